This design comes from an exercise in tuning for small area and a short achievable clock period on the open sky130 flow, not from production work. At most, simulation tests tie the RTL to the original design; equivalence was not proved. Order is by start time. A run may have started before the one above it ended, and the first run may already hold edits. Some runs may be left out. An edit can pass the tests and still lose a function that they never use. Function not checked in runs 6, 7, 15 to 17, 25, 26, 33, 37, 39 and 40: the RTL went through the layout flow alone.

==> config.mk <==
export PLATFORM = sky130hd
export DESIGN_NAME = top
export DESIGN_NICKNAME = top
export VERILOG_FILES = /design/flow/design.v
export SDC_FILE = /design/flow/constraint.sdc
export NUM_CORES = 4
export LEC_CHECK = 0
export CAP_MARGIN = 20
export CORE_MARGIN = 2
export CORE_UTILIZATION = 40
export SLEW_MARGIN = 20
==> constraint.sdc <==
create_clock -name core_clock -period 12.0 [get_ports {clk}]
set_input_delay 2.4000 -clock core_clock [delete_from_list [all_inputs] [get_ports {clk}]]
set_output_delay 2.4000 -clock core_clock [all_outputs]
set_load 0.01 [all_outputs]
==> design.v <==
`timescale 1ns / 1ps
module iir_section1 (input logic clk, rst, 
        input logic signed  [10:0] x,
        output logic signed [10:0] y);
localparam logic signed [11:0] b0=12'sb000000011100;
localparam logic signed [11:0] b1=12'sb000000100001;
localparam logic signed [11:0] b2=12'sb000000011100;
localparam logic signed [11:0] ma1=12'sb011000101001;  
localparam logic signed [11:0] ma2=12'sb110101101110;  
localparam logic signed [20:0] round_const=21'sb000000000001000000000;  
logic signed [10:0] x1;
logic signed [10:0] x2;
logic signed [10:0] y0;
logic signed [10:0] y1;
logic signed [10:0] y2;
logic signed [22:0] t0;
logic signed [22:0] t1;
logic signed [22:0] t2;
logic signed [22:0] t3;
logic signed [22:0] t4;
logic signed [22:0] tout;
logic signed [20:0] t_troncato;
logic signed [20:0] temp;
always_ff @(posedge clk)
begin
        if (rst)
                begin
                        x1<='0;
                        x2<='0;
                        y<='0;
                        y1<='0;
                        y2<='0;       
                end
        else
                begin
                        x1<=x;
                        x2<=x1;
                        y2<=y1;
                        y1<=y0;
                        y<=y0;
                end
end
assign t0 = b0*x;
assign t1= x1 * b1;
assign t2 = x2 * b2;
assign t3 = y1 * ma1;
assign t4 = y2 * ma2;
assign tout = t0 + t1 + t2 + t3 + t4;
assign t_troncato = signed '(tout[20:0]);
assign temp = t_troncato + round_const;
assign y0 = signed '(temp[20:10]);
endmodule
`timescale 1ns / 1ps
module iir_section2 (input logic clk, rst, 
        input logic signed  [10:0] x,
        output logic signed [10:0] y);
localparam logic signed [11:0] b0=12'sb000000101111;
localparam logic signed [11:0] b1=12'sb111111110010;
localparam logic signed [11:0] b2=12'sb000000101111;
localparam logic signed [11:0] ma1=12'sb011000001000;
localparam logic signed [11:0] ma2=12'sb110010001111;
localparam logic signed [20:0] round_const=21'sb000000000001000000000; 
logic signed [10:0] x1;
logic signed [10:0] x2;
logic signed [10:0] y0;
logic signed [10:0] y1;
logic signed [10:0] y2;
logic signed [22:0] t0;
logic signed [22:0] t1;
logic signed [22:0] t2;
logic signed [22:0] t3;
logic signed [22:0] t4;
logic signed [22:0] tout;
logic signed [20:0] t_troncato;
logic signed [20:0] temp;
always_ff @(posedge clk)
begin
        if (rst)
                begin
                        x1<='0;
                        x2<='0;
                        y<='0;
                        y1<='0;
                        y2<='0;       
                end
        else
                begin
                        x1<=x;
                        x2<=x1;
                        y2<=y1;
                        y1<=y0;
                        y<=y0;
                end
end
assign t0 = b0*x;
assign t1= x1 * b1;
assign t2 = x2 * b2;
assign t3 = y1 * ma1;
assign t4 = y2 * ma2;
assign tout = t0 + t1 + t2 + t3 + t4;
assign t_troncato = signed '(tout[20:0]);
assign temp = t_troncato + round_const;
assign y0 = signed '(temp[20:10]);
endmodule
`timescale 1ns / 1ps
module iir (input logic clk, rst, 
        input logic signed  [10:0] x,
        output logic signed [10:0] z);
logic signed [10:0] yreg;
logic signed [10:0] y_intermedia;
always_ff @(posedge clk)
begin
        if (rst)
                yreg <= '0;
        else
                yreg <=x;
end
iir_section1 iir1 (.clk(clk),.rst(rst),.x(yreg),.y(y_intermedia));
iir_section2 iir2 (.clk(clk),.rst(rst),.x(y_intermedia),.y(z));
endmodule
`timescale 1ns / 1ps
module aso (input logic clk, rst, 
        input logic signed  [10:0] z,
        output logic signed [11:0] p);
localparam logic signed [21:0] round_const=signed'({12'b0,1'b1, 9'b0});
logic signed [10:0] z0,z1,z2,z3,z4,t1;
logic signed [21:0] t2,temp;
logic signed [11:0] p1;
always_ff @(posedge clk)
begin
        if (rst)
                begin
                        z0<='0;
                        z1<='0;
                        z2<='0;
                        z3<='0;
                        z4<='0;
                        p<='0;
                end
        else
                begin
                        z0<=z;
                        z1<=z0;
                        z2<=z1;
                        z3<=z2;
                        z4<=z3;
                        p<=p1;
                end
end
always_comb 
begin
        t1 = z0-z4;
        t2 = t1 * z0;
        temp = t2 + round_const;
        p1 = signed'(temp[21:10]);
end
endmodule
`timescale 1ns / 1ps
module fir (input logic clk, rst, 
        input logic signed  [11:0] p,
        output logic signed [11:0] q);
localparam logic signed [9:0] b0=10'sb0000010101;
localparam logic signed [9:0] b1=10'sb0001000011;
localparam logic signed [9:0] b2=10'sb0010101010;
localparam logic signed [9:0] b3=10'sb0011111101;
localparam logic signed [9:0] b4=10'sb0011111101;
localparam logic signed [9:0] b5=10'sb0010101010;
localparam logic signed [9:0] b6=10'sb0001000011;
localparam logic signed [9:0] b7=10'sb0000010101;
localparam logic signed [21:0] round_const=signed'({12'b0,1'b1, 9'b0});
logic signed [11:0] p0,p1,p2,p3,p4,p5,p6,p7,q1;
logic signed [21:0] r0,r1,r2,r3,r4,r5,r6,r7,t_sum,temp;
always_ff @(posedge clk)
begin
        if (rst)
                begin
                        p0<='0;
                        p1<='0;
                        p2<='0;
                        p3<='0;
                        p4<='0;
                        p5<='0;
                        p6<='0;
                        p7<='0;
                        q<='0;
                end
        else
                begin
                        p0<=p;
                        p1<=p0;
                        p2<=p1;
                        p3<=p2;
                        p4<=p3;
                        p5<=p4;
                        p6<=p5;
                        p7<=p6;
                        q<=q1;
                end
end
always_comb 
begin
        r0 = b0 * p0;
        r1 = b1 * p1;
        r2 = b2 * p2;
        r3 = b3 * p3;
        r4 = b4 * p4;
        r5 = b5 * p5;
        r6 = b6 * p6;
        r7 = b7 * p7;
        t_sum = r0+r1+r2+r3+r4+r5+r6+r7;
        temp = t_sum + round_const;
        q1 = signed '(temp[21:10]);
end
endmodule
`timescale 1ns / 1ps
module enfasi (input logic clk, rst,
               input logic signed  [10:0] z,
               output logic signed [11:0] q);
logic signed [11:0] p;
aso D1 (.clk(clk),.rst(rst),.p(p),.z(z));
fir D2 (.clk(clk),.rst(rst),.p(p),.q(q));
endmodule
`timescale 1ns/1ps
module ser_par(input logic clk, rst,
               input logic enable, din,
               output logic signed [11:0] soglia);
logic signed [11:0] temp;
always_ff @(posedge clk)
begin
    if (rst)
        begin
            temp <='0;
        end
    else if (enable)
        begin
            temp[11:1]<=temp[10:0];
            temp[0]<=din;
        end
end
assign soglia = temp;
endmodule
`timescale 1ns/1ps
module fsm(input logic clk, rst,
          input logic signed [11:0] q, soglia,
          output logic spike);
typedef enum logic [2:0] {S0, S1, S2, S3, S4, Z2, Z3} stato_t;
stato_t stato_corrente, stato_futuro;
logic r;
always_comb 
    begin
        if (q>=soglia)
            r = 1'b 1;
        else
            r = 1'b 0;
    end
always_comb
    begin
        case (stato_corrente)
            S0: stato_futuro = (r)?S1:S0;
            S1: stato_futuro = (r)?S2:Z2;
            S2: stato_futuro = (r)?S3:Z3;
            S3: stato_futuro = S4;
            S4: stato_futuro = (r)?S4:S0;
            Z2: stato_futuro = (r)?S0:Z3;
            Z3: stato_futuro = (r)?S4:S0;
            default:
                stato_futuro = S0;
        endcase
    end
always_ff @(posedge clk)
    begin
        if (rst)
            stato_corrente <= S0;
        else
            stato_corrente <= stato_futuro;
    end
    assign spike = stato_corrente == S4;
endmodule
`timescale 1ns/1ps
module detector(input logic clk, rst,
               input logic enable, din,
               input logic signed [11:0] q,
               output logic spike);
logic signed [11:0] soglia;
ser_par m1 (.*);
fsm m2 (.*);
endmodule
`timescale 1ns/1ps
module top (input logic clk, rst,
            input logic enable, din,
            input logic signed [10:0] x,
            output logic signed [11:0] q,
            output logic spike);
logic signed [10:0] output_iir;
logic signed [11:0] output_enfasi;
iir blocco1 (.clk(clk),.rst(rst),.x(x),.z(output_iir));
enfasi blocco2(.clk(clk),.rst(rst),.z(output_iir),.q(output_enfasi));
detector blocco3(.clk(clk),.rst(rst),.enable(enable),.din(din),.q(output_enfasi),.spike(spike));
assign q = output_enfasi;
endmodule
==> run.sh <==
#!/bin/bash
# synth_recipe.tcl (not shown) runs the flow's synth.tcl, then flattens the netlist and writes it again
# the make line also repeats each setting of config.mk as NAME=value (left out here)
make -C /OpenROAD-flow-scripts/flow DESIGN_CONFIG=/design/flow/config.mk WORK_HOME=/design/flow/orfs CLKGATE_MAP_FILE= SYNTH_SCRIPT=/design/flow/synth_recipe.tcl finish
==> summary.txt, run 1 <==
* Status: no timing/DRC/antenna violations
* CTS tree: built
* Critical Path Max Stage Delay at 0.56 ns
* Vias per inst at 4.59
* CTS Buffer Depth at 3
* Required time of the critical path at 12.49 ns
* CTS Sinks at between 200 and 300
* Crit-path slowest cell: fa_1
* Fin util at 43.4%
* Layout Skew at approximately 0.038 ns
* Initial DRC count at 1080
* Die X at 344 um
* # H-tree levels at 2
* CTS root buffer: clkbuf_16
* Post-Syn Area at ~0.046 mm2
* Synth area leaders: fa_1 38%, ha_1 23%, inv_1 12%, dfxtp_1 12%, xnor2_1 3.0%
* Max-slew violations at 0
* Max_cap viols at 0
* Fmax at between 0.1 and 0.15 GHz
* Crit Path Max Fanout at 5
* Die ar. at between 0.1 and 0.15 mm2
* Yosys Warn Count at 7
* Max_slew headroom at 32.3%
* Number of global-route vias before repair at 30836
* Largest net degree at the start of global routing at 84
* Sequential area share after synthesis at 11.6%
* Period utilization at about 82%
* Post-synth EDFFs at 0
* Area share of the leading cell type in the synthesized netlist at 38.1%
* Total Nets Final at 6379
* Num CTS Buffers at 39
* Unrepaired setup endpoints after global routing: no
* Synth Register Bits at 267
* Final hold vios at 0
* Clock Pin Slew Worst Setup and Hold Paths at approximately 0.070 ns
* Via count at 28308
* Yosys top cell by area: fa_1
* Final HPWL DP at 86700 um
* Setup crit end kind: flop
* Final Wtd Congestion at 0.855
* Worst Setup Start Kind: flop
* # port buffers at 27
* Ports at 28
* Syn Area/Cell at 10.1 um2
* Measured slew at the worst slew-check pin at just over 1 ns
* Routed length per instance at 16.2 um
* Hold crit path type: reg -> reg
* Row Count at about 120
* GRT overflow at 0
* Most used DFF post-synth: dfxtp_1
* Clock Latency Late Sink at about 0.62 ns
* Die Y at 344 um
* Cts hold-fix bufs at 0
* Post-synth ARST share at 0%
* Detail Route Antenna Nets at 0
* Share of cells above drive strength 1 at around 2.6%
* Unique masters post-synth at 74
* Setup CP Type: reg -> reg
* Final WL at 100000 um
* Initial antenna violation count at 1
* Initial core utilization at 40.3%
* CP dominant cell by count: fa_1
* Critical Path AT at 10.38 ns
* Setup TNS at 0 ns
* Mapped Cells at 4588
* Cts repair resizes at 0
* Tightest hold margin at between 0.4 and 0.5 ns
* DR pass1 iterations at 27
* Global-route total usage across every layer at between 10% and 20%
* Post-CTS Setup Repair Bufs at 0
* Setup Viol. Count Final at 0
* Core Area at approximately 0.11 mm2
* Drt drc at 0
* Minimum clock period at 9.89 ns
* Layout area overhead at 7.47%
* First-pass GRT wire length at 166000 um
==> final cells by class <==
cell class                      count  area (um2)
Antenna cell                        2        5.00
Clock buffer                       49        1080
Clock inverter                     22         214
Fill cell                       11007       64900
Inverter                         1427        5360
Multi-Input combinational cell   2843       35300
Sequential cell                   267        5350
Tap cell                         1512        1890
Timing Repair Buffer               50         448
==> path summary, 6_finish.rpt <==
check | start | to | slack [ns] | cells after the start
hold / removal | blocco2.D1.p[2] | blocco2.D2.p0[2] | 0.43 | 1
setup / recovery | blocco2.D2.p2[5] | blocco2.D2.q[11] | 2.11 | 35
setup reg to reg | blocco2.D2.p2[5] | blocco2.D2.q[11] | 2.11 | 35
hold reg to reg | blocco2.D1.p[2] | blocco2.D2.p0[2] | 0.43 | 1
==> through the flow <==
stage	worst slack [ns]	instance area [um2]	instances
finish	2.11	49600	6172
global route	1.73	49600	6170
CTS	2.08	49600	6170
detailed placement	2.11	48300	6099
global placement	2.14	48300	6099
floorplan	2.69	46200	4588
==> cells by family after synthesis <==
group	share of synthesized area, %
compound gates	3.95
mux	0.485
xor+xnor	4.03
fa+ha+maj	61.3
flops	11.6
buf+inv	12.0
simple gates	6.63
==> metal layers <==
layer  GRT usage [%]  routed length [um]  up-vias
met1            26.0               49000    14107
met2            29.2               45800      343
li1                -                   -    13783
met5               0                   0        -
met3            2.45                3690       75
met4            3.26                1500        0
==> layout by cell type (no fill, tap or decap), drive strengths merged, types with 15 or more instances in the layout <==
cell / synthesis / layout
nand2: 100 / 100
a21o: 35 / 35
clkbuf: 46 / 49
xnor2: 158 / 158
nor2b: 159 / 159
nor3: 29 / 29
o21a: 15 / 15
dfxtp: 267 / 267
ha: 856 / 856
xor2: 52 / 52
o21ai: 51 / 51
nand2b: 20 / 20
nor2: 182 / 182
mux2i: 19 / 19
clkdlybuf4s50: 0 / 26
a21oi: 80 / 80
and2: 38 / 38
fa: 880 / 880
buf: 5 / 24
inv: 1427 / 1432
o21bai: 16 / 16
==> cells in the mapped netlist, drive strengths merged, types with 3 or more instances <==
master and number:
a21o 35, xnor2 158, o22a 3, nand2 100
and3 11, a2111oi 7, a2111o 4, mux2i 19
a31oi 6, nor2 182, clkbuf 46, a21oi 80
or2 14, mux2 3, o21ai 51, inv 1427
o21a 15, nand3 13, ha 856, buf 5
o21bai 16, a211oi 7, a41oi 6, and2 38
a21boi 8, o31a 3, o211ai 6, nand4 5
xor2 52, dfxtp 267, nor2b 159, a211o 3
or3 14, nor3b 5, nor3 29, fa 880
nand2b 20
==> worst max-delay path, delay by kind of cell, from the launching register on <==
kind	cells	cell delay [ns]
adder cells (fa/ha/maj)	15	6.20
buffers and inverters	7	0.33
AO/OA/AOI/OAI	7	1.52
XOR/XNOR	1	0.17
flip-flops	1	0.44
AND/OR/NAND/NOR	5	1.11
Power of run 1 is left out: the tool's default activity adds up to more than one toggle a clock period on the data nets, which glitch-free logic cannot reach.
==> run 2: too many edits to list; what changed since run 1 <==
design.v: 300 -> 2351 lines; modules unchanged: 0
  top: edited, 12 -> 2350 lines, shown in part
  removed: iir_section1, iir_section2, iir, aso, fir, enfasi, ser_par, fsm, detector
  code outside the modules changed too, not shown
==> module top, changes in run 2, first 91 of 2354 lines <==
@@ -4,9 +4,2347 @@
             output logic signed [11:0] q,
             output logic spike);
-logic signed [10:0] output_iir;
-logic signed [11:0] output_enfasi;
-iir blocco1 (.clk(clk),.rst(rst),.x(x),.z(output_iir));
-enfasi blocco2(.clk(clk),.rst(rst),.z(output_iir),.q(output_enfasi));
-detector blocco3(.clk(clk),.rst(rst),.enable(enable),.din(din),.q(output_enfasi),.spike(spike));
-assign q = output_enfasi;
+logic s1_f0_s;
+logic s1_f0_c;
+logic s1_f1_s;
+logic s1_f1_c;
+logic s1_f2_s;
+logic s1_f2_c;
+logic s1_f3_s;
+logic s1_f3_c;
+logic s1_f4_s;
+logic s1_f4_c;
+logic s1_f5_s;
+logic s1_f5_c;
+logic s1_f6_s;
+logic s1_f6_c;
+logic s1_f7_s;
+logic s1_f7_c;
+logic s1_f8_s;
+logic s1_f8_c;
+logic s1_f9_s;
+logic s1_f9_c;
+logic s1_f10_s;
+logic s1_f10_c;
+logic s1_f11_s;
+logic s1_f11_c;
+logic s1_f12_s;
+logic s1_f12_c;
+logic s1_f13_s;
+logic s1_f13_c;
+logic s1_f14_s;
+logic s1_f14_c;
+logic s1_f15_s;
+logic s1_f15_c;
+logic s1_f16_s;
+logic s1_f16_c;
+logic s1_f17_s;
+logic s1_f17_c;
+logic s1_f18_s;
+logic s1_f18_c;
+logic s1_f19_s;
+logic s1_f19_c;
+logic s1_f20_s;
+logic s1_f20_c;
+logic s1_f21_s;
+logic s1_f21_c;
+logic s1_f22_s;
+logic s1_f22_c;
+logic s1_f23_s;
+logic s1_f23_c;
+logic s1_f24_s;
+logic s1_f24_c;
+logic s1_f25_s;
+logic s1_f25_c;
+logic s1_f26_s;
+logic s1_f26_c;
+logic s1_f27_s;
+logic s1_f27_c;
+logic s1_f28_s;
+logic s1_f28_c;
+logic s1_f29_s;
+logic s1_f29_c;
+logic s1_f30_s;
+logic s1_f30_c;
+logic s1_f31_s;
+logic s1_f31_c;
+logic s1_f32_s;
+logic s1_f32_c;
+logic s1_f33_s;
+logic s1_f33_c;
+logic s1_f34_s;
+logic s1_f34_c;
+logic s1_f35_s;
+logic s1_f35_c;
+logic s1_f36_s;
+logic s1_f36_c;
+logic s1_f37_s;
+logic s1_f37_c;
+logic s1_f38_s;
+logic s1_f38_c;
+logic s1_f39_s;
+logic s1_f39_c;
+logic s1_f40_s;
+logic s1_f40_c;
==> summary.txt, run 2 <==
* Area share of the leading cell type in the synthesized netlist at 31.0% (-7.1 points)
* Most common library cell in the layout ignoring fill and taps: inv_1
* Most frequent cells after synthesis: 728 x inv_1, 437 x fa_1, 320 x dfxtp_1, 265 x ha_1, 232 x nor2_1
* Final WL at 59800 um (-40%)
* Unrepaired setup endpoints after global routing: no
* First-pass GRT wire length at 101000 um (-39%)
* Setup crit end kind: flop
* Share of cells above drive strength 1 at 3.45% (+0.83 points)
* Measured slew at the worst slew-check pin at 0.964 ns (-0.0440 ns)
* Initial core utilization at 40.4% (about the same)
* Yosys top cell by area: fa_1
* Unique masters post-synth at 70 (-5.4%)
* Syn Area/Cell at 9.50 um2 (-5.7%)
* Clock Pin Slew Worst Setup and Hold Paths at 0.06 ns (about the same)
* Most frequent cells in the layout: 728 x inv_1, 437 x fa_1, 320 x dfxtp_1
* CTS root buffer: clkbuf_16
* Number of global-route vias before repair at 19794 (-36%)
* Yosys Warn Count at 1 (-6)
* Final Wtd Congestion at 0.824 (-3.5%)
* Initial antenna violation count at 0 (-1)
* Max_cap viols at 0 (unchanged)
* Setup Viol. Count Final at 0 (unchanged)
* Post-synth ARST share at 0% (unchanged)
* Post-CTS Setup Repair Bufs at 0 (unchanged)
* Core Area at 0.0699 mm2 (-39%)
* Row Count at 97 (-22%)
* Initial DRC count at 953 (-12%)
* Fmax at 0.186 GHz (+84%)
* Vias per inst at 4.71 (+2.6%)
* Via count at 18619 (-34%)
* Tightest hold margin at 0.431 ns (+0.00543 ns)
* N_diodes at 0 (-2)
* Post-synth EDFFs at 0 (unchanged)
* GRT overflow at 0 (unchanged)
* Detail Route Antenna Nets at 0 (unchanged)
* CTS tree: built
* Setup TNS at 0 ns (unchanged)
* Die Y at 270 um (-22%)
* Num CTS Buffers at 40 (+2.6%)
* Die X at 270 um (-22%)
* Period utilization at 44.7% (-38 points)
* Final HPWL DP at 47300 um (-45%)
* CTS Buffer Depth at 3 (unchanged)
* Layout area overhead at 9.64%
* Crit Path Max Fanout at 9 (+4)
* Required time of the critical path at 12.40 ns (-0.09 ns)
* Most used DFF post-synth: dfxtp_1
* Minimum clock period at 5.36 ns (-4.53 ns)
* DR pass1 iterations at 5 (-81%)
* Largest net degree at the start of global routing at 135 (+61%)
* Layout Skew at 0.0224 ns (-0.0161 ns)
* Reg area at 0.00641 mm2 (+20%)
* Die ar. at 0.0727 mm2 (-39%)
* # H-tree levels at 2 (unchanged)
* Global-route total usage across every layer at 17.2% (-0.81 points)
* Clock Latency Late Sink at 0.57 ns (-0.05 ns)
* Critical Path AT at 5.76 ns (-4.62 ns)
* Synth Register Bits at 320 (+20%)
* Routed length per instance at 15.1 um (-6.6%)
* Cts repair resizes at 0 (unchanged)
* # port buffers at 27 (unchanged)
* Max-slew violations at 0 (unchanged)
* Ports at 28 (unchanged)
* Status: no timing/DRC/antenna violations
* Biggest regs: h1 (21), h2 (21), fe_r (16)
* Sequential area share after synthesis at 22.7% (+11 points)
* Mapped Cells at 2970 (-35%)
* Top-count cell post-synth: inv_1
* Setup CP Type: reg -> reg
* Hold crit path type: reg -> reg
* Finished Layout Cells at 3956 (-36%)
* Worst Setup Start Kind: flop
* CTS Sinks at 320 (+20%)
* Total Nets Final at 3701 (-42%)
* Synth area leaders: fa_1 31%, dfxtp_1 23%, ha_1 12%, inv_1 9.7%, nor2_1 3.1%
* Area of the multi-input gates at 0.0188 mm2 (-47%)
* Fill count at 6819 (-38%)
* Drt drc at 0 (unchanged)
* Cts hold-fix bufs at 0 (unchanged)
* Placed cell count at 3882 (-36%)
* Post-Syn Area at 0.0282 mm2 (-39%)
* Max_slew headroom at 35.7% (+3.4 points)
* Final hold vios at 0 (unchanged)
run 2: cell families (layout without fill, tap and decap cells):
group	Yosys count	count (layout)	synth area share, %
DFF	320	320	22.7
AOI/OAI and AO/OA	333	333	7.84
muxes	22	22	0.820
xor gates and xnor gates	87	87	2.70
and+or+nand+nor	716	716	12.7
buffers and inverters	790	836	10.5
adders and majority gates	702	702	42.8
run 2: worst paths after layout:
kind | from | end | slack, ns | cells after the start
setup / recovery | y1a[10] | h1[20] | 6.64 | 16
hold / removal | z1[8] | z2[8] | 0.43 | 1
setup reg to reg | y1a[10] | h1[20] | 6.64 | 16
hold reg to reg | z1[8] | z2[8] | 0.43 | 1
run 2: layer usage:
layer / up-vias / share of wire, % / routed length, um / track usage, %
met3: 82 / 3.1 / 1830 / 1.95
met2: 230 / 47 / 27800 / 28.6
met1: 9093 / 48 / 28900 / 23.9
met5: - / 0 / 0 / 0
li1: 9214 / - / - / -
met4: 0 / 2.2 / 1290 / 4.58
run 2: layout make-up:
cell class / count / area share (%)
well taps: 940 / 3.80
multi-input cells: 1860 / 60.9
clock inverters: 25 / 1.14
flip-flops and latches: 320 / 20.7
inverters: 728 / 8.83
repair buffers: 34 / 1.06
clock buffers: 49 / 3.54
run 2: metrics by stage:
stage / instance area (um2) / util (%) / setup WS (ns)
finish: 30900 / 44.3 / 6.64
global route: 30900 / 44.3 / 6.23
CTS: 30900 / 44.3 / 6.62
detailed placement: 29500 / 42.2 / 6.65
global placement: 29500 / 42.2 / 6.67
floorplan: 28200 / - / 7.23
run 2: critical path, stage by stage (launching register included):
cell and delay [ns]:
dfxtp_1 0.79, inv_1 0.45, fa_1 0.63, inv_1 0.05
fa_1 0.44, fa_1 0.54, inv_1 0.05, fa_1 0.53
inv_1 0.04, ha_1 0.30, nand2_1 0.09, nor3_1 0.22
a211oi_1 0.10, a311oi_1 0.49, a31oi_1 0.21, o21ai_1 0.17
a211oi_1 0.08
Power of run 2 is left out for the same reason.
==> inputs of run 3 (changes only) <==
--- a/config.mk
+++ b/config.mk
@@ -6,6 +6,7 @@
 export NUM_CORES = 4
 export LEC_CHECK = 0
-export CAP_MARGIN = 20
+export ABC_CLOCK_PERIOD_IN_PS = 3500
+export CAP_MARGIN = 50
 export CORE_MARGIN = 2
 export CORE_UTILIZATION = 40
-export SLEW_MARGIN = 20
+export SLEW_MARGIN = 80
==> summary.txt, run 3 <==
* Status: no timing/DRC/antenna violations
* Ports at 28 (unchanged)
* Required time of the critical path at 12.50 ns (+0.10 ns)
* Final hold vios at 0 (unchanged)
* Unrepaired setup endpoints after global routing: no
* Max-slew violations at 0 (unchanged)
* Die X at 270 um (unchanged)
* Final instance area at 0.0319 mm2 (+3.2%)
* CTS tree: built
* Drt drc at 0 (unchanged)
* Worst Setup Start Kind: flop
* Fmax at 0.197 GHz (+5.9%)
* Die Y at 270 um (unchanged)
* Max_cap viols at 0 (unchanged)
* Setup TNS at 0 ns (unchanged)
* Total Nets Final at 3725 (+0.65%)
* # port buffers at 27 (unchanged)
* Met3 WL post-DR at 2300 um (+26%)
* Layout Skew at 0.0245 ns (+0.00213 ns)
* Dpl cell area at 0.0302 mm2 (+2.6%)
* Yosys Warn Count at 1 (unchanged)
* Highest routed layer: met4
* Setup Viol. Count Final at 0 (unchanged)
* Global-route total usage across every layer at 17.5% (+0.25 points)
* Synth area leaders: fa_1 31%, dfxtp_1 23%, ha_1 12%, inv_1 9.7%, nor2_1 3.1%
* Final WS setup at 6.94 ns (+0.300 ns)
* Initial core utilization at 40.4% (unchanged)
* Share of cells above drive strength 1 at 8.53% (+5.1 points)
* Most frequent cells in the layout: 706 x inv_1, 437 x fa_1, 272 x dfxtp_1
* GRT overflow at 0 (unchanged)
* First-pass GRT wire length at 103000 um (+1.4%)
* Finished Layout Cells at 3979 (+0.58%)
* Critical Path AT at 5.56 ns (-0.20 ns)
* Crit Path Max Fanout at 12 (+3)
* Max_slew headroom at 80.7% (+45 points)
* Hold crit path type: reg -> reg
* Unique masters post-synth at 70 (unchanged)
* Initial antenna violation count at 0 (unchanged)
* Setup CP Type: reg -> reg
* Row Count at 97 (unchanged)
* Post-synth ARST share at 0% (unchanged)
* Yosys top cell by area: fa_1
* Clock Latency Late Sink at 0.58 ns (about the same)
* Via count at 18909 (+1.6%)
* Cts repair resizes at 0 (unchanged)
* Num CTS Buffers at 40 (unchanged)
* Post-Syn Area at 0.0282 mm2 (unchanged)
* Post-CTS Setup Repair Bufs at 0 (unchanged)
* Core Area at 0.0699 mm2 (unchanged)
* Most frequent cells after synthesis: 728 x inv_1, 437 x fa_1, 320 x dfxtp_1, 265 x ha_1, 232 x nor2_1
* Top-count cell post-synth: inv_1
* Setup crit end kind: flop
* Cts hold-fix bufs at 0 (unchanged)
* Vias per inst at 4.75 (+0.97%)
* Minimum clock period at 5.06 ns (-0.300 ns)
* # H-tree levels at 2 (unchanged)
* Final WL at 61100 um (+2.1%)
* Detail Route met2 WL at 28600 um (+2.8%)
* CTS root buffer: clkbuf_16
* Final HPWL DP at 48300 um (+2.1%)
* Clock Pin Slew Worst Setup and Hold Paths at 0.06 ns (about the same)
* Most used DFF post-synth: dfxtp_1
* Period utilization at 42.2% (-2.5 points)
* Met1 wire length at 29000 um (+0.36%)
* Sequential area share after synthesis at 22.7% (unchanged)
* Die ar. at 0.0727 mm2 (unchanged)
* Placed cell count at 3904 (+0.57%)
* Post-synth EDFFs at 0 (unchanged)
* Mapped Cells at 2970 (unchanged)
* Syn Area/Cell at 9.50 um2 (unchanged)
* Worst reg2reg path depth at 18 (+2)
* Routed length per instance at 15.4 um (+1.5%)
* Synth Register Bits at 320 (unchanged)
* DR pass1 iterations at 6 (+1)
* CTS Buffer Depth at 3 (unchanged)
* Most common library cell in the layout ignoring fill and taps: inv_1
* Measured slew at the worst slew-check pin at 0.287 ns (-0.677 ns)
* Initial DRC count at 943 (-1.0%)
* CTS Sinks at 320 (unchanged)
* Biggest regs: h1 (21), h2 (21), fe_r (16)
* Setup slack at placement at 6.97 ns (+0.320 ns)
* Detail Route Antenna Nets at 0 (unchanged)
* Largest net degree at the start of global routing at 36 (-73%)
* Min-Delay Path Depth at 1 (unchanged)
* Layout area overhead at 13.2%
* Area share of the leading cell type in the synthesized netlist at 31.0% (unchanged)
* Final Wtd Congestion at 0.824 (unchanged)
* Number of global-route vias before repair at 19932 (+0.70%)
==> run 3: cell counts after synthesis <==
Identical to the previous run, type by type.
==> run 3: worst paths after layout <==
kind                             start     to  slack, ns
worst max-delay path            z0[10]   p[9]       6.94
worst min-delay path             z2[2]  z3[2]       0.43
worst max register to register  z0[10]   p[9]       6.94
worst min register to register   z2[2]  z3[2]       0.43
==> run 3: area by class of cell <==
class,instances,area (um2)
sequential,320,6500
timing repair buffer,58,686
tap,940,1180
multi-input combinational,1860,19400
clock buffer,52,1120
clock inverter,20,280
fill,6714,38000
inverter,728,2760
antenna,1,2.50
==> run 3: metal layers <==
| metal | GRT usage, % | vias up |
|---|---|---|
| li1 | - | 9267 |
| met1 | 24.1 | 9290 |
| met2 | 29.0 | 272 |
| met3 | 2.68 | 80 |
| met4 | 3.99 | 0 |
| met5 | 0 | - |
==> run 3: logic make-up after synthesis <==
group                      share of synthesized area (%)
xor gates and xnor gates                            2.70
DFF                                                 22.7
AOI/OAI and AO/OA                                   7.84
buffers and inverters                               10.5
muxes                                              0.820
and+or+nand+nor                                     12.7
adders and majority gates                           42.8
==> run 3: per-stage QoR <==
step | hold WS, ns | util [%]
after floorplan | 0.414 | -
after global placement | 0.416 | 42.2
after detailed placement | 0.420 | 43.3
after CTS | 0.433 | 45.3
after global routing | 0.444 | 45.7
final | 0.427 | 45.7
==> run 3: worst max-delay path, cell delays in order (launching register included) <==
cell and delay, ns:
dfxtp_2 0.47, nand2_1 0.12, fa_1 0.54, inv_1 0.05, fa_1 0.49, inv_1 0.05, fa_1 0.37, fa_1 0.49
inv_1 0.05, fa_1 0.47, inv_1 0.04, ha_1 0.37, nand4_1 0.10, a211o_1 0.27, o211ai_1 0.21, buf_1 0.21
a21oi_1 0.14, or4b_1 0.48, nand3_1 0.08
Power of run 3 is left out for the same reason.
==> inputs of run 4 (changes only) <==
--- a/config.mk
+++ b/config.mk
@@ -7,6 +7,7 @@
 export LEC_CHECK = 0
 export ABC_CLOCK_PERIOD_IN_PS = 3500
-export CAP_MARGIN = 50
+export CAP_MARGIN = 20
 export CORE_MARGIN = 2
 export CORE_UTILIZATION = 40
-export SLEW_MARGIN = 80
+export SETUP_SLACK_MARGIN = 5
+export SLEW_MARGIN = 60
==> summary.txt, run 4 <==
* Final WL at 60000 um (-1.8%)
* Critical R2R Capture: p[9]
* Critical Path AT at 5.64 ns (+0.08 ns)
* Mapped Cells at 2970 (unchanged)
* Most common library cell in the layout ignoring fill and taps: inv_1
* Biggest regs: h1 (21), h2 (21), fe_r (16)
* Post-Syn Area at 0.0282 mm2 (unchanged)
* Ports at 28 (unchanged)
* Core Area at 0.0699 mm2 (unchanged)
* Area share of the leading cell type in the synthesized netlist at 31.0% (unchanged)
* Global-route total usage across every layer at 17.3% (-0.19 points)
* Setup TNS at 0 ns (unchanged)
* Routed length per instance at 15.2 um (-1.3%)
* Clock Pin Slew Worst Setup and Hold Paths at 0.06 ns (about the same)
* CTS root buffer: clkbuf_16
* First-pass GRT wire length at 102000 um (-0.87%)
* Yosys top cell by area: fa_1
* Hold EP: z3[2]
* Synth area leaders: fa_1 31%, dfxtp_1 23%, ha_1 12%, inv_1 9.7%, nor2_1 3.1%
* HP Start: z2[2]
* Final HPWL DP at 47700 um (-1.1%)
* Die ar. at 0.0727 mm2 (unchanged)
* CTS tree: built
* Hold crit path type: reg -> reg
* Yosys Warn Count at 1 (unchanged)
* Crit Path Max Fanout at 12 (unchanged)
* Layout Skew at 0.0283 ns (+0.00376 ns)
* GRT overflow at 0 (unchanged)
* Setup slack at placement at 6.87 ns (-0.101 ns)
* Fmax at 0.194 GHz (-1.6%)
* Top-count cell post-synth: inv_1
* Drt drc at 0 (unchanged)
* CTS Buffer Depth at 3 (unchanged)
* Row Count at 97 (unchanged)
* Largest net degree at the start of global routing at 96 (+170%)
* Post-synth ARST share at 0% (unchanged)
* Vias per inst at 4.71 (-0.98%)
* Syn Area/Cell at 9.50 um2 (unchanged)
* Initial antenna violation count at 0 (unchanged)
* Unique masters post-synth at 70 (unchanged)
* Setup Viol. Count Final at 0 (unchanged)
* # H-tree levels at 2 (unchanged)
* Minimum clock period at 5.15 ns (+0.0820 ns)
* Setup crit end kind: flop
* Max-slew violations at 0 (unchanged)
* Synth Register Bits at 320 (unchanged)
* # port buffers at 27 (unchanged)
* Cts repair resizes at 0 (unchanged)
* Most frequent cells in the layout: 719 x inv_1, 437 x fa_1, 309 x dfxtp_1
* Die X at 270 um (unchanged)
* Max_slew headroom at 60.6% (-20 points)
* Sequential area share after synthesis at 22.7% (unchanged)
* R2R Path Start: z0[10]
* Period utilization at 42.9% (+0.68 points)
* Worst Setup Start Kind: flop
* Status: no timing/DRC/antenna violations
* Final WS setup at 6.85 ns (-0.0820 ns)
* Detail Route Antenna Nets at 0 (unchanged)
* Cts hold-fix bufs at 0 (unchanged)
* Fin util at 44.4% (-1.3 points)
* Final instance area at 0.0310 mm2 (-2.8%)
* Num CTS Buffers at 41 (+2.5%)
* Initial core utilization at 40.4% (unchanged)
* Total Nets Final at 3706 (-0.51%)
* Final hold vios at 0 (unchanged)
* Most frequent cells after synthesis: 728 x inv_1, 437 x fa_1, 320 x dfxtp_1, 265 x ha_1, 232 x nor2_1
* Via count at 18635 (-1.4%)
* DR pass1 iterations at 5 (-1)
* Required time of the critical path at 12.49 ns (about the same)
* Setup CP Type: reg -> reg
* Post-synth EDFFs at 0 (unchanged)
* Unrepaired setup endpoints after global routing: no
* Number of global-route vias before repair at 19890 (-0.21%)
* Worst reg2reg path depth at 17 (-1)
* Post-CTS Setup Repair Bufs at 0 (unchanged)
* Clock Latency Late Sink at 0.57 ns (about the same)
* CTS Sinks at 320 (unchanged)
* Max_cap viols at 0 (unchanged)
* Dpl cell area at 0.0296 mm2 (-2.2%)
* Share of cells above drive strength 1 at 4.30% (-4.2 points)
* Measured slew at the worst slew-check pin at 0.590 ns (+0.303 ns)
* N_diodes at 0 (-1)
* Initial DRC count at 788 (-16%)
* FF-to-FF setup slack at 6.85 ns (-0.08 ns)
* Min-Delay Path Depth at 1 (unchanged)
* Layout area overhead at 9.97%
* Most used DFF post-synth: dfxtp_1
* Die Y at 270 um (unchanged)
* Final Wtd Congestion at 0.824 (unchanged)
run 4: cells by family (layout without fill, tap and decap cells):
group | after synthesis | in the layout | synth area share [%]
flip-flops | 320 | 320 | 22.7
adder cells (fa/ha/maj) | 702 | 702 | 42.8
multiplexers | 22 | 22 | 0.820
AND/OR/NAND/NOR | 716 | 716 | 12.7
XOR/XNOR | 87 | 87 | 2.70
buffers and inverters | 790 | 840 | 10.5
AO/OA/AOI/OAI | 333 | 333 | 7.84
run 4: worst max path at each step:
stage / start / endpoint / slack [ns] / cells after the start
2_1_floorplan: z0[10] / p[9] / 7.23 / 18
3_3_place_gp: y1a[8] / y1a[10] / 6.67 / 13
3_5_place_dp: z0[10] / p[9] / 6.87 / 17
4_1_cts: z0[10] / p[9] / 6.84 / 17
5_1_grt: z0[10] / p[9] / 6.49 / 17
6_report: z0[10] / p[9] / 6.85 / 17
run 4: metrics by stage:
stage,hold WS (ns),instances
global placement,0.416,3882
detailed placement,0.420,3885
floorplan,0.414,2970
finish,0.428,3960
CTS,0.431,3959
global route,0.444,3960
run 4: final cells by class:
type / instances / area (um2)
Fill cell: 6833 / 38900
Multi-Input combinational cell: 1860 / 18900
Sequential cell: 320 / 6420
Inverter: 728 / 2730
Tap cell: 940 / 1180
Clock buffer: 49 / 1090
Timing Repair Buffer: 38 / 424
Clock inverter: 25 / 335
run 4: worst max-delay path, cell delays in order, from the launching register on:
cell      delay (ns)
dfxtp_1         0.61
nand2_1         0.15
fa_1            0.55
inv_1           0.05
fa_1            0.50
inv_1           0.05
fa_1            0.37
fa_1            0.49
inv_1           0.05
fa_1            0.48
inv_1           0.04
ha_1            0.34
nand4_1         0.09
a211o_1         0.26
o211ai_1        0.31
a21oi_1         0.18
or4b_1          0.49
nand3_1         0.09
run 4: routing by layer:
metal	vias to the layer above	GRT usage, %	share of wire, %
met5	-	0	0
met4	0	4.04	1.9
met3	71	2.50	3.5
met2	255	28.8	47
met1	9093	23.8	48
li1	9216	-	-
Power of run 4 is left out for the same reason.
--- run 5: outline of the changes from run 4 ---
design.v: 2351 -> 1842 lines; modules unchanged: 0
  top: edited, 2350 -> 1833 lines, shown in part
  fa: new, 4 lines
  ha: new, 4 lines
==> module top as of run 5, first 113 of 1833 lines <==
module top (input logic clk, rst,
            input logic enable, din,
            input logic signed [10:0] x,
            output logic signed [11:0] q,
            output logic spike);
logic s1_0_s;
logic s1_0_c;
logic s1_1_s;
logic s1_1_c;
logic s1_2_s;
logic s1_2_c;
logic s1_3_s;
logic s1_3_c;
logic s1_4_s;
logic s1_4_c;
logic s1_5_s;
logic s1_5_c;
logic s1_6_s;
logic s1_6_c;
logic s1_7_s;
logic s1_7_c;
logic s1_8_s;
logic s1_8_c;
logic s1_9_s;
logic s1_9_c;
logic s1_10_s;
logic s1_10_c;
logic s1_11_s;
logic s1_11_c;
logic s1_12_s;
logic s1_12_c;
logic s1_13_s;
logic s1_13_c;
logic s1_14_s;
logic s1_14_c;
logic s1_15_s;
logic s1_15_c;
logic s1_16_s;
logic s1_16_c;
logic s1_17_s;
logic s1_17_c;
logic s1_18_s;
logic s1_18_c;
logic s1_19_s;
logic s1_19_c;
logic s1_20_s;
logic s1_20_c;
logic s1_21_s;
logic s1_21_c;
logic s1_22_s;
logic s1_22_c;
logic s1_23_s;
logic s1_23_c;
logic s1_24_s;
logic s1_24_c;
logic s1_25_s;
logic s1_25_c;
logic s1_26_s;
logic s1_26_c;
logic s1_27_s;
logic s1_27_c;
logic s1_28_s;
logic s1_28_c;
logic s1_29_s;
logic s1_29_c;
logic s1_30_s;
logic s1_30_c;
logic s1_31_s;
logic s1_31_c;
logic s1_32_s;
logic s1_32_c;
logic s1_33_s;
logic s1_33_c;
logic s1_34_s;
logic s1_34_c;
logic s1_35_s;
logic s1_35_c;
logic s1_36_s;
logic s1_36_c;
logic s1_37_s;
logic s1_37_c;
logic s1_38_s;
logic s1_38_c;
logic s1_39_s;
logic s1_39_c;
logic s1_40_s;
logic s1_40_c;
logic s1_41_s;
logic s1_41_c;
logic s1_42_s;
logic s1_42_c;
logic s1_43_s;
logic s1_43_c;
logic s1_44_s;
logic s1_44_c;
logic s1_45_s;
logic s1_45_c;
logic s1_46_s;
logic s1_46_c;
logic s1_47_s;
logic s1_47_c;
logic s1_48_s;
logic s1_48_c;
logic s1_49_s;
logic s1_49_c;
logic s1_50_s;
logic s1_50_c;
logic s1_51_s;
logic s1_51_c;
logic s1_52_s;
logic s1_52_c;
logic s1_53_s;
logic s1_53_c;
==> module fa as of run 5 <==
module fa (input logic a, b, c, output logic s, co);
assign s = a ^ b ^ c;
assign co = (a & b) | (a & c) | (b & c);
endmodule
==> module ha as of run 5 <==
module ha (input logic a, b, output logic s, co);
assign s = a ^ b;
assign co = a & b;
endmodule
--- a/config.mk
+++ b/config.mk
@@ -6,8 +6,8 @@
 export NUM_CORES = 4
 export LEC_CHECK = 0
-export ABC_CLOCK_PERIOD_IN_PS = 3500
 export CAP_MARGIN = 20
 export CORE_MARGIN = 2
 export CORE_UTILIZATION = 40
-export SETUP_SLACK_MARGIN = 5
-export SLEW_MARGIN = 60
+export SLEW_MARGIN = 20
+export SYNTH_HIERARCHICAL = 1
+export SYNTH_MINIMUM_KEEP_SIZE = 0
==> summary.txt, run 5 <==
* Status: no timing/DRC/antenna violations
* Detail Route met2 WL at 28900 um (+3.5%)
* Routed length per instance at 17.3 um (+14%)
* Synth area leaders: fa_1 29%, dfxtp_1 25%, ha_1 12%, inv_1 4.2%, nor2b_1 3.6%
* Initial DRC count at 959 (+22%)
* # H-tree levels at 2 (unchanged)
* Minimum clock period at 5.14 ns (-0.00249 ns)
* CTS Sinks at 326 (+1.9%)
* Share of cells above drive strength 1 at 3.57% (-0.73 points)
* Min-Delay Path Depth at 1 (unchanged)
* Critical Path AT at 5.61 ns (-0.03 ns)
* Setup crit end kind: flop
* Period utilization at 42.9% (about the same)
* Hold EP: z2[10]
* Final WL at 59400 um (-1.0%)
* Die X at 262 um (-2.8%)
* DR pass1 iterations at 5 (unchanged)
* Worst reg2reg path depth at 14 (-3)
* Cts hold-fix bufs at 0 (unchanged)
* Yosys top cell by area: fa_1
* Setup TNS at 0 ns (unchanged)
* GRT overflow at 0 (unchanged)
* CTS tree: built
* Drt drc at 0 (unchanged)
* FF-to-FF setup slack at 6.86 ns (about the same)
* Biggest regs: h1 (21), h2 (21), fe_r (16)
* R2R Path Start: y1a[3]
* Post-CTS Setup Repair Bufs at 0 (unchanged)
* Post-synth EDFFs at 0 (unchanged)
* HP Start: z1[10]
* Mapped Cells at 2542 (-14%)
* CTS Buffer Depth at 3 (unchanged)
* Layout Skew at 0.0238 ns (-0.00452 ns)
* Clock Pin Slew Worst Setup and Hold Paths at 0.06 ns (about the same)
* Worst Setup Start Kind: flop
* Post-synth ARST share at 0% (unchanged)
* Cts repair resizes at 0 (unchanged)
* # port buffers at 27 (unchanged)
* Most frequent cells in the layout: 392 x fa_1, 326 x dfxtp_1, 297 x inv_1
* Met1 wire length at 26900 um (-6.8%)
* Syn Area/Cell at 10.5 um2 (+10%)
* N_diodes at 0 (unchanged)
* Ports at 28 (unchanged)
* Max_cap viols at 0 (unchanged)
* Measured slew at the worst slew-check pin at 1.02 ns (+0.427 ns)
* Most common library cell in the layout ignoring fill and taps: fa_1
* Final hold vios at 0 (unchanged)
* Core Area at 0.0659 mm2 (-5.8%)
* Row Count at 94 (-3.1%)
* Global-route total usage across every layer at 18.0% (+0.73 points)
* Most frequent cells after synthesis: 392 x fa_1, 326 x dfxtp_1, 297 x inv_1, 263 x ha_1, 193 x nor2_1
* Number of global-route vias before repair at 18780 (-5.6%)
* Reg area at 0.00653 mm2 (+1.7%)
* Initial antenna violation count at 0 (unchanged)
* Vias per inst at 5.14 (+9.2%)
* Detail Route Antenna Nets at 0 (unchanged)
* Setup Viol. Count Final at 0 (unchanged)
* Sequential area share after synthesis at 24.5% (+1.8 points)
* Clock Latency Late Sink at 0.57 ns (about the same)
* Fill count at 6154 (-9.9%)
* Most used DFF post-synth: dfxtp_1
* Total Nets Final at 3220 (-13%)
* Top-count cell post-synth: fa_1
* First-pass GRT wire length at 98300 um (-3.3%)
* Required time of the critical path at 12.47 ns (-0.02 ns)
* Post-Syn Area at 0.0266 mm2 (-5.6%)
* Fmax at 0.194 GHz (about the same)
* Critical R2R Capture: h1[18]
* Hold crit path type: reg -> reg
* Area of the multi-input gates at 0.0187 mm2 (-0.67%)
* Setup CP Type: reg -> reg
* Yosys Warn Count at 7 (+6)
* Max-slew violations at 0 (unchanged)
* CTS root buffer: clkbuf_16
* Unique masters post-synth at 84 (+20%)
* Area share of the leading cell type in the synthesized netlist at 29.5% (-1.5 points)
* Final HPWL DP at 45800 um (-4.0%)
* Via count at 17681 (-5.1%)
* Synth Register Bits at 326 (+1.9%)
* Die Y at 262 um (-2.8%)
* Final Wtd Congestion at 0.887 (+7.6%)
* Crit Path Max Fanout at 11 (-1)
* Layout area overhead at 9.08%
* Num CTS Buffers at 39 (-4.9%)
* Die ar. at 0.0686 mm2 (-5.5%)
* Highest routed layer: met4
* Unrepaired setup endpoints after global routing: no
* Met3 WL post-DR at 2350 um (+13%)
* Max_slew headroom at 32.1% (-29 points)
* Largest net degree at the start of global routing at 124 (+29%)
* Initial core utilization at 40.4% (+0.069 points)
## run 5: cell count changes in the layout (fill, tap and decap cells not counted), sizes merged, moves of 17 or more
cell	previous run	this run
a21o	44	62
a22oi	1	49
and2	58	10
fa	437	392
inv	732	298
nand2	135	72
nor2	232	193
nor2b	107	155
nor3b	20	3
xnor2	57	100
xor2	30	53
## run 5: worst max-delay path, stage by stage (launching register included)
cell       delay [ns]
dfxtp_1          0.85
inv_1            0.36
ha_1             0.40
fa_1             0.54
inv_1            0.05
fa_1             0.41
fa_1             0.51
inv_1            0.04
ha_1             0.20
a2111oi_0        0.45
a21boi_2         0.29
o31ai_1          0.20
o31ai_4          0.31
nor4b_1          0.10
nor4b_1          0.31
## run 5: per-stage QoR
stage	util, %	std cells	setup slack (ns)	hold slack, ns	area [um2]
2_1_floorplan	-	2542	7.48	0.414	26600
4_1_cts	44.1	3440	6.76	0.434	29000
5_1_grt	44.1	3440	6.42	0.447	29000
6_report	44.1	3440	6.86	0.434	29000
3_3_place_gp	42.2	3373	6.86	0.416	27800
3_5_place_dp	42.2	3373	6.79	0.420	27800
## run 5: worst max path at each step
| stage | endpoint | startpoint | cells after the start |
|---|---|---|---|
| after global routing | h1[18] | y1a[3] | 15 |
| after floorplan | h1[19] | y1a[6] | 14 |
| final | h1[18] | y1a[3] | 14 |
| after detailed placement | y2a[7] | rst | 5 |
| after CTS | h1[18] | y1a[3] | 14 |
| after global placement | h2[19] | rst | 5 |
## run 5: layout make-up
class / instances / area share [%]
repair buffers: 36 / 1.18
clock inverters: 15 / 0.612
flip-flops and latches: 326 / 22.5
multi-input cells: 1850 / 64.5
inverters: 297 / 3.84
well taps: 864 / 3.72
clock buffers: 52 / 3.70
## run 5: per-layer routing
layer,up-vias,track usage (%)
li1,8444,-
met1,8873,24.1
met2,293,30.8
met3,71,2.90
met4,0,3.99
met5,-,0
## run 5: modules after synthesis (local to each module, per instance)
module	copies in the design	cell area, um2	flip-flops and latches
ha	48	12.5	0
fa	386	20.0	0
top	1	18300	326
## run 5: logic make-up after synthesis
logic type / share of synthesized area (%)
xor+xnor: 5.12
mux: 1.15
simple gates: 11.4
buf+inv: 5.16
flops: 24.5
fa+ha+maj: 41.8
compound gates: 10.8
Power of run 5 is left out for the same reason.
## Run 6: large edit since run 5, in outline
design.v: 1842 -> 1766 lines; modules unchanged: 2
  top: edited, 1833 -> 1757 lines, shown in part
==> module top, changes in run 6, first 100 of 731 lines <==
@@ -4,4 +4,6 @@
             output logic signed [11:0] q,
             output logic spike);
+logic [13:0] x7;
+logic [16:0] x33;
 logic s1_0_s;
 logic s1_0_c;
@@ -114,20 +116,4 @@
 logic s1_54_s;
 logic s1_54_c;
-logic s1_55_s;
-logic s1_55_c;
-logic s1_56_s;
-logic s1_56_c;
-logic s1_57_s;
-logic s1_57_c;
-logic s1_58_s;
-logic s1_58_c;
-logic s1_59_s;
-logic s1_59_c;
-logic s1_60_s;
-logic s1_60_c;
-logic s1_61_s;
-logic s1_61_c;
-logic s1_62_s;
-logic s1_62_c;
 logic [20:0] s1_a;
 logic [20:0] s1_b;
@@ -249,35 +235,10 @@
 logic h1n_57_s;
 logic h1n_57_c;
-logic h1n_58_s;
-logic h1n_58_c;
-logic h1n_59_s;
-logic h1n_59_c;
-logic h1n_60_s;
-logic h1n_60_c;
-logic h1n_61_s;
-logic h1n_61_c;
-logic h1n_62_s;
-logic h1n_62_c;
-logic h1n_63_s;
-logic h1n_63_c;
-logic h1n_64_s;
-logic h1n_64_c;
-logic h1n_65_s;
-logic h1n_65_c;
-logic h1n_66_s;
-logic h1n_66_c;
-logic h1n_67_s;
-logic h1n_67_c;
-logic h1n_68_s;
-logic h1n_68_c;
-logic h1n_69_s;
-logic h1n_69_c;
-logic h1n_70_s;
-logic h1n_70_c;
 logic [20:0] h1n_a;
 logic [20:0] h1n_b;
 logic [20:0] h1n;
-logic [10:0] xr;
-logic [10:0] u1;
+logic [13:0] w7;
+logic [16:0] w33;
+logic [13:0] w7d;
 logic [20:0] h1;
 logic [10:0] y1a;
@@ -387,4 +348,35 @@
 logic [20:0] s2_b;
 logic [20:0] s2;
+logic v47n_0_s;
+logic v47n_0_c;
+logic v47n_1_s;
+logic v47n_1_c;
+logic v47n_2_s;
+logic v47n_2_c;
+logic v47n_3_s;
+logic v47n_3_c;
+logic v47n_4_s;
+logic v47n_4_c;
+logic v47n_5_s;
+logic v47n_5_c;
+logic v47n_6_s;
+logic v47n_6_c;
+logic v47n_7_s;
+logic v47n_7_c;
+logic v47n_8_s;
+logic v47n_8_c;
+logic v47n_9_s;
+logic v47n_9_c;
+logic v47n_10_s;
+logic v47n_10_c;
+logic v47n_11_s;
+logic v47n_11_c;
+logic v47n_12_s;
+logic v47n_12_c;
+logic v47n_13_s;
+logic v47n_13_c;
+logic [16:0] v47n_a;
+logic [16:0] v47n_b;
--- a/config.mk
+++ b/config.mk
@@ -6,8 +6,10 @@
 export NUM_CORES = 4
 export LEC_CHECK = 0
+export ABC_CLOCK_PERIOD_IN_PS = 3500
 export CAP_MARGIN = 20
 export CORE_MARGIN = 2
 export CORE_UTILIZATION = 40
-export SLEW_MARGIN = 20
+export SETUP_SLACK_MARGIN = 5
+export SLEW_MARGIN = 60
 export SYNTH_HIERARCHICAL = 1
 export SYNTH_MINIMUM_KEEP_SIZE = 0
==> summary.txt, run 6 <==
* R2R Path Start: y1a[3]
* Layout area overhead at 10.4%
* HP Start: z2[10]
* Most common library cell in the layout ignoring fill and taps: fa_1
* Hold EP: z3[10]
* N_diodes at 0 (unchanged)
* Yosys Warn Count at 7 (unchanged)
* Synth Register Bits at 354 (+8.6%)
* Min-Delay Path Depth at 1 (unchanged)
* Top-count cell post-synth: fa_1
* Final WL at 58200 um (-2.0%)
* Die X at 265 um (+1.2%)
* Biggest regs: h1 (21), h2 (21)
* Post-CTS Setup Repair Bufs at 0 (unchanged)
* Cts hold-fix bufs at 0 (unchanged)
* Unrepaired setup endpoints after global routing: no
* Ports at 28 (unchanged)
* Syn Area/Cell at 10.4 um2 (-0.85%)
* Routed length per instance at 16.4 um (-5.0%)
* Unique masters post-synth at 72 (-14%)
* Global-route total usage across every layer at 17.2% (-0.82 points)
* Cts repair resizes at 0 (unchanged)
* Setup TNS at 0 ns (unchanged)
* Most frequent cells in the layout: 363 x fa_1, 334 x dfxtp_1, 297 x ha_1
* First-pass GRT wire length at 98200 um (about the same)
* Period utilization at 39.3% (-3.6 points)
* Setup CP Type: reg -> reg
* Total Nets Final at 3315 (+3.0%)
* Largest net degree at the start of global routing at 88 (-29%)
* Number of global-route vias before repair at 19577 (+4.2%)
* Required time of the critical path at 12.46 ns (about the same)
* Most frequent cells after synthesis: 363 x fa_1, 354 x dfxtp_1, 297 x ha_1, 277 x inv_1, 241 x nor2_1
* Drt drc at 0 (unchanged)
* Most used DFF post-synth: dfxtp_1
* Final hold vios at 0 (unchanged)
* Synth area leaders: fa_1 27%, dfxtp_1 26%, ha_1 14%, xnor2_1 3.9%, inv_1 3.8%
* Detail Route Antenna Nets at 0 (unchanged)
* Minimum clock period at 4.72 ns (-0.428 ns)
* Layout Skew at 0.0358 ns (+0.0121 ns)
* Post-Syn Area at 0.0273 mm2 (+2.3%)
* Mapped Cells at 2624 (+3.2%)
* DR pass1 iterations at 5 (unchanged)
* Max_slew headroom at 60.2% (+28 points)
* CTS tree: built
* Worst reg2reg path depth at 13 (-1)
* Vias per inst at 5.03 (-2.2%)
* Fmax at 0.212 GHz (+9.1%)
* Sequential area share after synthesis at 26.0% (+1.5 points)
* Die Y at 265 um (+1.2%)
* Post-synth EDFFs at 0 (unchanged)
* # H-tree levels at 2 (unchanged)
* # port buffers at 27 (unchanged)
* CTS root buffer: clkbuf_16
* Initial DRC count at 775 (-19%)
* Status: no timing/DRC/antenna violations
* Row Count at 95 (+1.1%)
* Via count at 17822 (+0.80%)
* Hold crit path type: reg -> reg
* Initial core utilization at 40.5% (+0.080 points)
* Critical Path AT at 5.18 ns (-0.43 ns)
* CTS Buffer Depth at 3 (unchanged)
* Initial antenna violation count at 0 (unchanged)
* Area share of the leading cell type in the synthesized netlist at 26.7% (-2.8 points)
* Final Wtd Congestion at 0.851 (-4.0%)
* Setup Viol. Count Final at 0 (unchanged)
* Num CTS Buffers at 42 (+7.7%)
* CTS Sinks at 354 (+8.6%)
* Die ar. at 0.0702 mm2 (+2.3%)
* Max_cap viols at 0 (unchanged)
* Crit Path Max Fanout at 13 (+2)
* Share of cells above drive strength 1 at 5.35% (+1.8 points)
* Setup crit end kind: flop
* FF-to-FF setup slack at 7.28 ns (+0.43 ns)
* Post-synth ARST share at 0% (unchanged)
* Core Area at 0.0673 mm2 (+2.1%)
* Worst Setup Start Kind: flop
* Max-slew violations at 0 (unchanged)
* Yosys top cell by area: fa_1
* Critical R2R Capture: h2[19]
* Measured slew at the worst slew-check pin at 0.596 ns (-0.420 ns)
* Clock Latency Late Sink at 0.59 ns (+0.02 ns)
* Final HPWL DP at 45500 um (-0.75%)
* Clock Pin Slew Worst Setup and Hold Paths at 0.06 ns (about the same)
* GRT overflow at 0 (unchanged)
## run 6: how the worst max path moves through the flow
stage | start | endpoint | slack [ns] | depth (start not counted)
3_5_place_dp | x[6] | w33[14] | 6.96 | 10
6_report | y1a[3] | h2[19] | 7.28 | 13
4_1_cts | y2a[7] | h2[19] | 7.31 | 13
2_1_floorplan | y1a[8] | h2[19] | 7.72 | 11
5_1_grt | y1a[3] | h2[19] | 7.06 | 13
3_3_place_gp | x[6] | w33[14] | 7.00 | 10
## run 6: modules after synthesis, one instance, submodules excluded
module | cells | cell area, um2
fa | 1 | 20.0
ha | 1 | 12.5
top | 2213 | 19400
## run 6: logic make-up after synthesis
logic type                 count (synthesis)  synth area share [%]
xor gates and xnor gates                 198                  6.36
adders and majority gates                660                  40.3
AOI/OAI and AO/OA                        408                  10.2
buffers and inverters                    347                  4.78
DFF                                      354                  26.0
muxes                                     22                 0.822
and+or+nand+nor                          635                  11.6
## run 6: area by class of cell
type	instances	area, um2
sequential	354	7110
inverter	277	1040
fill	6290	37200
clock inverter	19	278
timing repair buffer	42	444
multi-input combinational	1923	18900
tap	873	1090
clock buffer	57	1200
## run 6: worst max-delay path, cell delays in order (launching register included)
cell and delay (ns):
dfxtp_2 0.66, inv_1 0.34, ha_1 0.39, fa_1 0.50, fa_1 0.42, ha_1 0.38, a21oi_1 0.22, nor2b_1 0.10
o21ai_0 0.23, a211o_1 0.16, o31ai_1 0.10, a221o_1 0.38, a311oi_1 0.35, mux2_2 0.37
## run 6: stage by stage
step	cell area, um2	std cells	hold slack, ns	util [%]	worst slack, ns
6_report	30100	3545	0.436	44.7	7.28
5_1_grt	30100	3545	0.447	44.7	7.06
4_1_cts	30000	3545	0.439	44.6	7.31
3_5_place_dp	28600	3469	0.423	42.5	6.96
3_3_place_gp	28500	3467	0.416	42.3	7.00
2_1_floorplan	27300	2624	0.414	-	7.72
## run 6: metal layers
| metal | wire (um) | track usage [%] | share of wire (%) | up-vias |
|---|---|---|---|---|
| met1 | 26200 | 21.8 | 45 | 8755 |
| li1 | - | - | - | 8719 |
| met2 | 28700 | 30.5 | 49 | 231 |
| met3 | 1460 | 1.95 | 2.5 | 117 |
| met5 | 0 | 0 | 0 | - |
| met4 | 1840 | 6.00 | 3.2 | 0 |
Power of run 6 is left out for the same reason.
==> inputs of run 7 (changes only) <==
--- a/config.mk
+++ b/config.mk
@@ -6,10 +6,10 @@
 export NUM_CORES = 4
 export LEC_CHECK = 0
-export ABC_CLOCK_PERIOD_IN_PS = 3500
-export CAP_MARGIN = 20
+export ABC_CLOCK_PERIOD_IN_PS = 2500
+export CAP_MARGIN = 60
 export CORE_MARGIN = 2
 export CORE_UTILIZATION = 40
 export SETUP_SLACK_MARGIN = 5
-export SLEW_MARGIN = 60
+export SLEW_MARGIN = 85
 export SYNTH_HIERARCHICAL = 1
 export SYNTH_MINIMUM_KEEP_SIZE = 0
==> summary.txt, run 7 <==
* Most used DFF post-synth: dfxtp_1
* Ports at 28 (unchanged)
* Number of global-route vias before repair at 20625 (+5.4%)
* Mapped Cells at 2624 (unchanged)
* Crit Path Max Fanout at 4 (-9)
* Die ar. at 0.0702 mm2 (unchanged)
* Final WL at 63400 um (+9.0%)
* Unique masters post-synth at 72 (unchanged)
* CTS tree: built
* Via count at 19070 (+7.0%)
* CTS root buffer: clkbuf_16
* Setup CP Type: reg -> reg
* Area share of the leading cell type in the synthesized netlist at 26.7% (unchanged)
* Die X at 265 um (unchanged)
* Period utilization at 56.7% (+17 points)
* Finished Layout Cells at 3740 (+5.5%)
* Syn Area/Cell at 10.4 um2 (unchanged)
* Vias per inst at 5.10 (+1.4%)
* Row Count at 95 (unchanged)
* Initial core utilization at 40.5% (unchanged)
* Final Wtd Congestion at 0.851 (unchanged)
* Global-route total usage across every layer at 18.1% (+0.85 points)
* Clock Latency Late Sink at 0.58 ns (about the same)
* Met2 usage in global routing at 33.4% (+2.9 points)
* Yosys top cell by area: fa_1
* Biggest regs: h1 (21), h2 (21)
* Max-slew violations at 0 (unchanged)
* Worst Setup Start Kind: flop
* Drt drc at 0 (unchanged)
* GR peak layer: met2
* Core Area at 0.0673 mm2 (unchanged)
* Yosys Warn Count at 7 (unchanged)
* Placed cell count at 3614 (+4.2%)
* Crit-path slowest cell: clkdlybuf4s50_1
* Layout area overhead at 25.2%
* Measured slew at the worst slew-check pin at 0.287 ns (-0.310 ns)
* Synth area leaders: fa_1 27%, dfxtp_1 26%, ha_1 14%, xnor2_1 3.9%, inv_1 3.8%
* Final hold vios at 0 (unchanged)
* Initial DRC count at 744 (-4.0%)
* Post-synth EDFFs at 0 (unchanged)
* Sequential area share after synthesis at 26.0% (unchanged)
* Fmax at 0.147 GHz (-31%)
* Largest net degree at the start of global routing at 27 (-69%)
* Clock Pin Slew Worst Setup and Hold Paths at 0.06 ns (about the same)
* Fill count at 5831 (-7.3%)
* DR pass1 iterations at 5 (unchanged)
* Top-count cell post-synth: fa_1
* Total Nets Final at 3510 (+5.9%)
* # H-tree levels at 2 (unchanged)
* Minimum clock period at 6.80 ns (+2.08 ns)
* Post-synth ARST share at 0% (unchanged)
* Most common library cell in the layout ignoring fill and taps: fa_1
* Critical Path AT at 7.24 ns (+2.06 ns)
* N_diodes at 0 (unchanged)
* GR Layer Usage met3 at 2.01% (+0.056 points)
* Die Y at 265 um (unchanged)
* Setup Viol. Count Final at 0 (unchanged)
* Initial antenna violation count at 0 (unchanged)
* Most frequent cells after synthesis: 363 x fa_1, 354 x dfxtp_1, 297 x ha_1, 277 x inv_1, 241 x nor2_1
* First-pass GRT wire length at 104000 um (+5.5%)
* Post-Syn Area at 0.0273 mm2 (unchanged)
* GRT overflow at 0 (unchanged)
* Share of cells above drive strength 1 at 19.5% (+14 points)
* Unrepaired setup endpoints after global routing: no
* CTS Buffer Depth at 3 (unchanged)
* CTS Sinks at 354 (unchanged)
* Status: no timing/DRC/antenna violations
* Critical Path Max Stage Delay at 0.53 ns (-0.13 ns)
* Synth Register Bits at 354 (unchanged)
* Met1 global-route usage at 22.2% (+0.41 points)
* Required time of the critical path at 12.44 ns (-0.02 ns)
* Hold crit path type: reg -> reg
* Setup crit end kind: flop
* Detail Route Antenna Nets at 0 (unchanged)
* Num CTS Buffers at 43 (+2.4%)
* Final HPWL DP at 48900 um (+7.6%)
* Routed length per instance at 17.0 um (+3.3%)
* Most frequent cells in the layout: 356 x fa_1, 285 x dfxtp_1, 257 x inv_1
* Cts hold-fix bufs at 0 (unchanged)
* Layout Skew at 0.0404 ns (+0.00454 ns)
* Worst-path cell chain: fa_1 -> fa_1 -> ha_2 -> o21ai_2 -> o21ai_2 -> a31oi_2 -> o21ai_2 -> o41ai_4 -> clkdlybuf4s50_1 -> clkdlybuf4s50_1 -> clkdlybuf4s50_1 -> clkdlybuf4s50_1 -> clkdlybuf4s50_1 -> clkdlybuf4s50_1 -> clkdlybuf4s50_1 -> clkdlybuf4s50_1 -> xor2_1 -> nor2_1
* CP dominant cell by count: clkdlybuf4s50_1
* Setup TNS at 0 ns (unchanged)
* # port buffers at 27 (unchanged)
* Max_slew headroom at 80.9% (+21 points)
* Max_cap viols at 0 (unchanged)
==> run 7: changes by cell type in the layout (fill, tap and decap cells not counted), sizes merged <==
cell           previous run  this run
buf                      16        84
bufinv                    5         2
clkbuf                   58        72
clkdlybuf4s15             0         3
clkdlybuf4s25             0         7
clkdlybuf4s50            25       104
clkinv                   10        13
clkinvlp                  1         3
dlygate4sd2               0         4
dlymetal6s2s              0        18
==> run 7: path summary, 6_finish.rpt <==
check,start,cells past startpoint,slack [ns],to
worst max-delay path,p[2],18,5.20,ft_r[11]
worst min-delay path,z2[0],1,0.42,z3[0]
worst max register to register,p[2],18,5.20,ft_r[11]
worst min register to register,z2[0],1,0.42,z3[0]
==> run 7: repair_timing <==
item	CTS	global route
buffers inserted	1	4
gates cloned	0	0
resized for setup	38	84
endpoints found under the setup margin	5	12
pin swaps	5	24
==> run 7: metrics by stage <==
step                      setup WS (ns)  instance area [um2]  hold WS [ns]  utilization [%]
after floorplan                    7.72                27300         0.414                -
after detailed placement           3.53                31200         0.423             46.4
after CTS                          4.81                32700         0.414             48.6
after global routing               5.04                34100         0.435             50.7
final                              5.20                34100         0.416             50.7
after global placement             7.00                28500         0.416             42.3
==> run 7: modules after synthesis (local to each module, per instance) <==
module,flip-flops and latches,cell area [um2]
fa,0,20.0
ha,0,12.5
top,354,19400
==> run 7: layout make-up <==
class                           count  area, um2  area share (%)
Clock buffer                       56       1220            3.57
Clock inverter                     21        218           0.638
Inverter                          277       1060            3.11
Multi-Input combinational cell   1923      20900            61.2
Sequential cell                   354       7290            21.4
Tap cell                          873       1090            3.20
Timing Repair Buffer              236       2370            6.94
==> run 7: cell families (layout without fill, tap and decap cells) <==
logic type	Yosys count	count (layout)	share of synthesized area (%)
compound gates	408	408	10.2
xor+xnor	198	198	6.36
fa+ha+maj	660	660	40.3
buf+inv	347	590	4.78
flops	354	354	26.0
mux	22	22	0.822
simple gates	635	635	11.6
==> run 7: critical path: cells and delay by family, from the launching register on <==
kind / cells / cell delay [ns]
fa+ha+maj: 3 / 1.32
simple gates: 1 / 0.06
flops: 1 / 0.35
buf+inv: 8 / 3.96
compound gates: 5 / 0.81
xor+xnor: 1 / 0.15
==> run 7: layer usage <==
metal / up-vias / part of all wire [%] / wire [um]
met3: 116 / 3.0 / 1880
met4: 0 / 2.5 / 1560
li1: 9106 / - / -
met2: 325 / 52 / 33200
met1: 9523 / 42 / 26800
met5: - / 0 / 0
Power of run 7 is left out for the same reason.
## Run 8: large edit since run 7, in outline
design.v: 1766 -> 1775 lines; modules unchanged: 2
  top: edited, 1757 -> 1766 lines, shown in part
==> module top, changes in run 8, first 100 of 943 lines <==
@@ -243,4 +243,36 @@
 logic [20:0] h1;
 logic [10:0] y1a;
+logic [10:0] y1n;
+logic v47n_0_s;
+logic v47n_0_c;
+logic v47n_1_s;
+logic v47n_1_c;
+logic v47n_2_s;
+logic v47n_2_c;
+logic v47n_3_s;
+logic v47n_3_c;
+logic v47n_4_s;
+logic v47n_4_c;
+logic v47n_5_s;
+logic v47n_5_c;
+logic v47n_6_s;
+logic v47n_6_c;
+logic v47n_7_s;
+logic v47n_7_c;
+logic v47n_8_s;
+logic v47n_8_c;
+logic v47n_9_s;
+logic v47n_9_c;
+logic v47n_10_s;
+logic v47n_10_c;
+logic v47n_11_s;
+logic v47n_11_c;
+logic v47n_12_s;
+logic v47n_12_c;
+logic v47n_13_s;
+logic v47n_13_c;
+logic [16:0] v47n_a;
+logic [16:0] v47n_b;
+logic [16:0] v47n;
 logic s2_0_s;
 logic s2_0_c;
@@ -348,35 +380,4 @@
 logic [20:0] s2_b;
 logic [20:0] s2;
-logic v47n_0_s;
-logic v47n_0_c;
-logic v47n_1_s;
-logic v47n_1_c;
-logic v47n_2_s;
-logic v47n_2_c;
-logic v47n_3_s;
-logic v47n_3_c;
-logic v47n_4_s;
-logic v47n_4_c;
-logic v47n_5_s;
-logic v47n_5_c;
-logic v47n_6_s;
-logic v47n_6_c;
-logic v47n_7_s;
-logic v47n_7_c;
-logic v47n_8_s;
-logic v47n_8_c;
-logic v47n_9_s;
-logic v47n_9_c;
-logic v47n_10_s;
-logic v47n_10_c;
-logic v47n_11_s;
-logic v47n_11_c;
-logic v47n_12_s;
-logic v47n_12_c;
-logic v47n_13_s;
-logic v47n_13_c;
-logic [16:0] v47n_a;
-logic [16:0] v47n_b;
-logic [16:0] v47n;
 logic h2n_0_s;
 logic h2n_0_c;
@@ -503,23 +504,35 @@
 logic [20:0] h2;
 logic [10:0] y2a;
+logic [10:0] y2n;
 logic [10:0] t1n;
 logic [12:0] tb;
-logic [5:0] bneg_n;
-logic [5:0] bone_n;
-logic [5:0] btwo_n;
+logic [4:0] bop_n;
+logic [4:0] bon_n;
+logic [4:0] btp_n;
+logic [4:0] btn_n;
+logic [11:0] zs;
+logic [11:0] r5_n;
 logic [12:0] za;
+logic [12:0] zb;
 logic [11:0] pp0;
+logic bng0;
 logic [11:0] pp1;
+logic bng1;
 logic [11:0] pp2;
+logic bng2;
 logic [11:0] pp3;
+logic bng3;
 logic [11:0] pp4;
-logic [11:0] pp5;
--- a/config.mk
+++ b/config.mk
@@ -6,10 +6,9 @@
 export NUM_CORES = 4
 export LEC_CHECK = 0
-export ABC_CLOCK_PERIOD_IN_PS = 2500
-export CAP_MARGIN = 60
+export CAP_MARGIN = 20
 export CORE_MARGIN = 2
 export CORE_UTILIZATION = 40
 export SETUP_SLACK_MARGIN = 5
-export SLEW_MARGIN = 85
+export SLEW_MARGIN = 60
 export SYNTH_HIERARCHICAL = 1
 export SYNTH_MINIMUM_KEEP_SIZE = 0
==> summary.txt, run 8 <==
* Status: no timing/DRC/antenna violations
* Clock Latency Late Sink at 0.60 ns (+0.02 ns)
* GR Layer Usage met3 at 2.08% (+0.074 points)
* Max_slew headroom at 62.4% (-19 points)
* Setup TNS at 0 ns (unchanged)
* Total Nets Final at 3467 (-1.2%)
* HP Start: z2[4]
* Fin util at 44.5% (-6.2 points)
* Final hold vios at 0 (unchanged)
* # H-tree levels at 2 (unchanged)
* DR pass1 iterations at 5 (unchanged)
* GRT overflow at 0 (unchanged)
* Post-synth EDFFs at 0 (unchanged)
* Syn Area/Cell at 10.4 um2 (-0.23%)
* Drt drc at 0 (unchanged)
* Layout Skew at 0.0176 ns (-0.0228 ns)
* CTS Sinks at 401 (+13%)
* Setup CP Type: in -> reg
* Final WL at 63900 um (+0.70%)
* Routed length per instance at 16.9 um (-0.42%)
* Most used DFF post-synth: dfxtp_1
* Core Area at 0.0716 mm2 (+6.4%)
* Setup crit end kind: flop
* Die X at 273 um (+3.0%)
* Crit Path Max Fanout at 4 (unchanged)
* Clock Pin Slew Worst Setup and Hold Paths at 0.06 ns (about the same)
* Post-CTS Setup Repair Bufs at 0 (-1)
* Most common library cell in the layout ignoring fill and taps: dfxtp_1
* Cts repair resizes at 0 (-100%)
* Global-route total usage across every layer at 17.8% (-0.29 points)
* Initial antenna violation count at 0 (unchanged)
* Unrepaired setup endpoints after global routing: no
* Die ar. at 0.0746 mm2 (+6.1%)
* CP Launch Point: x[5]
* Required time of the critical path at 12.49 ns (+0.05 ns)
* Setup slack at placement at 6.87 ns (+3.34 ns)
* Dpl cell area at 0.0302 mm2 (-3.1%)
* Share of cells above drive strength 1 at 6.22% (-13 points)
* Cts hold-fix bufs at 0 (unchanged)
* Initial DRC count at 876 (+18%)
* Initial core utilization at 40.4% (-0.078 points)
* Worst Setup Start Kind: input port
* Most frequent cells after synthesis: 401 x dfxtp_1, 364 x fa_1, 294 x ha_1, 236 x inv_1, 233 x nor2_1
* Max-slew violations at 0 (unchanged)
* Layout area overhead at 9.99%
* Synth area leaders: dfxtp_1 28%, fa_1 25%, ha_1 13%, nor2b_1 3.7%, mux2i_1 3.4%
* Ports at 28 (unchanged)
* Die Y at 273 um (+3.0%)
* Final WS setup at 7.47 ns (+2.27 ns)
* Number of global-route vias before repair at 20540 (-0.41%)
* Unique masters post-synth at 85 (+18%)
* Met2 usage in global routing at 30.5% (-2.9 points)
* Setup Viol. Count Final at 0 (unchanged)
* Yosys top cell by area: dfxtp_1
* Max_cap viols at 0 (unchanged)
* # port buffers at 27 (unchanged)
* R2R Path Start: z0[7]
* Via count at 19374 (+1.6%)
* GR peak layer: met2
* CTS tree: built
* Largest net degree at the start of global routing at 100 (+270%)
* Final instance area at 0.0318 mm2 (-6.6%)
* Synth Register Bits at 401 (+13%)
* Final HPWL DP at 48600 um (-0.52%)
* Minimum clock period at 4.53 ns (-2.27 ns)
* Post-synth ARST share at 0% (unchanged)
* Hold crit path type: reg -> reg
* Biggest regs: h1 (21), h2 (21)
* First-pass GRT wire length at 107000 um (+3.0%)
* Row Count at 98 (+3.2%)
* Final Wtd Congestion at 0.836 (-1.8%)
* CTS Buffer Depth at 3 (unchanged)
* CTS root buffer: clkbuf_16
* Top-count cell post-synth: dfxtp_1
* Detail Route Antenna Nets at 0 (unchanged)
* Area share of the leading cell type in the synthesized netlist at 27.7% (+1.1 points)
* Sequential area share after synthesis at 27.7% (+1.7 points)
* Measured slew at the worst slew-check pin at 0.563 ns (+0.277 ns)
* Fmax at 0.221 GHz (+50%)
* Post-Syn Area at 0.0290 mm2 (+6.2%)
* Mapped Cells at 2794 (+6.5%)
* Num CTS Buffers at 47 (+9.3%)
* Vias per inst at 5.12 (+0.47%)
* Most frequent cells in the layout: 376 x dfxtp_1, 364 x fa_1, 294 x ha_1
* Met1 global-route usage at 23.6% (+1.4 points)
* Critical Path AT at 5.02 ns (-2.22 ns)
* Yosys Warn Count at 7 (unchanged)
* Period utilization at 37.8% (-19 points)
[run 8: cell count changes after synthesis, sizes merged, moves of 18 or more]
cell | previous run | this run
mux2i | 19 | 98
nand2 | 67 | 140
xnor2 | 122 | 59
a22oi | 52 | 5
dfxtp | 354 | 401
inv | 277 | 236
o21ai | 63 | 92
xor2 | 76 | 52
a21oi | 94 | 112
nor3 | 50 | 68
[run 8: cell families (layout without fill, tap and decap cells)]
logic type | Yosys count | in the layout | share of synthesized area [%]
other | 0 | 1 | 0
AOI/OAI and AO/OA | 403 | 403 | 9.19
muxes | 111 | 111 | 3.89
buffers and inverters | 326 | 363 | 4.36
and+or+nand+nor | 783 | 783 | 13.6
DFF | 401 | 401 | 27.7
adders and majority gates | 659 | 659 | 37.9
xor gates and xnor gates | 111 | 111 | 3.36
[run 8: area by class of cell]
class,count,area [um2]
diodes,1,2.50
multi-input cells,2067,19700
repair buffers,41,457
well taps,950,1190
flip-flops and latches,401,8060
clock inverters,24,274
inverters,236,886
fillers,6771,39800
clock buffers,62,1280
[run 8: routing by layer]
metal / up-vias / wire length (um)
met5: - / 0
met4: 0 / 1650
met3: 104 / 1950
met2: 291 / 30800
met1: 9636 / 29500
li1: 9343 / -
[run 8: path summary, 6_finish.rpt]
kind	endpoint	slack [ns]	depth (start not counted)
worst max-delay path	w33[15]	7.47	12
worst min-delay path	z3[4]	0.43	1
worst min register to register	z3[4]	0.43	1
worst max register to register	p[10]	7.58	14
[run 8: modules after synthesis (local to each module, per instance)]
module	flops+latches	area, um2
ha	0	12.5
top	401	21000
fa	0	20.0
[run 8: critical path: stages]
cell,delay (ns)
clkdlybuf4s50_1,0.58
ha_1,0.21
inv_1,0.06
fa_1,0.37
nor2b_1,0.15
o21ai_0,0.15
a21boi_0,0.28
o21a_1,0.17
o21ai_0,0.08
a21oi_1,0.23
o21bai_1,0.09
a221oi_1,0.26
[run 8: metrics by stage]
stage               instances  hold WS, ns
floorplan                2794        0.414
global placement         3691        0.421
detailed placement       3694        0.425
CTS                      3780        0.440
global route             3781        0.456
finish                   3782        0.427
Power of run 8 is left out for the same reason.
==> inputs of run 9 (changes only) <==
--- a/config.mk
+++ b/config.mk
@@ -8,7 +8,8 @@
 export CAP_MARGIN = 20
 export CORE_MARGIN = 2
-export CORE_UTILIZATION = 40
+export CORE_UTILIZATION = 50
+export PLACE_DENSITY = 0.6
 export SETUP_SLACK_MARGIN = 5
-export SLEW_MARGIN = 60
+export SLEW_MARGIN = 40
 export SYNTH_HIERARCHICAL = 1
 export SYNTH_MINIMUM_KEEP_SIZE = 0
==> summary.txt, run 9 <==
* Status: no timing/DRC/antenna violations
* Min-Delay Path Depth at 1 (unchanged)
* Max_slew headroom at 44.1% (-18 points)
* Worst reg2reg path depth at 12 (-2)
* Most common library cell in the layout ignoring fill and taps: dfxtp_1
* CP dominant cell by count: fa_1
* Number of global-route vias before repair at 20184 (-1.7%)
* Die Y at 245 um (-10%)
* Drt drc at 0 (unchanged)
* Synth Register Bits at 401 (unchanged)
* Ports at 28 (unchanged)
* Final WL at 62800 um (-1.6%)
* Sequential area share after synthesis at 27.7% (unchanged)
* Syn Area/Cell at 10.4 um2 (unchanged)
* Minimum clock period at 4.53 ns (+0.000960 ns)
* Final hold vios at 0 (unchanged)
* Detail Route Antenna Nets at 0 (unchanged)
* Setup slack at placement at 6.92 ns (+0.0479 ns)
* Final HPWL DP at 48100 um (-1.1%)
* Most used DFF post-synth: dfxtp_1
* Required time of the critical path at 12.45 ns (-0.04 ns)
* Fill count at 5079 (-25%)
* Max-slew violations at 0 (unchanged)
* R2R Path Start: y2a[6]
* Die X at 245 um (-10%)
* Setup CP Type: reg -> reg
* Layout Skew at 0.0195 ns (+0.00191 ns)
* Global-route total usage across every layer at 22.0% (+4.2 points)
* Crit Path Max Fanout at 11 (+7)
* Top-count cell post-synth: dfxtp_1
* Period utilization at 37.8% (about the same)
* Unrepaired setup endpoints after global routing: no
* Crit-path slowest cell: dfxtp_1
* Largest net degree at the start of global routing at 89 (-11%)
* CTS Buffer Depth at 3 (unchanged)
* Area share of the leading cell type in the synthesized netlist at 27.7% (unchanged)
* Initial antenna violation count at 0 (unchanged)
* Post-Syn Area at 0.0290 mm2 (unchanged)
* Max_cap viols at 0 (unchanged)
* Via count at 19114 (-1.3%)
* CTS root buffer: clkbuf_16
* Cts repair resizes at 0 (unchanged)
* Critical Path Max Stage Delay at 0.78 ns (+0.20 ns)
* CTS tree: built
* Post-CTS Setup Repair Bufs at 0 (unchanged)
* Met2 usage in global routing at 37.8% (+7.3 points)
* Measured slew at the worst slew-check pin at 0.838 ns (+0.274 ns)
* DR pass1 iterations at 7 (+2)
* Die ar. at 0.0598 mm2 (-20%)
* Fmax at 0.221 GHz (about the same)
* Cts hold-fix bufs at 0 (unchanged)
* First-pass GRT wire length at 105000 um (-2.0%)
* Clock Pin Slew Worst Setup and Hold Paths at 0.06 ns (about the same)
* Unique masters post-synth at 85 (unchanged)
* Met1 global-route usage at 29.2% (+5.6 points)
* Critical Path AT at 4.98 ns (-0.04 ns)
* FF-to-FF setup slack at 7.47 ns (-0.11 ns)
* Worst Setup Start Kind: flop
* Mapped Cells at 2794 (unchanged)
* CP Launch Point: y2a[6]
* # port buffers at 27 (unchanged)
* Layout area overhead at 8.65%
* Share of cells above drive strength 1 at 5.28% (-0.94 points)
* CTS Sinks at 401 (unchanged)
* Initial core utilization at 50.4% (+9.9 points)
* Yosys top cell by area: dfxtp_1
* GRT overflow at 0 (unchanged)
* Yosys Warn Count at 7 (unchanged)
* Core Area at 0.0575 mm2 (-20%)
* Post-synth EDFFs at 0 (unchanged)
* Row Count at 88 (-10%)
* Clock Latency Late Sink at 0.59 ns (about the same)
* Final Wtd Congestion at 0.841 (+0.59%)
* GR Layer Usage met3 at 2.65% (+0.56 points)
* # H-tree levels at 2 (unchanged)
* Synth area leaders: dfxtp_1 28%, fa_1 25%, ha_1 13%, nor2b_1 3.7%, mux2i_1 3.4%
* HP Start: z2[10]
* GR peak layer: met2
* Post-synth ARST share at 0% (unchanged)
* Vias per inst at 5.33 (+4.0%)
* Final WS setup at 7.47 ns (-0.000960 ns)
* Biggest regs: h1 (21), h2 (21)
* Setup crit end kind: flop
* Total Nets Final at 3462 (-0.14%)
* Setup TNS at 0 ns (unchanged)
* Worst-path cell chain: fa_1 -> fa_1 -> fa_1 -> ha_1 -> a21oi_1 -> o21a_1 -> o32ai_1 -> o41ai_1 -> o21ai_1 -> o31ai_1 -> xor2_1 -> nor2_1
* Num CTS Buffers at 47 (unchanged)
* Hold crit path type: reg -> reg
* Routed length per instance at 17.5 um (+3.7%)
* Initial DRC count at 811 (-7.4%)
* Most frequent cells after synthesis: 401 x dfxtp_1, 364 x fa_1, 294 x ha_1, 236 x inv_1, 233 x nor2_1
* Setup Viol. Count Final at 0 (unchanged)
* Most frequent cells in the layout: 395 x dfxtp_1, 364 x fa_1, 294 x ha_1
[run 9: modules after synthesis, one instance, submodules excluded]
module	times used	cell area [um2]
fa	357	20.0
ha	62	12.5
top	1	21000
[run 9: critical path: cells and delay by family, from the launching register on]
kind | cells | cell delay, ns
adder cells (fa/ha/maj) | 4 | 1.85
XOR/XNOR | 1 | 0.17
AND/OR/NAND/NOR | 1 | 0.05
flip-flops | 1 | 0.78
AO/OA/AOI/OAI | 6 | 1.54
[run 9: cell type report]
type | count | area [um2] | area share, %
inverter | 236 | 886 | 2.82
sequential | 401 | 8040 | 25.5
tap | 765 | 957 | 3.04
antenna | 1 | 2.50 | 0.00795
clock inverter | 23 | 235 | 0.748
clock buffer | 60 | 1330 | 4.22
timing repair buffer | 36 | 350 | 1.11
multi-input combinational | 2067 | 19700 | 62.5
[run 9: layer usage]
| layer | vias up | wire [um] |
|---|---|---|
| met5 | - | 0 |
| met4 | 0 | 1540 |
| met3 | 97 | 2110 |
| met2 | 281 | 30800 |
| met1 | 9396 | 28400 |
| li1 | 9340 | - |
[run 9: worst paths after layout]
| kind | endpoint |
|---|---|
| max reg2reg | h2[19] |
| max | h2[19] |
| min reg2reg | z3[10] |
| min | z3[10] |
[run 9: cell families (layout without fill, tap and decap cells)]
logic type	after synthesis	in the layout	share of synthesized area, %
compound gates	403	403	9.19
xor+xnor	111	111	3.36
fa+ha+maj	659	659	37.9
buf+inv	326	355	4.36
flops	401	401	27.7
mux	111	111	3.89
other cells	0	1	0
simple gates	783	783	13.6
[run 9: per-stage QoR]
stage | hold slack [ns] | cell area [um2] | util [%] | std cells
5_1_grt | 0.453 | 31500 | 54.7 | 3588
2_1_floorplan | 0.414 | 29000 | - | 2794
4_1_cts | 0.441 | 31400 | 54.7 | 3588
3_5_place_dp | 0.427 | 29900 | 52.0 | 3505
6_report | 0.436 | 31500 | 54.7 | 3589
3_3_place_gp | 0.417 | 29900 | 52.0 | 3505
Power of run 9 is left out for the same reason.
==> inputs of run 10 (changes only) <==
==> flow/run.sh (new file) <==
#!/bin/bash
# Standard ORFS layout (standard.sh), with timing repair aimed at a
# setup slack of 8.6 ns at the design's 12 ns clock, so that the resizer keeps
# improving paths that already meet 12 ns.  Logs: standard.log and orfs/logs.
set -euo pipefail
bash standard.sh SETUP_SLACK_MARGIN=8.6 finish > standard.log 2>&1
==> standard.sh (new file) <==
#!/bin/bash
# synth_recipe.tcl (not shown) runs the flow's synth.tcl, then flattens the netlist and writes it again
# the make line also repeats each setting of config.mk as NAME=value (left out here)
make -C /OpenROAD-flow-scripts/flow DESIGN_CONFIG=/design/flow/config.mk WORK_HOME=/design/flow/orfs CLKGATE_MAP_FILE= SYNTH_SCRIPT=/design/flow/synth_recipe.tcl "${@:-finish}"
--- a/config.mk
+++ b/config.mk
@@ -8,8 +8,7 @@
 export CAP_MARGIN = 20
 export CORE_MARGIN = 2
-export CORE_UTILIZATION = 50
-export PLACE_DENSITY = 0.6
+export CORE_UTILIZATION = 40
 export SETUP_SLACK_MARGIN = 5
-export SLEW_MARGIN = 40
+export SLEW_MARGIN = 60
 export SYNTH_HIERARCHICAL = 1
 export SYNTH_MINIMUM_KEEP_SIZE = 0
removed: run.sh
==> summary.txt, run 10 <==
* Final hold vios at 0 (unchanged)
* Clock Pin Slew Worst Setup and Hold Paths at 0.06 ns (about the same)
* Clock Latency Late Sink at 0.60 ns (about the same)
* Initial antenna violation count at 1 (+1)
* N_diodes at 0 (-1)
* Status: no timing/DRC/antenna violations
* Mapped Cells at 2794 (unchanged)
* Period utilization at 34.2% (-3.6 points)
* Syn Area/Cell at 10.4 um2 (unchanged)
* Worst Setup Start Kind: flop
* Setup Viol. Count Final at 0 (unchanged)
* Placed cell count at 3691 (+5.3%)
* Cts hold-fix bufs at 0 (unchanged)
* DR pass1 iterations at 5 (-2)
* Number of global-route vias before repair at 22056 (+9.3%)
* Die X at 273 um (+12%)
* Die ar. at 0.0746 mm2 (+25%)
* Unrepaired setup endpoints after global routing: yes
* Sequential area share after synthesis at 27.7% (unchanged)
* Critical Path AT at 4.59 ns (-0.39 ns)
* # H-tree levels at 2 (unchanged)
* Post-Syn Area at 0.0290 mm2 (unchanged)
* Layout area overhead at 25.4%
* Via count at 20679 (+8.2%)
* Initial DRC count at 945 (+17%)
* Yosys top cell by area: dfxtp_1
* Finished Layout Cells at 4008 (+12%)
* CTS Sinks at 401 (unchanged)
* Detail Route Antenna Nets at 0 (unchanged)
* CTS root buffer: clkbuf_16
* Area share of the leading cell type in the synthesized netlist at 27.7% (unchanged)
* Most frequent cells in the layout: 320 x fa_1, 286 x dfxtp_1, 228 x nor2_1
* Largest net degree at the start of global routing at 97 (+9.0%)
* Crit Path Max Fanout at 5 (-6)
* Unique masters post-synth at 85 (unchanged)
* Row Count at 98 (+11%)
* Share of cells above drive strength 1 at 26.9% (+22 points)
* CTS tree: built
* CTS Buffer Depth at 3 (unchanged)
* Most frequent cells after synthesis: 401 x dfxtp_1, 364 x fa_1, 294 x ha_1, 236 x inv_1, 233 x nor2_1
* Most used DFF post-synth: dfxtp_1
* # port buffers at 27 (unchanged)
* Total Nets Final at 3692 (+6.6%)
* Max-slew violations at 0 (unchanged)
* Final WL at 70100 um (+12%)
* Minimum clock period at 4.11 ns (-0.428 ns)
* Post-synth ARST share at 0% (unchanged)
* Final HPWL DP at 49300 um (+2.5%)
* Fmax at 0.244 GHz (+10%)
* Ports at 28 (unchanged)
* Die Y at 273 um (+12%)
* Final Wtd Congestion at 0.848 (+0.83%)
* Required time of the critical path at 12.48 ns (+0.03 ns)
* Hold crit path type: reg -> reg
* Vias per inst at 5.16 (-3.1%)
* Setup TNS at 0 ns (unchanged)
* Yosys Warn Count at 7 (unchanged)
* Biggest regs: h1 (21), h2 (21)
* GRT overflow at 0 (unchanged)
* Global-route total usage across every layer at 18.9% (-3.0 points)
* FF-to-FF setup slack at 7.89 ns (+0.43 ns)
* Max_cap viols at 0 (unchanged)
* Max_slew headroom at 62.7% (+19 points)
* Measured slew at the worst slew-check pin at 0.560 ns (-0.278 ns)
* Setup crit end kind: flop
* Setup CP Type: reg -> reg
* Core Area at 0.0716 mm2 (+25%)
* Top-count cell post-synth: dfxtp_1
* First-pass GRT wire length at 113000 um (+8.1%)
* Synth area leaders: dfxtp_1 28%, fa_1 25%, ha_1 13%, nor2b_1 3.7%, mux2i_1 3.4%
* Drt drc at 0 (unchanged)
* Initial core utilization at 40.4% (-9.9 points)
* Routed length per instance at 17.5 um (about the same)
* Post-synth EDFFs at 0 (unchanged)
* Layout Skew at 0.0276 ns (+0.00810 ns)
* Most common library cell in the layout ignoring fill and taps: fa_1
* Num CTS Buffers at 48 (+2.1%)
* Synth Register Bits at 401 (unchanged)
run 10: changes by cell type in the layout (fill, tap and decap cells not counted), moves of 44 or more:
cell,delta
dfxtp_4,+64
fa_2,+44
fa_1,-44
dfxtp_2,+45
buf_4,+183
ha_1,-69
ha_4,+60
dfxtp_1,-109
run 10: cells by family (layout without fill, tap and decap cells):
kind of cell | after synthesis | after routing | share of synthesized area (%)
fa+ha+maj | 659 | 659 | 37.9
buf+inv | 326 | 590 | 4.36
compound gates | 403 | 403 | 9.19
xor+xnor | 111 | 111 | 3.36
mux | 111 | 111 | 3.89
flops | 401 | 401 | 27.7
simple gates | 783 | 783 | 13.6
run 10: path summary, 6_finish.rpt:
path,startpoint,endpoint,depth (start not counted)
worst min-delay path,z2[7],z3[7],1
worst min register to register,z2[7],z3[7],1
worst max register to register,z0[10],p[10],12
worst max-delay path,z0[10],p[10],12
run 10: Yosys stat by module (local to each module, per instance):
module / cell area [um2] / cells inside / flip-flops and latches / times used
top: 21000 / 2375 / 401 / 1
ha: 12.5 / 1 / 0 / 62
fa: 20.0 / 1 / 0 / 357
run 10: area by class of cell:
| type | instances | area (um2) |
|---|---|---|
| Tap cell | 950 | 1190 |
| Fill cell | 6314 | 35300 |
| Sequential cell | 401 | 8330 |
| Clock inverter | 30 | 414 |
| Inverter | 236 | 896 |
| Timing Repair Buffer | 265 | 2400 |
| Clock buffer | 59 | 1310 |
| Multi-Input combinational cell | 2067 | 21800 |
run 10: stage by stage:
| step | utilization (%) | hold WS, ns | instance area [um2] | worst slack, ns |
|---|---|---|---|---|
| after global routing | 50.7 | 0.446 | 36300 | 7.80 |
| after floorplan | - | 0.414 | 29500 | 7.93 |
| after detailed placement | 42.8 | 0.427 | 30700 | 6.99 |
| after global placement | 42.7 | 0.424 | 30600 | 6.93 |
| after CTS | 49.0 | 0.441 | 35100 | 7.91 |
| final | 50.7 | 0.438 | 36300 | 7.89 |
run 10: timing repair:
| item | CTS | global route |
|---|---|---|
| buffers inserted | 172 | 55 |
| pin swaps | 163 | 141 |
| setup endpoints to repair | 130 | 130 |
| resized for setup | 451 | 182 |
run 10: worst max-delay path: stages (launching register included):
cell      delay (ns)
dfxtp_4         0.40
mux2i_1         0.22
o21ai_1         0.12
fa_2            0.58
fa_1            0.43
fa_1            0.50
ha_4            0.31
nand3_4         0.06
nor3_4          0.24
and4bb_2        0.29
o31a_2          0.35
o21bai_1        0.14
mux2_2          0.34
run 10: layer usage:
metal	share of wire, %	track usage [%]
met5	0	0
met4	3.6	7.00
met3	3.3	2.40
met2	50	32.9
met1	43	24.0
Power of run 10 is left out for the same reason.
==> inputs of run 11 (changes only) <==
==> flow/run.sh (replaced) <==
#!/bin/bash
# Standard ORFS layout (standard.sh), with timing repair aimed at a
# setup slack of 8.0 ns at the design's 12 ns clock, so that the resizer keeps
# improving paths that already meet 12 ns.  Logs: standard.log and orfs/logs.
set -euo pipefail
bash standard.sh SETUP_SLACK_MARGIN=8.0 finish > standard.log 2>&1
==> summary.txt, run 11 <==
* Required time of the critical path at 12.46 ns (-0.02 ns)
* Max-slew violations at 0 (unchanged)
* Setup CP Type: reg -> reg
* Measured slew at the worst slew-check pin at 0.526 ns (-0.0335 ns)
* Adder-Cell Fraction of Synth Area at 37.9% (unchanged)
* Crit-path slowest cell: fa_1
* First-pass GRT wire length at 106000 um (-6.4%)
* Post-Synth Simple-Gate Area at 13.6% (unchanged)
* Min-Delay Path Depth at 1 (unchanged)
* Setup crit end kind: flop
* Critical Path Max Stage Delay at 0.50 ns (-0.08 ns)
* Via count at 19421 (-6.1%)
* Num CTS Buffers at 45 (-6.3%)
* Synth Register Bits at 401 (unchanged)
* Combinational family with the most area after synthesis: adder cells
* Syn Area/Cell at 10.4 um2 (unchanged)
* CTS Sinks at 401 (unchanged)
* Post-synth ARST share at 0% (unchanged)
* Unique masters post-synth at 85 (unchanged)
* Core Area at 0.0716 mm2 (unchanged)
* Most frequent cells after synthesis: 401 x dfxtp_1, 364 x fa_1, 294 x ha_1, 236 x inv_1, 233 x nor2_1
* # port buffers at 27 (unchanged)
* Vias per inst at 5.06 (-1.8%)
* Most used DFF post-synth: dfxtp_1
* Clock Latency Late Sink at 0.60 ns (about the same)
* Drt drc at 0 (unchanged)
* Area share of the leading cell type in the synthesized netlist at 27.7% (unchanged)
* Minimum clock period at 4.09 ns (-0.0206 ns)
* DR pass1 iterations at 5 (unchanged)
* CTS tree: built
* Fmax at 0.245 GHz (+0.50%)
* Compound-Gate Fraction of Synth Area at 9.19% (unchanged)
* Initial DRC count at 846 (-10%)
* Critical R2R Capture: p[10]
* Die ar. at 0.0746 mm2 (unchanged)
* GRT overflow at 0 (unchanged)
* Fill count at 6662 (+5.5%)
* Detail Route Antenna Nets at 0 (unchanged)
* CTS Buffer Depth at 3 (unchanged)
* Worst Setup Start Kind: flop
* Share of cells above drive strength 1 at 12.4% (-15 points)
* Worst-path cell chain: mux2_2 -> a211oi_2 -> ha_1 -> inv_1 -> fa_1 -> fa_1 -> ha_2 -> nor2_1 -> o211ai_1 -> a211oi_2 -> nor3_2 -> and4bb_1 -> o31a_2 -> o21bai_1 -> mux2_2
* R2R Path Start: z0n[7]
* Xor-xnor portion of the synthesized cell area at 3.36% (unchanged)
* Final hold vios at 0 (unchanged)
* Final Wtd Congestion at 0.802 (-5.4%)
* CP bufs+invs at 1 (+1)
* N_diodes at 0 (unchanged)
* Setup TNS at 0 ns (unchanged)
* Total Nets Final at 3524 (-4.6%)
* Die Y at 273 um (unchanged)
* Layout area overhead at 13.5%
* Status: no timing/DRC/antenna violations
* Initial core utilization at 40.4% (unchanged)
* Mapped Cells at 2794 (unchanged)
* Global-route total usage across every layer at 17.6% (-1.3 points)
* Top-count cell post-synth: dfxtp_1
* HP Start: z2[5]
* Final HPWL DP at 48500 um (-1.7%)
* Final WL at 64400 um (-8.1%)
* Setup Viol. Count Final at 0 (unchanged)
* Yosys top cell by area: dfxtp_1
* Most frequent cells in the layout: 359 x fa_1, 329 x dfxtp_1, 278 x ha_1
* Stages on worst setup path at 15 (+3)
* Unrepaired setup endpoints after global routing: yes
* Crit Path Max Fanout at 4 (-1)
* Routed length per instance at 16.8 um (-3.9%)
* Period utilization at 34.0% (-0.17 points)
* Initial antenna violation count at 0 (-1)
* Biggest regs: h1 (21), h2 (21)
* Sequential area share after synthesis at 27.7% (unchanged)
* Post-synthesis mux area share at 3.89% (unchanged)
* Die X at 273 um (unchanged)
* Ports at 28 (unchanged)
* Cts hold-fix bufs at 0 (unchanged)
* Crit-path leading delay family: adder cells
* Synth area leaders: dfxtp_1 28%, fa_1 25%, ha_1 13%, nor2b_1 3.7%, mux2i_1 3.4%
* Worst reg2reg path depth at 15 (+3)
* Row Count at 98 (unchanged)
* Max_cap viols at 0 (unchanged)
* Layout Skew at 0.0288 ns (+0.00115 ns)
* Post-Syn Area at 0.0290 mm2 (unchanged)
* Max_slew headroom at 64.0% (+1.3 points)
* CTS root buffer: clkbuf_16
* Post-synth EDFFs at 0 (unchanged)
* Number of global-route vias before repair at 20654 (-6.4%)
* Largest net degree at the start of global routing at 88 (-9.3%)
* # H-tree levels at 2 (unchanged)
* FF-to-FF setup slack at 7.91 ns (+0.02 ns)
* Hold EP: z3[5]
* Hold crit path type: reg -> reg
* Critical Path AT at 4.55 ns (-0.04 ns)
* Clock Pin Slew Worst Setup and Hold Paths at 0.06 ns (about the same)
* Most common library cell in the layout ignoring fill and taps: fa_1
* Yosys Warn Count at 7 (unchanged)
-- run 11: worst reg2reg max path, stage by stage, from the launching register on --
cell and delay [ns]:
dfxtp_4 0.38, mux2_2 0.34, a211oi_2 0.21, ha_1 0.26, inv_1 0.07, fa_1 0.42, fa_1 0.50, ha_2 0.19
nor2_1 0.04, o211ai_1 0.13, a211oi_2 0.09, nor3_2 0.29, and4bb_1 0.25, o31a_2 0.30, o21bai_1 0.16, mux2_2 0.34
-- run 11: cell type report --
cell class / instances / area [um2] / share of cell area [%]
multi-input cells: 2067 / 20100 / 61.2
clock inverters: 30 / 369 / 1.12
clock buffers: 51 / 1200 / 3.65
flip-flops and latches: 401 / 8210 / 25.0
repair buffers: 100 / 897 / 2.73
well taps: 950 / 1190 / 3.62
inverters: 236 / 888 / 2.70
-- run 11: per-module statistics from Yosys (local to each module, per instance) --
module,area (um2),times used,flip-flops and latches,cells
ha,12.5,62,0,1
fa,20.0,357,0,1
top,21000,1,401,2375
-- run 11: how the worst max path moves through the flow --
| stage | startpoint | to | slack, ns |
|---|---|---|---|
| 2_1_floorplan | x[1] | w33[14] | 7.93 |
| 4_1_cts | bon[4] | p[10] | 7.80 |
| 6_report | z0n[7] | p[10] | 7.91 |
| 3_5_place_dp | x[0] | w33[15] | 6.98 |
| 3_3_place_gp | x[0] | w33[15] | 7.07 |
| 5_1_grt | btn[3] | p[10] | 7.76 |
-- run 11: cell families after synthesis --
family                   count (synthesis)
AND/OR/NAND/NOR                        783
adder cells (fa/ha/maj)                659
AO/OA/AOI/OAI                          403
flip-flops                             401
buffers and inverters                  326
XOR/XNOR                               111
multiplexers                           111
-- run 11: stage by stage --
step,hold slack (ns),util (%),setup slack (ns),cell area [um2],cells
after detailed placement,0.424,42.3,6.98,30300,3693
after global placement,0.416,42.1,7.07,30200,3689
after floorplan,0.414,-,7.93,29000,2794
after global routing,0.452,45.9,7.76,32900,3835
after CTS,0.436,45.1,7.80,32300,3796
final,0.432,45.9,7.91,32900,3835
-- run 11: repair_timing --
item / in CTS / in global routing
gates cloned: 0 / 0
pin swaps: 20 / 33
endpoints found under the setup margin: 32 / 46
gates resized for setup: 94 / 80
buffers inserted: 22 / 39
-- run 11: routing by layer --
layer | wire length [um] | vias up | part of all wire [%] | track usage, %
met5 | 0 | - | 0 | 0
met4 | 1730 | 0 | 2.7 | 5.94
met3 | 1810 | 100 | 2.8 | 2.13
met2 | 31700 | 234 | 49 | 30.8
met1 | 29100 | 9638 | 45 | 22.6
li1 | - | 9449 | - | -
Power of run 11 is left out for the same reason.
==> inputs of run 12 (changes only) <==
--- a/flow/run.sh
+++ b/flow/run.sh
@@ -4,3 +4,3 @@
 # improving paths that already meet 12 ns.  Logs: standard.log and orfs/logs.
 set -euo pipefail
-bash standard.sh SETUP_SLACK_MARGIN=8.0 finish > standard.log 2>&1
+bash standard.sh SETUP_SLACK_MARGIN=8.0 TNS_END_PERCENT=0 BUFFER_PORTS_ARGS="-buffer_cell sky130_fd_sc_hd__buf_2" finish > standard.log 2>&1
==> summary.txt, run 12 <==
* Status: no timing/DRC/antenna violations
* Yosys Warn Count at 7 (unchanged)
* Initial core utilization at 40.4% (unchanged)
* # port buffers at 27 (unchanged)
* Max_cap viols at 0 (unchanged)
* Clock Latency Late Sink at 0.60 ns (about the same)
* Largest net degree at the start of global routing at 86 (-2.3%)
* GRT overflow at 0 (unchanged)
* DR pass1 iterations at 5 (unchanged)
* Syn Area/Cell at 10.4 um2 (unchanged)
* Initial antenna violation count at 0 (unchanged)
* Required time of the critical path at 12.46 ns (about the same)
* CP Launch Point: bon[4]
* FF-to-FF setup slack at 7.79 ns (-0.13 ns)
* Critical R2R Capture: p[10]
* Die Y at 273 um (unchanged)
* Biggest regs: h1 (21), h2 (21)
* Setup TNS at 0 ns (unchanged)
* Detail Route Antenna Nets at 0 (unchanged)
* Core Area at 0.0716 mm2 (unchanged)
* Most common library cell in the layout ignoring fill and taps: fa_1
* # H-tree levels at 2 (unchanged)
* Worst-path cell chain: nor2b_4 -> a211o_1 -> ha_4 -> fa_1 -> fa_1 -> ha_4 -> nand2_2 -> o211ai_1 -> a211oi_2 -> nor3_2 -> and4bb_2 -> o31a_2 -> o21bai_1 -> mux2_4
* Worst Setup Start Kind: flop
* Setup crit end kind: flop
* Post-Syn Area at 0.0290 mm2 (unchanged)
* Drt drc at 0 (unchanged)
* Die ar. at 0.0746 mm2 (unchanged)
* R2R Path Start: bon[4]
* Most frequent cells after synthesis: 401 x dfxtp_1, 364 x fa_1, 294 x ha_1, 236 x inv_1, 233 x nor2_1
* CTS root buffer: clkbuf_16
* Setup Viol. Count Final at 0 (unchanged)
* Top-count cell post-synth: dfxtp_1
* Post-synth EDFFs at 0 (unchanged)
* Mapped Cells at 2794 (unchanged)
* Synth Register Bits at 401 (unchanged)
* Post-synth ARST share at 0% (unchanged)
* Clock Pin Slew Worst Setup and Hold Paths at 0.06 ns (about the same)
* Final Wtd Congestion at 0.837 (+4.4%)
* Initial DRC count at 1044 (+23%)
* First-pass GRT wire length at 106000 um (-0.42%)
* Unique masters post-synth at 85 (unchanged)
* Fin util at 44.6% (-1.3 points)
* Final HPWL DP at 49400 um (+1.8%)
* Measured slew at the worst slew-check pin at 0.531 ns (+0.00469 ns)
* Area share of the leading cell type in the synthesized netlist at 27.7% (unchanged)
* Fmax at 0.237 GHz (-3.0%)
* Unrepaired setup endpoints after global routing: yes
* Num CTS Buffers at 46 (+2.2%)
* Routed length per instance at 16.9 um (+0.46%)
* Vias per inst at 5.09 (+0.52%)
* Dpl cell area at 0.0302 mm2 (-0.46%)
* Crit-path slowest cell: fa_1
* Period utilization at 35.1% (+1.1 points)
* Setup CP Type: reg -> reg
* Sequential area share after synthesis at 27.7% (unchanged)
* Critical Path Max Stage Delay at 0.54 ns (+0.04 ns)
* CTS tree: built
* Critical Path Sink: p[10]
* Final WL at 63900 um (-0.85%)
* Critical Path AT at 4.67 ns (+0.12 ns)
* Most used DFF post-synth: dfxtp_1
* CTS Buffer Depth at 3 (unchanged)
* Layout Skew at 0.0349 ns (+0.00617 ns)
* Via count at 19268 (-0.79%)
* HP Start: z2[2]
* Crit Path Max Fanout at 6 (+2)
* Yosys top cell by area: dfxtp_1
* Share of cells above drive strength 1 at 9.42% (-3.0 points)
* CTS Sinks at 401 (unchanged)
* Ports at 28 (unchanged)
* Total Nets Final at 3473 (-1.4%)
* Max_slew headroom at 64.5% (+0.48 points)
* Cts hold-fix bufs at 0 (unchanged)
* Final hold vios at 0 (unchanged)
* Most frequent cells in the layout: 364 x fa_1, 341 x dfxtp_1, 288 x ha_1
* Max-slew violations at 0 (unchanged)
* Minimum clock period at 4.21 ns (+0.129 ns)
* Number of global-route vias before repair at 20454 (-0.97%)
* Row Count at 98 (unchanged)
* Global-route total usage across every layer at 17.6% (-0.045 points)
* Synth area leaders: dfxtp_1 28%, fa_1 25%, ha_1 13%, nor2b_1 3.7%, mux2i_1 3.4%
* Die X at 273 um (unchanged)
* Final instance area at 0.0319 mm2 (-2.9%)
* Hold crit path type: reg -> reg
* Layout area overhead at 10.2%
* Worst reg2reg path depth at 14 (-1)
## run 12: cell families after synthesis
| logic type | count (synthesis) | share of synthesized area [%] |
|---|---|---|
| adder cells (fa/ha/maj) | 659 | 37.9 |
| AO/OA/AOI/OAI | 403 | 9.19 |
| AND/OR/NAND/NOR | 783 | 13.6 |
| buffers and inverters | 326 | 4.36 |
| multiplexers | 111 | 3.89 |
| XOR/XNOR | 111 | 3.36 |
| flip-flops | 401 | 27.7 |
## run 12: routing by layer
layer  routed length, um  part of all wire (%)  global-route usage (%)  vias to the layer above
met5                   0                     0                       0                        -
met4                1690                   2.6                    5.39                        0
met3                2160                   3.4                    2.50                      104
met2               30900                    48                    29.9                      298
met1               29100                    46                    23.2                     9515
li1                    -                     -                       -                     9351
## run 12: per-stage QoR
step / hold slack, ns / std cells / setup slack (ns)
finish: 0.437 / 3785 / 7.79
global route: 0.454 / 3784 / 7.62
CTS: 0.436 / 3778 / 7.84
detailed placement: 0.426 / 3695 / 7.53
global placement: 0.420 / 3692 / 7.53
floorplan: 0.414 / 2794 / 7.93
## run 12: Yosys stat by module, one instance, submodules excluded
module / cell area (um2) / times used / cells inside
fa: 20.0 / 357 / 1
top: 21000 / 1 / 2375
ha: 12.5 / 62 / 1
## run 12: critical path: cells and delay by family, from the launching register on
family                   cells  cell delay [ns]
flip-flops                   1             0.37
AND/OR/NAND/NOR              4             0.75
multiplexers                 1             0.31
AO/OA/AOI/OAI                5             1.10
adder cells (fa/ha/maj)      4             1.58
## run 12: cell type report
| cell class | count | area [um2] |
|---|---|---|
| diodes | 1 | 2.50 |
| clock buffers | 60 | 1270 |
| clock inverters | 22 | 218 |
| fillers | 6782 | 39700 |
| inverters | 236 | 886 |
| multi-input cells | 2067 | 19900 |
| flip-flops and latches | 401 | 8120 |
| well taps | 950 | 1190 |
| repair buffers | 48 | 363 |
## run 12: what timing repair did
action	CTS	global route
resized for setup	46	19
buffers inserted	1	6
pin swaps	2	13
setup endpoints to repair	16	47
## run 12: worst min path at each step
stage | end | slack, ns | cells after the start
detailed placement | z3[0] | 0.43 | 1
global route | z3[2] | 0.45 | 1
global placement | z2[3] | 0.42 | 1
finish | z3[2] | 0.44 | 1
CTS | z3[0] | 0.44 | 1
floorplan | z2[0] | 0.41 | 1
Power of run 12 is left out for the same reason.
==> inputs of run 13 (changes only) <==
==> flow/run.sh (replaced) <==
#!/bin/bash
# Standard ORFS layout (standard.sh), with timing repair aimed at a
# setup slack of 8.0 ns at the design's 12 ns clock, so that the resizer keeps
# improving paths that already meet 12 ns.  Logs: standard.log and orfs/logs.
set -euo pipefail
bash standard.sh SETUP_SLACK_MARGIN=8.0 BUFFER_PORTS_ARGS="-buffer_cell sky130_fd_sc_hd__buf_2" finish > standard.log 2>&1
==> summary.txt, run 13 <==
* Fmax at 0.246 GHz (+3.5%)
* Minimum clock period at 4.07 ns (-0.142 ns)
* CTS tree: built
* Required time of the critical path at 12.47 ns (about the same)
* Tightest hold margin at 0.438 ns (+0.00171 ns)
* Mapped Cells at 2794 (unchanged)
* # port buffers at 27 (unchanged)
* Final HPWL DP at 48500 um (-1.7%)
* Hold crit path type: reg -> reg
* CTS Buffer Depth at 3 (unchanged)
* Ports at 28 (unchanged)
* Unique masters post-synth at 85 (unchanged)
* Period utilization at 33.9% (-1.2 points)
* Total Nets Final at 3509 (+1.0%)
* Post-synth EDFFs at 0 (unchanged)
* Status: no timing/DRC/antenna violations
* Adder-Cell Fraction of Synth Area at 37.9% (unchanged)
* Sequential area share after synthesis at 27.7% (unchanged)
* Number of global-route vias before repair at 20757 (+1.5%)
* Critical Path AT at 4.54 ns (-0.13 ns)
* Initial antenna violation count at 1 (+1)
* GRT overflow at 0 (unchanged)
* Post-synth ARST share at 0% (unchanged)
* Placed cell count at 3691 (-0.11%)
* Initial DRC count at 906 (-13%)
* Setup TNS at 0 ns (unchanged)
* Crit Path Max Fanout at 4 (-2)
* DR pass1 iterations at 5 (unchanged)
* Via count at 19460 (+1.0%)
* CTS Sinks at 401 (unchanged)
* Most common library cell in the layout ignoring fill and taps: fa_1
* Core Area at 0.0716 mm2 (unchanged)
* Most frequent cells after synthesis: 401 x dfxtp_1, 364 x fa_1, 294 x ha_1, 236 x inv_1, 233 x nor2_1
* Largest net degree at the start of global routing at 99 (+15%)
* Initial core utilization at 40.4% (unchanged)
* Setup crit end kind: flop
* Setup CP Type: reg -> reg
* Post-synthesis mux area share at 3.89% (unchanged)
* Clock Latency Late Sink at 0.59 ns (about the same)
* Yosys top cell by area: dfxtp_1
* Layout area overhead at 12.6%
* Post-Syn Area at 0.0290 mm2 (unchanged)
* Area share of the leading cell type in the synthesized netlist at 27.7% (unchanged)
* Max_cap viols at 0 (unchanged)
* Share of cells above drive strength 1 at 12.3% (+2.9 points)
* Biggest regs: h1 (21), h2 (21)
* Compound-Gate Fraction of Synth Area at 9.19% (unchanged)
* Post-Synth Simple-Gate Area at 13.6% (unchanged)
* Unrepaired setup endpoints after global routing: yes
* Die ar. at 0.0746 mm2 (unchanged)
* Cts hold-fix bufs at 0 (unchanged)
* Final WL at 63900 um (about the same)
* Finished Layout Cells at 3820 (+0.92%)
* Top-count cell post-synth: dfxtp_1
* Num CTS Buffers at 45 (-2.2%)
* CTS root buffer: clkbuf_16
* Synth Register Bits at 401 (unchanged)
* Yosys Warn Count at 7 (unchanged)
* N_diodes at 0 (-1)
* Clock Pin Slew Worst Setup and Hold Paths at 0.06 ns (about the same)
* Xor-xnor portion of the synthesized cell area at 3.36% (unchanged)
* Worst Setup Start Kind: flop
* Max-slew violations at 0 (unchanged)
* Max_slew headroom at 61.8% (-2.7 points)
* Final Wtd Congestion at 0.857 (+2.4%)
* Global-route total usage across every layer at 17.7% (+0.064 points)
* Combinational family with the most area after synthesis: adder cells
* Most frequent cells in the layout: 358 x fa_1, 323 x dfxtp_1, 279 x ha_1
* Measured slew at the worst slew-check pin at 0.568 ns (+0.0375 ns)
* Vias per inst at 5.09 (about the same)
* Routed length per instance at 16.7 um (-0.85%)
* Fill count at 6716 (-0.97%)
* Syn Area/Cell at 10.4 um2 (unchanged)
* Layout Skew at 0.0198 ns (-0.0151 ns)
* Synth area leaders: dfxtp_1 28%, fa_1 25%, ha_1 13%, nor2b_1 3.7%, mux2i_1 3.4%
* Most used DFF post-synth: dfxtp_1
* Drt drc at 0 (unchanged)
* # H-tree levels at 2 (unchanged)
* Final hold vios at 0 (unchanged)
* Row Count at 98 (unchanged)
* Setup Viol. Count Final at 0 (unchanged)
* First-pass GRT wire length at 106000 um (+0.69%)
* Die X at 273 um (unchanged)
* Die Y at 273 um (unchanged)
* Detail Route Antenna Nets at 0 (unchanged)
[run 13: area by class of cell]
type	count	area, um2	share of cell area, %
Multi-Input combinational cell	2067	20100	61.7
Timing Repair Buffer	85	639	1.96
Clock buffer	57	1220	3.75
Clock inverter	24	317	0.971
Inverter	236	888	2.72
Sequential cell	401	8230	25.2
Tap cell	950	1190	3.65
[run 13: metrics by stage]
step / setup slack (ns) / instance area [um2] / utilization (%)
5_1_grt: 7.73 / 32600 / 45.5
6_report: 7.93 / 32600 / 45.5
3_5_place_dp: 7.52 / 30100 / 42.1
4_1_cts: 7.86 / 32000 / 44.7
3_3_place_gp: 6.79 / 30000 / 41.9
2_1_floorplan: 7.93 / 29000 / -
[run 13: timing repair]
action	4_1_cts	5_1_grt
setup endpoints to repair	18	39
resized for setup	86	75
pin swaps	14	28
setup buffers	10	37
[run 13: critical path, cell delays in order (launching register included)]
cell and delay (ns):
dfxtp_4 0.39, mux2i_1 0.21, nand2_1 0.13, inv_1 0.10
fa_1 0.43, fa_1 0.51, fa_1 0.45, ha_4 0.30
nand3_1 0.09, nor3_2 0.25, and4bb_2 0.29, o31a_2 0.30
o21bai_1 0.15, mux2_2 0.34
[run 13: cells by family after synthesis]
group | after synthesis
flops | 401
simple gates | 783
compound gates | 403
fa+ha+maj | 659
buf+inv | 326
xor+xnor | 111
mux | 111
[run 13: per-module statistics from Yosys, one instance, submodules excluded]
module | flip-flops and latches | area [um2]
fa | 0 | 20.0
ha | 0 | 12.5
top | 401 | 21000
[run 13: final timing paths]
path / start / endpoint / slack (ns) / cells after the start
worst max register to register: z0n[9] / p[10] / 7.93 / 13
worst min-delay path: z1[7] / z2[7] / 0.44 / 1
worst max-delay path: z0n[9] / p[10] / 7.93 / 13
worst min register to register: z1[7] / z2[7] / 0.44 / 1
[run 13: metal layers]
| layer | track usage [%] | up-vias | wire length [um] |
|---|---|---|---|
| li1 | - | 9414 | - |
| met1 | 23.1 | 9659 | 29100 |
| met2 | 30.6 | 289 | 31300 |
| met3 | 2.20 | 98 | 1950 |
| met4 | 5.16 | 0 | 1620 |
| met5 | 0 | - | 0 |
Power of run 13 is left out for the same reason.
==> inputs of run 14 (changes only) <==
==> design.v: back to that of run 5 <==
==> run.sh (new file) <==
#!/bin/bash
# synth_recipe.tcl (not shown) runs the flow's synth.tcl, then flattens the netlist and writes it again
# the make line also repeats each setting of config.mk as NAME=value (left out here)
make -C /OpenROAD-flow-scripts/flow DESIGN_CONFIG=/design/flow/config.mk WORK_HOME=/design/flow/orfs CLKGATE_MAP_FILE= SYNTH_SCRIPT=/design/flow/synth_recipe.tcl finish
--- a/config.mk
+++ b/config.mk
@@ -6,4 +6,5 @@
 export NUM_CORES = 4
 export LEC_CHECK = 0
+export ABC_CLOCK_PERIOD_IN_PS = 3500
 export CAP_MARGIN = 20
 export CORE_MARGIN = 2
removed: flow/run.sh
removed: standard.sh
==> summary.txt, run 14 <==
* Ports at 28 (unchanged)
* Post-synth EDFFs at 0 (unchanged)
* Share of cells above drive strength 1 at 5.23% (-7.1 points)
* Final hold vios at 0 (unchanged)
* Max_slew headroom at 59.7% (-2.1 points)
* Final Wtd Congestion at 0.887 (+3.5%)
* Via count at 17658 (-9.3%)
* Layout area overhead at 10.0%
* Initial antenna violation count at 0 (-1)
* CTS Buffer Depth at 3 (unchanged)
* Die X at 262 um (-4.0%)
* Setup crit end kind: flop
* Post-CTS Setup Repair Bufs at 0 (-10)
* Total Nets Final at 3223 (-8.2%)
* Number of global-route vias before repair at 18987 (-8.5%)
* Area share of the leading cell type in the synthesized netlist at 29.5% (+1.7 points)
* Worst reg2reg path depth at 15 (+2)
* Core Area at 0.0659 mm2 (-8.0%)
* Vias per inst at 5.12 (+0.56%)
* Largest net degree at the start of global routing at 85 (-14%)
* Fin util at 44.5% (-1.1 points)
* Mapped Cells at 2542 (-9.0%)
* Setup CP Type: reg -> reg
* CP Launch Point: y1a[3]
* Clock Pin Slew Worst Setup and Hold Paths at 0.06 ns (about the same)
* Synth Register Bits at 326 (-19%)
* Most used DFF post-synth: dfxtp_1
* Most common library cell in the layout ignoring fill and taps: fa_1
* Initial DRC count at 950 (+4.9%)
* Final HPWL DP at 46000 um (-5.1%)
* Required time of the critical path at 12.51 ns (+0.04 ns)
* GRT overflow at 0 (unchanged)
* Unrepaired setup endpoints after global routing: no
* DR pass1 iterations at 5 (unchanged)
* FF-to-FF setup slack at 7.25 ns (-0.68 ns)
* Minimum clock period at 4.75 ns (+0.675 ns)
* Hold crit path type: reg -> reg
* Row Count at 94 (-4.1%)
* Post-Syn Area at 0.0266 mm2 (-8.0%)
* CTS Sinks at 326 (-19%)
* Max-slew violations at 0 (unchanged)
* Period utilization at 39.6% (+5.6 points)
* Routed length per instance at 17.3 um (+3.5%)
* Setup Viol. Count Final at 0 (unchanged)
* Crit Path Max Fanout at 11 (+7)
* Die ar. at 0.0686 mm2 (-7.9%)
* Max_cap viols at 0 (unchanged)
* Measured slew at the worst slew-check pin at 0.603 ns (+0.0348 ns)
* Critical Path Max Stage Delay at 0.60 ns (+0.09 ns)
* R2R Path Start: y1a[3]
* Global-route total usage across every layer at 18.1% (+0.41 points)
* Layout Skew at 0.0318 ns (+0.0119 ns)
* Cts repair resizes at 0 (-100%)
* Drt drc at 0 (unchanged)
* Clock Latency Late Sink at 0.58 ns (about the same)
* Syn Area/Cell at 10.5 um2 (+1.1%)
* Synth area leaders: fa_1 29%, dfxtp_1 25%, ha_1 12%, inv_1 4.2%, nor2b_1 3.6%
* Fmax at 0.211 GHz (-14%)
* Die Y at 262 um (-4.0%)
* Biggest regs: h1 (21), h2 (21), fe_r (16)
* First-pass GRT wire length at 99100 um (-6.8%)
* Yosys top cell by area: fa_1
* Setup TNS at 0 ns (unchanged)
* Initial core utilization at 40.4% (about the same)
* Worst Setup Start Kind: flop
* HP Start: z1[0]
* Min-Delay Path Depth at 1 (unchanged)
* Num CTS Buffers at 39 (-13%)
* Most frequent cells after synthesis: 392 x fa_1, 326 x dfxtp_1, 297 x inv_1, 263 x ha_1, 193 x nor2_1
* Final WL at 59700 um (-6.6%)
* # H-tree levels at 2 (unchanged)
* Unique masters post-synth at 84 (-1.2%)
* Yosys Warn Count at 7 (unchanged)
* CTS root buffer: clkbuf_16
* Crit-path slowest cell: dfxtp_2
* Fill count at 6165 (-8.2%)
* Critical Path AT at 5.26 ns (+0.72 ns)
* Worst-path cell chain: inv_1 -> ha_1 -> fa_1 -> fa_1 -> inv_1 -> fa_1 -> inv_1 -> ha_1 -> nand2_1 -> o21ai_0 -> nor3_1 -> a21oi_1 -> a32oi_1 -> nor4b_1 -> a211o_1
* # port buffers at 27 (unchanged)
* Top-count cell post-synth: fa_1
* Sequential area share after synthesis at 24.5% (-3.2 points)
* Tightest hold margin at 0.433 ns (-0.00573 ns)
* CTS tree: built
* Status: no timing/DRC/antenna violations
* Post-synth ARST share at 0% (unchanged)
* Detail Route Antenna Nets at 0 (unchanged)
* N_diodes at 0 (unchanged)
* Most frequent cells in the layout: 392 x fa_1, 300 x dfxtp_1, 297 x inv_1
* Cts hold-fix bufs at 0 (unchanged)
[run 14: logic make-up (layout without fill, tap and decap cells)]
logic type / count (synthesis) / after routing / share of synthesized area [%]
adder cells (fa/ha/maj): 655 / 655 / 41.8
XOR/XNOR: 154 / 154 / 5.12
AND/OR/NAND/NOR: 593 / 593 / 11.4
multiplexers: 29 / 29 / 1.15
AO/OA/AOI/OAI: 419 / 419 / 10.8
buffers and inverters: 366 / 407 / 5.16
flip-flops: 326 / 326 / 24.5
[run 14: stage by stage]
stage | setup slack (ns) | area, um2 | cells
final | 7.25 | 29300 | 3447
after CTS | 7.23 | 29300 | 3446
after detailed placement | 7.25 | 27900 | 3375
after global routing | 6.93 | 29300 | 3447
after global placement | 6.86 | 27800 | 3373
after floorplan | 7.48 | 26600 | 2542
[run 14: worst max-delay path, delay by kind of cell (launching register included)]
| family | cells | cell delay [ns] |
|---|---|---|
| simple gates | 3 | 0.48 |
| fa+ha+maj | 5 | 2.20 |
| compound gates | 4 | 1.03 |
| buf+inv | 3 | 0.38 |
| flops | 1 | 0.60 |
[run 14: layout make-up]
type | instances | area (um2) | share of cell area (%)
Sequential cell | 326 | 6560 | 22.4
Clock inverter | 20 | 236 | 0.807
Timing Repair Buffer | 39 | 423 | 1.44
Tap cell | 864 | 1080 | 3.69
Clock buffer | 51 | 1100 | 3.76
Inverter | 297 | 1110 | 3.81
Multi-Input combinational cell | 1850 | 18800 | 64.1
[run 14: worst paths after layout]
kind / endpoint
worst max register to register: h2[19]
worst min-delay path: z2[0]
worst max-delay path: h2[19]
worst min register to register: z2[0]
[run 14: metal layers]
layer	up-vias	GRT usage [%]	part of all wire, %
met4	0	3.99	1.7
met3	67	2.89	3.4
met5	-	0	0
met1	8857	23.7	46
li1	8454	-	-
met2	280	31.4	49
[run 14: modules after synthesis, one instance, submodules excluded]
module	times used	area [um2]	flops+latches
ha	48	12.5	0
fa	386	20.0	0
top	1	18300	326
Power of run 14 is left out for the same reason.
==> run 15: too many edits to list; what changed since run 14 <==
design.v: 1842 -> 1752 lines; modules unchanged: 2
  top: edited, 1833 -> 1743 lines, shown in part
==> module top, changes in run 15, first 101 of 1485 lines <==
@@ -4,4 +4,6 @@
             output logic signed [11:0] q,
             output logic spike);
+logic [13:0] x7;
+logic [16:0] x33;
 logic s1_0_s;
 logic s1_0_c;
@@ -114,20 +116,4 @@
 logic s1_54_s;
 logic s1_54_c;
-logic s1_55_s;
-logic s1_55_c;
-logic s1_56_s;
-logic s1_56_c;
-logic s1_57_s;
-logic s1_57_c;
-logic s1_58_s;
-logic s1_58_c;
-logic s1_59_s;
-logic s1_59_c;
-logic s1_60_s;
-logic s1_60_c;
-logic s1_61_s;
-logic s1_61_c;
-logic s1_62_s;
-logic s1_62_c;
 logic [20:0] s1_a;
 logic [20:0] s1_b;
@@ -249,37 +235,42 @@
 logic h1n_57_s;
 logic h1n_57_c;
-logic h1n_58_s;
-logic h1n_58_c;
-logic h1n_59_s;
-logic h1n_59_c;
-logic h1n_60_s;
-logic h1n_60_c;
-logic h1n_61_s;
-logic h1n_61_c;
-logic h1n_62_s;
-logic h1n_62_c;
-logic h1n_63_s;
-logic h1n_63_c;
-logic h1n_64_s;
-logic h1n_64_c;
-logic h1n_65_s;
-logic h1n_65_c;
-logic h1n_66_s;
-logic h1n_66_c;
-logic h1n_67_s;
-logic h1n_67_c;
-logic h1n_68_s;
-logic h1n_68_c;
-logic h1n_69_s;
-logic h1n_69_c;
-logic h1n_70_s;
-logic h1n_70_c;
 logic [20:0] h1n_a;
 logic [20:0] h1n_b;
 logic [20:0] h1n;
-logic [10:0] xr;
-logic [10:0] u1;
+logic [13:0] w7;
+logic [16:0] w33;
+logic [13:0] w7d;
 logic [20:0] h1;
 logic [10:0] y1a;
+logic [10:0] y1n;
+logic v47n_0_s;
+logic v47n_0_c;
+logic v47n_1_s;
+logic v47n_1_c;
+logic v47n_2_s;
+logic v47n_2_c;
+logic v47n_3_s;
+logic v47n_3_c;
+logic v47n_4_s;
+logic v47n_4_c;
+logic v47n_5_s;
+logic v47n_5_c;
+logic v47n_6_s;
+logic v47n_6_c;
+logic v47n_7_s;
+logic v47n_7_c;
+logic v47n_8_s;
+logic v47n_8_c;
+logic v47n_9_s;
+logic v47n_9_c;
+logic v47n_10_s;
+logic v47n_10_c;
+logic v47n_11_s;
+logic v47n_11_c;
+logic v47n_12_s;
+logic v47n_12_c;
+logic [20:0] v47n_a;
+logic [20:0] v47n_b;
+logic [20:0] v47n;
 logic s2_0_s;
 logic s2_0_c;
@@ -499,77 +490,43 @@
 logic h2n_55_s;
removed: run.sh
==> flow/run.sh (new file) <==
#!/bin/bash
# Standard ORFS layout (standard.sh), with timing repair aimed at a
# setup slack of 8.0 ns at the design's 12 ns clock, so that the resizer keeps
# improving paths that already meet 12 ns.  Logs: standard.log and orfs/logs.
set -euo pipefail
bash standard.sh SETUP_SLACK_MARGIN=8.0 BUFFER_PORTS_ARGS="-buffer_cell sky130_fd_sc_hd__buf_2" finish > standard.log 2>&1
==> standard.sh (new file) <==
#!/bin/bash
# synth_recipe.tcl (not shown) runs the flow's synth.tcl, then flattens the netlist and writes it again
# the make line also repeats each setting of config.mk as NAME=value (left out here)
make -C /OpenROAD-flow-scripts/flow DESIGN_CONFIG=/design/flow/config.mk WORK_HOME=/design/flow/orfs CLKGATE_MAP_FILE= SYNTH_SCRIPT=/design/flow/synth_recipe.tcl "${@:-finish}"
--- a/config.mk
+++ b/config.mk
@@ -6,5 +6,4 @@
 export NUM_CORES = 4
 export LEC_CHECK = 0
-export ABC_CLOCK_PERIOD_IN_PS = 3500
 export CAP_MARGIN = 20
 export CORE_MARGIN = 2
==> summary.txt, run 15 <==
* Status: no timing/DRC/antenna violations
* Yosys top cell by area: dfxtp_1
* Compound-Gate Fraction of Synth Area at 9.73% (-1.1 points)
* Most frequent cells in the layout: 349 x fa_1, 327 x dfxtp_1, 296 x ha_1
* Top-count cell post-synth: dfxtp_1
* Required time of the critical path at 12.51 ns (about the same)
* Biggest regs: h1 (21), h2 (21), v47 (19)
* Most used DFF post-synth: dfxtp_1
* Detail Route met2 WL at 31300 um (+6.0%)
* GRT overflow at 0 (unchanged)
* Largest net degree at the start of global routing at 88 (+3.5%)
* Met3 WL post-DR at 1910 um (-5.9%)
* Period utilization at 32.8% (-6.8 points)
* Combinational family with the most area after synthesis: adder cells
* Crit Path Max Fanout at 4 (-7)
* Routed length per instance at 16.6 um (-4.2%)
* Max-slew violations at 0 (unchanged)
* Finished Layout Cells at 3828 (+11%)
* Crit-path leading delay family: adder cells
* # port buffers at 27 (unchanged)
* Sequential area share after synthesis at 27.8% (+3.3 points)
* DR pass1 iterations at 5 (unchanged)
* Cts hold-fix bufs at 0 (unchanged)
* Global-route total usage across every layer at 17.3% (-0.79 points)
* Most common library cell in the layout ignoring fill and taps: fa_1
* Synth area leaders: dfxtp_1 28%, fa_1 25%, ha_1 13%, nor2b_1 3.8%, mux2i_1 3.5%
* Post-Syn Area at 0.0290 mm2 (+8.8%)
* Measured slew at the worst slew-check pin at 0.563 ns (-0.0406 ns)
* Tightest hold margin at 0.439 ns (+0.00592 ns)
* First-pass GRT wire length at 104000 um (+5.0%)
* CP dominant cell by count: a21o_1
* Yosys Warn Count at 7 (unchanged)
* Row Count at 98 (+4.3%)
* CTS tree: built
* CTS Buffer Depth at 3 (unchanged)
* Unrepaired setup endpoints after global routing: yes
* Clock Latency Late Sink at 0.60 ns (+0.02 ns)
* Final WL at 63500 um (+6.4%)
* Area share of the leading cell type in the synthesized netlist at 27.8% (-1.6 points)
* Worst Setup Start Kind: flop
* N_diodes at 0 (unchanged)
* Initial DRC count at 928 (-2.3%)
* Setup crit end kind: flop
* Fmax at 0.254 GHz (+21%)
* Highest routed layer: met4
* CP bufs+invs at 1 (-2)
* Detail Route Antenna Nets at 0 (unchanged)
* Ports at 28 (unchanged)
* Crit-path slowest cell: fa_1
* Syn Area/Cell at 10.4 um2 (-0.55%)
* Total Nets Final at 3522 (+9.3%)
* Met1 wire length at 28900 um (+6.2%)
* Setup CP Type: reg -> reg
* Core Area at 0.0716 mm2 (+8.7%)
* Vias per inst at 5.10 (-0.35%)
* Unique masters post-synth at 72 (-14%)
* Max_cap viols at 0 (unchanged)
* Critical Path Max Stage Delay at 0.58 ns (-0.02 ns)
* Initial core utilization at 40.5% (about the same)
* CTS Sinks at 403 (+24%)
* Mapped Cells at 2781 (+9.4%)
* Post-synthesis mux area share at 3.53% (+2.4 points)
* Critical Path AT at 4.44 ns (-0.82 ns)
* Most frequent cells after synthesis: 403 x dfxtp_1, 356 x fa_1, 311 x ha_1, 228 x inv_1, 222 x nor2_1
* Clock Pin Slew Worst Setup and Hold Paths at 0.07 ns (about the same)
* Final Wtd Congestion at 0.826 (-6.9%)
* Max_slew headroom at 62.1% (+2.4 points)
* Num CTS Buffers at 47 (+21%)
* Worst-path cell chain: mux2i_1 -> nand2_1 -> fa_2 -> fa_1 -> fa_1 -> ha_4 -> a21o_1 -> a21o_1 -> a21o_1 -> a2111oi_2 -> o211ai_1 -> and3_1 -> buf_4 -> nor3_1
* Drt drc at 0 (unchanged)
* # H-tree levels at 2 (unchanged)
* Minimum clock period at 3.93 ns (-0.813 ns)
* Die ar. at 0.0746 mm2 (+8.7%)
* Setup TNS at 0 ns (unchanged)
* Post-Synth Simple-Gate Area at 12.6% (+1.2 points)
* Final HPWL DP at 48100 um (+4.4%)
* Final hold vios at 0 (unchanged)
* Synth Register Bits at 403 (+24%)
* Post-synth ARST share at 0% (unchanged)
* Initial antenna violation count at 0 (unchanged)
* Xor-xnor portion of the synthesized cell area at 4.05% (-1.1 points)
* Layout Skew at 0.0264 ns (-0.00541 ns)
* Hold crit path type: reg -> reg
* Post-synth EDFFs at 0 (unchanged)
* Layout area overhead at 13.8%
* Adder-Cell Fraction of Synth Area at 38.1% (-3.8 points)
* Via count at 19541 (+11%)
* CTS root buffer: clkbuf_16
* Setup Viol. Count Final at 0 (unchanged)
* Placed cell count at 3684 (+9.2%)
* Fin util at 46.0% (+1.6 points)
* Die X at 273 um (+4.2%)
* Share of cells above drive strength 1 at 12.3% (+7.0 points)
* Die Y at 273 um (+4.2%)
* Number of global-route vias before repair at 20186 (+6.3%)
## run 15: metal layers
| layer | vias to the layer above | GRT usage (%) |
|---|---|---|
| li1 | 9459 | - |
| met1 | 9724 | 22.8 |
| met2 | 258 | 29.9 |
| met3 | 100 | 2.14 |
| met4 | 0 | 4.66 |
| met5 | - | 0 |
## run 15: logic make-up (layout without fill, tap and decap cells)
| group | Yosys count | count (layout) |
|---|---|---|
| xor+xnor | 134 | 134 |
| compound gates | 424 | 424 |
| flops | 403 | 403 |
| mux | 102 | 102 |
| fa+ha+maj | 668 | 668 |
| simple gates | 735 | 735 |
| other cells | 1 | 2 |
| buf+inv | 314 | 410 |
## run 15: stage by stage
step	cell area [um2]	setup slack, ns
CTS	32200	7.97
global placement	30100	6.85
finish	33000	8.07
detailed placement	30200	7.52
global route	33000	7.90
floorplan	29000	7.94
## run 15: path summary, 6_finish.rpt
kind	startpoint	end	slack [ns]	depth (start not counted)
setup / recovery	z0[5]	p[10]	8.07	14
hold / removal	z2[3]	z3[3]	0.44	1
setup reg to reg	z0[5]	p[10]	8.07	14
hold reg to reg	z2[3]	z3[3]	0.44	1
## run 15: per-module statistics from Yosys, one instance, submodules excluded
module,flip-flops and latches,copies in the design,cells inside
top,403,1,2360
ha,0,73,1
fa,0,348,1
## run 15: what timing repair did
| action | CTS | global route |
|---|---|---|
| pin swaps | 6 | 58 |
| endpoints found under the hold margin | 0 | 0 |
| setup buffers | 8 | 48 |
| gates resized for setup | 82 | 93 |
| setup endpoints to repair | 31 | 35 |
## run 15: layout make-up
| class | count | area [um2] |
|---|---|---|
| fill | 6687 | 38600 |
| multi-input combinational | 2065 | 20200 |
| sequential | 403 | 8250 |
| clock buffer | 62 | 1320 |
| tap | 950 | 1190 |
| inverter | 228 | 856 |
| timing repair buffer | 95 | 748 |
| clock inverter | 25 | 415 |
Power of run 15 is left out for the same reason.
==> run 16: too many edits to list; what changed since run 15 <==
design.v: 1752 -> 1818 lines; modules unchanged: 2
  top: edited, 1743 -> 1809 lines, shown in part
==> module top, changes in run 16, first 81 of 378 lines <==
@@ -4,6 +4,4 @@
             output logic signed [11:0] q,
             output logic spike);
-logic [13:0] x7;
-logic [16:0] x33;
 logic s1_0_s;
 logic s1_0_c;
@@ -116,4 +114,26 @@
 logic s1_54_s;
 logic s1_54_c;
+logic s1_55_s;
+logic s1_55_c;
+logic s1_56_s;
+logic s1_56_c;
+logic s1_57_s;
+logic s1_57_c;
+logic s1_58_s;
+logic s1_58_c;
+logic s1_59_s;
+logic s1_59_c;
+logic s1_60_s;
+logic s1_60_c;
+logic s1_61_s;
+logic s1_61_c;
+logic s1_62_s;
+logic s1_62_c;
+logic s1_63_s;
+logic s1_63_c;
+logic s1_64_s;
+logic s1_64_c;
+logic s1_65_s;
+logic s1_65_c;
 logic [20:0] s1_a;
 logic [20:0] s1_b;
@@ -235,10 +255,33 @@
 logic h1n_57_s;
 logic h1n_57_c;
+logic h1n_58_s;
+logic h1n_58_c;
+logic h1n_59_s;
+logic h1n_59_c;
+logic h1n_60_s;
+logic h1n_60_c;
+logic h1n_61_s;
+logic h1n_61_c;
+logic h1n_62_s;
+logic h1n_62_c;
+logic h1n_63_s;
+logic h1n_63_c;
+logic h1n_64_s;
+logic h1n_64_c;
+logic h1n_65_s;
+logic h1n_65_c;
+logic h1n_66_s;
+logic h1n_66_c;
+logic h1n_67_s;
+logic h1n_67_c;
+logic h1n_68_s;
+logic h1n_68_c;
+logic h1n_69_s;
+logic h1n_69_c;
 logic [20:0] h1n_a;
 logic [20:0] h1n_b;
 logic [20:0] h1n;
-logic [13:0] w7;
-logic [16:0] w33;
-logic [13:0] w7d;
+logic [10:0] xr;
+logic [10:0] u1;
 logic [20:0] h1;
 logic [10:0] y1a;
@@ -1004,147 +1047,170 @@
 logic [2:0] st;
 logic [0:0] spk;
-assign x7 = {x, 3'b000} - {{3{x[10]}}, x};
-assign x33 = {x[10], x, 5'b00000} + {{6{x[10]}}, x};
-ha s1_0 (.a(w7[3]), .b(y1a[5]), .s(s1_0_s), .co(s1_0_c));
-fa s1_1 (.a(w7[4]), .b(y1a[6]), .c(y1a[3]), .s(s1_1_s), .co(s1_1_c));
-fa s1_2 (.a(w7[5]), .b(y1a[7]), .c(y1a[4]), .s(s1_2_s), .co(s1_2_c));
-fa s1_3 (.a(w7[6]), .b(y1a[8]), .c(y1a[5]), .s(s1_3_s), .co(s1_3_c));
-fa s1_4 (.a(w7[7]), .b(y1a[9]), .c(y1a[6]), .s(s1_4_s), .co(s1_4_c));
==> summary.txt, run 16 <==
* CTS Buffer Depth at 3 (unchanged)
* Status: no timing/DRC/antenna violations
* Number of global-route vias before repair at 20503 (+1.6%)
* Vias per inst at 5.15 (+0.81%)
* Most used DFF post-synth: dfxtp_1
* Critical Path AT at 4.82 ns (+0.38 ns)
* First-pass GRT wire length at 109000 um (+5.2%)
* Cts hold-fix bufs at 0 (unchanged)
* Area share of the leading cell type in the synthesized netlist at 27.0% (-0.86 points)
* N_diodes at 0 (unchanged)
* Max-slew violations at 0 (unchanged)
* Compound-Gate Fraction of Synth Area at 9.55% (-0.18 points)
* Period utilization at 35.7% (+2.9 points)
* Fill count at 6372 (-4.7%)
* CTS tree: built
* Most frequent cells in the layout: 366 x fa_1, 297 x dfxtp_1, 267 x ha_1
* Crit Path Max Fanout at 5 (+1)
* Setup TNS at 0 ns (unchanged)
* Post-Syn Area at 0.0283 mm2 (-2.4%)
* Minimum clock period at 4.29 ns (+0.353 ns)
* Clock Latency Late Sink at 0.60 ns (about the same)
* Max_cap viols at 0 (unchanged)
* Detail Route Antenna Nets at 0 (unchanged)
* CTS root buffer: clkbuf_16
* Mapped Cells at 2684 (-3.5%)
* Core Area at 0.0700 mm2 (-2.2%)
* Hold crit path type: reg -> reg
* Synth Register Bits at 381 (-5.5%)
* Share of cells above drive strength 1 at 15.0% (+2.7 points)
* Via count at 19170 (-1.9%)
* Post-synthesis mux area share at 3.71% (+0.18 points)
* Post-synth ARST share at 0% (unchanged)
* Post-synth EDFFs at 0 (unchanged)
* Final HPWL DP at 50700 um (+5.4%)
* Worst reg2reg path depth at 12 (-2)
* # port buffers at 27 (unchanged)
* Final hold vios at 0 (unchanged)
* Global-route total usage across every layer at 18.6% (+1.3 points)
* Required time of the critical path at 12.54 ns (+0.03 ns)
* Setup CP Type: reg -> reg
* Final WS setup at 7.71 ns (-0.353 ns)
* Setup crit end kind: flop
* Adder-Cell Fraction of Synth Area at 39.6% (+1.5 points)
* Combinational family with the most area after synthesis: adder cells
* Row Count at 97 (-1.0%)
* Min-Delay Path Depth at 1 (unchanged)
* Measured slew at the worst slew-check pin at 0.567 ns (+0.00469 ns)
* GRT overflow at 0 (unchanged)
* # H-tree levels at 2 (unchanged)
* Xor-xnor portion of the synthesized cell area at 3.41% (-0.64 points)
* Sequential area share after synthesis at 27.0% (-0.86 points)
* Synth area leaders: dfxtp_1 27%, fa_1 27%, ha_1 13%, mux2i_1 3.5%, nor2b_1 3.3%
* Largest net degree at the start of global routing at 87 (-1.1%)
* Layout area overhead at 15.4%
* Setup slack at placement at 7.48 ns (-0.0348 ns)
* Initial antenna violation count at 1 (+1)
* Die ar. at 0.0728 mm2 (-2.4%)
* Die X at 270 um (-1.2%)
* Most common library cell in the layout ignoring fill and taps: fa_1
* Fmax at 0.233 GHz (-8.2%)
* Unrepaired setup endpoints after global routing: yes
* Area of the multi-input gates at 0.0202 mm2 (+0.14%)
* Worst Setup Start Kind: flop
* Setup Viol. Count Final at 0 (unchanged)
* Most frequent cells after synthesis: 381 x dfxtp_1, 376 x fa_1, 292 x ha_1, 237 x inv_1, 210 x nor2_1
* Routed length per instance at 18.0 um (+8.4%)
* Num CTS Buffers at 46 (-2.1%)
* Final Wtd Congestion at 0.863 (+4.5%)
* Post-Synth Simple-Gate Area at 12.4% (-0.26 points)
* Biggest regs: h1 (21), h2 (21), v47 (19)
* Top-count cell post-synth: dfxtp_1
* Die Y at 270 um (-1.2%)
* Final WL at 67000 um (+5.5%)
* Max_slew headroom at 62.0% (-0.13 points)
* Layout Skew at 0.0325 ns (+0.00611 ns)
* Drt drc at 0 (unchanged)
* DR pass1 iterations at 5 (unchanged)
* Reg area at 0.00785 mm2 (-4.9%)
* Unique masters post-synth at 84 (+17%)
* Ports at 28 (unchanged)
* Total Nets Final at 3432 (-2.6%)
* Initial core utilization at 40.4% (-0.098 points)
* Syn Area/Cell at 10.5 um2 (+1.1%)
* Yosys Warn Count at 7 (unchanged)
* Clock Pin Slew Worst Setup and Hold Paths at 0.06 ns (about the same)
* CTS Sinks at 381 (-5.5%)
* Yosys top cell by area: dfxtp_1
* Initial DRC count at 819 (-12%)
[run 16: Yosys stat by module, one instance, submodules excluded]
module | flip-flops and latches | cells inside
ha | 0 | 1
top | 381 | 2244
fa | 0 | 1
[run 16: final cells by class]
class	instances	share of cell area, %
sequential	381	24.1
clock buffer	59	3.93
timing repair buffer	102	2.46
inverter	238	2.76
tap	940	3.61
multi-input combinational	1980	62.0
clock inverter	25	1.17
[run 16: final timing paths]
check	slack [ns]	to	from
max	7.71	p[11]	z0n[6]
min	0.43	z3[4]	z2[4]
max reg2reg	7.71	p[11]	z0n[6]
min reg2reg	0.43	z3[4]	z2[4]
[run 16: timing repair]
action                     CTS  global route
setup endpoints to repair   53            64
pin swaps                   40            68
setup buffers               47            21
resized for setup          141            99
[run 16: worst max-delay path: stages (launching register included)]
cell and delay (ns):
dfxtp_4 0.40, mux2i_1 0.22, nand2_1 0.13, fa_1 0.47, fa_1 0.53, fa_1 0.46
ha_4 0.32, and4_4 0.25, nand3_2 0.08, o2111a_2 0.31, or4b_4 0.50, a2111o_1 0.38
or4b_1 0.16
[run 16: kinds of logic (layout without fill, tap and decap cells)]
kind of cell,Yosys count,in the layout
AOI/OAI and AO/OA,395,395
xor gates and xnor gates,110,110
adders and majority gates,669,669
buffers and inverters,324,424
DFF,381,381
muxes,104,104
other,1,2
and+or+nand+nor,700,700
[run 16: metal layers]
layer,global-route usage [%],vias to the layer above,share of wire (%)
li1,-,9145,-
met1,24.4,9598,45
met2,32.3,320,50
met3,2.14,105,2.9
met4,5.56,2,2.4
met5,0,-,0.019
[run 16: through the flow]
step / cell area, um2 / std cells / util, % / hold WS [ns]
after floorplan: 28400 / 2685 / - / 0.414
after global placement: 29400 / 3569 / 42.0 / 0.417
after detailed placement: 29500 / 3573 / 42.1 / 0.422
after CTS: 32000 / 3704 / 45.6 / 0.436
after global routing: 32600 / 3725 / 46.6 / 0.455
final: 32600 / 3725 / 46.6 / 0.435
Power of run 16 is left out for the same reason.
--- run 17: outline of the changes from run 16 ---
design.v: 1818 -> 1756 lines; modules unchanged: 2
  top: edited, 1809 -> 1747 lines, shown in part
==> module top, changes in run 17, first 92 of 674 lines <==
@@ -4,4 +4,6 @@
             output logic signed [11:0] q,
             output logic spike);
+logic [13:0] x7;
+logic [16:0] x33;
 logic s1_0_s;
 logic s1_0_c;
@@ -114,26 +116,4 @@
 logic s1_54_s;
 logic s1_54_c;
-logic s1_55_s;
-logic s1_55_c;
-logic s1_56_s;
-logic s1_56_c;
-logic s1_57_s;
-logic s1_57_c;
-logic s1_58_s;
-logic s1_58_c;
-logic s1_59_s;
-logic s1_59_c;
-logic s1_60_s;
-logic s1_60_c;
-logic s1_61_s;
-logic s1_61_c;
-logic s1_62_s;
-logic s1_62_c;
-logic s1_63_s;
-logic s1_63_c;
-logic s1_64_s;
-logic s1_64_c;
-logic s1_65_s;
-logic s1_65_c;
 logic [20:0] s1_a;
 logic [20:0] s1_b;
@@ -255,36 +235,12 @@
 logic h1n_57_s;
 logic h1n_57_c;
-logic h1n_58_s;
-logic h1n_58_c;
-logic h1n_59_s;
-logic h1n_59_c;
-logic h1n_60_s;
-logic h1n_60_c;
-logic h1n_61_s;
-logic h1n_61_c;
-logic h1n_62_s;
-logic h1n_62_c;
-logic h1n_63_s;
-logic h1n_63_c;
-logic h1n_64_s;
-logic h1n_64_c;
-logic h1n_65_s;
-logic h1n_65_c;
-logic h1n_66_s;
-logic h1n_66_c;
-logic h1n_67_s;
-logic h1n_67_c;
-logic h1n_68_s;
-logic h1n_68_c;
-logic h1n_69_s;
-logic h1n_69_c;
 logic [20:0] h1n_a;
 logic [20:0] h1n_b;
 logic [20:0] h1n;
-logic [10:0] xr;
-logic [10:0] u1;
+logic [13:0] w7;
+logic [16:0] w33;
+logic [13:0] w7d;
 logic [20:0] h1;
 logic [10:0] y1a;
-logic [10:0] y1n;
 logic v47n_0_s;
 logic v47n_0_c;
@@ -539,5 +495,4 @@
 logic [20:0] h2;
 logic [10:0] y2a;
-logic [10:0] y2n;
 logic [10:0] t1n;
 logic [12:0] tb;
@@ -570,5 +525,4 @@
 logic [10:0] z2;
 logic [10:0] z3;
-logic [10:0] z0n;
 logic [11:0] r5;
 logic pm_0_s;
@@ -1047,173 +1001,152 @@
 logic [2:0] st;
 logic [0:0] spk;
-assign s1_0_s = 1'b1 ^ xr[4] ^ y1a[9];
-assign s1_0_c = (1'b1 & xr[4]) | (1'b1 & y1a[9]) | (xr[4] & y1a[9]);
-assign s1_1_s = 1'b1 ^ xr[5] ^ y1n[10];
==> summary.txt, run 17 <==
* Final WL at 64400 um (-3.9%)
* Total Nets Final at 3541 (+3.2%)
* Area of the multi-input gates at 0.0199 mm2 (-1.7%)
* FF-to-FF setup slack at 7.86 ns (+0.14 ns)
* Crit-path slowest cell: fa_1
* N_diodes at 0 (unchanged)
* Required time of the critical path at 12.43 ns (-0.11 ns)
* Critical Path Max Stage Delay at 0.54 ns (about the same)
* Cts hold-fix bufs at 0 (unchanged)
* CTS tree: built
* Initial core utilization at 40.3% (about the same)
* Unique masters post-synth at 78 (-7.1%)
* Setup crit end kind: flop
* Synth Register Bits at 370 (-2.9%)
* Mapped Cells at 2751 (+2.5%)
* Vias per inst at 5.07 (-1.4%)
* Die X at 270 um (-0.11%)
* Period utilization at 34.5% (-1.2 points)
* Worst Setup Start Kind: flop
* Status: no timing/DRC/antenna violations
* Most frequent cells in the layout: 349 x fa_1, 312 x dfxtp_1, 295 x ha_1
* Final hold vios at 0 (unchanged)
* Post-Syn Area at 0.0282 mm2 (-0.23%)
* Fill count at 6565 (+3.0%)
* Drt drc at 0 (unchanged)
* Hold crit path type: reg -> reg
* Post-synth EDFFs at 0 (unchanged)
* Most frequent cells after synthesis: 370 x dfxtp_1, 355 x fa_1, 312 x ha_1, 293 x inv_1, 228 x nor2_1
* Via count at 19442 (+1.4%)
* CP dominant cell by count: fa_1
* Detail Route Antenna Nets at 0 (unchanged)
* Post-synth ARST share at 0% (unchanged)
* Clock Latency Late Sink at 0.58 ns (-0.02 ns)
* Die Y at 270 um (-0.11%)
* Area share of the leading cell type in the synthesized netlist at 26.3% (-0.72 points)
* Layout area overhead at 14.5%
* Clock Pin Slew Worst Setup and Hold Paths at 0.06 ns (about the same)
* Worst-path cell chain: buf_6 -> mux2i_1 -> nand2_1 -> fa_1 -> fa_1 -> fa_1 -> ha_4 -> a21o_1 -> a21o_1 -> a21oi_2 -> nor2b_1 -> a31o_2 -> o41a_1 -> a31oi_1 -> xor2_1 -> nor2_1
* Num CTS Buffers at 44 (-4.3%)
* CTS root buffer: clkbuf_16
* Initial DRC count at 893 (+9.0%)
* Final HPWL DP at 48000 um (-5.2%)
* # H-tree levels at 2 (unchanged)
* Max-slew violations at 0 (unchanged)
* Most common library cell in the layout ignoring fill and taps: fa_1
* Max_slew headroom at 63.9% (+1.9 points)
* Final Wtd Congestion at 0.843 (-2.3%)
* Yosys Warn Count at 7 (unchanged)
* Share of cells above drive strength 1 at 13.5% (-1.5 points)
* CTS Sinks at 370 (-2.9%)
* Measured slew at the worst slew-check pin at 0.542 ns (-0.0252 ns)
* GRT overflow at 0 (unchanged)
* Setup Viol. Count Final at 0 (unchanged)
* Sequential area share after synthesis at 26.3% (-0.72 points)
* Initial antenna violation count at 0 (-1)
* Top-count cell post-synth: dfxtp_1
* Ports at 28 (unchanged)
* DR pass1 iterations at 5 (unchanged)
* Fmax at 0.241 GHz (+3.5%)
* Critical Path AT at 4.58 ns (-0.24 ns)
* CTS Buffer Depth at 3 (unchanged)
* Global-route total usage across every layer at 17.9% (-0.71 points)
* Layout Skew at 0.0259 ns (-0.00658 ns)
* Unrepaired setup endpoints after global routing: yes
* Minimum clock period at 4.14 ns (-0.143 ns)
* Most used DFF post-synth: dfxtp_1
* Core Area at 0.0699 mm2 (-0.17%)
* Routed length per instance at 16.8 um (-6.6%)
* First-pass GRT wire length at 106000 um (-2.9%)
* Yosys top cell by area: dfxtp_1
* # port buffers at 27 (unchanged)
* Max_cap viols at 0 (unchanged)
* Largest net degree at the start of global routing at 79 (-9.2%)
* Row Count at 97 (unchanged)
* Crit Path Max Fanout at 4 (-1)
* Biggest regs: h1 (21), h2 (21), v47 (19)
* Number of global-route vias before repair at 20555 (+0.25%)
* Synth area leaders: dfxtp_1 26%, fa_1 25%, ha_1 14%, inv_1 3.9%, mux2i_1 3.5%
* Syn Area/Cell at 10.3 um2 (-2.7%)
* Die ar. at 0.0726 mm2 (-0.23%)
* Reg area at 0.00755 mm2 (-3.8%)
* Setup TNS at 0 ns (unchanged)
* Setup CP Type: reg -> reg
==> run 17: cell types whose count changed after synthesis, sizes merged, moves of 11 or more <==
cell | before | now
and2 | 27 | 9
and3 | 13 | 29
a21oi | 92 | 104
inv | 237 | 293
ha | 292 | 312
nor2 | 210 | 229
nand2b | 18 | 29
dfxtp | 381 | 370
fa | 376 | 355
xnor2 | 55 | 70
==> run 17: timing repair <==
item | in CTS | in global routing
pin swaps | 25 | 36
setup buffers | 62 | 37
gates resized for setup | 92 | 68
gates cloned | 0 | 0
hold endpoints to repair | 0 | 0
endpoints found under the setup margin | 42 | 49
==> run 17: critical path: cells and delay by family, from the launching register on <==
family | cells | cell delay (ns)
multiplexers | 1 | 0.16
buffers and inverters | 1 | 0.10
adder cells (fa/ha/maj) | 4 | 1.71
flip-flops | 1 | 0.38
AO/OA/AOI/OAI | 6 | 1.29
XOR/XNOR | 1 | 0.17
AND/OR/NAND/NOR | 3 | 0.20
==> run 17: kinds of logic (layout without fill, tap and decap cells) <==
group / count (synthesis) / count (layout) / share of synthesized area (%)
fa+ha+maj: 667 / 667 / 39.0
buf+inv: 368 / 509 / 4.99
simple gates: 724 / 724 / 12.9
compound gates: 392 / 392 / 9.21
mux: 102 / 102 / 3.63
xor+xnor: 127 / 127 / 3.97
other cells: 1 / 1 / 0.0133
flops: 370 / 370 / 26.3
==> run 17: worst paths after layout <==
| kind | startpoint | endpoint | depth (start not counted) |
|---|---|---|---|
| min | z2[10] | z3[10] | 1 |
| min reg2reg | z2[10] | z3[10] | 1 |
| max | z0[7] | p[11] | 16 |
| max reg2reg | z0[7] | p[11] | 16 |
==> run 17: metal layers <==
metal  up-vias  routed length (um)  track usage [%]
met5         -                   0                0
met4         0                1820             5.92
met3       106                1770             1.97
met2       293               31300             30.7
met1      9669               29500             23.6
li1       9374                   -                -
==> run 17: metrics by stage <==
stage | util, % | worst slack [ns] | instance area, um2 | hold slack, ns | std cells
after floorplan | - | 7.88 | 28300 | 0.414 | 2751
after global placement | 42.0 | 7.38 | 29400 | 0.417 | 3654
after detailed placement | 42.1 | 7.34 | 29400 | 0.420 | 3654
after CTS | 45.4 | 7.76 | 31700 | 0.434 | 3795
after global routing | 46.2 | 7.69 | 32300 | 0.452 | 3832
final | 46.2 | 7.86 | 32300 | 0.435 | 3832
==> run 17: layout make-up <==
cell class,instances,share of cell area (%)
timing repair buffer,137,3.35
clock inverter,19,0.663
multi-input combinational,2013,61.5
clock buffer,60,3.94
inverter,293,3.51
sequential,370,23.4
tap,940,3.64
==> run 17: modules after synthesis (local to each module, per instance) <==
module | flops+latches | copies in the design
ha | 0 | 61
top | 370 | 1
fa | 0 | 347
Power of run 17 is left out for the same reason.
--- run 18: outline of the changes from run 17 ---
design.v: 1756 -> 1750 lines; modules unchanged: 2
  top: edited, 1747 -> 1741 lines, shown in part
==> module top, changes in run 18, first 44 of 517 lines <==
@@ -243,4 +243,5 @@
 logic [20:0] h1;
 logic [10:0] y1a;
+logic [10:0] y1n;
 logic v47n_0_s;
 logic v47n_0_c;
@@ -495,4 +496,5 @@
 logic [20:0] h2;
 logic [10:0] y2a;
+logic [10:0] y2n;
 logic [10:0] t1n;
 logic [12:0] tb;
@@ -504,5 +506,4 @@
 logic [11:0] r5_n;
 logic [11:0] r5p;
-logic [11:0] r5m;
 logic [12:0] za;
 logic [12:0] zb;
@@ -525,4 +526,5 @@
 logic [10:0] z2;
 logic [10:0] z3;
+logic [10:0] z0n;
 logic [11:0] r5;
 logic pm_0_s;
@@ -1008,19 +1010,19 @@
 fa s1_3 (.a(w7[6]), .b(y1a[8]), .c(y1a[5]), .s(s1_3_s), .co(s1_3_c));
 fa s1_4 (.a(w7[7]), .b(y1a[9]), .c(y1a[6]), .s(s1_4_s), .co(s1_4_c));
-ha s1_5 (.a(y1a[4]), .b(h1[9]), .s(s1_5_s), .co(s1_5_c));
-fa s1_6 (.a(w7[8]), .b(y1a[7]), .c(y1a[5]), .s(s1_6_s), .co(s1_6_c));
-fa s1_7 (.a(y1a[10]), .b(y1a[1]), .c(~h1[10]), .s(s1_7_s), .co(s1_7_c));
+ha s1_5 (.a(y1a[4]), .b(y1n[0]), .s(s1_5_s), .co(s1_5_c));
+fa s1_6 (.a(w7[8]), .b(y1n[10]), .c(y1a[7]), .s(s1_6_s), .co(s1_6_c));
+fa s1_7 (.a(y1a[5]), .b(y1n[1]), .c(h1[10]), .s(s1_7_s), .co(s1_7_c));
 fa s1_8 (.a(w7[9]), .b(y1a[8]), .c(y1a[6]), .s(s1_8_s), .co(s1_8_c));
-fa s1_9 (.a(~y1a[2]), .b(y1a[0]), .c(h1[11]), .s(s1_9_s), .co(s1_9_c));
+fa s1_9 (.a(y1n[2]), .b(y1a[0]), .c(h1[11]), .s(s1_9_s), .co(s1_9_c));
 fa s1_10 (.a(w7[10]), .b(y1a[9]), .c(y1a[7]), .s(s1_10_s), .co(s1_10_c));
-fa s1_11 (.a(~y1a[3]), .b(y1a[1]), .c(h1[12]), .s(s1_11_s), .co(s1_11_c));
-fa s1_12 (.a(w7[11]), .b(y1a[8]), .c(y1a[2]), .s(s1_12_s), .co(s1_12_c));
-fa s1_13 (.a(y1a[10]), .b(y1a[4]), .c(~h1[13]), .s(s1_13_s), .co(s1_13_c));
-fa s1_14 (.a(w7[12]), .b(y1a[9]), .c(y1a[3]), .s(s1_14_s), .co(s1_14_c));
-assign s1_15_s = h1[14] ^ y1a[5];
-assign s1_15_c = h1[14] & ~y1a[5];
-fa s1_16 (.a(w7[13]), .b(y1a[10]), .c(y1a[6]), .s(s1_16_s), .co(s1_16_c));
--- a/config.mk
+++ b/config.mk
@@ -6,4 +6,5 @@
 export NUM_CORES = 4
 export LEC_CHECK = 0
+export ABC_AREA = 1
 export CAP_MARGIN = 20
 export CORE_MARGIN = 2
==> summary.txt, run 18 <==
* Initial DRC count at 1354 (+52%)
* Total Nets Final at 4121 (+16%)
* Vias per inst at 4.97 (-2.1%)
* Top-count cell post-synth: inv_1
* Die ar. at 0.0767 mm2 (+5.6%)
* GRT overflow at 0 (unchanged)
* Yosys Warn Count at 7 (unchanged)
* Yosys top cell by area: dfxtp_1
* Synth Register Bits at 403 (+8.9%)
* Via count at 22064 (+13%)
* Post-synth EDFFs at 0 (unchanged)
* Setup TNS at 0 ns (unchanged)
* Biggest regs: h1 (21), h2 (21), v47 (19)
* CTS root buffer: clkbuf_16
* # port buffers at 27 (unchanged)
* Clock Pin Slew Worst Setup and Hold Paths at 0.06 ns (about the same)
* Critical Path AT at 4.34 ns (-0.24 ns)
* Most common library cell in the layout ignoring fill and taps: inv_1
* Row Count at 100 (+3.1%)
* Unique masters post-synth at 55 (-29%)
* Worst reg2reg path depth at 15 (-1)
* Synth area leaders: dfxtp_1 27%, fa_1 24%, ha_1 13%, inv_1 6.5%, nand2_1 5.8%
* DR pass1 iterations at 7 (+2)
* Routed length per instance at 15.5 um (-7.7%)
* Share of cells above drive strength 1 at 8.47% (-5.1 points)
* Fmax at 0.261 GHz (+8.1%)
* Final HPWL DP at 53400 um (+11%)
* Min-Delay Path Depth at 2 (+1)
* # H-tree levels at 2 (unchanged)
* Die Y at 277 um (+2.8%)
* Sequential area share after synthesis at 27.1% (+0.79 points)
* Drt drc at 0 (unchanged)
* Layout area overhead at 10.3%
* Post-synth ARST share at 0% (unchanged)
* Largest net degree at the start of global routing at 82 (+3.8%)
* Unrepaired setup endpoints after global routing: yes
* Hold EP: z3[3]
* Ports at 28 (unchanged)
* N_diodes at 0 (unchanged)
* Minimum clock period at 3.83 ns (-0.309 ns)
* Final hold vios at 0 (unchanged)
* Area share of the leading cell type in the synthesized netlist at 27.1% (+0.79 points)
* Final instance area at 0.0329 mm2 (+1.8%)
* Required time of the critical path at 12.51 ns (+0.08 ns)
* Most used DFF post-synth: dfxtp_1
* CTS Buffer Depth at 3 (unchanged)
* Detail Route Antenna Nets at 0 (unchanged)
* CTS tree: built
* Max-slew violations at 0 (unchanged)
* FF-to-FF setup slack at 8.17 ns (+0.31 ns)
* Number of global-route vias before repair at 21385 (+4.0%)
* Final WL at 68800 um (+6.9%)
* Max_slew headroom at 63.1% (-0.81 points)
* Clock Latency Late Sink at 0.60 ns (+0.02 ns)
* Core Area at 0.0741 mm2 (+6.0%)
* Crit Path Max Fanout at 8 (+4)
* Die X at 277 um (+2.8%)
* Hold crit path type: reg -> reg
* Num CTS Buffers at 45 (+2.3%)
* Setup CP Type: reg -> reg
* R2R Path Start: bon[3]
* Mapped Cells at 3414 (+24%)
* Worst Setup Start Kind: flop
* Initial antenna violation count at 0 (unchanged)
* CTS Sinks at 403 (+8.9%)
* Status: no timing/DRC/antenna violations
* Layout Skew at 0.0247 ns (-0.00121 ns)
* Initial core utilization at 40.2% (-0.090 points)
* Most frequent cells after synthesis: 517 x inv_1, 463 x nand2_1, 403 x dfxtp_1, 356 x fa_1, 330 x a21oi_1
* Setup Viol. Count Final at 0 (unchanged)
* Most frequent cells in the layout: 511 x inv_1, 461 x nand2_1, 358 x dfxtp_1
* Max_cap viols at 0 (unchanged)
* Final Wtd Congestion at 0.845 (+0.18%)
* Period utilization at 32.0% (-2.6 points)
* Post-Syn Area at 0.0298 mm2 (+5.7%)
* Dpl cell area at 0.0310 mm2 (+5.4%)
* Critical R2R Capture: p[9]
* HP Start: z2[3]
* First-pass GRT wire length at 113000 um (+6.1%)
* Global-route total usage across every layer at 18.2% (+0.29 points)
* Syn Area/Cell at 8.73 um2 (-15%)
* Setup crit end kind: flop
* Measured slew at the worst slew-check pin at 0.548 ns (+0.00639 ns)
==> run 18: through the flow <==
stage / instances / setup slack, ns / hold WS [ns] / util (%)
after floorplan: 3415 / 8.04 / 0.388 / -
after global placement: 4350 / 7.24 / 0.389 / 41.8
after detailed placement: 4350 / 7.66 / 0.393 / 41.9
after CTS: 4428 / 8.01 / 0.401 / 43.9
after global routing: 4441 / 7.90 / 0.405 / 44.4
final: 4441 / 8.17 / 0.399 / 44.4
==> run 18: cells by family after synthesis <==
kind of cell / count (synthesis) / synth area share, %
AO/OA/AOI/OAI: 747 / 14.0
XOR/XNOR: 14 / 0.411
adder cells (fa/ha/maj): 665 / 36.9
buffers and inverters: 593 / 7.50
flip-flops: 403 / 27.1
other: 1 / 0.0126
AND/OR/NAND/NOR: 991 / 14.2
==> run 18: repair_timing <==
| action | CTS | global route |
|---|---|---|
| hold buffers | 0 | 0 |
| resized for setup | 15 | 74 |
| pin swaps | 1 | 4 |
| endpoints found under the setup margin | 8 | 29 |
| setup buffers | 0 | 11 |
==> run 18: final cells by class <==
class | instances | area, um2
repair buffers | 44 | 329
fillers | 7325 | 41200
flip-flops and latches | 403 | 8160
well taps | 969 | 1210
clock inverters | 19 | 203
multi-input cells | 2419 | 19700
inverters | 528 | 2010
clock buffers | 59 | 1280
==> run 18: per-layer routing <==
metal	GRT usage, %	vias up	part of all wire [%]
li1	-	11173	-
met1	26.2	10415	49
met2	29.1	382	45
met3	2.08	94	4.2
met4	4.74	0	2.0
met5	0	-	0
==> run 18: worst max path at each step <==
| stage | start | endpoint | slack [ns] | depth (start not counted) |
|---|---|---|---|---|
| global route | ft_r[8] | qr[11] | 7.90 | 13 |
| floorplan | x[0] | w33[15] | 8.04 | 18 |
| CTS | z0[2] | p[11] | 8.01 | 15 |
| global placement | rst | h1[16] | 7.24 | 5 |
| detailed placement | x[5] | w33[15] | 7.66 | 19 |
| finish | bon[3] | p[9] | 8.17 | 15 |
==> run 18: worst max-delay path: stages, from the launching register on <==
cell and delay, ns:
dfxtp_1 0.35, clkinvlp_4 0.19, buf_4 0.19, nand2_1 0.04, o21ai_0 0.07, o211ai_1 0.17
fa_1 0.49, fa_1 0.51, fa_1 0.41, ha_1 0.40, nand2_1 0.16, o21a_1 0.24
o221a_2 0.24, o21ai_2 0.08, o21ai_0 0.10, a21oi_1 0.13
==> run 18: modules after synthesis, one instance, submodules excluded <==
module  cell area (um2)  copies in the design  cells  flip-flops and latches
top               21900                     1   2993                     403
ha                 12.5                    73      1                       0
fa                 20.0                   348      1                       0
Power of run 18 is left out for the same reason.
==> inputs of run 19 (changes only) <==
--- a/config.mk
+++ b/config.mk
@@ -6,5 +6,4 @@
 export NUM_CORES = 4
 export LEC_CHECK = 0
-export ABC_AREA = 1
 export CAP_MARGIN = 20
 export CORE_MARGIN = 2
==> summary.txt, run 19 <==
* Clock Pin Slew Worst Setup and Hold Paths at 0.06 ns (about the same)
* Adder-Cell Fraction of Synth Area at 38.2% (+1.3 points)
* Initial core utilization at 40.3% (+0.091 points)
* Layout area overhead at 16.3%
* Area share of the leading cell type in the synthesized netlist at 28.0% (+0.96 points)
* Core Area at 0.0714 mm2 (-3.7%)
* Most frequent cells in the layout: 347 x fa_1, 326 x dfxtp_1, 281 x ha_1
* GRT overflow at 0 (unchanged)
* Worst Setup Start Kind: flop
* Die ar. at 0.0741 mm2 (-3.4%)
* Num CTS Buffers at 45 (unchanged)
* Die X at 272 um (-1.7%)
* Measured slew at the worst slew-check pin at 0.566 ns (+0.0176 ns)
* Crit Path Max Fanout at 8 (unchanged)
* Layout Skew at 0.0162 ns (-0.00853 ns)
* Final Wtd Congestion at 0.826 (-2.2%)
* Synth area leaders: dfxtp_1 28%, fa_1 25%, ha_1 13%, nor2b_1 3.5%, mux2i_1 3.4%
* First-pass GRT wire length at 105000 um (-6.6%)
* Setup crit end kind: flop
* Global-route total usage across every layer at 17.5% (-0.66 points)
* Max_slew headroom at 62.3% (-0.79 points)
* DR pass1 iterations at 7 (unchanged)
* Sequential area share after synthesis at 28.0% (+0.96 points)
* Unique masters post-synth at 77 (+40%)
* Via count at 19366 (-12%)
* Yosys top cell by area: dfxtp_1
* Setup slack at placement at 7.04 ns (-0.614 ns)
* CTS root buffer: clkbuf_16
* Setup CP Type: reg -> reg
* Combinational family with the most area after synthesis: adder cells
* Setup TNS at 0 ns (unchanged)
* Detail Route Antenna Nets at 0 (unchanged)
* Share of cells above drive strength 1 at 15.9% (+7.5 points)
* Routed length per instance at 16.7 um (+8.0%)
* Most frequent cells after synthesis: 403 x dfxtp_1, 356 x fa_1, 309 x ha_1, 229 x inv_1, 222 x nor2_1
* Die Y at 272 um (-1.7%)
* Fmax at 0.251 GHz (-3.8%)
* Final HPWL DP at 47100 um (-12%)
* Post-Syn Area at 0.0288 mm2 (-3.4%)
* Mapped Cells at 2766 (-19%)
* Cts hold-fix bufs at 0 (unchanged)
* Post-synth ARST share at 0% (unchanged)
* Vias per inst at 5.02 (+1.1%)
* Total Nets Final at 3556 (-14%)
* Setup Viol. Count Final at 0 (unchanged)
* Ports at 28 (unchanged)
* Hold crit path type: reg -> reg
* Initial DRC count at 852 (-37%)
* Clock Latency Late Sink at 0.58 ns (-0.02 ns)
* Synth Register Bits at 403 (unchanged)
* Initial antenna violation count at 0 (unchanged)
* CTS Sinks at 403 (unchanged)
* Syn Area/Cell at 10.4 um2 (+19%)
* Unrepaired setup endpoints after global routing: yes
* Row Count at 98 (-2.0%)
* Fill count at 6640 (-9.4%)
* CTS Buffer Depth at 3 (unchanged)
* Max-slew violations at 0 (unchanged)
* Yosys Warn Count at 7 (unchanged)
* Final WS setup at 8.01 ns (-0.153 ns)
* Biggest regs: h1 (21), h2 (21), v47 (19)
* Most common library cell in the layout ignoring fill and taps: fa_1
* Top-count cell post-synth: dfxtp_1
* # H-tree levels at 2 (unchanged)
* Post-Synth Simple-Gate Area at 12.8% (-1.4 points)
* N_diodes at 0 (unchanged)
* Minimum clock period at 3.99 ns (+0.153 ns)
* Max_cap viols at 0 (unchanged)
* Final hold vios at 0 (unchanged)
* # port buffers at 27 (unchanged)
* Period utilization at 33.2% (+1.3 points)
* Largest net degree at the start of global routing at 77 (-6.1%)
* Required time of the critical path at 12.47 ns (-0.04 ns)
* Post-synthesis mux area share at 3.46% (+3.5 points)
* CTS tree: built
* Final WL at 64600 um (-6.2%)
* Drt drc at 0 (unchanged)
* Xor-xnor portion of the synthesized cell area at 4.14% (+3.7 points)
* Compound-Gate Fraction of Synth Area at 9.16% (-4.8 points)
* Post-synth EDFFs at 0 (unchanged)
* Most used DFF post-synth: dfxtp_1
* Number of global-route vias before repair at 20418 (-4.5%)
* Status: no timing/DRC/antenna violations
* Critical Path AT at 4.46 ns (+0.12 ns)
## run 19: cell count changes after synthesis, moves of 97 or more
| cell | previous run | this run |
|---|---|---|
| mux2i_1 | 0 | 97 |
| nor2b_1 | 0 | 160 |
| inv_1 | 517 | 229 |
| a21oi_1 | 330 | 112 |
| nand2_1 | 463 | 132 |
| o21ai_0 | 257 | 79 |
## run 19: worst max-delay path, stage by stage (launching register included)
cell       delay, ns
dfxtp_4         0.36
inv_4           0.06
ha_4            0.14
inv_2           0.04
fa_2            0.35
a21o_1          0.22
a221oi_4        0.29
a21oi_2         0.13
nand2_1         0.10
a2bb2oi_2       0.19
o21a_4          0.20
clkinv_8        0.07
nor2_4          0.08
a21oi_2         0.04
ha_2            0.19
inv_2           0.07
ha_4            0.17
a21oi_2         0.07
o21bai_2        0.20
a21oi_2         0.10
buf_4           0.16
a2111oi_4       0.30
a211oi_1        0.08
a211o_1         0.25
## run 19: modules after synthesis (local to each module, per instance)
| module | cells | flops+latches |
|---|---|---|
| ha | 1 | 0 |
| fa | 1 | 0 |
| top | 2345 | 403 |
## run 19: logic make-up (layout without fill, tap and decap cells)
kind of cell | Yosys count | in the layout
xor gates and xnor gates | 136 | 136
AOI/OAI and AO/OA | 400 | 400
other | 1 | 2
and+or+nand+nor | 739 | 739
buffers and inverters | 323 | 463
muxes | 99 | 99
adders and majority gates | 665 | 665
DFF | 403 | 403
## run 19: final cells by class
cell class / count / area [um2] / share of cell area (%)
clock buffer: 56 / 1190 / 3.55
tap: 950 / 1190 / 3.55
clock inverter: 22 / 302 / 0.901
inverter: 230 / 881 / 2.63
sequential: 403 / 8290 / 24.7
multi-input combinational: 2041 / 20400 / 60.9
timing repair buffer: 155 / 1240 / 3.71
## run 19: path summary, 6_finish.rpt
kind	start	endpoint	slack, ns	cells after the start
setup reg to reg	y2a[0]	r5[10]	8.01	23
hold reg to reg	z2[2]	z3[2]	0.43	1
setup / recovery	y2a[0]	r5[10]	8.01	23
hold / removal	z2[2]	z3[2]	0.43	1
## run 19: metal layers
layer | wire length (um) | GRT usage, %
met5 | 0 | 0
met4 | 1370 | 5.02
met3 | 1710 | 2.07
met2 | 31900 | 30.4
met1 | 29600 | 23.0
## run 19: what timing repair did
item	CTS	global route
setup buffers	59	62
pin swaps	16	65
gates resized for setup	112	137
endpoints found under the hold margin	0	0
endpoints found under the setup margin	44	42
## run 19: per-stage QoR
step,utilization (%),instance area [um2],hold slack (ns),cells
floorplan,-,29000,0.414,2767
global placement,42.0,29900,0.421,3655
detailed placement,42.2,30100,0.424,3658
CTS,45.3,32400,0.438,3795
global route,46.9,33500,0.453,3857
finish,46.9,33500,0.433,3857
Power of run 19 is left out for the same reason.
==> inputs of run 20 (changes only) <==
--- a/config.mk
+++ b/config.mk
@@ -6,7 +6,11 @@
 export NUM_CORES = 4
 export LEC_CHECK = 0
+export ABC_AREA = 1
 export CAP_MARGIN = 20
 export CORE_MARGIN = 2
-export CORE_UTILIZATION = 40
+export CORE_UTILIZATION = 55
+export CTS_CLUSTER_DIAMETER = 60
+export CTS_CLUSTER_SIZE = 30
+export PLACE_DENSITY = 0.65
 export SETUP_SLACK_MARGIN = 5
 export SLEW_MARGIN = 60
==> summary.txt, run 20 <==
* Detail Route Antenna Nets at 0 (unchanged)
* Number of global-route vias before repair at 22892 (+12%)
* Row Count at 85 (-13%)
* Clock Pin Slew Worst Setup and Hold Paths at 0.09 ns (+0.03 ns)
* Compound-Gate Fraction of Synth Area at 14.0% (+4.8 points)
* Met1 global-route usage at 34.6% (+12 points)
* Largest net degree at the start of global routing at 93 (+21%)
* Most common library cell in the layout ignoring fill and taps: inv_1
* Max-slew violations at 0 (unchanged)
* Num CTS Buffers at 38 (-16%)
* Final hold vios at 0 (unchanged)
* Crit Path Max Fanout at 9 (+1)
* Met2 usage in global routing at 43.5% (+13 points)
* Final Wtd Congestion at 0.896 (+8.5%)
* First-pass GRT wire length at 115000 um (+9.5%)
* # port buffers at 27 (unchanged)
* Syn Area/Cell at 8.73 um2 (-16%)
* Post-synth EDFFs at 0 (unchanged)
* Minimum clock period at 3.84 ns (-0.146 ns)
* Die X at 237 um (-13%)
* CP Launch Point: z0[10]
* CTS root buffer: clkbuf_16
* Routed length per instance at 16.7 um (about the same)
* Max_cap viols at 0 (unchanged)
* Max_slew headroom at 62.0% (-0.26 points)
* Global-route total usage across every layer at 25.5% (+8.0 points)
* Synth area leaders: dfxtp_1 27%, fa_1 24%, ha_1 13%, inv_1 6.5%, nand2_1 5.8%
* Drt drc at 0 (unchanged)
* Initial DRC count at 1335 (+57%)
* Critical Path AT at 4.31 ns (-0.15 ns)
* Combinational family with the most area after synthesis: adder cells
* N_diodes at 0 (unchanged)
* GR peak layer: met2
* Adder-Cell Fraction of Synth Area at 36.9% (-1.3 points)
* Final WL at 69800 um (+8.1%)
* Final HPWL DP at 54900 um (+16%)
* Die ar. at 0.0561 mm2 (-24%)
* Final instance area at 0.0325 mm2 (-2.9%)
* Cts hold-fix bufs at 0 (unchanged)
* Fmax at 0.260 GHz (+3.8%)
* Vias per inst at 5.43 (+8.2%)
* Unrepaired setup endpoints after global routing: yes
* R2R Path Start: z0[10]
* DR pass1 iterations at 8 (+1)
* Post-synthesis mux area share at 0% (-3.5 points)
* CTS Sinks at 403 (unchanged)
* Status: no timing/DRC/antenna violations
* Dpl cell area at 0.0307 mm2 (+2.2%)
* Via count at 22648 (+17%)
* Setup Viol. Count Final at 0 (unchanged)
* Sequential area share after synthesis at 27.1% (-0.96 points)
* Initial core utilization at 55.5% (+15 points)
* Most frequent cells after synthesis: 517 x inv_1, 463 x nand2_1, 403 x dfxtp_1, 356 x fa_1, 330 x a21oi_1
* Synth Register Bits at 403 (unchanged)
* Area share of the leading cell type in the synthesized netlist at 27.1% (-0.96 points)
* CTS tree: built
* Share of cells above drive strength 1 at 8.58% (-7.3 points)
* Measured slew at the worst slew-check pin at 0.570 ns (+0.00385 ns)
* Mapped Cells at 3414 (+23%)
* Worst Setup Start Kind: flop
* Initial antenna violation count at 0 (unchanged)
* Layout area overhead at 9.07%
* Unique masters post-synth at 55 (-29%)
* Xor-xnor portion of the synthesized cell area at 0.411% (-3.7 points)
* GRT overflow at 0 (unchanged)
* Biggest regs: h1 (21), h2 (21), v47 (19)
* Post-Synth Simple-Gate Area at 14.2% (+1.4 points)
* Total Nets Final at 4122 (+16%)
* Final WS setup at 8.16 ns (+0.146 ns)
* Post-Syn Area at 0.0298 mm2 (+3.6%)
* CTS Buffer Depth at 3 (unchanged)
* Required time of the critical path at 12.47 ns (about the same)
* Layout Skew at 0.0230 ns (+0.00684 ns)
* Period utilization at 32.0% (-1.2 points)
* Core Area at 0.0537 mm2 (-25%)
* Setup CP Type: reg -> reg
* Die Y at 237 um (-13%)
* Most frequent cells in the layout: 510 x inv_1, 460 x nand2_1, 354 x fa_1
* Setup TNS at 0 ns (unchanged)
* # H-tree levels at 2 (unchanged)
* Clock Latency Late Sink at 0.58 ns (about the same)
* Post-synth ARST share at 0% (unchanged)
* Setup slack at placement at 7.65 ns (+0.606 ns)
* Yosys Warn Count at 7 (unchanged)
* Yosys top cell by area: dfxtp_1
* Ports at 28 (unchanged)
* HP Start: z1[10]
* GR Layer Usage met3 at 2.69% (+0.62 points)
* Top-count cell post-synth: inv_1
* Setup crit end kind: flop
* Most used DFF post-synth: dfxtp_1
* Hold crit path type: reg -> reg
## run 20: cell count changes in the layout (fill, tap and decap cells not counted), moves of 73 or more
cell	change
a21oi_1	+229
buf_4	-97
inv_1	+290
mux2i_1	-96
nand2_1	+331
nand3_1	+73
nor2_1	+94
nor2b_1	-156
o21ai_0	+187
xnor2_1	-76
## run 20: stage by stage
step | hold slack, ns | utilization, % | instances
after floorplan | 0.388 | - | 3415
after global placement | 0.389 | 57.0 | 4076
after detailed placement | 0.392 | 57.2 | 4079
after CTS | 0.404 | 59.9 | 4149
after global routing | 0.412 | 60.5 | 4168
final | 0.401 | 60.5 | 4168
## run 20: logic make-up (layout without fill, tap and decap cells)
kind of cell / Yosys count / count (layout)
AOI/OAI and AO/OA: 747 / 747
adders and majority gates: 665 / 665
DFF: 403 / 403
buffers and inverters: 593 / 650
xor gates and xnor gates: 14 / 14
and+or+nand+nor: 991 / 991
other: 1 / 2
## run 20: final cells by class
| cell class | count | area [um2] |
|---|---|---|
| repair buffers | 52 | 392 |
| fillers | 4671 | 21200 |
| flip-flops and latches | 403 | 8180 |
| multi-input cells | 2419 | 19700 |
| inverters | 528 | 2010 |
| clock buffers | 44 | 1040 |
| clock inverters | 26 | 365 |
| well taps | 696 | 871 |
## run 20: path summary, 6_finish.rpt
| path | end | slack [ns] | depth (start not counted) |
|---|---|---|---|
| hold / removal | z2[10] | 0.40 | 2 |
| setup / recovery | p[11] | 8.16 | 15 |
| hold reg to reg | z2[10] | 0.40 | 2 |
| setup reg to reg | p[11] | 8.16 | 15 |
## run 20: worst max-delay path, cell delays in order, from the launching register on
cell,delay (ns)
dfxtp_4,0.43
clkinvlp_4,0.16
o21ai_0,0.16
o21ai_0,0.14
fa_1,0.57
fa_1,0.42
fa_1,0.44
ha_1,0.36
a21oi_1,0.21
o21ai_0,0.12
a21oi_2,0.17
inv_1,0.06
a21oi_1,0.12
nand2_1,0.13
o21ai_1,0.17
a21oi_1,0.05
## run 20: repair_timing
action,4_1_cts,5_1_grt
pin swaps,2,8
setup buffers,0,19
gates resized for setup,16,82
endpoints found under the setup margin,9,25
## run 20: modules after synthesis (local to each module, per instance)
module | copies in the design | cell area [um2] | cells inside
fa | 348 | 20.0 | 1
top | 1 | 21900 | 2993
ha | 73 | 12.5 | 1
## run 20: per-layer routing
layer / vias up / wire [um]
li1: 11165 / -
met1: 10858 / 31600
met2: 503 / 33300
met3: 122 / 2960
met4: 0 / 1880
met5: - / 0
Power of run 20 is left out for the same reason.
==> inputs of run 21 (changes only) <==
==> flow/run.sh (replaced) <==
#!/bin/bash
# Standard ORFS layout (standard.sh), with timing repair aimed at a
# setup slack of 8.3 ns at the design's 12 ns clock, so that the resizer keeps
# improving paths that already meet 12 ns.  Logs: standard.log and orfs/logs.
set -euo pipefail
bash standard.sh SETUP_SLACK_MARGIN=8.3 BUFFER_PORTS_ARGS="-buffer_cell sky130_fd_sc_hd__buf_2" finish > standard.log 2>&1
--- a/config.mk
+++ b/config.mk
@@ -9,8 +9,5 @@
 export CAP_MARGIN = 20
 export CORE_MARGIN = 2
-export CORE_UTILIZATION = 55
-export CTS_CLUSTER_DIAMETER = 60
-export CTS_CLUSTER_SIZE = 30
-export PLACE_DENSITY = 0.65
+export CORE_UTILIZATION = 40
 export SETUP_SLACK_MARGIN = 5
 export SLEW_MARGIN = 60
==> summary.txt, run 21 <==
* Initial antenna violation count at 0 (unchanged)
* Fmax at 0.273 GHz (+4.7%)
* Via count at 22350 (-1.3%)
* Most frequent cells after synthesis: 517 x inv_1, 463 x nand2_1, 403 x dfxtp_1, 356 x fa_1, 330 x a21oi_1
* Num CTS Buffers at 47 (+24%)
* Die ar. at 0.0767 mm2 (+37%)
* N_diodes at 0 (unchanged)
* CTS Buffer Depth at 3 (unchanged)
* Core Area at 0.0741 mm2 (+38%)
* Global-route total usage across every layer at 18.4% (-7.1 points)
* Most used DFF post-synth: dfxtp_1
* Largest net degree at the start of global routing at 83 (-11%)
* Layout Skew at 0.0198 ns (-0.00319 ns)
* Max-slew violations at 0 (unchanged)
* Total Nets Final at 4172 (+1.2%)
* Crit Path Max Fanout at 12 (+3)
* Die X at 277 um (+17%)
* Worst Setup Start Kind: flop
* CTS tree: built
* Die Y at 277 um (+17%)
* Hold crit path type: reg -> reg
* Yosys Warn Count at 7 (unchanged)
* Setup CP Type: reg -> reg
* Crit-path slowest cell: fa_1
* Top-count cell post-synth: inv_1
* CTS root buffer: clkbuf_16
* Area share of the leading cell type in the synthesized netlist at 27.1% (unchanged)
* Final Wtd Congestion at 0.859 (-4.2%)
* Post-synth ARST share at 0% (unchanged)
* Minimum clock period at 3.67 ns (-0.173 ns)
* Routed length per instance at 15.6 um (-7.1%)
* # port buffers at 27 (unchanged)
* # H-tree levels at 2 (unchanged)
* Ports at 28 (unchanged)
* Setup crit end kind: flop
* Crit-path leading delay family: adder cells
* Setup Viol. Count Final at 0 (unchanged)
* CP dominant cell by count: fa_1
* Clock Latency Late Sink at 0.58 ns (about the same)
* Critical Path AT at 4.17 ns (-0.14 ns)
* Critical Path Max Stage Delay at 0.52 ns (-0.05 ns)
* Most common library cell in the layout ignoring fill and taps: inv_1
* Mapped Cells at 3414 (unchanged)
* Final HPWL DP at 53300 um (-2.8%)
* Required time of the critical path at 12.50 ns (+0.03 ns)
* Initial core utilization at 40.2% (-15 points)
* Initial DRC count at 1352 (+1.3%)
* Setup TNS at 0 ns (unchanged)
* Final WL at 69900 um (+0.19%)
* CTS Sinks at 403 (unchanged)
* GRT overflow at 0 (unchanged)
* Period utilization at 30.6% (-1.4 points)
* Most frequent cells in the layout: 505 x inv_1, 451 x nand2_1, 352 x fa_1
* Cts hold-fix bufs at 0 (unchanged)
* Post-Syn Area at 0.0298 mm2 (unchanged)
* Measured slew at the worst slew-check pin at 0.560 ns (-0.00989 ns)
* Sequential area share after synthesis at 27.1% (unchanged)
* Row Count at 100 (+18%)
* Biggest regs: h1 (21), h2 (21), v47 (19)
* Layout area overhead at 14.2%
* Syn Area/Cell at 8.73 um2 (unchanged)
* CP bufs+invs at 1 (-1)
* Fin util at 46.0% (-15 points)
* Synth area leaders: dfxtp_1 27%, fa_1 24%, ha_1 13%, inv_1 6.5%, nand2_1 5.8%
* Yosys top cell by area: dfxtp_1
* Vias per inst at 4.97 (-8.5%)
* Final hold vios at 0 (unchanged)
* Max_cap viols at 0 (unchanged)
* Worst-path cell chain: clkinvlp_4 -> o211ai_1 -> fa_1 -> fa_1 -> fa_1 -> ha_4 -> nand2_1 -> o21a_1 -> o221a_2 -> o21ai_4 -> o21ai_0 -> a21oi_1
* Max_slew headroom at 62.7% (+0.66 points)
* Status: no timing/DRC/antenna violations
* Unrepaired setup endpoints after global routing: yes
* First-pass GRT wire length at 115000 um (-0.80%)
* Drt drc at 0 (unchanged)
* Detail Route Antenna Nets at 0 (unchanged)
* Share of cells above drive strength 1 at 12.7% (+4.1 points)
* Synth Register Bits at 403 (unchanged)
* Post-synth EDFFs at 0 (unchanged)
* DR pass1 iterations at 7 (-1)
* Clock Pin Slew Worst Setup and Hold Paths at 0.07 ns (-0.02 ns)
* Unique masters post-synth at 55 (unchanged)
* Number of global-route vias before repair at 21937 (-4.2%)
==> run 21: cell counts after synthesis <==
No cell type changed its count.
==> run 21: final timing paths <==
kind	start	endpoint	slack [ns]	cells past startpoint
worst min-delay path	z1[0]	z2[0]	0.39	2
worst min register to register	z1[0]	z2[0]	0.39	2
worst max register to register	btn[4]	p[9]	8.33	12
worst max-delay path	btn[4]	p[9]	8.33	12
==> run 21: cells by family after synthesis <==
logic type	synth area share (%)
other	0.0126
and+or+nand+nor	14.2
buffers and inverters	7.50
adders and majority gates	36.9
AOI/OAI and AO/OA	14.0
xor gates and xnor gates	0.411
DFF	27.1
==> run 21: timing repair <==
action / in CTS / in global routing
gates resized for setup: 102 / 152
pin swaps: 8 / 40
buffers inserted: 17 / 43
setup endpoints to repair: 38 / 61
==> run 21: worst reg2reg max path, stage by stage, from the launching register on <==
cell and delay, ns:
dfxtp_1 0.38, clkinvlp_4 0.23, o211ai_1 0.28, fa_1 0.47
fa_1 0.52, fa_1 0.45, ha_4 0.32, nand2_1 0.13
o21a_1 0.24, o221a_2 0.26, o21ai_4 0.08, o21ai_0 0.10
a21oi_1 0.15
==> run 21: per-module statistics from Yosys (local to each module, per instance) <==
module | flip-flops and latches | cells inside | area, um2
ha | 0 | 1 | 12.5
top | 403 | 2993 | 21900
fa | 0 | 1 | 20.0
==> run 21: stage by stage <==
step,hold slack [ns],setup WS [ns],area (um2),instances
floorplan,0.388,8.07,29900,3415
global placement,0.390,7.23,31000,4351
detailed placement,0.394,7.71,31100,4351
CTS,0.394,8.23,33100,4451
global route,0.417,8.17,34000,4495
finish,0.395,8.33,34000,4495
==> run 21: layout make-up <==
cell class / instances / area [um2]
Clock buffer: 57 / 1230
Clock inverter: 26 / 375
Fill cell: 7246 / 40000
Inverter: 528 / 2020
Multi-Input combinational cell: 2419 / 20200
Sequential cell: 403 / 8230
Tap cell: 969 / 1210
Timing Repair Buffer: 93 / 764
==> run 21: routing by layer <==
layer  vias to the layer above  GRT usage, %  part of all wire [%]
li1                      11286             -                     -
met5                         -             0                     0
met3                        92          2.06                   3.6
met1                     10604          26.4                    49
met4                         0          4.40                   2.0
met2                       368          29.8                    45
Power of run 21 is left out for the same reason.
==> inputs of run 22 (changes only) <==
==> flow/run.sh (replaced) <==
#!/bin/bash
# Standard ORFS layout (standard.sh), with timing repair aimed at a
# setup slack of 8.6 ns at the design's 12 ns clock, so that the resizer keeps
# improving paths that already meet 12 ns.  Logs: standard.log and orfs/logs.
set -euo pipefail
bash standard.sh SETUP_SLACK_MARGIN=8.6 BUFFER_PORTS_ARGS="-buffer_cell sky130_fd_sc_hd__buf_2" finish > standard.log 2>&1
==> summary.txt, run 22 <==
* Status: no timing/DRC/antenna violations
* Initial DRC count at 1287 (-4.8%)
* Final WS setup at 8.37 ns (+0.0351 ns)
* Final WL at 73500 um (+5.1%)
* Largest net degree at the start of global routing at 77 (-7.2%)
* CP Launch Point: z0[9]
* Required time of the critical path at 12.51 ns (about the same)
* Minimum clock period at 3.63 ns (-0.0351 ns)
* Period utilization at 30.3% (-0.29 points)
* GRT overflow at 0 (unchanged)
* Unrepaired setup endpoints after global routing: yes
* Synth area leaders: dfxtp_1 27%, fa_1 24%, ha_1 13%, inv_1 6.5%, nand2_1 5.8%
* Combinational family with the most area after synthesis: adder cells
* Final HPWL DP at 53800 um (+0.77%)
* Core Area at 0.0741 mm2 (unchanged)
* Vias per inst at 5.03 (+1.2%)
* Clock Latency Late Sink at 0.60 ns (+0.02 ns)
* Area of the multi-input gates at 0.0220 mm2 (+8.7%)
* Setup CP Type: reg -> reg
* Yosys top cell by area: dfxtp_1
* Post-Synth Simple-Gate Area at 14.2% (unchanged)
* Post-synthesis mux area share at 0% (unchanged)
* Yosys Warn Count at 7 (unchanged)
* Most common library cell in the layout ignoring fill and taps: inv_1
* Max_cap viols at 0 (unchanged)
* Max-slew violations at 0 (unchanged)
* Sequential area share after synthesis at 27.1% (unchanged)
* Placed cell count at 4350 (-0.023%)
* R2R Path Start: z0[9]
* Fmax at 0.275 GHz (+0.96%)
* Drt drc at 0 (unchanged)
* Synth Register Bits at 403 (unchanged)
* Most used DFF post-synth: dfxtp_1
* Row Count at 100 (unchanged)
* Mapped Cells at 3414 (unchanged)
* CTS Sinks at 403 (unchanged)
* Biggest regs: h1 (21), h2 (21), v47 (19)
* Layout Skew at 0.0333 ns (+0.0135 ns)
* Total Nets Final at 4247 (+1.8%)
* HP Start: z1[0]
* Final hold vios at 0 (unchanged)
* Setup slack at placement at 7.68 ns (-0.0292 ns)
* Most frequent cells after synthesis: 517 x inv_1, 463 x nand2_1, 403 x dfxtp_1, 356 x fa_1, 330 x a21oi_1
* Die Y at 277 um (unchanged)
* # H-tree levels at 2 (unchanged)
* Share of cells above drive strength 1 at 23.1% (+10 points)
* Finished Layout Cells at 4574 (+1.8%)
* Via count at 23009 (+2.9%)
* CTS tree: built
* Unique masters post-synth at 55 (unchanged)
* Reg area at 0.00831 mm2 (+1.0%)
* Global-route total usage across every layer at 19.0% (+0.58 points)
* Setup crit end kind: flop
* Ports at 28 (unchanged)
* Syn Area/Cell at 8.73 um2 (unchanged)
* Xor-xnor portion of the synthesized cell area at 0.411% (unchanged)
* Clock Pin Slew Worst Setup and Hold Paths at 0.06 ns (about the same)
* Worst Setup Start Kind: flop
* Adder-Cell Fraction of Synth Area at 36.9% (unchanged)
* Initial antenna violation count at 0 (unchanged)
* Setup TNS at 0 ns (unchanged)
* Post-Syn Area at 0.0298 mm2 (unchanged)
* Number of global-route vias before repair at 22918 (+4.5%)
* Critical Path AT at 4.14 ns (-0.03 ns)
* Top-count cell post-synth: inv_1
* Num CTS Buffers at 47 (unchanged)
* Hold crit path type: reg -> reg
* Post-synth ARST share at 0% (unchanged)
* Area share of the leading cell type in the synthesized netlist at 27.1% (unchanged)
* Detail Route Antenna Nets at 0 (unchanged)
* CTS root buffer: clkbuf_16
* Post-synth EDFFs at 0 (unchanged)
* Die X at 277 um (unchanged)
* Compound-Gate Fraction of Synth Area at 14.0% (unchanged)
* Routed length per instance at 16.1 um (+3.3%)
* Die ar. at 0.0767 mm2 (unchanged)
* Most frequent cells in the layout: 492 x inv_1, 405 x nand2_1, 328 x fa_1
* N_diodes at 0 (unchanged)
* Final Wtd Congestion at 0.862 (+0.44%)
* Layout area overhead at 23.1%
* First-pass GRT wire length at 119000 um (+3.8%)
* Crit Path Max Fanout at 12 (unchanged)
* Setup Viol. Count Final at 0 (unchanged)
* Fill count at 6874 (-5.1%)
* CTS Buffer Depth at 3 (unchanged)
* Initial core utilization at 40.2% (unchanged)
* # port buffers at 27 (unchanged)
* DR pass1 iterations at 5 (-2)
## run 22: cell counts after synthesis
Identical to the previous run, type by type.
## run 22: worst max-delay path, cell delays in order (launching register included)
cell and delay [ns]:
dfxtp_4 0.44, nand2_1 0.08, o21ai_0 0.08, o211ai_1 0.16, fa_1 0.61, fa_1 0.45
fa_1 0.52, ha_4 0.34, nand2_2 0.11, o21a_1 0.25, o221a_4 0.23, o21ai_4 0.07
o21ai_1 0.09, a21oi_1 0.12
## run 22: through the flow
stage / util, % / hold slack [ns] / area, um2
floorplan: - / 0.388 / 30100
global route: 49.6 / 0.408 / 36700
finish: 49.6 / 0.400 / 36700
detailed placement: 42.2 / 0.394 / 31300
global placement: 42.1 / 0.389 / 31200
CTS: 47.1 / 0.403 / 34900
## run 22: cell families after synthesis
logic type                 Yosys count
AOI/OAI and AO/OA                  747
xor gates and xnor gates            14
adders and majority gates          665
buffers and inverters              593
DFF                                403
other                                1
and+or+nand+nor                    991
## run 22: final cells by class
class | instances | area share [%]
Sequential cell | 403 | 22.6
Inverter | 528 | 5.58
Timing Repair Buffer | 168 | 4.22
Multi-Input combinational cell | 2419 | 59.8
Clock inverter | 27 | 0.774
Tap cell | 969 | 3.30
Clock buffer | 60 | 3.64
## run 22: final timing paths
kind            to  slack, ns  cells after the start
max           p[9]       8.37                     13
min          z2[0]       0.40                      2
max reg2reg   p[9]       8.37                     13
min reg2reg  z2[0]       0.40                      2
## run 22: modules after synthesis, one instance, submodules excluded
module / times used / flip-flops and latches / cell area [um2]
fa: 348 / 0 / 20.0
ha: 73 / 0 / 12.5
top: 1 / 403 / 21900
## run 22: routing by layer
layer,global-route usage (%),share of wire [%],vias up,wire [um]
li1,-,-,11450,-
met5,0,0,-,0
met3,2.43,3.7,142,2710
met2,30.7,46,401,33600
met4,6.02,2.9,0,2140
met1,26.5,48,11016,35000
## run 22: timing repair
item,in CTS,in global routing
hold buffers,0,0
setup endpoints to repair,181,114
gates resized for setup,342,346
buffers inserted,78,59
pin swaps,98,182
Power of run 22 is left out for the same reason.
==> inputs of run 23 (changes only) <==
==> flow/run.sh (replaced) <==
#!/bin/bash
# Standard ORFS layout (standard.sh), with timing repair aimed at a
# setup slack of 8.3 ns at the design's 12 ns clock, so that the resizer keeps
# improving paths that already meet 12 ns.  Logs: standard.log and orfs/logs.
set -euo pipefail
bash standard.sh SETUP_SLACK_MARGIN=8.3 TNS_END_PERCENT=30 BUFFER_PORTS_ARGS="-buffer_cell sky130_fd_sc_hd__buf_2" finish > standard.log 2>&1
==> summary.txt, run 23 <==
* Status: no timing/DRC/antenna violations
* Most frequent cells after synthesis: 517 x inv_1, 463 x nand2_1, 403 x dfxtp_1, 356 x fa_1, 330 x a21oi_1
* Post-synth ARST share at 0% (unchanged)
* Final WL at 69900 um (-4.9%)
* CTS root buffer: clkbuf_16
* Top-count cell post-synth: inv_1
* Max_slew headroom at 61.0%
* Row Count at 100 (unchanged)
* # H-tree levels at 2 (unchanged)
* Minimum clock period at 3.65 ns (+0.0124 ns)
* Final HPWL DP at 53900 um (+0.23%)
* Final Wtd Congestion at 0.865 (+0.29%)
* Routed length per instance at 15.6 um (-2.9%)
* Vias per inst at 5.01 (-0.46%)
* Clock Pin Slew Worst Setup and Hold Paths at 0.06 ns (about the same)
* Number of global-route vias before repair at 21944 (-4.2%)
* Largest net degree at the start of global routing at 78 (+1.3%)
* # port buffers at 27 (unchanged)
* Ports at 28 (unchanged)
* Yosys top cell by area: dfxtp_1
* Via count at 22413 (-2.6%)
* Setup CP Type: reg -> reg
* Share of cells above drive strength 1 at 11.7% (-11 points)
* Die ar. at 0.0767 mm2 (unchanged)
* Total Nets Final at 4152 (-2.2%)
* Die X at 277 um (unchanged)
* Die Y at 277 um (unchanged)
* Period utilization at 30.4% (+0.10 points)
* CTS Sinks at 403 (unchanged)
* Tightest hold margin at 0.396 ns (-0.00316 ns)
* Detail Route Antenna Nets at 0 (unchanged)
* Critical Path Max Stage Delay at 0.53 ns (-0.08 ns)
* Initial DRC count at 1416 (+10%)
* Max-slew violations at 0 (unchanged)
* Synth Register Bits at 403 (unchanged)
* Layout Skew at 0.0171 ns (-0.0162 ns)
* Unrepaired setup endpoints after global routing: yes
* Fmax at 0.274 GHz (-0.34%)
* Yosys Warn Count at 7 (unchanged)
* Most common library cell in the layout ignoring fill and taps: inv_1
* Global-route total usage across every layer at 18.4% (-0.62 points)
* Worst Setup Start Kind: flop
* Max_cap viols at 0 (unchanged)
* First-pass GRT wire length at 115000 um (-3.6%)
* Area share of the leading cell type in the synthesized netlist at 27.1% (unchanged)
* Post-Syn Area at 0.0298 mm2 (unchanged)
* Setup TNS at 0 ns (unchanged)
* Critical Path AT at 4.14 ns (about the same)
* Initial antenna violation count at 0 (unchanged)
* Hold crit path type: reg -> reg
* CP bufs+invs at 2 (+2)
* Crit-path slowest cell: fa_1
* DR pass1 iterations at 5 (unchanged)
* Setup slack at placement at 7.70 ns (+0.0185 ns)
* Mapped Cells at 3414 (unchanged)
* Num CTS Buffers at 47 (unchanged)
* Measured slew at the worst slew-check pin at 0.585 ns
* Synth area leaders: dfxtp_1 27%, fa_1 24%, ha_1 13%, inv_1 6.5%, nand2_1 5.8%
* Required time of the critical path at 12.50 ns (about the same)
* Most frequent cells in the layout: 507 x inv_1, 451 x nand2_1, 350 x fa_1
* Unique masters post-synth at 55 (unchanged)
* Clock Latency Late Sink at 0.60 ns (about the same)
* Biggest regs: h1 (21), h2 (21), v47 (19)
* Post-synth EDFFs at 0 (unchanged)
* Crit Path Max Fanout at 5 (-7)
* CTS Buffer Depth at 3 (unchanged)
* Final hold vios at 0 (unchanged)
* Syn Area/Cell at 8.73 um2 (unchanged)
* Sequential area share after synthesis at 27.1% (unchanged)
* N_diodes at 0 (unchanged)
* Most used DFF post-synth: dfxtp_1
* Setup Viol. Count Final at 0 (unchanged)
* CTS tree: built
* Core Area at 0.0741 mm2 (unchanged)
* Layout area overhead at 13.2%
* Final WS setup at 8.35 ns (-0.0124 ns)
* Setup crit end kind: flop
* GRT overflow at 0 (unchanged)
* Crit-path leading delay family: adder cells
* Initial core utilization at 40.2% (unchanged)
* Drt drc at 0 (unchanged)
* Worst-path cell chain: buf_12 -> fa_1 -> fa_1 -> fa_1 -> ha_1 -> nand2_1 -> o21ai_0 -> a21oi_1 -> o21ai_0 -> nand3_1 -> nand2_1 -> nand2_1 -> nand3_1 -> inv_1
[run 23: worst register-to-register path: stages, from the launching register on]
cell and delay [ns]:
dfxtp_4 0.38, buf_12 0.14, fa_1 0.46, fa_1 0.53, fa_1 0.44, ha_1 0.37
nand2_1 0.13, o21ai_0 0.18, a21oi_1 0.08, o21ai_0 0.35, nand3_1 0.16, nand2_1 0.10
nand2_1 0.07, nand3_1 0.09, inv_1 0.05
[run 23: layer usage]
metal	part of all wire (%)	wire (um)	track usage (%)	up-vias
li1	-	-	-	11263
met1	48	33800	26.4	10639
met2	45	31800	29.3	397
met3	3.6	2540	1.87	114
met4	2.6	1780	5.62	0
met5	0	0	0	-
[run 23: path summary, 6_finish.rpt]
kind         startpoint  endpoint  slack [ns]  cells past startpoint
min reg2reg       z2[7]     z3[7]        0.40                      2
max             y1n[10]    y1a[5]        8.35                     14
min               z2[7]     z3[7]        0.40                      2
max reg2reg     y1n[10]    y1a[5]        8.35                     14
[run 23: final cells by class]
| type | count | area, um2 |
|---|---|---|
| sequential | 403 | 8230 |
| tap | 969 | 1210 |
| timing repair buffer | 73 | 581 |
| clock buffer | 59 | 1300 |
| inverter | 528 | 2010 |
| fill | 7244 | 40300 |
| multi-input combinational | 2419 | 20000 |
| clock inverter | 25 | 358 |
[run 23: cells by family (layout without fill, tap and decap cells)]
| family | after synthesis | in the layout | share of synthesized area, % |
|---|---|---|---|
| flops | 403 | 403 | 27.1 |
| buf+inv | 593 | 685 | 7.50 |
| compound gates | 747 | 747 | 14.0 |
| simple gates | 991 | 991 | 14.2 |
| fa+ha+maj | 665 | 665 | 36.9 |
| xor+xnor | 14 | 14 | 0.411 |
| other cells | 1 | 2 | 0.0126 |
[run 23: repair_timing]
item	CTS	global route
pin swaps	8	35
hold buffers	0	0
setup endpoints to repair	37	68
setup buffers	10	31
gates resized for setup	83	135
[run 23: modules after synthesis, one instance, submodules excluded]
module | area, um2 | times used | cells | flip-flops and latches
ha | 12.5 | 73 | 1 | 0
top | 21900 | 1 | 2993 | 403
fa | 20.0 | 348 | 1 | 0
[run 23: stage by stage]
| step | cell area (um2) | std cells | utilization [%] |
|---|---|---|---|
| 6_report | 33700 | 4476 | 45.5 |
| 5_1_grt | 33700 | 4476 | 45.5 |
| 4_1_cts | 33000 | 4445 | 44.6 |
| 3_5_place_dp | 31100 | 4351 | 41.9 |
| 3_3_place_gp | 31000 | 4349 | 41.8 |
| 2_1_floorplan | 29800 | 3415 | - |
Power of run 23 is left out for the same reason.
==> inputs of run 24 (changes only) <==
==> flow/run.sh (replaced) <==
#!/bin/bash
# Standard ORFS layout (standard.sh), with timing repair aimed at a
# setup slack of 8.3 ns at the design's 12 ns clock, so that the resizer keeps
# improving paths that already meet 12 ns.  Logs: standard.log and orfs/logs.
set -euo pipefail
bash standard.sh SETUP_SLACK_MARGIN=8.3  BUFFER_PORTS_ARGS="-buffer_cell sky130_fd_sc_hd__buf_2" finish > standard.log 2>&1
--- a/config.mk
+++ b/config.mk
@@ -11,5 +11,5 @@
 export CORE_UTILIZATION = 40
 export SETUP_SLACK_MARGIN = 5
-export SLEW_MARGIN = 60
+export SLEW_MARGIN = 20
 export SYNTH_HIERARCHICAL = 1
 export SYNTH_MINIMUM_KEEP_SIZE = 0
==> summary.txt, run 24 <==
* CP dominant cell by count: fa_1
* Critical Path Max Stage Delay at 0.47 ns (-0.06 ns)
* Clock Latency Late Sink at 0.60 ns (about the same)
* Syn Area/Cell at 8.73 um2 (unchanged)
* CTS tree: built
* Cts hold-fix bufs at 0 (unchanged)
* Via count at 22253 (-0.71%)
* Drt drc at 0 (unchanged)
* Setup crit end kind: flop
* Final hold vios at 0 (unchanged)
* Row Count at 100 (unchanged)
* Post-synth ARST share at 0% (unchanged)
* Yosys top cell by area: dfxtp_1
* Most used DFF post-synth: dfxtp_1
* Initial core utilization at 40.2% (unchanged)
* Biggest regs: h1 (21), h2 (21), v47 (19)
* Worst-path cell chain: ha_1 -> fa_1 -> fa_1 -> fa_1 -> ha_1 -> a21oi_1 -> inv_1 -> a221oi_1 -> o21ai_2 -> a21oi_2 -> o21ai_1 -> a21oi_1 -> o21ai_0
* Status: no timing/DRC/antenna violations
* Most frequent cells after synthesis: 517 x inv_1, 463 x nand2_1, 403 x dfxtp_1, 356 x fa_1, 330 x a21oi_1
* CTS root buffer: clkbuf_16
* Layout Skew at 0.0226 ns (+0.00548 ns)
* Die Y at 277 um (unchanged)
* Setup Viol. Count Final at 0 (unchanged)
* Area share of the leading cell type in the synthesized netlist at 27.1% (unchanged)
* Max_slew headroom at 61.9% (+0.83 points)
* DR pass1 iterations at 5 (unchanged)
* Die ar. at 0.0767 mm2 (unchanged)
* Fill count at 7267 (+0.32%)
* Unique masters post-synth at 55 (unchanged)
* Final WL at 69700 um (-0.29%)
* Mapped Cells at 3414 (unchanged)
* Routed length per instance at 15.5 um (-0.44%)
* Crit-path leading delay family: adder cells
* Critical Path AT at 4.11 ns (-0.03 ns)
* Post-Syn Area at 0.0298 mm2 (unchanged)
* Sequential area share after synthesis at 27.1% (unchanged)
* Total Nets Final at 4157 (+0.12%)
* Num CTS Buffers at 47 (unchanged)
* Die X at 277 um (unchanged)
* Period utilization at 30.2% (-0.18 points)
* Layout area overhead at 14.1%
* Top-count cell post-synth: inv_1
* Initial antenna violation count at 0 (unchanged)
* # H-tree levels at 2 (unchanged)
* Yosys Warn Count at 7 (unchanged)
* Largest net degree at the start of global routing at 83 (+6.4%)
* Crit-path slowest cell: fa_1
* Post-synth EDFFs at 0 (unchanged)
* Required time of the critical path at 12.48 ns (-0.02 ns)
* Ports at 28 (unchanged)
* Share of cells above drive strength 1 at 12.7% (+0.97 points)
* Minimum clock period at 3.63 ns (-0.0211 ns)
* Hold crit path type: reg -> reg
* Fmax at 0.276 GHz (+0.58%)
* Most common library cell in the layout ignoring fill and taps: inv_1
* Initial DRC count at 1236 (-13%)
* Detail Route Antenna Nets at 0 (unchanged)
* CTS Buffer Depth at 3 (unchanged)
* Worst Setup Start Kind: flop
* Setup CP Type: reg -> reg
* Crit Path Max Fanout at 7 (+2)
* Vias per inst at 4.96 (-0.87%)
* Final Wtd Congestion at 0.859 (-0.73%)
* Max_cap viols at 0 (unchanged)
* Reg area at 0.00824 mm2 (+0.12%)
* N_diodes at 0 (unchanged)
* Measured slew at the worst slew-check pin at 0.572 ns (-0.0125 ns)
* Clock Pin Slew Worst Setup and Hold Paths at 0.06 ns (about the same)
* CP bufs+invs at 1 (-1)
* Number of global-route vias before repair at 21883 (-0.28%)
* Final HPWL DP at 53400 um (-0.92%)
* Unrepaired setup endpoints after global routing: yes
* CTS Sinks at 403 (unchanged)
* Synth Register Bits at 403 (unchanged)
* Synth area leaders: dfxtp_1 27%, fa_1 24%, ha_1 13%, inv_1 6.5%, nand2_1 5.8%
* Area of the multi-input gates at 0.0203 mm2 (+1.2%)
* # port buffers at 27 (unchanged)
* First-pass GRT wire length at 114000 um (-0.42%)
* Most frequent cells in the layout: 504 x inv_1, 452 x nand2_1, 352 x fa_1
* Max-slew violations at 0 (unchanged)
* Setup TNS at 0 ns (unchanged)
* Core Area at 0.0741 mm2 (unchanged)
* GRT overflow at 0 (unchanged)
* Global-route total usage across every layer at 18.4% (about the same)
run 24: timing repair:
action / in CTS / in global routing
resized for setup: 145 / 169
setup endpoints to repair: 204 / 124
cloned: 0 / 0
setup buffers: 12 / 34
pin swaps: 9 / 52
run 24: layout make-up:
cell class                      instances  area share (%)
Tap cell                              969            3.56
Clock inverter                         21           0.853
Timing Repair Buffer                   78            1.77
Sequential cell                       403            24.2
Multi-Input combinational cell       2419            59.6
Inverter                              528            5.96
Clock buffer                           65            4.04
run 24: worst min-delay path: stages, from the launching register on:
cell and delay (ns):
dfxtp_1 0.29, inv_1 0.04, nor2_1 0.03
run 24: per-module statistics from Yosys, one instance, submodules excluded:
module / cells / copies in the design / flops+latches / area [um2]
fa: 1 / 348 / 0 / 20.0
ha: 1 / 73 / 0 / 12.5
top: 2993 / 1 / 403 / 21900
run 24: kinds of logic (layout without fill, tap and decap cells):
family          after synthesis  after routing  share of synthesized area (%)
xor+xnor                     14             14                          0.411
fa+ha+maj                   665            665                           36.9
compound gates              747            747                           14.0
buf+inv                     593            692                           7.50
flops                       403            403                           27.1
other cells                   1              2                         0.0126
simple gates                991            991                           14.2
run 24: final timing paths:
path	to	slack, ns	cells after the start	start
min reg2reg	z3[1]	0.40	2	z2[1]
min	z3[1]	0.40	2	z2[1]
max reg2reg	h2[20]	8.37	13	y1n[10]
max	h2[20]	8.37	13	y1n[10]
run 24: per-layer routing:
layer  global-route usage [%]  part of all wire, %
met1                     26.3                   48
met2                     29.7                   45
met3                     2.29                  4.3
met4                     4.24                  1.9
met5                        0                    0
run 24: through the flow:
step                      utilization [%]  hold WS, ns  instances  setup slack, ns  cell area (um2)
after floorplan                         -        0.388       3415             8.07            29900
after global placement               41.9        0.390       4351             7.23            31000
after detailed placement             41.9        0.394       4351             7.21            31000
after CTS                            44.8        0.401       4449             8.27            33200
after global routing                 45.9        0.414       4483             8.18            34000
final                                45.9        0.400       4483             8.37            34000
Power of run 24 is left out for the same reason.
==> inputs of run 25 (changes only) <==
--- a/design.v
+++ b/design.v
@@ -675,6 +675,4 @@
 logic ft_22_s;
 logic ft_22_c;
-logic ft_23_s;
-logic ft_23_c;
 logic [14:0] ft_a;
 logic [14:0] ft_b;
@@ -726,30 +724,4 @@
 logic fd_22_s;
 logic fd_22_c;
-logic fd_23_s;
-logic fd_23_c;
-logic fd_24_s;
-logic fd_24_c;
-logic fd_25_s;
-logic fd_25_c;
-logic fd_26_s;
-logic fd_26_c;
-logic fd_27_s;
-logic fd_27_c;
-logic fd_28_s;
-logic fd_28_c;
-logic fd_29_s;
-logic fd_29_c;
-logic fd_30_s;
-logic fd_30_c;
-logic fd_31_s;
-logic fd_31_c;
-logic fd_32_s;
-logic fd_32_c;
-logic fd_33_s;
-logic fd_33_c;
-logic fd_34_s;
-logic fd_34_c;
-logic fd_35_s;
-logic fd_35_c;
 logic [13:0] fd_a;
 logic [13:0] fd_b;
@@ -870,6 +842,4 @@
 logic fe_52_s;
 logic fe_52_c;
-logic fe_53_s;
-logic fe_53_c;
 logic [15:0] fe_a;
 logic [15:0] fe_b;
@@ -1152,24 +1122,24 @@
   end
 end
-assign v47n_0_s = 1'b1 ^ y1a[5];
-assign v47n_0_c = 1'b1 & y1a[5];
-assign v47n_1_s = 1'b1 ^ y1a[0];
-assign v47n_1_c = 1'b1 & y1a[0];
-fa v47n_2 (.a(y1a[0]), .b(y1a[1]), .c(y1n[5]), .s(v47n_2_s), .co(v47n_2_c));
-fa v47n_3 (.a(y1a[1]), .b(y1a[2]), .c(y1n[6]), .s(v47n_3_s), .co(v47n_3_c));
-fa v47n_4 (.a(y1a[2]), .b(y1a[3]), .c(y1n[7]), .s(v47n_4_s), .co(v47n_4_c));
-fa v47n_5 (.a(y1a[3]), .b(y1a[4]), .c(y1n[8]), .s(v47n_5_s), .co(v47n_5_c));
-fa v47n_6 (.a(y1a[4]), .b(y1a[5]), .c(y1n[9]), .s(v47n_6_s), .co(v47n_6_c));
-fa v47n_7 (.a(y1a[6]), .b(y1a[10]), .c(v47n_0_s), .s(v47n_7_s), .co(v47n_7_c));
-fa v47n_8 (.a(y1a[6]), .b(y1a[7]), .c(v47n_0_c), .s(v47n_8_s), .co(v47n_8_c));
+assign v47n_0_s = 1'b1 ^ y1a[0] ^ y1n[4];
+assign v47n_0_c = (1'b1 & y1a[0]) | (1'b1 & y1n[4]) | (y1a[0] & y1n[4]);
+fa v47n_1 (.a(y1a[0]), .b(y1a[1]), .c(y1n[5]), .s(v47n_1_s), .co(v47n_1_c));
+fa v47n_2 (.a(y1a[1]), .b(y1a[2]), .c(y1n[6]), .s(v47n_2_s), .co(v47n_2_c));
+fa v47n_3 (.a(y1a[2]), .b(y1a[3]), .c(y1n[7]), .s(v47n_3_s), .co(v47n_3_c));
+fa v47n_4 (.a(y1a[3]), .b(y1a[4]), .c(y1n[8]), .s(v47n_4_s), .co(v47n_4_c));
+fa v47n_5 (.a(y1a[4]), .b(y1a[5]), .c(y1n[9]), .s(v47n_5_s), .co(v47n_5_c));
+assign v47n_6_s = 1'b1 ^ y1a[5] ^ y1a[6];
+assign v47n_6_c = (1'b1 & y1a[5]) | (1'b1 & y1a[6]) | (y1a[5] & y1a[6]);
+fa v47n_7 (.a(y1a[10]), .b(v47n_5_c), .c(v47n_6_s), .s(v47n_7_s), .co(v47n_7_c));
+fa v47n_8 (.a(y1a[6]), .b(y1a[7]), .c(v47n_6_c), .s(v47n_8_s), .co(v47n_8_c));
 assign v47n_9_s = 1'b1 ^ y1a[7] ^ y1a[8];
 assign v47n_9_c = (1'b1 & y1a[7]) | (1'b1 & y1a[8]) | (y1a[7] & y1a[8]);
-ha v47n_10 (.a(y1a[8]), .b(y1a[9]), .s(v47n_10_s), .co(v47n_10_c));
+fa v47n_10 (.a(y1a[8]), .b(y1a[9]), .c(v47n_9_c), .s(v47n_10_s), .co(v47n_10_c));
 assign v47n_11_s = 1'b1 ^ y1a[9] ^ y1n[10];
 assign v47n_11_c = (1'b1 & y1a[9]) | (1'b1 & y1n[10]) | (y1a[9] & y1n[10]);
-assign v47n_12_s = 1'b1 ^ y1n[10];
-assign v47n_12_c = 1'b1 & y1n[10];
-assign v47n_a = {1'b0, 1'b0, 1'b0, 1'b1, v47n_12_c, v47n_11_c, v47n_10_c, v47n_9_c, v47n_8_c, v47n_7_c, v47n_6_c, v47n_5_c, v47n_4_c, v47n_3_c, v47n_2_c, v47n_1_c, v47n_1_s, y1n[3], y1n[2], 1'b1, 1'b1};
-assign v47n_b = {1'b0, 1'b0, 1'b0, 1'b0, 1'b1, v47n_12_s, v47n_11_s, v47n_10_s, v47n_9_s, v47n_8_s, v47n_7_s, v47n_6_s, v47n_5_s, v47n_4_s, v47n_3_s, v47n_2_s, y1n[4], 1'b0, 1'b0, y1n[1], y1n[0]};
+assign v47n_12_s = 1'b1 ^ y1n[10] ^ v47n_11_c;
+assign v47n_12_c = (1'b1 & y1n[10]) | (1'b1 & v47n_11_c) | (y1n[10] & v47n_11_c);
+assign v47n_a = {1'b0, 1'b0, 1'b0, 1'b1, 1'b1, v47n_12_s, v47n_11_s, v47n_10_s, v47n_9_s, v47n_7_c, v47n_7_s, v47n_4_c, v47n_3_c, v47n_2_c, v47n_1_c, v47n_0_c, v47n_0_s, y1n[3], y1n[2], 1'b1, 1'b1};
+assign v47n_b = {1'b0, 1'b0, 1'b0, 1'b0, v47n_12_c, 1'b0, v47n_10_c, 1'b0, v47n_8_c, v47n_8_s, 1'b0, v47n_5_s, v47n_4_s, v47n_3_s, v47n_2_s, v47n_1_s, 1'b0, 1'b0, 1'b0, y1n[1], y1n[0]};
 assign v47n = v47n_a + v47n_b;
 ha s2_0 (.a(y1a[0]), .b(y1a[1]), .s(s2_0_s), .co(s2_0_c));
@@ -1475,75 +1445,57 @@
   end
 end
-ha ft_0 (.a(p[1]), .b(p6[1]), .s(ft_0_s), .co(ft_0_c));
+fa ft_0 (.a(p[1]), .b(p6[1]), .c(p1[0]), .s(ft_0_s), .co(ft_0_c));
 fa ft_1 (.a(p[2]), .b(p6[2]), .c(p1[1]), .s(ft_1_s), .co(ft_1_c));
-fa ft_2 (.a(p[3]), .b(p6[3]), .c(p1[2]), .s(ft_2_s), .co(ft_2_c));
-fa ft_3 (.a(p[4]), .b(p6[4]), .c(p1[3]), .s(ft_3_s), .co(ft_3_c));
-fa ft_4 (.a(p[5]), .b(p6[5]), .c(p1[4]), .s(ft_4_s), .co(ft_4_c));
-fa ft_5 (.a(p[6]), .b(p6[6]), .c(p1[5]), .s(ft_5_s), .co(ft_5_c));
-fa ft_6 (.a(p[7]), .b(p6[7]), .c(p1[6]), .s(ft_6_s), .co(ft_6_c));
-fa ft_7 (.a(p[8]), .b(p6[8]), .c(p1[7]), .s(ft_7_s), .co(ft_7_c));
-fa ft_8 (.a(p[9]), .b(p6[9]), .c(p1[8]), .s(ft_8_s), .co(ft_8_c));
-fa ft_9 (.a(p[10]), .b(p6[10]), .c(p1[9]), .s(ft_9_s), .co(ft_9_c));
-fa ft_10 (.a(p[11]), .b(p6[11]), .c(~p1[10]), .s(ft_10_s), .co(ft_10_c));
-assign ft_11_s = p1[11] ^ p4[11];
-assign ft_11_c = p1[11] | p4[11];
-ha ft_12 (.a(p1[0]), .b(p4[0]), .s(ft_12_s), .co(ft_12_c));
-fa ft_13 (.a(p4[1]), .b(ft_0_c), .c(ft_1_s), .s(ft_13_s), .co(ft_13_c));
-fa ft_14 (.a(p4[2]), .b(ft_1_c), .c(ft_2_s), .s(ft_14_s), .co(ft_14_c));
-fa ft_15 (.a(p4[3]), .b(ft_2_c), .c(ft_3_s), .s(ft_15_s), .co(ft_15_c));
-fa ft_16 (.a(p4[4]), .b(ft_3_c), .c(ft_4_s), .s(ft_16_s), .co(ft_16_c));
-fa ft_17 (.a(p4[5]), .b(ft_4_c), .c(ft_5_s), .s(ft_17_s), .co(ft_17_c));
-fa ft_18 (.a(p4[6]), .b(ft_5_c), .c(ft_6_s), .s(ft_18_s), .co(ft_18_c));
-fa ft_19 (.a(p4[7]), .b(ft_6_c), .c(ft_7_s), .s(ft_19_s), .co(ft_19_c));
-fa ft_20 (.a(p4[8]), .b(ft_7_c), .c(ft_8_s), .s(ft_20_s), .co(ft_20_c));
-fa ft_21 (.a(p4[9]), .b(ft_8_c), .c(ft_9_s), .s(ft_21_s), .co(ft_21_c));
-fa ft_22 (.a(p4[10]), .b(ft_9_c), .c(~ft_10_s), .s(ft_22_s), .co(ft_22_c));
-assign ft_23_s = 1'b1 ^ ft_11_s ^ ~ft_10_c;
-assign ft_23_c = (1'b1 & ft_11_s) | (1'b1 & ~ft_10_c) | (ft_11_s & ~ft_10_c);
-assign ft_a = {1'b1, ft_23_c, ft_22_c, ft_21_c, ft_20_c, ft_19_c, ft_18_c, ft_17_c, ft_16_c, ft_15_c, ft_14_c, ft_13_c, ft_12_c, ft_12_s, p[0]};
-assign ft_b = {1'b0, ~ft_11_c, ft_23_s, ft_22_s, ft_21_s, ft_20_s, ft_19_s, ft_18_s, ft_17_s, ft_16_s, ft_15_s, ft_14_s, ft_13_s, ft_0_s, p6[0]};
+fa ft_2 (.a(p4[1]), .b(ft_0_c), .c(ft_1_s), .s(ft_2_s), .co(ft_2_c));
+fa ft_3 (.a(p[3]), .b(p6[3]), .c(p1[2]), .s(ft_3_s), .co(ft_3_c));
+fa ft_4 (.a(p4[2]), .b(ft_1_c), .c(ft_3_s), .s(ft_4_s), .co(ft_4_c));
+fa ft_5 (.a(p[4]), .b(p6[4]), .c(p1[3]), .s(ft_5_s), .co(ft_5_c));
+fa ft_6 (.a(p4[3]), .b(ft_3_c), .c(ft_5_s), .s(ft_6_s), .co(ft_6_c));
+fa ft_7 (.a(p[5]), .b(p6[5]), .c(p1[4]), .s(ft_7_s), .co(ft_7_c));
+fa ft_8 (.a(p4[4]), .b(ft_5_c), .c(ft_7_s), .s(ft_8_s), .co(ft_8_c));
+fa ft_9 (.a(p[6]), .b(p6[6]), .c(p1[5]), .s(ft_9_s), .co(ft_9_c));
+fa ft_10 (.a(p4[5]), .b(ft_7_c), .c(ft_9_s), .s(ft_10_s), .co(ft_10_c));
+fa ft_11 (.a(p[7]), .b(p6[7]), .c(p1[6]), .s(ft_11_s), .co(ft_11_c));
+fa ft_12 (.a(p4[6]), .b(ft_9_c), .c(ft_11_s), .s(ft_12_s), .co(ft_12_c));
+fa ft_13 (.a(p[8]), .b(p6[8]), .c(p1[7]), .s(ft_13_s), .co(ft_13_c));
+fa ft_14 (.a(p4[7]), .b(ft_11_c), .c(ft_13_s), .s(ft_14_s), .co(ft_14_c));
+fa ft_15 (.a(p[9]), .b(p6[9]), .c(p1[8]), .s(ft_15_s), .co(ft_15_c));
+fa ft_16 (.a(p4[8]), .b(ft_13_c), .c(ft_15_s), .s(ft_16_s), .co(ft_16_c));
+fa ft_17 (.a(p[10]), .b(p6[10]), .c(p1[9]), .s(ft_17_s), .co(ft_17_c));
+fa ft_18 (.a(p4[9]), .b(ft_15_c), .c(ft_17_s), .s(ft_18_s), .co(ft_18_c));
+fa ft_19 (.a(p[11]), .b(p6[11]), .c(~p1[10]), .s(ft_19_s), .co(ft_19_c));
+fa ft_20 (.a(p4[10]), .b(ft_17_c), .c(ft_18_c), .s(ft_20_s), .co(ft_20_c));
+assign ft_21_s = ~1'b1 ^ p1[11] ^ p4[11];
+assign ft_21_c = (~1'b1 & p1[11]) | (~1'b1 & p4[11]) | (p1[11] & p4[11]);
+fa ft_22 (.a(ft_19_c), .b(ft_21_s), .c(~ft_20_c), .s(ft_22_s), .co(ft_22_c));
+assign ft_a = {1'b1, ~ft_21_c, ~ft_22_s, ~ft_19_s, ft_16_c, ft_14_c, ft_12_c, ft_10_c, ft_8_c, ft_6_c, ft_4_c, ft_2_c, ft_2_s, p4[0], p[0]};
+assign ft_b = {1'b0, ~ft_22_c, 1'b0, ft_20_s, ft_18_s, ft_16_s, ft_14_s, ft_12_s, ft_10_s, ft_8_s, ft_6_s, ft_4_s, 1'b0, ft_0_s, p6[0]};
 assign ft = ft_a + ft_b;
-assign fd_0_s = 1'b1 ^ p0[1];
-assign fd_0_c = 1'b1 & p0[1];
-ha fd_1 (.a(p0[2]), .b(p5[2]), .s(fd_1_s), .co(fd_1_c));
-ha fd_2 (.a(p0[3]), .b(p5[3]), .s(fd_2_s), .co(fd_2_c));
-ha fd_3 (.a(p0[4]), .b(p5[4]), .s(fd_3_s), .co(fd_3_c));
-ha fd_4 (.a(p0[5]), .b(p5[5]), .s(fd_4_s), .co(fd_4_c));
-ha fd_5 (.a(p0[6]), .b(p5[6]), .s(fd_5_s), .co(fd_5_c));
-ha fd_6 (.a(p0[7]), .b(p5[7]), .s(fd_6_s), .co(fd_6_c));
-ha fd_7 (.a(p0[8]), .b(p5[8]), .s(fd_7_s), .co(fd_7_c));
-ha fd_8 (.a(p0[9]), .b(p5[9]), .s(fd_8_s), .co(fd_8_c));
-ha fd_9 (.a(p0[10]), .b(p5[10]), .s(fd_9_s), .co(fd_9_c));
-assign fd_10_s = p0[11] ^ p5[11];
-assign fd_10_c = p0[11] | p5[11];
-ha fd_11 (.a(p0[0]), .b(p5[0]), .s(fd_11_s), .co(fd_11_c));
-fa fd_12 (.a(~p5[1]), .b(p2[1]), .c(p3[1]), .s(fd_12_s), .co(fd_12_c));
-fa fd_13 (.a(p2[2]), .b(p3[2]), .c(~fd_0_c), .s(fd_13_s), .co(fd_13_c));
-fa fd_14 (.a(p2[3]), .b(p3[3]), .c(~fd_1_c), .s(fd_14_s), .co(fd_14_c));
-fa fd_15 (.a(p2[4]), .b(p3[4]), .c(~fd_2_c), .s(fd_15_s), .co(fd_15_c));
-fa fd_16 (.a(p2[5]), .b(p3[5]), .c(~fd_3_c), .s(fd_16_s), .co(fd_16_c));
-fa fd_17 (.a(p2[6]), .b(p3[6]), .c(~fd_4_c), .s(fd_17_s), .co(fd_17_c));
-fa fd_18 (.a(p2[7]), .b(p3[7]), .c(~fd_5_c), .s(fd_18_s), .co(fd_18_c));
-fa fd_19 (.a(p2[8]), .b(p3[8]), .c(~fd_6_c), .s(fd_19_s), .co(fd_19_c));
-fa fd_20 (.a(p2[9]), .b(p3[9]), .c(~fd_7_c), .s(fd_20_s), .co(fd_20_c));
-fa fd_21 (.a(p2[10]), .b(p3[10]), .c(~fd_8_c), .s(fd_21_s), .co(fd_21_c));
-fa fd_22 (.a(p2[11]), .b(p3[11]), .c(fd_9_c), .s(fd_22_s), .co(fd_22_c));
-assign fd_23_s = p2[0] ^ p3[0];
-assign fd_23_c = p2[0] | p3[0];
-fa fd_24 (.a(fd_11_c), .b(fd_0_s), .c(~fd_12_s), .s(fd_24_s), .co(fd_24_c));
-fa fd_25 (.a(~fd_1_s), .b(fd_12_c), .c(fd_13_s), .s(fd_25_s), .co(fd_25_c));
-fa fd_26 (.a(~fd_2_s), .b(fd_13_c), .c(fd_14_s), .s(fd_26_s), .co(fd_26_c));
-fa fd_27 (.a(~fd_3_s), .b(fd_14_c), .c(fd_15_s), .s(fd_27_s), .co(fd_27_c));
-fa fd_28 (.a(~fd_4_s), .b(fd_15_c), .c(fd_16_s), .s(fd_28_s), .co(fd_28_c));
-fa fd_29 (.a(~fd_5_s), .b(fd_16_c), .c(fd_17_s), .s(fd_29_s), .co(fd_29_c));
-fa fd_30 (.a(~fd_6_s), .b(fd_17_c), .c(fd_18_s), .s(fd_30_s), .co(fd_30_c));
-fa fd_31 (.a(~fd_7_s), .b(fd_18_c), .c(fd_19_s), .s(fd_31_s), .co(fd_31_c));
-fa fd_32 (.a(~fd_8_s), .b(fd_19_c), .c(fd_20_s), .s(fd_32_s), .co(fd_32_c));
-fa fd_33 (.a(~fd_9_s), .b(fd_20_c), .c(fd_21_s), .s(fd_33_s), .co(fd_33_c));
-fa fd_34 (.a(fd_10_s), .b(fd_22_s), .c(~fd_21_c), .s(fd_34_s), .co(fd_34_c));
-assign fd_35_s = fd_22_c ^ fd_10_c;
-assign fd_35_c = fd_22_c & ~fd_10_c;
-assign fd_a = {fd_35_c, fd_34_c, ~fd_33_c, ~fd_32_c, ~fd_31_c, ~fd_30_c, ~fd_29_c, ~fd_28_c, ~fd_27_c, ~fd_26_c, ~fd_25_c, fd_24_c, ~fd_23_c, fd_23_s};
-assign fd_b = {1'b1, ~fd_35_s, fd_34_s, ~fd_33_s, ~fd_32_s, ~fd_31_s, ~fd_30_s, ~fd_29_s, ~fd_28_s, ~fd_27_s, ~fd_26_s, ~fd_25_s, fd_24_s, fd_11_s};
+fa fd_0 (.a(p0[0]), .b(p5[0]), .c(~p2[0]), .s(fd_0_s), .co(fd_0_c));
+assign fd_1_s = 1'b1 ^ p0[1] ^ p5[1];
+assign fd_1_c = (1'b1 & p0[1]) | (1'b1 & p5[1]) | (p0[1] & p5[1]);
+fa fd_2 (.a(p2[1]), .b(p3[1]), .c(~fd_1_s), .s(fd_2_s), .co(fd_2_c));
+fa fd_3 (.a(p0[2]), .b(p5[2]), .c(~p2[2]), .s(fd_3_s), .co(fd_3_c));
+fa fd_4 (.a(~p3[2]), .b(fd_1_c), .c(fd_3_s), .s(fd_4_s), .co(fd_4_c));
+fa fd_5 (.a(p0[3]), .b(p5[3]), .c(~p2[3]), .s(fd_5_s), .co(fd_5_c));
+fa fd_6 (.a(~p3[3]), .b(fd_3_c), .c(fd_5_s), .s(fd_6_s), .co(fd_6_c));
+fa fd_7 (.a(p0[4]), .b(p5[4]), .c(~p2[4]), .s(fd_7_s), .co(fd_7_c));
+fa fd_8 (.a(~p3[4]), .b(fd_5_c), .c(fd_7_s), .s(fd_8_s), .co(fd_8_c));
+fa fd_9 (.a(p0[5]), .b(p5[5]), .c(~p2[5]), .s(fd_9_s), .co(fd_9_c));
+fa fd_10 (.a(~p3[5]), .b(fd_7_c), .c(fd_9_s), .s(fd_10_s), .co(fd_10_c));
+fa fd_11 (.a(p0[6]), .b(p5[6]), .c(~p2[6]), .s(fd_11_s), .co(fd_11_c));
+fa fd_12 (.a(~p3[6]), .b(fd_9_c), .c(fd_11_s), .s(fd_12_s), .co(fd_12_c));
+fa fd_13 (.a(p0[7]), .b(p5[7]), .c(~p2[7]), .s(fd_13_s), .co(fd_13_c));
+fa fd_14 (.a(~p3[7]), .b(fd_11_c), .c(fd_13_s), .s(fd_14_s), .co(fd_14_c));
+fa fd_15 (.a(p0[8]), .b(p5[8]), .c(~p2[8]), .s(fd_15_s), .co(fd_15_c));
+fa fd_16 (.a(~p3[8]), .b(fd_13_c), .c(fd_15_s), .s(fd_16_s), .co(fd_16_c));
+fa fd_17 (.a(p0[9]), .b(p5[9]), .c(~p2[9]), .s(fd_17_s), .co(fd_17_c));
+fa fd_18 (.a(~p3[9]), .b(fd_15_c), .c(fd_17_s), .s(fd_18_s), .co(fd_18_c));
+fa fd_19 (.a(p0[10]), .b(p5[10]), .c(~p2[10]), .s(fd_19_s), .co(fd_19_c));
+fa fd_20 (.a(~p3[10]), .b(fd_17_c), .c(fd_19_s), .s(fd_20_s), .co(fd_20_c));
+fa fd_21 (.a(p0[11]), .b(p5[11]), .c(~p2[11]), .s(fd_21_s), .co(fd_21_c));
+fa fd_22 (.a(p3[11]), .b(fd_19_c), .c(~fd_21_s), .s(fd_22_s), .co(fd_22_c));
+assign fd_a = {1'b1, ~fd_21_c, fd_20_c, fd_18_c, fd_16_c, fd_14_c, fd_12_c, fd_10_c, fd_8_c, fd_6_c, fd_4_c, ~fd_2_c, fd_0_c, ~p3[0]};
+assign fd_b = {1'b0, fd_22_c, fd_22_s, fd_20_s, fd_18_s, fd_16_s, fd_14_s, fd_12_s, fd_10_s, fd_8_s, fd_6_s, fd_4_s, ~fd_2_s, fd_0_s};
 assign fd = fd_a + fd_b;
 always_ff @(posedge clk) begin
@@ -1570,67 +1522,65 @@
   end
 end
-assign fe_0_s = 1'b1 ^ p0[7];
-assign fe_0_c = 1'b1 & p0[7];
-assign fe_1_s = 1'b1 ^ p0[8] ^ p5[8];
-assign fe_1_c = (1'b1 & p0[8]) | (1'b1 & p5[8]) | (p0[8] & p5[8]);
-ha fe_2 (.a(p0[9]), .b(p5[9]), .s(fe_2_s), .co(fe_2_c));
-ha fe_3 (.a(p0[10]), .b(p5[10]), .s(fe_3_s), .co(fe_3_c));
-assign fe_4_s = 1'b1 ^ p1[10] ^ p4[10];
-assign fe_4_c = (1'b1 & p1[10]) | (1'b1 & p4[10]) | (p1[10] & p4[10]);
-fa fe_5 (.a(p0[2]), .b(p5[2]), .c(p1[1]), .s(fe_5_s), .co(fe_5_c));
-fa fe_6 (.a(p0[3]), .b(p5[3]), .c(p1[2]), .s(fe_6_s), .co(fe_6_c));
-ha fe_7 (.a(p4[2]), .b(p2[1]), .s(fe_7_s), .co(fe_7_c));
+fa fe_0 (.a(p0[1]), .b(p5[1]), .c(p1[0]), .s(fe_0_s), .co(fe_0_c));
+fa fe_1 (.a(p0[2]), .b(p5[2]), .c(p1[1]), .s(fe_1_s), .co(fe_1_c));
+fa fe_2 (.a(p4[1]), .b(p2[0]), .c(p3[0]), .s(fe_2_s), .co(fe_2_c));
+fa fe_3 (.a(fe_0_c), .b(fe_1_s), .c(fe_2_s), .s(fe_3_s), .co(fe_3_c));
+fa fe_4 (.a(p0[3]), .b(p5[3]), .c(p1[2]), .s(fe_4_s), .co(fe_4_c));
+fa fe_5 (.a(p4[2]), .b(p2[1]), .c(p3[1]), .s(fe_5_s), .co(fe_5_c));
+fa fe_6 (.a(fe_1_c), .b(fe_2_c), .c(fe_4_s), .s(fe_6_s), .co(fe_6_c));
+fa fe_7 (.a(fe_5_s), .b(fe_3_c), .c(fe_6_s), .s(fe_7_s), .co(fe_7_c));
 fa fe_8 (.a(p0[4]), .b(p5[4]), .c(p1[3]), .s(fe_8_s), .co(fe_8_c));
 fa fe_9 (.a(p4[3]), .b(p2[2]), .c(p3[2]), .s(fe_9_s), .co(fe_9_c));
-fa fe_10 (.a(p0[5]), .b(p5[5]), .c(p1[4]), .s(fe_10_s), .co(fe_10_c));
-fa fe_11 (.a(p4[4]), .b(p2[3]), .c(p3[3]), .s(fe_11_s), .co(fe_11_c));
-fa fe_12 (.a(p0[6]), .b(p5[6]), .c(p1[5]), .s(fe_12_s), .co(fe_12_c));
-fa fe_13 (.a(p4[5]), .b(p2[4]), .c(p3[4]), .s(fe_13_s), .co(fe_13_c));
-fa fe_14 (.a(p5[7]), .b(p1[6]), .c(p4[6]), .s(fe_14_s), .co(fe_14_c));
-fa fe_15 (.a(p2[5]), .b(p3[5]), .c(fe_0_s), .s(fe_15_s), .co(fe_15_c));
-fa fe_16 (.a(p1[7]), .b(p4[7]), .c(p2[6]), .s(fe_16_s), .co(fe_16_c));
-fa fe_17 (.a(p3[6]), .b(fe_0_c), .c(fe_1_s), .s(fe_17_s), .co(fe_17_c));
-fa fe_18 (.a(p1[8]), .b(p4[8]), .c(p2[7]), .s(fe_18_s), .co(fe_18_c));
-fa fe_19 (.a(p3[7]), .b(fe_2_s), .c(fe_1_c), .s(fe_19_s), .co(fe_19_c));
-fa fe_20 (.a(p1[9]), .b(p4[9]), .c(p2[8]), .s(fe_20_s), .co(fe_20_c));
-fa fe_21 (.a(p3[8]), .b(fe_2_c), .c(fe_3_s), .s(fe_21_s), .co(fe_21_c));
-fa fe_22 (.a(p2[9]), .b(p3[9]), .c(fe_3_c), .s(fe_22_s), .co(fe_22_c));
-fa fe_23 (.a(p0[11]), .b(p5[11]), .c(~fe_4_s), .s(fe_23_s), .co(fe_23_c));
-assign fe_24_s = 1'b1 ^ p2[10] ^ p3[10];
-assign fe_24_c = (1'b1 & p2[10]) | (1'b1 & p3[10]) | (p2[10] & p3[10]);
-fa fe_25 (.a(p1[11]), .b(p4[11]), .c(~fe_4_c), .s(fe_25_s), .co(fe_25_c));
-assign fe_26_s = p2[11] ^ p3[11];
-assign fe_26_c = p2[11] | p3[11];
-ha fe_27 (.a(p0[1]), .b(p5[1]), .s(fe_27_s), .co(fe_27_c));
-fa fe_28 (.a(p4[1]), .b(p2[0]), .c(p3[0]), .s(fe_28_s), .co(fe_28_c));
-fa fe_29 (.a(p3[1]), .b(fe_7_s), .c(fe_5_c), .s(fe_29_s), .co(fe_29_c));
-fa fe_30 (.a(fe_7_c), .b(fe_6_c), .c(fe_8_s), .s(fe_30_s), .co(fe_30_c));
-fa fe_31 (.a(fe_8_c), .b(fe_9_c), .c(fe_10_s), .s(fe_31_s), .co(fe_31_c));
-fa fe_32 (.a(fe_10_c), .b(fe_11_c), .c(fe_12_s), .s(fe_32_s), .co(fe_32_c));
-fa fe_33 (.a(fe_12_c), .b(fe_13_c), .c(fe_14_s), .s(fe_33_s), .co(fe_33_c));
-fa fe_34 (.a(fe_14_c), .b(fe_16_s), .c(fe_15_c), .s(fe_34_s), .co(fe_34_c));
-fa fe_35 (.a(fe_16_c), .b(fe_18_s), .c(fe_17_c), .s(fe_35_s), .co(fe_35_c));
-fa fe_36 (.a(fe_18_c), .b(fe_20_s), .c(fe_21_s), .s(fe_36_s), .co(fe_36_c));
-fa fe_37 (.a(fe_20_c), .b(fe_21_c), .c(fe_22_s), .s(fe_37_s), .co(fe_37_c));
-fa fe_38 (.a(fe_24_s), .b(fe_22_c), .c(~fe_23_c), .s(fe_38_s), .co(fe_38_c));
-assign fe_39_s = 1'b1 ^ fe_26_s ^ fe_24_c;
-assign fe_39_c = (1'b1 & fe_26_s) | (1'b1 & fe_24_c) | (fe_26_s & fe_24_c);
-ha fe_40 (.a(p1[0]), .b(p4[0]), .s(fe_40_s), .co(fe_40_c));
-fa fe_41 (.a(fe_27_c), .b(fe_28_s), .c(fe_5_s), .s(fe_41_s), .co(fe_41_c));
-fa fe_42 (.a(fe_28_c), .b(fe_6_s), .c(fe_29_s), .s(fe_42_s), .co(fe_42_c));
-fa fe_43 (.a(fe_9_s), .b(fe_29_c), .c(fe_30_s), .s(fe_43_s), .co(fe_43_c));
-fa fe_44 (.a(fe_11_s), .b(fe_30_c), .c(fe_31_s), .s(fe_44_s), .co(fe_44_c));
-fa fe_45 (.a(fe_13_s), .b(fe_31_c), .c(fe_32_s), .s(fe_45_s), .co(fe_45_c));
-fa fe_46 (.a(fe_15_s), .b(fe_32_c), .c(fe_33_s), .s(fe_46_s), .co(fe_46_c));
-fa fe_47 (.a(fe_33_c), .b(fe_17_s), .c(fe_34_s), .s(fe_47_s), .co(fe_47_c));
-fa fe_48 (.a(fe_19_s), .b(fe_34_c), .c(fe_35_s), .s(fe_48_s), .co(fe_48_c));
-fa fe_49 (.a(fe_19_c), .b(fe_36_s), .c(fe_35_c), .s(fe_49_s), .co(fe_49_c));
-fa fe_50 (.a(fe_36_c), .b(fe_37_s), .c(~fe_23_s), .s(fe_50_s), .co(fe_50_c));
-fa fe_51 (.a(fe_37_c), .b(~fe_25_s), .c(fe_38_s), .s(fe_51_s), .co(fe_51_c));
-fa fe_52 (.a(fe_39_s), .b(~fe_25_c), .c(fe_38_c), .s(fe_52_s), .co(fe_52_c));
-assign fe_53_s = 1'b1 ^ ~fe_26_c ^ fe_39_c;
-assign fe_53_c = (1'b1 & ~fe_26_c) | (1'b1 & fe_39_c) | (~fe_26_c & fe_39_c);
-assign fe_a = {fe_53_c, fe_52_c, fe_51_c, fe_50_c, fe_49_c, fe_48_c, fe_47_c, fe_46_c, fe_45_c, fe_44_c, fe_43_c, fe_42_c, fe_41_c, fe_40_c, fe_40_s, p0[0]};
-assign fe_b = {1'b0, fe_53_s, fe_52_s, fe_51_s, fe_50_s, fe_49_s, fe_48_s, fe_47_s, fe_46_s, fe_45_s, fe_44_s, fe_43_s, fe_42_s, fe_41_s, fe_27_s, p5[0]};
+fa fe_10 (.a(fe_4_c), .b(fe_5_c), .c(fe_8_s), .s(fe_10_s), .co(fe_10_c));
+fa fe_11 (.a(fe_9_s), .b(fe_6_c), .c(fe_10_s), .s(fe_11_s), .co(fe_11_c));
+fa fe_12 (.a(p0[5]), .b(p5[5]), .c(p1[4]), .s(fe_12_s), .co(fe_12_c));
+fa fe_13 (.a(p4[4]), .b(p2[3]), .c(p3[3]), .s(fe_13_s), .co(fe_13_c));
+fa fe_14 (.a(fe_8_c), .b(fe_9_c), .c(fe_12_s), .s(fe_14_s), .co(fe_14_c));
+fa fe_15 (.a(fe_13_s), .b(fe_10_c), .c(fe_14_s), .s(fe_15_s), .co(fe_15_c));
+fa fe_16 (.a(p0[6]), .b(p5[6]), .c(p1[5]), .s(fe_16_s), .co(fe_16_c));
+fa fe_17 (.a(p4[5]), .b(p2[4]), .c(p3[4]), .s(fe_17_s), .co(fe_17_c));
+fa fe_18 (.a(fe_12_c), .b(fe_13_c), .c(fe_16_s), .s(fe_18_s), .co(fe_18_c));
+fa fe_19 (.a(fe_17_s), .b(fe_14_c), .c(fe_18_s), .s(fe_19_s), .co(fe_19_c));
+assign fe_20_s = 1'b1 ^ p0[7] ^ p5[7];
+assign fe_20_c = (1'b1 & p0[7]) | (1'b1 & p5[7]) | (p0[7] & p5[7]);
+fa fe_21 (.a(p1[6]), .b(p4[6]), .c(p2[5]), .s(fe_21_s), .co(fe_21_c));
+fa fe_22 (.a(p3[5]), .b(fe_16_c), .c(fe_17_c), .s(fe_22_s), .co(fe_22_c));
+fa fe_23 (.a(fe_20_s), .b(fe_21_s), .c(fe_18_c), .s(fe_23_s), .co(fe_23_c));
+fa fe_24 (.a(fe_22_s), .b(fe_19_c), .c(fe_23_s), .s(fe_24_s), .co(fe_24_c));
+assign fe_25_s = 1'b1 ^ p0[8] ^ p5[8];
+assign fe_25_c = (1'b1 & p0[8]) | (1'b1 & p5[8]) | (p0[8] & p5[8]);
+fa fe_26 (.a(p1[7]), .b(p4[7]), .c(p2[6]), .s(fe_26_s), .co(fe_26_c));
+fa fe_27 (.a(p3[6]), .b(fe_20_c), .c(fe_21_c), .s(fe_27_s), .co(fe_27_c));
+fa fe_28 (.a(fe_25_s), .b(fe_26_s), .c(fe_22_c), .s(fe_28_s), .co(fe_28_c));
+fa fe_29 (.a(fe_27_s), .b(fe_23_c), .c(fe_28_s), .s(fe_29_s), .co(fe_29_c));
+fa fe_30 (.a(p0[9]), .b(p5[9]), .c(p1[8]), .s(fe_30_s), .co(fe_30_c));
+fa fe_31 (.a(p4[8]), .b(p2[7]), .c(p3[7]), .s(fe_31_s), .co(fe_31_c));
+fa fe_32 (.a(fe_25_c), .b(fe_26_c), .c(fe_30_s), .s(fe_32_s), .co(fe_32_c));
+fa fe_33 (.a(fe_31_s), .b(fe_27_c), .c(fe_32_s), .s(fe_33_s), .co(fe_33_c));
+fa fe_34 (.a(fe_28_c), .b(fe_33_s), .c(fe_29_c), .s(fe_34_s), .co(fe_34_c));
+fa fe_35 (.a(p0[10]), .b(p5[10]), .c(p1[9]), .s(fe_35_s), .co(fe_35_c));
+fa fe_36 (.a(p4[9]), .b(p2[8]), .c(p3[8]), .s(fe_36_s), .co(fe_36_c));
+fa fe_37 (.a(fe_30_c), .b(fe_31_c), .c(fe_35_s), .s(fe_37_s), .co(fe_37_c));
+fa fe_38 (.a(fe_36_s), .b(fe_32_c), .c(fe_37_s), .s(fe_38_s), .co(fe_38_c));
+fa fe_39 (.a(fe_33_c), .b(fe_38_s), .c(fe_34_c), .s(fe_39_s), .co(fe_39_c));
+assign fe_40_s = 1'b1 ^ p1[10] ^ p4[10];
+assign fe_40_c = (1'b1 & p1[10]) | (1'b1 & p4[10]) | (p1[10] & p4[10]);
+fa fe_41 (.a(p0[11]), .b(p5[11]), .c(~p2[9]), .s(fe_41_s), .co(fe_41_c));
+fa fe_42 (.a(p3[9]), .b(fe_35_c), .c(fe_36_c), .s(fe_42_s), .co(fe_42_c));
+fa fe_43 (.a(fe_40_s), .b(fe_37_c), .c(fe_42_s), .s(fe_43_s), .co(fe_43_c));
+fa fe_44 (.a(~fe_41_s), .b(fe_38_c), .c(fe_43_s), .s(fe_44_s), .co(fe_44_c));
+assign fe_45_s = 1'b1 ^ p2[10] ^ p3[10];
+assign fe_45_c = (1'b1 & p2[10]) | (1'b1 & p3[10]) | (p2[10] & p3[10]);
+fa fe_46 (.a(p1[11]), .b(p4[11]), .c(~fe_40_c), .s(fe_46_s), .co(fe_46_c));
+fa fe_47 (.a(fe_45_s), .b(~fe_41_c), .c(fe_42_c), .s(fe_47_s), .co(fe_47_c));
+fa fe_48 (.a(~fe_46_s), .b(fe_43_c), .c(fe_47_s), .s(fe_48_s), .co(fe_48_c));
+assign fe_49_s = ~1'b1 ^ p2[11] ^ p3[11];
+assign fe_49_c = (~1'b1 & p2[11]) | (~1'b1 & p3[11]) | (p2[11] & p3[11]);
+fa fe_50 (.a(~fe_45_c), .b(fe_49_s), .c(fe_46_c), .s(fe_50_s), .co(fe_50_c));
+fa fe_51 (.a(fe_47_c), .b(~fe_50_s), .c(fe_48_c), .s(fe_51_s), .co(fe_51_c));
+assign fe_52_s = ~1'b1 ^ fe_49_c ^ fe_50_c;
+assign fe_52_c = (~1'b1 & fe_49_c) | (~1'b1 & fe_50_c) | (fe_49_c & fe_50_c);
+assign fe_a = {~fe_52_c, ~fe_52_s, fe_51_s, fe_44_c, fe_44_s, fe_39_s, fe_34_s, fe_24_c, fe_24_s, fe_15_c, fe_11_c, fe_7_c, fe_7_s, fe_3_s, p4[0], p0[0]};
+assign fe_b = {1'b0, fe_51_c, 1'b0, fe_48_s, fe_39_c, 1'b0, 1'b0, fe_29_s, 1'b0, fe_19_s, fe_15_s, fe_11_s, 1'b0, 1'b0, fe_0_s, p5[0]};
 assign fe = fe_a + fe_b;
 assign fq_0_s = 1'b1 ^ ft_r[9];
==> flow/run.sh (replaced) <==
#!/bin/bash
# Standard ORFS layout (standard.sh), with timing repair aimed at a
# setup slack of 8.3 ns at the design's 12 ns clock, so that the resizer keeps
# improving paths that already meet 12 ns.  Logs: standard.log and orfs/logs.
set -euo pipefail
bash standard.sh SETUP_SLACK_MARGIN=8.3 TNS_END_PERCENT=30 BUFFER_PORTS_ARGS="-buffer_cell sky130_fd_sc_hd__buf_2" finish > standard.log 2>&1
--- a/config.mk
+++ b/config.mk
@@ -11,5 +11,5 @@
 export CORE_UTILIZATION = 40
 export SETUP_SLACK_MARGIN = 5
-export SLEW_MARGIN = 20
+export SLEW_MARGIN = 60
 export SYNTH_HIERARCHICAL = 1
 export SYNTH_MINIMUM_KEEP_SIZE = 0
==> summary.txt, run 25 <==
* Final hold vios at 0 (unchanged)
* Initial antenna violation count at 0 (unchanged)
* Max-slew violations at 0 (unchanged)
* Final Wtd Congestion at 0.878 (+2.3%)
* Final WL at 69500 um (-0.24%)
* HP Start: z2[2]
* Dpl cell area at 0.0305 mm2 (-1.5%)
* First-pass GRT wire length at 113000 um (-0.84%)
* CP dominant cell by count: inv_1
* Drt drc at 0 (unchanged)
* Period utilization at 31.1% (+0.92 points)
* Final HPWL DP at 52300 um (-2.0%)
* Clock Latency Late Sink at 0.61 ns (about the same)
* Top-count cell post-synth: inv_1
* Setup slack at placement at 7.66 ns (+0.455 ns)
* Hold crit path type: reg -> reg
* Worst reg2reg path depth at 16 (+3)
* Setup CP Type: reg -> reg
* CTS root buffer: clkbuf_16
* Tightest hold margin at 0.397 ns (-0.00293 ns)
* Biggest regs: h1 (21), h2 (21), v47 (19)
* Post-synth EDFFs at 0 (unchanged)
* Detail Route Antenna Nets at 0 (unchanged)
* Final instance area at 0.0338 mm2 (-0.61%)
* Worst Setup Start Kind: flop
* Setup Viol. Count Final at 0 (unchanged)
* Initial DRC count at 1352 (+9.4%)
* Setup crit end kind: flop
* Yosys top cell by area: dfxtp_1
* DR pass1 iterations at 5 (unchanged)
* Unique masters post-synth at 51 (-7.3%)
* Hold EP: z3[2]
* Vias per inst at 5.04 (+1.6%)
* Most used DFF post-synth: dfxtp_1
* CTS tree: built
* Global-route total usage across every layer at 18.8% (+0.43 points)
* Die Y at 274 um (-0.95%)
* Post-Syn Area at 0.0292 mm2 (-1.9%)
* Fmax at 0.268 GHz (-3.0%)
* Synth Register Bits at 403 (unchanged)
* Status: no timing/DRC/antenna violations
* Synth area leaders: dfxtp_1 28%, fa_1 25%, ha_1 12%, inv_1 6.3%, nand2_1 5.8%
* Measured slew at the worst slew-check pin at 0.532 ns (-0.0405 ns)
* Clock Pin Slew Worst Setup and Hold Paths at 0.06 ns (about the same)
* CTS Sinks at 403 (unchanged)
* Row Count at 99 (-1.0%)
* CTS Buffer Depth at 3 (unchanged)
* Core Area at 0.0727 mm2 (-1.8%)
* Initial core utilization at 40.2% (about the same)
* Yosys Warn Count at 7 (unchanged)
* Crit Path Max Fanout at 7 (unchanged)
* Critical Path Max Stage Delay at 0.50 ns (+0.03 ns)
* Ports at 28 (unchanged)
* Area share of the leading cell type in the synthesized netlist at 27.6% (+0.53 points)
* Unrepaired setup endpoints after global routing: yes
* # H-tree levels at 2 (unchanged)
* Die ar. at 0.0753 mm2 (-1.9%)
* Routed length per instance at 15.8 um (+1.7%)
* Max_slew headroom at 64.1% (+2.2 points)
* Layout Skew at 0.0262 ns (+0.00362 ns)
* Critical R2R Capture: y1a[2]
* Share of cells above drive strength 1 at 13.6% (+0.92 points)
* R2R Path Start: y1a[6]
* Most common library cell in the layout ignoring fill and taps: inv_1
* Worst-path cell chain: buf_12 -> fa_1 -> fa_1 -> fa_1 -> ha_1 -> nand2_1 -> inv_1 -> nand3_1 -> inv_1 -> a21oi_1 -> inv_1 -> a21boi_0 -> inv_1 -> or2_2 -> nand3_1 -> inv_1
* Crit-path slowest cell: fa_1
* Layout area overhead at 15.7%
* Die X at 274 um (-0.95%)
* Post-synth ARST share at 0% (unchanged)
* Final WS setup at 8.26 ns (-0.111 ns)
* Largest net degree at the start of global routing at 83 (unchanged)
* Max_cap viols at 0 (unchanged)
* N_diodes at 0 (unchanged)
* Critical Path AT at 4.24 ns (+0.13 ns)
* Minimum clock period at 3.74 ns (+0.111 ns)
* Cts hold-fix bufs at 0 (unchanged)
* Num CTS Buffers at 47 (unchanged)
* Required time of the critical path at 12.50 ns (+0.02 ns)
* Setup TNS at 0 ns (unchanged)
* Number of global-route vias before repair at 21655 (-1.0%)
* GRT overflow at 0 (unchanged)
* Via count at 22185 (-0.31%)
* Most frequent cells after synthesis: 487 x inv_1, 453 x nand2_1, 403 x dfxtp_1, 363 x fa_1, 316 x nor2_1
* Most frequent cells in the layout: 476 x inv_1, 438 x nand2_1, 347 x fa_1
* Sequential area share after synthesis at 27.6% (+0.53 points)
* Min-Delay Path Depth at 2 (unchanged)
* Mapped Cells at 3313 (-3.0%)
* FF-to-FF setup slack at 8.26 ns (-0.11 ns)
* Total Nets Final at 4058 (-2.4%)
* # port buffers at 27 (unchanged)
* Syn Area/Cell at 8.82 um2 (+1.1%)
[run 25: cell types whose count changed after synthesis, sizes merged, moves of 5 or more]
cell   previous run  this run
a21oi           334       292
inv             523       491
o21ai           265       233
ha              309       280
nand2           490       478
nand4            18        26
o21a             25        33
a31oi            10        17
fa              356       363
nand3           100       106
a21o             12        17
[run 25: cell type report]
type / count / area [um2]
fill: 6877 / 38900
timing repair buffer: 101 / 808
clock inverter: 29 / 566
clock buffer: 59 / 1300
tap: 959 / 1200
sequential: 403 / 8210
inverter: 497 / 1910
multi-input combinational: 2350 / 19800
[run 25: critical path, delay by kind of cell, from the launching register on]
kind	cells	cell delay [ns]
compound gates	2	0.64
fa+ha+maj	4	1.63
buf+inv	6	0.44
flops	1	0.40
simple gates	4	0.52
[run 25: cell families (layout without fill, tap and decap cells)]
family / Yosys count / in the layout / synth area share [%]
other cells: 1 / 2 / 0.0128
fa+ha+maj: 643 / 643 / 36.8
flops: 403 / 403 / 27.6
compound gates: 693 / 693 / 13.5
xor+xnor: 16 / 16 / 0.479
simple gates: 996 / 996 / 14.4
buf+inv: 561 / 686 / 7.21
[run 25: per-layer routing]
metal	GRT usage [%]	vias up	wire [um]
met5	0	-	0
met4	6.28	0	2050
met3	2.46	124	3000
met2	30.3	455	31700
met1	26.1	10601	32800
li1	-	11005	-
[run 25: how the worst max path moves through the flow]
stage                     startpoint  endpoint  slack (ns)  cells after the start
after floorplan                 x[0]   w33[15]        8.06                     18
after global placement           rst     w7[5]        7.19                      5
after detailed placement        x[3]    w7[10]        7.66                     14
after CTS                      p0[5]  fe_r[12]        8.22                     14
after global routing          y2a[5]    h2[17]        8.05                     13
final                         y1a[6]    y1a[2]        8.26                     16
[run 25: modules after synthesis, one instance, submodules excluded]
module  copies in the design  flip-flops and latches
top                        1                     403
fa                       356                       0
ha                        55                       0
[run 25: through the flow]
step | std cells | utilization (%)
after floorplan | 3314 | -
after global placement | 4245 | 41.9
after detailed placement | 4246 | 42.0
after CTS | 4347 | 45.2
after global routing | 4398 | 46.5
final | 4398 | 46.5
[run 25: timing repair]
action / 4_1_cts / 5_1_grt
resized for setup: 112 / 147
pin swaps: 17 / 56
setup endpoints to repair: 41 / 69
buffers inserted: 13 / 51
Power of run 25 is left out for the same reason.
==> inputs of run 26 (changes only) <==
--- a/design.v
+++ b/design.v
@@ -527,5 +527,4 @@
 logic [10:0] z2;
 logic [10:0] z3;
-logic [10:0] z0n;
 logic [11:0] r5;
 logic pm_0_s;
@@ -675,4 +674,6 @@
 logic ft_22_s;
 logic ft_22_c;
+logic ft_23_s;
+logic ft_23_c;
 logic [14:0] ft_a;
 logic [14:0] ft_b;
@@ -724,4 +725,30 @@
 logic fd_22_s;
 logic fd_22_c;
+logic fd_23_s;
+logic fd_23_c;
+logic fd_24_s;
+logic fd_24_c;
+logic fd_25_s;
+logic fd_25_c;
+logic fd_26_s;
+logic fd_26_c;
+logic fd_27_s;
+logic fd_27_c;
+logic fd_28_s;
+logic fd_28_c;
+logic fd_29_s;
+logic fd_29_c;
+logic fd_30_s;
+logic fd_30_c;
+logic fd_31_s;
+logic fd_31_c;
+logic fd_32_s;
+logic fd_32_c;
+logic fd_33_s;
+logic fd_33_c;
+logic fd_34_s;
+logic fd_34_c;
+logic fd_35_s;
+logic fd_35_c;
 logic [13:0] fd_a;
 logic [13:0] fd_b;
@@ -842,4 +869,6 @@
 logic fe_52_s;
 logic fe_52_c;
+logic fe_53_s;
+logic fe_53_c;
 logic [15:0] fe_a;
 logic [15:0] fe_b;
@@ -1122,24 +1151,24 @@
   end
 end
-assign v47n_0_s = 1'b1 ^ y1a[0] ^ y1n[4];
-assign v47n_0_c = (1'b1 & y1a[0]) | (1'b1 & y1n[4]) | (y1a[0] & y1n[4]);
-fa v47n_1 (.a(y1a[0]), .b(y1a[1]), .c(y1n[5]), .s(v47n_1_s), .co(v47n_1_c));
-fa v47n_2 (.a(y1a[1]), .b(y1a[2]), .c(y1n[6]), .s(v47n_2_s), .co(v47n_2_c));
-fa v47n_3 (.a(y1a[2]), .b(y1a[3]), .c(y1n[7]), .s(v47n_3_s), .co(v47n_3_c));
-fa v47n_4 (.a(y1a[3]), .b(y1a[4]), .c(y1n[8]), .s(v47n_4_s), .co(v47n_4_c));
-fa v47n_5 (.a(y1a[4]), .b(y1a[5]), .c(y1n[9]), .s(v47n_5_s), .co(v47n_5_c));
-assign v47n_6_s = 1'b1 ^ y1a[5] ^ y1a[6];
-assign v47n_6_c = (1'b1 & y1a[5]) | (1'b1 & y1a[6]) | (y1a[5] & y1a[6]);
-fa v47n_7 (.a(y1a[10]), .b(v47n_5_c), .c(v47n_6_s), .s(v47n_7_s), .co(v47n_7_c));
-fa v47n_8 (.a(y1a[6]), .b(y1a[7]), .c(v47n_6_c), .s(v47n_8_s), .co(v47n_8_c));
+assign v47n_0_s = 1'b1 ^ y1a[5];
+assign v47n_0_c = 1'b1 & y1a[5];
+assign v47n_1_s = 1'b1 ^ y1a[0];
+assign v47n_1_c = 1'b1 & y1a[0];
+fa v47n_2 (.a(y1a[0]), .b(y1a[1]), .c(y1n[5]), .s(v47n_2_s), .co(v47n_2_c));
+fa v47n_3 (.a(y1a[1]), .b(y1a[2]), .c(y1n[6]), .s(v47n_3_s), .co(v47n_3_c));
+fa v47n_4 (.a(y1a[2]), .b(y1a[3]), .c(y1n[7]), .s(v47n_4_s), .co(v47n_4_c));
+fa v47n_5 (.a(y1a[3]), .b(y1a[4]), .c(y1n[8]), .s(v47n_5_s), .co(v47n_5_c));
+fa v47n_6 (.a(y1a[4]), .b(y1a[5]), .c(y1n[9]), .s(v47n_6_s), .co(v47n_6_c));
+fa v47n_7 (.a(y1a[6]), .b(y1a[10]), .c(v47n_0_s), .s(v47n_7_s), .co(v47n_7_c));
+fa v47n_8 (.a(y1a[6]), .b(y1a[7]), .c(v47n_0_c), .s(v47n_8_s), .co(v47n_8_c));
 assign v47n_9_s = 1'b1 ^ y1a[7] ^ y1a[8];
 assign v47n_9_c = (1'b1 & y1a[7]) | (1'b1 & y1a[8]) | (y1a[7] & y1a[8]);
-fa v47n_10 (.a(y1a[8]), .b(y1a[9]), .c(v47n_9_c), .s(v47n_10_s), .co(v47n_10_c));
+ha v47n_10 (.a(y1a[8]), .b(y1a[9]), .s(v47n_10_s), .co(v47n_10_c));
 assign v47n_11_s = 1'b1 ^ y1a[9] ^ y1n[10];
 assign v47n_11_c = (1'b1 & y1a[9]) | (1'b1 & y1n[10]) | (y1a[9] & y1n[10]);
-assign v47n_12_s = 1'b1 ^ y1n[10] ^ v47n_11_c;
-assign v47n_12_c = (1'b1 & y1n[10]) | (1'b1 & v47n_11_c) | (y1n[10] & v47n_11_c);
-assign v47n_a = {1'b0, 1'b0, 1'b0, 1'b1, 1'b1, v47n_12_s, v47n_11_s, v47n_10_s, v47n_9_s, v47n_7_c, v47n_7_s, v47n_4_c, v47n_3_c, v47n_2_c, v47n_1_c, v47n_0_c, v47n_0_s, y1n[3], y1n[2], 1'b1, 1'b1};
-assign v47n_b = {1'b0, 1'b0, 1'b0, 1'b0, v47n_12_c, 1'b0, v47n_10_c, 1'b0, v47n_8_c, v47n_8_s, 1'b0, v47n_5_s, v47n_4_s, v47n_3_s, v47n_2_s, v47n_1_s, 1'b0, 1'b0, 1'b0, y1n[1], y1n[0]};
+assign v47n_12_s = 1'b1 ^ y1n[10];
+assign v47n_12_c = 1'b1 & y1n[10];
+assign v47n_a = {1'b0, 1'b0, 1'b0, 1'b1, v47n_12_c, v47n_11_c, v47n_10_c, v47n_9_c, v47n_8_c, v47n_7_c, v47n_6_c, v47n_5_c, v47n_4_c, v47n_3_c, v47n_2_c, v47n_1_c, v47n_1_s, y1n[3], y1n[2], 1'b1, 1'b1};
+assign v47n_b = {1'b0, 1'b0, 1'b0, 1'b0, 1'b1, v47n_12_s, v47n_11_s, v47n_10_s, v47n_9_s, v47n_8_s, v47n_7_s, v47n_6_s, v47n_5_s, v47n_4_s, v47n_3_s, v47n_2_s, y1n[4], 1'b0, 1'b0, y1n[1], y1n[0]};
 assign v47n = v47n_a + v47n_b;
 ha s2_0 (.a(y1a[0]), .b(y1a[1]), .s(s2_0_s), .co(s2_0_c));
@@ -1293,5 +1322,5 @@
 assign zs = {y2a[10], y2a};
 assign za = {z0[10], z0, 1'b0};
-assign zb = ~{z0n[10], z0n, 1'b1};
+assign zb = za;
 assign pp0[0] = (bop[0] & za[1]) | (bon[0] & ~za[1]) | (btp[0] & za[0]) | (btn[0] & ~za[0]);
 assign pp0[1] = (bop[0] & za[2]) | (bon[0] & ~za[2]) | (btp[0] & za[1]) | (btn[0] & ~za[1]);
@@ -1373,5 +1402,4 @@
     z2 <= 11'd0;
     z3 <= 11'd0;
-    z0n <= 11'd2047;
     r5 <= 12'd3414;
   end else begin
@@ -1380,5 +1408,4 @@
     z2 <= z1;
     z3 <= z2;
-    z0n <= ~y2a;
     r5 <= r5_n;
   end
@@ -1445,57 +1472,75 @@
   end
 end
-fa ft_0 (.a(p[1]), .b(p6[1]), .c(p1[0]), .s(ft_0_s), .co(ft_0_c));
+ha ft_0 (.a(p[1]), .b(p6[1]), .s(ft_0_s), .co(ft_0_c));
 fa ft_1 (.a(p[2]), .b(p6[2]), .c(p1[1]), .s(ft_1_s), .co(ft_1_c));
-fa ft_2 (.a(p4[1]), .b(ft_0_c), .c(ft_1_s), .s(ft_2_s), .co(ft_2_c));
-fa ft_3 (.a(p[3]), .b(p6[3]), .c(p1[2]), .s(ft_3_s), .co(ft_3_c));
-fa ft_4 (.a(p4[2]), .b(ft_1_c), .c(ft_3_s), .s(ft_4_s), .co(ft_4_c));
-fa ft_5 (.a(p[4]), .b(p6[4]), .c(p1[3]), .s(ft_5_s), .co(ft_5_c));
-fa ft_6 (.a(p4[3]), .b(ft_3_c), .c(ft_5_s), .s(ft_6_s), .co(ft_6_c));
-fa ft_7 (.a(p[5]), .b(p6[5]), .c(p1[4]), .s(ft_7_s), .co(ft_7_c));
-fa ft_8 (.a(p4[4]), .b(ft_5_c), .c(ft_7_s), .s(ft_8_s), .co(ft_8_c));
-fa ft_9 (.a(p[6]), .b(p6[6]), .c(p1[5]), .s(ft_9_s), .co(ft_9_c));
-fa ft_10 (.a(p4[5]), .b(ft_7_c), .c(ft_9_s), .s(ft_10_s), .co(ft_10_c));
-fa ft_11 (.a(p[7]), .b(p6[7]), .c(p1[6]), .s(ft_11_s), .co(ft_11_c));
-fa ft_12 (.a(p4[6]), .b(ft_9_c), .c(ft_11_s), .s(ft_12_s), .co(ft_12_c));
-fa ft_13 (.a(p[8]), .b(p6[8]), .c(p1[7]), .s(ft_13_s), .co(ft_13_c));
-fa ft_14 (.a(p4[7]), .b(ft_11_c), .c(ft_13_s), .s(ft_14_s), .co(ft_14_c));
-fa ft_15 (.a(p[9]), .b(p6[9]), .c(p1[8]), .s(ft_15_s), .co(ft_15_c));
-fa ft_16 (.a(p4[8]), .b(ft_13_c), .c(ft_15_s), .s(ft_16_s), .co(ft_16_c));
-fa ft_17 (.a(p[10]), .b(p6[10]), .c(p1[9]), .s(ft_17_s), .co(ft_17_c));
-fa ft_18 (.a(p4[9]), .b(ft_15_c), .c(ft_17_s), .s(ft_18_s), .co(ft_18_c));
-fa ft_19 (.a(p[11]), .b(p6[11]), .c(~p1[10]), .s(ft_19_s), .co(ft_19_c));
-fa ft_20 (.a(p4[10]), .b(ft_17_c), .c(ft_18_c), .s(ft_20_s), .co(ft_20_c));
-assign ft_21_s = ~1'b1 ^ p1[11] ^ p4[11];
-assign ft_21_c = (~1'b1 & p1[11]) | (~1'b1 & p4[11]) | (p1[11] & p4[11]);
-fa ft_22 (.a(ft_19_c), .b(ft_21_s), .c(~ft_20_c), .s(ft_22_s), .co(ft_22_c));
-assign ft_a = {1'b1, ~ft_21_c, ~ft_22_s, ~ft_19_s, ft_16_c, ft_14_c, ft_12_c, ft_10_c, ft_8_c, ft_6_c, ft_4_c, ft_2_c, ft_2_s, p4[0], p[0]};
-assign ft_b = {1'b0, ~ft_22_c, 1'b0, ft_20_s, ft_18_s, ft_16_s, ft_14_s, ft_12_s, ft_10_s, ft_8_s, ft_6_s, ft_4_s, 1'b0, ft_0_s, p6[0]};
+fa ft_2 (.a(p[3]), .b(p6[3]), .c(p1[2]), .s(ft_2_s), .co(ft_2_c));
+fa ft_3 (.a(p[4]), .b(p6[4]), .c(p1[3]), .s(ft_3_s), .co(ft_3_c));
+fa ft_4 (.a(p[5]), .b(p6[5]), .c(p1[4]), .s(ft_4_s), .co(ft_4_c));
+fa ft_5 (.a(p[6]), .b(p6[6]), .c(p1[5]), .s(ft_5_s), .co(ft_5_c));
+fa ft_6 (.a(p[7]), .b(p6[7]), .c(p1[6]), .s(ft_6_s), .co(ft_6_c));
+fa ft_7 (.a(p[8]), .b(p6[8]), .c(p1[7]), .s(ft_7_s), .co(ft_7_c));
+fa ft_8 (.a(p[9]), .b(p6[9]), .c(p1[8]), .s(ft_8_s), .co(ft_8_c));
+fa ft_9 (.a(p[10]), .b(p6[10]), .c(p1[9]), .s(ft_9_s), .co(ft_9_c));
+fa ft_10 (.a(p[11]), .b(p6[11]), .c(~p1[10]), .s(ft_10_s), .co(ft_10_c));
+assign ft_11_s = p1[11] ^ p4[11];
+assign ft_11_c = p1[11] | p4[11];
+ha ft_12 (.a(p1[0]), .b(p4[0]), .s(ft_12_s), .co(ft_12_c));
+fa ft_13 (.a(p4[1]), .b(ft_0_c), .c(ft_1_s), .s(ft_13_s), .co(ft_13_c));
+fa ft_14 (.a(p4[2]), .b(ft_1_c), .c(ft_2_s), .s(ft_14_s), .co(ft_14_c));
+fa ft_15 (.a(p4[3]), .b(ft_2_c), .c(ft_3_s), .s(ft_15_s), .co(ft_15_c));
+fa ft_16 (.a(p4[4]), .b(ft_3_c), .c(ft_4_s), .s(ft_16_s), .co(ft_16_c));
+fa ft_17 (.a(p4[5]), .b(ft_4_c), .c(ft_5_s), .s(ft_17_s), .co(ft_17_c));
+fa ft_18 (.a(p4[6]), .b(ft_5_c), .c(ft_6_s), .s(ft_18_s), .co(ft_18_c));
+fa ft_19 (.a(p4[7]), .b(ft_6_c), .c(ft_7_s), .s(ft_19_s), .co(ft_19_c));
+fa ft_20 (.a(p4[8]), .b(ft_7_c), .c(ft_8_s), .s(ft_20_s), .co(ft_20_c));
+fa ft_21 (.a(p4[9]), .b(ft_8_c), .c(ft_9_s), .s(ft_21_s), .co(ft_21_c));
+fa ft_22 (.a(p4[10]), .b(ft_9_c), .c(~ft_10_s), .s(ft_22_s), .co(ft_22_c));
+assign ft_23_s = 1'b1 ^ ft_11_s ^ ~ft_10_c;
+assign ft_23_c = (1'b1 & ft_11_s) | (1'b1 & ~ft_10_c) | (ft_11_s & ~ft_10_c);
+assign ft_a = {1'b1, ft_23_c, ft_22_c, ft_21_c, ft_20_c, ft_19_c, ft_18_c, ft_17_c, ft_16_c, ft_15_c, ft_14_c, ft_13_c, ft_12_c, ft_12_s, p[0]};
+assign ft_b = {1'b0, ~ft_11_c, ft_23_s, ft_22_s, ft_21_s, ft_20_s, ft_19_s, ft_18_s, ft_17_s, ft_16_s, ft_15_s, ft_14_s, ft_13_s, ft_0_s, p6[0]};
 assign ft = ft_a + ft_b;
-fa fd_0 (.a(p0[0]), .b(p5[0]), .c(~p2[0]), .s(fd_0_s), .co(fd_0_c));
-assign fd_1_s = 1'b1 ^ p0[1] ^ p5[1];
-assign fd_1_c = (1'b1 & p0[1]) | (1'b1 & p5[1]) | (p0[1] & p5[1]);
-fa fd_2 (.a(p2[1]), .b(p3[1]), .c(~fd_1_s), .s(fd_2_s), .co(fd_2_c));
-fa fd_3 (.a(p0[2]), .b(p5[2]), .c(~p2[2]), .s(fd_3_s), .co(fd_3_c));
-fa fd_4 (.a(~p3[2]), .b(fd_1_c), .c(fd_3_s), .s(fd_4_s), .co(fd_4_c));
-fa fd_5 (.a(p0[3]), .b(p5[3]), .c(~p2[3]), .s(fd_5_s), .co(fd_5_c));
-fa fd_6 (.a(~p3[3]), .b(fd_3_c), .c(fd_5_s), .s(fd_6_s), .co(fd_6_c));
-fa fd_7 (.a(p0[4]), .b(p5[4]), .c(~p2[4]), .s(fd_7_s), .co(fd_7_c));
-fa fd_8 (.a(~p3[4]), .b(fd_5_c), .c(fd_7_s), .s(fd_8_s), .co(fd_8_c));
-fa fd_9 (.a(p0[5]), .b(p5[5]), .c(~p2[5]), .s(fd_9_s), .co(fd_9_c));
-fa fd_10 (.a(~p3[5]), .b(fd_7_c), .c(fd_9_s), .s(fd_10_s), .co(fd_10_c));
-fa fd_11 (.a(p0[6]), .b(p5[6]), .c(~p2[6]), .s(fd_11_s), .co(fd_11_c));
-fa fd_12 (.a(~p3[6]), .b(fd_9_c), .c(fd_11_s), .s(fd_12_s), .co(fd_12_c));
-fa fd_13 (.a(p0[7]), .b(p5[7]), .c(~p2[7]), .s(fd_13_s), .co(fd_13_c));
-fa fd_14 (.a(~p3[7]), .b(fd_11_c), .c(fd_13_s), .s(fd_14_s), .co(fd_14_c));
-fa fd_15 (.a(p0[8]), .b(p5[8]), .c(~p2[8]), .s(fd_15_s), .co(fd_15_c));
-fa fd_16 (.a(~p3[8]), .b(fd_13_c), .c(fd_15_s), .s(fd_16_s), .co(fd_16_c));
-fa fd_17 (.a(p0[9]), .b(p5[9]), .c(~p2[9]), .s(fd_17_s), .co(fd_17_c));
-fa fd_18 (.a(~p3[9]), .b(fd_15_c), .c(fd_17_s), .s(fd_18_s), .co(fd_18_c));
-fa fd_19 (.a(p0[10]), .b(p5[10]), .c(~p2[10]), .s(fd_19_s), .co(fd_19_c));
-fa fd_20 (.a(~p3[10]), .b(fd_17_c), .c(fd_19_s), .s(fd_20_s), .co(fd_20_c));
-fa fd_21 (.a(p0[11]), .b(p5[11]), .c(~p2[11]), .s(fd_21_s), .co(fd_21_c));
-fa fd_22 (.a(p3[11]), .b(fd_19_c), .c(~fd_21_s), .s(fd_22_s), .co(fd_22_c));
-assign fd_a = {1'b1, ~fd_21_c, fd_20_c, fd_18_c, fd_16_c, fd_14_c, fd_12_c, fd_10_c, fd_8_c, fd_6_c, fd_4_c, ~fd_2_c, fd_0_c, ~p3[0]};
-assign fd_b = {1'b0, fd_22_c, fd_22_s, fd_20_s, fd_18_s, fd_16_s, fd_14_s, fd_12_s, fd_10_s, fd_8_s, fd_6_s, fd_4_s, ~fd_2_s, fd_0_s};
+assign fd_0_s = 1'b1 ^ p0[1];
+assign fd_0_c = 1'b1 & p0[1];
+ha fd_1 (.a(p0[2]), .b(p5[2]), .s(fd_1_s), .co(fd_1_c));
+ha fd_2 (.a(p0[3]), .b(p5[3]), .s(fd_2_s), .co(fd_2_c));
+ha fd_3 (.a(p0[4]), .b(p5[4]), .s(fd_3_s), .co(fd_3_c));
+ha fd_4 (.a(p0[5]), .b(p5[5]), .s(fd_4_s), .co(fd_4_c));
+ha fd_5 (.a(p0[6]), .b(p5[6]), .s(fd_5_s), .co(fd_5_c));
+ha fd_6 (.a(p0[7]), .b(p5[7]), .s(fd_6_s), .co(fd_6_c));
+ha fd_7 (.a(p0[8]), .b(p5[8]), .s(fd_7_s), .co(fd_7_c));
+ha fd_8 (.a(p0[9]), .b(p5[9]), .s(fd_8_s), .co(fd_8_c));
+ha fd_9 (.a(p0[10]), .b(p5[10]), .s(fd_9_s), .co(fd_9_c));
+assign fd_10_s = p0[11] ^ p5[11];
+assign fd_10_c = p0[11] | p5[11];
+ha fd_11 (.a(p0[0]), .b(p5[0]), .s(fd_11_s), .co(fd_11_c));
+fa fd_12 (.a(~p5[1]), .b(p2[1]), .c(p3[1]), .s(fd_12_s), .co(fd_12_c));
+fa fd_13 (.a(p2[2]), .b(p3[2]), .c(~fd_0_c), .s(fd_13_s), .co(fd_13_c));
+fa fd_14 (.a(p2[3]), .b(p3[3]), .c(~fd_1_c), .s(fd_14_s), .co(fd_14_c));
+fa fd_15 (.a(p2[4]), .b(p3[4]), .c(~fd_2_c), .s(fd_15_s), .co(fd_15_c));
+fa fd_16 (.a(p2[5]), .b(p3[5]), .c(~fd_3_c), .s(fd_16_s), .co(fd_16_c));
+fa fd_17 (.a(p2[6]), .b(p3[6]), .c(~fd_4_c), .s(fd_17_s), .co(fd_17_c));
+fa fd_18 (.a(p2[7]), .b(p3[7]), .c(~fd_5_c), .s(fd_18_s), .co(fd_18_c));
+fa fd_19 (.a(p2[8]), .b(p3[8]), .c(~fd_6_c), .s(fd_19_s), .co(fd_19_c));
+fa fd_20 (.a(p2[9]), .b(p3[9]), .c(~fd_7_c), .s(fd_20_s), .co(fd_20_c));
+fa fd_21 (.a(p2[10]), .b(p3[10]), .c(~fd_8_c), .s(fd_21_s), .co(fd_21_c));
+fa fd_22 (.a(p2[11]), .b(p3[11]), .c(fd_9_c), .s(fd_22_s), .co(fd_22_c));
+assign fd_23_s = p2[0] ^ p3[0];
+assign fd_23_c = p2[0] | p3[0];
+fa fd_24 (.a(fd_11_c), .b(fd_0_s), .c(~fd_12_s), .s(fd_24_s), .co(fd_24_c));
+fa fd_25 (.a(~fd_1_s), .b(fd_12_c), .c(fd_13_s), .s(fd_25_s), .co(fd_25_c));
+fa fd_26 (.a(~fd_2_s), .b(fd_13_c), .c(fd_14_s), .s(fd_26_s), .co(fd_26_c));
+fa fd_27 (.a(~fd_3_s), .b(fd_14_c), .c(fd_15_s), .s(fd_27_s), .co(fd_27_c));
+fa fd_28 (.a(~fd_4_s), .b(fd_15_c), .c(fd_16_s), .s(fd_28_s), .co(fd_28_c));
+fa fd_29 (.a(~fd_5_s), .b(fd_16_c), .c(fd_17_s), .s(fd_29_s), .co(fd_29_c));
+fa fd_30 (.a(~fd_6_s), .b(fd_17_c), .c(fd_18_s), .s(fd_30_s), .co(fd_30_c));
+fa fd_31 (.a(~fd_7_s), .b(fd_18_c), .c(fd_19_s), .s(fd_31_s), .co(fd_31_c));
+fa fd_32 (.a(~fd_8_s), .b(fd_19_c), .c(fd_20_s), .s(fd_32_s), .co(fd_32_c));
+fa fd_33 (.a(~fd_9_s), .b(fd_20_c), .c(fd_21_s), .s(fd_33_s), .co(fd_33_c));
+fa fd_34 (.a(fd_10_s), .b(fd_22_s), .c(~fd_21_c), .s(fd_34_s), .co(fd_34_c));
+assign fd_35_s = fd_22_c ^ fd_10_c;
+assign fd_35_c = fd_22_c & ~fd_10_c;
+assign fd_a = {fd_35_c, fd_34_c, ~fd_33_c, ~fd_32_c, ~fd_31_c, ~fd_30_c, ~fd_29_c, ~fd_28_c, ~fd_27_c, ~fd_26_c, ~fd_25_c, fd_24_c, ~fd_23_c, fd_23_s};
+assign fd_b = {1'b1, ~fd_35_s, fd_34_s, ~fd_33_s, ~fd_32_s, ~fd_31_s, ~fd_30_s, ~fd_29_s, ~fd_28_s, ~fd_27_s, ~fd_26_s, ~fd_25_s, fd_24_s, fd_11_s};
 assign fd = fd_a + fd_b;
 always_ff @(posedge clk) begin
@@ -1522,65 +1567,67 @@
   end
 end
-fa fe_0 (.a(p0[1]), .b(p5[1]), .c(p1[0]), .s(fe_0_s), .co(fe_0_c));
-fa fe_1 (.a(p0[2]), .b(p5[2]), .c(p1[1]), .s(fe_1_s), .co(fe_1_c));
-fa fe_2 (.a(p4[1]), .b(p2[0]), .c(p3[0]), .s(fe_2_s), .co(fe_2_c));
-fa fe_3 (.a(fe_0_c), .b(fe_1_s), .c(fe_2_s), .s(fe_3_s), .co(fe_3_c));
-fa fe_4 (.a(p0[3]), .b(p5[3]), .c(p1[2]), .s(fe_4_s), .co(fe_4_c));
-fa fe_5 (.a(p4[2]), .b(p2[1]), .c(p3[1]), .s(fe_5_s), .co(fe_5_c));
-fa fe_6 (.a(fe_1_c), .b(fe_2_c), .c(fe_4_s), .s(fe_6_s), .co(fe_6_c));
-fa fe_7 (.a(fe_5_s), .b(fe_3_c), .c(fe_6_s), .s(fe_7_s), .co(fe_7_c));
+assign fe_0_s = 1'b1 ^ p0[7];
+assign fe_0_c = 1'b1 & p0[7];
+assign fe_1_s = 1'b1 ^ p0[8] ^ p5[8];
+assign fe_1_c = (1'b1 & p0[8]) | (1'b1 & p5[8]) | (p0[8] & p5[8]);
+ha fe_2 (.a(p0[9]), .b(p5[9]), .s(fe_2_s), .co(fe_2_c));
+ha fe_3 (.a(p0[10]), .b(p5[10]), .s(fe_3_s), .co(fe_3_c));
+assign fe_4_s = 1'b1 ^ p1[10] ^ p4[10];
+assign fe_4_c = (1'b1 & p1[10]) | (1'b1 & p4[10]) | (p1[10] & p4[10]);
+fa fe_5 (.a(p0[2]), .b(p5[2]), .c(p1[1]), .s(fe_5_s), .co(fe_5_c));
+fa fe_6 (.a(p0[3]), .b(p5[3]), .c(p1[2]), .s(fe_6_s), .co(fe_6_c));
+ha fe_7 (.a(p4[2]), .b(p2[1]), .s(fe_7_s), .co(fe_7_c));
 fa fe_8 (.a(p0[4]), .b(p5[4]), .c(p1[3]), .s(fe_8_s), .co(fe_8_c));
 fa fe_9 (.a(p4[3]), .b(p2[2]), .c(p3[2]), .s(fe_9_s), .co(fe_9_c));
-fa fe_10 (.a(fe_4_c), .b(fe_5_c), .c(fe_8_s), .s(fe_10_s), .co(fe_10_c));
-fa fe_11 (.a(fe_9_s), .b(fe_6_c), .c(fe_10_s), .s(fe_11_s), .co(fe_11_c));
-fa fe_12 (.a(p0[5]), .b(p5[5]), .c(p1[4]), .s(fe_12_s), .co(fe_12_c));
-fa fe_13 (.a(p4[4]), .b(p2[3]), .c(p3[3]), .s(fe_13_s), .co(fe_13_c));
-fa fe_14 (.a(fe_8_c), .b(fe_9_c), .c(fe_12_s), .s(fe_14_s), .co(fe_14_c));
-fa fe_15 (.a(fe_13_s), .b(fe_10_c), .c(fe_14_s), .s(fe_15_s), .co(fe_15_c));
-fa fe_16 (.a(p0[6]), .b(p5[6]), .c(p1[5]), .s(fe_16_s), .co(fe_16_c));
-fa fe_17 (.a(p4[5]), .b(p2[4]), .c(p3[4]), .s(fe_17_s), .co(fe_17_c));
-fa fe_18 (.a(fe_12_c), .b(fe_13_c), .c(fe_16_s), .s(fe_18_s), .co(fe_18_c));
-fa fe_19 (.a(fe_17_s), .b(fe_14_c), .c(fe_18_s), .s(fe_19_s), .co(fe_19_c));
-assign fe_20_s = 1'b1 ^ p0[7] ^ p5[7];
-assign fe_20_c = (1'b1 & p0[7]) | (1'b1 & p5[7]) | (p0[7] & p5[7]);
-fa fe_21 (.a(p1[6]), .b(p4[6]), .c(p2[5]), .s(fe_21_s), .co(fe_21_c));
-fa fe_22 (.a(p3[5]), .b(fe_16_c), .c(fe_17_c), .s(fe_22_s), .co(fe_22_c));
-fa fe_23 (.a(fe_20_s), .b(fe_21_s), .c(fe_18_c), .s(fe_23_s), .co(fe_23_c));
-fa fe_24 (.a(fe_22_s), .b(fe_19_c), .c(fe_23_s), .s(fe_24_s), .co(fe_24_c));
-assign fe_25_s = 1'b1 ^ p0[8] ^ p5[8];
-assign fe_25_c = (1'b1 & p0[8]) | (1'b1 & p5[8]) | (p0[8] & p5[8]);
-fa fe_26 (.a(p1[7]), .b(p4[7]), .c(p2[6]), .s(fe_26_s), .co(fe_26_c));
-fa fe_27 (.a(p3[6]), .b(fe_20_c), .c(fe_21_c), .s(fe_27_s), .co(fe_27_c));
-fa fe_28 (.a(fe_25_s), .b(fe_26_s), .c(fe_22_c), .s(fe_28_s), .co(fe_28_c));
-fa fe_29 (.a(fe_27_s), .b(fe_23_c), .c(fe_28_s), .s(fe_29_s), .co(fe_29_c));
-fa fe_30 (.a(p0[9]), .b(p5[9]), .c(p1[8]), .s(fe_30_s), .co(fe_30_c));
-fa fe_31 (.a(p4[8]), .b(p2[7]), .c(p3[7]), .s(fe_31_s), .co(fe_31_c));
-fa fe_32 (.a(fe_25_c), .b(fe_26_c), .c(fe_30_s), .s(fe_32_s), .co(fe_32_c));
-fa fe_33 (.a(fe_31_s), .b(fe_27_c), .c(fe_32_s), .s(fe_33_s), .co(fe_33_c));
-fa fe_34 (.a(fe_28_c), .b(fe_33_s), .c(fe_29_c), .s(fe_34_s), .co(fe_34_c));
-fa fe_35 (.a(p0[10]), .b(p5[10]), .c(p1[9]), .s(fe_35_s), .co(fe_35_c));
-fa fe_36 (.a(p4[9]), .b(p2[8]), .c(p3[8]), .s(fe_36_s), .co(fe_36_c));
-fa fe_37 (.a(fe_30_c), .b(fe_31_c), .c(fe_35_s), .s(fe_37_s), .co(fe_37_c));
-fa fe_38 (.a(fe_36_s), .b(fe_32_c), .c(fe_37_s), .s(fe_38_s), .co(fe_38_c));
-fa fe_39 (.a(fe_33_c), .b(fe_38_s), .c(fe_34_c), .s(fe_39_s), .co(fe_39_c));
-assign fe_40_s = 1'b1 ^ p1[10] ^ p4[10];
-assign fe_40_c = (1'b1 & p1[10]) | (1'b1 & p4[10]) | (p1[10] & p4[10]);
-fa fe_41 (.a(p0[11]), .b(p5[11]), .c(~p2[9]), .s(fe_41_s), .co(fe_41_c));
-fa fe_42 (.a(p3[9]), .b(fe_35_c), .c(fe_36_c), .s(fe_42_s), .co(fe_42_c));
-fa fe_43 (.a(fe_40_s), .b(fe_37_c), .c(fe_42_s), .s(fe_43_s), .co(fe_43_c));
-fa fe_44 (.a(~fe_41_s), .b(fe_38_c), .c(fe_43_s), .s(fe_44_s), .co(fe_44_c));
-assign fe_45_s = 1'b1 ^ p2[10] ^ p3[10];
-assign fe_45_c = (1'b1 & p2[10]) | (1'b1 & p3[10]) | (p2[10] & p3[10]);
-fa fe_46 (.a(p1[11]), .b(p4[11]), .c(~fe_40_c), .s(fe_46_s), .co(fe_46_c));
-fa fe_47 (.a(fe_45_s), .b(~fe_41_c), .c(fe_42_c), .s(fe_47_s), .co(fe_47_c));
-fa fe_48 (.a(~fe_46_s), .b(fe_43_c), .c(fe_47_s), .s(fe_48_s), .co(fe_48_c));
-assign fe_49_s = ~1'b1 ^ p2[11] ^ p3[11];
-assign fe_49_c = (~1'b1 & p2[11]) | (~1'b1 & p3[11]) | (p2[11] & p3[11]);
-fa fe_50 (.a(~fe_45_c), .b(fe_49_s), .c(fe_46_c), .s(fe_50_s), .co(fe_50_c));
-fa fe_51 (.a(fe_47_c), .b(~fe_50_s), .c(fe_48_c), .s(fe_51_s), .co(fe_51_c));
-assign fe_52_s = ~1'b1 ^ fe_49_c ^ fe_50_c;
-assign fe_52_c = (~1'b1 & fe_49_c) | (~1'b1 & fe_50_c) | (fe_49_c & fe_50_c);
-assign fe_a = {~fe_52_c, ~fe_52_s, fe_51_s, fe_44_c, fe_44_s, fe_39_s, fe_34_s, fe_24_c, fe_24_s, fe_15_c, fe_11_c, fe_7_c, fe_7_s, fe_3_s, p4[0], p0[0]};
-assign fe_b = {1'b0, fe_51_c, 1'b0, fe_48_s, fe_39_c, 1'b0, 1'b0, fe_29_s, 1'b0, fe_19_s, fe_15_s, fe_11_s, 1'b0, 1'b0, fe_0_s, p5[0]};
+fa fe_10 (.a(p0[5]), .b(p5[5]), .c(p1[4]), .s(fe_10_s), .co(fe_10_c));
+fa fe_11 (.a(p4[4]), .b(p2[3]), .c(p3[3]), .s(fe_11_s), .co(fe_11_c));
+fa fe_12 (.a(p0[6]), .b(p5[6]), .c(p1[5]), .s(fe_12_s), .co(fe_12_c));
+fa fe_13 (.a(p4[5]), .b(p2[4]), .c(p3[4]), .s(fe_13_s), .co(fe_13_c));
+fa fe_14 (.a(p5[7]), .b(p1[6]), .c(p4[6]), .s(fe_14_s), .co(fe_14_c));
+fa fe_15 (.a(p2[5]), .b(p3[5]), .c(fe_0_s), .s(fe_15_s), .co(fe_15_c));
+fa fe_16 (.a(p1[7]), .b(p4[7]), .c(p2[6]), .s(fe_16_s), .co(fe_16_c));
+fa fe_17 (.a(p3[6]), .b(fe_0_c), .c(fe_1_s), .s(fe_17_s), .co(fe_17_c));
+fa fe_18 (.a(p1[8]), .b(p4[8]), .c(p2[7]), .s(fe_18_s), .co(fe_18_c));
+fa fe_19 (.a(p3[7]), .b(fe_2_s), .c(fe_1_c), .s(fe_19_s), .co(fe_19_c));
+fa fe_20 (.a(p1[9]), .b(p4[9]), .c(p2[8]), .s(fe_20_s), .co(fe_20_c));
+fa fe_21 (.a(p3[8]), .b(fe_2_c), .c(fe_3_s), .s(fe_21_s), .co(fe_21_c));
+fa fe_22 (.a(p2[9]), .b(p3[9]), .c(fe_3_c), .s(fe_22_s), .co(fe_22_c));
+fa fe_23 (.a(p0[11]), .b(p5[11]), .c(~fe_4_s), .s(fe_23_s), .co(fe_23_c));
+assign fe_24_s = 1'b1 ^ p2[10] ^ p3[10];
+assign fe_24_c = (1'b1 & p2[10]) | (1'b1 & p3[10]) | (p2[10] & p3[10]);
+fa fe_25 (.a(p1[11]), .b(p4[11]), .c(~fe_4_c), .s(fe_25_s), .co(fe_25_c));
+assign fe_26_s = p2[11] ^ p3[11];
+assign fe_26_c = p2[11] | p3[11];
+ha fe_27 (.a(p0[1]), .b(p5[1]), .s(fe_27_s), .co(fe_27_c));
+fa fe_28 (.a(p4[1]), .b(p2[0]), .c(p3[0]), .s(fe_28_s), .co(fe_28_c));
+fa fe_29 (.a(p3[1]), .b(fe_7_s), .c(fe_5_c), .s(fe_29_s), .co(fe_29_c));
+fa fe_30 (.a(fe_7_c), .b(fe_6_c), .c(fe_8_s), .s(fe_30_s), .co(fe_30_c));
+fa fe_31 (.a(fe_8_c), .b(fe_9_c), .c(fe_10_s), .s(fe_31_s), .co(fe_31_c));
+fa fe_32 (.a(fe_10_c), .b(fe_11_c), .c(fe_12_s), .s(fe_32_s), .co(fe_32_c));
+fa fe_33 (.a(fe_12_c), .b(fe_13_c), .c(fe_14_s), .s(fe_33_s), .co(fe_33_c));
+fa fe_34 (.a(fe_14_c), .b(fe_16_s), .c(fe_15_c), .s(fe_34_s), .co(fe_34_c));
+fa fe_35 (.a(fe_16_c), .b(fe_18_s), .c(fe_17_c), .s(fe_35_s), .co(fe_35_c));
+fa fe_36 (.a(fe_18_c), .b(fe_20_s), .c(fe_21_s), .s(fe_36_s), .co(fe_36_c));
+fa fe_37 (.a(fe_20_c), .b(fe_21_c), .c(fe_22_s), .s(fe_37_s), .co(fe_37_c));
+fa fe_38 (.a(fe_24_s), .b(fe_22_c), .c(~fe_23_c), .s(fe_38_s), .co(fe_38_c));
+assign fe_39_s = 1'b1 ^ fe_26_s ^ fe_24_c;
+assign fe_39_c = (1'b1 & fe_26_s) | (1'b1 & fe_24_c) | (fe_26_s & fe_24_c);
+ha fe_40 (.a(p1[0]), .b(p4[0]), .s(fe_40_s), .co(fe_40_c));
+fa fe_41 (.a(fe_27_c), .b(fe_28_s), .c(fe_5_s), .s(fe_41_s), .co(fe_41_c));
+fa fe_42 (.a(fe_28_c), .b(fe_6_s), .c(fe_29_s), .s(fe_42_s), .co(fe_42_c));
+fa fe_43 (.a(fe_9_s), .b(fe_29_c), .c(fe_30_s), .s(fe_43_s), .co(fe_43_c));
+fa fe_44 (.a(fe_11_s), .b(fe_30_c), .c(fe_31_s), .s(fe_44_s), .co(fe_44_c));
+fa fe_45 (.a(fe_13_s), .b(fe_31_c), .c(fe_32_s), .s(fe_45_s), .co(fe_45_c));
+fa fe_46 (.a(fe_15_s), .b(fe_32_c), .c(fe_33_s), .s(fe_46_s), .co(fe_46_c));
+fa fe_47 (.a(fe_33_c), .b(fe_17_s), .c(fe_34_s), .s(fe_47_s), .co(fe_47_c));
+fa fe_48 (.a(fe_19_s), .b(fe_34_c), .c(fe_35_s), .s(fe_48_s), .co(fe_48_c));
+fa fe_49 (.a(fe_19_c), .b(fe_36_s), .c(fe_35_c), .s(fe_49_s), .co(fe_49_c));
+fa fe_50 (.a(fe_36_c), .b(fe_37_s), .c(~fe_23_s), .s(fe_50_s), .co(fe_50_c));
+fa fe_51 (.a(fe_37_c), .b(~fe_25_s), .c(fe_38_s), .s(fe_51_s), .co(fe_51_c));
+fa fe_52 (.a(fe_39_s), .b(~fe_25_c), .c(fe_38_c), .s(fe_52_s), .co(fe_52_c));
+assign fe_53_s = 1'b1 ^ ~fe_26_c ^ fe_39_c;
+assign fe_53_c = (1'b1 & ~fe_26_c) | (1'b1 & fe_39_c) | (~fe_26_c & fe_39_c);
+assign fe_a = {fe_53_c, fe_52_c, fe_51_c, fe_50_c, fe_49_c, fe_48_c, fe_47_c, fe_46_c, fe_45_c, fe_44_c, fe_43_c, fe_42_c, fe_41_c, fe_40_c, fe_40_s, p0[0]};
+assign fe_b = {1'b0, fe_53_s, fe_52_s, fe_51_s, fe_50_s, fe_49_s, fe_48_s, fe_47_s, fe_46_s, fe_45_s, fe_44_s, fe_43_s, fe_42_s, fe_41_s, fe_27_s, p5[0]};
 assign fe = fe_a + fe_b;
 assign fq_0_s = 1'b1 ^ ft_r[9];
==> summary.txt, run 26 <==
* Status: no timing/DRC/antenna violations
* Most used DFF post-synth: dfxtp_1
* Placed cell count at 4303 (+1.3%)
* Area share of the leading cell type in the synthesized netlist at 26.7% (-0.90 points)
* Initial core utilization at 40.4% (+0.15 points)
* Finished Layout Cells at 4458 (+1.4%)
* Initial DRC count at 1610 (+19%)
* CTS Sinks at 392 (-2.7%)
* Layout Skew at 0.0391 ns (+0.0129 ns)
* Share of cells above drive strength 1 at 13.2% (-0.43 points)
* Syn Area/Cell at 8.69 um2 (-1.5%)
* Period utilization at 30.6% (-0.54 points)
* Die ar. at 0.0757 mm2 (+0.54%)
* Vias per inst at 5.03 (-0.20%)
* Setup TNS at 0 ns (unchanged)
* Routed length per instance at 16.3 um (+3.0%)
* Synth area leaders: dfxtp_1 27%, fa_1 24%, ha_1 13%, inv_1 6.3%, nand2_1 5.9%
* Worst Setup Start Kind: flop
* Total Nets Final at 4143 (+2.1%)
* Minimum clock period at 3.67 ns (-0.0653 ns)
* Final hold vios at 0 (unchanged)
* Setup CP Type: reg -> reg
* Fmax at 0.272 GHz (+1.8%)
* Drt drc at 0 (unchanged)
* N_diodes at 0 (unchanged)
* Post-synth EDFFs at 0 (unchanged)
* Fill count at 7057 (+2.6%)
* CTS Buffer Depth at 3 (unchanged)
* Global-route total usage across every layer at 19.1% (+0.31 points)
* Biggest regs: h1 (21), h2 (21), v47 (19)
* Top-count cell post-synth: inv_1
* Ports at 28 (unchanged)
* Most frequent cells after synthesis: 495 x inv_1, 459 x nand2_1, 392 x dfxtp_1, 356 x fa_1, 326 x nor2_1
* Number of global-route vias before repair at 21788 (+0.61%)
* # port buffers at 27 (unchanged)
* GRT overflow at 0 (unchanged)
* Detail Route Antenna Nets at 0 (unchanged)
* Max_cap viols at 0 (unchanged)
* Max_slew headroom at 56.4% (-7.7 points)
* Core Area at 0.0728 mm2 (+0.17%)
* Sequential area share after synthesis at 26.7% (-0.90 points)
* Post-synth ARST share at 0% (unchanged)
* Initial antenna violation count at 0 (unchanged)
* Final HPWL DP at 54500 um (+4.3%)
* Most frequent cells in the layout: 485 x inv_1, 444 x nand2_1, 344 x fa_1
* Hold crit path type: reg -> reg
* Cts hold-fix bufs at 0 (unchanged)
* Unrepaired setup endpoints after global routing: yes
* Yosys Warn Count at 7 (unchanged)
* Measured slew at the worst slew-check pin at 0.650 ns (+0.119 ns)
* Clock Latency Late Sink at 0.61 ns (about the same)
* Unique masters post-synth at 48 (-5.9%)
* CTS tree: built
* Final Wtd Congestion at 0.864 (-1.6%)
* Mapped Cells at 3383 (+2.1%)
* Required time of the critical path at 12.46 ns (-0.04 ns)
* Yosys top cell by area: dfxtp_1
* Die Y at 275 um (+0.27%)
* CTS root buffer: clkbuf_16
* Clock Pin Slew Worst Setup and Hold Paths at 0.06 ns (about the same)
* Post-Syn Area at 0.0294 mm2 (+0.54%)
* Critical Path AT at 4.13 ns (-0.11 ns)
* # H-tree levels at 2 (unchanged)
* Most common library cell in the layout ignoring fill and taps: inv_1
* First-pass GRT wire length at 115000 um (+1.5%)
* Crit Path Max Fanout at 10 (+3)
* Max-slew violations at 0 (unchanged)
* Largest net degree at the start of global routing at 83 (unchanged)
* Via count at 22442 (+1.2%)
* Layout area overhead at 14.7%
* Setup crit end kind: flop
* Synth Register Bits at 392 (-2.7%)
* Row Count at 99 (unchanged)
* Die X at 275 um (+0.27%)
* Setup Viol. Count Final at 0 (unchanged)
* DR pass1 iterations at 5 (unchanged)
* Final WL at 72600 um (+4.4%)
* Num CTS Buffers at 45 (-4.3%)
[run 26: cell types whose count changed after synthesis, sizes merged, moves of 5 or more]
cell / change
o21ai: +39
a21oi: +35
ha: +29
o21a: -14
clkbuf: +13
dfxtp: -11
nor2: +11
nand4: -9
inv: +8
fa: -7
o21bai: -7
a31oi: -6
nand3b: -5
[run 26: final cells by class]
class	instances	area, um2	area share (%)
clock buffer	61	1280	3.78
clock inverter	22	249	0.738
inverter	505	1920	5.70
timing repair buffer	106	902	2.67
tap	959	1200	3.56
sequential	392	8010	23.7
multi-input combinational	2413	20200	59.8
[run 26: path summary, 6_finish.rpt]
path / end / cells after the start / slack (ns) / start
hold reg to reg: z3[10] / 2 / 0.40 / z2[10]
setup / recovery: p[11] / 15 / 8.33 / z0[6]
setup reg to reg: p[11] / 15 / 8.33 / z0[6]
hold / removal: z3[10] / 2 / 0.40 / z2[10]
[run 26: metrics by stage]
stage               utilization, %  worst slack [ns]  hold WS (ns)  instance area [um2]
global placement              42.0              7.24         0.390                30600
floorplan                        -              8.07         0.388                29500
detailed placement            42.1              7.65         0.394                30700
finish                        46.3              8.33         0.399                33700
CTS                           44.5              8.17         0.402                32400
global route                  46.3              8.14         0.416                33700
[run 26: cells by family after synthesis]
kind of cell,share of synthesized area [%]
DFF,26.7
xor gates and xnor gates,0.536
buffers and inverters,7.39
adders and majority gates,37.4
and+or+nand+nor,14.1
AOI/OAI and AO/OA,13.9
other,0.0128
[run 26: modules after synthesis (local to each module, per instance)]
module  copies in the design  flip-flops and latches  cells  cell area [um2]
fa                       348                       0      1             20.0
top                        1                     392   2962            21500
ha                        73                       0      1             12.5
[run 26: worst max-delay path, cell delays in order, from the launching register on]
cell	delay, ns
dfxtp_4	0.42
nand2_1	0.07
o21ai_0	0.07
o211ai_1	0.14
fa_1	0.54
fa_1	0.57
fa_1	0.46
ha_4	0.30
a21oi_4	0.18
o21ai_2	0.07
a21oi_2	0.15
nor2_2	0.06
a2111oi_2	0.24
nand2_2	0.11
nor2_2	0.10
nor3b_2	0.05
[run 26: routing by layer]
layer / GRT usage (%) / vias to the layer above / wire (um)
li1: - / 11195 / -
met1: 27.5 / 10684 / 35200
met2: 30.4 / 471 / 32500
met3: 2.63 / 92 / 3260
met4: 4.57 / 0 / 1580
met5: 0 / - / 0
[run 26: timing repair]
action	4_1_cts	5_1_grt
hold endpoints to repair	0	0
pin swaps	6	65
gates resized for setup	55	222
buffers inserted	10	61
endpoints found under the setup margin	35	73
Power of run 26 is left out for the same reason.
==> inputs of run 27 (changes only) <==
--- a/design.v
+++ b/design.v
@@ -527,4 +527,5 @@
 logic [10:0] z2;
 logic [10:0] z3;
+logic [10:0] z0n;
 logic [11:0] r5;
 logic pm_0_s;
@@ -1322,5 +1323,5 @@
 assign zs = {y2a[10], y2a};
 assign za = {z0[10], z0, 1'b0};
-assign zb = za;
+assign zb = ~{z0n[10], z0n, 1'b1};
 assign pp0[0] = (bop[0] & za[1]) | (bon[0] & ~za[1]) | (btp[0] & za[0]) | (btn[0] & ~za[0]);
 assign pp0[1] = (bop[0] & za[2]) | (bon[0] & ~za[2]) | (btp[0] & za[1]) | (btn[0] & ~za[1]);
@@ -1402,4 +1403,5 @@
     z2 <= 11'd0;
     z3 <= 11'd0;
+    z0n <= 11'd2047;
     r5 <= 12'd3414;
   end else begin
@@ -1408,4 +1410,5 @@
     z2 <= z1;
     z3 <= z2;
+    z0n <= ~y2a;
     r5 <= r5_n;
   end
--- a/config.mk
+++ b/config.mk
@@ -9,7 +9,8 @@
 export CAP_MARGIN = 20
 export CORE_MARGIN = 2
-export CORE_UTILIZATION = 40
+export CORE_UTILIZATION = 55
+export PLACE_DENSITY = 0.65
 export SETUP_SLACK_MARGIN = 5
-export SLEW_MARGIN = 60
+export SLEW_MARGIN = 20
 export SYNTH_HIERARCHICAL = 1
 export SYNTH_MINIMUM_KEEP_SIZE = 0
==> summary.txt, run 27 <==
* Status: no timing/DRC/antenna violations
* Fill count at 4576 (-35%)
* Layout Skew at 0.0206 ns (-0.0186 ns)
* Synth area leaders: dfxtp_1 27%, fa_1 24%, ha_1 13%, inv_1 6.5%, nand2_1 5.8%
* Global-route total usage across every layer at 25.9% (+6.8 points)
* Biggest regs: h1 (21), h2 (21), v47 (19)
* Post-Syn Area at 0.0298 mm2 (+1.4%)
* Drt drc at 0 (unchanged)
* Unrepaired setup endpoints after global routing: yes
* Area share of the leading cell type in the synthesized netlist at 27.1% (+0.37 points)
* Syn Area/Cell at 8.73 um2 (+0.49%)
* CP dominant cell by count: fa_1
* Setup TNS at 0 ns (unchanged)
* Row Count at 85 (-14%)
* Min-Delay Path Depth at 2 (unchanged)
* Clock Pin Slew Worst Setup and Hold Paths at 0.06 ns (about the same)
* Final Wtd Congestion at 0.890 (+3.1%)
* Most frequent cells in the layout: 507 x inv_1, 450 x nand2_1, 351 x fa_1
* # H-tree levels at 2 (unchanged)
* GR peak layer: met2
* Met1 global-route usage at 35.1% (+7.6 points)
* Required time of the critical path at 12.45 ns (about the same)
* Worst-path cell chain: o21ai_0 -> o211ai_1 -> fa_1 -> fa_1 -> fa_1 -> ha_4 -> a21oi_4 -> o21ai_1 -> a21oi_2 -> inv_1 -> a21oi_1 -> nand2_1 -> o21ai_1 -> a21oi_1
* Unique masters post-synth at 55 (+15%)
* Yosys Warn Count at 7 (unchanged)
* Most common library cell in the layout ignoring fill and taps: inv_1
* Number of global-route vias before repair at 22908 (+5.1%)
* Sequential area share after synthesis at 27.1% (+0.37 points)
* Most frequent cells after synthesis: 517 x inv_1, 463 x nand2_1, 403 x dfxtp_1, 356 x fa_1, 330 x a21oi_1
* Initial core utilization at 55.5% (+15 points)
* Critical Path Max Stage Delay at 0.58 ns (about the same)
* Via count at 22858 (+1.9%)
* Fin util at 62.7% (+16 points)
* Initial antenna violation count at 0 (unchanged)
* Routed length per instance at 16.9 um (+3.7%)
* Die ar. at 0.0561 mm2 (-26%)
* Worst reg2reg path depth at 14 (-1)
* Setup CP Type: reg -> reg
* First-pass GRT wire length at 117000 um (+1.4%)
* Core Area at 0.0537 mm2 (-26%)
* Detail Route Antenna Nets at 0 (unchanged)
* CP Launch Point: bop[1]
* DR pass1 iterations at 5 (unchanged)
* Post-synth EDFFs at 0 (unchanged)
* Max-slew violations at 0 (unchanged)
* GR Layer Usage met3 at 3.53% (+0.91 points)
* Final hold vios at 0 (unchanged)
* Setup crit end kind: flop
* Die Y at 237 um (-14%)
* Crit-path slowest cell: fa_1
* Tightest hold margin at 0.401 ns (+0.00178 ns)
* Final WL at 71200 um (-1.9%)
* Post-synth ARST share at 0% (unchanged)
* Vias per inst at 5.42 (+7.6%)
* Largest net degree at the start of global routing at 86 (+3.6%)
* R2R Path Start: bop[1]
* CTS root buffer: clkbuf_16
* Crit Path Max Fanout at 10 (unchanged)
* CTS Buffer Depth at 3 (unchanged)
* Minimum clock period at 3.73 ns (+0.0621 ns)
* Initial DRC count at 1569 (-2.5%)
* Period utilization at 31.1% (+0.52 points)
* Share of cells above drive strength 1 at 12.3% (-0.83 points)
* Hold crit path type: reg -> reg
* # port buffers at 27 (unchanged)
* Total Nets Final at 4168 (+0.60%)
* Clock Latency Late Sink at 0.58 ns (-0.03 ns)
* Top-count cell post-synth: inv_1
* Final HPWL DP at 54600 um (about the same)
* Layout area overhead at 13.0%
* N_diodes at 0 (unchanged)
* Mapped Cells at 3414 (+0.92%)
* Worst Setup Start Kind: flop
* CTS tree: built
* Fmax at 0.268 GHz (-1.7%)
* Yosys top cell by area: dfxtp_1
* Max_slew headroom at 58.7% (+2.4 points)
* Synth Register Bits at 403 (+2.8%)
* Ports at 28 (unchanged)
* Max_cap viols at 0 (unchanged)
* CTS Sinks at 403 (+2.8%)
* Num CTS Buffers at 47 (+4.4%)
* Most used DFF post-synth: dfxtp_1
* GRT overflow at 0 (unchanged)
* Die X at 237 um (-14%)
* Critical Path AT at 4.18 ns (+0.05 ns)
* Measured slew at the worst slew-check pin at 0.614 ns (-0.0362 ns)
* Setup Viol. Count Final at 0 (unchanged)
* HP Start: z2[6]
* Met2 usage in global routing at 42.8% (+12 points)
run 27: cell type report:
type                            instances  area (um2)  area share, %
Multi-Input combinational cell       2419       20300           60.3
Sequential cell                       403        8230           24.4
Inverter                              528        2010           5.98
Clock buffer                           68        1360           4.03
Tap cell                              696         871           2.59
Timing Repair Buffer                   88         676           2.01
Clock inverter                         18         231          0.687
Timing Repair inverter                  1        7.51         0.0223
run 27: kinds of logic after synthesis:
family	synth area share, %
simple gates	14.2
buf+inv	7.50
flops	27.1
compound gates	14.0
xor+xnor	0.411
other cells	0.0126
fa+ha+maj	36.9
run 27: path summary, 6_finish.rpt:
path / slack, ns / to
max: 8.27 / p[11]
min: 0.40 / z3[6]
max reg2reg: 8.27 / p[11]
min reg2reg: 0.40 / z3[6]
run 27: routing by layer:
layer	routed length [um]	part of all wire (%)
met1	32100	45
met2	33500	47
met3	3380	4.7
met4	2330	3.3
met5	0	0
run 27: critical path, delay by kind of cell (launching register included):
kind	cells	cell delay (ns)
AO/OA/AOI/OAI	8	1.21
adder cells (fa/ha/maj)	4	1.83
buffers and inverters	1	0.06
flip-flops	1	0.38
AND/OR/NAND/NOR	1	0.14
run 27: per-module statistics from Yosys, one instance, submodules excluded:
module	area (um2)	cells inside	flip-flops and latches	copies in the design
ha	12.5	1	0	73
top	21900	2993	403	1
fa	20.0	1	0	348
run 27: metrics by stage:
step           std cells  setup WS (ns)  area (um2)
2_1_floorplan       3415           8.06       29800
3_3_place_gp        4077           7.31       30600
3_5_place_dp        4077           7.25       30600
4_1_cts             4173           8.17       32600
5_1_grt             4221           8.19       33700
6_report            4221           8.27       33700
run 27: repair_timing:
action	in CTS	in global routing
setup endpoints to repair	183	156
gates resized for setup	122	174
pin swaps	18	50
buffers inserted	9	48
gates cloned	1	0
endpoints found under the hold margin	0	0
hold buffers	0	0
Power of run 27 is left out for the same reason.
==> inputs of run 28 (changes only) <==
--- a/config.mk
+++ b/config.mk
@@ -9,6 +9,5 @@
 export CAP_MARGIN = 20
 export CORE_MARGIN = 2
-export CORE_UTILIZATION = 55
-export PLACE_DENSITY = 0.65
+export CORE_UTILIZATION = 40
 export SETUP_SLACK_MARGIN = 5
 export SLEW_MARGIN = 20
==> summary.txt, run 28 <==
* Worst-path cell chain: buf_2 -> inv_1 -> ha_1 -> a21oi_1 -> o221ai_1 -> a21oi_1 -> nor2_1 -> o21ai_0 -> nand2_1 -> a21oi_1 -> o21a_1
* Routed length per instance at 15.5 um (-8.5%)
* Most used DFF post-synth: dfxtp_1
* CTS tree: built
* Minimum clock period at 3.65 ns (-0.0801 ns)
* Critical Path Max Stage Delay at 0.35 ns (-0.23 ns)
* # port buffers at 27 (unchanged)
* Max-slew violations at 0 (unchanged)
* Total Nets Final at 4175 (+0.17%)
* Num CTS Buffers at 47 (unchanged)
* Measured slew at the worst slew-check pin at 0.783 ns (+0.169 ns)
* Fill count at 7186 (+57%)
* Area share of the leading cell type in the synthesized netlist at 27.1% (unchanged)
* Clock Pin Slew Worst Setup and Hold Paths at 0.06 ns (about the same)
* CP dominant cell by count: a21oi_1
* Drt drc at 0 (unchanged)
* Unrepaired setup endpoints after global routing: yes
* Setup crit end kind: flop
* Setup TNS at 0 ns (unchanged)
* Max_slew headroom at 47.8% (-11 points)
* # H-tree levels at 2 (unchanged)
* Hold crit path type: reg -> reg
* Global-route total usage across every layer at 18.3% (-7.6 points)
* Final HPWL DP at 53300 um (-2.4%)
* Crit-path slowest cell: ha_1
* Finished Layout Cells at 4503 (+6.7%)
* Most common library cell in the layout ignoring fill and taps: inv_1
* Status: no timing/DRC/antenna violations
* Post-synth EDFFs at 0 (unchanged)
* DR pass1 iterations at 6 (+1)
* Ports at 28 (unchanged)
* Worst Setup Start Kind: input port
* Period utilization at 30.4% (-0.67 points)
* Post-synth ARST share at 0% (unchanged)
* Most frequent cells in the layout: 505 x inv_1, 453 x nand2_1, 352 x fa_1
* Via count at 22404 (-2.0%)
* Critical Path AT at 4.19 ns (about the same)
* Sequential area share after synthesis at 27.1% (unchanged)
* Yosys Warn Count at 7 (unchanged)
* Core Area at 0.0741 mm2 (+38%)
* Final hold vios at 0 (unchanged)
* Initial antenna violation count at 0 (unchanged)
* Syn Area/Cell at 8.73 um2 (unchanged)
* Crit Path Max Fanout at 7 (-3)
* Biggest regs: h1 (21), h2 (21), v47 (19)
* Yosys top cell by area: dfxtp_1
* Setup Viol. Count Final at 0 (unchanged)
* Detail Route Antenna Nets at 0 (unchanged)
* CTS Buffer Depth at 3 (unchanged)
* Most frequent cells after synthesis: 517 x inv_1, 463 x nand2_1, 403 x dfxtp_1, 356 x fa_1, 330 x a21oi_1
* Synth area leaders: dfxtp_1 27%, fa_1 24%, ha_1 13%, inv_1 6.5%, nand2_1 5.8%
* Cts hold-fix bufs at 0 (unchanged)
* CTS Sinks at 403 (unchanged)
* Top-count cell post-synth: inv_1
* Share of cells above drive strength 1 at 12.8% (+0.45 points)
* Unique masters post-synth at 55 (unchanged)
* Die ar. at 0.0767 mm2 (+37%)
* Max_cap viols at 0 (unchanged)
* Final WL at 69600 um (-2.3%)
* Vias per inst at 4.98 (-8.1%)
* Setup CP Type: in -> reg
* Post-Syn Area at 0.0298 mm2 (unchanged)
* Fin util at 46.0% (-17 points)
* Mapped Cells at 3414 (unchanged)
* Required time of the critical path at 12.54 ns (+0.09 ns)
* Synth Register Bits at 403 (unchanged)
* Clock Latency Late Sink at 0.60 ns (+0.02 ns)
* Fmax at 0.274 GHz (+2.2%)
* Final Wtd Congestion at 0.865 (-2.8%)
* Number of global-route vias before repair at 21939 (-4.2%)
* First-pass GRT wire length at 114000 um (-1.9%)
* Largest net degree at the start of global routing at 150 (+74%)
* Initial core utilization at 40.2% (-15 points)
* GRT overflow at 0 (unchanged)
* Placed cell count at 4349 (+6.7%)
* Layout Skew at 0.0253 ns (+0.00472 ns)
* CTS root buffer: clkbuf_16
* Die X at 277 um (+17%)
* Initial DRC count at 1464 (-6.7%)
* Die Y at 277 um (+17%)
* Row Count at 100 (+18%)
* Layout area overhead at 14.2%
==> run 28: cell families after synthesis <==
| family | share of synthesized area [%] |
|---|---|
| simple gates | 14.2 |
| other cells | 0.0126 |
| buf+inv | 7.50 |
| compound gates | 14.0 |
| xor+xnor | 0.411 |
| fa+ha+maj | 36.9 |
| flops | 27.1 |
==> run 28: repair_timing <==
action                                  4_1_cts  5_1_grt
resized for setup                           118      168
pin swaps                                     8       56
gates cloned                                  1        0
endpoints found under the hold margin         0        0
endpoints found under the setup margin      117      121
setup buffers                                10       55
==> run 28: cell type report <==
class                   instances  area, um2  share of cell area, %
repair inverters                1       7.51                 0.0221
clock inverters                29        424                   1.25
diodes                          1       2.50                0.00735
multi-input cells            2419      20200                   59.2
repair buffers                 95        693                   2.04
clock buffers                  58       1290                   3.78
inverters                     528       2020                   5.94
flip-flops and latches        403       8250                   24.2
well taps                     969       1210                   3.56
==> run 28: Yosys stat by module, one instance, submodules excluded <==
module  flip-flops and latches  copies in the design  cells inside
fa                           0                   348             1
top                        403                     1          2993
ha                           0                    73             1
==> run 28: worst paths after layout <==
kind / startpoint / end / slack, ns / cells past startpoint
worst max-delay path: x[4] / w7[9] / 8.35 / 11
worst min-delay path: z1[6] / z2[6] / 0.40 / 2
worst max register to register: y1n[10] / y1a[7] / 8.36 / 12
worst min register to register: z1[6] / z2[6] / 0.40 / 2
==> run 28: worst max-delay path: cells and delay by family <==
family	cells	cell delay (ns)
and+or+nand+nor	2	0.16
buffers and inverters	2	0.19
adders and majority gates	1	0.35
AOI/OAI and AO/OA	6	1.10
==> run 28: through the flow <==
step	cell area, um2	worst slack, ns	hold WS, ns
floorplan	29800	8.06	0.388
global placement	31000	7.37	0.389
detailed placement	31000	7.36	0.393
CTS	33000	8.21	0.394
global route	34000	8.19	0.405
finish	34000	8.35	0.395
==> run 28: per-layer routing <==
metal	wire, um	track usage [%]
met4	1560	4.85
met3	2960	2.24
met2	31400	29.2
met5	0	0
met1	33700	26.3
Power of run 28 is left out for the same reason.
==> inputs of run 29 (changes only) <==
--- a/design.v
+++ b/design.v
@@ -519,8 +519,4 @@
 logic [11:0] pp4;
 logic bng4;
-logic [4:0] bop;
-logic [4:0] bon;
-logic [4:0] btp;
-logic [4:0] btn;
 logic [10:0] z0;
 logic [10:0] z1;
@@ -528,4 +524,8 @@
 logic [10:0] z3;
 logic [10:0] z0n;
+logic [4:0] bop;
+logic [4:0] bon;
+logic [4:0] btp;
+logic [4:0] btn;
 logic [11:0] r5;
 logic pm_0_s;
@@ -1392,10 +1392,4 @@
 assign r5_n = r5p + 12'd3414 + {11'd0, ~t1n[9] & t1n[10]};
 always_ff @(posedge clk) begin
-  bop <= bop_n;
-  bon <= bon_n;
-  btp <= btp_n;
-  btn <= btn_n;
-end
-always_ff @(posedge clk) begin
   if (rst) begin
     z0 <= 11'd0;
@@ -1404,4 +1398,8 @@
     z3 <= 11'd0;
     z0n <= 11'd2047;
+    bop <= 5'd0;
+    bon <= 5'd0;
+    btp <= 5'd0;
+    btn <= 5'd0;
     r5 <= 12'd3414;
   end else begin
@@ -1411,4 +1409,8 @@
     z3 <= z2;
     z0n <= ~y2a;
+    bop <= bop_n;
+    bon <= bon_n;
+    btp <= btp_n;
+    btn <= btn_n;
     r5 <= r5_n;
   end
--- a/config.mk
+++ b/config.mk
@@ -11,5 +11,5 @@
 export CORE_UTILIZATION = 40
 export SETUP_SLACK_MARGIN = 5
-export SLEW_MARGIN = 20
+export SLEW_MARGIN = 60
 export SYNTH_HIERARCHICAL = 1
 export SYNTH_MINIMUM_KEEP_SIZE = 0
==> summary.txt, run 29 <==
* HP Start: z2[9]
* Synth area leaders: dfxtp_1 27%, fa_1 24%, ha_1 13%, inv_1 6.7%, nand2_1 6.0%
* Post-synth EDFFs at 0 (unchanged)
* # H-tree levels at 2 (unchanged)
* Layout Skew at 0.0320 ns (+0.00674 ns)
* # port buffers at 27 (unchanged)
* Num CTS Buffers at 46 (-2.1%)
* Post-Syn Area at 0.0297 mm2 (-0.28%)
* Max_cap viols at 0 (unchanged)
* Worst-path cell chain: fa_1 -> fa_1 -> fa_1 -> ha_1 -> nand2_1 -> nor2_4 -> o21ai_0 -> o211ai_1 -> nor2_1 -> o21bai_1 -> nand3_1 -> nand2_1 -> xor2_1 -> nand2_1
* Measured slew at the worst slew-check pin at 0.526 ns (-0.257 ns)
* Most frequent cells in the layout: 515 x inv_1, 466 x nand2_1, 348 x fa_1
* Mapped Cells at 3406 (-0.23%)
* R2R Path Start: y1n[9]
* Crit-path leading delay family: adder cells
* Worst Setup Start Kind: flop
* Ports at 28 (unchanged)
* Number of global-route vias before repair at 21627 (-1.4%)
* Die ar. at 0.0765 mm2 (-0.27%)
* Crit-path slowest cell: fa_1
* Fmax at 0.270 GHz (-1.3%)
* Final hold vios at 0 (unchanged)
* Setup crit end kind: flop
* Synth Register Bits at 403 (unchanged)
* Yosys Warn Count at 7 (unchanged)
* Detail Route Antenna Nets at 0 (unchanged)
* Unrepaired setup endpoints after global routing: yes
* N_diodes at 0 (-1)
* Vias per inst at 5.02 (+0.82%)
* Sequential area share after synthesis at 27.1% (+0.076 points)
* Minimum clock period at 3.70 ns (+0.0484 ns)
* Layout area overhead at 14.6%
* Global-route total usage across every layer at 18.4% (+0.074 points)
* CP bufs+invs at 0 (-2)
* Setup CP Type: reg -> reg
* Drt drc at 0 (unchanged)
* Via count at 22473 (+0.31%)
* Max_slew headroom at 64.9% (+17 points)
* CP Launch Point: y1n[9]
* Total Nets Final at 4170 (-0.12%)
* Most used DFF post-synth: dfxtp_1
* Syn Area/Cell at 8.73 um2 (about the same)
* Hold crit path type: reg -> reg
* DR pass1 iterations at 6 (unchanged)
* Most frequent cells after synthesis: 527 x inv_1, 479 x nand2_1, 403 x dfxtp_1, 356 x fa_1, 315 x a21oi_1
* CTS Buffer Depth at 3 (unchanged)
* Crit Path Max Fanout at 5 (-2)
* CTS root buffer: clkbuf_16
* Initial DRC count at 1404 (-4.1%)
* Final WL at 70400 um (+1.2%)
* Fill count at 7038 (-2.1%)
* Critical Path Max Stage Delay at 0.53 ns (+0.18 ns)
* Die Y at 277 um (-0.14%)
* Status: no timing/DRC/antenna violations
* Period utilization at 30.8% (+0.40 points)
* Row Count at 99 (-1.0%)
* Final HPWL DP at 53500 um (+0.43%)
* Setup Viol. Count Final at 0 (unchanged)
* Top-count cell post-synth: inv_1
* Setup TNS at 0 ns (unchanged)
* Biggest regs: h1 (21), h2 (21), v47 (19)
* Core Area at 0.0732 mm2 (-1.2%)
* Required time of the critical path at 12.50 ns (-0.04 ns)
* Share of cells above drive strength 1 at 12.4% (-0.38 points)
* Area share of the leading cell type in the synthesized netlist at 27.1% (+0.076 points)
* Clock Pin Slew Worst Setup and Hold Paths at 0.06 ns (about the same)
* Routed length per instance at 15.7 um (+1.7%)
* GRT overflow at 0 (unchanged)
* Max-slew violations at 0 (unchanged)
* Clock Latency Late Sink at 0.61 ns (about the same)
* Cts hold-fix bufs at 0 (unchanged)
* Post-synth ARST share at 0% (unchanged)
* Largest net degree at the start of global routing at 81 (-46%)
* Most common library cell in the layout ignoring fill and taps: inv_1
* Initial antenna violation count at 0 (unchanged)
* Critical Path AT at 4.20 ns (about the same)
* Yosys top cell by area: dfxtp_1
* CTS Sinks at 403 (unchanged)
* Initial core utilization at 40.6% (+0.36 points)
* Die X at 277 um (-0.14%)
* Unique masters post-synth at 54 (-1.8%)
* CTS tree: built
* Final Wtd Congestion at 0.844 (-2.4%)
* First-pass GRT wire length at 114000 um (-0.17%)
## run 29: path summary, 6_finish.rpt
check | endpoint | slack, ns | cells after the start
worst max-delay path | h1[17] | 8.30 | 14
worst min-delay path | z3[9] | 0.40 | 2
worst max register to register | h1[17] | 8.30 | 14
worst min register to register | z3[9] | 0.40 | 2
## run 29: repair_timing
item                       CTS  global route
buffers inserted            20            47
pin swaps                    4            59
hold endpoints to repair     0             0
gates resized for setup     86           186
cloned                       0             0
setup endpoints to repair   39            66
## run 29: stage by stage
step	utilization (%)	worst slack, ns	hold slack [ns]	std cells	instance area (um2)
2_1_floorplan	-	8.06	0.388	3407	29700
3_3_place_gp	42.2	7.20	0.389	4332	30900
3_5_place_dp	42.3	7.67	0.394	4333	31000
4_1_cts	44.9	8.22	0.400	4432	32900
5_1_grt	46.5	8.14	0.416	4480	34100
6_report	46.5	8.30	0.400	4480	34100
## run 29: per-module statistics from Yosys (local to each module, per instance)
module,times used,cells inside
top,1,2985
ha,73,1
fa,348,1
## run 29: area by class of cell
cell class | instances | area, um2 | area share (%)
multi-input cells | 2404 | 20200 | 59.3
flip-flops and latches | 403 | 8250 | 24.2
inverters | 534 | 2050 | 6.02
clock buffers | 62 | 1300 | 3.82
well taps | 959 | 1200 | 3.52
repair buffers | 101 | 805 | 2.36
clock inverters | 17 | 268 | 0.786
## run 29: cell families after synthesis
logic type | share of synthesized area [%]
buffers and inverters | 7.61
other | 0.0126
AOI/OAI and AO/OA | 13.6
xor gates and xnor gates | 0.471
adders and majority gates | 37.0
DFF | 27.1
and+or+nand+nor | 14.2
## run 29: per-layer routing
layer / up-vias / routed length, um / track usage, %
met5: - / 0 / 0
met2: 407 / 32000 / 29.8
li1: 11265 / - / -
met3: 102 / 3030 / 2.36
met4: 0 / 1660 / 4.78
met1: 10699 / 33700 / 26.0
## run 29: worst register-to-register path, cell delays in order, from the launching register on
cell and delay [ns]:
dfxtp_4 0.38, fa_1 0.50, fa_1 0.53, fa_1 0.41
ha_1 0.39, nand2_1 0.14, nor2_4 0.17, o21ai_0 0.12
o211ai_1 0.17, nor2_1 0.14, o21bai_1 0.24, nand3_1 0.09
nand2_1 0.08, xor2_1 0.15, nand2_1 0.07
Power of run 29 is left out for the same reason.
==> inputs of run 30 (changes only) <==
==> flow/run.sh (replaced) <==
#!/bin/bash
# Standard ORFS layout (standard.sh), with timing repair aimed at a
# setup slack of 8.3 ns at the design's 12 ns clock, so that the resizer keeps
# improving paths that already meet 12 ns.  Logs: standard.log and orfs/logs.
set -euo pipefail
bash standard.sh SETUP_SLACK_MARGIN=8.3  BUFFER_PORTS_ARGS="-buffer_cell sky130_fd_sc_hd__buf_2" finish > standard.log 2>&1
--- a/config.mk
+++ b/config.mk
@@ -11,5 +11,5 @@
 export CORE_UTILIZATION = 40
 export SETUP_SLACK_MARGIN = 5
-export SLEW_MARGIN = 60
+export SLEW_MARGIN = 20
 export SYNTH_HIERARCHICAL = 1
 export SYNTH_MINIMUM_KEEP_SIZE = 0
==> summary.txt, run 30 <==
* Hold crit path type: reg -> reg
* Worst reg2reg path depth at 16 (+2)
* Yosys Warn Count at 7 (unchanged)
* Mapped Cells at 3406 (unchanged)
* Setup CP Type: reg -> reg
* Max_cap viols at 0 (unchanged)
* Biggest regs: h1 (21), h2 (21), v47 (19)
* Top-count cell post-synth: inv_1
* # H-tree levels at 2 (unchanged)
* Area of the multi-input gates at 0.0203 mm2 (+0.69%)
* Total Nets Final at 4181 (+0.26%)
* Initial antenna violation count at 0 (unchanged)
* Layout Skew at 0.0356 ns (+0.00353 ns)
* Max-slew violations at 0 (unchanged)
* Vias per inst at 5.01 (-0.18%)
* Number of global-route vias before repair at 21811 (+0.85%)
* Layout area overhead at 15.6%
* Most frequent cells after synthesis: 527 x inv_1, 479 x nand2_1, 403 x dfxtp_1, 356 x fa_1, 315 x a21oi_1
* Status: no timing/DRC/antenna violations
* Syn Area/Cell at 8.73 um2 (unchanged)
* Post-Syn Area at 0.0297 mm2 (unchanged)
* Clock Pin Slew Worst Setup and Hold Paths at 0.06 ns (about the same)
* Ports at 28 (unchanged)
* Detail Route Antenna Nets at 0 (unchanged)
* Die ar. at 0.0765 mm2 (unchanged)
* Most used DFF post-synth: dfxtp_1
* Fmax at 0.277 GHz (+2.5%)
* Synth area leaders: dfxtp_1 27%, fa_1 24%, ha_1 13%, inv_1 6.7%, nand2_1 6.0%
* Routed length per instance at 15.7 um (-0.14%)
* Initial DRC count at 1379 (-1.8%)
* Final HPWL DP at 53300 um (-0.47%)
* Most frequent cells in the layout: 512 x inv_1, 463 x nand2_1, 347 x fa_1
* Final hold vios at 0 (unchanged)
* Measured slew at the worst slew-check pin at 0.562 ns (+0.0357 ns)
* Final Wtd Congestion at 0.844 (about the same)
* Synth Register Bits at 403 (unchanged)
* Post-synth EDFFs at 0 (unchanged)
* Minimum clock period at 3.61 ns (-0.0907 ns)
* Fill count at 6982 (-0.80%)
* Worst Setup Start Kind: flop
* Initial core utilization at 40.6% (unchanged)
* Share of cells above drive strength 1 at 13.9% (+1.5 points)
* Period utilization at 30.1% (-0.76 points)
* CTS tree: built
* Critical Path AT at 4.07 ns (-0.13 ns)
* # port buffers at 27 (unchanged)
* Sequential area share after synthesis at 27.1% (unchanged)
* Via count at 22503 (+0.13%)
* DR pass1 iterations at 7 (+1)
* CTS Buffer Depth at 3 (unchanged)
* Unique masters post-synth at 54 (unchanged)
* Unrepaired setup endpoints after global routing: yes
* Core Area at 0.0732 mm2 (unchanged)
* Largest net degree at the start of global routing at 82 (+1.2%)
* Post-synth ARST share at 0% (unchanged)
* Row Count at 99 (unchanged)
* Num CTS Buffers at 45 (-2.2%)
* Global-route total usage across every layer at 18.5% (+0.083 points)
* Drt drc at 0 (unchanged)
* Reg area at 0.00826 mm2 (+0.17%)
* Clock Latency Late Sink at 0.60 ns (about the same)
* Required time of the critical path at 12.46 ns (-0.04 ns)
* Setup TNS at 0 ns (unchanged)
* Most common library cell in the layout ignoring fill and taps: inv_1
* Cts hold-fix bufs at 0 (unchanged)
* Die X at 277 um (unchanged)
* CTS Sinks at 403 (unchanged)
* First-pass GRT wire length at 115000 um (+0.56%)
* N_diodes at 0 (unchanged)
* Area share of the leading cell type in the synthesized netlist at 27.1% (unchanged)
* Crit Path Max Fanout at 10 (+5)
* CTS root buffer: clkbuf_16
* Setup crit end kind: flop
* Die Y at 277 um (unchanged)
* Min-Delay Path Depth at 2 (unchanged)
* GRT overflow at 0 (unchanged)
* Setup Viol. Count Final at 0 (unchanged)
* Final WL at 70500 um (+0.17%)
* Yosys top cell by area: dfxtp_1
* Max_slew headroom at 62.5% (-2.4 points)
==> run 30: cell counts after synthesis <==
Identical to the previous run, type by type.
==> run 30: per-stage QoR <==
stage / instances / hold WS (ns) / instance area, um2 / util (%) / worst slack, ns
final: 4494 / 0.395 / 34400 / 46.9 / 8.39
after detailed placement: 4332 / 0.394 / 30900 / 42.2 / 7.17
after floorplan: 3407 / 0.388 / 29800 / - / 8.07
after global placement: 4332 / 0.389 / 30900 / 42.2 / 7.20
after CTS: 4435 / 0.391 / 33000 / 45.1 / 8.26
after global routing: 4494 / 0.410 / 34400 / 46.9 / 8.17
==> run 30: path summary, 6_finish.rpt <==
check,slack [ns],from,end
setup reg to reg,8.39,bon[2],p[9]
hold reg to reg,0.39,z2[2],z3[2]
setup / recovery,8.39,bon[2],p[9]
hold / removal,0.39,z2[2],z3[2]
==> run 30: layout make-up <==
cell class                 count  area share (%)
clock buffer                  58            3.74
sequential                   403            24.0
multi-input combinational   2404            59.2
timing repair buffer         113            2.62
tap                          959            3.49
inverter                     534            5.98
clock inverter                23           0.983
==> run 30: Yosys stat by module, one instance, submodules excluded <==
module,cells,cell area [um2],copies in the design
ha,1,12.5,73
top,2985,21800,1
fa,1,20.0,348
==> run 30: timing repair <==
action | in CTS | in global routing
setup buffers | 22 | 59
gates resized for setup | 134 | 226
pin swaps | 10 | 85
setup endpoints to repair | 204 | 146
==> run 30: layer usage <==
metal | GRT usage (%) | up-vias | wire [um] | part of all wire, %
li1 | - | 11286 | - | -
met1 | 26.3 | 10690 | 34000 | 48
met2 | 29.8 | 417 | 32100 | 46
met3 | 2.13 | 110 | 2720 | 3.9
met4 | 4.85 | 0 | 1680 | 2.4
met5 | 0 | - | 0 | 0
==> run 30: critical path, stage by stage (launching register included) <==
cell       delay [ns]
dfxtp_4          0.39
o21ai_0          0.21
o211ai_1         0.16
fa_2             0.56
fa_1             0.45
fa_1             0.57
ha_4             0.24
nand2_4          0.10
nor2_4           0.04
nand3_2          0.07
o2111ai_2        0.14
nand2_1          0.12
nand2_2          0.08
a21oi_2          0.18
nand2_1          0.07
nand2_1          0.07
nor2_2           0.05
==> run 30: logic make-up after synthesis <==
family / count (synthesis) / synth area share, %
AO/OA/AOI/OAI: 723 / 13.6
adder cells (fa/ha/maj): 665 / 37.0
flip-flops: 403 / 27.1
AND/OR/NAND/NOR: 998 / 14.2
buffers and inverters: 600 / 7.61
other: 1 / 0.0126
XOR/XNOR: 16 / 0.471
Power of run 30 is left out for the same reason.
==> inputs of run 31 (changes only) <==
--- a/config.mk
+++ b/config.mk
@@ -10,4 +10,6 @@
 export CORE_MARGIN = 2
 export CORE_UTILIZATION = 40
+export CTS_BUF_LIST = sky130_fd_sc_hd__clkbuf_4 sky130_fd_sc_hd__clkbuf_8
+export CTS_CLUSTER_SIZE = 20
 export SETUP_SLACK_MARGIN = 5
 export SLEW_MARGIN = 20
==> summary.txt, run 31 <==
* Status: no timing/DRC/antenna violations
* Vias per inst at 4.99 (-0.40%)
* Period utilization at 30.4% (+0.32 points)
* Compound-Gate Fraction of Synth Area at 13.6% (unchanged)
* Adder-Cell Fraction of Synth Area at 37.0% (unchanged)
* Number of global-route vias before repair at 22036 (+1.0%)
* Initial antenna violation count at 1 (+1)
* Hold crit path type: reg -> reg
* Required time of the critical path at 12.53 ns (+0.07 ns)
* Setup CP Type: reg -> reg
* Initial core utilization at 40.6% (unchanged)
* Worst Setup Start Kind: flop
* Crit-path slowest cell: fa_2
* GRT overflow at 0 (unchanged)
* Post-synth ARST share at 0% (unchanged)
* Die X at 277 um (unchanged)
* Dpl cell area at 0.0309 mm2 (unchanged)
* Final WL at 70600 um (+0.14%)
* Final Wtd Congestion at 0.844 (unchanged)
* Clock Pin Slew Worst Setup and Hold Paths at 0.06 ns (about the same)
* Unrepaired setup endpoints after global routing: yes
* Clock Latency Late Sink at 0.66 ns (+0.06 ns)
* Biggest regs: h1 (21), h2 (21), v47 (19)
* Measured slew at the worst slew-check pin at 0.602 ns (+0.0405 ns)
* Share of cells above drive strength 1 at 14.2% (+0.28 points)
* Most frequent cells after synthesis: 527 x inv_1, 479 x nand2_1, 403 x dfxtp_1, 356 x fa_1, 315 x a21oi_1
* Post-synthesis mux area share at 0% (unchanged)
* Top-count cell post-synth: inv_1
* Layout area overhead at 14.8%
* Row Count at 99 (unchanged)
* Critical Path AT at 4.18 ns (+0.11 ns)
* Crit Path Max Fanout at 9 (-1)
* Crit-path leading delay family: adder cells
* CTS Sinks at 403 (unchanged)
* DR pass1 iterations at 5 (-2)
* CTS root buffer: clkbuf_8
* Core Area at 0.0732 mm2 (unchanged)
* Die ar. at 0.0765 mm2 (unchanged)
* CP bufs+invs at 2 (+2)
* Drt drc at 0 (unchanged)
* Combinational family with the most area after synthesis: adder cells
* Critical Path Max Stage Delay at 0.59 ns (+0.02 ns)
* Mapped Cells at 3406 (unchanged)
* Largest net degree at the start of global routing at 82 (unchanged)
* Fill count at 7010 (+0.40%)
* Most common library cell in the layout ignoring fill and taps: inv_1
* Most frequent cells in the layout: 513 x inv_1, 467 x nand2_1, 348 x fa_1
* Post-synth EDFFs at 0 (unchanged)
* Die Y at 277 um (unchanged)
* Max-slew violations at 0 (unchanged)
* CP dominant cell by count: o21ai_1
* Ports at 28 (unchanged)
* Minimum clock period at 3.65 ns (+0.0388 ns)
* Final instance area at 0.0341 mm2 (-0.71%)
* # H-tree levels at 3 (+1)
* Sequential area share after synthesis at 27.1% (unchanged)
* Worst-path cell chain: inv_4 -> o21ai_0 -> o21ai_1 -> fa_2 -> fa_1 -> fa_1 -> ha_4 -> a21oi_4 -> o21ai_1 -> a21oi_1 -> inv_1 -> nand2_2 -> o2111ai_4 -> o21ai_1 -> a21oi_1
* Post-Syn Area at 0.0297 mm2 (unchanged)
* Post-Synth Simple-Gate Area at 14.2% (unchanged)
* First-pass GRT wire length at 115000 um (+0.34%)
* Most used DFF post-synth: dfxtp_1
* Layout Skew at 0.0602 ns (+0.0247 ns)
* Tightest hold margin at 0.397 ns (+0.00246 ns)
* Max_slew headroom at 59.8% (-2.7 points)
* Setup Viol. Count Final at 0 (unchanged)
* Fmax at 0.274 GHz (-1.1%)
* Global-route total usage across every layer at 18.6% (+0.12 points)
* Initial DRC count at 1455 (+5.5%)
* Final HPWL DP at 53300 um (unchanged)
* Yosys Warn Count at 7 (unchanged)
* Synth Register Bits at 403 (unchanged)
* Unique masters post-synth at 54 (unchanged)
* Syn Area/Cell at 8.73 um2 (unchanged)
* Setup crit end kind: flop
* Max_cap viols at 0 (unchanged)
* Final hold vios at 0 (unchanged)
* Cts hold-fix bufs at 0 (unchanged)
* CTS Buffer Depth at 3 (unchanged)
* Synth area leaders: dfxtp_1 27%, fa_1 24%, ha_1 13%, inv_1 6.7%, nand2_1 6.0%
* CTS tree: built
* # port buffers at 27 (unchanged)
* Area share of the leading cell type in the synthesized netlist at 27.1% (unchanged)
* Num CTS Buffers at 73 (+62%)
* Via count at 22557 (+0.24%)
* Routed length per instance at 15.6 um (-0.50%)
* Setup TNS at 0 ns (unchanged)
* Yosys top cell by area: dfxtp_1
* Total Nets Final at 4192 (+0.26%)
* Detail Route Antenna Nets at 0 (unchanged)
* Xor-xnor portion of the synthesized cell area at 0.471% (unchanged)
## run 31: cell counts after synthesis
No cell type changed its count.
## run 31: final cells by class
type                       count  area, um2  share of cell area, %
timing repair buffer          94        743                   2.18
multi-input combinational   2404      20300                   59.4
inverter                     534       2060                   6.03
timing repair inverter         2       12.5                 0.0367
antenna                        1       2.50                0.00733
clock buffer                 113       1460                   4.26
tap                          959       1200                   3.52
clock inverter                13        136                  0.400
sequential                   403       8250                   24.2
## run 31: final timing paths
kind | start | to | slack (ns) | cells past startpoint
hold / removal | z1[8] | z2[8] | 0.40 | 2
setup reg to reg | z0[10] | p[11] | 8.35 | 15
setup / recovery | z0[10] | p[11] | 8.35 | 15
hold reg to reg | z1[8] | z2[8] | 0.40 | 2
## run 31: metrics by stage
step,utilization [%],setup slack (ns),instances
final,46.6,8.35,4523
after global routing,46.6,8.19,4523
after CTS,45.0,8.26,4477
after detailed placement,42.2,7.17,4332
after global placement,42.2,7.20,4332
after floorplan,-,8.07,3407
## run 31: kinds of logic after synthesis
family,after synthesis
AND/OR/NAND/NOR,998
other,1
buffers and inverters,600
AO/OA/AOI/OAI,723
adder cells (fa/ha/maj),665
XOR/XNOR,16
flip-flops,403
## run 31: routing by layer
metal,global-route usage (%),part of all wire (%),vias to the layer above
met5,0,0,-
met4,5.98,2.7,0
met3,2.50,4.0,121
met2,29.5,45,433
met1,26.3,48,10684
li1,-,-,11319
## run 31: timing repair
action / CTS / global route
buffers inserted: 19 / 43
gates cloned: 0 / 2
gates resized for setup: 137 / 204
endpoints found under the setup margin: 203 / 195
pin swaps: 10 / 72
## run 31: worst min-delay path: cells and delay by family (launching register included)
family | cells | cell delay [ns]
flops | 1 | 0.29
buf+inv | 1 | 0.04
simple gates | 1 | 0.03
## run 31: modules after synthesis, one instance, submodules excluded
| module | times used | area (um2) | cells | flops+latches |
|---|---|---|---|---|
| fa | 348 | 20.0 | 1 | 0 |
| ha | 73 | 12.5 | 1 | 0 |
| top | 1 | 21800 | 2985 | 403 |
Power of run 31 is left out for the same reason.
==> inputs of run 32 (changes only) <==
--- a/config.mk
+++ b/config.mk
@@ -10,6 +10,5 @@
 export CORE_MARGIN = 2
 export CORE_UTILIZATION = 40
-export CTS_BUF_LIST = sky130_fd_sc_hd__clkbuf_4 sky130_fd_sc_hd__clkbuf_8
-export CTS_CLUSTER_SIZE = 20
+export CTS_BUF_LIST = sky130_fd_sc_hd__clkbuf_8
 export SETUP_SLACK_MARGIN = 5
 export SLEW_MARGIN = 20
==> summary.txt, run 32 <==
* GRT overflow at 0 (unchanged)
* Final Wtd Congestion at 0.844 (unchanged)
* Max-slew violations at 0 (unchanged)
* Fmax at 0.271 GHz (-1.1%)
* Setup crit end kind: flop
* Number of global-route vias before repair at 22033 (-0.014%)
* Fin util at 46.7% (+0.070 points)
* CTS root buffer: clkbuf_8
* Setup slack at placement at 7.17 ns (unchanged)
* Unique masters post-synth at 54 (unchanged)
* Final WL at 70500 um (-0.16%)
* CTS Buffer Depth at 3 (unchanged)
* Final WS setup at 8.31 ns (-0.0421 ns)
* Top-count cell post-synth: inv_1
* Most common library cell in the layout ignoring fill and taps: inv_1
* Setup CP Type: reg -> reg
* HP Start: z1[8]
* Detail Route Antenna Nets at 0 (unchanged)
* Fill count at 7014 (+0.057%)
* Hold EP: z2[8]
* Post-synth EDFFs at 0 (unchanged)
* # H-tree levels at 3 (unchanged)
* First-pass GRT wire length at 115000 um (-0.16%)
* Setup Viol. Count Final at 0 (unchanged)
* Syn Area/Cell at 8.73 um2 (unchanged)
* CTS Sinks at 403 (unchanged)
* Biggest regs: h1 (21), h2 (21), v47 (19)
* R2R Path Start: btn[2]
* Ports at 28 (unchanged)
* Initial core utilization at 40.6% (unchanged)
* Most frequent cells in the layout: 528 x inv_1, 461 x nand2_1, 346 x fa_1
* Post-Syn Area at 0.0297 mm2 (unchanged)
* Layout Skew at 0.0558 ns (-0.00444 ns)
* # port buffers at 27 (unchanged)
* Routed length per instance at 15.6 um (-0.29%)
* Area share of the leading cell type in the synthesized netlist at 27.1% (unchanged)
* Share of cells above drive strength 1 at 14.0% (-0.14 points)
* Global-route total usage across every layer at 18.6% (-0.024 points)
* Required time of the critical path at 12.53 ns (about the same)
* Clock Pin Slew Worst Setup and Hold Paths at 0.06 ns (about the same)
* Period utilization at 30.8% (+0.35 points)
* Core Area at 0.0732 mm2 (unchanged)
* Drt drc at 0 (unchanged)
* Clock Latency Late Sink at 0.66 ns (about the same)
* Most frequent cells after synthesis: 527 x inv_1, 479 x nand2_1, 403 x dfxtp_1, 356 x fa_1, 315 x a21oi_1
* Worst Setup Start Kind: flop
* Die Y at 277 um (unchanged)
* Final hold vios at 0 (unchanged)
* FF-to-FF setup slack at 8.31 ns (-0.04 ns)
* Final instance area at 0.0342 mm2 (+0.15%)
* Synth Register Bits at 403 (unchanged)
* Unrepaired setup endpoints after global routing: yes
* Max_cap viols at 0 (unchanged)
* Worst reg2reg path depth at 16 (+1)
* Post-synth ARST share at 0% (unchanged)
* Most used DFF post-synth: dfxtp_1
* Die ar. at 0.0765 mm2 (unchanged)
* Sequential area share after synthesis at 27.1% (unchanged)
* Setup TNS at 0 ns (unchanged)
* Minimum clock period at 3.69 ns (+0.0421 ns)
* Measured slew at the worst slew-check pin at 0.599 ns (-0.00383 ns)
* Max_slew headroom at 60.1% (+0.26 points)
* Initial DRC count at 1419 (-2.5%)
* Num CTS Buffers at 73 (unchanged)
* Largest net degree at the start of global routing at 82 (unchanged)
* Synth area leaders: dfxtp_1 27%, fa_1 24%, ha_1 13%, inv_1 6.7%, nand2_1 6.0%
* Row Count at 99 (unchanged)
* Critical Path AT at 4.23 ns (+0.05 ns)
* Final HPWL DP at 53300 um (unchanged)
* Status: no timing/DRC/antenna violations
* Mapped Cells at 3406 (unchanged)
* Via count at 22535 (-0.098%)
* Dpl cell area at 0.0309 mm2 (unchanged)
* Critical R2R Capture: p[5]
* Yosys top cell by area: dfxtp_1
* CTS tree: built
* Min-Delay Path Depth at 2 (unchanged)
* Layout area overhead at 15.0%
* Total Nets Final at 4198 (+0.14%)
* Crit Path Max Fanout at 4 (-5)
* DR pass1 iterations at 5 (unchanged)
* Hold crit path type: reg -> reg
* Yosys Warn Count at 7 (unchanged)
* Die X at 277 um (unchanged)
* Vias per inst at 4.98 (-0.23%)
* Initial antenna violation count at 1 (unchanged)
* Cts hold-fix bufs at 0 (unchanged)
[run 32: cell counts after synthesis]
No cell type changed its count.
[run 32: Yosys stat by module (local to each module, per instance)]
module | copies in the design | area [um2]
ha | 73 | 12.5
top | 1 | 21800
fa | 348 | 20.0
[run 32: repair_timing]
item                                    in CTS  in global routing
endpoints found under the hold margin        0                  0
endpoints found under the setup margin     203                186
pin swaps                                   10                 86
buffers inserted                            18                 52
resized for setup                          136                219
[run 32: layout make-up]
class | count | area, um2 | area share (%)
Clock buffer | 97 | 1340 | 3.91
Tap cell | 959 | 1200 | 3.51
Clock inverter | 29 | 196 | 0.575
Inverter | 534 | 2050 | 6.01
Multi-Input combinational cell | 2404 | 20300 | 59.5
Timing Repair Buffer | 102 | 791 | 2.31
Sequential cell | 403 | 8260 | 24.2
Antenna cell | 1 | 2.50 | 0.00732
[run 32: per-stage QoR]
stage,instances,hold slack (ns)
4_1_cts,4476,0.399
2_1_floorplan,3407,0.388
3_5_place_dp,4332,0.394
3_3_place_gp,4332,0.389
5_1_grt,4529,0.409
6_report,4529,0.396
[run 32: cells by family (layout without fill, tap and decap cells)]
group	count (synthesis)	after routing	synth area share, %
compound gates	723	723	13.6
xor+xnor	16	16	0.471
fa+ha+maj	665	665	37.0
buf+inv	600	762	7.61
flops	403	403	27.1
other cells	1	3	0.0126
simple gates	998	998	14.2
[run 32: worst max-delay path, stage by stage, from the launching register on]
cell and delay, ns:
dfxtp_2 0.35, clkinvlp_4 0.13, buf_6 0.14, o211ai_1 0.19
fa_2 0.48, fa_1 0.56, fa_2 0.47, ha_4 0.33
nand2_8 0.08, nor2_4 0.09, nand3_2 0.10, o2111ai_4 0.12
nand2_2 0.08, nand2_2 0.11, buf_6 0.10, o21ai_0 0.07
a21oi_1 0.17
[run 32: how the worst max path moves through the flow]
stage               startpoint  endpoint  slack [ns]  cells past startpoint
floorplan                 x[0]   w33[15]        8.07                     18
global placement           rst   ft_r[3]        7.20                      5
detailed placement         rst   fd_r[7]        7.17                      5
CTS                     y1a[9]    y1a[9]        8.26                     14
global route            btn[2]      p[5]        8.13                     16
finish                  btn[2]      p[5]        8.31                     16
[run 32: per-layer routing]
layer | track usage (%) | routed length (um)
met1 | 26.3 | 33800
met2 | 29.3 | 31500
met3 | 2.85 | 3190
met4 | 5.60 | 2000
met5 | 0 | 0
Power of run 32 is left out for the same reason.
--- run 33: outline of the changes from run 32 ---
design.v: 1752 -> 1764 lines; modules unchanged: 2
  top: edited, 1743 -> 1755 lines, shown in part
==> module top, changes in run 33, first 54 of 498 lines <==
@@ -240,5 +240,5 @@
 logic [13:0] w7;
 logic [16:0] w33;
-logic [13:0] w7d;
+logic [13:0] w7di;
 logic [20:0] h1;
 logic [10:0] y1a;
@@ -519,7 +519,7 @@
 logic bng4;
 logic [10:0] z0;
-logic [10:0] z1;
+logic [10:0] z1i;
 logic [10:0] z2;
-logic [10:0] z3;
+logic [10:0] z3i;
 logic [10:0] z0n;
 logic [4:0] bop;
@@ -754,11 +754,11 @@
 logic [13:0] fd_b;
 logic [13:0] fd;
-logic [11:0] p0;
+logic [11:0] p0i;
 logic [11:0] p1;
-logic [11:0] p2;
+logic [11:0] p2i;
 logic [11:0] p3;
-logic [11:0] p4;
+logic [11:0] p4i;
 logic [11:0] p5;
-logic [11:0] p6;
+logic [11:0] p6i;
 logic [14:0] ft_r;
 logic [13:0] fd_r;
@@ -1066,38 +1066,40 @@
 assign h1n_0_s = 1'b1 ^ w33[9];
 assign h1n_0_c = 1'b1 & w33[9];
-ha h1n_1 (.a(w33[10]), .b(w7d[8]), .s(h1n_1_s), .co(h1n_1_c));
-assign h1n_2_s = 1'b1 ^ w33[11] ^ w7d[9];
-assign h1n_2_c = (1'b1 & w33[11]) | (1'b1 & w7d[9]) | (w33[11] & w7d[9]);
+ha h1n_1 (.a(w33[10]), .b(y1n[9]), .s(h1n_1_s), .co(h1n_1_c));
+assign h1n_2_s = 1'b1 ^ w33[11] ^ y1a[10];
+assign h1n_2_c = (1'b1 & w33[11]) | (1'b1 & y1a[10]) | (w33[11] & y1a[10]);
 assign h1n_3_s = 1'b1 ^ w33[12];
 assign h1n_3_c = 1'b1 & w33[12];
 assign h1n_4_s = 1'b1 ^ w33[4];
 assign h1n_4_c = 1'b1 & w33[4];
-ha h1n_5 (.a(w33[5]), .b(w7d[3]), .s(h1n_5_s), .co(h1n_5_c));
-ha h1n_6 (.a(w33[6]), .b(w7d[4]), .s(h1n_6_s), .co(h1n_6_c));
-assign h1n_7_s = 1'b1 ^ w33[7] ^ w7d[5];
-assign h1n_7_c = (1'b1 & w33[7]) | (1'b1 & w7d[5]) | (w33[7] & w7d[5]);
-ha h1n_8 (.a(y1n[6]), .b(y1n[3]), .s(h1n_8_s), .co(h1n_8_c));
-fa h1n_9 (.a(w33[8]), .b(w7d[6]), .c(y1n[7]), .s(h1n_9_s), .co(h1n_9_c));
-ha h1n_10 (.a(y1n[4]), .b(y1n[1]), .s(h1n_10_s), .co(h1n_10_c));
-fa h1n_11 (.a(w7d[7]), .b(y1n[8]), .c(y1n[5]), .s(h1n_11_s), .co(h1n_11_c));
--- a/config.mk
+++ b/config.mk
@@ -10,5 +10,4 @@
 export CORE_MARGIN = 2
 export CORE_UTILIZATION = 40
-export CTS_BUF_LIST = sky130_fd_sc_hd__clkbuf_8
 export SETUP_SLACK_MARGIN = 5
 export SLEW_MARGIN = 20
==> summary.txt, run 33 <==
* Drt drc at 0 (unchanged)
* Synth Register Bits at 404 (+0.25%)
* Share of cells above drive strength 1 at 14.0% (about the same)
* Setup TNS at 0 ns (unchanged)
* Max_cap viols at 0 (unchanged)
* Layout area overhead at 15.2%
* Number of global-route vias before repair at 22058 (+0.11%)
* Required time of the critical path at 12.51 ns (-0.02 ns)
* Die Y at 276 um (-0.29%)
* Post-synth EDFFs at 0 (unchanged)
* Mapped Cells at 3365 (-1.2%)
* Die X at 276 um (-0.29%)
* Largest net degree at the start of global routing at 103 (+26%)
* Critical Path AT at 4.28 ns (+0.05 ns)
* Hold crit path type: reg -> reg
* Vias per inst at 5.08 (+2.0%)
* Sequential area share after synthesis at 27.4% (+0.23 points)
* GRT overflow at 0 (unchanged)
* Crit Path Max Fanout at 6 (+2)
* CTS root buffer: clkbuf_16
* Final Wtd Congestion at 0.914 (+8.3%)
* Initial DRC count at 1493 (+5.2%)
* Num CTS Buffers at 46 (-37%)
* Yosys Warn Count at 7 (unchanged)
* Most frequent cells in the layout: 567 x nand2_1, 427 x inv_1, 350 x fa_1
* Final hold vios at 0 (unchanged)
* Biggest regs: h1 (21), h2 (21), v47 (19)
* Initial core utilization at 40.4% (-0.17 points)
* Setup crit end kind: flop
* Unrepaired setup endpoints after global routing: yes
* Setup Viol. Count Final at 0 (unchanged)
* Most frequent cells after synthesis: 581 x nand2_1, 444 x inv_1, 404 x dfxtp_1, 358 x fa_1, 329 x a21oi_1
* Post-Syn Area at 0.0296 mm2 (-0.58%)
* Row Count at 99 (unchanged)
* Top-count cell post-synth: nand2_1
* Clock Pin Slew Worst Setup and Hold Paths at 0.06 ns (about the same)
* Period utilization at 31.4% (+0.66 points)
* Total Nets Final at 4136 (-1.5%)
* Setup CP Type: reg -> reg
* CTS Sinks at 404 (+0.25%)
* Status: no timing/DRC/antenna violations
* Most common library cell in the layout ignoring fill and taps: nand2_1
* Most used DFF post-synth: dfxtp_1
* Syn Area/Cell at 8.78 um2 (+0.63%)
* Clock Latency Late Sink at 0.59 ns (-0.07 ns)
* Cts hold-fix bufs at 0 (unchanged)
* Final WL at 73200 um (+3.7%)
* # port buffers at 27 (unchanged)
* Die ar. at 0.0761 mm2 (-0.57%)
* Layout Skew at 0.0112 ns (-0.0446 ns)
* N_diodes at 0 (-1)
* Initial antenna violation count at 0 (-1)
* Detail Route Antenna Nets at 0 (unchanged)
* Global-route total usage across every layer at 19.5% (+0.87 points)
* Via count at 22594 (+0.26%)
* CTS Buffer Depth at 3 (unchanged)
* Area share of the leading cell type in the synthesized netlist at 27.4% (+0.23 points)
* Post-synth ARST share at 0% (unchanged)
* Yosys top cell by area: dfxtp_1
* Measured slew at the worst slew-check pin at 0.944 ns (+0.345 ns)
* Worst Setup Start Kind: flop
* Ports at 28 (unchanged)
* Max_slew headroom at 37.1% (-23 points)
* Fmax at 0.265 GHz (-2.1%)
* Max-slew violations at 0 (unchanged)
* Synth area leaders: dfxtp_1 27%, fa_1 24%, ha_1 13%, nand2_1 7.4%, inv_1 5.6%
* Routed length per instance at 16.4 um (+5.6%)
* Minimum clock period at 3.77 ns (+0.0787 ns)
* Fill count at 6914 (-1.4%)
* Unique masters post-synth at 49 (-9.3%)
* Final HPWL DP at 55700 um (+4.7%)
* First-pass GRT wire length at 117000 um (+1.7%)
* CTS tree: built
* # H-tree levels at 2 (-1)
* DR pass1 iterations at 26 (+21)
* Core Area at 0.0731 mm2 (-0.17%)
run 33: critical path: stages (launching register included):
cell      delay (ns)
dfxtp_4         0.36
clkinv_4        0.05
nand2_1         0.04
o21ai_1         0.07
o211ai_1        0.19
fa_1            0.61
fa_1            0.45
fa_1            0.54
ha_4            0.34
nand4_1         0.13
nor3_2          0.13
nand2_1         0.11
nand2_4         0.12
a21boi_4        0.08
buf_6           0.12
or2_4           0.22
a21oi_2         0.14
run 33: final timing paths:
check | from | to | slack [ns] | cells after the start
hold / removal | z2[6] | z3i[6] | 0.37 | 1
setup reg to reg | bon[1] | p[3] | 8.23 | 16
hold reg to reg | z2[6] | z3i[6] | 0.37 | 1
setup / recovery | bon[1] | p[3] | 8.23 | 16
run 33: kinds of logic after synthesis:
kind of cell    synth area share, %
buf+inv                        6.64
flops                          27.4
xor+xnor                      0.444
other cells                  0.0127
compound gates                 13.8
simple gates                   14.6
fa+ha+maj                      37.2
run 33: area by class of cell:
cell class | count | area [um2] | share of cell area [%]
inverters | 455 | 1760 | 5.18
clock inverters | 16 | 215 | 0.632
multi-input cells | 2440 | 20400 | 59.9
well taps | 959 | 1200 | 3.52
clock buffers | 65 | 1350 | 3.98
repair buffers | 111 | 857 | 2.52
flip-flops and latches | 404 | 8250 | 24.2
run 33: per-module statistics from Yosys, one instance, submodules excluded:
module,cells,times used,cell area [um2],flip-flops and latches
top,2956,1,21800,404
fa,1,350,20.0,0
ha,1,59,12.5,0
run 33: through the flow:
step / worst slack (ns) / cells / hold WS [ns] / utilization [%] / instance area, um2
CTS: 8.18 / 4389 / 0.368 / 45.0 / 32900
floorplan: 8.12 / 3366 / 0.352 / - / 29700
detailed placement: 7.15 / 4291 / 0.355 / 42.2 / 30800
global placement: 7.18 / 4291 / 0.353 / 42.2 / 30800
global route: 8.03 / 4450 / 0.381 / 46.6 / 34000
finish: 8.23 / 4450 / 0.369 / 46.6 / 34000
run 33: what timing repair did:
action,CTS,global route
endpoints found under the setup margin,225,68
gates resized for setup,127,193
setup buffers,17,61
pin swaps,14,70
run 33: routing by layer:
layer  global-route usage [%]  up-vias  routed length, um
li1                         -    11240                  -
met1                     27.8    10784              35200
met2                     31.2      477              32800
met3                     2.67       93               3600
met4                     4.49        0               1510
met5                        0        -                  0
Power of run 33 is left out for the same reason.
==> inputs of run 34 (changes only) <==
==> design.v: back to that of run 29 <==
--- a/config.mk
+++ b/config.mk
@@ -6,5 +6,4 @@
 export NUM_CORES = 4
 export LEC_CHECK = 0
-export ABC_AREA = 1
 export CAP_MARGIN = 20
 export CORE_MARGIN = 2
==> summary.txt, run 34 <==
* Initial DRC count at 883 (-41%)
* Num CTS Buffers at 44 (-4.3%)
* Most common library cell in the layout ignoring fill and taps: fa_1
* GRT overflow at 0 (unchanged)
* Mapped Cells at 2785 (-17%)
* Synth area leaders: dfxtp_1 28%, fa_1 25%, ha_1 13%, nor2b_1 3.6%, mux2i_1 3.6%
* Final hold vios at 0 (unchanged)
* Die X at 273 um (-0.96%)
* DR pass1 iterations at 5 (-81%)
* Top-count cell post-synth: dfxtp_1
* Routed length per instance at 17.4 um (+5.8%)
* Most frequent cells after synthesis: 403 x dfxtp_1, 356 x fa_1, 309 x ha_1, 226 x inv_1, 218 x nor2_1
* Setup crit end kind: flop
* Final WS setup at 8.07 ns (-0.160 ns)
* Setup CP Type: reg -> reg
* Post-synth EDFFs at 0 (unchanged)
* Vias per inst at 5.18 (+2.0%)
* Share of cells above drive strength 1 at 20.2% (+6.1 points)
* R2R Path Start: z0n[7]
* Die Y at 273 um (-0.96%)
* Core Area at 0.0716 mm2 (-2.0%)
* Setup Viol. Count Final at 0 (unchanged)
* Final Wtd Congestion at 0.845 (-7.5%)
* Setup slack at placement at 7.56 ns (+0.407 ns)
* Row Count at 98 (-1.0%)
* Critical Path AT at 4.41 ns (+0.13 ns)
* HP Start: z2[2]
* Unique masters post-synth at 75 (+53%)
* CTS Sinks at 403 (-0.25%)
* Yosys top cell by area: dfxtp_1
* Via count at 20260 (-10%)
* Total Nets Final at 3606 (-13%)
* Required time of the critical path at 12.48 ns (-0.03 ns)
* Hold EP: z3[2]
* Yosys Warn Count at 7 (unchanged)
* Worst-path cell chain: mux2i_1 -> nand2_1 -> fa_1 -> fa_1 -> fa_1 -> ha_4 -> a21o_1 -> a21oi_4 -> buf_4 -> nor2_1 -> a21oi_1 -> o31ai_4 -> or3_1 -> and3_1
* Fin util at 48.5% (+2.0 points)
* Biggest regs: h1 (21), h2 (21), v47 (19)
* Max_cap viols at 0 (unchanged)
* Ports at 28 (unchanged)
* N_diodes at 0 (unchanged)
* Max_slew headroom at 39.5% (+2.4 points)
* Clock Pin Slew Worst Setup and Hold Paths at 0.06 ns (about the same)
* Crit Path Max Fanout at 4 (-2)
* Post-synth ARST share at 0% (unchanged)
* Global-route total usage across every layer at 18.1% (-1.4 points)
* # H-tree levels at 2 (unchanged)
* CTS root buffer: clkbuf_16
* Final HPWL DP at 48300 um (-13%)
* Die ar. at 0.0746 mm2 (-1.9%)
* Largest net degree at the start of global routing at 100 (-2.9%)
* Layout area overhead at 19.9%
* Post-Syn Area at 0.0290 mm2 (-1.9%)
* Detail Route Antenna Nets at 0 (unchanged)
* # port buffers at 27 (unchanged)
* CTS Buffer Depth at 3 (unchanged)
* Drt drc at 0 (unchanged)
* CP dominant cell by count: fa_1
* Area share of the leading cell type in the synthesized netlist at 27.8% (+0.47 points)
* CTS tree: built
* Most used DFF post-synth: dfxtp_1
* Sequential area share after synthesis at 27.8% (+0.47 points)
* Final WL at 68000 um (-7.0%)
* Status: no timing/DRC/antenna violations
* Initial core utilization at 40.5% (about the same)
* Period utilization at 32.8% (+1.3 points)
* Critical Path Max Stage Delay at 0.56 ns (-0.05 ns)
* Fmax at 0.254 GHz (-4.1%)
* Setup TNS at 0 ns (unchanged)
* Max-slew violations at 0 (unchanged)
* Worst reg2reg path depth at 14 (-2)
* Unrepaired setup endpoints after global routing: yes
* Critical R2R Capture: p[7]
* Layout Skew at 0.0142 ns (+0.00296 ns)
* Measured slew at the worst slew-check pin at 0.900 ns (-0.0439 ns)
* Fill count at 6463 (-6.5%)
* Number of global-route vias before repair at 21279 (-3.5%)
* FF-to-FF setup slack at 8.07 ns (-0.16 ns)
* First-pass GRT wire length at 109000 um (-6.8%)
* Minimum clock period at 3.93 ns (+0.160 ns)
* Hold crit path type: reg -> reg
* Worst Setup Start Kind: flop
* Initial antenna violation count at 0 (unchanged)
* Crit-path slowest cell: fa_1
* Most frequent cells in the layout: 333 x fa_1, 314 x dfxtp_1, 257 x ha_1
* Clock Latency Late Sink at 0.60 ns (about the same)
* Syn Area/Cell at 10.4 um2 (+18%)
* Synth Register Bits at 403 (-0.25%)
* Min-Delay Path Depth at 1 (unchanged)
==> run 34: cell type report <==
cell class                      count  area, um2  share of cell area [%]
Multi-Input combinational cell   2067      21300                    61.2
Clock buffer                       55       1230                    3.55
Timing Repair Buffer              183       1510                    4.34
Sequential cell                   403       8310                    23.9
Inverter                          227        867                    2.49
Tap cell                          950       1190                    3.42
Clock inverter                     26        384                    1.11
==> run 34: worst max-delay path: cells and delay by family (launching register included) <==
kind	cells	cell delay, ns
AOI/OAI and AO/OA	4	0.70
buffers and inverters	1	0.15
DFF	1	0.38
adders and majority gates	4	1.78
muxes	1	0.18
and+or+nand+nor	4	0.63
==> run 34: worst max-delay path by stage <==
stage	cells past startpoint	slack (ns)	from	to
after CTS	21	8.04	y2a[0]	r5[10]
after detailed placement	10	7.56	x[0]	w7[13]
after global placement	10	7.54	x[1]	w33[14]
after floorplan	9	7.93	x[1]	w33[14]
after global routing	21	7.90	y2a[0]	r5[10]
final	14	8.07	z0n[7]	p[7]
==> run 34: repair_timing <==
| item | 4_1_cts | 5_1_grt |
|---|---|---|
| pin swaps | 73 | 128 |
| endpoints found under the setup margin | 84 | 82 |
| gates cloned | 0 | 0 |
| hold buffers | 0 | 0 |
| buffers inserted | 76 | 73 |
| resized for setup | 215 | 172 |
==> run 34: per-stage QoR <==
stage                     cells  area (um2)  hold WS [ns]
after floorplan            2786       29300         0.414
after global placement     3681       30300         0.416
after detailed placement   3681       30300         0.424
final                      3911       34800         0.430
after CTS                  3838       33300         0.438
after global routing       3911       34800         0.448
==> run 34: metal layers <==
metal	routed length, um	GRT usage (%)	vias to the layer above
met4	1880	5.65	0
li1	-	-	9708
met2	33800	31.2	360
met5	0	0	-
met1	30300	23.6	10060
met3	2040	2.22	132
==> run 34: cells by family after synthesis <==
kind of cell / synth area share, %
xor gates and xnor gates: 3.51
AOI/OAI and AO/OA: 9.58
adders and majority gates: 37.9
buffers and inverters: 4.11
other: 0.0129
DFF: 27.8
and+or+nand+nor: 13.1
muxes: 3.95
==> run 34: per-module statistics from Yosys, one instance, submodules excluded <==
module  times used  area [um2]
ha              73        12.5
fa             348        20.0
top              1       21100
Power of run 34 is left out for the same reason.
==> inputs of run 35 (changes only) <==
==> flow/run.sh (replaced) <==
#!/bin/bash
# Standard ORFS layout (standard.sh), with timing repair aimed at a
# setup slack of 8.4 ns at the design's 12 ns clock, so that the resizer keeps
# improving paths that already meet 12 ns.  Logs: standard.log and orfs/logs.
set -euo pipefail
bash standard.sh SETUP_SLACK_MARGIN=8.4  BUFFER_PORTS_ARGS="-buffer_cell sky130_fd_sc_hd__buf_2" finish > standard.log 2>&1
--- a/config.mk
+++ b/config.mk
@@ -6,4 +6,5 @@
 export NUM_CORES = 4
 export LEC_CHECK = 0
+export ABC_AREA = 1
 export CAP_MARGIN = 20
 export CORE_MARGIN = 2
==> summary.txt, run 35 <==
* Max-slew violations at 0 (unchanged)
* Crit-path slowest cell: fa_1
* Largest net degree at the start of global routing at 158 (+58%)
* Post-synth EDFFs at 0 (unchanged)
* Worst-path cell chain: o21ai_2 -> o211ai_1 -> fa_1 -> fa_1 -> fa_1 -> ha_4 -> a21oi_4 -> o21ai_1 -> a21oi_2 -> inv_1 -> nand2_2 -> o2111ai_4 -> o21ai_1 -> a21oi_1
* Crit-path leading delay family: adder cells
* Fmax at 0.279 GHz (+9.6%)
* Status: no timing/DRC/antenna violations
* Syn Area/Cell at 8.73 um2 (-16%)
* GRT overflow at 0 (unchanged)
* Measured slew at the worst slew-check pin at 0.862 ns (-0.0381 ns)
* Die Y at 277 um (+1.3%)
* Final HPWL DP at 53100 um (+10%)
* Setup Viol. Count Final at 0 (unchanged)
* Global-route total usage across every layer at 18.6% (+0.52 points)
* Ports at 28 (unchanged)
* Layout area overhead at 18.1%
* Synth Register Bits at 403 (unchanged)
* Unrepaired setup endpoints after global routing: yes
* Num CTS Buffers at 46 (+4.5%)
* Initial antenna violation count at 0 (unchanged)
* Most common library cell in the layout ignoring fill and taps: inv_1
* Share of cells above drive strength 1 at 16.6% (-3.6 points)
* Initial core utilization at 40.6% (+0.14 points)
* Mapped Cells at 3406 (+22%)
* Row Count at 99 (+1.0%)
* Max_cap viols at 0 (unchanged)
* # H-tree levels at 2 (unchanged)
* Biggest regs: h1 (21), h2 (21), v47 (19)
* Sequential area share after synthesis at 27.1% (-0.70 points)
* Top-count cell post-synth: inv_1
* Die ar. at 0.0765 mm2 (+2.5%)
* CTS Sinks at 403 (unchanged)
* Critical Path AT at 4.06 ns (-0.35 ns)
* Post-Syn Area at 0.0297 mm2 (+2.6%)
* Synth area leaders: dfxtp_1 27%, fa_1 24%, ha_1 13%, inv_1 6.7%, nand2_1 6.0%
* Core Area at 0.0732 mm2 (+2.2%)
* Period utilization at 29.9% (-2.9 points)
* Setup CP Type: reg -> reg
* # port buffers at 27 (unchanged)
* Routed length per instance at 15.8 um (-9.3%)
* Final hold vios at 0 (unchanged)
* Placed cell count at 4333 (+18%)
* Hold crit path type: reg -> reg
* Critical Path Max Stage Delay at 0.60 ns (+0.04 ns)
* Most frequent cells after synthesis: 527 x inv_1, 479 x nand2_1, 403 x dfxtp_1, 356 x fa_1, 315 x a21oi_1
* Vias per inst at 4.97 (-4.0%)
* CTS root buffer: clkbuf_16
* Final Wtd Congestion at 0.874 (+3.4%)
* Drt drc at 0 (unchanged)
* Area share of the leading cell type in the synthesized netlist at 27.1% (-0.70 points)
* Crit Path Max Fanout at 10 (+6)
* N_diodes at 0 (unchanged)
* Yosys Warn Count at 7 (unchanged)
* Detail Route Antenna Nets at 0 (unchanged)
* Worst Setup Start Kind: flop
* Finished Layout Cells at 4523 (+16%)
* Most frequent cells in the layout: 510 x inv_1, 451 x nand2_1, 336 x fa_1
* Via count at 22494 (+11%)
* Layout Skew at 0.0412 ns (+0.0270 ns)
* Minimum clock period at 3.59 ns (-0.344 ns)
* Unique masters post-synth at 54 (-28%)
* Yosys top cell by area: dfxtp_1
* Post-synth ARST share at 0% (unchanged)
* First-pass GRT wire length at 116000 um (+6.1%)
* Max_slew headroom at 42.5% (+3.1 points)
* CTS Buffer Depth at 3 (unchanged)
* Die X at 277 um (+1.3%)
* Final instance area at 0.0351 mm2 (+1.0%)
* Setup crit end kind: flop
* Number of global-route vias before repair at 22176 (+4.2%)
* Clock Pin Slew Worst Setup and Hold Paths at 0.06 ns (about the same)
* Dpl cell area at 0.0310 mm2 (+2.2%)
* CTS tree: built
* CP dominant cell by count: fa_1
* Total Nets Final at 4209 (+17%)
* Most used DFF post-synth: dfxtp_1
* Initial DRC count at 1462 (+66%)
* Clock Latency Late Sink at 0.62 ns (+0.02 ns)
* CP bufs+invs at 1 (unchanged)
* Final WL at 71300 um (+4.9%)
* Required time of the critical path at 12.48 ns (about the same)
* Setup TNS at 0 ns (unchanged)
* DR pass1 iterations at 6 (+1)
==> run 35: cell types whose count changed after synthesis, moves of 62 or more <==
cell / previous run / this run
nor2_1: 218 / 307
mux2i_1: 103 / 0
o21ai_0: 86 / 236
nand2_1: 127 / 479
inv_1: 226 / 527
nand3_1: 35 / 97
nor2b_1: 165 / 0
a21oi_1: 97 / 315
==> run 35: what timing repair did <==
item	in CTS	in global routing
setup buffers	21	85
hold buffers	0	0
cloned	0	1
pin swaps	17	117
endpoints found under the hold margin	0	0
endpoints found under the setup margin	132	82
gates resized for setup	179	274
==> run 35: cell type report <==
type	count	area, um2
clock buffer	60	1270
clock inverter	23	338
fill	6904	38100
inverter	534	2050
multi-input combinational	2404	20900
sequential	403	8280
tap	959	1200
timing repair buffer	139	1100
timing repair inverter	1	7.51
==> run 35: worst register-to-register path, cell delays in order, from the launching register on <==
cell and delay, ns:
dfxtp_4 0.38, o21ai_2 0.17, o211ai_1 0.15, fa_1 0.60, fa_1 0.45, fa_1 0.57, ha_4 0.24, a21oi_4 0.15
o21ai_1 0.09, a21oi_2 0.17, inv_1 0.08, nand2_2 0.08, o2111ai_4 0.14, o21ai_1 0.17, a21oi_1 0.05
==> run 35: cells by family after synthesis <==
| logic type | Yosys count | synth area share, % |
|---|---|---|
| flops | 403 | 27.1 |
| other cells | 1 | 0.0126 |
| fa+ha+maj | 665 | 37.0 |
| compound gates | 723 | 13.6 |
| xor+xnor | 16 | 0.471 |
| buf+inv | 600 | 7.61 |
| simple gates | 998 | 14.2 |
==> run 35: per-module statistics from Yosys, one instance, submodules excluded <==
module,copies in the design,cells inside,flops+latches
fa,348,1,0
ha,73,1,0
top,1,2985,403
==> run 35: metal layers <==
metal | vias to the layer above | part of all wire (%) | global-route usage (%)
met4 | 0 | 2.5 | 5.35
met1 | 10587 | 47 | 26.0
met5 | - | 0 | 0
li1 | 11352 | - | -
met2 | 447 | 46 | 30.2
met3 | 108 | 4.5 | 2.51
==> run 35: final timing paths <==
kind	to	startpoint	slack (ns)	cells past startpoint
setup reg to reg	p[11]	bop[1]	8.41	14
hold reg to reg	z2[3]	z1[3]	0.40	2
hold / removal	z2[3]	z1[3]	0.40	2
setup / recovery	p[11]	bop[1]	8.41	14
==> run 35: metrics by stage <==
step / util [%] / hold slack (ns) / setup slack (ns)
detailed placement: 42.3 / 0.392 / 7.34
global placement: 42.3 / 0.389 / 7.35
floorplan: - / 0.388 / 8.07
CTS: 45.4 / 0.391 / 8.36
finish: 48.0 / 0.395 / 8.41
global route: 48.0 / 0.417 / 8.26
Power of run 35 is left out for the same reason.
==> inputs of run 36 (changes only) <==
==> flow/run.sh (replaced) <==
#!/bin/bash
# Standard ORFS layout (standard.sh), with timing repair aimed at a
# setup slack of 8.1 ns at the design's 12 ns clock, so that the resizer keeps
# improving paths that already meet 12 ns.  Logs: standard.log and orfs/logs.
set -euo pipefail
bash standard.sh SETUP_SLACK_MARGIN=8.1  BUFFER_PORTS_ARGS="-buffer_cell sky130_fd_sc_hd__buf_2" finish > standard.log 2>&1
==> summary.txt, run 36 <==
* DR pass1 iterations at 7 (+1)
* Die ar. at 0.0765 mm2 (unchanged)
* Max-slew violations at 0 (unchanged)
* Most used DFF post-synth: dfxtp_1
* Total Nets Final at 4131 (-1.9%)
* Minimum clock period at 3.81 ns (+0.222 ns)
* First-pass GRT wire length at 113000 um (-2.0%)
* Layout Skew at 0.0265 ns (-0.0147 ns)
* Hold crit path type: reg -> reg
* Crit-path slowest cell: fa_1
* Setup crit end kind: flop
* Status: no timing/DRC/antenna violations
* Yosys top cell by area: dfxtp_1
* Detail Route Antenna Nets at 0 (unchanged)
* Unique masters post-synth at 54 (unchanged)
* Global-route total usage across every layer at 18.2% (-0.36 points)
* CTS tree: built
* Setup CP Type: reg -> reg
* Setup Viol. Count Final at 0 (unchanged)
* Ports at 28 (unchanged)
* Clock Latency Late Sink at 0.61 ns (about the same)
* Post-synth EDFFs at 0 (unchanged)
* Critical Path Max Stage Delay at 0.51 ns (-0.09 ns)
* Final hold vios at 0 (unchanged)
* Required time of the critical path at 12.47 ns (about the same)
* Initial core utilization at 40.6% (unchanged)
* Layout area overhead at 11.3%
* Yosys Warn Count at 7 (unchanged)
* # H-tree levels at 2 (unchanged)
* Largest net degree at the start of global routing at 81 (-49%)
* Fmax at 0.263 GHz (-5.8%)
* Most common library cell in the layout ignoring fill and taps: inv_1
* Worst-path cell chain: fa_1 -> fa_1 -> fa_1 -> ha_1 -> nand2_1 -> nor2_2 -> o21ai_0 -> o211ai_1 -> nor2_1 -> o21bai_2 -> nand3_1 -> nand2_1 -> xor2_1 -> nand2_1
* GRT overflow at 0 (unchanged)
* Synth Register Bits at 403 (unchanged)
* Initial DRC count at 1536 (+5.1%)
* Row Count at 99 (unchanged)
* N_diodes at 0 (unchanged)
* Routed length per instance at 15.5 um (-1.7%)
* CTS Buffer Depth at 3 (unchanged)
* Biggest regs: h1 (21), h2 (21), v47 (19)
* Die Y at 277 um (unchanged)
* Post-synth ARST share at 0% (unchanged)
* Number of global-route vias before repair at 21597 (-2.6%)
* Unrepaired setup endpoints after global routing: yes
* Area share of the leading cell type in the synthesized netlist at 27.1% (unchanged)
* Sequential area share after synthesis at 27.1% (unchanged)
* # port buffers at 27 (unchanged)
* Final HPWL DP at 53400 um (+0.53%)
* Measured slew at the worst slew-check pin at 0.721 ns (-0.141 ns)
* Initial antenna violation count at 0 (unchanged)
* Drt drc at 0 (unchanged)
* Crit Path Max Fanout at 8 (-2)
* Share of cells above drive strength 1 at 8.87% (-7.7 points)
* Vias per inst at 4.98 (+0.18%)
* FF-to-FF setup slack at 8.19 ns (-0.22 ns)
* Max_slew headroom at 52.0% (+9.4 points)
* Die X at 277 um (unchanged)
* Clock Pin Slew Worst Setup and Hold Paths at 0.06 ns (about the same)
* Top-count cell post-synth: inv_1
* Core Area at 0.0732 mm2 (unchanged)
* Final WL at 68800 um (-3.5%)
* Cts hold-fix bufs at 0 (unchanged)
* Post-Syn Area at 0.0297 mm2 (unchanged)
* Final Wtd Congestion at 0.844 (-3.4%)
* Num CTS Buffers at 46 (unchanged)
* Most frequent cells in the layout: 519 x inv_1, 477 x nand2_1, 354 x fa_1
* Critical Path AT at 4.28 ns (+0.22 ns)
* Worst Setup Start Kind: flop
* Via count at 22131 (-1.6%)
* Setup TNS at 0 ns (unchanged)
* CTS Sinks at 403 (unchanged)
* CTS root buffer: clkbuf_16
* Most frequent cells after synthesis: 527 x inv_1, 479 x nand2_1, 403 x dfxtp_1, 356 x fa_1, 315 x a21oi_1
* Syn Area/Cell at 8.73 um2 (unchanged)
* Mapped Cells at 3406 (unchanged)
* Synth area leaders: dfxtp_1 27%, fa_1 24%, ha_1 13%, inv_1 6.7%, nand2_1 6.0%
* Max_cap viols at 0 (unchanged)
* Period utilization at 31.7% (+1.9 points)
-- run 36: changes by cell type in the layout (fill, tap and decap cells not counted), moves of 19 or more --
cell / previous run / this run
o21ai_1: 38 / 17
nand2_2: 36 / 15
nand2_1: 451 / 477
buf_4: 99 / 29
a21oi_1: 278 / 305
dfxtp_4: 47 / 21
dfxtp_1: 328 / 347
o21ai_0: 193 / 224
ha_4: 51 / 4
ha_1: 250 / 303
-- run 36: critical path: cells and delay by family, from the launching register on --
| family | cells | cell delay [ns] |
|---|---|---|
| fa+ha+maj | 4 | 1.79 |
| xor+xnor | 1 | 0.16 |
| compound gates | 3 | 0.52 |
| flops | 1 | 0.49 |
| simple gates | 6 | 0.69 |
-- run 36: cell families (layout without fill, tap and decap cells) --
group           count (synthesis)  in the layout  synth area share (%)
other cells                     1              2                0.0126
buf+inv                       600            676                  7.61
compound gates                723            723                  13.6
flops                         403            403                  27.1
fa+ha+maj                     665            665                  37.0
xor+xnor                       16             16                 0.471
simple gates                  998            998                  14.2
-- run 36: area by class of cell --
class	instances	area (um2)
clock buffers	62	1330
clock inverters	18	289
fillers	7127	40100
inverters	534	2040
multi-input cells	2404	19600
flip-flops and latches	403	8190
well taps	959	1200
repair buffers	62	443
-- run 36: worst paths after layout --
check,end,from,depth (start not counted)
min,z3[5],z2[5],2
max reg2reg,h1[17],y1n[5],14
min reg2reg,z3[5],z2[5],2
max,h1[17],y1n[5],14
-- run 36: per-stage QoR --
step | util (%) | worst slack, ns | hold slack [ns] | cells | instance area (um2)
4_1_cts | 44.5 | 8.10 | 0.403 | 4415 | 32600
5_1_grt | 45.2 | 8.02 | 0.417 | 4442 | 33100
3_3_place_gp | 42.2 | 7.20 | 0.389 | 4332 | 30900
6_report | 45.2 | 8.19 | 0.400 | 4442 | 33100
2_1_floorplan | - | 8.06 | 0.388 | 3407 | 29700
3_5_place_dp | 42.2 | 7.19 | 0.395 | 4332 | 30900
-- run 36: what timing repair did --
action                                  CTS  global route
buffers inserted                          3            27
resized for setup                        60            95
pin swaps                                 1            13
endpoints found under the setup margin  149            45
-- run 36: Yosys stat by module (local to each module, per instance) --
module | cells | times used
ha | 1 | 73
fa | 1 | 348
top | 2985 | 1
-- run 36: layer usage --
metal / up-vias / global-route usage [%] / routed length (um)
met5: - / 0 / 0
met1: 10458 / 25.8 / 33300
met3: 77 / 2.69 / 2990
met2: 413 / 29.5 / 31300
met4: 0 / 4.08 / 1290
li1: 11183 / - / -
Power of run 36 is left out for the same reason.
==> run 37: too many edits to list; what changed since run 36 <==
design.v: 1752 -> 1689 lines; modules unchanged: 2
  top: edited, 1743 -> 1680 lines, shown in part
==> module top as of run 37, first 113 of 1680 lines <==
module top (input logic clk, rst,
            input logic enable, din,
            input logic signed [10:0] x,
            output logic signed [11:0] q,
            output logic spike);
logic [13:0] x7;
logic [16:0] x33;
logic s1_0_s;
logic s1_0_c;
logic s1_1_s;
logic s1_1_c;
logic s1_2_s;
logic s1_2_c;
logic s1_3_s;
logic s1_3_c;
logic s1_4_s;
logic s1_4_c;
logic s1_5_s;
logic s1_5_c;
logic s1_6_s;
logic s1_6_c;
logic s1_7_s;
logic s1_7_c;
logic s1_8_s;
logic s1_8_c;
logic s1_9_s;
logic s1_9_c;
logic s1_10_s;
logic s1_10_c;
logic s1_11_s;
logic s1_11_c;
logic s1_12_s;
logic s1_12_c;
logic s1_13_s;
logic s1_13_c;
logic s1_14_s;
logic s1_14_c;
logic s1_15_s;
logic s1_15_c;
logic s1_16_s;
logic s1_16_c;
logic s1_17_s;
logic s1_17_c;
logic s1_18_s;
logic s1_18_c;
logic s1_19_s;
logic s1_19_c;
logic s1_20_s;
logic s1_20_c;
logic s1_21_s;
logic s1_21_c;
logic s1_22_s;
logic s1_22_c;
logic s1_23_s;
logic s1_23_c;
logic s1_24_s;
logic s1_24_c;
logic s1_25_s;
logic s1_25_c;
logic s1_26_s;
logic s1_26_c;
logic s1_27_s;
logic s1_27_c;
logic s1_28_s;
logic s1_28_c;
logic s1_29_s;
logic s1_29_c;
logic s1_30_s;
logic s1_30_c;
logic s1_31_s;
logic s1_31_c;
logic s1_32_s;
logic s1_32_c;
logic s1_33_s;
logic s1_33_c;
logic s1_34_s;
logic s1_34_c;
logic s1_35_s;
logic s1_35_c;
logic s1_36_s;
logic s1_36_c;
logic s1_37_s;
logic s1_37_c;
logic s1_38_s;
logic s1_38_c;
logic s1_39_s;
logic s1_39_c;
logic s1_40_s;
logic s1_40_c;
logic s1_41_s;
logic s1_41_c;
logic s1_42_s;
logic s1_42_c;
logic s1_43_s;
logic s1_43_c;
logic s1_44_s;
logic s1_44_c;
logic s1_45_s;
logic s1_45_c;
logic s1_46_s;
logic s1_46_c;
logic s1_47_s;
logic s1_47_c;
logic s1_48_s;
logic s1_48_c;
logic s1_49_s;
logic s1_49_c;
logic s1_50_s;
logic s1_50_c;
logic s1_51_s;
logic s1_51_c;
logic s1_52_s;
logic s1_52_c;
==> flow/run.sh (replaced) <==
#!/bin/bash
# Standard ORFS layout (standard.sh), with timing repair aimed at a
# setup slack of 8.2 ns at the design's 12 ns clock, so that the resizer keeps
# improving paths that already meet 12 ns.  Logs: standard.log and orfs/logs.
set -euo pipefail
bash standard.sh SETUP_SLACK_MARGIN=8.2  BUFFER_PORTS_ARGS="-buffer_cell sky130_fd_sc_hd__buf_2" finish > standard.log 2>&1
==> summary.txt, run 37 <==
* Status: no timing/DRC/antenna violations
* Setup TNS at 0 ns (unchanged)
* Setup slack at placement at 7.47 ns (+0.284 ns)
* Biggest regs: h1 (21), h2 (21), v47 (19)
* Core Area at 0.0727 mm2 (-0.68%)
* Num CTS Buffers at 46 (unchanged)
* Most common library cell in the layout ignoring fill and taps: inv_1
* Syn Area/Cell at 8.74 um2 (+0.18%)
* FF-to-FF setup slack at 8.21 ns (+0.02 ns)
* Worst Setup Start Kind: flop
* Global-route total usage across every layer at 19.1% (+0.81 points)
* Critical Path AT at 4.25 ns (-0.03 ns)
* Post-Syn Area at 0.0293 mm2 (-1.3%)
* Synth area leaders: dfxtp_1 28%, fa_1 24%, ha_1 12%, inv_1 6.5%, nand2_1 5.7%
* Measured slew at the worst slew-check pin at 0.685 ns (-0.0355 ns)
* # H-tree levels at 2 (unchanged)
* Hold crit path type: reg -> reg
* Setup Viol. Count Final at 0 (unchanged)
* Unrepaired setup endpoints after global routing: yes
* Top-count cell post-synth: inv_1
* Ports at 28 (unchanged)
* Min-Delay Path Depth at 2 (unchanged)
* Fmax at 0.264 GHz (+0.42%)
* Die X at 275 um (-0.67%)
* GRT overflow at 0 (unchanged)
* Area share of the leading cell type in the synthesized netlist at 27.5% (+0.37 points)
* Synth Register Bits at 403 (unchanged)
* Drt drc at 0 (unchanged)
* CTS tree: built
* Yosys Warn Count at 7 (unchanged)
* Max_cap viols at 0 (unchanged)
* Most frequent cells after synthesis: 505 x inv_1, 449 x nand2_1, 403 x dfxtp_1, 355 x fa_1, 319 x nor2_1
* Post-synth ARST share at 0% (unchanged)
* Setup crit end kind: flop
* CTS Buffer Depth at 3 (unchanged)
* Most used DFF post-synth: dfxtp_1
* Detail Route Antenna Nets at 0 (unchanged)
* Clock Pin Slew Worst Setup and Hold Paths at 0.06 ns (about the same)
* Unique masters post-synth at 49 (-9.3%)
* Initial DRC count at 1497 (-2.5%)
* Vias per inst at 5.02 (+0.80%)
* Period utilization at 31.6% (-0.13 points)
* Final WL at 71400 um (+3.8%)
* # port buffers at 27 (unchanged)
* Post-synth EDFFs at 0 (unchanged)
* Most frequent cells in the layout: 494 x inv_1, 437 x nand2_1, 351 x fa_1
* Max_slew headroom at 54.3% (+2.4 points)
* N_diodes at 0 (unchanged)
* Total Nets Final at 4114 (-0.41%)
* Final Wtd Congestion at 0.883 (+4.7%)
* Fill count at 6967 (-2.2%)
* Critical R2R Capture: p[8]
* Sequential area share after synthesis at 27.5% (+0.37 points)
* Crit Path Max Fanout at 7 (-1)
* Final HPWL DP at 54300 um (+1.7%)
* Minimum clock period at 3.79 ns (-0.0160 ns)
* Max-slew violations at 0 (unchanged)
* Routed length per instance at 16.1 um (+3.6%)
* CTS Sinks at 403 (unchanged)
* Share of cells above drive strength 1 at 12.9% (+4.1 points)
* Via count at 22343 (+0.96%)
* Mapped Cells at 3354 (-1.5%)
* Number of global-route vias before repair at 21476 (-0.56%)
* Layout Skew at 0.0265 ns (-0.00000860 ns)
* Final WS setup at 8.21 ns (+0.0160 ns)
* CP Launch Point: btn[2]
* Setup CP Type: reg -> reg
* CTS root buffer: clkbuf_16
* Required time of the critical path at 12.45 ns (-0.02 ns)
* Dpl cell area at 0.0305 mm2 (-1.3%)
* First-pass GRT wire length at 115000 um (+1.4%)
* Layout area overhead at 14.7%
* Largest net degree at the start of global routing at 89 (+9.9%)
* Clock Latency Late Sink at 0.60 ns (about the same)
* R2R Path Start: btn[2]
* Initial core utilization at 40.3% (-0.27 points)
* Yosys top cell by area: dfxtp_1
* Final hold vios at 0 (unchanged)
* Critical Path Sink: p[8]
* Die ar. at 0.0755 mm2 (-1.3%)
* Initial antenna violation count at 0 (unchanged)
* Worst reg2reg path depth at 15 (+1)
* Final instance area at 0.0336 mm2 (+1.6%)
* Die Y at 275 um (-0.67%)
* Row Count at 99 (unchanged)
* DR pass1 iterations at 6 (-1)
## run 37: layer usage
layer	track usage, %	vias to the layer above	routed length [um]
met1	27.1	10663	33800
met3	2.77	117	3270
met5	0	-	0
met4	4.28	0	1630
li1	-	11130	-
met2	30.7	433	32700
## run 37: what timing repair did
action	CTS	global route
setup endpoints to repair	79	148
pin swaps	8	69
gates cloned	0	2
resized for setup	103	187
hold buffers	0	0
setup buffers	18	65
## run 37: stage by stage
| step | util [%] | hold WS (ns) | cells |
|---|---|---|---|
| floorplan | - | 0.388 | 3355 |
| global placement | 41.9 | 0.388 | 4279 |
| detailed placement | 41.9 | 0.394 | 4279 |
| CTS | 44.6 | 0.393 | 4382 |
| global route | 46.3 | 0.413 | 4449 |
| finish | 46.3 | 0.400 | 4449 |
## run 37: critical path, stage by stage (launching register included)
cell	delay, ns
dfxtp_2	0.35
clkinvlp_4	0.16
buf_4	0.18
o211ai_1	0.30
fa_1	0.50
fa_2	0.38
fa_1	0.56
ha_4	0.23
a21oi_2	0.19
o21ai_0	0.12
nand2_1	0.13
o2111ai_4	0.14
nand2_1	0.09
o211ai_1	0.12
o21ai_1	0.15
a21oi_1	0.06
## run 37: worst min path at each step
stage                start     end
floorplan            z1[0]   z2[0]
global placement    z2[10]  z3[10]
detailed placement   z1[4]   z2[4]
global route         z2[1]   z3[1]
CTS                  z2[2]   z3[2]
finish               z1[4]   z2[4]
## run 37: cell families after synthesis
logic type / Yosys count / synth area share, %
and+or+nand+nor: 976 / 13.9
AOI/OAI and AO/OA: 733 / 14.0
adders and majority gates: 646 / 36.6
buffers and inverters: 578 / 7.41
DFF: 403 / 27.5
xor gates and xnor gates: 17 / 0.508
other: 1 / 0.0128
## run 37: Yosys stat by module (local to each module, per instance)
module / cells inside / times used / cell area, um2
fa: 1 / 348 / 20.0
ha: 1 / 56 / 12.5
top: 2950 / 1 / 21700
## run 37: area by class of cell
cell class,count,area (um2),share of cell area (%)
multi-input cells,2374,19800,58.9
flip-flops and latches,403,8230,24.5
inverters,512,1960,5.82
clock buffers,63,1320,3.91
well taps,959,1200,3.57
repair buffers,114,851,2.53
clock inverters,22,267,0.792
repair inverters,2,12.5,0.0372
Power of run 37 is left out for the same reason.
==> inputs of run 38 (changes only) <==
==> design.v: back to that of run 29 <==
==> summary.txt, run 38 <==
* Status: no timing/DRC/antenna violations
* DR pass1 iterations at 5 (-1)
* Max-slew violations at 0 (unchanged)
* Post-Syn Area at 0.0297 mm2 (+1.4%)
* Clock Latency Late Sink at 0.61 ns (about the same)
* Yosys top cell by area: dfxtp_1
* Total Nets Final at 4135 (+0.51%)
* # H-tree levels at 2 (unchanged)
* Worst Setup Start Kind: flop
* Fill count at 7072 (+1.5%)
* CTS tree: built
* Setup TNS at 0 ns (unchanged)
* Adder-Cell Fraction of Synth Area at 37.0% (+0.33 points)
* Yosys Warn Count at 7 (unchanged)
* Most frequent cells after synthesis: 527 x inv_1, 479 x nand2_1, 403 x dfxtp_1, 356 x fa_1, 315 x a21oi_1
* Post-synth EDFFs at 0 (unchanged)
* CTS Buffer Depth at 3 (unchanged)
* First-pass GRT wire length at 114000 um (-0.76%)
* Post-Synth Simple-Gate Area at 14.2% (+0.31 points)
* Die X at 277 um (+0.67%)
* Routed length per instance at 15.5 um (-3.3%)
* CP bufs+invs at 3 (+1)
* Clock Pin Slew Worst Setup and Hold Paths at 0.06 ns (about the same)
* Sequential area share after synthesis at 27.1% (-0.37 points)
* Num CTS Buffers at 47 (+2.2%)
* Die ar. at 0.0765 mm2 (+1.3%)
* Setup crit end kind: flop
* Final hold vios at 0 (unchanged)
* Crit-path leading delay family: adder cells
* Vias per inst at 4.98 (-0.76%)
* Drt drc at 0 (unchanged)
* Xor-xnor portion of the synthesized cell area at 0.471% (-0.036 points)
* R2R Path Start: y1n[10]
* Min-Delay Path Depth at 2 (unchanged)
* Row Count at 99 (unchanged)
* Mapped Cells at 3406 (+1.6%)
* Placed cell count at 4332 (+1.2%)
* Fin util at 45.4% (-0.83 points)
* Final Wtd Congestion at 0.850 (-3.7%)
* CTS Sinks at 403 (unchanged)
* Combinational family with the most area after synthesis: adder cells
* Number of global-route vias before repair at 21847 (+1.7%)
* Final instance area at 0.0333 mm2 (-1.1%)
* Core Area at 0.0732 mm2 (+0.68%)
* Syn Area/Cell at 8.73 um2 (-0.18%)
* Required time of the critical path at 12.51 ns (+0.06 ns)
* Period utilization at 30.5% (-1.1 points)
* Most used DFF post-synth: dfxtp_1
* Setup Viol. Count Final at 0 (unchanged)
* Post-synth ARST share at 0% (unchanged)
* Via count at 22173 (-0.76%)
* N_diodes at 0 (unchanged)
* Finished Layout Cells at 4449 (unchanged)
* Area share of the leading cell type in the synthesized netlist at 27.1% (-0.37 points)
* Synth Register Bits at 403 (unchanged)
* Ports at 28 (unchanged)
* Cts hold-fix bufs at 0 (unchanged)
* Unique masters post-synth at 54 (+10%)
* Reg area at 0.00822 mm2 (-0.17%)
* Initial antenna violation count at 0 (unchanged)
* Critical Path AT at 4.17 ns (-0.08 ns)
* Final HPWL DP at 53200 um (-2.0%)
* Fmax at 0.273 GHz (+3.6%)
* Detail Route Antenna Nets at 0 (unchanged)
* Most common library cell in the layout ignoring fill and taps: inv_1
* # port buffers at 27 (unchanged)
* Biggest regs: h1 (21), h2 (21), v47 (19)
* Crit Path Max Fanout at 5 (-2)
* Max_cap viols at 0 (unchanged)
* Most frequent cells in the layout: 517 x inv_1, 470 x nand2_1, 355 x fa_1
* Unrepaired setup endpoints after global routing: yes
* Crit-path slowest cell: fa_1
* Critical Path Max Stage Delay at 0.53 ns (-0.03 ns)
* Top-count cell post-synth: inv_1
* Area of the multi-input gates at 0.0199 mm2 (+0.23%)
* Worst reg2reg path depth at 16 (+1)
* Post-synthesis mux area share at 0% (unchanged)
* Layout Skew at 0.0372 ns (+0.0107 ns)
* Initial core utilization at 40.6% (+0.27 points)
* Dpl cell area at 0.0309 mm2 (+1.3%)
* Largest net degree at the start of global routing at 81 (-9.0%)
* Compound-Gate Fraction of Synth Area at 13.6% (-0.44 points)
* Worst-path cell chain: buf_12 -> fa_1 -> fa_1 -> fa_1 -> ha_4 -> a21oi_1 -> inv_1 -> nor2_1 -> nand2_1 -> a31oi_4 -> o21ai_2 -> nand2_1 -> o211ai_1 -> or2_2 -> nand3_1 -> inv_1
* HP Start: z1[5]
* GRT overflow at 0 (unchanged)
* Share of cells above drive strength 1 at 10.2% (-2.7 points)
* FF-to-FF setup slack at 8.34 ns (+0.13 ns)
* Initial DRC count at 1339 (-11%)
* Die Y at 277 um (+0.67%)
* Final WL at 69100 um (-3.3%)
* Hold crit path type: reg -> reg
* Global-route total usage across every layer at 18.4% (-0.70 points)
* Measured slew at the worst slew-check pin at 0.597 ns (-0.0881 ns)
* Minimum clock period at 3.66 ns (-0.131 ns)
* Critical R2R Capture: y1a[9]
* Hold EP: z2[5]
* Max_slew headroom at 60.2% (+5.9 points)
* Synth area leaders: dfxtp_1 27%, fa_1 24%, ha_1 13%, inv_1 6.7%, nand2_1 6.0%
* CP Launch Point: y1n[10]
* CTS root buffer: clkbuf_16
* Layout area overhead at 11.9%
* CP dominant cell by count: fa_1
* Setup CP Type: reg -> reg
run 38: worst min-delay path: stages, from the launching register on:
cell	delay (ns)
dfxtp_1	0.29
inv_1	0.04
nor2_1	0.03
run 38: layout make-up:
cell class                      instances  share of cell area [%]
Clock buffer                           68                    4.01
Clock inverter                         16                   0.402
Inverter                              534                    6.13
Multi-Input combinational cell       2404                    59.7
Sequential cell                       403                    24.7
Tap cell                              959                    3.61
Timing Repair Buffer                   64                    1.45
Timing Repair inverter                  1                  0.0150
run 38: logic make-up after synthesis:
logic type	Yosys count
AOI/OAI and AO/OA	723
xor gates and xnor gates	16
adders and majority gates	665
buffers and inverters	600
DFF	403
other	1
and+or+nand+nor	998
run 38: repair_timing:
action / 4_1_cts / 5_1_grt
endpoints found under the setup margin: 198 / 76
resized for setup: 90 / 147
cloned: 0 / 1
pin swaps: 6 / 28
buffers inserted: 14 / 18
run 38: how the worst max path moves through the flow:
stage | endpoint | depth (start not counted)
finish | y1a[9] | 16
floorplan | w33[15] | 18
detailed placement | fd_r[7] | 5
global placement | ft_r[4] | 5
global route | p[10] | 14
CTS | y1a[9] | 14
run 38: metrics by stage:
stage / hold slack [ns] / worst slack (ns)
finish: 0.398 / 8.34
global route: 0.407 / 8.14
CTS: 0.397 / 8.20
detailed placement: 0.392 / 7.20
global placement: 0.389 / 7.22
floorplan: 0.388 / 8.06
run 38: modules after synthesis (local to each module, per instance):
module	area (um2)	times used	flops+latches
top	21800	1	403
fa	20.0	348	0
ha	12.5	73	0
run 38: metal layers:
metal,wire (um),track usage (%),up-vias
met2,31500,29.5,393
met4,1480,5.14,0
met3,2810,2.41,88
met1,33300,25.9,10510
met5,0,0,-
li1,-,-,11182
Power of run 38 is left out for the same reason.
==> inputs of run 39 (changes only) <==
==> design.v: back to that of run 37 <==
==> flow/run.sh (replaced) <==
#!/bin/bash
# Standard ORFS layout (standard.sh), with timing repair aimed at a
# setup slack of 8.3 ns at the design's 12 ns clock, so that the resizer keeps
# improving paths that already meet 12 ns.  Logs: standard.log and orfs/logs.
set -euo pipefail
bash standard.sh SETUP_SLACK_MARGIN=8.3  BUFFER_PORTS_ARGS="-buffer_cell sky130_fd_sc_hd__buf_2" finish > standard.log 2>&1
==> summary.txt, run 39 <==
* Fill count at 6932 (-2.0%)
* Ports at 28 (unchanged)
* Setup Viol. Count Final at 0 (unchanged)
* Post-Syn Area at 0.0293 mm2 (-1.3%)
* Setup CP Type: reg -> reg
* Drt drc at 0 (unchanged)
* Global-route total usage across every layer at 19.1% (+0.79 points)
* Synth Register Bits at 403 (unchanged)
* Worst-path cell chain: buf_4 -> fa_1 -> fa_1 -> fa_1 -> ha_4 -> nand3_4 -> nor4_4 -> a21oi_2 -> o21a_1 -> or2_2 -> nand3_2 -> inv_1
* Top-count cell post-synth: inv_1
* CTS tree: built
* Measured slew at the worst slew-check pin at 0.608 ns (+0.0111 ns)
* Most used DFF post-synth: dfxtp_1
* Worst Setup Start Kind: flop
* Most frequent cells after synthesis: 505 x inv_1, 449 x nand2_1, 403 x dfxtp_1, 355 x fa_1, 319 x nor2_1
* Core Area at 0.0727 mm2 (-0.68%)
* Die ar. at 0.0755 mm2 (-1.3%)
* Unique masters post-synth at 49 (-9.3%)
* # H-tree levels at 2 (unchanged)
* Yosys top cell by area: dfxtp_1
* Via count at 22533 (+1.6%)
* Sequential area share after synthesis at 27.5% (+0.37 points)
* Total Nets Final at 4126 (-0.22%)
* Max-slew violations at 0 (unchanged)
* Synth area leaders: dfxtp_1 28%, fa_1 24%, ha_1 12%, inv_1 6.5%, nand2_1 5.7%
* Row Count at 99 (unchanged)
* Critical Path Max Stage Delay at 0.57 ns (+0.04 ns)
* Hold crit path type: reg -> reg
* GRT overflow at 0 (unchanged)
* Routed length per instance at 16.1 um (+3.5%)
* Critical Path AT at 4.19 ns (+0.02 ns)
* Initial DRC count at 1496 (+12%)
* Vias per inst at 5.06 (+1.5%)
* Layout area overhead at 16.1%
* Die Y at 275 um (-0.67%)
* Tightest hold margin at 0.400 ns (+0.00230 ns)
* DR pass1 iterations at 5 (unchanged)
* Initial antenna violation count at 0 (unchanged)
* Mapped Cells at 3354 (-1.5%)
* Most frequent cells in the layout: 491 x inv_1, 429 x nand2_1, 351 x fa_1
* Period utilization at 30.8% (+0.33 points)
* Setup TNS at 0 ns (unchanged)
* Number of global-route vias before repair at 22226 (+1.7%)
* Crit Path Max Fanout at 7 (+2)
* Final hold vios at 0 (unchanged)
* Biggest regs: h1 (21), h2 (21), v47 (19)
* Setup crit end kind: flop
* Required time of the critical path at 12.49 ns (-0.02 ns)
* CTS root buffer: clkbuf_16
* Most common library cell in the layout ignoring fill and taps: inv_1
* Clock Pin Slew Worst Setup and Hold Paths at 0.06 ns (about the same)
* Detail Route Antenna Nets at 0 (unchanged)
* Post-synth ARST share at 0% (unchanged)
* Post-synth EDFFs at 0 (unchanged)
* Num CTS Buffers at 44 (-6.4%)
* CTS Buffer Depth at 3 (unchanged)
* Cts hold-fix bufs at 0 (unchanged)
* Area share of the leading cell type in the synthesized netlist at 27.5% (+0.37 points)
* Initial core utilization at 40.3% (-0.27 points)
* # port buffers at 27 (unchanged)
* Crit-path slowest cell: fa_1
* Fmax at 0.270 GHz (-1.1%)
* Max_slew headroom at 59.5% (-0.74 points)
* Layout Skew at 0.0380 ns (+0.000712 ns)
* Reg area at 0.00828 mm2 (+0.72%)
* Clock Latency Late Sink at 0.60 ns (about the same)
* Area of the multi-input gates at 0.0201 mm2 (+1.2%)
* Final HPWL DP at 53600 um (+0.77%)
* Minimum clock period at 3.70 ns (+0.0398 ns)
* Largest net degree at the start of global routing at 86 (+6.2%)
* CTS Sinks at 403 (unchanged)
* Max_cap viols at 0 (unchanged)
* CP dominant cell by count: fa_1
* Unrepaired setup endpoints after global routing: yes
* Final Wtd Congestion at 0.856 (+0.65%)
* Die X at 275 um (-0.67%)
* N_diodes at 0 (unchanged)
* Share of cells above drive strength 1 at 14.8% (+4.6 points)
* Yosys Warn Count at 7 (unchanged)
* Syn Area/Cell at 8.74 um2 (+0.18%)
* Final WL at 71600 um (+3.6%)
* Status: no timing/DRC/antenna violations
* First-pass GRT wire length at 116000 um (+1.6%)
run 39: cell count changes after synthesis, moves of 7 or more:
cell	previous run	this run
o21ai_0	236	249
ha_1	309	291
nor2_1	307	319
inv_1	527	505
a21oi_1	315	308
nand2_1	479	449
run 39: area by class of cell:
class	instances	area share [%]
clock buffers	54	3.49
clock inverters	22	0.900
inverters	512	5.80
multi-input cells	2374	59.0
flip-flops and latches	403	24.3
well taps	959	3.52
repair buffers	129	2.97
repair inverters	1	0.0147
run 39: what timing repair did:
action,4_1_cts,5_1_grt
setup buffers,32,67
cloned,1,0
pin swaps,25,76
setup endpoints to repair,209,165
gates resized for setup,190,195
run 39: logic make-up (layout without fill, tap and decap cells):
kind of cell	count (synthesis)	in the layout	share of synthesized area, %
and+or+nand+nor	976	976	13.9
buffers and inverters	578	718	7.41
AOI/OAI and AO/OA	733	733	14.0
adders and majority gates	646	646	36.6
xor gates and xnor gates	17	17	0.508
other	1	2	0.0128
DFF	403	403	27.5
run 39: modules after synthesis (local to each module, per instance):
module | flops+latches | cells inside
ha | 0 | 1
fa | 0 | 1
top | 403 | 2950
run 39: through the flow:
step | utilization, % | cell area [um2] | std cells | setup WS [ns]
after global placement | 41.9 | 30500 | 4278 | 7.19
final | 46.8 | 34100 | 4454 | 8.30
after CTS | 45.1 | 32800 | 4387 | 8.20
after detailed placement | 41.9 | 30500 | 4278 | 7.21
after global routing | 46.8 | 34100 | 4454 | 8.12
after floorplan | - | 29400 | 3355 | 8.07
run 39: worst max-delay path, delay by kind of cell, from the launching register on:
kind | cells | cell delay (ns)
fa+ha+maj | 4 | 1.82
simple gates | 4 | 0.85
flops | 1 | 0.38
compound gates | 2 | 0.33
buf+inv | 2 | 0.20
run 39: routing by layer:
metal	vias up	part of all wire [%]	GRT usage, %
met5	-	0	0
met4	0	2.3	5.15
met3	111	4.9	2.42
met2	503	46	30.9
met1	10736	47	27.1
li1	11183	-	-
run 39: final timing paths:
kind | start | to | slack (ns) | cells after the start
worst max-delay path | y1a[5] | y1a[4] | 8.30 | 12
worst min-delay path | z2[6] | z3[6] | 0.40 | 2
worst max register to register | y1a[5] | y1a[4] | 8.30 | 12
worst min register to register | z2[6] | z3[6] | 0.40 | 2
Power of run 39 is left out for the same reason.
==> run 40: too many edits to list; what changed since run 39 <==
design.v: 1689 -> 1749 lines; modules unchanged: 2
  top: edited, 1680 -> 1740 lines, shown in part
==> module top, changes in run 40, first 80 of 866 lines <==
@@ -227,4 +227,12 @@
 logic h1n_53_s;
 logic h1n_53_c;
+logic h1n_54_s;
+logic h1n_54_c;
+logic h1n_55_s;
+logic h1n_55_c;
+logic h1n_56_s;
+logic h1n_56_c;
+logic h1n_57_s;
+logic h1n_57_c;
 logic [20:0] h1n_a;
 logic [20:0] h1n_b;
@@ -480,4 +488,6 @@
 logic h2n_54_s;
 logic h2n_54_c;
+logic h2n_55_s;
+logic h2n_55_c;
 logic [20:0] h2n_a;
 logic [20:0] h2n_b;
@@ -512,5 +522,4 @@
 logic [10:0] z2;
 logic [10:0] z3;
-logic [10:0] z0n;
 logic [4:0] bop;
 logic [4:0] bon;
@@ -664,4 +673,6 @@
 logic ft_22_s;
 logic ft_22_c;
+logic ft_23_s;
+logic ft_23_c;
 logic [14:0] ft_a;
 logic [14:0] ft_b;
@@ -713,4 +724,30 @@
 logic fd_22_s;
 logic fd_22_c;
+logic fd_23_s;
+logic fd_23_c;
+logic fd_24_s;
+logic fd_24_c;
+logic fd_25_s;
+logic fd_25_c;
+logic fd_26_s;
+logic fd_26_c;
+logic fd_27_s;
+logic fd_27_c;
+logic fd_28_s;
+logic fd_28_c;
+logic fd_29_s;
+logic fd_29_c;
+logic fd_30_s;
+logic fd_30_c;
+logic fd_31_s;
+logic fd_31_c;
+logic fd_32_s;
+logic fd_32_c;
+logic fd_33_s;
+logic fd_33_c;
+logic fd_34_s;
+logic fd_34_c;
+logic fd_35_s;
+logic fd_35_c;
 logic [13:0] fd_a;
 logic [13:0] fd_b;
@@ -831,4 +868,6 @@
 logic fe_52_s;
 logic fe_52_c;
+logic fe_53_s;
+logic fe_53_c;
 logic [15:0] fe_a;
 logic [15:0] fe_b;
@@ -965,10 +1004,10 @@
 assign x7 = {x, 3'b000} - {{3{x[10]}}, x};
 assign x33 = {x[10], x, 5'b00000} + {{6{x[10]}}, x};
-fa s1_0 (.a(w7[3]), .b(y1a[5]), .c(y1a[2]), .s(s1_0_s), .co(s1_0_c));
+ha s1_0 (.a(w7[3]), .b(y1a[5]), .s(s1_0_s), .co(s1_0_c));
 fa s1_1 (.a(w7[4]), .b(y1a[6]), .c(y1a[3]), .s(s1_1_s), .co(s1_1_c));
 fa s1_2 (.a(w7[5]), .b(y1a[7]), .c(y1a[4]), .s(s1_2_s), .co(s1_2_c));
 fa s1_3 (.a(w7[6]), .b(y1a[8]), .c(y1a[5]), .s(s1_3_s), .co(s1_3_c));
 fa s1_4 (.a(w7[7]), .b(y1a[9]), .c(y1a[6]), .s(s1_4_s), .co(s1_4_c));
==> flow/run.sh (replaced) <==
#!/bin/bash
# Standard ORFS layout (standard.sh), with timing repair aimed at a
# setup slack of 8.2 ns at the design's 12 ns clock, so that the resizer keeps
# improving paths that already meet 12 ns.  Logs: standard.log and orfs/logs.
set -euo pipefail
bash standard.sh SETUP_SLACK_MARGIN=8.2  BUFFER_PORTS_ARGS="-buffer_cell sky130_fd_sc_hd__buf_2" finish > standard.log 2>&1
==> summary.txt, run 40 <==
* N_diodes at 0 (unchanged)
* Max_slew headroom at 56.0% (-3.5 points)
* Post-Syn Area at 0.0296 mm2 (+0.94%)
* Worst-path cell chain: clkinvlp_4 -> buf_4 -> buf_4 -> o21ai_0 -> fa_1 -> fa_1 -> ha_2 -> a21oi_2 -> o21ai_0 -> a2111oi_2 -> nand2_1 -> nor2_2 -> nor3b_2
* HP Start: z2[8]
* Hold EP: z3[8]
* Setup crit end kind: flop
* Drt drc at 0 (unchanged)
* Setup TNS at 0 ns (unchanged)
* Final hold vios at 0 (unchanged)
* Min-Delay Path Depth at 2 (unchanged)
* Max-slew violations at 0 (unchanged)
* Final WS setup at 8.19 ns (-0.113 ns)
* Die ar. at 0.0762 mm2 (+0.93%)
* First-pass GRT wire length at 117000 um (+1.1%)
* Area share of the leading cell type in the synthesized netlist at 26.5% (-1.0 points)
* FF-to-FF setup slack at 8.19 ns (-0.11 ns)
* Critical Path Max Stage Delay at 0.52 ns (-0.05 ns)
* Most used DFF post-synth: dfxtp_1
* Initial DRC count at 1257 (-16%)
* GRT overflow at 0 (unchanged)
* Max_cap viols at 0 (unchanged)
* Global-route total usage across every layer at 18.9% (-0.21 points)
* Largest net degree at the start of global routing at 84 (-2.3%)
* Final HPWL DP at 54200 um (+1.1%)
* Fmax at 0.262 GHz (-3.0%)
* Unique masters post-synth at 55 (+12%)
* Syn Area/Cell at 8.73 um2 (-0.16%)
* Most frequent cells after synthesis: 497 x inv_1, 443 x nand2_1, 392 x dfxtp_1, 356 x fa_1, 323 x nor2_1
* CP bufs+invs at 3 (+1)
* CTS root buffer: clkbuf_16
* Total Nets Final at 4142 (+0.39%)
* Die Y at 276 um (+0.46%)
* Setup slack at placement at 7.21 ns (+0.00143 ns)
* Setup CP Type: reg -> reg
* Synth area leaders: dfxtp_1 27%, fa_1 24%, ha_1 13%, inv_1 6.3%, nand2_1 5.6%
* Core Area at 0.0731 mm2 (+0.51%)
* Biggest regs: h1 (21), h2 (21), v47 (19)
* Top-count cell post-synth: inv_1
* CTS tree: built
* Vias per inst at 5.07 (+0.19%)
* Post-synth EDFFs at 0 (unchanged)
* Critical Path AT at 4.27 ns (+0.08 ns)
* Hold crit path type: reg -> reg
* Yosys Warn Count at 7 (unchanged)
* # H-tree levels at 2 (unchanged)
* Synth Register Bits at 392 (-2.7%)
* Routed length per instance at 16.2 um (+0.72%)
* Number of global-route vias before repair at 22339 (+0.51%)
* Minimum clock period at 3.81 ns (+0.113 ns)
* Crit Path Max Fanout at 8 (+1)
* Initial antenna violation count at 0 (unchanged)
* # port buffers at 27 (unchanged)
* Setup Viol. Count Final at 0 (unchanged)
* Num CTS Buffers at 45 (+2.3%)
* Clock Pin Slew Worst Setup and Hold Paths at 0.06 ns (about the same)
* Clock Latency Late Sink at 0.61 ns (about the same)
* Yosys top cell by area: dfxtp_1
* Critical R2R Capture: p[11]
* Share of cells above drive strength 1 at 12.4% (-2.4 points)
* Post-synth ARST share at 0% (unchanged)
* Mapped Cells at 3391 (+1.1%)
* Ports at 28 (unchanged)
* Initial core utilization at 40.5% (+0.17 points)
* Crit-path leading delay family: adder cells
* Die X at 276 um (+0.46%)
* CTS Buffer Depth at 3 (unchanged)
* Layout Skew at 0.0241 ns (-0.0139 ns)
* Sequential area share after synthesis at 26.5% (-1.0 points)
* DR pass1 iterations at 6 (+1)
* Period utilization at 31.8% (+0.95 points)
* Required time of the critical path at 12.46 ns (-0.03 ns)
* Final Wtd Congestion at 0.847 (-1.0%)
* R2R Path Start: btn[3]
* Tightest hold margin at 0.400 ns (-0.000604 ns)
* Via count at 22591 (+0.26%)
* Status: no timing/DRC/antenna violations
* Worst reg2reg path depth at 13 (+1)
* Crit-path slowest cell: fa_1
* Measured slew at the worst slew-check pin at 0.661 ns (+0.0526 ns)
* Detail Route Antenna Nets at 0 (unchanged)
* Layout area overhead at 14.1%
* Row Count at 99 (unchanged)
* Unrepaired setup endpoints after global routing: yes
* Worst Setup Start Kind: flop
* Final WL at 72200 um (+0.79%)
* Most common library cell in the layout ignoring fill and taps: inv_1
* Most frequent cells in the layout: 484 x inv_1, 435 x nand2_1, 352 x fa_1
* CTS Sinks at 392 (-2.7%)
[run 40: worst min-delay path: stages, from the launching register on]
cell and delay [ns]:
dfxtp_1 0.30, inv_1 0.04, nor2_1 0.03
[run 40: kinds of logic (layout without fill, tap and decap cells)]
kind of cell | count (synthesis) | in the layout | synth area share, %
fa+ha+maj | 665 | 665 | 37.1
flops | 392 | 392 | 26.5
compound gates | 751 | 751 | 14.2
xor+xnor | 15 | 15 | 0.444
buf+inv | 580 | 686 | 7.36
other cells | 1 | 2 | 0.0127
simple gates | 987 | 987 | 14.3
[run 40: worst max path at each step]
stage                     slack, ns  cells past startpoint    from       to
after floorplan                8.06                     18    x[0]  w33[15]
after global routing           7.98                     14  btn[3]    p[11]
final                          8.19                     13  btn[3]    p[11]
after detailed placement       7.21                      5     rst      spk
after CTS                      8.10                     14  bon[2]    p[11]
after global placement         7.22                      5     rst      spk
[run 40: metrics by stage]
stage	util (%)	std cells	cell area [um2]
2_1_floorplan	-	3392	29600
3_3_place_gp	42.0	4306	30700
3_5_place_dp	42.0	4306	30700
4_1_cts	44.9	4405	32800
5_1_grt	46.2	4457	33800
6_report	46.2	4457	33800
[run 40: area by class of cell]
type	instances	area, um2
Clock buffer	60	1260
Clock inverter	23	434
Fill cell	6994	39300
Inverter	504	1920
Multi-Input combinational cell	2420	20200
Sequential cell	392	8010
Tap cell	959	1200
Timing Repair Buffer	99	748
[run 40: modules after synthesis, one instance, submodules excluded]
module | cell area (um2) | flops+latches | cells | copies in the design
top | 21700 | 392 | 2970 | 1
fa | 20.0 | 0 | 1 | 348
ha | 12.5 | 0 | 1 | 73
[run 40: metal layers]
layer / routed length, um / global-route usage [%]
met3: 3340 / 2.56
met1: 33900 / 26.4
met4: 1730 / 5.30
met5: 0 / 0
met2: 33200 / 30.8
[run 40: timing repair]
item,4_1_cts,5_1_grt
endpoints found under the setup margin,176,64
gates resized for setup,110,152
pin swaps,7,38
hold buffers,0,0
setup buffers,16,52
gates cloned,0,0
Power of run 40 is left out for the same reason.
==> inputs of run 41 (changes only) <==
--- a/design.v
+++ b/design.v
@@ -523,4 +523,5 @@
 logic [10:0] z2;
 logic [10:0] z3;
+logic [10:0] z0n;
 logic [4:0] bop;
 logic [4:0] bon;
@@ -1322,5 +1323,5 @@
 assign zs = {y2a[10], y2a};
 assign za = {z0[10], z0, 1'b0};
-assign zb = za;
+assign zb = ~{z0n[10], z0n, 1'b1};
 assign pp0[0] = (bop[0] & za[1]) | (bon[0] & ~za[1]) | (btp[0] & za[0]) | (btn[0] & ~za[0]);
 assign pp0[1] = (bop[0] & za[2]) | (bon[0] & ~za[2]) | (btp[0] & za[1]) | (btn[0] & ~za[1]);
@@ -1396,4 +1397,5 @@
     z2 <= 11'd0;
     z3 <= 11'd0;
+    z0n <= 11'd2047;
     bop <= 5'd0;
     bon <= 5'd0;
@@ -1406,4 +1408,5 @@
     z2 <= z1;
     z3 <= z2;
+    z0n <= ~y2a;
     bop <= bop_n;
     bon <= bon_n;
==> flow/run.sh (replaced) <==
#!/bin/bash
# Standard ORFS layout (standard.sh), with timing repair aimed at a
# setup slack of 8.2 ns at the design's 12 ns clock, so that the resizer keeps
# improving paths that already meet 12 ns.  Logs: standard.log and orfs/logs.
set -euo pipefail
bash standard.sh SETUP_SLACK_MARGIN=8.2 TNS_END_PERCENT=30 BUFFER_PORTS_ARGS="-buffer_cell sky130_fd_sc_hd__buf_2" finish > standard.log 2>&1
--- a/config.mk
+++ b/config.mk
@@ -11,5 +11,5 @@
 export CORE_UTILIZATION = 40
 export SETUP_SLACK_MARGIN = 5
-export SLEW_MARGIN = 20
+export SLEW_MARGIN = 60
 export SYNTH_HIERARCHICAL = 1
 export SYNTH_MINIMUM_KEEP_SIZE = 0
==> summary.txt, run 41 <==
* DR pass1 iterations at 5 (-1)
* CTS tree: built
* Critical Path Max Stage Delay at 0.33 ns (-0.19 ns)
* Post-Syn Area at 0.0297 mm2 (+0.42%)
* Global-route total usage across every layer at 18.3% (-0.67 points)
* # port buffers at 27 (unchanged)
* Initial core utilization at 40.6% (+0.10 points)
* Sequential area share after synthesis at 27.1% (+0.63 points)
* Syn Area/Cell at 8.73 um2 (about the same)
* First-pass GRT wire length at 113000 um (-3.3%)
* Most used DFF post-synth: dfxtp_1
* Via count at 22207 (-1.7%)
* Detail Route Antenna Nets at 0 (unchanged)
* Biggest regs: h1 (21), h2 (21), v47 (19)
* Layout Skew at 0.0341 ns (+0.0100 ns)
* N_diodes at 0 (unchanged)
* Final HPWL DP at 53500 um (-1.4%)
* Final Wtd Congestion at 0.844 (-0.37%)
* Die Y at 277 um (+0.21%)
* Worst-path cell chain: buf_2 -> ha_4 -> inv_2 -> fa_2 -> inv_2 -> nand3_1 -> nand2_2 -> nand2_1 -> nand2_1 -> a21oi_2 -> nor2_1 -> nor2_1 -> o21bai_1 -> nand2_1 -> inv_1 -> nor2_1 -> nor2_1 -> o21ai_1 -> inv_1
* CTS Buffer Depth at 3 (unchanged)
* Initial antenna violation count at 0 (unchanged)
* Minimum clock period at 3.74 ns (-0.0792 ns)
* Post-synth ARST share at 0% (unchanged)
* Post-synth EDFFs at 0 (unchanged)
* Layout area overhead at 11.8%
* Drt drc at 0 (unchanged)
* Fmax at 0.268 GHz (+2.1%)
* Initial DRC count at 1509 (+20%)
* Crit Path Max Fanout at 4 (-4)
* Unique masters post-synth at 54 (-1.8%)
* CTS Sinks at 403 (+2.8%)
* Synth Register Bits at 403 (+2.8%)
* Most frequent cells in the layout: 518 x inv_1, 476 x nand2_1, 355 x fa_1
* Required time of the critical path at 12.56 ns (+0.10 ns)
* Setup crit end kind: flop
* Max-slew violations at 0 (unchanged)
* Total Nets Final at 4136 (-0.14%)
* Most common library cell in the layout ignoring fill and taps: inv_1
* Top-count cell post-synth: inv_1
* Worst Setup Start Kind: input port
* Setup TNS at 0 ns (unchanged)
* Measured slew at the worst slew-check pin at 0.528 ns (-0.132 ns)
* Final WL at 69000 um (-4.3%)
* Synth area leaders: dfxtp_1 27%, fa_1 24%, ha_1 13%, inv_1 6.7%, nand2_1 6.0%
* Most frequent cells after synthesis: 527 x inv_1, 479 x nand2_1, 403 x dfxtp_1, 356 x fa_1, 315 x a21oi_1
* Yosys Warn Count at 7 (unchanged)
* CP dominant cell by count: nor2_1
* Routed length per instance at 15.5 um (-4.1%)
* Setup Viol. Count Final at 0 (unchanged)
* Vias per inst at 4.99 (-1.5%)
* Core Area at 0.0732 mm2 (+0.17%)
* Period utilization at 31.1% (-0.66 points)
* Tightest hold margin at 0.400 ns (+0.000740 ns)
* Max_slew headroom at 64.5% (+8.5 points)
* Share of cells above drive strength 1 at 9.41% (-3.0 points)
* Die X at 277 um (+0.21%)
* Number of global-route vias before repair at 21503 (-3.7%)
* Status: no timing/DRC/antenna violations
* Max_cap viols at 0 (unchanged)
* Die ar. at 0.0765 mm2 (+0.41%)
* Yosys top cell by area: dfxtp_1
* Cts hold-fix bufs at 0 (unchanged)
* CTS root buffer: clkbuf_16
* Critical Path AT at 4.30 ns (+0.03 ns)
* Largest net degree at the start of global routing at 81 (-3.6%)
* Hold crit path type: reg -> reg
* # H-tree levels at 2 (unchanged)
* Mapped Cells at 3406 (+0.44%)
* Clock Latency Late Sink at 0.61 ns (about the same)
* Ports at 28 (unchanged)
* Setup CP Type: in -> reg
* Row Count at 99 (unchanged)
* Unrepaired setup endpoints after global routing: yes
* Clock Pin Slew Worst Setup and Hold Paths at 0.06 ns (about the same)
* Num CTS Buffers at 46 (+2.2%)
* Final hold vios at 0 (unchanged)
* Area share of the leading cell type in the synthesized netlist at 27.1% (+0.63 points)
* GRT overflow at 0 (unchanged)
* Crit-path slowest cell: fa_2
run 41: logic make-up (layout without fill, tap and decap cells):
family / count (synthesis) / after routing / synth area share [%]
simple gates: 998 / 998 / 14.2
xor+xnor: 16 / 16 / 0.471
buf+inv: 600 / 680 / 7.61
flops: 403 / 403 / 27.1
fa+ha+maj: 665 / 665 / 37.0
compound gates: 723 / 723 / 13.6
other cells: 1 / 2 / 0.0126
run 41: final timing paths:
kind | startpoint | to | slack [ns] | cells past startpoint
setup / recovery | x[5] | w33[15] | 8.26 | 19
hold / removal | z2[5] | z3[5] | 0.40 | 2
setup reg to reg | y1a[7] | y1a[9] | 8.27 | 15
hold reg to reg | z2[5] | z3[5] | 0.40 | 2
run 41: metal layers:
metal	track usage [%]	vias up	routed length [um]
met1	25.8	10500	33300
met2	29.6	407	31100
met5	0	-	0
met4	4.61	0	1540
met3	2.39	98	3070
li1	-	11202	-
run 41: modules after synthesis, one instance, submodules excluded:
module  times used  cells  flops+latches  area, um2
top              1   2985            403      21800
fa             348      1              0       20.0
ha              73      1              0       12.5
run 41: critical path: cells and delay by family:
kind | cells | cell delay, ns
simple gates | 9 | 0.65
fa+ha+maj | 2 | 0.50
buf+inv | 5 | 0.43
compound gates | 3 | 0.30
run 41: cell type report:
| class | count | area (um2) |
|---|---|---|
| repair buffers | 67 | 541 |
| clock buffers | 62 | 1300 |
| multi-input cells | 2404 | 19700 |
| fillers | 7132 | 40000 |
| flip-flops and latches | 403 | 8210 |
| clock inverters | 17 | 268 |
| well taps | 959 | 1200 |
| inverters | 534 | 2040 |
run 41: per-stage QoR:
stage / area [um2] / worst slack, ns / std cells / utilization [%]
2_1_floorplan: 29700 / 8.06 / 3407 / -
3_3_place_gp: 30900 / 7.20 / 4332 / 42.2
3_5_place_dp: 31000 / 7.67 / 4333 / 42.3
4_1_cts: 32600 / 8.10 / 4415 / 44.6
5_1_grt: 33200 / 8.07 / 4446 / 45.4
6_report: 33200 / 8.26 / 4446 / 45.4
run 41: timing repair:
item	in CTS	in global routing
hold endpoints to repair	0	0
buffers inserted	3	30
setup endpoints to repair	28	47
cloned	0	0
pin swaps	2	14
gates resized for setup	48	96
Power of run 41 is left out for the same reason.
==> inputs of run 42 (changes only) <==
==> flow/run.sh (replaced) <==
#!/bin/bash
# Standard ORFS layout (standard.sh), with timing repair aimed at a
# setup slack of 8.2 ns at the design's 12 ns clock, so that the resizer keeps
# improving paths that already meet 12 ns.  Logs: standard.log and orfs/logs.
set -euo pipefail
bash standard.sh SETUP_SLACK_MARGIN=8.2  BUFFER_PORTS_ARGS="-buffer_cell sky130_fd_sc_hd__buf_2" finish > standard.log 2>&1
--- a/config.mk
+++ b/config.mk
@@ -10,6 +10,8 @@
 export CORE_MARGIN = 2
 export CORE_UTILIZATION = 40
+export CTS_BUF_LIST = sky130_fd_sc_hd__clkbuf_4 sky130_fd_sc_hd__clkbuf_8
+export CTS_CLUSTER_SIZE = 20
 export SETUP_SLACK_MARGIN = 5
-export SLEW_MARGIN = 60
+export SLEW_MARGIN = 20
 export SYNTH_HIERARCHICAL = 1
 export SYNTH_MINIMUM_KEEP_SIZE = 0
==> summary.txt, run 42 <==
* Status: no timing/DRC/antenna violations
* Unrepaired setup endpoints after global routing: yes
* Period utilization at 30.3% (-0.81 points)
* Max-slew violations at 0 (unchanged)
* Post-synth EDFFs at 0 (unchanged)
* Setup crit end kind: flop
* Vias per inst at 4.96 (-0.61%)
* Fmax at 0.275 GHz (+2.7%)
* # H-tree levels at 3 (+1)
* Measured slew at the worst slew-check pin at 0.716 ns (+0.188 ns)
* Most frequent cells in the layout: 517 x inv_1, 473 x nand2_1, 355 x fa_1
* Area share of the leading cell type in the synthesized netlist at 27.1% (unchanged)
* Cts hold-fix bufs at 0 (unchanged)
* Initial DRC count at 1299 (-14%)
* Worst Setup Start Kind: flop
* Num CTS Buffers at 71 (+54%)
* Met1 global-route usage at 25.9% (+0.056 points)
* Setup CP Type: reg -> reg
* Compound-Gate Fraction of Synth Area at 13.6% (unchanged)
* Ports at 28 (unchanged)
* Minimum clock period at 3.64 ns (-0.0973 ns)
* GRT overflow at 0 (unchanged)
* Combinational family with the most area after synthesis: adder cells
* GR peak layer: met2
* Syn Area/Cell at 8.73 um2 (unchanged)
* Core Area at 0.0732 mm2 (unchanged)
* Most used DFF post-synth: dfxtp_1
* GR Layer Usage met3 at 2.70% (+0.31 points)
* Final HPWL DP at 53200 um (-0.51%)
* Layout Skew at 0.0268 ns (-0.00730 ns)
* Largest net degree at the start of global routing at 81 (unchanged)
* Top-count cell post-synth: inv_1
* Critical Path AT at 4.18 ns (-0.12 ns)
* First-pass GRT wire length at 114000 um (+0.92%)
* Sequential area share after synthesis at 27.1% (unchanged)
* Routed length per instance at 15.5 um (-0.12%)
* Clock Pin Slew Worst Setup and Hold Paths at 0.06 ns (about the same)
* Post-synth ARST share at 0% (unchanged)
* Max_slew headroom at 52.3% (-12 points)
* Share of cells above drive strength 1 at 11.1% (+1.7 points)
* Yosys Warn Count at 7 (unchanged)
* Most common library cell in the layout ignoring fill and taps: inv_1
* Mapped Cells at 3406 (unchanged)
* Post-Synth Simple-Gate Area at 14.2% (unchanged)
* Final WL at 69400 um (+0.60%)
* Synth area leaders: dfxtp_1 27%, fa_1 24%, ha_1 13%, inv_1 6.7%, nand2_1 6.0%
* CTS root buffer: clkbuf_8
* Met2 usage in global routing at 29.6% (+0.032 points)
* DR pass1 iterations at 5 (unchanged)
* Total Nets Final at 4154 (+0.44%)
* Number of global-route vias before repair at 21942 (+2.0%)
* CTS Sinks at 403 (unchanged)
* Final Wtd Congestion at 0.850 (+0.75%)
* Die X at 277 um (unchanged)
* Detail Route Antenna Nets at 0 (unchanged)
* Clock Latency Late Sink at 0.66 ns (+0.05 ns)
* Row Count at 99 (unchanged)
* Crit Path Max Fanout at 8 (+4)
* Adder-Cell Fraction of Synth Area at 37.0% (unchanged)
* Die ar. at 0.0765 mm2 (unchanged)
* Required time of the critical path at 12.55 ns (about the same)
* Yosys top cell by area: dfxtp_1
* Initial core utilization at 40.6% (unchanged)
* Global-route total usage across every layer at 18.5% (+0.19 points)
* Layout area overhead at 11.7% (about the same)
* Max_cap viols at 0 (unchanged)
* Xor-xnor portion of the synthesized cell area at 0.471% (unchanged)
* Post-synthesis mux area share at 0% (unchanged)
* Final hold vios at 0 (unchanged)
* Setup TNS at 0 ns (unchanged)
* Die Y at 277 um (unchanged)
* Setup Viol. Count Final at 0 (unchanged)
* Unique masters post-synth at 54 (unchanged)
* CTS Buffer Depth at 3 (unchanged)
* Biggest regs: h1 (21), h2 (21), v47 (19)
* Most frequent cells after synthesis: 527 x inv_1, 479 x nand2_1, 403 x dfxtp_1, 356 x fa_1, 315 x a21oi_1
* Synth Register Bits at 403 (unchanged)
* Via count at 22231 (+0.11%)
* # port buffers at 27 (unchanged)
* Initial antenna violation count at 1 (+1)
* Post-Syn Area at 0.0297 mm2 (unchanged)
* Hold crit path type: reg -> reg
* Fill count at 7090 (-0.59%)
* CTS tree: built
* Drt drc at 0 (unchanged)
run 42: cell count changes in the layout (fill, tap and decap cells not counted), sizes merged:
| cell | previous run | this run |
|---|---|---|
| clkbuf | 63 | 98 |
| buf | 66 | 59 |
| clkinv | 13 | 15 |
| bufinv | 5 | 4 |
| clkinvlp | 4 | 5 |
| diode | 0 | 1 |
| inv | 529 | 530 |
run 42: routing by layer:
layer,up-vias,share of wire (%)
met2,439,46
met4,0,2.3
met3,110,4.1
li1,11224,-
met1,10458,48
met5,-,0
run 42: per-stage QoR:
stage                     hold slack [ns]  cells  util, %  worst slack, ns  cell area (um2)
after CTS                           0.401   4460     44.5             8.19            32600
after global routing                0.408   4478     45.4             8.15            33200
final                               0.398   4478     45.4             8.36            33200
after floorplan                     0.388   3407        -             8.06            29800
after global placement              0.389   4332     42.2             7.22            30900
after detailed placement            0.392   4332     42.2             7.20            30900
run 42: logic make-up (layout without fill, tap and decap cells):
family          Yosys count  after routing
fa+ha+maj               665            665
xor+xnor                 16             16
flops                   403            403
compound gates          723            723
other cells               1              3
buf+inv                 600            711
simple gates            998            998
run 42: worst paths after layout:
kind,cells past startpoint,slack (ns),to,start
hold reg to reg,2,0.40,z2[7],z1[7]
setup reg to reg,12,8.36,h2[19],y1n[7]
hold / removal,2,0.40,z2[7],z1[7]
setup / recovery,12,8.36,h2[19],y1n[7]
run 42: area by class of cell:
type	count	area, um2	share of cell area, %
multi-input combinational	2404	19800	59.7
sequential	403	8230	24.8
inverter	534	2040	6.15
clock buffer	97	1250	3.76
tap	959	1200	3.61
timing repair buffer	60	425	1.28
clock inverter	20	228	0.686
antenna	1	2.50	0.00754
run 42: timing repair:
| action | in CTS | in global routing |
|---|---|---|
| buffers inserted | 11 | 17 |
| pin swaps | 5 | 16 |
| endpoints found under the setup margin | 189 | 82 |
| gates resized for setup | 88 | 137 |
run 42: Yosys stat by module (local to each module, per instance):
module,cells,area [um2],times used,flip-flops and latches
top,2985,21800,1,403
fa,1,20.0,348,0
ha,1,12.5,73,0
run 42: worst max-delay path, stage by stage, from the launching register on:
cell and delay, ns:
dfxtp_4 0.45, ha_1 0.27, fa_1 0.41, fa_1 0.51, fa_1 0.45, ha_4 0.26, a21oi_1 0.19, o31ai_1 0.11
a221oi_1 0.37, o211ai_1 0.14, buf_4 0.17, o21ai_0 0.14, a21oi_1 0.05
Power of run 42 is left out for the same reason.

==> port drivers added, routing unchanged <==
Ports are ideal in the flow. The routed layouts listed here were re-timed in OpenROAD.
Step 1 sets driving cells, clkbuf_16 on the clock port and buf_2 on the other inputs (assumed; they add their load-dependent delay and slew).
Step 2 times the ports against the registers' clock, not the clock port: input delays grow and output delays shrink by t, the midpoint of the rising clock arrivals with the driver on.
Slacks: no drivers / after step 1 / after step 2; pairs: no drivers / after step 1.
| run | t, ns | slack for setup (ns) | hold slack, ns |
|---|---|---|---|
| run 1 | 0.667 | 2.111 / 2.111 / 2.111 | 0.425 / 0.425 / 0.425 |
| run 2 | 0.617 | 6.636 / 6.636 / 6.636 | 0.431 / 0.431 / 0.431 |
| run 3 | 0.624 | 6.936 / 6.936 / 6.936 | 0.427 / 0.427 / 0.427 |
| run 4 | 0.625 | 6.854 / 6.854 / 6.854 | 0.428 / 0.428 / 0.428 |
| run 5 | 0.619 | 6.857 / 6.857 / 6.764 | 0.434 / 0.434 / 0.434 |
| run 6 | 0.621 | 7.285 / 7.285 / 6.939 | 0.436 / 0.436 / 0.436 |
| run 7 | 0.619 | 5.200 / 5.200 / 4.642 | 0.416 / 0.416 / 0.416 |
| run 8 | 0.647 | 7.467 / 7.496 / 6.849 | 0.427 / 0.427 / 0.427 |
| run 9 | 0.645 | 7.466 / 7.466 / 6.887 | 0.436 / 0.436 / 0.436 |
| run 10 | 0.645 | 7.894 / 7.894 / 7.606 | 0.438 / 0.438 / 0.438 |
| run 11 | 0.649 | 7.915 / 7.915 / 7.453 | 0.432 / 0.432 / 0.432 |
| run 12 | 0.639 | 7.786 / 7.786 / 7.477 | 0.437 / 0.437 / 0.437 |
| run 13 | 0.647 | 7.928 / 7.928 / 7.570 | 0.438 / 0.438 / 0.438 |
| run 14 | 0.628 | 7.253 / 7.253 / 7.247 | 0.433 / 0.433 / 0.433 |
| run 15 | 0.649 | 8.066 / 8.066 / 7.489 | 0.439 / 0.439 / 0.439 |
| run 16 | 0.648 | 7.713 / 7.713 / 7.713 | 0.435 / 0.435 / 0.435 |
| run 17 | 0.630 | 7.856 / 7.856 / 7.567 | 0.435 / 0.435 / 0.435 |
| run 18 | 0.648 | 8.165 / 8.165 / 7.606 | 0.399 / 0.399 / 0.399 |
| run 19 | 0.641 | 8.012 / 8.012 / 7.559 | 0.433 / 0.433 / 0.433 |
| run 20 | 0.629 | 8.158 / 8.158 / 7.630 | 0.401 / 0.401 / 0.401 |
| run 21 | 0.637 | 8.331 / 8.331 / 7.832 | 0.395 / 0.395 / 0.395 |
| run 22 | 0.648 | 8.366 / 8.366 / 7.816 | 0.400 / 0.400 / 0.400 |
| run 23 | 0.657 | 8.353 / 8.353 / 7.745 | 0.396 / 0.396 / 0.396 |
| run 24 | 0.655 | 8.374 / 8.374 / 7.797 | 0.400 / 0.400 / 0.400 |
| run 25 | 0.658 | 8.264 / 8.264 / 7.788 | 0.397 / 0.397 / 0.397 |
| run 26 | 0.649 | 8.329 / 8.329 / 7.709 | 0.399 / 0.399 / 0.399 |
| run 27 | 0.629 | 8.267 / 8.267 / 7.793 | 0.401 / 0.401 / 0.401 |
| run 28 | 0.647 | 8.347 / 8.358 / 7.745 | 0.395 / 0.395 / 0.395 |
| run 29 | 0.657 | 8.299 / 8.299 / 7.805 | 0.400 / 0.400 / 0.400 |
| run 30 | 0.643 | 8.389 / 8.389 / 7.797 | 0.395 / 0.395 / 0.395 |
| run 31 | 0.692 | 8.351 / 8.351 / 7.774 | 0.397 / 0.397 / 0.397 |
| run 32 | 0.690 | 8.308 / 8.308 / 7.737 | 0.396 / 0.396 / 0.396 |
| run 33 | 0.643 | 8.230 / 8.230 / 7.629 | 0.369 / 0.369 / 0.369 |
| run 34 | 0.649 | 8.070 / 8.070 / 7.671 | 0.430 / 0.430 / 0.430 |
| run 35 | 0.659 | 8.414 / 8.414 / 7.826 | 0.395 / 0.395 / 0.395 |
| run 36 | 0.660 | 8.191 / 8.191 / 7.644 | 0.400 / 0.400 / 0.400 |
| run 37 | 0.645 | 8.207 / 8.207 / 7.743 | 0.400 / 0.400 / 0.400 |
| run 38 | 0.659 | 8.339 / 8.339 / 7.760 | 0.398 / 0.398 / 0.398 |
| run 39 | 0.641 | 8.299 / 8.299 / 7.661 | 0.400 / 0.400 / 0.400 |
| run 40 | 0.651 | 8.185 / 8.185 / 7.612 | 0.400 / 0.400 / 0.400 |
| run 41 | 0.657 | 8.265 / 8.265 / 7.642 | 0.400 / 0.400 / 0.400 |
| run 42 | 0.703 | 8.362 / 8.362 / 7.695 | 0.398 / 0.398 / 0.398 |
After both steps setup and hold are still met in every run listed. The setup slack of run 42, which loses most, moves by 0.000 ns with the drivers and by -0.667 ns with both steps.
